Source: an optimization exercise on an open RTL-to-GDS flow (aim: a short achievable clock period and few clock cycles). Production flows keep margins and buffers that such runs may drop. RTL that was checked went through simulation tests only; none was proved equivalent to the original. The runs stand in the order in which they began. Some may have run side by side, so a run need not build on the results above it, and the first need not be the original design. Not every run is shown, and edits may drop behaviour that the tests do not exercise. The RTL of runs 2, 4 to 9, 11, 14, 18, 20, 22 and 23 was laid out without a check of its function. The clock cells of runs 11 to 23 come from the design's own scripts or RTL, not from TritonCTS. The flow treats the clock pin as an ideal source. Dropping or thinning the clock tree relies on that and would not hold on a real chip. Power is estimated from default activity; no workload was simulated.

--- design.v ---
module FullAdder (A, B, cin, sum, cout);
	input logic A, B, cin;
	output logic sum, cout;
	assign sum = A ^ B ^ cin;
	assign cout = A&B | cin & (A^B);
endmodule 
module adder #(parameter N = 3) (
	input logic [N-1:0] a, b, 
	input logic cin,
	output logic [N-1:0] result,
	output logic cout0
	);
	wire [N-1:0]cout;
	assign cout0 = cout[N-1];
	genvar i;
	generate 
		for(i=0; i<N; i++) begin : Adders
			if (i==0) FullAdder FA0 (.A(a[i]), .B(b[i]), .cin(cin), .sum(result[i]), .cout(cout[i]));
			else FullAdder FA (.A(a[i]), .B(b[i]), .cin(cout[i-1]), .sum(result[i]), .cout(cout[i]));
		end
	endgenerate
endmodule 
module alu (
	input logic [31:0] a, b,
	input logic [1:0] ALUControl,
	output logic [31:0] Result,
	output logic [3:0] ALUFlags
	);
	logic [31:0] sum, AND, OR, b_new;
	logic cout;
	always_comb begin
		if (ALUControl[0]) b_new = ~b;  
		else b_new = b;                 
	end
	adder #(.N(32)) adding (.a, .b(b_new), .cin(ALUControl[0]), .result(sum), .cout0(cout));
	assign AND = a & b;
	assign OR = a | b;
	always_comb begin
		case(ALUControl)
			2'b10: Result = AND;
			2'b11: Result = OR;
			default: Result = sum;
		endcase
	end
	assign ALUFlags[0] = ~( (ALUControl[0]) ^ (a[31]) ^ (b[31]) ) & ( (a[31]) ^ (sum[31]) ) & ~( ALUControl[1] );
	assign ALUFlags[1] = ~ALUControl[1] & cout;
	assign ALUFlags[2] = (Result == 0);
	assign ALUFlags[3] = Result[31];
endmodule 
module reg_file(clk, wr_en, write_data, write_addr, read_addr1,
							read_addr2, read_data1, read_data2);
	input logic clk, wr_en;
	input logic [31:0] write_data;
	input logic [3:0] write_addr; 
	input logic [3:0]	read_addr1, read_addr2;
	output logic [31:0] read_data1, read_data2;
	logic [15:0][31:0] memory;
	always_ff @(posedge clk) begin
		if (wr_en) begin
			memory[write_addr] <= write_data;
		end
	end
	assign read_data1 = (wr_en && (write_addr == read_addr1)) ? write_data : memory[read_addr1];
	assign read_data2 = (wr_en && (write_addr == read_addr2)) ? write_data : memory[read_addr2];
endmodule
module arm (
    input  logic        clk, rst,
    input  logic [31:0] Instr,
    input  logic [31:0] ReadData,
    output logic [31:0] WriteData, 
    output logic [31:0] PC, ALUResult,
    output logic        MemWrite
);
    logic [31:0] PCF, PCPrime, PCPlus4F, PCPlus8D;  
	 logic [31:0] InstrF, InstrD;                    
	 logic [ 3:0] CondE;                             
    logic [ 3:0] RA1D, RA2D, RA1E, RA2E;            
    logic [31:0] RD1, RD2, RD1D, RD2D, RD1E, RD2E;  
	 logic [31:0] temp1, temp2;                      
	 logic [31:0] ExtImmD, ExtImmE;                  
	 logic [31:0] SrcAE, SrcBE;                      
    logic [ 3:0] ALUFlags;                          
    logic [31:0] ALUResultE, ALUOutM, ALUOutW;      
	 logic [ 3:0] WA3E, WA3M, WA3W;                  
	 logic [31:0] WriteDataE, WriteDataM;            
	 logic [31:0] ReadDataM, ReadDataW;              
    logic [31:0] ResultW;                           
	 logic [ 3:0] FlagsPrime, FlagsRegE;             
    logic       PCSrcD, PCSrcE, PCSrcM, PCSrcW;              
	 logic       MemtoRegD, MemtoRegE, MemtoRegM, MemtoRegW;  
	 logic       ALUSrcD, ALUSrcE;                            
	 logic       RegWriteD, RegWriteE, RegWriteM, RegWriteW;  
	 logic       CondExE;                                     
	 logic       MemWriteD, MemWriteE, MemWriteM;             
	 logic [1:0] ALUControlD, ALUControlE;                    
	 logic       BranchD, BranchE;                            
	 logic [1:0] FlagWD, FlagWE;                              
	 logic [1:0] FlagsWriteE;                                 
	 logic [1:0] RegSrcD;                                     
	 logic [1:0] ImmSrcD;                                     
	 logic       Match_1E_M, Match_2E_M;    
	 logic       Match_1E_W, Match_2E_W;    
	 logic [1:0] ForwardAE, ForwardBE;      
	 logic       Match_12D_E;               
	 logic       Idrstall, StallF, StallD;  
	 logic       FlushF, FlushD, FlushE;    
	 logic       BranchTakenE;              
	 assign PC        = PCF;         
	 assign ALUResult = ALUOutM;     
	 assign WriteData = WriteDataM;  
	 assign MemWrite  = MemWriteM;   
	 always_comb begin
		if (BranchTakenE)  PCPrime = ALUResultE;
		else if (PCSrcW) PCPrime = ResultW;
		else               PCPrime = PCPlus4F;
	 end
    assign PCPlus4F = PCF + 'd4;                      
    assign PCPlus8D = PCPlus4F;                       
    always_ff @(posedge clk) begin
        if (rst) PCF <= '0; 
        else if (~StallF) PCF <= PCPrime;
    end
	 localparam logic [31:0] BUBBLE = 32'hF00F000F;
	 assign InstrF = (rst | FlushF) ? BUBBLE : Instr;
	 always_ff @(posedge clk) begin
		if (~StallD) InstrD <= InstrF;  
		else if (FlushD) InstrD <= BUBBLE;  
	 end
    assign RA1D = RegSrcD[0] ? 4'd15        : InstrD[19:16];
    assign RA2D = RegSrcD[1] ? InstrD[15:12] : InstrD[ 3: 0];
    reg_file u_reg_file (
        .clk       (clk), 
        .wr_en     (RegWriteW),
        .write_data(ResultW),
        .write_addr(WA3W),
        .read_addr1(RA1D), 
        .read_addr2(RA2D),
        .read_data1(RD1),  
        .read_data2(RD2)   
    );
    always_comb begin
		  if (FlushD) ExtImmD = '0;
        else if      (ImmSrcD == 'b00) ExtImmD = {{24{InstrD[7]}},InstrD[7:0]};           
        else if (ImmSrcD == 'b01) ExtImmD = {20'b0, InstrD[11:0]};                  
        else                      ExtImmD = {{6{InstrD[23]}}, InstrD[23:0], 2'b00};  
    end
	 always_comb begin
			RD1D = (FlushD) ? '0 : ((RA1D == 'd15) ? PCPlus8D : RD1);
			RD2D = (FlushD) ? '0 : ((RA2D == 'd15) ? PCPlus8D : RD2);
	 end
	 always_ff @(posedge clk) begin
		if(FlushE) begin  
			RD1E <= '0;
			RD2E <= '0;
			WA3E <= '0;
			ExtImmE <= '0;
			RA1E <= '0;
			RA2E <= '0;
		end
		else begin  
			RD1E <= RD1D;
			RD2E <= RD2D;
			WA3E <= InstrD[15:12];
			ExtImmE <= ExtImmD;
			RA1E <= RA1D;
			RA2E <= RA2D;
		end
	 end
	 assign SrcAE = temp1;
	 assign SrcBE = (ALUSrcE) ? ExtImmE : temp2;
	 assign WriteDataE = temp2; 
	 always_comb begin
			case(ForwardAE)
				2'b00: temp1 = RD1E;
				2'b01: temp1 = ResultW;
				2'b10: temp1 = ALUOutM;
				default: temp1 = 'X;
			endcase
			case(ForwardBE)
				2'b00: temp2 = RD2E;
				2'b01: temp2 = ResultW;
				2'b10: temp2 = ALUOutM;
				default: temp2 = 'X;
			endcase
	 end
    alu u_alu (
        .a          (SrcAE), 
        .b          (SrcBE),
        .ALUControl (ALUControlE),
        .Result     (ALUResultE),
        .ALUFlags   (ALUFlags)
    );
	 assign FlagsWriteE = {2{CondExE}} & FlagWE;
	 assign FlagsPrime[3:2] = FlagsWriteE[1] ? ALUFlags[3:2] : FlagsRegE[3:2];
	 assign FlagsPrime[1:0] = FlagsWriteE[0] ? ALUFlags[1:0] : FlagsRegE[1:0]; 
	 always_ff @(posedge clk) begin
		if (rst) begin
			FlagsRegE <= '0;
		end
		else begin
			FlagsRegE <= FlagsPrime; 
		end
	 end
	 always_ff @(posedge clk) begin
		if (rst) begin 
			ALUOutM    <= '0;
			WriteDataM <= '0;
			WA3M       <= '0;
		end
		else begin
			ALUOutM    <= ALUResultE;
			WriteDataM <= WriteDataE;
			WA3M       <= WA3E;
		end
	 end
	 assign ReadDataM = ReadData;
	 always_ff @(posedge clk) begin
		if (rst) begin
			ReadDataW <= '0;
			ALUOutW   <= '0;
			WA3W      <= '0;
		end
		else begin
			ReadDataW <= ReadDataM;
			ALUOutW   <= ALUOutM;
			WA3W      <= WA3M;
		end
	 end
    assign ResultW = MemtoRegW ? ReadDataW : ALUOutW;     
    always_comb begin
		if (FlushD) begin  
			PCSrcD    = 0; 
         MemtoRegD = 0;  
         MemWriteD = 0; 
         ALUSrcD   = 0;
         RegWriteD = 0;
			BranchD = 0;
			FlagWD = 2'b00;
         RegSrcD   = 'b00;
         ImmSrcD   = 'b00; 
         ALUControlD = 'b00;   
		end
		else begin
        casez (InstrD[27:20])
            8'b00?_0100_? : begin    
                PCSrcD    = 0;
                MemtoRegD = 0; 
                MemWriteD = 0; 
                ALUSrcD   = InstrD[25];  
                RegWriteD = 1;
					 BranchD = 0;
					 FlagWD = InstrD[20] ? 2'b11 : 2'b00;
                RegSrcD   = 'b00;
                ImmSrcD   = 'b00; 
                ALUControlD = 'b00;
            end
            8'b00?_0010_? : begin    
                PCSrcD    = 0; 
                MemtoRegD = 0; 
                MemWriteD = 0; 
                ALUSrcD   = InstrD[25];  
                RegWriteD = 1; 
					 BranchD = 0;
					 FlagWD = InstrD[20] ? 2'b11 : 2'b00;  
                RegSrcD   = 'b00;
                ImmSrcD   = 'b00; 
                ALUControlD = 'b01;
            end
            8'b000_0000_? : begin
                PCSrcD    = 0; 
                MemtoRegD = 0; 
                MemWriteD = 0; 
                ALUSrcD   = 0; 
                RegWriteD = 1;
					 BranchD = 0;
					 FlagWD = InstrD[20] ? 2'b10 : 2'b00;
                RegSrcD   = 'b00;
                ImmSrcD   = 'b00;     
                ALUControlD = 'b10;  
            end
            8'b000_1100_? : begin
                PCSrcD    = 0; 
                MemtoRegD = 0; 
                MemWriteD = 0; 
                ALUSrcD   = 0; 
                RegWriteD = 1;
					 BranchD = 0;
					 FlagWD = InstrD[20] ? 2'b10 : 2'b00;
                RegSrcD   = 'b00;
                ImmSrcD   = 'b00;     
                ALUControlD = 'b11;
            end
            8'b010_1100_1 : begin
                PCSrcD    = 0; 
                MemtoRegD = 1; 
                MemWriteD = 0; 
                ALUSrcD   = 1;
                RegWriteD = 1;
					 BranchD = 0;
					 FlagWD = 2'b00;
                RegSrcD   = 'b10;     
                ImmSrcD   = 'b01; 
                ALUControlD = 'b00;   
            end
            8'b010_1100_0 : begin
                PCSrcD    = 0; 
                MemtoRegD = 0;  
                MemWriteD = 1; 
                ALUSrcD   = 1;
                RegWriteD = 0;
					 BranchD = 0;
					 FlagWD = 2'b00;
                RegSrcD   = 'b10;     
                ImmSrcD   = 'b01; 
                ALUControlD = 'b00;   
            end
            8'b1010_???? : begin
                    PCSrcD    = 0;  
                    MemtoRegD = 0;
                    MemWriteD = 0; 
                    ALUSrcD   = 1;
                    RegWriteD = 0;
						  BranchD = 1;
						  FlagWD = 2'b00;
                    RegSrcD   = 'b01;
                    ImmSrcD   = 'b10; 
                    ALUControlD = 'b00;   
            end
			default: begin
					PCSrcD    = 0; 
               MemtoRegD = 0;  
               MemWriteD = 0; 
               ALUSrcD   = 0;
               RegWriteD = 0;
					BranchD = 0;
					FlagWD = 2'b00;
               RegSrcD   = 'b00;
               ImmSrcD   = 'b00; 
               ALUControlD = 'b00;   
			end
        endcase
		end
    end
	 always_ff @(posedge clk) begin
		if(FlushE) begin  
			PCSrcE <= '0;
			RegWriteE <= '0;
			MemtoRegE <= '0;
			MemWriteE <= '0;
			ALUControlE <= '0;
			BranchE <= '0;
			ALUSrcE <= '0;
			FlagWE <= '0;
			CondE <= '1;  
		end
		else begin  
			PCSrcE <= PCSrcD;
			RegWriteE <= RegWriteD;
			MemtoRegE <= MemtoRegD;
			MemWriteE <= MemWriteD;
			ALUControlE <= ALUControlD;
			BranchE <= BranchD;
			ALUSrcE <= ALUSrcD;
			FlagWE <= FlagWD;
			CondE <= InstrD[31:28];
		end
	 end
	 always_comb begin
			case (CondE) 
				4'b0000: CondExE = FlagsRegE[2];                                  
				4'b0001: CondExE = ~FlagsRegE[2];                                 
				4'b0010: CondExE = FlagsRegE[1];                                  
				4'b0011: CondExE = ~FlagsRegE[1];                                 
				4'b0100: CondExE = FlagsRegE[3];                                  
				4'b0101: CondExE = ~FlagsRegE[3];                                 
				4'b0110: CondExE = FlagsRegE[0];                                  
				4'b0111: CondExE = ~FlagsRegE[0];                                 
				4'b1000: CondExE = ~FlagsRegE[2] & FlagsRegE[1];                   
				4'b1001: CondExE = FlagsRegE[2] | ~FlagsRegE[1];                   
				4'b1010: CondExE = ~(FlagsRegE[3] ^ FlagsRegE[0]);                 
				4'b1011: CondExE = FlagsRegE[3] ^ FlagsRegE[0];                    
				4'b1100: CondExE = ~FlagsRegE[2] & ~(FlagsRegE[3] ^ FlagsRegE[0]);  
				4'b1101: CondExE = FlagsRegE[2] | (FlagsRegE[3] ^ FlagsRegE[0]);    
				4'b1110: CondExE = 1;                                            
				default: CondExE = 0; 
			endcase
	 end
	 assign BranchTakenE = (CondExE) ? BranchE : '0;
	 always_ff @(posedge clk) begin
		if (rst) begin 
			PCSrcM    <= '0;
			RegWriteM <= '0;
			MemtoRegM <= '0;
			MemWriteM <= '0;
		end
		else begin
			PCSrcM    <= (PCSrcE & CondExE); 
			RegWriteM <= RegWriteE & CondExE;
			MemtoRegM <= MemtoRegE;
			MemWriteM <= MemWriteE & CondExE;
		end
	 end
	 always_ff @(posedge clk) begin
		if (rst) begin
			PCSrcW    <= '0;
			RegWriteW <= '0;
			MemtoRegW <= '0;
		end
		else begin
			PCSrcW    <= PCSrcM;
			RegWriteW <= RegWriteM;
			MemtoRegW <= MemtoRegM;
		end
	 end
	 assign Match_1E_M = (RA1E == WA3M);
	 assign Match_2E_M = (RA2E == WA3M);
	 assign Match_1E_W = (RA1E == WA3W);
	 assign Match_2E_W = (RA2E == WA3W);
	 always_comb begin
			if (Match_1E_M * RegWriteM) ForwardAE = 2'b10;
			else if (Match_1E_W * RegWriteW) ForwardAE = 2'b01;
			else ForwardAE = 2'b00;
			if (Match_2E_M * RegWriteM) ForwardBE = 2'b10;
			else if (Match_2E_W * RegWriteW) ForwardBE = 2'b01;
			else ForwardBE = 2'b00; 
	 end
	 assign FlushF = (rst) ? '0 : (BranchD | BranchTakenE);   
	 assign FlushD = (rst) ? '0 : BranchTakenE;               
	 assign FlushE = (rst) ? '0 : (Idrstall | BranchTakenE);  
	 assign Match_12D_E = (RA1D == WA3E) | (RA2D == WA3E);
	 assign Idrstall = (MemtoRegE) ? Match_12D_E : '0;
	 assign StallF = (rst) ? '0 : (Idrstall | BranchD);
	 assign StallD = (rst) ? '0 : (Idrstall);
endmodule 
--- run.sh ---
#!/bin/bash
# synth_recipe.tcl (not shown) runs the flow's synth.tcl, then flattens the netlist and writes it again
# the make line also repeats each setting of config.mk as NAME=value (left out here)
make -C /OpenROAD-flow-scripts/flow DESIGN_CONFIG=/design/flow/config.mk WORK_HOME=/design/flow/orfs CLKGATE_MAP_FILE= SYNTH_SCRIPT=/design/flow/synth_recipe.tcl finish
--- config.mk ---
export PLATFORM = sky130hd
export DESIGN_NAME = arm
export DESIGN_NICKNAME = arm
export VERILOG_FILES = /design/flow/design.v
export SDC_FILE = /design/flow/constraint.sdc
export NUM_CORES = 4
export LEC_CHECK = 0
export CAP_MARGIN = 20
export CORE_MARGIN = 2
export CORE_UTILIZATION = 40
export SLEW_MARGIN = 20
--- constraint.sdc ---
create_clock -name core_clock -period 16.0 [get_ports {clk}]
set_input_delay 3.2000 -clock core_clock [delete_from_list [all_inputs] [get_ports {clk}]]
set_output_delay 3.2000 -clock core_clock [all_outputs]
set_load 0.01 [all_outputs]
==> impl_metrics.json, run 1 <==
{
  "crit_path_frequent_cell": "fa_2",
  "rows": 122,
  "total_power_uw": 5840,
  "grt_pass1_vias": 33700,
  "worstMarginPinSlew_ps": 1100,
  "n_fill_cell": 10400,
  "min_path_type": "flip-flop to flip-flop",
  "clock_sinks": 836,
  "ios": 163,
  "clock-skew-final_ps": 26.4,
  "coreArea_mm2": 0.111,
  "syn_area_mm2": 0.0448,
  "yosysSeqAreaShare_pct": 49.5,
  "cp.arrival_ps": 15410,
  "rsz0062_at_grt": "no",
  "p_clk_share_pct": 36.8,
  "async_flop_share_pct": 0,
  "rrSetupSlack_ps": 1150,
  "antenna_found_initial": 0,
  "synth_area_leader_cell": "edfxtp_1",
  "wirelength_mm": 157,
  "area_growth_pct": 13.8,
  "synth_cell_types": 78,
  "clk_latency_ps": 680,
  "clock_path_buffers": 3,
  "gp_congestion": 0.931,
  "power_frac_seq_pct": 43.7,
  "powerDensity_mw_per_mm2": 114,
  "postRouteAntennaNets": 0,
  "ys_ff_latch": 836,
  "hold_viol": 0,
  "avgSynthCellArea_um2": 10.2,
  "startpoint_type": "flip-flop",
  "cap_violations": 0,
  "fin_setup_tns_ps": 0,
  "critPathSlowestCell": "nor3_1",
  "setup_viol": 0,
  "synth_edf_count": 544,
  "via_per_inst": 6.05,
  "gr-total-overflow": 0,
  "yosysTopAreaCellShare_pct": 36.4,
  "r2r-end": "FlagsRegE[2]$_SDFFE_PP0P_",
  "dpl.hpwl_mm": 97.9,
  "fin_nets": 4471,
  "period_share_pct": 92.8,
  "die-area_mm2": 0.115,
  "dieHeight_um": 339,
  "drive_gt1_share_pct": 11.3,
  "ys_top_cells_by_area": "edfxtp_1 36%, dfxtp_1 13%, mux4_2 6.5%, mux2i_1 6.1%, o21ai_0 5.3%",
  "startpoint": "WA3M[3]$_SDFF_PP0_",
  "port_buffers": 162,
  "reg2regPathDepth": 44,
  "drt_iter0_drc": 4519,
  "fin_cells": 5943,
  "synth_warnings": 3,
  "initial_core_util_pct": 40.4,
  "grt_max_degree": 87,
  "comb_power_share_pct": 19.5,
  "critPathKind": "flip-flop to flip-flop",
  "p_int_uw": 4090,
  "p_leak_uw": 0.0182,
  "slew_viol_final": 0,
  "grt_pass1_wl_mm": 231,
  "hold_slack_ps": 427,
  "post-route-min-period_ps": 14850,
  "track_usage_pct": 26.6,
  "cts_resized": 0,
  "cts_tree": "yes",
  "cp.required_ps": 16560,
  "routed-via-count": 36000,
  "ys.flop_type": "edfxtp_1",
  "path_max_fanout": 25,
  "synthCells": 4398,
  "firstDrtPassIters": 6,
  "clk_pin_slew_worst_paths_ps": 60,
  "htreeDepth": 3,
  "cts_setup_buffers": 0,
  "slowest_delay_ps": 620,
  "wl_per_cell_um": 26.5,
  "clock-root-buffer": "clkbuf_16",
  "die_x_um": 339,
  "peakVddDrop_mv": 0.0725,
  "dp_cells": 5766,
  "r2r_start": "WA3M[3]$_SDFF_PP0_",
  "relSlewSlack_pct": 26.5,
  "drcViolationCount": 0,
  "crit_path_end_kind": "flip-flop",
  "status": "no timing/DRC/antenna violations",
  "cts_buffers": 90,
  "max_freq_mhz": 67.3,
  "holdBufCountCts": 0,
  "swShare_pct": 29.9,
  "crit_path_end": "FlagsRegE[2]$_SDFFE_PP0P_",
  "switching_power_uw": 1750
}
==> worst min path at each step <==
stage	cells past startpoint	slack, ps	end	startpoint
6_report	1	430	CondE[0]$_SDFF_PP1_	InstrD[28]$_SDFFCE_PP1P_
5_1_grt	1	450	CondE[1]$_SDFF_PP1_	InstrD[29]$_SDFFCE_PP1P_
3_3_place_gp	1	410	CondE[0]$_SDFF_PP1_	InstrD[28]$_SDFFCE_PP1P_
3_5_place_dp	1	410	CondE[0]$_SDFF_PP1_	InstrD[28]$_SDFFCE_PP1P_
2_1_floorplan	1	410	CondE[0]$_SDFF_PP1_	InstrD[28]$_SDFFCE_PP1P_
4_1_cts	1	430	CondE[0]$_SDFF_PP1_	InstrD[28]$_SDFFCE_PP1P_
==> power by group through the flow <==
stage | Clock, uW | Sequential (uW) | Combinational (uW)
after floorplan | 0 | 2560 | 646
after CTS | 2170 | 2550 | 1110
final | 2150 | 2550 | 1140
after global routing | 2250 | 2560 | 1210
after global placement | 0 | 2590 | 1100
after detailed placement | 0 | 2590 | 1110
==> stage by stage <==
step                      worst slack [ps]  utilization (%)  cell area [um^2]
final                                 1150             46.0             51000
after global routing                   585             45.9             51000
after CTS                             1140             45.9             50900
after detailed placement              1220             43.2             48000
after global placement                1250             43.2             48000
after floorplan                      -1150                -             44900
==> Yosys cell counts (all sizes together) (16+ instances only) <==
cell and count:
a221o 26, mux2 27, fa 31, o22ai 32
inv 32, clkbuf 313, nor2 318, mux4 129
a211oi 44, dfxtp 292, xnor2 59, and2 114
and3 16, nand3 59, a211o 27, a21oi 466
xor2 36, nor3 33, a22oi 42, a31oi 33
o221ai 33, edfxtp 544, o2bb2ai 24, a221oi 53
o21ai 481, buf 80, nor2b 88, nand2b 23
mux2i 276, nand2 531
==> cell families after synthesis <==
family | count (synthesis) | share of synthesized area [%]
flops | 836 | 49.5
simple gates | 1235 | 12.4
mux | 432 | 13.3
xor+xnor | 95 | 1.86
fa+ha+maj | 37 | 1.54
compound gates | 1336 | 17.7
buf+inv | 427 | 3.72
==> worst max-delay path: cells and delay by family, from the launching register on <==
| family | cells | cell delay (ps) |
|---|---|---|
| XOR/XNOR | 1 | 170 |
| AND/OR/NAND/NOR | 6 | 2090 |
| AO/OA/AOI/OAI | 4 | 920 |
| adder cells (fa/ha/maj) | 30 | 11040 |
| buffers and inverters | 3 | 170 |
| flip-flops | 1 | 340 |
==> registers in the layout (all words and copies together), names as in the netlist, 32 cells and up <==
| register | cells |
|---|---|
| ALUOutW | 32 |
| ReadDataW | 32 |
| RD1E | 32 |
| InstrD | 32 |
| PCF | 32 |
| RD2E | 32 |
| u_reg_file.memory | 512 |
| WriteDataM | 32 |
| ALUOutM | 32 |
==> layout make-up <==
| type | instances | area, um^2 | area share, % |
|---|---|---|---|
| flip-flops and latches | 836 | 22200 | 43.5 |
| multi-input cells | 3135 | 21300 | 41.8 |
| clock buffers | 126 | 2590 | 5.09 |
| repair buffers | 274 | 2490 | 4.89 |
| well taps | 1488 | 1860 | 3.65 |
| clock inverters | 42 | 389 | 0.763 |
| inverters | 34 | 128 | 0.250 |
| diodes | 8 | 20.0 | 0.0393 |
==> metal layers <==
metal,part of all wire (%),GRT usage [%],vias to the layer above
li1,-,-,16200
met1,42,36.8,17600
met2,44,40.6,1865
met3,9.5,5.20,338
met4,4.5,11.4,0
met5,0,0,-
==> cell usage in the layout (no fill, tap or decap), types with 57 or more instances in the layout <==
master,netlist,final
edfxtp_1,544,544
nand2_1,531,522
o21ai_0,478,473
a21oi_1,466,463
nor2_1,318,312
dfxtp_1,292,290
mux2i_1,275,271
clkdlybuf4s50_1,0,161
mux4_2,129,129
and2_1,113,111
buf_4,0,111
clkbuf_16,0,95
nor2b_1,88,88
xnor2_1,59,59
nand3_1,59,57
Testbench counts, summed over its fixed seeds: cycles 39,379.
==> inputs of run 2 (changes only) <==
==> design.v (replaced) <==
module FullAdder (A, B, cin, sum, cout);
	input logic A, B, cin;
	output logic sum, cout;
	assign sum = A ^ B ^ cin;
	assign cout = A&B | cin & (A^B);
endmodule 
module adder #(parameter N = 32) (
	input  logic [N-1:0] a, b,
	input  logic         cin,
	output logic [N-1:0] result,
	output logic         cout0
	);
	localparam int L = $clog2(N);
	logic [N-1:0] p0;
	logic [N-1:0] g [0:L];
	logic [N-1:0] p [0:L];
	assign p0   = a ^ b;
	assign g[0] = (a & b) | {{(N-1){1'b0}}, p0[0] & cin};
	assign p[0] = p0;
	genvar i, k;
	generate
		for (k = 0; k < L; k++) begin : lvl
			for (i = 0; i < N; i++) begin : bit_
				if (i >= (1 << k)) begin : comb
					assign g[k+1][i] = g[k][i] | (p[k][i] & g[k][i - (1 << k)]);
					assign p[k+1][i] = p[k][i] & p[k][i - (1 << k)];
				end else begin : pass
					assign g[k+1][i] = g[k][i];
					assign p[k+1][i] = p[k][i];
				end
			end
		end
	endgenerate
	assign result = p0 ^ {g[L][N-2:0], cin};
	assign cout0  = g[L][N-1];
endmodule
module alu (
	input  logic [31:0] a, b,
	input  logic        sub,       
	input  logic        do_and,    
	input  logic        do_orr,    
	output logic [31:0] Result,
	output logic [3:0]  ALUFlags   
	);
	logic [31:0] bx, sum, pz;
	logic        cout, zsum, zlog;
	assign bx = sub ? ~b : b;
	adder #(.N(32)) adding (.a(a), .b(bx), .cin(sub), .result(sum), .cout0(cout));
	assign pz   = (a ^ bx) ^ {(a[30:0] | bx[30:0]), sub};
	assign zsum = ~|pz;
	assign zlog = do_and ? ~|(a & b) : ~|(a | b);
	always_comb begin
		if (do_and)      Result = a & b;
		else if (do_orr) Result = a | b;
		else             Result = sum;
	end
	assign ALUFlags[3] = Result[31];
	assign ALUFlags[2] = (do_and | do_orr) ? zlog : zsum;
	assign ALUFlags[1] = cout;
	assign ALUFlags[0] = ~(a[31] ^ bx[31]) & (a[31] ^ sum[31]);
endmodule
module reg_file (
	input  logic        clk, wr_en,
	input  logic [31:0] write_data,
	input  logic [3:0]  write_addr,
	input  logic [3:0]  read_addr1, read_addr2,
	output logic [31:0] read_data1, read_data2
	);
	logic [14:0][31:0] memory;
	genvar i;
	generate
		for (i = 0; i < 15; i++) begin : regs
			always_ff @(posedge clk)
				if (wr_en && write_addr == i) memory[i] <= write_data;
		end
	endgenerate
	assign read_data1 = (wr_en && write_addr == read_addr1) ? write_data : memory[read_addr1];
	assign read_data2 = (wr_en && write_addr == read_addr2) ? write_data : memory[read_addr2];
endmodule
module arm (
    input  logic        clk, rst,
    input  logic [31:0] Instr,
    input  logic [31:0] ReadData,
    output logic [31:0] WriteData,
    output logic [31:0] PC, ALUResult,
    output logic        MemWrite
);
    logic [29:0] PCF;
    logic [3:0]       btb_v;
    logic [3:0][7:0]  btb_tag;    
    logic [3:0][9:0]  btb_tgt;    
    logic [31:0] InstrD;
    logic [29:0] PCD;
    logic        validD;
    logic        validE;
    logic [3:0]  CondE;
    logic        RegWriteE, MemWriteE, MemtoRegE, SubE, AndE, OrrE;
    logic        FlagNZE, FlagCVE;
    logic [3:0]  WA3E;
    logic [31:0] SrcAE, SrcBE, StDataE;
    logic        FwdAME, FwdAWE, FwdBME, FwdBWE, FwdSME, FwdSWE;
    logic [3:0]  FlagsReg;        
    logic [31:0] ALUOutM, WriteDataM;
    logic [3:0]  WA3M;
    logic        RegWriteM, MemWriteM, MemtoRegM;
    logic [31:0] ResultW;
    logic [3:0]  WA3W;
    logic        RegWriteW;
    assign PC        = {PCF, 2'b00};
    assign ALUResult = ALUOutM;
    assign WriteData = WriteDataM;
    assign MemWrite  = MemWriteM;
    function automatic logic cond_pass(input logic [3:0] c, input logic [3:0] f);
        logic n, z, cf, v;
        {n, z, cf, v} = f;
        case (c)
            4'h0: cond_pass = z;
            4'h1: cond_pass = ~z;
            4'h2: cond_pass = cf;
            4'h3: cond_pass = ~cf;
            4'h4: cond_pass = n;
            4'h5: cond_pass = ~n;
            4'h6: cond_pass = v;
            4'h7: cond_pass = ~v;
            4'h8: cond_pass = cf & ~z;
            4'h9: cond_pass = ~cf | z;
            4'hA: cond_pass = ~(n ^ v);
            4'hB: cond_pass = n ^ v;
            4'hC: cond_pass = ~z & ~(n ^ v);
            4'hD: cond_pass = z | (n ^ v);
            4'hE: cond_pass = 1'b1;
            default: cond_pass = 1'b0;
        endcase
    endfunction
    logic [7:0] opD;
    logic isAddD, isSubD, isAndD, isOrrD, isLdrD, isStrD, isBD, immD;
    logic useAD, useBD, aluImmD;
    logic [3:0] RA1D, RA2D;
    logic [31:0] RD1, RD2, PC8D, ImmD;
    logic stall;
    assign opD    = InstrD[27:20];
    assign immD   = InstrD[25];
    assign isAddD = (opD[7:6] == 2'b00) & (opD[4:1] == 4'b0100);
    assign isSubD = (opD[7:6] == 2'b00) & (opD[4:1] == 4'b0010);
    assign isAndD = (opD[7:1] == 7'b0000000);
    assign isOrrD = (opD[7:1] == 7'b0001100);
    assign isLdrD = (opD == 8'b01011001);
    assign isStrD = (opD == 8'b01011000);
    assign isBD   = (opD[7:4] == 4'b1010);
    assign aluImmD = ((isAddD | isSubD) & immD) | isLdrD | isStrD;
    assign useAD   = isAddD | isSubD | isAndD | isOrrD | isLdrD | isStrD;
    assign useBD   = ((isAddD | isSubD) & ~immD) | isAndD | isOrrD | isStrD;
    assign RA1D = InstrD[19:16];
    assign RA2D = isStrD ? InstrD[15:12] : InstrD[3:0];
    assign ImmD = (isLdrD | isStrD) ? {20'b0, InstrD[11:0]} : {{24{InstrD[7]}}, InstrD[7:0]};
    assign PC8D = {PCD + 30'd2, 2'b00};
    reg_file u_reg_file (
        .clk       (clk),
        .wr_en     (RegWriteW),
        .write_data(ResultW),
        .write_addr(WA3W),
        .read_addr1(RA1D),
        .read_addr2(RA2D),
        .read_data1(RD1),
        .read_data2(RD2)
    );
    logic [31:0] RD1D, RD2D;
    assign RD1D = (RA1D == 4'd15) ? PC8D : RD1;
    assign RD2D = (RA2D == 4'd15) ? PC8D : RD2;
    logic fa_m, fa_w, fb_m, fb_w;
    assign fa_m = (RA1D != 4'd15) & (RA1D == WA3E);
    assign fa_w = (RA1D != 4'd15) & (RA1D == WA3M) & RegWriteM;
    assign fb_m = (RA2D != 4'd15) & (RA2D == WA3E);
    assign fb_w = (RA2D != 4'd15) & (RA2D == WA3M) & RegWriteM;
    logic condPassE;
    assign stall = validD & validE & MemtoRegE & condPassE &
                   ((useAD & fa_m) | (useBD & fb_m));
    logic [31:0] A, B, StData, ALUResultE;
    logic [3:0]  ALUFlags, FlagsPrime;
    always_comb begin
        if (FwdAME & RegWriteM)      A = ALUOutM;
        else if (FwdAWE)             A = ResultW;
        else                         A = SrcAE;
        if (FwdBME & RegWriteM)      B = ALUOutM;
        else if (FwdBWE)             B = ResultW;
        else                         B = SrcBE;
        if (FwdSME & RegWriteM)      StData = ALUOutM;
        else if (FwdSWE)             StData = ResultW;
        else                         StData = StDataE;
    end
    alu u_alu (
        .a       (A),
        .b       (B),
        .sub     (SubE),
        .do_and  (AndE),
        .do_orr  (OrrE),
        .Result  (ALUResultE),
        .ALUFlags(ALUFlags)
    );
    assign condPassE = cond_pass(CondE, FlagsReg);
    logic doE;
    assign doE = validE & condPassE;
    assign FlagsPrime[3:2] = (doE & FlagNZE) ? ALUFlags[3:2] : FlagsReg[3:2];
    assign FlagsPrime[1:0] = (doE & FlagCVE) ? ALUFlags[1:0] : FlagsReg[1:0];
    logic [29:0] TargetD, PC4D;
    logic takenD, mispD;
    assign TargetD = PCD + 30'd2 + {{6{InstrD[23]}}, InstrD[23:0]};
    assign PC4D    = PCD + 30'd1;
    assign takenD  = isBD & cond_pass(InstrD[31:28], FlagsPrime);
    assign mispD   = validD & (takenD ? (TargetD != PCF) : (PC4D != PCF));
    logic [1:0]  fidx;
    logic        btb_hit;
    assign fidx    = PCF[1:0];
    assign btb_hit = btb_v[fidx] & (btb_tag[fidx] == PCF[9:2]);
    always_ff @(posedge clk) begin
        if (rst)          PCF <= '0;
        else if (mispD)   PCF <= takenD ? TargetD : PC4D;
        else if (stall)   PCF <= PCF;
        else if (btb_hit) PCF <= {PCF[29:10], btb_tgt[fidx]};
        else              PCF <= PCF + 30'd1;
    end
    always_ff @(posedge clk) begin
        if (rst) btb_v <= '0;
        else if (mispD) begin
            btb_v[PCD[1:0]]   <= takenD;
            btb_tag[PCD[1:0]] <= PCD[9:2];
            btb_tgt[PCD[1:0]] <= TargetD[9:0];
        end
    end
    always_ff @(posedge clk) begin
        if (!stall) begin
            InstrD <= Instr;
            PCD    <= PCF;
        end
        if (rst)        validD <= 1'b0;
        else if (!stall) validD <= ~mispD;
    end
    always_ff @(posedge clk) begin
        if (rst) validE <= 1'b0;
        else     validE <= validD & ~stall;
        CondE     <= InstrD[31:28];
        RegWriteE <= isAddD | isSubD | isAndD | isOrrD | isLdrD;
        MemWriteE <= isStrD;
        MemtoRegE <= isLdrD;
        SubE      <= isSubD;
        AndE      <= isAndD;
        OrrE      <= isOrrD;
        FlagNZE   <= InstrD[20] & (isAddD | isSubD | isAndD | isOrrD);
        FlagCVE   <= InstrD[20] & (isAddD | isSubD);
        WA3E      <= InstrD[15:12];
        SrcAE     <= RD1D;
        SrcBE     <= aluImmD ? ImmD : RD2D;
        StDataE   <= RD2D;
        FwdAME    <= fa_m;
        FwdAWE    <= fa_w;
        FwdBME    <= fb_m & ~aluImmD;
        FwdBWE    <= fb_w & ~aluImmD;
        FwdSME    <= fb_m;
        FwdSWE    <= fb_w;
    end
    always_ff @(posedge clk) begin
        if (rst) FlagsReg <= '0;
        else     FlagsReg <= FlagsPrime;
    end
    always_ff @(posedge clk) begin
        if (rst) begin
            RegWriteM <= 1'b0;
            MemWriteM <= 1'b0;
        end else begin
            RegWriteM <= doE & RegWriteE;
            MemWriteM <= doE & MemWriteE;
        end
        MemtoRegM  <= MemtoRegE;
        ALUOutM    <= ALUResultE;
        WriteDataM <= StData;
        WA3M       <= WA3E;
    end
    always_ff @(posedge clk) begin
        if (rst) RegWriteW <= 1'b0;
        else     RegWriteW <= RegWriteM;
        ResultW <= MemtoRegM ? ReadData : ALUOutM;
        WA3W    <= WA3M;
    end
endmodule
--- a/config.mk
+++ b/config.mk
@@ -7,2 +7,3 @@
 export LEC_CHECK = 0
+export ABC_CLOCK_PERIOD_IN_PS = 4000
 export CAP_MARGIN = 20
==> run 2 against run 1 <==
  * Final area increased by 6.9%
  * Flip-flop and latch count is 44 higher
  * Utilization is 0.32 points lower
  * Largest cell class unchanged
  * Non-clock buffer count fell by 31
  * Sequential power rose by about 20%
  * Hold slack got worse by 80 ps
  * Die area up 7.0%
  * Count of clock-buffer cells in the layout shrank 6
  * Synthesized cell count is 1.3% lower
  * Maximum frequency up 63%
==> impl_metrics.json, run 2 <==
{
  "ios": 163,
  "cts_buffers": 93,
  "cts_setup_buffers": 0,
  "period_share_pct": 56.9,
  "max_freq_mhz": 110,
  "clock-root-buffer": "clkbuf_16",
  "grt_pass1_vias": 35000,
  "crit_path_frequent_cell": "nor2_1",
  "cap_violations": 0,
  "cts_tree": "yes",
  "routed-via-count": 36700,
  "grt_max_degree": 153,
  "path_max_fanout": 73,
  "die_x_um": 350,
  "ys.flop_type": "edfxtp_1",
  "yosysSeqAreaShare_pct": 49.5,
  "min_path_type": "flip-flop to flip-flop",
  "fin_nets": 4541,
  "crit_path_end_kind": "flip-flop",
  "drt_iter0_drc": 4641,
  "startpoint_type": "flip-flop",
  "coreArea_mm2": 0.119,
  "netlist_top_cells_count": "635 x nand2_1, 614 x edfxtp_1, 266 x dfxtp_1",
  "grt_pass1_wl_mm": 239,
  "port_buffers": 160,
  "powerDensity_mw_per_mm2": 121,
  "slew_viol_final": 0,
  "wl_per_cell_um": 27.3,
  "total_power_uw": 6570,
  "drcViolationCount": 0,
  "dieHeight_um": 350,
  "track_usage_pct": 26.5,
  "clk_pin_slew_worst_paths_ps": 60,
  "regMostFlops": "u_reg_file.memory",
  "antenna_found_initial": 6,
  "setup_viol": 0,
  "firstDrtPassIters": 6,
  "synthCells": 4343,
  "clock_sinks": 880,
  "wirelength_mm": 165,
  "rows": 127,
  "cp.required_ps": 16320,
  "ys_ff_latch": 880,
  "gr-total-overflow": 0,
  "hold_viol": 0,
  "status": "no timing/DRC/antenna violations",
  "cp.arrival_ps": 9430,
  "htreeDepth": 3,
  "synth_warnings": 6,
  "die-area_mm2": 0.123,
  "clk_latency_ps": 720,
  "critPathKind": "flip-flop to flip-flop",
  "avgSynthCellArea_um2": 11.1,
  "relSlewSlack_pct": 20.8,
  "holdBufCountCts": 0,
  "dpl.hpwl_mm": 111,
  "p_leak_uw": 0.0195,
  "via_per_inst": 6.06,
  "ys_top_cells_by_area": "edfxtp_1 38%, dfxtp_1 11%, mux4_2 8.4%, nand2_1 5.0%, mux2i_1 4.1%",
  "cts_resized": 0,
  "postRouteAntennaNets": 0,
  "slowest_delay_ps": 840,
  "gp_congestion": 0.993,
  "synth_area_leader_cell": "edfxtp_1",
  "crit_chain": "buf_4, mux2_2, mux2i_1, xnor2_1, ha_1, nand4_1, nor3_1, nor2_1, nor3_1, nor2_1, a2111oi_4, nor2_1, a21o_2, a211oi_4, nor2_1, a21oi_4, buf_4, nand2_1, o21ai_1, xor2_1, o31a_1, nand2_1, inv_2, buf_4",
  "yosysTopAreaCellShare_pct": 38.4,
  "clock-skew-final_ps": 46.0,
  "largest_register_ffs": 480,
  "synth_cell_types": 101,
  "multi_input_comb_area_mm2": 0.0229,
  "n_fill_cell": 11100,
  "fin_setup_tns_ps": 0,
  "mostFrequentLayoutCell": "nand2_1",
  "async_flop_share_pct": 0,
  "most-common-layout-cells": "634 x nand2_1, 614 x edfxtp_1, 262 x dfxtp_1, 247 x a21oi_1, 241 x o21ai_0",
  "ff_latch_area_mm2": 0.0238,
  "clock_path_buffers": 3,
  "critPathSlowestCell": "o31a_1",
  "rsz0062_at_grt": "no",
  "syn_area_mm2": 0.0480,
  "yosysMostFrequentCell": "nand2_1",
  "post-route-min-period_ps": 9110,
  "hold_slack_ps": 347,
  "area_growth_pct": 13.6,
  "synth_edf_count": 614,
  "drive_gt1_share_pct": 13.5,
  "initial_core_util_pct": 40.2,
  "worstMarginPinSlew_ps": 1180,
  "peakVddDrop_mv": 0.0875
}
## run 2: changes by cell type in the layout (fill, tap and decap cells not counted), sizes merged, moves of 77 or more
cell,previous run,this run
o21ai,481,251
a21oi,466,250
nor2,318,147
nand3,59,188
nand2,531,636
xnor2,59,158
ha,3,99
and2,114,25
mux2,27,104
## run 2: layout make-up
cell class / instances / area share [%]
flip-flops and latches: 880 / 43.6
multi-input cells: 3048 / 41.9
clock buffers: 120 / 4.78
repair buffers: 243 / 4.17
well taps: 1612 / 3.70
clock inverters: 53 / 1.10
inverters: 108 / 0.744
diodes: 1 / 0.00459
## run 2: power by group
group          internal, uW  total [uW]  switching, uW  leakage [uW]
Clock                  1290        2270            979       0.00156
Combinational           492        1240            747        0.0101
Sequential             2750        3060            311       0.00791
## run 2: metrics by stage
step | instances | cell area, um^2 | worst slack, ps | utilization, %
after CTS | 6064 | 54500 | 7100 | 45.6
after floorplan | 4344 | 48000 | 8530 | -
after detailed placement | 5891 | 51300 | 7150 | 42.9
after global placement | 5891 | 51300 | 7270 | 42.9
final | 6065 | 54500 | 6890 | 45.6
after global routing | 6064 | 54500 | 6330 | 45.6
## run 2: path summary, 6_finish.rpt
| kind | startpoint | end | slack [ps] | depth (start not counted) |
|---|---|---|---|---|
| setup / recovery | FwdBWE$_DFF_P_ | btb_tag[10]$_DFFE_PP_ | 6890 | 24 |
| hold / removal | MemtoRegE$_DFF_P_ | MemtoRegM$_DFF_P_ | 350 | 0 |
| setup reg to reg | FwdBWE$_DFF_P_ | btb_tag[10]$_DFFE_PP_ | 6890 | 24 |
| hold reg to reg | MemtoRegE$_DFF_P_ | MemtoRegM$_DFF_P_ | 350 | 0 |
## run 2: cells by family (layout without fill, tap and decap cells)
family	after synthesis	count (layout)	synth area share [%]
buf+inv	416	524	3.44
flops	880	880	49.5
mux	486	486	15.2
simple gates	1301	1301	12.5
other cells	1	3	0.00781
compound gates	895	895	11.9
fa+ha+maj	101	101	2.66
xor+xnor	263	263	4.80
## run 2: worst max-delay path: cells and delay by family (launching register included)
family | cells | cell delay, ps
AOI/OAI and AO/OA | 6 | 2270
and+or+nand+nor | 9 | 2120
buffers and inverters | 4 | 1800
muxes | 2 | 820
xor gates and xnor gates | 2 | 670
adders and majority gates | 1 | 470
DFF | 1 | 420
## run 2: per-layer routing
metal / global-route usage [%] / wire, um / vias up
li1: - / - / 16200
met1: 36.9 / 70000 / 18400
met2: 41.4 / 75200 / 1807
met3: 4.11 / 13600 / 298
met4: 10.3 / 6710 / 4
met5: 0 / 27 / -
==> inputs of run 3 (changes only) <==
--- a/design.v
+++ b/design.v
@@ -12,3 +12,3 @@
 	);
-	localparam int L = $clog2(N);
+	localparam int L = 5;  
 	logic [N-1:0] p0;
--- a/config.mk
+++ b/config.mk
@@ -7,3 +7,2 @@
 export LEC_CHECK = 0
-export ABC_CLOCK_PERIOD_IN_PS = 4000
 export CAP_MARGIN = 20
==> run 3 against run 2 <==
  * Routed wire length is the same
  * Worst setup slack is the same
  * Largest power group unchanged
  * First-iteration DRC count is the same
  * Non-clock buffer count is the same
  * Highest routed layer unchanged
  * Critical endpoint unchanged
  * Final cell count is the same
  * Total power is the same
  * Via count is the same
  * Register-to-register slack is essentially flat
  * Maximum frequency is the same
  * Area after synthesis is the same
  * Clock power is essentially flat
  * Sequential share of layout area is the same
==> impl_metrics.json, run 3 <==
{
  "period_share_pct": 56.9,
  "reg2regPathDepth": 24,
  "mostFrequentLayoutCell": "nand2_1",
  "rsz0062_at_grt": "no",
  "cap_violations": 0,
  "htreeDepth": 3,
  "setup_viol": 0,
  "regMostFlops": "u_reg_file.memory",
  "area_growth_pct": 13.6,
  "grt_pass1_wl_mm": 239,
  "hold_path_end": "MemtoRegM$_DFF_P_",
  "min_path_cells": 0,
  "dieHeight_um": 350,
  "r2r-end": "btb_tag[10]$_DFFE_PP_",
  "startpoint_type": "flip-flop",
  "max_freq_mhz": 110,
  "place_ws_ps": 7150,
  "syn_area_mm2": 0.0480,
  "critPathKind": "flip-flop to flip-flop",
  "postRouteAntennaNets": 0,
  "min_path_type": "flip-flop to flip-flop",
  "post-route-min-period_ps": 9110,
  "cts_setup_buffers": 0,
  "ios": 163,
  "track_usage_pct": 26.5,
  "grt_pass1_vias": 35000,
  "cp.required_ps": 16320,
  "clock-root-buffer": "clkbuf_16",
  "die_x_um": 350,
  "synthCells": 4343,
  "cts_buffers": 93,
  "yosysMostFrequentCell": "nand2_1",
  "rows": 127,
  "cts_resized": 0,
  "most-common-layout-cells": "634 x nand2_1, 614 x edfxtp_1, 262 x dfxtp_1, 247 x a21oi_1, 241 x o21ai_0",
  "worstMarginPinSlew_ps": 1180,
  "synth_warnings": 6,
  "initial_core_util_pct": 40.2,
  "grt_max_degree": 153,
  "setup_ws_ps": 6890,
  "ys_top_cells_by_area": "edfxtp_1 38%, dfxtp_1 11%, mux4_2 8.4%, nand2_1 5.0%, mux2i_1 4.1%",
  "coreArea_mm2": 0.119,
  "netlist_top_cells_count": "635 x nand2_1, 614 x edfxtp_1, 266 x dfxtp_1",
  "fin_setup_tns_ps": 0,
  "antenna_found_initial": 6,
  "rrSetupSlack_ps": 6890,
  "peakVddDrop_mv": 0.0875,
  "hp-start": "MemtoRegE$_DFF_P_",
  "via_per_inst": 6.06,
  "clk_pin_slew_worst_paths_ps": 60,
  "drive_gt1_share_pct": 13.5,
  "drt_iter0_drc": 4641,
  "yosysSeqAreaShare_pct": 49.5,
  "path_max_fanout": 73,
  "clock-skew-final_ps": 46.0,
  "gr-total-overflow": 0,
  "clk_latency_ps": 720,
  "ys_ff_latch": 880,
  "slew_viol_final": 0,
  "routed-via-count": 36700,
  "avgSynthCellArea_um2": 11.1,
  "cts_tree": "yes",
  "fin_nets": 4541,
  "wirelength_mm": 165,
  "status": "no timing/DRC/antenna violations",
  "ys.flop_type": "edfxtp_1",
  "synth_edf_count": 614,
  "relSlewSlack_pct": 20.8,
  "hold_viol": 0,
  "holdBufCountCts": 0,
  "largest_register_ffs": 480,
  "gp_congestion": 0.993,
  "cp.arrival_ps": 9430,
  "wl_per_cell_um": 27.3,
  "crit_path_end_kind": "flip-flop",
  "async_flop_share_pct": 0,
  "r2r_start": "FwdBWE$_DFF_P_",
  "drcViolationCount": 0,
  "die-area_mm2": 0.123,
  "clock_sinks": 880,
  "firstDrtPassIters": 6,
  "synth_cell_types": 101,
  "synth_area_leader_cell": "edfxtp_1",
  "p_leak_uw": 0.0195,
  "port_buffers": 160,
  "yosysTopAreaCellShare_pct": 38.4,
  "dpl.hpwl_mm": 111,
  "clock_path_buffers": 3,
  "powerDensity_mw_per_mm2": 121
}
==> run 3: how the worst max path moves through the flow <==
stage                           from                     to  slack [ps]  cells past startpoint
CTS                   FwdAWE$_DFF_P_   btb_tag[5]$_DFFE_PP_        7100                     22
finish                FwdBWE$_DFF_P_  btb_tag[10]$_DFFE_PP_        6890                     24
detailed placement    FwdAWE$_DFF_P_  btb_tag[10]$_DFFE_PP_        7150                     22
global route          FwdAWE$_DFF_P_  btb_tgt[17]$_DFFE_PP_        6330                     23
global placement    PCD[1]$_DFFE_PN_   btb_tag[3]$_DFFE_PP_        7270                     25
floorplan           PCD[1]$_DFFE_PN_   btb_tag[0]$_DFFE_PP_        8530                     24
==> run 3: area by class of cell <==
class | instances | area [um^2]
diodes | 1 | 2.50
clock buffers | 120 | 2610
clock inverters | 53 | 598
fillers | 11100 | 65000
inverters | 108 | 405
multi-input cells | 3048 | 22900
flip-flops and latches | 880 | 23800
well taps | 1612 | 2020
repair buffers | 243 | 2270
==> run 3: metal layers <==
layer / global-route usage (%) / share of wire (%)
met2: 41.4 / 45
met3: 4.11 / 8.2
met1: 36.9 / 42
met4: 10.3 / 4.1
met5: 0 / 0.016
==> run 3: cell families after synthesis <==
kind of cell / share of synthesized area, %
flops: 49.5
mux: 15.2
buf+inv: 3.44
simple gates: 12.5
fa+ha+maj: 2.66
xor+xnor: 4.80
compound gates: 11.9
other cells: 0.00781
==> run 3: critical path: stages (launching register included) <==
cell and delay (ps):
dfxtp_1 420, buf_4 500, mux2_2 410, mux2i_1 410, xnor2_1 170, ha_1 470
nand4_1 270, nor3_1 400, nor2_1 100, nor3_1 350, nor2_1 210, a2111oi_4 370
nor2_1 90, a21o_2 240, a211oi_4 480, nor2_1 230, a21oi_4 180, buf_4 450
nand2_1 100, o21ai_1 160, xor2_1 500, o31a_1 840, nand2_1 370, inv_2 100
buf_4 750
==> run 3: through the flow <==
stage	instances	area, um^2	hold WS [ps]	power, uW	util (%)
final	6065	54500	347	6570	45.6
after floorplan	4344	48000	331	3690	-
after CTS	6064	54500	349	6570	45.6
after global placement	5891	51300	334	4320	42.9
after global routing	6064	54500	353	6780	45.6
after detailed placement	5891	51300	340	4320	42.9
==> run 3: report_power, final <==
group / internal [uW] / total, uW / switching [uW]
registers: 2750 / 3060 / 311
logic: 492 / 1240 / 747
clock network: 1290 / 2270 / 979
Testbench counts for the RTL of run 3, summed over its fixed seeds: cycles 33,683.
==> inputs of run 4 (changes only) <==
--- a/design.v
+++ b/design.v
@@ -42,3 +42,4 @@
 	output logic [31:0] Result,
-	output logic [3:0]  ALUFlags   
+	output logic [3:0]  ALUFlags,  
+	output logic        ZFast      
 	);
@@ -57,3 +58,4 @@
 	assign ALUFlags[3] = Result[31];
-	assign ALUFlags[2] = (do_and | do_orr) ? zlog : zsum;
+	assign ZFast       = (do_and | do_orr) ? zlog : zsum;
+	assign ALUFlags[2] = ZFast;
 	assign ALUFlags[1] = cout;
@@ -175,4 +177,5 @@
     logic condPassE;
-    assign stall = validD & validE & MemtoRegE & condPassE &
-                   ((useAD & fa_m) | (useBD & fb_m));
+    logic bstall;
+    assign stall = (validD & validE & MemtoRegE & condPassE &
+                    ((useAD & fa_m) | (useBD & ~isStrD & fb_m))) | bstall;
     logic [31:0] A, B, StData, ALUResultE;
@@ -186,3 +189,3 @@
         else                         B = SrcBE;
-        if (FwdSME & RegWriteM)      StData = ALUOutM;
+        if (FwdSME & RegWriteM)      StData = MemtoRegM ? ReadData : ALUOutM;
         else if (FwdSWE)             StData = ResultW;
@@ -190,2 +193,3 @@
     end
+    logic ZFastE;
     alu u_alu (
@@ -197,3 +201,4 @@
         .Result  (ALUResultE),
-        .ALUFlags(ALUFlags)
+        .ALUFlags(ALUFlags),
+        .ZFast   (ZFastE)
     );
@@ -205,7 +210,27 @@
     logic [29:0] TargetD, PC4D;
+    logic [3:0]  condD, FlagsD;
     logic takenD, mispD;
+    logic needN, needZ, needC, needV, setNZ, setCV;
+    assign condD = InstrD[31:28];
+    always_comb begin
+        needN = 1'b0; needZ = 1'b0; needC = 1'b0; needV = 1'b0;
+        case (condD)
+            4'h0, 4'h1: needZ = 1'b1;
+            4'h2, 4'h3: needC = 1'b1;
+            4'h4, 4'h5: needN = 1'b1;
+            4'h6, 4'h7: needV = 1'b1;
+            4'h8, 4'h9: begin needC = 1'b1; needZ = 1'b1; end
+            4'hA, 4'hB: begin needN = 1'b1; needV = 1'b1; end
+            4'hC, 4'hD: begin needN = 1'b1; needV = 1'b1; needZ = 1'b1; end
+            default: ;
+        endcase
+    end
+    assign setNZ  = validE & condPassE & FlagNZE;
+    assign setCV  = validE & condPassE & FlagCVE;
+    assign bstall = validD & isBD & ((needN & setNZ) | ((needC | needV) & setCV));
+    assign FlagsD = {FlagsReg[3], setNZ ? ZFastE : FlagsReg[2], FlagsReg[1:0]};
     assign TargetD = PCD + 30'd2 + {{6{InstrD[23]}}, InstrD[23:0]};
     assign PC4D    = PCD + 30'd1;
-    assign takenD  = isBD & cond_pass(InstrD[31:28], FlagsPrime);
-    assign mispD   = validD & (takenD ? (TargetD != PCF) : (PC4D != PCF));
+    assign takenD  = isBD & cond_pass(condD, FlagsD);
+    assign mispD   = validD & ~bstall & (takenD ? (TargetD != PCF) : (PC4D != PCF));
     logic [1:0]  fidx;
@@ -221,8 +246,17 @@
     end
+    logic       upd, upd_v;
+    logic [9:0] upd_pc, upd_tgt;
+    always_ff @(posedge clk) begin
+        if (rst) upd <= 1'b0;
+        else     upd <= mispD;
+        upd_v   <= takenD;
+        upd_pc  <= PCD[9:0];
+        upd_tgt <= TargetD[9:0];
+    end
     always_ff @(posedge clk) begin
         if (rst) btb_v <= '0;
-        else if (mispD) begin
-            btb_v[PCD[1:0]]   <= takenD;
-            btb_tag[PCD[1:0]] <= PCD[9:2];
-            btb_tgt[PCD[1:0]] <= TargetD[9:0];
+        else if (upd) begin
+            btb_v[upd_pc[1:0]]   <= upd_v;
+            btb_tag[upd_pc[1:0]] <= upd_pc[9:2];
+            btb_tgt[upd_pc[1:0]] <= upd_tgt;
         end
==> flow/run.sh (new file) <==
#!/bin/bash
# The standard ORFS layout (standard.sh), with repair_timing asked to leave
# SETUP_SLACK_MARGIN ns of setup slack beyond the clock period, so that gates on
# the critical paths are sized and buffered for speed. The clock, the SDC and
# every other step are unchanged. standard.sh's output goes to standard.log;
# each ORFS step's own log is under orfs/logs/.
set -euo pipefail
export SETUP_SLACK_MARGIN="${MARGIN:-11}"
bash standard.sh > standard.log 2>&1
==> standard.sh (new file) <==
#!/bin/bash
# synth_recipe.tcl (not shown) runs the flow's synth.tcl, then flattens the netlist and writes it again
# the make line also repeats each setting of config.mk as NAME=value (left out here)
make -C /OpenROAD-flow-scripts/flow DESIGN_CONFIG=/design/flow/config.mk WORK_HOME=/design/flow/orfs CLKGATE_MAP_FILE= SYNTH_SCRIPT=/design/flow/synth_recipe.tcl "${@:-finish}"
--- a/config.mk
+++ b/config.mk
@@ -7,2 +7,3 @@
 export LEC_CHECK = 0
+export ABC_CLOCK_PERIOD_IN_PS = 4000
 export CAP_MARGIN = 20
removed: run.sh
==> run 4 against run 3 <==
  * Die area decreased by 0.74%
  * Sequential share of layout area decreased by 0.86 points
  * Total power rose by 3.2%
  * Critical path depth stayed put
  * Area after synthesis is 0.75% lower
  * Flip-flop and latch count is 25 higher
  * First-iteration DRC count decreased by 8.0%
  * Final area grew 4.7%
  * Hold slack gained 26 ps
  * Critical path type unchanged
  * Largest cell class unchanged
  * Largest power group unchanged
  * Highest routed layer unchanged
==> impl_metrics.json, run 4 <==
{
  "clock-skew-final_ps": 37.8,
  "total_power_uw": 6780,
  "rrSetupSlack_ps": 10770,
  "largest_register_ffs": 480,
  "netlist_top_cells_count": "614 x edfxtp_1, 404 x nand2_1, 291 x dfxtp_1",
  "grt_pass1_vias": 34100,
  "slowest_delay_ps": 430,
  "most-common-layout-cells": "614 x edfxtp_1, 400 x nand2_1, 250 x o21ai_0, 243 x mux4_2, 218 x dfxtp_1",
  "diodes": 0,
  "clk_latency_ps": 690,
  "min_path_type": "flip-flop to flip-flop",
  "routed-via-count": 35500,
  "syn_area_mm2": 0.0476,
  "synth_warnings": 6,
  "crit_path_end_kind": "flip-flop",
  "post-route-min-period_ps": 5230,
  "hold_slack_ps": 373,
  "cts_buffers": 94,
  "hold_viol": 0,
  "synth_edf_count": 614,
  "period_share_pct": 32.7,
  "die-area_mm2": 0.122,
  "use_met2_pct": 40.7,
  "htreeDepth": 3,
  "synth_top_family_by_area": "multiplexers",
  "synthMuxAreaShare_pct": 18.3,
  "holdBufCountCts": 0,
  "ys_top_cells_by_area": "edfxtp_1 39%, dfxtp_1 12%, mux4_2 11%, mux2i_1 4.2%, xnor2_1 3.4%",
  "via_per_inst": 6.11,
  "synth-simple-area-share_pct": 9.74,
  "ys.flop_type": "edfxtp_1",
  "dpl.hpwl_mm": 104,
  "dieHeight_um": 349,
  "async_flop_share_pct": 0,
  "max_freq_mhz": 191,
  "area_growth_pct": 19.8,
  "fin_nets": 4368,
  "rsz0062_at_grt": "yes",
  "p_leak_uw": 0.0202,
  "clock_path_buffers": 3,
  "ys_ff_latch": 905,
  "die_x_um": 349,
  "synth-xor-area-share_pct": 4.69,
  "setup_viol": 0,
  "gp_congestion": 0.982,
  "clock_sinks": 905,
  "grt_max_degree": 99,
  "initial_core_util_pct": 40.3,
  "port_buffers": 160,
  "wl_per_cell_um": 27.4,
  "clock-root-buffer": "clkbuf_16",
  "grt_pass1_wl_mm": 231,
  "met1_usage_pct": 35.5,
  "status": "no timing/DRC/antenna violations",
  "cp.arrival_ps": 5830,
  "critPathSlowestCell": "dfxtp_4",
  "clk_pin_slew_worst_paths_ps": 70,
  "gr-total-overflow": 0,
  "wirelength_mm": 159,
  "ios": 163,
  "worstMarginPinSlew_ps": 1240,
  "mostFrequentLayoutCell": "edfxtp_1",
  "synthCells": 3998,
  "cp.required_ps": 16600,
  "path_max_fanout": 7,
  "synth_compound_area_share_pct": 9.97,
  "rows": 126,
  "track_usage_pct": 25.5,
  "regMostFlops": "u_reg_file.memory",
  "cts_tree": "yes",
  "synth_fa_ha_area_share_pct": 2.82,
  "coreArea_mm2": 0.118,
  "grtUsageMet3_pct": 3.66,
  "reg2regPathDepth": 24,
  "yosysTopAreaCellShare_pct": 38.7,
  "synth_cell_types": 99,
  "min_path_cells": 0,
  "fin_setup_tns_ps": 0,
  "drt_iter0_drc": 4270,
  "postRouteAntennaNets": 0,
  "critPathKind": "flip-flop to flip-flop",
  "avgSynthCellArea_um2": 11.9,
  "yosysSeqAreaShare_pct": 50.9,
  "crit_chain": "buf_12, buf_16, mux2_2, mux2i_4, xnor2_2, inv_1, ha_4, xnor2_2, nor4_4, nand2_1, nor3_4, nor3_2, o211a_4, o21ai_4, buf_6, buf_6, nand3_4, a32oi_2, nand4_1, nor4_4, buf_4, nand4bb_4, and3_1, a211oi_1",
  "slew_viol_final": 0,
  "powerDensity_mw_per_mm2": 119,
  "relSlewSlack_pct": 16.9,
  "startpoint_type": "flip-flop",
  "peakVddDrop_mv": 0.120,
  "drcViolationCount": 0,
  "yosysMostFrequentCell": "edfxtp_1",
  "antenna_found_initial": 4,
  "synth_area_leader_cell": "edfxtp_1",
  "busiest_layer": "met2",
  "cap_violations": 0,
  "firstDrtPassIters": 6,
  "drive_gt1_share_pct": 24.0
}
run 4: cell types whose count changed after synthesis, sizes merged, moves of 36 or more:
cell	before	now
inv	101	176
clkbuf	237	196
a21oi	250	186
nand3	188	108
mux4	179	243
xor2	105	69
o211ai	53	17
nand2	636	408
run 4: final timing paths:
kind | start | end
worst min-delay path | MemtoRegE$_DFF_P_ | MemtoRegM$_DFF_P_
worst max-delay path | FwdBWE$_DFF_P_ | PCF[20]$_SDFFE_PP0P_
worst min register to register | MemtoRegE$_DFF_P_ | MemtoRegM$_DFF_P_
worst max register to register | FwdBWE$_DFF_P_ | PCF[20]$_SDFFE_PP0P_
run 4: worst max-delay path, delay by kind of cell (launching register included):
family	cells	cell delay (ps)
AOI/OAI and AO/OA	4	800
xor gates and xnor gates	2	340
adders and majority gates	1	240
buffers and inverters	6	820
DFF	1	430
muxes	2	570
and+or+nand+nor	9	1910
run 4: kinds of logic after synthesis:
family | after synthesis
AND/OR/NAND/NOR | 988
flip-flops | 905
AO/OA/AOI/OAI | 756
multiplexers | 551
buffers and inverters | 436
XOR/XNOR | 255
adder cells (fa/ha/maj) | 106
other | 1
run 4: per-layer routing:
layer  up-vias  part of all wire [%]
met4         4                   3.9
li1      15500                     -
met5         -                 0.021
met1     17800                    41
met2      1933                    46
met3       301                   8.8
run 4: report_power, final:
group | switching [uW] | leakage, uW | internal [uW]
combinational | 772 | 0.0105 | 599
sequential | 350 | 0.00813 | 2840
clock | 981 | 0.00152 | 1240
total | 2100 | 0.0202 | 4680
run 4: cell type report:
type                            count  area (um^2)
Clock inverter                     55          569
Tap cell                         1536         1920
Timing Repair Buffer              352         3410
Fill cell                       10400        61000
Sequential cell                   905        24400
Multi-Input combinational cell   2666        23500
Inverter                          177          677
Clock buffer                      120         2550
run 4: stage by stage:
stage / instances / utilization [%] / instance area, um^2 / worst slack, ps
floorplan: 3999 / - / 47700 / 11000
global placement: 5508 / 43.1 / 50900 / 8390
detailed placement: 5508 / 43.1 / 50900 / 8260
CTS: 5798 / 48.0 / 56700 / 10930
global route: 5811 / 48.3 / 57100 / 10620
finish: 5811 / 48.3 / 57100 / 10770
run 4: what timing repair did:
action | in CTS | in global routing
gates resized for setup | 318 | 77
pin swaps | 59 | 30
endpoints found under the setup margin | 196 | 68
buffers inserted | 101 | 13
gates cloned | 14 | 0
==> inputs of run 5 (changes only) <==
--- a/flow/run.sh
+++ b/flow/run.sh
@@ -7,3 +7,3 @@
 set -euo pipefail
-export SETUP_SLACK_MARGIN="${MARGIN:-11}"
+export SETUP_SLACK_MARGIN="${MARGIN:-12.5}"
 bash standard.sh > standard.log 2>&1
==> run 5 against run 4 <==
  * Still clean on timing, DRC and antenna
  * Die area unchanged
  * Clock skew fell by 3.7 ps
  * Maximum frequency is 0.24% lower
  * Count of clock-buffer cells in the layout increased by 16
  * Register-to-register slack barely moved
  * Synthesized cell count stayed put
  * Critical endpoint is now PCF[11]$_SDFFE_PP0P_
==> impl_metrics.json, run 5 <==
{
  "top_layer_used": "met5",
  "cap_violations": 0,
  "cp.arrival_ps": 5800,
  "yosysTopAreaCellShare_pct": 38.7,
  "dpl.hpwl_mm": 105,
  "dieHeight_um": 349,
  "cts_tree": "yes",
  "grt_pass1_wl_mm": 246,
  "ff_latch_area_mm2": 0.0246,
  "crit_path_end_kind": "flip-flop",
  "ys_top_cells_by_area": "edfxtp_1 39%, dfxtp_1 12%, mux4_2 11%, mux2i_1 4.2%, xnor2_1 3.4%",
  "grt_max_degree": 89,
  "holdBufCountCts": 0,
  "n_fill_cell": 9731,
  "synth_warnings": 6,
  "avgSynthCellArea_um2": 11.9,
  "cts_buffers": 95,
  "antenna_found_initial": 5,
  "ios": 163,
  "fin_nets": 4651,
  "dp_cells": 5499,
  "max_freq_mhz": 191,
  "gp_congestion": 0.961,
  "slew_viol_final": 0,
  "min_path_type": "flip-flop to flip-flop",
  "rrSetupSlack_ps": 10760,
  "synth_cell_types": 99,
  "die-area_mm2": 0.122,
  "firstDrtPassIters": 6,
  "place_area_mm2": 0.0518,
  "area_growth_pct": 33.1,
  "die_x_um": 349,
  "postRouteAntennaNets": 0,
  "fin_setup_tns_ps": 0,
  "wirelength_mm": 173,
  "critPathKind": "flip-flop to flip-flop",
  "wl_met3_mm": 14.9,
  "drcViolationCount": 0,
  "period_share_pct": 32.8,
  "yosysSeqAreaShare_pct": 50.9,
  "initial_core_util_pct": 40.3,
  "ys.flop_type": "edfxtp_1",
  "regMostFlops": "u_reg_file.memory",
  "mostFrequentLayoutCell": "edfxtp_1",
  "async_flop_share_pct": 0,
  "rsz0062_at_grt": "yes",
  "synthCells": 3998,
  "port_buffers": 160,
  "routed-via-count": 37700,
  "clk_latency_ps": 690,
  "yosysMostFrequentCell": "edfxtp_1",
  "ys_ff_latch": 905,
  "p_leak_uw": 0.0232,
  "coreArea_mm2": 0.118,
  "final_cell_area_mm2": 0.0634,
  "powerDensity_mw_per_mm2": 115,
  "hold_viol": 0,
  "most-common-layout-cells": "614 x edfxtp_1, 368 x nand2_1, 270 x buf_4, 243 x mux4_2, 183 x o21ai_0",
  "clock-skew-final_ps": 34.0,
  "synth_area_leader_cell": "edfxtp_1",
  "grt_pass1_vias": 35900,
  "clk_pin_slew_worst_paths_ps": 60,
  "multi_input_comb_area_mm2": 0.0255,
  "track_usage_pct": 27.4,
  "worstMarginPinSlew_ps": 1070,
  "netlist_top_cells_count": "614 x edfxtp_1, 404 x nand2_1, 291 x dfxtp_1",
  "path_max_fanout": 7,
  "drive_gt1_share_pct": 37.7,
  "wl_per_cell_um": 28.4,
  "clock_path_buffers": 3,
  "clock_sinks": 905,
  "setup_viol": 0,
  "gr-total-overflow": 0,
  "startpoint_type": "flip-flop",
  "cp.required_ps": 16560,
  "fin_cells": 6098,
  "wl_met2_mm": 79.8,
  "htreeDepth": 3,
  "drt_iter0_drc": 4354,
  "synth_edf_count": 614,
  "status": "no timing/DRC/antenna violations",
  "largest_register_ffs": 480,
  "peakVddDrop_mv": 0.105,
  "post-route-min-period_ps": 5240,
  "via_per_inst": 6.18,
  "rows": 126,
  "syn_area_mm2": 0.0476,
  "drt-met1-wl_mm": 70.4,
  "clock-root-buffer": "clkbuf_16",
  "hold_slack_ps": 344,
  "relSlewSlack_pct": 28.2
}
[run 5: cells by family (layout without fill, tap and decap cells)]
kind of cell,count (synthesis),count (layout),share of synthesized area [%]
DFF,905,905,50.9
and+or+nand+nor,988,994,9.74
buffers and inverters,436,992,3.58
muxes,551,551,18.3
adders and majority gates,106,106,2.82
other,1,3,0.00787
AOI/OAI and AO/OA,756,756,9.97
xor gates and xnor gates,255,255,4.69
[run 5: critical path, stage by stage (launching register included)]
cell and delay, ps:
dfxtp_4 370, buf_12 140, buf_16 140, mux2_4 310, mux2i_4 210, xnor2_2 190
ha_4 280, xnor2_4 140, nor4_4 410, nand4_1 230, nor3_4 340, nor3_2 100
o211a_4 180, o21ai_4 220, nand2_8 100, a2111oi_4 340, a41oi_2 170, o32a_1 390
buf_4 150, nand4bb_4 300, buf_6 200, nand4_1 120, o31ai_2 80
[run 5: final cells by class]
type                    instances  area share (%)
flip-flops and latches        905            38.8
repair buffers                635            11.8
clock inverters                43           0.760
diodes                          1         0.00395
repair inverters                1          0.0138
inverters                     177            1.09
clock buffers                 136            4.38
well taps                    1536            3.03
multi-input cells            2664            40.2
[run 5: metrics by stage]
stage	worst slack (ps)	util [%]	power [uW]
6_report	10760	53.7	7260
5_1_grt	10620	53.7	7480
4_1_cts	10960	51.5	7110
3_5_place_dp	8600	43.9	4500
3_3_place_gp	8760	43.9	4500
2_1_floorplan	11040	-	3880
[run 5: report_power, final]
part	switching (uW)	internal, uW
combinational	905	833
sequential	358	2860
clock	968	1340
total	2230	5030
[run 5: what timing repair did]
action / 4_1_cts / 5_1_grt
setup buffers: 254 / 116
pin swaps: 96 / 137
setup endpoints to repair: 440 / 385
gates cloned: 42 / 7
resized for setup: 1001 / 361
endpoints found under the hold margin: 0 / 0
[run 5: path summary, 6_finish.rpt]
| path | to | startpoint | cells past startpoint |
|---|---|---|---|
| hold reg to reg | MemtoRegM$_DFF_P_ | MemtoRegE$_DFF_P_ | 0 |
| setup / recovery | PCF[11]$_SDFFE_PP0P_ | FwdBWE$_DFF_P_ | 22 |
| setup reg to reg | PCF[11]$_SDFFE_PP0P_ | FwdBWE$_DFF_P_ | 22 |
| hold / removal | MemtoRegM$_DFF_P_ | MemtoRegE$_DFF_P_ | 0 |
[run 5: routing by layer]
metal,vias up,track usage (%)
li1,16100,-
met1,19100,38.2
met2,2158,43.2
met3,400,3.52
met4,2,11.6
met5,-,0
==> inputs of run 6 (changes only) <==
--- a/design.v
+++ b/design.v
@@ -102,4 +102,4 @@
     logic [31:0] SrcAE, SrcBE, StDataE;
-    logic        FwdAME, FwdAWE, FwdBME, FwdBWE, FwdSME, FwdSWE;
-    logic [3:0]  FlagsReg;        
+    logic        FwdAE, FwdBE, FwdSE;     
+    logic [3:0]  FlagsReg;                
     logic [31:0] ALUOutM, WriteDataM;
@@ -136,2 +136,5 @@
     endfunction
+    logic condPassE, doE;
+    assign condPassE = cond_pass(CondE, FlagsReg);
+    assign doE       = validE & condPassE;
     logic [7:0] opD;
@@ -140,4 +143,3 @@
     logic [3:0] RA1D, RA2D;
-    logic [31:0] RD1, RD2, PC8D, ImmD;
-    logic stall;
+    logic [31:0] RD1, RD2, PC8D, ImmD, ResultM;
     assign opD    = InstrD[27:20];
@@ -168,5 +170,3 @@
     );
-    logic [31:0] RD1D, RD2D;
-    assign RD1D = (RA1D == 4'd15) ? PC8D : RD1;
-    assign RD2D = (RA2D == 4'd15) ? PC8D : RD2;
+    assign ResultM = MemtoRegM ? ReadData : ALUOutM;
     logic fa_m, fa_w, fb_m, fb_w;
@@ -176,50 +176,32 @@
     assign fb_w = (RA2D != 4'd15) & (RA2D == WA3M) & RegWriteM;
-    logic condPassE;
-    logic bstall;
-    assign stall = (validD & validE & MemtoRegE & condPassE &
-                    ((useAD & fa_m) | (useBD & ~isStrD & fb_m))) | bstall;
-    logic [31:0] A, B, StData, ALUResultE;
-    logic [3:0]  ALUFlags, FlagsPrime;
+    logic [31:0] RD1D, RD2D;
     always_comb begin
-        if (FwdAME & RegWriteM)      A = ALUOutM;
-        else if (FwdAWE)             A = ResultW;
-        else                         A = SrcAE;
-        if (FwdBME & RegWriteM)      B = ALUOutM;
-        else if (FwdBWE)             B = ResultW;
-        else                         B = SrcBE;
-        if (FwdSME & RegWriteM)      StData = MemtoRegM ? ReadData : ALUOutM;
-        else if (FwdSWE)             StData = ResultW;
-        else                         StData = StDataE;
-    end
-    logic ZFastE;
-    alu u_alu (
-        .a       (A),
-        .b       (B),
-        .sub     (SubE),
-        .do_and  (AndE),
-        .do_orr  (OrrE),
-        .Result  (ALUResultE),
-        .ALUFlags(ALUFlags),
-        .ZFast   (ZFastE)
-    );
-    assign condPassE = cond_pass(CondE, FlagsReg);
-    logic doE;
-    assign doE = validE & condPassE;
-    assign FlagsPrime[3:2] = (doE & FlagNZE) ? ALUFlags[3:2] : FlagsReg[3:2];
-    assign FlagsPrime[1:0] = (doE & FlagCVE) ? ALUFlags[1:0] : FlagsReg[1:0];
-    logic [29:0] TargetD, PC4D;
-    logic [3:0]  condD, FlagsD;
-    logic takenD, mispD;
-    logic needN, needZ, needC, needV, setNZ, setCV;
+        if (RA1D == 4'd15) RD1D = PC8D;
+        else if (fa_w)     RD1D = ResultM;
+        else               RD1D = RD1;
+        if (RA2D == 4'd15) RD2D = PC8D;
+        else if (fb_w)     RD2D = ResultM;
+        else               RD2D = RD2;
+    end
+    logic wrE;
+    assign wrE = doE & RegWriteE;
+    logic stall, lstall, bstall;
+    assign lstall = validD & wrE & MemtoRegE &
+                    ((useAD & fa_m) | (useBD & ~isStrD & fb_m));
+    assign stall  = lstall | bstall;
+    logic [29:0] TargetD, PC4D, PCPlus1F, PCHoldF;
+    logic [3:0]  condD;
+    logic needN, needC, needV, setNZ, setCV, ZFastE, ZD;
+    logic neT, neN, btb_hit;
+    logic taken0, taken1, misp0, misp1, mispD, takenD;
+    logic [29:0] next0, next1;
+    logic [1:0]  fidx;
     assign condD = InstrD[31:28];
     always_comb begin
-        needN = 1'b0; needZ = 1'b0; needC = 1'b0; needV = 1'b0;
+        needN = 1'b0; needC = 1'b0; needV = 1'b0;
         case (condD)
-            4'h0, 4'h1: needZ = 1'b1;
-            4'h2, 4'h3: needC = 1'b1;
-            4'h4, 4'h5: needN = 1'b1;
-            4'h6, 4'h7: needV = 1'b1;
-            4'h8, 4'h9: begin needC = 1'b1; needZ = 1'b1; end
-            4'hA, 4'hB: begin needN = 1'b1; needV = 1'b1; end
-            4'hC, 4'hD: begin needN = 1'b1; needV = 1'b1; needZ = 1'b1; end
+            4'h2, 4'h3, 4'h8, 4'h9: needC = 1'b1;
+            4'h4, 4'h5:             needN = 1'b1;
+            4'h6, 4'h7:             needV = 1'b1;
+            4'hA, 4'hB, 4'hC, 4'hD: begin needN = 1'b1; needV = 1'b1; end
             default: ;
@@ -227,20 +209,29 @@
     end
-    assign setNZ  = validE & condPassE & FlagNZE;
-    assign setCV  = validE & condPassE & FlagCVE;
+    assign setNZ  = doE & FlagNZE;
+    assign setCV  = doE & FlagCVE;
     assign bstall = validD & isBD & ((needN & setNZ) | ((needC | needV) & setCV));
-    assign FlagsD = {FlagsReg[3], setNZ ? ZFastE : FlagsReg[2], FlagsReg[1:0]};
     assign TargetD = PCD + 30'd2 + {{6{InstrD[23]}}, InstrD[23:0]};
     assign PC4D    = PCD + 30'd1;
-    assign takenD  = isBD & cond_pass(condD, FlagsD);
-    assign mispD   = validD & ~bstall & (takenD ? (TargetD != PCF) : (PC4D != PCF));
-    logic [1:0]  fidx;
-    logic        btb_hit;
-    assign fidx    = PCF[1:0];
-    assign btb_hit = btb_v[fidx] & (btb_tag[fidx] == PCF[9:2]);
-    always_ff @(posedge clk) begin
-        if (rst)          PCF <= '0;
-        else if (mispD)   PCF <= takenD ? TargetD : PC4D;
-        else if (stall)   PCF <= PCF;
-        else if (btb_hit) PCF <= {PCF[29:10], btb_tgt[fidx]};
-        else              PCF <= PCF + 30'd1;
+    assign neT     = (TargetD != PCF);
+    assign neN     = (PC4D != PCF);
+    assign taken0 = isBD & cond_pass(condD, {FlagsReg[3], 1'b0, FlagsReg[1:0]});
+    assign taken1 = isBD & cond_pass(condD, {FlagsReg[3], 1'b1, FlagsReg[1:0]});
+    assign misp0  = validD & ~bstall & (taken0 ? neT : neN);
+    assign misp1  = validD & ~bstall & (taken1 ? neT : neN);
+    assign fidx     = PCF[1:0];
+    assign btb_hit  = btb_v[fidx] & (btb_tag[fidx] == PCF[9:2]);
+    assign PCPlus1F = PCF + 30'd1;
+    always_comb begin
+        if (stall)        PCHoldF = PCF;
+        else if (btb_hit) PCHoldF = {PCF[29:10], btb_tgt[fidx]};
+        else              PCHoldF = PCPlus1F;
+    end
+    assign next0 = misp0 ? (taken0 ? TargetD : PC4D) : PCHoldF;
+    assign next1 = misp1 ? (taken1 ? TargetD : PC4D) : PCHoldF;
+    assign ZD     = setNZ ? ZFastE : FlagsReg[2];
+    assign mispD  = ZD ? misp1 : misp0;
+    assign takenD = ZD ? taken1 : taken0;
+    always_ff @(posedge clk) begin
+        if (rst) PCF <= '0;
+        else     PCF <= ZD ? next1 : next0;
     end
@@ -263,2 +254,17 @@
     end
+    logic [31:0] A, B, StData, ALUResultE;
+    logic [3:0]  ALUFlags;
+    assign A      = FwdAE ? ALUOutM : SrcAE;
+    assign B      = FwdBE ? ALUOutM : SrcBE;
+    assign StData = FwdSE ? ResultM : StDataE;
+    alu u_alu (
+        .a       (A),
+        .b       (B),
+        .sub     (SubE),
+        .do_and  (AndE),
+        .do_orr  (OrrE),
+        .Result  (ALUResultE),
+        .ALUFlags(ALUFlags),
+        .ZFast   (ZFastE)
+    );
     always_ff @(posedge clk) begin
@@ -268,3 +274,3 @@
         end
-        if (rst)        validD <= 1'b0;
+        if (rst)         validD <= 1'b0;
         else if (!stall) validD <= ~mispD;
@@ -287,8 +293,5 @@
         StDataE   <= RD2D;
-        FwdAME    <= fa_m;
-        FwdAWE    <= fa_w;
-        FwdBME    <= fb_m & ~aluImmD;
-        FwdBWE    <= fb_w & ~aluImmD;
-        FwdSME    <= fb_m;
-        FwdSWE    <= fb_w;
+        FwdAE     <= fa_m & wrE;
+        FwdBE     <= fb_m & wrE & ~aluImmD;
+        FwdSE     <= fb_m & wrE;
     end
@@ -296,3 +299,6 @@
         if (rst) FlagsReg <= '0;
-        else     FlagsReg <= FlagsPrime;
+        else begin
+            if (doE & FlagNZE) FlagsReg[3:2] <= ALUFlags[3:2];
+            if (doE & FlagCVE) FlagsReg[1:0] <= ALUFlags[1:0];
+        end
     end
@@ -303,3 +309,3 @@
         end else begin
-            RegWriteM <= doE & RegWriteE;
+            RegWriteM <= wrE;
             MemWriteM <= doE & MemWriteE;
@@ -314,3 +320,3 @@
         else     RegWriteW <= RegWriteM;
-        ResultW <= MemtoRegM ? ReadData : ALUOutM;
+        ResultW <= ResultM;
         WA3W    <= WA3M;
==> run 6 against run 5 <==
  * Clock power is 2% higher
  * First-iteration DRC count rose by 29%
  * Critical path depth increased by 1
  * Utilization increased by 0.79 points
  * Worst setup slack gained 510 ps
  * Combinational power increased by 37%
  * Sequential share of layout area fell by 2.4 points
  * Non-clock buffer count increased by 103
  * Area after synthesis increased by 4.2%
  * Die area rose by 4.2%
  * Critical path type unchanged
  * Highest routed layer unchanged
==> impl_metrics.json, run 6 <==
{
  "status": "no timing/DRC/antenna violations",
  "startpoint_type": "flip-flop",
  "wl_per_cell_um": 29.7,
  "holdBufCountCts": 0,
  "ios": 163,
  "antenna_found_initial": 5,
  "drcViolationCount": 0,
  "yosysSeqAreaShare_pct": 48.8,
  "postRouteAntennaNets": 0,
  "clock_sinks": 902,
  "post-route-min-period_ps": 4730,
  "cp.required_ps": 16560,
  "place_ws_ps": 9780,
  "cts_buffers": 96,
  "p_leak_uw": 0.0252,
  "ff_latch_area_mm2": 0.0245,
  "synth_area_leader_cell": "edfxtp_1",
  "yosysMostFrequentCell": "nand2_1",
  "routed-via-count": 43400,
  "final_cell_area_mm2": 0.0673,
  "via_per_inst": 6.26,
  "fin_nets": 5393,
  "gp_congestion": 0.962,
  "multi_input_comb_area_mm2": 0.0278,
  "path_delay_family": "simple AND/OR/NAND/NOR gates",
  "dpl.hpwl_mm": 117,
  "met1_usage_pct": 41.2,
  "critPathSlowestCell": "edfxtp_1",
  "initial_core_util_pct": 40.2,
  "area_growth_pct": 35.5,
  "slowest_delay_ps": 440,
  "cp.arrival_ps": 5290,
  "clock-skew-final_ps": 52.4,
  "fin_cells": 6940,
  "synthCells": 4736,
  "clk_latency_ps": 720,
  "ys_top_cells_by_area": "edfxtp_1 37%, dfxtp_1 12%, mux4_2 7.0%, nand2_1 4.9%, mux2i_1 3.7%",
  "cp_num_buf_inv": 7,
  "drt_iter0_drc": 5623,
  "most-common-layout-cells": "628 x nand2_1, 614 x edfxtp_1, 365 x buf_4, 224 x nor2_1, 192 x inv_1",
  "yosysTopAreaCellShare_pct": 37.1,
  "period_share_pct": 29.6,
  "track_usage_pct": 31.0,
  "max_freq_mhz": 211,
  "clock-root-buffer": "clkbuf_16",
  "avgSynthCellArea_um2": 10.5,
  "relSlewSlack_pct": 24.5,
  "netlist_top_cells_count": "645 x nand2_1, 614 x edfxtp_1, 288 x dfxtp_1",
  "async_flop_share_pct": 0,
  "wirelength_mm": 206,
  "grt_pass1_wl_mm": 288,
  "die-area_mm2": 0.127,
  "path_max_fanout": 8,
  "cts_tree": "yes",
  "largest_register_ffs": 480,
  "n_fill_cell": 10300,
  "regMostFlops": "u_reg_file.memory",
  "fin_setup_tns_ps": 0,
  "htreeDepth": 3,
  "grt_pass1_vias": 41000,
  "clk_pin_slew_worst_paths_ps": 70,
  "crit_path_frequent_cell": "buf_4",
  "syn_area_mm2": 0.0496,
  "dieHeight_um": 356,
  "grt_max_degree": 63,
  "mostFrequentLayoutCell": "nand2_1",
  "crit_chain": "buf_4, nand4_1, buf_6, nor4_4, buf_6, nand3_4, xnor2_2, buf_4, ha_4, nand2_8, nor2_4, a21oi_2, buf_4, o311ai_4, nor2_4, xor2_2, a2111o_1, nor4_4, nand3_4, buf_12, buf_16, nand4_1, o221ai_2",
  "port_buffers": 160,
  "clock_path_buffers": 3,
  "critPathKind": "flip-flop to flip-flop",
  "rows": 129,
  "synth_warnings": 6,
  "use_met2_pct": 47.3,
  "setup_ws_ps": 11270,
  "ys.flop_type": "edfxtp_1",
  "hold_viol": 0,
  "ys_ff_latch": 902,
  "die_x_um": 356,
  "grtUsageMet3_pct": 6.07,
  "place_area_mm2": 0.0537,
  "min_path_type": "flip-flop to flip-flop",
  "synth_edf_count": 614,
  "rsz0062_at_grt": "yes",
  "firstDrtPassIters": 6,
  "dp_cells": 6242,
  "setup_viol": 0,
  "crit_path_end_kind": "flip-flop",
  "busiest_layer": "met2",
  "drive_gt1_share_pct": 33.0,
  "synth_cell_types": 94,
  "post-route-util_pct": 54.5,
  "gr-total-overflow": 0,
  "slew_viol_final": 0,
  "powerDensity_mw_per_mm2": 118,
  "peakVddDrop_mv": 0.0979,
  "worstMarginPinSlew_ps": 1130,
  "coreArea_mm2": 0.123,
  "cap_violations": 0
}
## run 6: cell types whose count changed in the layout (fill, tap and decap cells not counted), sizes merged, moves of 72 or more
cell | previous run | this run
a21oi | 186 | 260
buf | 553 | 649
mux2 | 108 | 36
mux4 | 243 | 154
nand2 | 411 | 645
nor2 | 171 | 257
## run 6: cell type report
class	count	area share (%)
multi-input cells	3259	41.3
diodes	1	0.00372
repair buffers	738	13.0
flip-flops and latches	902	36.4
well taps	1637	3.04
clock buffers	137	4.22
clock inverters	42	0.692
inverters	224	1.28
## run 6: cells by family after synthesis
logic type	count (synthesis)	share of synthesized area (%)
other cells	1	0.00755
fa+ha+maj	106	2.70
buf+inv	583	4.62
mux	369	11.4
flops	902	48.8
xor+xnor	283	5.36
compound gates	953	12.5
simple gates	1539	14.7
## run 6: repair_timing
action                     4_1_cts  5_1_grt
hold endpoints to repair         0        0
gates cloned                    65       18
setup endpoints to repair      421      380
pin swaps                      183      185
gates resized for setup       1241      278
setup buffers                  347       88
## run 6: power breakdown
group | switching [uW] | internal [uW] | leakage, uW
combinational | 1360 | 1030 | 0.0155
sequential | 343 | 2890 | 0.00812
clock | 1010 | 1340 | 0.00162
total | 2710 | 5260 | 0.0252
## run 6: final timing paths
| kind | startpoint | to | slack (ps) | depth (start not counted) |
|---|---|---|---|---|
| worst min-delay path | MemtoRegE$_DFF_P_ | MemtoRegM$_DFF_P_ | 350 | 0 |
| worst max-delay path | PCD[10]$_DFFE_PN_ | PCF[14]$_SDFF_PP0_ | 11270 | 23 |
| worst min register to register | MemtoRegE$_DFF_P_ | MemtoRegM$_DFF_P_ | 350 | 0 |
| worst max register to register | PCD[10]$_DFFE_PN_ | PCF[14]$_SDFF_PP0_ | 11270 | 23 |
## run 6: per-stage QoR
stage / hold WS (ps) / power [uW]
2_1_floorplan: 331 / 4260
3_3_place_gp: 337 / 4990
4_1_cts: 348 / 7750
3_5_place_dp: 339 / 5000
6_report: 347 / 7970
5_1_grt: 360 / 8210
## run 6: per-layer routing
layer,vias to the layer above,wire [um]
met1,21600,78200
met4,8,13800
met2,2768,91500
met5,-,49
li1,18500,-
met3,591,22200
==> inputs of run 7 (changes only) <==
--- a/design.v
+++ b/design.v
@@ -94,3 +94,3 @@
     logic [31:0] InstrD;
-    logic [29:0] PCD;
+    logic [29:0] PCD, PCD4, PCD8;     
     logic        validD;
@@ -159,3 +159,3 @@
     assign ImmD = (isLdrD | isStrD) ? {20'b0, InstrD[11:0]} : {{24{InstrD[7]}}, InstrD[7:0]};
-    assign PC8D = {PCD + 30'd2, 2'b00};
+    assign PC8D = {PCD8, 2'b00};
     reg_file u_reg_file (
@@ -191,3 +191,3 @@
     assign stall  = lstall | bstall;
-    logic [29:0] TargetD, PC4D, PCPlus1F, PCHoldF;
+    logic [29:0] TargetD, PC4D, PCPlus1F, PCPlus2F, PCHoldF;
     logic [3:0]  condD;
@@ -212,6 +212,11 @@
     assign bstall = validD & isBD & ((needN & setNZ) | ((needC | needV) & setCV));
-    assign TargetD = PCD + 30'd2 + {{6{InstrD[23]}}, InstrD[23:0]};
-    assign PC4D    = PCD + 30'd1;
-    assign neT     = (TargetD != PCF);
-    assign neN     = (PC4D != PCF);
+    logic [29:0] OffD, csS, csC, zt;
+    assign OffD    = {{6{InstrD[23]}}, InstrD[23:0]};
+    assign TargetD = PCD8 + OffD;
+    assign PC4D    = PCD4;
+    assign csS = PCD8 ^ OffD ^ ~PCF;
+    assign csC = {(PCD8[28:0] & OffD[28:0]) | (PCD8[28:0] & ~PCF[28:0]) | (OffD[28:0] & ~PCF[28:0]), 1'b0};
+    assign zt  = (csS ^ csC) ^ {(csS[28:0] | csC[28:0]), 1'b1};
+    assign neT = |zt;
+    assign neN = (PC4D != PCF);
     assign taken0 = isBD & cond_pass(condD, {FlagsReg[3], 1'b0, FlagsReg[1:0]});
@@ -223,2 +228,3 @@
     assign PCPlus1F = PCF + 30'd1;
+    assign PCPlus2F = PCF + 30'd2;
     always_comb begin
@@ -273,2 +279,4 @@
             PCD    <= PCF;
+            PCD4   <= PCPlus1F;
+            PCD8   <= PCPlus2F;
         end
==> flow/run.sh (replaced) <==
#!/bin/bash
# The standard ORFS layout (standard.sh), with two resizer options changed:
# repair_timing is asked to leave SETUP_SLACK_MARGIN ns of setup slack beyond
# the clock period, so that gates on the critical paths are sized and buffered
# for speed, and it may swap a cell for one of another footprint
# (MATCH_CELL_FOOTPRINT=0), so that slow port buffers can be replaced. The
# clock, the SDC and every other step are unchanged. standard.sh's output goes
# to standard.log; each ORFS step's own log is under orfs/logs/.
set -euo pipefail
export SETUP_SLACK_MARGIN="${MARGIN:-12.5}"
bash standard.sh MATCH_CELL_FOOTPRINT=0 finish > standard.log 2>&1
==> run 7 against run 6 <==
  * Clock skew shrank 8.6 ps
  * Area after synthesis grew 1.5%
  * Non-clock buffer count shrank 84
  * Final cell count shrank 4.5%
  * Clock power grew 2%
  * Combinational power shrank 2%
  * Maximum frequency grew 5.7%
  * Final area grew 0.80%
  * Via count shrank 2.6%
  * Sequential share of layout area grew 1.4 points
  * Largest cell class unchanged
  * Largest power group unchanged
==> impl_metrics.json, run 7 <==
{
  "status": "no timing/DRC/antenna violations",
  "cts_buffers": 100,
  "clock-skew-final_ps": 43.8,
  "max_freq_mhz": 224,
  "largest_register_ffs": 480,
  "fin_nets": 5116,
  "mostFrequentLayoutCell": "edfxtp_1",
  "yosysSeqAreaShare_pct": 50.4,
  "yosysMostFrequentCell": "edfxtp_1",
  "synth_area_leader_cell": "edfxtp_1",
  "grt_pass1_wl_mm": 278,
  "track_usage_pct": 29.0,
  "fin_cells": 6628,
  "worstMarginPinSlew_ps": 1140,
  "postRouteAntennaNets": 0,
  "rsz0062_at_grt": "yes",
  "syn_area_mm2": 0.0504,
  "grt_pass1_vias": 39300,
  "gr-total-overflow": 0,
  "clk_pin_slew_worst_paths_ps": 70,
  "place_area_mm2": 0.0543,
  "area_growth_pct": 34.6,
  "synthCells": 4458,
  "ys_ff_latch": 941,
  "coreArea_mm2": 0.125,
  "clock_path_buffers": 3,
  "synth_cell_types": 95,
  "dp_cells": 6000,
  "clock_sinks": 941,
  "synth_top_family_by_area": "compound AO/OA/AOI/OAI gates",
  "hold_viol": 0,
  "ys_top_cells_by_area": "edfxtp_1 39%, dfxtp_1 11%, mux4_2 6.5%, xnor2_1 3.6%, mux2i_1 3.5%",
  "cts_tree": "yes",
  "p_leak_uw": 0.0250,
  "htreeDepth": 3,
  "avgSynthCellArea_um2": 11.3,
  "fin_setup_tns_ps": 0,
  "post-route-util_pct": 54.1,
  "cp_num_buf_inv": 1,
  "critPathSlowestCell": "dfxtp_4",
  "port_buffers": 160,
  "cap_violations": 0,
  "synth_fa_ha_area_share_pct": 4.41,
  "reg2regPathDepth": 19,
  "period_share_pct": 28.0,
  "cp.arrival_ps": 1270,
  "initial_core_util_pct": 40.2,
  "routed-via-count": 42300,
  "netlist_top_cells_count": "653 x edfxtp_1, 395 x nand2_1, 288 x dfxtp_1",
  "peakVddDrop_mv": 0.0868,
  "powerDensity_mw_per_mm2": 120,
  "min_path_type": "flip-flop to flip-flop",
  "drive_gt1_share_pct": 35.1,
  "via_per_inst": 6.38,
  "yosysTopAreaCellShare_pct": 38.9,
  "firstDrtPassIters": 6,
  "antenna_found_initial": 2,
  "slowest_delay_ps": 400,
  "ys.flop_type": "edfxtp_1",
  "drcViolationCount": 0,
  "relSlewSlack_pct": 23.7,
  "hold_path_end": "upd_pc[1]$_DFF_P_",
  "synth-xor-area-share_pct": 4.80,
  "setup_viol": 0,
  "min_path_cells": 0,
  "dieHeight_um": 359,
  "synth-simple-area-share_pct": 11.0,
  "async_flop_share_pct": 0,
  "clk_latency_ps": 760,
  "gp_congestion": 0.937,
  "clock-root-buffer": "clkbuf_16",
  "most-common-layout-cells": "653 x edfxtp_1, 346 x nand2_1, 278 x buf_4, 212 x nor2_1, 207 x inv_1",
  "wl_per_cell_um": 30.5,
  "synth_edf_count": 653,
  "path_max_fanout": 2,
  "startpoint_type": "flip-flop",
  "crit_chain": "buf_6",
  "grt_max_degree": 65,
  "rrSetupSlack_ps": 11920,
  "r2r-end": "PCF[29]$_SDFF_PP0_",
  "regMostFlops": "u_reg_file.memory",
  "slew_viol_final": 0,
  "synth_warnings": 6,
  "drt_iter0_drc": 5992,
  "r2r_start": "FwdBE$_DFF_P_",
  "cp.required_ps": 12800,
  "post-route-min-period_ps": 4470,
  "synth_compound_area_share_pct": 14.4,
  "dpl.hpwl_mm": 115,
  "final_cell_area_mm2": 0.0678,
  "die-area_mm2": 0.129,
  "critPathKind": "flip-flop to output port",
  "synthMuxAreaShare_pct": 10.4,
  "wirelength_mm": 202,
  "path_delay_family": "flip-flops",
  "hp-start": "PCD[1]$_DFFE_PN_",
  "ios": 163,
  "rows": 130,
  "die_x_um": 359,
  "crit_path_end_kind": "output port"
}
run 7: cell types whose count changed after synthesis, moves of 36 or more:
cell	delta
a211oi_1	+184
a21oi_1	-70
and3_1	+36
edfxtp_1	+39
nand2_1	-250
nand3_1	-101
nand4_1	-40
o21ai_0	-45
o2bb2ai_1	+41
run 7: per-layer routing:
layer  GRT usage [%]  wire (um)
met5               0         13
met1            38.2      76500
met3            7.29      23000
met2            44.2      89500
met4            15.2      12900
run 7: layout make-up:
cell class / count / area [um^2]
Inverter: 231 / 920
Clock buffer: 142 / 2950
Timing Repair inverter: 2 / 22.5
Multi-Input combinational cell: 2961 / 28000
Antenna cell: 2 / 5.00
Sequential cell: 941 / 25700
Tap cell: 1650 / 2060
Fill cell: 10100 / 57400
Clock inverter: 45 / 380
Timing Repair Buffer: 654 / 7760
run 7: worst max-delay path by stage:
stage,startpoint,to,slack (ps),cells after the start
after global routing,ALUOutM[21]$_DFF_P_,ALUResult[21],11520,1
final,ALUOutM[15]$_DFF_P_,ALUResult[15],11530,1
after detailed placement,InstrD[22]$_DFFE_PN_,SrcBE[6]$_DFF_P_,10570,13
after floorplan,rst,btb_tag[0]$_DFFE_PP_,11190,2
after global placement,InstrD[22]$_DFFE_PN_,SrcBE[6]$_DFF_P_,10590,13
after CTS,ALUOutM[21]$_DFF_P_,ALUResult[21],11500,1
run 7: cells by family after synthesis:
group                    after synthesis
XOR/XNOR                             276
adder cells (fa/ha/maj)              159
AND/OR/NAND/NOR                     1136
flip-flops                           941
multiplexers                         339
AO/OA/AOI/OAI                       1037
other                                  1
buffers and inverters                569
run 7: per-stage QoR:
stage               total power [uW]  setup WS [ps]  hold WS (ps)
finish                          8150          11530           340
global route                    8360          11520           347
detailed placement              5090          10570           327
floorplan                       4350          11190           323
global placement                5080          10590           327
CTS                             7800          11500           337
run 7: power by group:
| group | switching [uW] | internal [uW] |
|---|---|---|
| combinational | 1330 | 1010 |
| sequential | 395 | 3020 |
| clock | 1050 | 1340 |
run 7: timing repair:
item                                     CTS  global route
cloned                                    62            21
gates resized for setup                 1022           508
endpoints found under the setup margin   450           259
hold buffers                               0             0
buffers inserted                         215           141
pin swaps                                192           312
==> inputs of run 8 (changes only) <==
--- a/design.v
+++ b/design.v
@@ -37,3 +37,3 @@
 module alu (
-	input  logic [31:0] a, b,
+	input  logic [31:0] a, b,      
 	input  logic        sub,       
@@ -47,3 +47,3 @@
 	logic        cout, zsum, zlog;
-	assign bx = sub ? ~b : b;
+	assign bx = b;
 	adder #(.N(32)) adding (.a(a), .b(bx), .cin(sub), .result(sum), .cout0(cout));
@@ -67,4 +67,4 @@
 	input  logic [3:0]  write_addr,
-	input  logic [3:0]  read_addr1, read_addr2,
-	output logic [31:0] read_data1, read_data2
+	input  logic [3:0]  read_addr1, read_addr2, read_addr3,
+	output logic [31:0] read_data1, read_data2, read_data3
 	);
@@ -80,2 +80,3 @@
 	assign read_data2 = (wr_en && write_addr == read_addr2) ? write_data : memory[read_addr2];
+	assign read_data3 = (wr_en && write_addr == read_addr3) ? write_data : memory[read_addr3];
 endmodule
@@ -90,5 +91,2 @@
     logic [29:0] PCF;
-    logic [3:0]       btb_v;
-    logic [3:0][7:0]  btb_tag;    
-    logic [3:0][9:0]  btb_tgt;    
     logic [31:0] InstrD;
@@ -102,3 +100,4 @@
     logic [31:0] SrcAE, SrcBE, StDataE;
-    logic        FwdAE, FwdBE, FwdSE;     
+    logic        FwdAE, FwdSE;            
+    logic        FwdBE, FwdBpE, FwdBnE;   
     logic [3:0]  FlagsReg;                
@@ -142,4 +141,4 @@
     logic useAD, useBD, aluImmD;
-    logic [3:0] RA1D, RA2D;
-    logic [31:0] RD1, RD2, PC8D, ImmD, ResultM;
+    logic [3:0] RA1D, RA2D, RA3D;
+    logic [31:0] RD1, RD2, RD3, PC8D, ImmD, ResultM;
     assign opD    = InstrD[27:20];
@@ -155,5 +154,6 @@
     assign useAD   = isAddD | isSubD | isAndD | isOrrD | isLdrD | isStrD;
-    assign useBD   = ((isAddD | isSubD) & ~immD) | isAndD | isOrrD | isStrD;
+    assign useBD   = ((isAddD | isSubD) & ~immD) | isAndD | isOrrD;
     assign RA1D = InstrD[19:16];
-    assign RA2D = isStrD ? InstrD[15:12] : InstrD[3:0];
+    assign RA2D = InstrD[3:0];      
+    assign RA3D = InstrD[15:12];    
     assign ImmD = (isLdrD | isStrD) ? {20'b0, InstrD[11:0]} : {{24{InstrD[7]}}, InstrD[7:0]};
@@ -167,7 +167,9 @@
         .read_addr2(RA2D),
+        .read_addr3(RA3D),
         .read_data1(RD1),
-        .read_data2(RD2)
+        .read_data2(RD2),
+        .read_data3(RD3)
     );
     assign ResultM = MemtoRegM ? ReadData : ALUOutM;
-    logic fa_m, fa_w, fb_m, fb_w;
+    logic fa_m, fa_w, fb_m, fb_w, fs_m, fs_w;
     assign fa_m = (RA1D != 4'd15) & (RA1D == WA3E);
@@ -176,3 +178,5 @@
     assign fb_w = (RA2D != 4'd15) & (RA2D == WA3M) & RegWriteM;
-    logic [31:0] RD1D, RD2D;
+    assign fs_m = (RA3D != 4'd15) & (RA3D == WA3E);
+    assign fs_w = (RA3D != 4'd15) & (RA3D == WA3M) & RegWriteM;
+    logic [31:0] RD1D, RD2D, RD3D, OpBD;
     always_comb begin
@@ -184,3 +188,7 @@
         else               RD2D = RD2;
+        if (RA3D == 4'd15) RD3D = PC8D;
+        else if (fs_w)     RD3D = ResultM;
+        else               RD3D = RD3;
     end
+    assign OpBD = aluImmD ? ImmD : RD2D;
     logic wrE;
@@ -189,3 +197,3 @@
     assign lstall = validD & wrE & MemtoRegE &
-                    ((useAD & fa_m) | (useBD & ~isStrD & fb_m));
+                    ((useAD & fa_m) | (useBD & fb_m));
     assign stall  = lstall | bstall;
@@ -194,6 +202,6 @@
     logic needN, needC, needV, setNZ, setCV, ZFastE, ZD;
-    logic neT, neN, btb_hit;
+    logic neT, neN, predF;
     logic taken0, taken1, misp0, misp1, mispD, takenD;
     logic [29:0] next0, next1;
-    logic [1:0]  fidx;
+    logic [9:0]  FTargetLo;
     assign condD = InstrD[31:28];
@@ -225,10 +233,11 @@
     assign misp1  = validD & ~bstall & (taken1 ? neT : neN);
-    assign fidx     = PCF[1:0];
-    assign btb_hit  = btb_v[fidx] & (btb_tag[fidx] == PCF[9:2]);
-    assign PCPlus1F = PCF + 30'd1;
-    assign PCPlus2F = PCF + 30'd2;
+    assign PCPlus1F  = PCF + 30'd1;
+    assign PCPlus2F  = PCF + 30'd2;
+    assign FTargetLo = PCPlus2F[9:0] + Instr[9:0];
+    assign predF     = (Instr[27:24] == 4'b1010) &
+                       ((Instr[31:28] == 4'hE) | (Instr[23] & (Instr[31:28] != 4'hF)));
     always_comb begin
-        if (stall)        PCHoldF = PCF;
-        else if (btb_hit) PCHoldF = {PCF[29:10], btb_tgt[fidx]};
-        else              PCHoldF = PCPlus1F;
+        if (stall)      PCHoldF = PCF;
+        else if (predF) PCHoldF = {PCF[29:10], FTargetLo};
+        else            PCHoldF = PCPlus1F;
     end
@@ -243,19 +252,2 @@
     end
-    logic       upd, upd_v;
-    logic [9:0] upd_pc, upd_tgt;
-    always_ff @(posedge clk) begin
-        if (rst) upd <= 1'b0;
-        else     upd <= mispD;
-        upd_v   <= takenD;
-        upd_pc  <= PCD[9:0];
-        upd_tgt <= TargetD[9:0];
-    end
-    always_ff @(posedge clk) begin
-        if (rst) btb_v <= '0;
-        else if (upd) begin
-            btb_v[upd_pc[1:0]]   <= upd_v;
-            btb_tag[upd_pc[1:0]] <= upd_pc[9:2];
-            btb_tgt[upd_pc[1:0]] <= upd_tgt;
-        end
-    end
     logic [31:0] A, B, StData, ALUResultE;
@@ -263,3 +255,4 @@
     assign A      = FwdAE ? ALUOutM : SrcAE;
-    assign B      = FwdBE ? ALUOutM : SrcBE;
+    assign B      = ({32{FwdBpE}} & ALUOutM) | ({32{FwdBnE}} & ~ALUOutM) |
+                    ({32{~FwdBE}} & SrcBE);
     assign StData = FwdSE ? ResultM : StDataE;
@@ -299,7 +292,9 @@
         SrcAE     <= RD1D;
-        SrcBE     <= aluImmD ? ImmD : RD2D;
-        StDataE   <= RD2D;
+        SrcBE     <= isSubD ? ~OpBD : OpBD;
+        StDataE   <= RD3D;
         FwdAE     <= fa_m & wrE;
         FwdBE     <= fb_m & wrE & ~aluImmD;
-        FwdSE     <= fb_m & wrE;
+        FwdBpE    <= fb_m & wrE & ~aluImmD & ~isSubD;
+        FwdBnE    <= fb_m & wrE & ~aluImmD & isSubD;
+        FwdSE     <= fs_m & wrE;
     end
==> run 8 against run 7 <==
  * Still clean on timing, DRC and antenna
  * Non-clock buffer count shrank 201
  * Global-route usage shrank 1.0 points
  * First-iteration DRC count shrank 23%
  * Critical path depth grew 12
  * Hold slack improved by 28 ps
  * Clock power is 3% lower
  * Total power fell by 12%
  * Die area decreased by 1.3%
  * Largest power group unchanged
==> impl_metrics.json, run 8 <==
{
  "postRouteAntennaNets": 0,
  "synth_cell_types": 86,
  "antenna_found_initial": 2,
  "fin_cells": 6117,
  "clock_path_buffers": 3,
  "synth_fa_ha_area_share_pct": 4.68,
  "critPathKind": "input port to flip-flop",
  "dieHeight_um": 357,
  "relSlewSlack_pct": 22.2,
  "drcViolationCount": 0,
  "clk_pin_slew_worst_paths_ps": 60,
  "cts_buffers": 93,
  "async_flop_share_pct": 0,
  "worstMarginPinSlew_ps": 1170,
  "slew_viol_final": 0,
  "wl_per_cell_um": 30.1,
  "synth_edf_count": 572,
  "fin_setup_tns_ps": 0,
  "most-common-layout-cells": "572 x edfxtp_1, 384 x mux4_2, 332 x nand2_1, 206 x mux2i_1, 198 x nor2_1",
  "final_cell_area_mm2": 0.0621,
  "min_path_type": "flip-flop to flip-flop",
  "ios": 163,
  "yosysSeqAreaShare_pct": 45.2,
  "synth_top_family_by_area": "multiplexers",
  "ys_top_cells_by_area": "edfxtp_1 35%, mux4_2 17%, dfxtp_1 11%, mux2i_1 5.4%, ha_1 3.3%",
  "setup_viol": 0,
  "holdBufCountCts": 0,
  "grt_pass1_wl_mm": 258,
  "ys_ff_latch": 836,
  "crit_path_end_kind": "flip-flop",
  "avgSynthCellArea_um2": 12.0,
  "hold_viol": 0,
  "synth-xor-area-share_pct": 5.32,
  "clock-root-buffer": "clkbuf_16",
  "clock_sinks": 836,
  "grt_max_degree": 101,
  "diodes": 0,
  "rsz0062_at_grt": "yes",
  "wirelength_mm": 184,
  "routed-via-count": 37800,
  "cap_violations": 0,
  "gr-total-overflow": 0,
  "port_buffers": 160,
  "fin_nets": 4631,
  "syn_area_mm2": 0.0497,
  "startpoint_type": "input port",
  "cts_tree": "yes",
  "hold_slack_ps": 367,
  "cp.arrival_ps": 5080,
  "place_area_mm2": 0.0540,
  "largest_register_ffs": 480,
  "synthCells": 4149,
  "netlist_top_cells_count": "572 x edfxtp_1, 384 x mux4_2, 338 x nand2_1",
  "regMostFlops": "u_reg_file.memory",
  "period_share_pct": 28.3,
  "powerDensity_mw_per_mm2": 116,
  "dp_cells": 5713,
  "p_leak_uw": 0.0221,
  "yosysTopAreaCellShare_pct": 34.5,
  "synthMuxAreaShare_pct": 23.0,
  "path_max_fanout": 2,
  "coreArea_mm2": 0.123,
  "mostFrequentLayoutCell": "edfxtp_1",
  "dpl.hpwl_mm": 110,
  "drive_gt1_share_pct": 33.2,
  "gp_congestion": 0.909,
  "rrSetupSlack_ps": 12070,
  "area_growth_pct": 24.8,
  "cp.required_ps": 16560,
  "ys.flop_type": "edfxtp_1",
  "post-route-util_pct": 50.3,
  "peakVddDrop_mv": 0.102,
  "die_x_um": 357,
  "status": "no timing/DRC/antenna violations",
  "synth_warnings": 6,
  "track_usage_pct": 28.0,
  "drt_iter0_drc": 4595,
  "yosysMostFrequentCell": "edfxtp_1",
  "firstDrtPassIters": 6,
  "htreeDepth": 3,
  "die-area_mm2": 0.127,
  "synth_compound_area_share_pct": 9.76,
  "rows": 129,
  "via_per_inst": 6.19,
  "clock-skew-final_ps": 50.8,
  "post-route-min-period_ps": 4530,
  "clk_latency_ps": 710,
  "synth-simple-area-share_pct": 7.93,
  "initial_core_util_pct": 40.3,
  "synth_area_leader_cell": "edfxtp_1",
  "max_freq_mhz": 221,
  "grt_pass1_vias": 36300
}
==> run 8: cell count changes after synthesis, sizes merged, moves of 60 or more <==
cell	before	now
a211oi	229	95
edfxtp	653	572
mux2i	179	268
a311oi	63	3
and3	120	22
o21ai	166	292
mux4	146	384
==> run 8: final cells by class <==
type                            instances  area (um^2)
Inverter                              220          893
Sequential cell                       836        22800
Fill cell                           10600        61400
Clock buffer                          128         2640
Tap cell                             1637         2050
Multi-Input combinational cell       2794        27900
Timing Repair Buffer                  453         5110
Clock inverter                         48          669
Timing Repair inverter                  1         11.3
==> run 8: logic make-up after synthesis <==
kind of cell             Yosys count
buffers and inverters            525
adder cells (fa/ha/maj)          166
AO/OA/AOI/OAI                    804
multiplexers                     659
XOR/XNOR                         302
other                              1
AND/OR/NAND/NOR                  856
flip-flops                       836
==> run 8: per-stage QoR <==
stage / power, uW / setup slack [ps]
final: 7200 / 11470
after global routing: 7420 / 11380
after CTS: 7060 / 11490
after detailed placement: 4410 / 10370
after global placement: 4400 / 10350
after floorplan: 3790 / 11100
==> run 8: timing repair <==
item                       4_1_cts  5_1_grt
pin swaps                      131      135
gates resized for setup        860      225
setup endpoints to repair      368      202
setup buffers                  160       43
gates cloned                    17        8
==> run 8: worst paths after layout <==
check	end	cells past startpoint	start
min	MemtoRegM$_DFF_P_	0	MemtoRegE$_DFF_P_
max	PCF[8]$_SDFF_PP0_	13	Instr[0]
min reg2reg	MemtoRegM$_DFF_P_	0	MemtoRegE$_DFF_P_
max reg2reg	PCF[28]$_SDFF_PP0_	15	SrcBE[2]$_DFF_P_
==> run 8: power breakdown <==
| group | leakage, uW | total (uW) | internal, uW | switching, uW |
|---|---|---|---|---|
| logic | 0.0128 | 1900 | 896 | 1010 |
| registers | 0.00761 | 2970 | 2660 | 314 |
| clock network | 0.00160 | 2320 | 1360 | 959 |
| total | 0.0221 | 7200 | 4920 | 2280 |
==> run 8: per-layer routing <==
| metal | vias to the layer above | part of all wire (%) | GRT usage [%] |
|---|---|---|---|
| li1 | 16200 | - | - |
| met1 | 19100 | 38 | 36.9 |
| met2 | 2167 | 46 | 44.3 |
| met3 | 451 | 9.9 | 5.75 |
| met4 | 2 | 5.6 | 13.3 |
| met5 | - | 0.0065 | 0 |
==> run 8: critical path, cell delays in order <==
cell	delay, ps
buf_8	100
ha_4	150
fa_2	340
a21o_1	180
a21oi_2	170
o21bai_1	100
a21oi_2	170
o21ai_1	100
xor2_1	160
nor2_1	110
a31oi_1	50
o22ai_1	170
a21oi_1	80
==> inputs of run 9 (changes only) <==
--- a/design.v
+++ b/design.v
@@ -195,6 +195,5 @@
     assign wrE = doE & RegWriteE;
-    logic stall, lstall, bstall;
-    assign lstall = validD & wrE & MemtoRegE &
-                    ((useAD & fa_m) | (useBD & fb_m));
-    assign stall  = lstall | bstall;
+    logic stall, ures;
+    assign stall = validD & wrE & MemtoRegE &
+                   ((useAD & fa_m) | (useBD & fb_m));
     logic [29:0] TargetD, PC4D, PCPlus1F, PCPlus2F, PCHoldF;
@@ -205,3 +204,6 @@
     logic [29:0] next0, next1;
-    logic [9:0]  FTargetLo;
+    logic [29:0] FTarget;
+    logic [24:0] QHi, QHiP1, QHiM1;
+    logic [5:0]  QLoSum;
+    logic        smallF;
     assign condD = InstrD[31:28];
@@ -219,3 +221,3 @@
     assign setCV  = doE & FlagCVE;
-    assign bstall = validD & isBD & ((needN & setNZ) | ((needC | needV) & setCV));
+    assign ures   = validD & isBD & ((needN & setNZ) | ((needC | needV) & setCV));
     logic [29:0] OffD, csS, csC, zt;
@@ -231,16 +233,32 @@
     assign taken1 = isBD & cond_pass(condD, {FlagsReg[3], 1'b1, FlagsReg[1:0]});
-    assign misp0  = validD & ~bstall & (taken0 ? neT : neN);
-    assign misp1  = validD & ~bstall & (taken1 ? neT : neN);
-    assign PCPlus1F  = PCF + 30'd1;
-    assign PCPlus2F  = PCF + 30'd2;
-    assign FTargetLo = PCPlus2F[9:0] + Instr[9:0];
-    assign predF     = (Instr[27:24] == 4'b1010) &
-                       ((Instr[31:28] == 4'hE) | (Instr[23] & (Instr[31:28] != 4'hF)));
+    assign misp0  = validD & ~ures & (taken0 ? neT : neN);
+    assign misp1  = validD & ~ures & (taken1 ? neT : neN);
+    logic        UresE, neTE, neNE, mispE;
+    logic [29:0] TargetE, PC4E, corrE;
+    assign mispE = validE & UresE & (condPassE ? neTE : neNE);
+    assign corrE = condPassE ? TargetE : PC4E;
+    assign PCPlus1F = PCF + 30'd1;
+    assign PCPlus2F = PCF + 30'd2;
+    assign QHi      = PCPlus2F[29:5];
+    assign QHiP1    = QHi + 25'd1;
+    assign QHiM1    = QHi - 25'd1;
+    assign QLoSum   = {1'b0, PCPlus2F[4:0]} + {1'b0, Instr[4:0]};
+    assign smallF   = Instr[23] ? (&Instr[22:5]) : ~(|Instr[22:5]);
+    always_comb begin
+        case ({Instr[23], QLoSum[5]})
+            2'b00:   FTarget = {QHi,   QLoSum[4:0]};
+            2'b01:   FTarget = {QHiP1, QLoSum[4:0]};
+            2'b10:   FTarget = {QHiM1, QLoSum[4:0]};
+            default: FTarget = {QHi,   QLoSum[4:0]};
+        endcase
+    end
+    assign predF = (Instr[27:24] == 4'b1010) & smallF &
+                   ((Instr[31:28] == 4'hE) | (Instr[23] & (Instr[31:28] != 4'hF)));
     always_comb begin
         if (stall)      PCHoldF = PCF;
-        else if (predF) PCHoldF = {PCF[29:10], FTargetLo};
+        else if (predF) PCHoldF = FTarget;
         else            PCHoldF = PCPlus1F;
     end
-    assign next0 = misp0 ? (taken0 ? TargetD : PC4D) : PCHoldF;
-    assign next1 = misp1 ? (taken1 ? TargetD : PC4D) : PCHoldF;
+    assign next0 = mispE ? corrE : misp0 ? (taken0 ? TargetD : PC4D) : PCHoldF;
+    assign next1 = mispE ? corrE : misp1 ? (taken1 ? TargetD : PC4D) : PCHoldF;
     assign ZD     = setNZ ? ZFastE : FlagsReg[2];
@@ -275,3 +293,3 @@
         end
-        if (rst)         validD <= 1'b0;
+        if (rst | mispE) validD <= 1'b0;
         else if (!stall) validD <= ~mispD;
@@ -280,3 +298,8 @@
         if (rst) validE <= 1'b0;
-        else     validE <= validD & ~stall;
+        else     validE <= validD & ~stall & ~mispE;
+        UresE     <= ures;
+        neTE      <= neT;
+        neNE      <= neN;
+        TargetE   <= TargetD;
+        PC4E      <= PC4D;
         CondE     <= InstrD[31:28];
==> run 9 against run 8 <==
  * Non-clock buffer count increased by 90
  * Routed wire length increased by 15%
  * Flip-flop and latch count increased by 63
  * Critical path type unchanged
  * Largest cell class unchanged
  * Largest power group unchanged
==> impl_metrics.json, run 9 <==
{
  "drcViolationCount": 0,
  "drt_iter0_drc": 5817,
  "relSlewSlack_pct": 20.7,
  "slew_viol_final": 0,
  "ys_ff_latch": 899,
  "critPathSlowestCell": "a311o_1",
  "most-common-layout-cells": "572 x edfxtp_1, 384 x mux4_2, 313 x nand2_1, 244 x buf_4, 234 x mux2i_1",
  "clk_latency_ps": 710,
  "cts_buffers": 100,
  "wirelength_mm": 211,
  "setup_viol": 0,
  "max_freq_mhz": 157,
  "synth_edf_count": 572,
  "rows": 134,
  "regMostFlops": "u_reg_file.memory",
  "ys_top_cells_by_area": "edfxtp_1 32%, mux4_2 16%, dfxtp_1 12%, mux2i_1 5.4%, ha_1 3.3%",
  "clock-skew-final_ps": 37.0,
  "hp-start": "MemtoRegE$_DFF_P_",
  "port_buffers": 160,
  "startpoint_type": "input port",
  "avgSynthCellArea_um2": 11.7,
  "peakVddDrop_mv": 0.0797,
  "diodes": 0,
  "synth_cell_types": 108,
  "largest_register_ffs": 480,
  "hold_slack_ps": 361,
  "clk_pin_slew_worst_paths_ps": 60,
  "holdBufCountCts": 0,
  "ios": 163,
  "grt_pass1_wl_mm": 298,
  "path_max_fanout": 5,
  "ys.flop_type": "edfxtp_1",
  "die_x_um": 371,
  "cp.arrival_ps": 6930,
  "min_path_cells": 0,
  "place_area_mm2": 0.0582,
  "cp_num_buf_inv": 3,
  "yosysTopAreaCellShare_pct": 32.0,
  "clock_sinks": 899,
  "r2r-end": "PCF[25]$_SDFF_PP0_",
  "cap_violations": 0,
  "p_leak_uw": 0.0244,
  "routed-via-count": 43100,
  "n_fill_cell": 11500,
  "slowest_delay_ps": 370,
  "area_growth_pct": 25.9,
  "reg2regPathDepth": 21,
  "initial_core_util_pct": 40.3,
  "fin_nets": 5156,
  "rsz0062_at_grt": "yes",
  "wl_per_cell_um": 31.1,
  "crit_path_frequent_cell": "a21oi_2",
  "clock_path_buffers": 3,
  "post-route-min-period_ps": 6360,
  "synth_warnings": 6,
  "rrSetupSlack_ps": 11300,
  "fin_setup_tns_ps": 0,
  "synthCells": 4601,
  "die-area_mm2": 0.137,
  "grt_max_degree": 65,
  "path_delay_family": "compound AO/OA/AOI/OAI gates",
  "hold_path_end": "MemtoRegM$_DFF_P_",
  "postRouteAntennaNets": 0,
  "status": "no timing/DRC/antenna violations",
  "cp.required_ps": 16570,
  "firstDrtPassIters": 7,
  "coreArea_mm2": 0.133,
  "post-route-util_pct": 50.7,
  "drive_gt1_share_pct": 34.9,
  "antenna_found_initial": 11,
  "final_cell_area_mm2": 0.0676,
  "synth_area_leader_cell": "edfxtp_1",
  "netlist_top_cells_count": "572 x edfxtp_1, 384 x mux4_2, 332 x o21ai_0",
  "grt_pass1_vias": 41300,
  "syn_area_mm2": 0.0537,
  "crit_path_end_kind": "flip-flop",
  "yosysSeqAreaShare_pct": 44.2,
  "async_flop_share_pct": 0,
  "min_path_type": "flip-flop to flip-flop",
  "critPathKind": "input port to flip-flop",
  "yosysMostFrequentCell": "edfxtp_1",
  "dieHeight_um": 371,
  "worstMarginPinSlew_ps": 1190,
  "powerDensity_mw_per_mm2": 114,
  "via_per_inst": 6.37,
  "cts_tree": "yes",
  "dpl.hpwl_mm": 128,
  "crit_chain": "buf_8, ha_4, a21o_1, a21oi_2, o21bai_1, a21oi_2, buf_4, ha_4, buf_12, nand4b_1, mux2i_2, o221ai_4, a32o_2, o221ai_4, a21oi_2, o311ai_4, a41oi_1, a311o_1, a32oi_1, o21ai_1",
  "track_usage_pct": 29.9,
  "period_share_pct": 39.7,
  "clock-root-buffer": "clkbuf_16",
  "r2r_start": "PCF[1]$_SDFF_PP0_",
  "mostFrequentLayoutCell": "edfxtp_1",
  "hold_viol": 0,
  "htreeDepth": 3,
  "gr-total-overflow": 0,
  "gp_congestion": 0.926
}
-- run 9: changes by cell type after synthesis, moves of 23 or more --
cell	delta
nand4_1	+31
inv_1	+23
mux2i_1	+24
dfxtp_1	+63
o22ai_1	-32
o21ai_0	+45
-- run 9: per-layer routing --
layer | GRT usage (%) | vias to the layer above | part of all wire (%)
li1 | - | 18100 | -
met1 | 40.3 | 21700 | 38
met2 | 45.8 | 2774 | 45
met3 | 7.34 | 504 | 12
met4 | 12.6 | 12 | 4.8
met5 | 0 | - | 0.084
-- run 9: through the flow --
stage               total power [uW]  instances  worst slack (ps)
detailed placement              4640       6283              7590
CTS                             7520       6706              9610
global route                    7900       6768              9490
finish                          7680       6768              9640
global placement                4640       6283              7560
floorplan                       3980       4602              8830
-- run 9: cell families after synthesis --
logic type | count (synthesis) | share of synthesized area, %
muxes | 692 | 21.9
adders and majority gates | 173 | 4.49
DFF | 899 | 44.2
xor gates and xnor gates | 291 | 4.82
AOI/OAI and AO/OA | 976 | 11.3
buffers and inverters | 578 | 4.24
and+or+nand+nor | 991 | 9.07
other | 1 | 0.00698
-- run 9: worst max-delay path by stage --
| stage | startpoint | end | slack, ps | cells past startpoint |
|---|---|---|---|---|
| floorplan | Instr[1] | PCF[25]$_SDFF_PP0_ | 8830 | 23 |
| global placement | Instr[1] | PCF[25]$_SDFF_PP0_ | 7560 | 20 |
| detailed placement | Instr[1] | PCF[25]$_SDFF_PP0_ | 7590 | 20 |
| CTS | Instr[1] | PCF[25]$_SDFF_PP0_ | 9610 | 20 |
| global route | Instr[1] | PCF[25]$_SDFF_PP0_ | 9490 | 20 |
| finish | Instr[1] | PCF[25]$_SDFF_PP0_ | 9640 | 20 |
-- run 9: what timing repair did --
| item | in CTS | in global routing |
|---|---|---|
| resized for setup | 1008 | 221 |
| pin swaps | 192 | 144 |
| cloned | 21 | 5 |
| buffers inserted | 217 | 57 |
| setup endpoints to repair | 397 | 283 |
-- run 9: power breakdown --
group          internal (uW)  switching, uW  total (uW)
logic                    957           1140        2100
clock network           1430            999        2430
registers               2820            327        3150
total                   5210           2470        7680
-- run 9: layout make-up --
| class | instances | area, um^2 | area share [%] |
|---|---|---|---|
| timing repair inverter | 1 | 8.76 | 0.0129 |
| multi-input combinational | 3126 | 31100 | 45.9 |
| timing repair buffer | 543 | 5860 | 8.66 |
| clock inverter | 43 | 531 | 0.784 |
| tap | 1768 | 2210 | 3.27 |
| sequential | 899 | 24000 | 35.5 |
| clock buffer | 142 | 2920 | 4.31 |
| inverter | 246 | 1010 | 1.50 |
-- run 9: worst register-to-register path: cells and delay by family, from the launching register on --
family,cells,cell delay [ps]
compound gates,11,2330
xor+xnor,1,320
fa+ha+maj,3,720
buf+inv,4,460
flops,1,380
mux,1,270
simple gates,1,110
==> inputs of run 10 (changes only) <==
--- a/design.v
+++ b/design.v
@@ -91,2 +91,5 @@
     logic [29:0] PCF;
+    logic [3:0]       btb_v;
+    logic [3:0][7:0]  btb_tag;    
+    logic [3:0][9:0]  btb_tgt;    
     logic [31:0] InstrD;
@@ -195,5 +198,6 @@
     assign wrE = doE & RegWriteE;
-    logic stall, ures;
-    assign stall = validD & wrE & MemtoRegE &
-                   ((useAD & fa_m) | (useBD & fb_m));
+    logic stall, lstall, bstall;
+    assign lstall = validD & wrE & MemtoRegE &
+                    ((useAD & fa_m) | (useBD & fb_m));
+    assign stall  = lstall | bstall;
     logic [29:0] TargetD, PC4D, PCPlus1F, PCPlus2F, PCHoldF;
@@ -201,9 +205,6 @@
     logic needN, needC, needV, setNZ, setCV, ZFastE, ZD;
-    logic neT, neN, predF;
+    logic neT, neN, btb_hit;
     logic taken0, taken1, misp0, misp1, mispD, takenD;
     logic [29:0] next0, next1;
-    logic [29:0] FTarget;
-    logic [24:0] QHi, QHiP1, QHiM1;
-    logic [5:0]  QLoSum;
-    logic        smallF;
+    logic [1:0]  fidx;
     assign condD = InstrD[31:28];
@@ -221,3 +222,3 @@
     assign setCV  = doE & FlagCVE;
-    assign ures   = validD & isBD & ((needN & setNZ) | ((needC | needV) & setCV));
+    assign bstall = validD & isBD & ((needN & setNZ) | ((needC | needV) & setCV));
     logic [29:0] OffD, csS, csC, zt;
@@ -233,32 +234,15 @@
     assign taken1 = isBD & cond_pass(condD, {FlagsReg[3], 1'b1, FlagsReg[1:0]});
-    assign misp0  = validD & ~ures & (taken0 ? neT : neN);
-    assign misp1  = validD & ~ures & (taken1 ? neT : neN);
-    logic        UresE, neTE, neNE, mispE;
-    logic [29:0] TargetE, PC4E, corrE;
-    assign mispE = validE & UresE & (condPassE ? neTE : neNE);
-    assign corrE = condPassE ? TargetE : PC4E;
+    assign misp0  = validD & ~bstall & (taken0 ? neT : neN);
+    assign misp1  = validD & ~bstall & (taken1 ? neT : neN);
+    assign fidx     = PCF[1:0];
+    assign btb_hit  = btb_v[fidx] & (btb_tag[fidx] == PCF[9:2]);
     assign PCPlus1F = PCF + 30'd1;
     assign PCPlus2F = PCF + 30'd2;
-    assign QHi      = PCPlus2F[29:5];
-    assign QHiP1    = QHi + 25'd1;
-    assign QHiM1    = QHi - 25'd1;
-    assign QLoSum   = {1'b0, PCPlus2F[4:0]} + {1'b0, Instr[4:0]};
-    assign smallF   = Instr[23] ? (&Instr[22:5]) : ~(|Instr[22:5]);
     always_comb begin
-        case ({Instr[23], QLoSum[5]})
-            2'b00:   FTarget = {QHi,   QLoSum[4:0]};
-            2'b01:   FTarget = {QHiP1, QLoSum[4:0]};
-            2'b10:   FTarget = {QHiM1, QLoSum[4:0]};
-            default: FTarget = {QHi,   QLoSum[4:0]};
-        endcase
-    end
-    assign predF = (Instr[27:24] == 4'b1010) & smallF &
-                   ((Instr[31:28] == 4'hE) | (Instr[23] & (Instr[31:28] != 4'hF)));
-    always_comb begin
-        if (stall)      PCHoldF = PCF;
-        else if (predF) PCHoldF = FTarget;
-        else            PCHoldF = PCPlus1F;
+        if (stall)        PCHoldF = PCF;
+        else if (btb_hit) PCHoldF = {PCF[29:10], btb_tgt[fidx]};
+        else              PCHoldF = PCPlus1F;
     end
-    assign next0 = mispE ? corrE : misp0 ? (taken0 ? TargetD : PC4D) : PCHoldF;
-    assign next1 = mispE ? corrE : misp1 ? (taken1 ? TargetD : PC4D) : PCHoldF;
+    assign next0 = misp0 ? (taken0 ? TargetD : PC4D) : PCHoldF;
+    assign next1 = misp1 ? (taken1 ? TargetD : PC4D) : PCHoldF;
     assign ZD     = setNZ ? ZFastE : FlagsReg[2];
@@ -270,2 +254,19 @@
     end
+    logic       upd, upd_v;
+    logic [9:0] upd_pc, upd_tgt;
+    always_ff @(posedge clk) begin
+        if (rst) upd <= 1'b0;
+        else     upd <= mispD;
+        upd_v   <= takenD;
+        upd_pc  <= PCD[9:0];
+        upd_tgt <= TargetD[9:0];
+    end
+    always_ff @(posedge clk) begin
+        if (rst) btb_v <= '0;
+        else if (upd) begin
+            btb_v[upd_pc[1:0]]   <= upd_v;
+            btb_tag[upd_pc[1:0]] <= upd_pc[9:2];
+            btb_tgt[upd_pc[1:0]] <= upd_tgt;
+        end
+    end
     logic [31:0] A, B, StData, ALUResultE;
@@ -293,3 +294,3 @@
         end
-        if (rst | mispE) validD <= 1'b0;
+        if (rst)         validD <= 1'b0;
         else if (!stall) validD <= ~mispD;
@@ -298,8 +299,3 @@
         if (rst) validE <= 1'b0;
-        else     validE <= validD & ~stall & ~mispE;
-        UresE     <= ures;
-        neTE      <= neT;
-        neNE      <= neN;
-        TargetE   <= TargetD;
-        PC4E      <= PC4D;
+        else     validE <= validD & ~stall;
         CondE     <= InstrD[31:28];
==> run 10 against run 9 <==
  * Final area fell by 2.1%
  * Total power increased by 4.4%
  * Via count decreased by 6.9%
  * Critical endpoint is now ALUResult[14]
  * Largest power group unchanged
  * Highest routed layer is now met4
==> impl_metrics.json, run 10 <==
{
  "hp-start": "PCD[9]$_DFFE_PN_",
  "p_clk_share_pct": 30.3,
  "wirelength_mm": 195,
  "path_delay_family": "flip-flops",
  "status": "no timing/DRC/antenna violations",
  "startpoint": "ALUOutM[14]$_DFF_P_",
  "clk_latency_ps": 730,
  "yosysSeqAreaShare_pct": 47.1,
  "port_buffers": 160,
  "ios": 163,
  "fin_setup_tns_ps": 0,
  "cap_violations": 0,
  "swShare_pct": 33.0,
  "grt_max_degree": 89,
  "startpoint_type": "flip-flop",
  "dieHeight_um": 371,
  "r2r-end": "PCF[13]$_SDFF_PP0_",
  "synthCells": 4363,
  "postRouteAntennaNets": 0,
  "multi_input_comb_area_mm2": 0.0289,
  "n_fill_cell": 11400,
  "worstMarginPinSlew_ps": 1180,
  "powerDensity_mw_per_mm2": 121,
  "yosysMostFrequentCell": "edfxtp_1",
  "critPathSlowestCell": "dfxtp_4",
  "mostFrequentLayoutCell": "edfxtp_1",
  "ys_top_cells_by_area": "edfxtp_1 36%, mux4_2 17%, dfxtp_1 11%, mux2i_1 5.4%, ha_1 3.0%",
  "firstDrtPassIters": 6,
  "area_growth_pct": 22.8,
  "clock_sinks": 943,
  "synth_edf_count": 653,
  "rows": 134,
  "ys.flop_type": "edfxtp_1",
  "netlist_top_cells_count": "653 x edfxtp_1, 402 x mux4_2, 303 x nand2_1",
  "p_int_uw": 5370,
  "cp.required_ps": 12800,
  "clock_path_buffers": 3,
  "reg2regPathDepth": 15,
  "rrSetupSlack_ps": 12200,
  "synth_area_leader_cell": "edfxtp_1",
  "grt_pass1_vias": 38800,
  "drt_iter0_drc": 5417,
  "holdBufCountCts": 0,
  "final_cell_area_mm2": 0.0662,
  "crit_chain": "buf_6",
  "hold_viol": 0,
  "slowest_delay_ps": 410,
  "regMostFlops": "u_reg_file.memory",
  "slew_viol_final": 0,
  "relSlewSlack_pct": 20.9,
  "gp_congestion": 0.926,
  "ff_latch_area_mm2": 0.0257,
  "die_x_um": 371,
  "largest_register_ffs": 480,
  "avgSynthCellArea_um2": 12.4,
  "min_path_type": "flip-flop to flip-flop",
  "antenna_found_initial": 0,
  "power_frac_seq_pct": 41.5,
  "cp.arrival_ps": 1260,
  "cp_num_buf_inv": 1,
  "period_share_pct": 27.9,
  "routed-via-count": 40200,
  "drive_gt1_share_pct": 32.8,
  "htreeDepth": 3,
  "crit_path_end_kind": "output port",
  "cts_tree": "yes",
  "comb_power_share_pct": 28.2,
  "yosysTopAreaCellShare_pct": 36.4,
  "initial_core_util_pct": 40.3,
  "clk_pin_slew_worst_paths_ps": 60,
  "synth_cell_types": 92,
  "post-route-util_pct": 49.5,
  "coreArea_mm2": 0.134,
  "dp_cells": 6038,
  "place_area_mm2": 0.0582,
  "grt_pass1_wl_mm": 275,
  "cts_buffers": 100,
  "setup_viol": 0,
  "critPathKind": "flip-flop to output port",
  "syn_area_mm2": 0.0539,
  "p_leak_uw": 0.0237,
  "track_usage_pct": 27.4,
  "fin_nets": 4829,
  "hold_path_end": "upd_pc[9]$_DFF_P_",
  "min_path_cells": 0,
  "switching_power_uw": 2650,
  "clock-root-buffer": "clkbuf_16",
  "die-area_mm2": 0.138,
  "rsz0062_at_grt": "yes",
  "post-route-min-period_ps": 4460,
  "peakVddDrop_mv": 0.0768,
  "gr-total-overflow": 0,
  "drcViolationCount": 0,
  "dpl.hpwl_mm": 116,
  "via_per_inst": 6.22,
  "synth_warnings": 6,
  "path_max_fanout": 4,
  "r2r_start": "InstrD[23]$_DFFE_PN_",
  "wl_per_cell_um": 30.2,
  "clock-skew-final_ps": 32.7,
  "most-common-layout-cells": "653 x edfxtp_1, 402 x mux4_2, 291 x nand2_1, 230 x mux2i_1, 223 x inv_1",
  "critical_path_depth": 1,
  "async_flop_share_pct": 0,
  "ys_ff_latch": 943,
  "fin_cells": 6455,
  "max_freq_mhz": 224
}
## run 10: power by group through the flow
stage	registers (uW)	logic, uW	clock network [uW]
floorplan	3280	1110	0
global placement	3440	1670	0
detailed placement	3440	1670	0
CTS	3330	2040	2460
global route	3360	2360	2550
finish	3330	2260	2430
## run 10: what timing repair did
| action | in CTS | in global routing |
|---|---|---|
| gates resized for setup | 795 | 252 |
| setup buffers | 125 | 66 |
| setup endpoints to repair | 439 | 301 |
| gates cloned | 23 | 15 |
| pin swaps | 102 | 120 |
## run 10: cells by family after synthesis
logic type      count (synthesis)  synth area share, %
xor+xnor                      300                 4.87
buf+inv                       590                 4.30
other cells                     1              0.00696
mux                           719                 22.8
compound gates                841                 9.71
simple gates                  807                 6.96
fa+ha+maj                     162                 4.21
flops                         943                 47.1
## run 10: metrics by stage
| stage | hold WS, ps | total power, uW | setup WS [ps] |
|---|---|---|---|
| after floorplan | 323 | 4380 | 11190 |
| after CTS | 342 | 7820 | 11490 |
| after global routing | 338 | 8270 | 11540 |
| after global placement | 326 | 5110 | 10600 |
| after detailed placement | 329 | 5120 | 10540 |
| final | 339 | 8020 | 11540 |
## run 10: worst max path at each step
stage                                 to  slack, ps
global route               ALUResult[14]      11540
floorplan           btb_tag[0]$_DFFE_PP_      11190
CTS                        ALUResult[14]      11490
global placement      PCF[20]$_SDFF_PP0_      10600
finish                     ALUResult[14]      11540
detailed placement    PCF[25]$_SDFF_PP0_      10540
## run 10: layer usage
layer  GRT usage (%)  routed length, um
met5               0                  0
met4            13.1               9830
met3            5.76              18800
met2            43.2              90400
met1            36.2              75900
## run 10: cell type report
type / instances / area share, %
repair inverters: 1 / 0.0113
inverters: 267 / 1.56
well taps: 1768 / 3.34
clock buffers: 120 / 4.05
multi-input cells: 2841 / 43.7
repair buffers: 447 / 7.43
diodes: 2 / 0.00756
clock inverters: 66 / 1.05
flip-flops and latches: 943 / 38.8
Testbench counts for the RTL of run 10, summed over its fixed seeds: cycles 33,433.
==> inputs of run 11 (changes only) <==
==> design.v: back to that of run 9 <==
==> flow/run.sh (replaced) <==
#!/bin/bash
# The standard ORFS layout (standard.sh), with three changes:
# - repair_timing is asked to leave SETUP_SLACK_MARGIN ns of setup slack
#   beyond the clock period, so that gates on the critical paths are sized and
#   buffered for speed;
# - it may swap a cell for one of another footprint (MATCH_CELL_FOOTPRINT=0),
#   so that slow port buffers can be replaced;
# - the clock tree is a balanced two-level tree built by flow/mycts.tcl
#   (hooked in with PRE_CTS_TCL) instead of TritonCTS's three-level tree.
# The clock, the SDC, the floorplan, power grid and every other step are
# unchanged. standard.sh's output goes to standard.log; each ORFS step's own
# log is under orfs/logs/.
set -euo pipefail
export SETUP_SLACK_MARGIN="${MARGIN:-12.5}"
export PRE_CTS_TCL="$PWD/flow/cts_hook.tcl"
bash standard.sh MATCH_CELL_FOOTPRINT=0 finish > standard.log 2>&1
==> flow/cts_hook.tcl (new file) <==
# Sourced by ORFS's cts.tcl before clock tree synthesis (PRE_CTS_TCL).
# Replaces TritonCTS's three-level H-tree with the two-level tree of
# mycts.tcl, which reaches every flip-flop through two clock buffers and so
# has a shorter clock latency. Everything after CTS in cts.tcl (placement
# legalisation, repair_timing for setup and hold) runs as usual.
source [file join [file dirname [info script]] mycts.tcl]
rename clock_tree_synthesis tritoncts_clock_tree_synthesis
proc clock_tree_synthesis { args } {
  mycts_build 20 4 sky130_fd_sc_hd__clkbuf_16
  set_propagated_clock [all_clocks]
}
==> flow/mycts.tcl (new file) <==
# Two-level clock tree built in place of TritonCTS's tree. The clock port
# drives 4 root buffers, each root drives the leaf buffers of a quarter of
# the flip-flops, and each leaf buffer drives a compact group of at most
# CTS_LEAF_MAX flip-flops. Every flip-flop is reached through exactly two
# clock buffers, and the groups are balanced in size.

proc mycts_split { pts nparts } {
  # pts: list of {payload x y}; split into nparts groups of near equal size
  # by cutting across the longer side of the bounding box, recursively
  if { $nparts <= 1 } { return [list $pts] }
  set xs {}; set ys {}
  foreach p $pts { lappend xs [lindex $p 1]; lappend ys [lindex $p 2] }
  set xs [lsort -integer $xs]; set ys [lsort -integer $ys]
  set idx [expr { ([lindex $xs end] - [lindex $xs 0]) >= ([lindex $ys end] - [lindex $ys 0]) ? 1 : 2 }]
  set sorted [lsort -integer -index $idx $pts]
  set n1 [expr { $nparts / 2 }]
  set cut [expr { ([llength $sorted] * $n1) / $nparts }]
  return [concat [mycts_split [lrange $sorted 0 [expr { $cut - 1 }]] $n1] \
                 [mycts_split [lrange $sorted $cut end] [expr { $nparts - $n1 }]]]
}

proc mycts_centroid { pts } {
  set sx 0; set sy 0
  foreach p $pts { set sx [expr { $sx + [lindex $p 1] }]; set sy [expr { $sy + [lindex $p 2] }] }
  set n [llength $pts]
  return [list [expr { $sx / $n }] [expr { $sy / $n }]]
}

proc mycts_build { leaf_max nroots bufname } {
  set block [ord::get_db_block]
  set master [[ord::get_db] findMaster $bufname]
  set clk [$block findNet clk]
  set sinks {}
  foreach it [$clk getITerms] {
    set r [$it getBBox]
    lappend sinks [list $it [expr { ([$r xMin] + [$r xMax]) / 2 }] [expr { ([$r yMin] + [$r yMax]) / 2 }]]
  }
  puts "mycts: [llength $sinks] clock sinks"
  set nleaves [expr { ([llength $sinks] + $leaf_max - 1) / $leaf_max }]
  set groups [mycts_split $sinks $nleaves]
  set leaves {}
  set i 0
  foreach g $groups {
    lassign [mycts_centroid $g] cx cy
    set inst [odb::dbInst_create $block $master "clkbuf_leaf_$i"]
    $inst setLocation [expr { $cx - [$master getWidth] / 2 }] [expr { $cy - [$master getHeight] / 2 }]
    $inst setPlacementStatus PLACED
    set net [odb::dbNet_create $block "clknet_leaf_$i"]
    $net setSigType CLOCK
    [$inst findITerm X] connect $net
    foreach p $g {
      set it [lindex $p 0]
      $it disconnect
      $it connect $net
    }
    lappend leaves [list $inst $cx $cy]
    incr i
  }
  puts "mycts: [llength $leaves] leaf buffers"
  set rgroups [mycts_split $leaves $nroots]
  set j 0
  foreach g $rgroups {
    lassign [mycts_centroid $g] cx cy
    set inst [odb::dbInst_create $block $master "clkbuf_root_$j"]
    $inst setLocation [expr { $cx - [$master getWidth] / 2 }] [expr { $cy - [$master getHeight] / 2 }]
    $inst setPlacementStatus PLACED
    set net [odb::dbNet_create $block "clknet_root_$j"]
    $net setSigType CLOCK
    [$inst findITerm X] connect $net
    foreach p $g { [[lindex $p 0] findITerm A] connect $net }
    [$inst findITerm A] connect $clk
    incr j
  }
  puts "mycts: [llength $rgroups] root buffers"
  $clk setSigType CLOCK
}
==> run 11 against run 10 <==
  * Still clean
  * Worst setup slack worse by 2100 ps
  * Final cell count is 2.9% higher
  * Critical path depth is 18 higher
  * Routed wire length is 6.7% higher
  * Via count is 6.0% higher
  * Flip-flop and latch count is 44 lower
  * Combinational power is 6% lower
  * Register-to-register slack worse by 960 ps
  * Maximum frequency is 33% lower
  * Area after synthesis is 0.33% lower
  * Critical endpoint is now PCF[25]$_SDFF_PP0_
  * Largest cell class unchanged
  * Largest power group unchanged
  * Highest routed layer is now met5
==> impl_metrics.json, run 11 <==
{
  "status": "no timing/DRC/antenna violations",
  "synth_area_leader_cell": "edfxtp_1",
  "largest_register_ffs": 480,
  "peakVddDrop_mv": 0.0785,
  "gr-total-overflow": 0,
  "fin_setup_tns_ps": 0,
  "cap_violations": 0,
  "setup_ws_ps": 9390,
  "relSlewSlack_pct": 22.1,
  "dieHeight_um": 371,
  "clk_pin_slew_worst_paths_ps": 100,
  "place_ws_ps": 7590,
  "most-common-layout-cells": "572 x edfxtp_1, 384 x mux4_2, 315 x nand2_1, 236 x mux2i_1, 225 x dfxtp_1",
  "initial_core_util_pct": 40.3,
  "fin_nets": 5112,
  "ys_top_cells_by_area": "edfxtp_1 32%, mux4_2 16%, dfxtp_1 12%, mux2i_1 5.4%, ha_1 3.3%",
  "path_max_fanout": 10,
  "hold_viol": 0,
  "gp_congestion": 0.926,
  "diodes": 0,
  "syn_area_mm2": 0.0537,
  "die-area_mm2": 0.137,
  "coreArea_mm2": 0.133,
  "avgSynthCellArea_um2": 11.7,
  "max_freq_mhz": 151,
  "hold_path_end": "MemtoRegM$_DFF_P_",
  "p_leak_uw": 0.0235,
  "slew_viol_final": 0,
  "powerDensity_mw_per_mm2": 99.9,
  "yosysSeqAreaShare_pct": 44.2,
  "via_per_inst": 6.41,
  "drcViolationCount": 0,
  "postRouteAntennaNets": 0,
  "post-route-util_pct": 49.4,
  "rrSetupSlack_ps": 11240,
  "area_growth_pct": 22.6,
  "r2r_start": "PCF[1]$_SDFF_PP0_",
  "grt_pass1_vias": 40600,
  "synth_edf_count": 572,
  "crit_chain": "buf_8, ha_4, a21o_1, a21oi_2, o21bai_2, a21oi_2, buf_4, ha_4, buf_12, buf_6, nor3_1, and3b_1, a21boi_0, a21oi_2, o311ai_4, a41oi_1, a311o_1, a32oi_1, o21ai_1",
  "yosysTopAreaCellShare_pct": 32.0,
  "synth_warnings": 6,
  "critPathKind": "input port to flip-flop",
  "synth_cell_types": 108,
  "ios": 163,
  "grt_max_degree": 105,
  "clock-skew-final_ps": 53.3,
  "grt_pass1_wl_mm": 293,
  "antenna_found_initial": 10,
  "cp.required_ps": 16360,
  "drt_iter0_drc": 5450,
  "wl_per_cell_um": 31.3,
  "port_buffers": 160,
  "place_area_mm2": 0.0582,
  "worstMarginPinSlew_ps": 1170,
  "path_delay_family": "compound AO/OA/AOI/OAI gates",
  "post-route-min-period_ps": 6610,
  "hold_slack_ps": 364,
  "startpoint_type": "input port",
  "setup_viol": 0,
  "rows": 134,
  "clk_latency_ps": 480,
  "drive_gt1_share_pct": 34.2,
  "min_path_cells": 0,
  "critPathSlowestCell": "a21boi_0",
  "crit_path_frequent_cell": "a21oi_2",
  "synthCells": 4601,
  "hp-start": "MemtoRegE$_DFF_P_",
  "period_share_pct": 41.3,
  "slowest_delay_ps": 520,
  "mostFrequentLayoutCell": "edfxtp_1",
  "routed-via-count": 42600,
  "rsz0062_at_grt": "yes",
  "regMostFlops": "u_reg_file.memory",
  "r2r-end": "PCF[25]$_SDFF_PP0_",
  "wirelength_mm": 208,
  "ys_ff_latch": 899,
  "cp.arrival_ps": 6960,
  "ys.flop_type": "edfxtp_1",
  "reg2regPathDepth": 17,
  "final_cell_area_mm2": 0.0659,
  "netlist_top_cells_count": "572 x edfxtp_1, 384 x mux4_2, 332 x o21ai_0",
  "yosysMostFrequentCell": "edfxtp_1",
  "min_path_type": "flip-flop to flip-flop",
  "async_flop_share_pct": 0,
  "firstDrtPassIters": 6,
  "track_usage_pct": 29.1,
  "die_x_um": 371,
  "dpl.hpwl_mm": 128,
  "cp_num_buf_inv": 4,
  "crit_path_end_kind": "flip-flop"
}
run 11: logic make-up (layout without fill, tap and decap cells):
group	count (synthesis)	count (layout)	synth area share, %
and+or+nand+nor	991	992	9.07
AOI/OAI and AO/OA	976	976	11.3
DFF	899	899	44.2
muxes	692	692	21.9
buffers and inverters	578	846	4.24
xor gates and xnor gates	291	291	4.82
adders and majority gates	173	173	4.49
other	1	2	0.00698
run 11: worst max path at each step:
| stage | slack, ps | startpoint | cells past startpoint | to |
|---|---|---|---|---|
| floorplan | 8830 | Instr[1] | 23 | PCF[25]$_SDFF_PP0_ |
| global placement | 7560 | Instr[1] | 20 | PCF[25]$_SDFF_PP0_ |
| detailed placement | 7590 | Instr[1] | 20 | PCF[25]$_SDFF_PP0_ |
| CTS | 9380 | Instr[1] | 20 | PCF[25]$_SDFF_PP0_ |
| global route | 9260 | Instr[1] | 22 | PCF[19]$_SDFF_PP0_ |
| finish | 9390 | Instr[1] | 19 | PCF[25]$_SDFF_PP0_ |
run 11: worst reg2reg max path, cell delays in order, from the launching register on:
cell      delay, ps
dfxtp_4         410
nand3_1         440
xnor2_1         510
ha_4            270
a21oi_2         170
buf_4           150
ha_4            190
buf_12          140
buf_6           170
nor3_1           80
and3b_1         350
a21boi_0        520
a21oi_2         160
o311ai_4        310
a41oi_1         160
a311o_1         370
a32oi_1         190
o21ai_1          80
run 11: where the power goes:
group | switching [uW] | internal (uW) | leakage [uW]
Clock | 750 | 544 | 0.000604
Combinational | 1130 | 988 | 0.0148
Sequential | 352 | 2810 | 0.00814
run 11: cell type report:
cell class                 count  area (um^2)
buffer                        49         1230
fill                       11700        67600
timing repair inverter         1         8.76
sequential                   899        24000
multi-input combinational   3126        31300
timing repair buffer         550         5970
inverter                     246         1080
tap                         1768         2210
run 11: repair_timing:
| item | 4_1_cts | 5_1_grt |
|---|---|---|
| resized for setup | 1066 | 258 |
| hold buffers | 0 | 0 |
| gates cloned | 20 | 9 |
| setup endpoints to repair | 448 | 323 |
| buffers inserted | 198 | 80 |
| pin swaps | 202 | 165 |
run 11: routing by layer:
layer  part of all wire (%)  GRT usage [%]
met5                   0.10              0
met4                    4.9           11.0
met3                     11           6.01
met2                     45           45.3
met1                     39           40.0
run 11: through the flow:
| stage | cells | total power (uW) |
|---|---|---|
| after global routing | 6639 | 6790 |
| after CTS | 6550 | 6360 |
| final | 6639 | 6580 |
| after detailed placement | 6283 | 4640 |
| after floorplan | 4602 | 3980 |
| after global placement | 6283 | 4640 |
==> inputs of run 12 (changes only) <==
--- a/design.v
+++ b/design.v
@@ -91,2 +91,5 @@
     logic [29:0] PCF;
+    logic [3:0]       btb_v;
+    logic [3:0][7:0]  btb_tag;    
+    logic [3:0][9:0]  btb_tgt;    
     logic [31:0] InstrD;
@@ -96,19 +99,20 @@
     logic [3:0]  CondE;
-    logic        RegWriteE, MemWriteE, MemtoRegE, SubE, AndE, OrrE;
+    logic        RegWriteE, MemtoRegE, SubE, AndE, OrrE;
     logic        FlagNZE, FlagCVE;
     logic [3:0]  WA3E;
-    logic [31:0] SrcAE, SrcBE, StDataE;
-    logic        FwdAE, FwdSE;            
+    logic [31:0] SrcAE, SrcBE;
+    logic        FwdAE;                   
     logic        FwdBE, FwdBpE, FwdBnE;   
     logic [3:0]  FlagsReg;                
-    logic [31:0] ALUOutM, WriteDataM;
+    logic [31:0] MemAddrE, WDataE;        
+    logic        MemWrE;
+    logic [31:0] ResM;
     logic [3:0]  WA3M;
-    logic        RegWriteM, MemWriteM, MemtoRegM;
-    logic [31:0] ResultW;
-    logic [3:0]  WA3W;
-    logic        RegWriteW;
+    logic        RegWriteM;
     assign PC        = {PCF, 2'b00};
-    assign ALUResult = ALUOutM;
-    assign WriteData = WriteDataM;
-    assign MemWrite  = MemWriteM;
+    assign ALUResult = MemAddrE;
+    assign WriteData = WDataE;
+    assign MemWrite  = MemWrE;
+    logic rstq;
+    always_ff @(posedge clk) rstq <= rst;
     function automatic logic cond_pass(input logic [3:0] c, input logic [3:0] f);
@@ -135,2 +139,3 @@
     endfunction
+    logic [31:0] ALUResultE;
     logic condPassE, doE;
@@ -140,5 +145,5 @@
     logic isAddD, isSubD, isAndD, isOrrD, isLdrD, isStrD, isBD, immD;
-    logic useAD, useBD, aluImmD;
+    logic aluImmD;
     logic [3:0] RA1D, RA2D, RA3D;
-    logic [31:0] RD1, RD2, RD3, PC8D, ImmD, ResultM;
+    logic [31:0] RD1, RD2, RD3, PC8D, ImmD;
     assign opD    = InstrD[27:20];
@@ -153,4 +158,2 @@
     assign aluImmD = ((isAddD | isSubD) & immD) | isLdrD | isStrD;
-    assign useAD   = isAddD | isSubD | isAndD | isOrrD | isLdrD | isStrD;
-    assign useBD   = ((isAddD | isSubD) & ~immD) | isAndD | isOrrD;
     assign RA1D = InstrD[19:16];
@@ -162,5 +165,5 @@
         .clk       (clk),
-        .wr_en     (RegWriteW),
-        .write_data(ResultW),
-        .write_addr(WA3W),
+        .wr_en     (RegWriteM),
+        .write_data(ResM),
+        .write_addr(WA3M),
         .read_addr1(RA1D),
@@ -172,38 +175,29 @@
     );
-    assign ResultM = MemtoRegM ? ReadData : ALUOutM;
-    logic fa_m, fa_w, fb_m, fb_w, fs_m, fs_w;
-    assign fa_m = (RA1D != 4'd15) & (RA1D == WA3E);
-    assign fa_w = (RA1D != 4'd15) & (RA1D == WA3M) & RegWriteM;
-    assign fb_m = (RA2D != 4'd15) & (RA2D == WA3E);
-    assign fb_w = (RA2D != 4'd15) & (RA2D == WA3M) & RegWriteM;
-    assign fs_m = (RA3D != 4'd15) & (RA3D == WA3E);
-    assign fs_w = (RA3D != 4'd15) & (RA3D == WA3M) & RegWriteM;
     logic [31:0] RD1D, RD2D, RD3D, OpBD;
-    always_comb begin
-        if (RA1D == 4'd15) RD1D = PC8D;
-        else if (fa_w)     RD1D = ResultM;
-        else               RD1D = RD1;
-        if (RA2D == 4'd15) RD2D = PC8D;
-        else if (fb_w)     RD2D = ResultM;
-        else               RD2D = RD2;
-        if (RA3D == 4'd15) RD3D = PC8D;
-        else if (fs_w)     RD3D = ResultM;
-        else               RD3D = RD3;
-    end
+    assign RD1D = (RA1D == 4'd15) ? PC8D : RD1;
+    assign RD2D = (RA2D == 4'd15) ? PC8D : RD2;
+    assign RD3D = (RA3D == 4'd15) ? PC8D : RD3;
     assign OpBD = aluImmD ? ImmD : RD2D;
-    logic wrE;
-    assign wrE = doE & RegWriteE;
-    logic stall, ures;
-    assign stall = validD & wrE & MemtoRegE &
-                   ((useAD & fa_m) | (useBD & fb_m));
+    logic wrE, fa_e, fb_e, fs_e;
+    assign wrE  = doE & RegWriteE;
+    assign fa_e = (RA1D != 4'd15) & (RA1D == WA3E) & wrE;
+    assign fb_e = (RA2D != 4'd15) & (RA2D == WA3E) & wrE;
+    assign fs_e = (RA3D != 4'd15) & (RA3D == WA3E) & wrE;
+    logic [31:0] AddrD, WDataD;
+    logic        condOKD, MemWrD;
+    assign AddrD   = RD1D + {20'b0, InstrD[11:0]};
+    assign WDataD  = fs_e ? (MemtoRegE ? ReadData : ALUResultE) : RD3D;
+    assign condOKD = cond_pass(InstrD[31:28], FlagsReg);
+    logic stall, ures, setNZ, setCV;
+    assign setNZ = doE & FlagNZE;
+    assign setCV = doE & FlagCVE;
+    assign stall = validD & (((isLdrD | isStrD) & fa_e) |
+                             (isStrD & (InstrD[31:28] != 4'hE) & (setNZ | setCV)));
     logic [29:0] TargetD, PC4D, PCPlus1F, PCPlus2F, PCHoldF;
     logic [3:0]  condD;
-    logic needN, needC, needV, setNZ, setCV, ZFastE, ZD;
-    logic neT, neN, predF;
+    logic needN, needC, needV, ZFastE, ZD;
+    logic neT, neN, btb_hit;
     logic taken0, taken1, misp0, misp1, mispD, takenD;
     logic [29:0] next0, next1;
-    logic [29:0] FTarget;
-    logic [24:0] QHi, QHiP1, QHiM1;
-    logic [5:0]  QLoSum;
-    logic        smallF;
+    logic [1:0]  fidx;
     assign condD = InstrD[31:28];
@@ -219,4 +213,2 @@
     end
-    assign setNZ  = doE & FlagNZE;
-    assign setCV  = doE & FlagCVE;
     assign ures   = validD & isBD & ((needN & setNZ) | ((needC | needV) & setCV));
@@ -239,23 +231,10 @@
     assign corrE = condPassE ? TargetE : PC4E;
+    assign fidx     = PCF[1:0];
+    assign btb_hit  = btb_v[fidx] & (btb_tag[fidx] == PCF[9:2]);
     assign PCPlus1F = PCF + 30'd1;
     assign PCPlus2F = PCF + 30'd2;
-    assign QHi      = PCPlus2F[29:5];
-    assign QHiP1    = QHi + 25'd1;
-    assign QHiM1    = QHi - 25'd1;
-    assign QLoSum   = {1'b0, PCPlus2F[4:0]} + {1'b0, Instr[4:0]};
-    assign smallF   = Instr[23] ? (&Instr[22:5]) : ~(|Instr[22:5]);
-    always_comb begin
-        case ({Instr[23], QLoSum[5]})
-            2'b00:   FTarget = {QHi,   QLoSum[4:0]};
-            2'b01:   FTarget = {QHiP1, QLoSum[4:0]};
-            2'b10:   FTarget = {QHiM1, QLoSum[4:0]};
-            default: FTarget = {QHi,   QLoSum[4:0]};
-        endcase
-    end
-    assign predF = (Instr[27:24] == 4'b1010) & smallF &
-                   ((Instr[31:28] == 4'hE) | (Instr[23] & (Instr[31:28] != 4'hF)));
     always_comb begin
-        if (stall)      PCHoldF = PCF;
-        else if (predF) PCHoldF = FTarget;
-        else            PCHoldF = PCPlus1F;
+        if (stall)        PCHoldF = PCF;
+        else if (btb_hit) PCHoldF = {PCF[29:10], btb_tgt[fidx]};
+        else              PCHoldF = PCPlus1F;
     end
@@ -267,11 +246,27 @@
     always_ff @(posedge clk) begin
-        if (rst) PCF <= '0;
-        else     PCF <= ZD ? next1 : next0;
+        if (rstq) PCF <= {29'b0, ~rst};
+        else      PCF <= ZD ? next1 : next0;
     end
-    logic [31:0] A, B, StData, ALUResultE;
+    logic       upd, upd_v;
+    logic [9:0] upd_pc, upd_tgt;
+    always_ff @(posedge clk) begin
+        if (rstq) upd <= 1'b0;
+        else     upd <= mispD & ~mispE;
+        upd_v   <= takenD;
+        upd_pc  <= PCD[9:0];
+        upd_tgt <= TargetD[9:0];
+    end
+    always_ff @(posedge clk) begin
+        if (rstq) btb_v <= '0;
+        else if (upd) begin
+            btb_v[upd_pc[1:0]]   <= upd_v;
+            btb_tag[upd_pc[1:0]] <= upd_pc[9:2];
+            btb_tgt[upd_pc[1:0]] <= upd_tgt;
+        end
+    end
+    logic [31:0] A, B;
     logic [3:0]  ALUFlags;
-    assign A      = FwdAE ? ALUOutM : SrcAE;
-    assign B      = ({32{FwdBpE}} & ALUOutM) | ({32{FwdBnE}} & ~ALUOutM) |
+    assign A      = FwdAE ? ResM : SrcAE;
+    assign B      = ({32{FwdBpE}} & ResM) | ({32{FwdBnE}} & ~ResM) |
                     ({32{~FwdBE}} & SrcBE);
-    assign StData = FwdSE ? ResultM : StDataE;
     alu u_alu (
@@ -293,7 +288,8 @@
         end
-        if (rst | mispE) validD <= 1'b0;
-        else if (!stall) validD <= ~mispD;
+        if (rstq)         validD <= ~rst;
+        else if (mispE)   validD <= 1'b0;
+        else if (!stall)  validD <= ~mispD;
     end
     always_ff @(posedge clk) begin
-        if (rst) validE <= 1'b0;
+        if (rstq) validE <= 1'b0;
         else     validE <= validD & ~stall & ~mispE;
@@ -306,3 +302,2 @@
         RegWriteE <= isAddD | isSubD | isAndD | isOrrD | isLdrD;
-        MemWriteE <= isStrD;
         MemtoRegE <= isLdrD;
@@ -316,11 +311,13 @@
         SrcBE     <= isSubD ? ~OpBD : OpBD;
-        StDataE   <= RD3D;
-        FwdAE     <= fa_m & wrE;
-        FwdBE     <= fb_m & wrE & ~aluImmD;
-        FwdBpE    <= fb_m & wrE & ~aluImmD & ~isSubD;
-        FwdBnE    <= fb_m & wrE & ~aluImmD & isSubD;
-        FwdSE     <= fs_m & wrE;
+        FwdAE     <= fa_e;
+        FwdBE     <= fb_e & ~aluImmD;
+        FwdBpE    <= fb_e & ~aluImmD & ~isSubD;
+        FwdBnE    <= fb_e & ~aluImmD & isSubD;
+        MemAddrE  <= AddrD;
+        WDataE    <= WDataD;
+        if (rstq) MemWrE <= 1'b0;
+        else      MemWrE <= validD & isStrD & condOKD & ~stall & ~mispE;
     end
     always_ff @(posedge clk) begin
-        if (rst) FlagsReg <= '0;
+        if (rstq) FlagsReg <= '0;
         else begin
@@ -331,19 +328,6 @@
     always_ff @(posedge clk) begin
-        if (rst) begin
-            RegWriteM <= 1'b0;
-            MemWriteM <= 1'b0;
-        end else begin
-            RegWriteM <= wrE;
-            MemWriteM <= doE & MemWriteE;
-        end
-        MemtoRegM  <= MemtoRegE;
-        ALUOutM    <= ALUResultE;
-        WriteDataM <= StData;
-        WA3M       <= WA3E;
-    end
-    always_ff @(posedge clk) begin
-        if (rst) RegWriteW <= 1'b0;
-        else     RegWriteW <= RegWriteM;
-        ResultW <= ResultM;
-        WA3W    <= WA3M;
+        if (rstq) RegWriteM <= 1'b0;
+        else      RegWriteM <= wrE;
+        ResM <= MemtoRegE ? ReadData : ALUResultE;
+        WA3M <= WA3E;
     end
==> run 12 against run 11 <==
  * Hold slack worse by 21 ps
  * Clock skew up 18 ps
  * Maximum frequency grew 52%
  * Area after synthesis up 3.5%
==> impl_metrics.json, run 12 <==
{
  "area_growth_pct": 19.7,
  "peakVddDrop_mv": 0.0838,
  "crit_path_end_kind": "output port",
  "wirelength_mm": 208,
  "switching_power_uw": 2250,
  "regMostFlops": "u_reg_file.memory",
  "antenna_found_initial": 8,
  "synth_edf_count": 654,
  "largest_register_ffs": 480,
  "drive_gt1_share_pct": 30.6,
  "async_flop_share_pct": 0,
  "coreArea_mm2": 0.138,
  "worstMarginPinSlew_ps": 1050,
  "clock-skew-final_ps": 71.1,
  "clk_pin_slew_worst_paths_ps": 110,
  "synth-simple-area-share_pct": 8.37,
  "status": "no timing/DRC/antenna violations",
  "cp.arrival_ps": 1150,
  "cp.required_ps": 12800,
  "p_clk_share_pct": 20.8,
  "setup_ws_ps": 11650,
  "path_max_fanout": 1,
  "syn_area_mm2": 0.0556,
  "p_int_uw": 4380,
  "cap_violations": 0,
  "ys.flop_type": "edfxtp_1",
  "netlist_top_cells_count": "654 x edfxtp_1, 400 x mux4_2, 375 x nand2_1",
  "gr-total-overflow": 0,
  "path_delay_family": "flip-flops",
  "port_buffers": 160,
  "dieHeight_um": 377,
  "wl_per_cell_um": 31.3,
  "ys_ff_latch": 957,
  "synth_area_leader_cell": "edfxtp_1",
  "period_share_pct": 27.2,
  "gp_congestion": 0.938,
  "die_x_um": 377,
  "fin_setup_tns_ps": 0,
  "grt_pass1_vias": 39800,
  "track_usage_pct": 28.2,
  "cp_num_buf_inv": 1,
  "swShare_pct": 33.9,
  "power_frac_seq_pct": 50.7,
  "most-common-layout-cells": "654 x edfxtp_1, 400 x mux4_2, 336 x nand2_1, 296 x inv_1, 242 x mux2i_1",
  "grt_pass1_wl_mm": 292,
  "firstDrtPassIters": 6,
  "fin_nets": 5095,
  "mostFrequentLayoutCell": "edfxtp_1",
  "synth_top_family_by_area": "multiplexers",
  "powerDensity_mw_per_mm2": 99.5,
  "synth_cell_types": 98,
  "routed-via-count": 42400,
  "yosysMostFrequentCell": "edfxtp_1",
  "synth_compound_area_share_pct": 10.1,
  "critPathKind": "flip-flop to output port",
  "max_freq_mhz": 230,
  "synth_fa_ha_area_share_pct": 4.45,
  "post-route-min-period_ps": 4350,
  "synth-xor-area-share_pct": 4.74,
  "drcViolationCount": 0,
  "crit_chain": "buf_6",
  "p_leak_uw": 0.0245,
  "place_ws_ps": 10430,
  "synthMuxAreaShare_pct": 21.5,
  "synth_warnings": 6,
  "relSlewSlack_pct": 29.8,
  "clk_latency_ps": 490,
  "yosysSeqAreaShare_pct": 46.2,
  "dpl.hpwl_mm": 133,
  "yosysTopAreaCellShare_pct": 35.3,
  "hold_viol": 0,
  "comb_power_share_pct": 28.4,
  "n_fill_cell": 12000,
  "rows": 136,
  "setup_viol": 0,
  "postRouteAntennaNets": 0,
  "drt_iter0_drc": 6016,
  "synthCells": 4609,
  "rsz0062_at_grt": "yes",
  "startpoint_type": "flip-flop",
  "grt_max_degree": 141,
  "ys_top_cells_by_area": "edfxtp_1 35%, mux4_2 16%, dfxtp_1 11%, mux2i_1 4.9%, xnor2_1 3.8%",
  "via_per_inst": 6.37,
  "slew_viol_final": 0,
  "initial_core_util_pct": 40.4,
  "min_path_type": "flip-flop to flip-flop",
  "die-area_mm2": 0.142,
  "ios": 163,
  "critPathSlowestCell": "dfxtp_4",
  "avgSynthCellArea_um2": 12.1,
  "slowest_delay_ps": 490
}
## run 12: timing repair
item                                    in CTS  in global routing
hold endpoints to repair                     0                  0
gates resized for setup                   1011                215
hold buffers                                 0                  0
buffers inserted                           172                 69
pin swaps                                  149                142
cloned                                      23                  3
endpoints found under the setup margin     348                267
## run 12: final timing paths
check	startpoint	end	slack, ps	cells past startpoint
setup / recovery	WDataE[29]$_DFF_P_	WriteData[29]	11650	1
hold / removal	PCD[1]$_DFFE_PN_	upd_pc[1]$_DFF_P_	340	0
setup reg to reg	InstrD[16]$_DFFE_PN_	MemAddrE[23]$_DFF_P_	11730	18
hold reg to reg	PCD[1]$_DFFE_PN_	upd_pc[1]$_DFF_P_	340	0
## run 12: through the flow
step / utilization (%) / total power, uW / std cells / hold slack (ps) / cell area, um^2
4_1_cts: 47.1 / 6440 / 6571 / 344 / 64900
3_3_place_gp: 43.1 / 4820 / 6324 / 323 / 59300
6_report: 48.3 / 6630 / 6646 / 343 / 66600
3_5_place_dp: 43.1 / 4820 / 6324 / 329 / 59300
5_1_grt: 48.3 / 6830 / 6643 / 350 / 66600
2_1_floorplan: - / 4130 / 4610 / 323 / 56200
## run 12: cell families after synthesis
family | after synthesis
mux | 692
other cells | 1
fa+ha+maj | 178
flops | 957
compound gates | 850
xor+xnor | 300
buf+inv | 644
simple gates | 987
## run 12: per-layer routing
metal | track usage [%] | part of all wire (%) | up-vias
met4 | 8.91 | 4.1 | 2
met3 | 6.24 | 12 | 382
li1 | - | - | 17800
met5 | 0 | 0.0053 | -
met1 | 40.8 | 40 | 21500
met2 | 41.9 | 43 | 2664
## run 12: area by class of cell
cell class / instances / area, um^2 / area share [%]
timing repair buffer: 505 / 5490 / 8.25
antenna: 3 / 7.51 / 0.0113
sequential: 957 / 26100 / 39.2
buffer: 52 / 1300 / 1.95
inverter: 321 / 1260 / 1.89
multi-input combinational: 3014 / 30200 / 45.4
tap: 1794 / 2240 / 3.37
## run 12: power groups by stage
stage / registers [uW] / clock network [uW] / logic [uW]
after floorplan: 3210 / 0 / 925
after global placement: 3410 / 0 / 1400
after detailed placement: 3420 / 0 / 1400
after CTS: 3350 / 1390 / 1700
after global routing: 3380 / 1470 / 1980
final: 3360 / 1380 / 1880
Testbench counts for the RTL of run 12, summed over its fixed seeds: cycles 32,721.
==> inputs of run 13 (changes only) <==
--- a/design.v
+++ b/design.v
@@ -99,18 +99,19 @@
     logic [3:0]  CondE;
-    logic        RegWriteE, MemtoRegE, SubE, AndE, OrrE;
+    logic        RegWriteE, MemWriteE, MemtoRegE, SubE, AndE, OrrE;
     logic        FlagNZE, FlagCVE;
     logic [3:0]  WA3E;
-    logic [31:0] SrcAE, SrcBE;
-    logic        FwdAE;                   
+    logic [31:0] SrcAE, SrcBE, StDataE;
+    logic        FwdAE, FwdSE;            
     logic        FwdBE, FwdBpE, FwdBnE;   
     logic [3:0]  FlagsReg;                
-    logic [31:0] MemAddrE, WDataE;        
-    logic        MemWrE;
-    logic [31:0] ResM;
+    logic [31:0] ALUOutM, WriteDataM;
     logic [3:0]  WA3M;
-    logic        RegWriteM;
+    logic        RegWriteM, MemWriteM, MemtoRegM;
+    logic [31:0] ResultW;
+    logic [3:0]  WA3W;
+    logic        RegWriteW;
     assign PC        = {PCF, 2'b00};
-    assign ALUResult = MemAddrE;
-    assign WriteData = WDataE;
-    assign MemWrite  = MemWrE;
+    assign ALUResult = ALUOutM;
+    assign WriteData = WriteDataM;
+    assign MemWrite  = MemWriteM;
     logic rstq;
@@ -139,3 +140,2 @@
     endfunction
-    logic [31:0] ALUResultE;
     logic condPassE, doE;
@@ -145,5 +145,5 @@
     logic isAddD, isSubD, isAndD, isOrrD, isLdrD, isStrD, isBD, immD;
-    logic aluImmD;
+    logic useAD, useBD, aluImmD;
     logic [3:0] RA1D, RA2D, RA3D;
-    logic [31:0] RD1, RD2, RD3, PC8D, ImmD;
+    logic [31:0] RD1, RD2, RD3, PC8D, ImmD, ResultM;
     assign opD    = InstrD[27:20];
@@ -158,2 +158,4 @@
     assign aluImmD = ((isAddD | isSubD) & immD) | isLdrD | isStrD;
+    assign useAD   = isAddD | isSubD | isAndD | isOrrD | isLdrD | isStrD;
+    assign useBD   = ((isAddD | isSubD) & ~immD) | isAndD | isOrrD;
     assign RA1D = InstrD[19:16];
@@ -165,5 +167,5 @@
         .clk       (clk),
-        .wr_en     (RegWriteM),
-        .write_data(ResM),
-        .write_addr(WA3M),
+        .wr_en     (RegWriteW),
+        .write_data(ResultW),
+        .write_addr(WA3W),
         .read_addr1(RA1D),
@@ -175,25 +177,31 @@
     );
+    assign ResultM = MemtoRegM ? ReadData : ALUOutM;
+    logic fa_m, fa_w, fb_m, fb_w, fs_m, fs_w;
+    assign fa_m = (RA1D != 4'd15) & (RA1D == WA3E);
+    assign fa_w = (RA1D != 4'd15) & (RA1D == WA3M) & RegWriteM;
+    assign fb_m = (RA2D != 4'd15) & (RA2D == WA3E);
+    assign fb_w = (RA2D != 4'd15) & (RA2D == WA3M) & RegWriteM;
+    assign fs_m = (RA3D != 4'd15) & (RA3D == WA3E);
+    assign fs_w = (RA3D != 4'd15) & (RA3D == WA3M) & RegWriteM;
     logic [31:0] RD1D, RD2D, RD3D, OpBD;
-    assign RD1D = (RA1D == 4'd15) ? PC8D : RD1;
-    assign RD2D = (RA2D == 4'd15) ? PC8D : RD2;
-    assign RD3D = (RA3D == 4'd15) ? PC8D : RD3;
+    always_comb begin
+        if (RA1D == 4'd15) RD1D = PC8D;
+        else if (fa_w)     RD1D = ResultM;
+        else               RD1D = RD1;
+        if (RA2D == 4'd15) RD2D = PC8D;
+        else if (fb_w)     RD2D = ResultM;
+        else               RD2D = RD2;
+        if (RA3D == 4'd15) RD3D = PC8D;
+        else if (fs_w)     RD3D = ResultM;
+        else               RD3D = RD3;
+    end
     assign OpBD = aluImmD ? ImmD : RD2D;
-    logic wrE, fa_e, fb_e, fs_e;
-    assign wrE  = doE & RegWriteE;
-    assign fa_e = (RA1D != 4'd15) & (RA1D == WA3E) & wrE;
-    assign fb_e = (RA2D != 4'd15) & (RA2D == WA3E) & wrE;
-    assign fs_e = (RA3D != 4'd15) & (RA3D == WA3E) & wrE;
-    logic [31:0] AddrD, WDataD;
-    logic        condOKD, MemWrD;
-    assign AddrD   = RD1D + {20'b0, InstrD[11:0]};
-    assign WDataD  = fs_e ? (MemtoRegE ? ReadData : ALUResultE) : RD3D;
-    assign condOKD = cond_pass(InstrD[31:28], FlagsReg);
-    logic stall, ures, setNZ, setCV;
-    assign setNZ = doE & FlagNZE;
-    assign setCV = doE & FlagCVE;
-    assign stall = validD & (((isLdrD | isStrD) & fa_e) |
-                             (isStrD & (InstrD[31:28] != 4'hE) & (setNZ | setCV)));
+    logic wrE;
+    assign wrE = doE & RegWriteE;
+    logic stall, ures;
+    assign stall = validD & wrE & MemtoRegE &
+                   ((useAD & fa_m) | (useBD & fb_m));
     logic [29:0] TargetD, PC4D, PCPlus1F, PCPlus2F, PCHoldF;
     logic [3:0]  condD;
-    logic needN, needC, needV, ZFastE, ZD;
+    logic needN, needC, needV, setNZ, setCV, ZFastE, ZD;
     logic neT, neN, btb_hit;
@@ -213,2 +221,4 @@
     end
+    assign setNZ  = doE & FlagNZE;
+    assign setCV  = doE & FlagCVE;
     assign ures   = validD & isBD & ((needN & setNZ) | ((needC | needV) & setCV));
@@ -266,7 +276,8 @@
     end
-    logic [31:0] A, B;
+    logic [31:0] A, B, StData, ALUResultE;
     logic [3:0]  ALUFlags;
-    assign A      = FwdAE ? ResM : SrcAE;
-    assign B      = ({32{FwdBpE}} & ResM) | ({32{FwdBnE}} & ~ResM) |
+    assign A      = FwdAE ? ALUOutM : SrcAE;
+    assign B      = ({32{FwdBpE}} & ALUOutM) | ({32{FwdBnE}} & ~ALUOutM) |
                     ({32{~FwdBE}} & SrcBE);
+    assign StData = FwdSE ? ResultM : StDataE;
     alu u_alu (
@@ -302,2 +313,3 @@
         RegWriteE <= isAddD | isSubD | isAndD | isOrrD | isLdrD;
+        MemWriteE <= isStrD;
         MemtoRegE <= isLdrD;
@@ -311,10 +323,8 @@
         SrcBE     <= isSubD ? ~OpBD : OpBD;
-        FwdAE     <= fa_e;
-        FwdBE     <= fb_e & ~aluImmD;
-        FwdBpE    <= fb_e & ~aluImmD & ~isSubD;
-        FwdBnE    <= fb_e & ~aluImmD & isSubD;
-        MemAddrE  <= AddrD;
-        WDataE    <= WDataD;
-        if (rstq) MemWrE <= 1'b0;
-        else      MemWrE <= validD & isStrD & condOKD & ~stall & ~mispE;
+        StDataE   <= RD3D;
+        FwdAE     <= fa_m & wrE;
+        FwdBE     <= fb_m & wrE & ~aluImmD;
+        FwdBpE    <= fb_m & wrE & ~aluImmD & ~isSubD;
+        FwdBnE    <= fb_m & wrE & ~aluImmD & isSubD;
+        FwdSE     <= fs_m & wrE;
     end
@@ -328,6 +338,19 @@
     always_ff @(posedge clk) begin
-        if (rstq) RegWriteM <= 1'b0;
-        else      RegWriteM <= wrE;
-        ResM <= MemtoRegE ? ReadData : ALUResultE;
-        WA3M <= WA3E;
+        if (rstq) begin
+            RegWriteM <= 1'b0;
+            MemWriteM <= 1'b0;
+        end else begin
+            RegWriteM <= wrE;
+            MemWriteM <= doE & MemWriteE;
+        end
+        MemtoRegM  <= MemtoRegE;
+        ALUOutM    <= ALUResultE;
+        WriteDataM <= StData;
+        WA3M       <= WA3E;
+    end
+    always_ff @(posedge clk) begin
+        if (rstq) RegWriteW <= 1'b0;
+        else     RegWriteW <= RegWriteM;
+        ResultW <= ResultM;
+        WA3W    <= WA3M;
     end
==> run 13 against run 12 <==
  * Utilization fell by 0.12 points
  * Sequential power grew 2%
  * Clock power grew 4%
  * Hold slack better by 6.5 ps
  * Largest cell class unchanged
  * Largest power group unchanged
==> impl_metrics.json, run 13 <==
{
  "diodes": 0,
  "initial_core_util_pct": 40.2,
  "hold_path_end": "upd_pc[1]$_DFF_P_",
  "postRouteAntennaNets": 0,
  "hold_viol": 0,
  "holdBufCountCts": 0,
  "firstDrtPassIters": 6,
  "synth_warnings": 6,
  "fin_cells": 6714,
  "r2r-end": "PCF[9]$_SDFF_PP0_",
  "setup_ws_ps": 11790,
  "die-area_mm2": 0.143,
  "drive_gt1_share_pct": 32.0,
  "cap_violations": 0,
  "slew_viol_final": 0,
  "yosysTopAreaCellShare_pct": 35.1,
  "ys_top_cells_by_area": "edfxtp_1 35%, mux4_2 16%, dfxtp_1 12%, mux2i_1 5.8%, ha_1 3.0%",
  "dpl.hpwl_mm": 129,
  "largest_register_ffs": 480,
  "synth_edf_count": 654,
  "drt_iter0_drc": 4864,
  "status": "no timing/DRC/antenna violations",
  "yosysMostFrequentCell": "edfxtp_1",
  "avgSynthCellArea_um2": 12.2,
  "clock-skew-final_ps": 40.1,
  "rrSetupSlack_ps": 11890,
  "r2r_start": "FwdAE$_DFF_P_",
  "path_delay_family": "flip-flops",
  "via_per_inst": 6.12,
  "setup_viol": 0,
  "antenna_found_initial": 5,
  "min_path_cells": 0,
  "min_path_type": "flip-flop to flip-flop",
  "grt_pass1_wl_mm": 288,
  "ios": 163,
  "regMostFlops": "u_reg_file.memory",
  "dp_cells": 6391,
  "most-common-layout-cells": "654 x edfxtp_1, 399 x mux4_2, 327 x nand2_1, 273 x mux2i_1, 246 x inv_1",
  "ys.flop_type": "edfxtp_1",
  "startpoint_type": "flip-flop",
  "reg2regPathDepth": 17,
  "cp.arrival_ps": 1010,
  "gr-total-overflow": 0,
  "crit_path_end_kind": "output port",
  "drcViolationCount": 0,
  "period_share_pct": 26.3,
  "powerDensity_mw_per_mm2": 105,
  "relSlewSlack_pct": 27.9,
  "dieHeight_um": 378,
  "ys_ff_latch": 997,
  "hp-start": "PCD[1]$_DFFE_PN_",
  "place_ws_ps": 10610,
  "slowest_delay_ps": 410,
  "rows": 137,
  "mostFrequentLayoutCell": "edfxtp_1",
  "worstMarginPinSlew_ps": 1080,
  "coreArea_mm2": 0.139,
  "netlist_top_cells_count": "654 x edfxtp_1, 399 x mux4_2, 343 x dfxtp_1",
  "critPathKind": "flip-flop to output port",
  "fin_setup_tns_ps": 0,
  "rsz0062_at_grt": "yes",
  "critPathSlowestCell": "dfxtp_4",
  "clk_pin_slew_worst_paths_ps": 90,
  "grt_max_degree": 73,
  "synth_area_leader_cell": "edfxtp_1",
  "max_freq_mhz": 238,
  "synth_cell_types": 93,
  "die_x_um": 378,
  "port_buffers": 160,
  "syn_area_mm2": 0.0560,
  "crit_chain": "buf_6",
  "cp_num_buf_inv": 1,
  "wl_per_cell_um": 30.3,
  "grt_pass1_vias": 39600,
  "p_leak_uw": 0.0240,
  "peakVddDrop_mv": 0.0890,
  "synthCells": 4606,
  "async_flop_share_pct": 0,
  "post-route-min-period_ps": 4210,
  "gp_congestion": 0.931,
  "cp.required_ps": 12800,
  "wirelength_mm": 203,
  "track_usage_pct": 27.6,
  "area_growth_pct": 19.7,
  "clk_latency_ps": 490,
  "routed-via-count": 41100,
  "yosysSeqAreaShare_pct": 47.3,
  "path_max_fanout": 2,
  "fin_nets": 5071
}
## run 13: cell types whose count changed in the layout (fill, tap and decap cells not counted), moves of 23 or more
cell	delta
a31oi_1	-23
a21o_1	-32
buf_6	+31
a21oi_4	+32
o21ai_1	+50
xnor2_1	-63
mux2i_1	+31
dfxtp_1	+71
xor2_1	+57
mux2_2	+35
a21oi_2	+37
inv_1	-50
## run 13: worst max-delay path by stage
stage	start	cells past startpoint	to
2_1_floorplan	ReadData[10]	6	SrcBE[10]$_DFF_P_
3_3_place_gp	ReadData[8]	7	SrcBE[8]$_DFF_P_
3_5_place_dp	ReadData[8]	7	SrcBE[8]$_DFF_P_
4_1_cts	ALUOutM[11]$_DFF_P_	1	ALUResult[11]
5_1_grt	ALUOutM[11]$_DFF_P_	1	ALUResult[11]
6_report	ALUOutM[11]$_DFF_P_	1	ALUResult[11]
## run 13: cells by family (layout without fill, tap and decap cells)
logic type / after synthesis / count (layout) / share of synthesized area, %
simple gates: 893 / 896 / 7.37
flops: 997 / 997 / 47.3
xor+xnor: 296 / 296 / 4.64
mux: 782 / 782 / 23.0
fa+ha+maj: 166 / 166 / 4.13
other cells: 1 / 2 / 0.00669
compound gates: 839 / 841 / 9.11
buf+inv: 632 / 858 / 4.40
## run 13: metal layers
metal | routed length [um] | share of wire [%] | GRT usage (%)
met5 | 34 | 0.017 | 0
met4 | 9260 | 4.6 | 10.7
met3 | 19500 | 9.6 | 6.09
met2 | 93200 | 46 | 43.6
met1 | 81400 | 40 | 37.0
## run 13: stage by stage
| stage | utilization, % | power (uW) | cell area, um^2 | hold WS (ps) |
|---|---|---|---|---|
| 3_5_place_dp | 43.3 | 5020 | 60300 | 329 |
| 5_1_grt | 48.2 | 7270 | 67100 | 356 |
| 3_3_place_gp | 43.3 | 5020 | 60300 | 325 |
| 4_1_cts | 47.1 | 6840 | 65500 | 349 |
| 6_report | 48.2 | 7040 | 67100 | 349 |
| 2_1_floorplan | - | 4330 | 56900 | 323 |
## run 13: what timing repair did
action / 4_1_cts / 5_1_grt
gates cloned: 15 / 2
setup buffers: 180 / 72
endpoints found under the setup margin: 440 / 275
resized for setup: 1003 / 237
pin swaps: 144 / 127
## run 13: layout make-up
cell class	count	area, um^2
Sequential cell	997	26800
Tap cell	1876	2350
Inverter	292	1230
Timing Repair Buffer	512	5440
Multi-Input combinational cell	2983	29900
Buffer	54	1350
Fill cell	12400	72100
## run 13: power by group
group          total [uW]  internal (uW)  switching, uW
Clock                1430            599            832
Combinational        2160            993           1170
Sequential           3440           3110            330
Testbench counts for the RTL of run 13, summed over its fixed seeds: cycles 33,295.
==> inputs of run 14 (changes only) <==
--- a/design.v
+++ b/design.v
@@ -67,3 +67,3 @@
 	input  logic [3:0]  write_addr,
-	input  logic [3:0]  read_addr1, read_addr2, read_addr3,
+	input  logic [15:0] read_sel1, read_sel2, read_sel3,
 	output logic [31:0] read_data1, read_data2, read_data3
@@ -78,5 +78,14 @@
 	endgenerate
-	assign read_data1 = (wr_en && write_addr == read_addr1) ? write_data : memory[read_addr1];
-	assign read_data2 = (wr_en && write_addr == read_addr2) ? write_data : memory[read_addr2];
-	assign read_data3 = (wr_en && write_addr == read_addr3) ? write_data : memory[read_addr3];
+	function automatic logic [31:0] read_port(input logic [15:0] sel,
+	                                          input logic [14:0][31:0] m);
+		logic [31:0] r;
+		r = '0;
+		for (int k = 0; k < 15; k++) r = r | ({32{sel[k]}} & m[k]);
+		read_port = r;
+	endfunction
+	logic wr_lo;
+	assign wr_lo = wr_en & (write_addr != 4'd15);
+	assign read_data1 = (wr_lo & read_sel1[write_addr]) ? write_data : read_port(read_sel1, memory);
+	assign read_data2 = (wr_lo & read_sel2[write_addr]) ? write_data : read_port(read_sel2, memory);
+	assign read_data3 = (wr_lo & read_sel3[write_addr]) ? write_data : read_port(read_sel3, memory);
 endmodule
@@ -91,6 +100,4 @@
     logic [29:0] PCF;
-    logic [3:0]       btb_v;
-    logic [3:0][7:0]  btb_tag;    
-    logic [3:0][9:0]  btb_tgt;    
     logic [31:0] InstrD;
+    logic [15:0] RS1D, RS2D, RS3D;    
     logic [29:0] PCD, PCD4, PCD8;     
@@ -99,21 +106,40 @@
     logic [3:0]  CondE;
-    logic        RegWriteE, MemWriteE, MemtoRegE, SubE, AndE, OrrE;
+    logic        RegWriteE, MemtoRegE, SubE, AndE, OrrE;
     logic        FlagNZE, FlagCVE;
     logic [3:0]  WA3E;
-    logic [31:0] SrcAE, SrcBE, StDataE;
-    logic        FwdAE, FwdSE;            
+    logic [31:0] SrcAE, SrcBE;
+    logic        FwdAE;                   
     logic        FwdBE, FwdBpE, FwdBnE;   
     logic [3:0]  FlagsReg;                
-    logic [31:0] ALUOutM, WriteDataM;
+    logic [31:0] MemAddrE, WDataE;        
+    logic        MemWrE;
+    logic [31:0] ResM;
     logic [3:0]  WA3M;
-    logic        RegWriteM, MemWriteM, MemtoRegM;
-    logic [31:0] ResultW;
-    logic [3:0]  WA3W;
-    logic        RegWriteW;
+    logic        RegWriteM;
     assign PC        = {PCF, 2'b00};
-    assign ALUResult = ALUOutM;
-    assign WriteData = WriteDataM;
-    assign MemWrite  = MemWriteM;
+    assign ALUResult = MemAddrE;
+    assign WriteData = WDataE;
+    assign MemWrite  = MemWrE;
     logic rstq;
     always_ff @(posedge clk) rstq <= rst;
+    function automatic logic [32:0] ks_add(input logic [31:0] a, b, input logic cin);
+        logic [31:0] p0, g, p, gn, pn;
+        p0 = a ^ b;
+        g  = (a & b) | {31'b0, p0[0] & cin};
+        p  = p0;
+        for (int k = 0; k < 5; k++) begin
+            for (int i = 0; i < 32; i++) begin
+                if (i >= (1 << k)) begin
+                    gn[i] = g[i] | (p[i] & g[i - (1 << k)]);
+                    pn[i] = p[i] & p[i - (1 << k)];
+                end else begin
+                    gn[i] = g[i];
+                    pn[i] = p[i];
+                end
+            end
+            g = gn;
+            p = pn;
+        end
+        ks_add = {g[31], p0 ^ {g[30:0], cin}};
+    endfunction
     function automatic logic cond_pass(input logic [3:0] c, input logic [3:0] f);
@@ -140,2 +166,3 @@
     endfunction
+    logic [31:0] ALUResultE;
     logic condPassE, doE;
@@ -145,5 +172,5 @@
     logic isAddD, isSubD, isAndD, isOrrD, isLdrD, isStrD, isBD, immD;
-    logic useAD, useBD, aluImmD;
+    logic aluImmD;
     logic [3:0] RA1D, RA2D, RA3D;
-    logic [31:0] RD1, RD2, RD3, PC8D, ImmD, ResultM;
+    logic [31:0] RD1, RD2, RD3, PC8D, ImmD;
     assign opD    = InstrD[27:20];
@@ -158,4 +185,2 @@
     assign aluImmD = ((isAddD | isSubD) & immD) | isLdrD | isStrD;
-    assign useAD   = isAddD | isSubD | isAndD | isOrrD | isLdrD | isStrD;
-    assign useBD   = ((isAddD | isSubD) & ~immD) | isAndD | isOrrD;
     assign RA1D = InstrD[19:16];
@@ -165,47 +190,48 @@
     assign PC8D = {PCD8, 2'b00};
-    reg_file u_reg_file (
-        .clk       (clk),
-        .wr_en     (RegWriteW),
-        .write_data(ResultW),
-        .write_addr(WA3W),
-        .read_addr1(RA1D),
-        .read_addr2(RA2D),
-        .read_addr3(RA3D),
-        .read_data1(RD1),
-        .read_data2(RD2),
-        .read_data3(RD3)
-    );
-    assign ResultM = MemtoRegM ? ReadData : ALUOutM;
-    logic fa_m, fa_w, fb_m, fb_w, fs_m, fs_w;
-    assign fa_m = (RA1D != 4'd15) & (RA1D == WA3E);
-    assign fa_w = (RA1D != 4'd15) & (RA1D == WA3M) & RegWriteM;
-    assign fb_m = (RA2D != 4'd15) & (RA2D == WA3E);
-    assign fb_w = (RA2D != 4'd15) & (RA2D == WA3M) & RegWriteM;
-    assign fs_m = (RA3D != 4'd15) & (RA3D == WA3E);
-    assign fs_w = (RA3D != 4'd15) & (RA3D == WA3M) & RegWriteM;
+    logic [14:0][31:0] regs;
+    always_ff @(posedge clk)
+        for (int k = 0; k < 15; k++)
+            if (RegWriteM && WA3M == k) regs[k] <= ResM;
+    function automatic logic [31:0] read_port(input logic [15:0] sel,
+                                              input logic [14:0][31:0] m);
+        logic [31:0] r;
+        r = '0;
+        for (int k = 0; k < 15; k++) r = r | ({32{sel[k]}} & m[k]);
+        read_port = r;
+    endfunction
+    logic wr_lo;
+    assign wr_lo = RegWriteM & (WA3M != 4'd15);
+    assign RD1 = (wr_lo & RS1D[WA3M]) ? ResM : read_port(RS1D, regs);
+    assign RD2 = (wr_lo & RS2D[WA3M]) ? ResM : read_port(RS2D, regs);
+    assign RD3 = (wr_lo & RS3D[WA3M]) ? ResM : read_port(RS3D, regs);
     logic [31:0] RD1D, RD2D, RD3D, OpBD;
-    always_comb begin
-        if (RA1D == 4'd15) RD1D = PC8D;
-        else if (fa_w)     RD1D = ResultM;
-        else               RD1D = RD1;
-        if (RA2D == 4'd15) RD2D = PC8D;
-        else if (fb_w)     RD2D = ResultM;
-        else               RD2D = RD2;
-        if (RA3D == 4'd15) RD3D = PC8D;
-        else if (fs_w)     RD3D = ResultM;
-        else               RD3D = RD3;
-    end
+    assign RD1D = RD1 | ({32{RS1D[15]}} & PC8D);
+    assign RD2D = RD2 | ({32{RS2D[15]}} & PC8D);
+    assign RD3D = RD3 | ({32{RS3D[15]}} & PC8D);
     assign OpBD = aluImmD ? ImmD : RD2D;
-    logic wrE;
-    assign wrE = doE & RegWriteE;
-    logic stall, ures;
-    assign stall = validD & wrE & MemtoRegE &
-                   ((useAD & fa_m) | (useBD & fb_m));
-    logic [29:0] TargetD, PC4D, PCPlus1F, PCPlus2F, PCHoldF;
+    logic wrE, fa_e, fb_e, fs_e;
+    assign wrE  = doE & RegWriteE;
+    assign fa_e = (RA1D != 4'd15) & (RA1D == WA3E) & wrE;
+    assign fb_e = (RA2D != 4'd15) & (RA2D == WA3E) & wrE;
+    assign fs_e = (RA3D != 4'd15) & (RA3D == WA3E) & wrE;
+    logic [31:0] AddrD, WDataD;
+    logic        condOKD, MemWrD;
+    logic [12:0] AddrLo;
+    logic [19:0] BaseHiP1;
+    assign AddrLo   = {1'b0, RD1D[11:0]} + {1'b0, InstrD[11:0]};
+    assign BaseHiP1 = RD1D[31:12] + 20'd1;
+    assign AddrD    = {AddrLo[12] ? BaseHiP1 : RD1D[31:12], AddrLo[11:0]};
+    assign WDataD  = fs_e ? (MemtoRegE ? ReadData : ALUResultE) : RD3D;
+    assign condOKD = cond_pass(InstrD[31:28], FlagsReg);
+    logic stall, ures, setNZ, setCV;
+    assign setNZ = doE & FlagNZE;
+    assign setCV = doE & FlagCVE;
+    assign stall = validD & (((isLdrD | isStrD) & fa_e) |
+                             (isStrD & (InstrD[31:28] != 4'hE) & (setNZ | setCV)));
+    logic [29:0] TargetD, PC4D, PCPlus1F, PCPlus2F;
     logic [3:0]  condD;
-    logic needN, needC, needV, setNZ, setCV, ZFastE, ZD;
-    logic neT, neN, btb_hit;
+    logic needN, needC, needV, ZFastE, ZD;
+    logic neT, neN;
     logic taken0, taken1, misp0, misp1, mispD, takenD;
-    logic [29:0] next0, next1;
-    logic [1:0]  fidx;
+    logic [29:0] PCNextF;
     assign condD = InstrD[31:28];
@@ -221,4 +247,2 @@
     end
-    assign setNZ  = doE & FlagNZE;
-    assign setCV  = doE & FlagCVE;
     assign ures   = validD & isBD & ((needN & setNZ) | ((needC | needV) & setCV));
@@ -241,13 +265,4 @@
     assign corrE = condPassE ? TargetE : PC4E;
-    assign fidx     = PCF[1:0];
-    assign btb_hit  = btb_v[fidx] & (btb_tag[fidx] == PCF[9:2]);
     assign PCPlus1F = PCF + 30'd1;
     assign PCPlus2F = PCF + 30'd2;
-    always_comb begin
-        if (stall)        PCHoldF = PCF;
-        else if (btb_hit) PCHoldF = {PCF[29:10], btb_tgt[fidx]};
-        else              PCHoldF = PCPlus1F;
-    end
-    assign next0 = mispE ? corrE : misp0 ? (taken0 ? TargetD : PC4D) : PCHoldF;
-    assign next1 = mispE ? corrE : misp1 ? (taken1 ? TargetD : PC4D) : PCHoldF;
     assign ZD     = setNZ ? ZFastE : FlagsReg[2];
@@ -255,39 +270,45 @@
     assign takenD = ZD ? taken1 : taken0;
-    always_ff @(posedge clk) begin
-        if (rstq) PCF <= {29'b0, ~rst};
-        else      PCF <= ZD ? next1 : next0;
-    end
-    logic       upd, upd_v;
-    logic [9:0] upd_pc, upd_tgt;
-    always_ff @(posedge clk) begin
-        if (rstq) upd <= 1'b0;
-        else     upd <= mispD & ~mispE;
-        upd_v   <= takenD;
-        upd_pc  <= PCD[9:0];
-        upd_tgt <= TargetD[9:0];
-    end
-    always_ff @(posedge clk) begin
-        if (rstq) btb_v <= '0;
-        else if (upd) begin
-            btb_v[upd_pc[1:0]]   <= upd_v;
-            btb_tag[upd_pc[1:0]] <= upd_pc[9:2];
-            btb_tgt[upd_pc[1:0]] <= upd_tgt;
-        end
-    end
-    logic [31:0] A, B, StData, ALUResultE;
+    logic [24:0] QHi;
+    assign QHi = PCPlus2F[29:5];
+    fetch_next u_fetch_next (
+        .Instr   (Instr),
+        .PCF     (PCF),
+        .PCPlus1F(PCPlus1F),
+        .Q2Lo    (PCPlus2F[4:0]),
+        .QHi     (QHi),
+        .QHiP1   (QHi + 25'd1),
+        .QHiM1   (QHi - 25'd1),
+        .stall   (stall),
+        .mispE   (mispE),
+        .corrE   (corrE),
+        .TargetD (TargetD),
+        .PC4D    (PC4D),
+        .misp0   (misp0),
+        .misp1   (misp1),
+        .taken0  (taken0),
+        .taken1  (taken1),
+        .ZD      (ZD),
+        .rstq    (rstq),
+        .rst     (rst),
+        .PCNext  (PCNextF)
+    );
+    always_ff @(posedge clk) PCF <= PCNextF;
+    logic [31:0] A, B;
     logic [3:0]  ALUFlags;
-    assign A      = FwdAE ? ALUOutM : SrcAE;
-    assign B      = ({32{FwdBpE}} & ALUOutM) | ({32{FwdBnE}} & ~ALUOutM) |
+    assign A      = FwdAE ? ResM : SrcAE;
+    assign B      = ({32{FwdBpE}} & ResM) | ({32{FwdBnE}} & ~ResM) |
                     ({32{~FwdBE}} & SrcBE);
-    assign StData = FwdSE ? ResultM : StDataE;
-    alu u_alu (
-        .a       (A),
-        .b       (B),
-        .sub     (SubE),
-        .do_and  (AndE),
-        .do_orr  (OrrE),
-        .Result  (ALUResultE),
-        .ALUFlags(ALUFlags),
-        .ZFast   (ZFastE)
-    );
+    logic [32:0] SumE;
+    logic        ZSumE, ZLogE;
+    assign SumE  = ks_add(A, B, SubE);
+    assign ZSumE = ~|((A ^ B) ^ {(A[30:0] | B[30:0]), SubE});
+    assign ZLogE = AndE ? ~|(A & B) : ~|(A | B);
+    always_comb begin
+        if (AndE)      ALUResultE = A & B;
+        else if (OrrE) ALUResultE = A | B;
+        else           ALUResultE = SumE[31:0];
+    end
+    assign ZFastE   = (AndE | OrrE) ? ZLogE : ZSumE;
+    assign ALUFlags = {ALUResultE[31], ZFastE, SumE[32],
+                       ~(A[31] ^ B[31]) & (A[31] ^ SumE[31])};
     always_ff @(posedge clk) begin
@@ -295,2 +316,5 @@
             InstrD <= Instr;
+            RS1D   <= 16'b1 << Instr[19:16];
+            RS2D   <= 16'b1 << Instr[3:0];
+            RS3D   <= 16'b1 << Instr[15:12];
             PCD    <= PCF;
@@ -313,3 +337,2 @@
         RegWriteE <= isAddD | isSubD | isAndD | isOrrD | isLdrD;
-        MemWriteE <= isStrD;
         MemtoRegE <= isLdrD;
@@ -323,8 +346,10 @@
         SrcBE     <= isSubD ? ~OpBD : OpBD;
-        StDataE   <= RD3D;
-        FwdAE     <= fa_m & wrE;
-        FwdBE     <= fb_m & wrE & ~aluImmD;
-        FwdBpE    <= fb_m & wrE & ~aluImmD & ~isSubD;
-        FwdBnE    <= fb_m & wrE & ~aluImmD & isSubD;
-        FwdSE     <= fs_m & wrE;
+        FwdAE     <= fa_e;
+        FwdBE     <= fb_e & ~aluImmD;
+        FwdBpE    <= fb_e & ~aluImmD & ~isSubD;
+        FwdBnE    <= fb_e & ~aluImmD & isSubD;
+        MemAddrE  <= AddrD;
+        WDataE    <= WDataD;
+        if (rstq) MemWrE <= 1'b0;
+        else      MemWrE <= validD & isStrD & condOKD & ~stall & ~mispE;
     end
@@ -338,20 +363,42 @@
     always_ff @(posedge clk) begin
-        if (rstq) begin
-            RegWriteM <= 1'b0;
-            MemWriteM <= 1'b0;
-        end else begin
-            RegWriteM <= wrE;
-            MemWriteM <= doE & MemWriteE;
-        end
-        MemtoRegM  <= MemtoRegE;
-        ALUOutM    <= ALUResultE;
-        WriteDataM <= StData;
-        WA3M       <= WA3E;
+        if (rstq) RegWriteM <= 1'b0;
+        else      RegWriteM <= wrE;
+        ResM <= MemtoRegE ? ReadData : ALUResultE;
+        WA3M <= WA3E;
     end
-    always_ff @(posedge clk) begin
-        if (rstq) RegWriteW <= 1'b0;
-        else     RegWriteW <= RegWriteM;
-        ResultW <= ResultM;
-        WA3W    <= WA3M;
+endmodule
+module fetch_next (
+    input  logic [31:0] Instr,
+    input  logic [29:0] PCF, PCPlus1F,
+    input  logic [4:0]  Q2Lo,
+    input  logic [24:0] QHi, QHiP1, QHiM1,
+    input  logic        stall, mispE,
+    input  logic [29:0] corrE, TargetD, PC4D,
+    input  logic        misp0, misp1, taken0, taken1, ZD,
+    input  logic        rstq, rst,
+    output logic [29:0] PCNext
+);
+    logic [5:0]  LoSum;
+    logic        shortF, predF;
+    logic [29:0] FTarget, hold, next0, next1;
+    assign LoSum = {1'b0, Q2Lo} + {1'b0, Instr[4:0]};
+    assign shortF = Instr[23] ? (&Instr[22:5]) : ~(|Instr[22:5]);
+    always_comb begin
+        case ({Instr[23], LoSum[5]})
+            2'b00:   FTarget = {QHi,   LoSum[4:0]};
+            2'b01:   FTarget = {QHiP1, LoSum[4:0]};
+            2'b10:   FTarget = {QHiM1, LoSum[4:0]};
+            default: FTarget = {QHi,   LoSum[4:0]};
+        endcase
     end
+    assign predF = (Instr[27:24] == 4'b1010) & shortF &
+                   ((Instr[31:28] == 4'hE) | (Instr[23] & (Instr[31:28] != 4'hF)));
+    always_comb begin
+        if (stall)      hold = PCF;
+        else if (predF) hold = FTarget;
+        else            hold = PCPlus1F;
+    end
+    assign next0 = mispE ? corrE : misp0 ? (taken0 ? TargetD : PC4D) : hold;
+    assign next1 = mispE ? corrE : misp1 ? (taken1 ? TargetD : PC4D) : hold;
+    assign PCNext = rstq ? {29'b0, ~rst} : (ZD ? next1 : next0);
 endmodule
--- a/config.mk
+++ b/config.mk
@@ -12 +12,3 @@
 export SLEW_MARGIN = 20
+export SYNTH_HIERARCHICAL = 1
+export SYNTH_MINIMUM_KEEP_SIZE = 10
==> run 14 against run 13 <==
  * Final cell count is 0.31% higher
  * Final area decreased by 8.4%
  * Critical path depth increased by 14
  * Synthesized cell count rose by 5.0%
  * Sequential power shrank 8.7%
  * Critical endpoint is now PCF[19]$_DFF_P_
  * Critical path type is now input port to flip-flop
  * Largest power group unchanged
==> impl_metrics.json, run 14 <==
{
  "dieHeight_um": 360,
  "gr-total-overflow": 0,
  "synth_compound_area_share_pct": 21.1,
  "netlist_top_cells_count": "621 x edfxtp_1, 355 x nand2_1, 326 x a22oi_1",
  "fin_nets": 5335,
  "r2r_start": "RS1D[15]$_SDFFCE_PN0N_",
  "synth_edf_count": 621,
  "grt_max_degree": 78,
  "period_share_pct": 31.0,
  "synthCells": 4837,
  "yosysTopAreaCellShare_pct": 36.8,
  "area_growth_pct": 21.4,
  "cap_violations": 0,
  "ys_ff_latch": 908,
  "grt_pass1_wl_mm": 345,
  "rows": 130,
  "port_buffers": 160,
  "die_x_um": 360,
  "ios": 163,
  "postRouteAntennaNets": 0,
  "synth-simple-area-share_pct": 11.4,
  "drt_iter0_drc": 10300,
  "track_usage_pct": 36.8,
  "synth_area_leader_cell": "edfxtp_1",
  "crit_chain": "buf_12, ha_4, a21o_1, a21oi_2, nor2b_1, o21ai_1, nand2b_1, ha_4, clkbuf_16, buf_4, nand2_4, o21ai_2, mux2i_1, a21oi_1, o21a_1",
  "relSlewSlack_pct": 24.8,
  "cp.arrival_ps": 5410,
  "fin_setup_tns_ps": 0,
  "fin_cells": 6735,
  "die-area_mm2": 0.129,
  "dpl.hpwl_mm": 146,
  "post-route-min-period_ps": 4970,
  "path_max_fanout": 7,
  "path_delay_family": "compound AO/OA/AOI/OAI gates",
  "gp_congestion": 0.974,
  "synth_warnings": 8,
  "coreArea_mm2": 0.126,
  "clk_latency_ps": 500,
  "wl_per_cell_um": 37.5,
  "rsz0062_at_grt": "yes",
  "place_area_mm2": 0.0547,
  "crit_path_frequent_cell": "ha_4",
  "syn_area_mm2": 0.0506,
  "wirelength_mm": 252,
  "grt_pass1_vias": 45000,
  "crit_path_end_kind": "flip-flop",
  "routed-via-count": 47900,
  "startpoint": "Instr[1]",
  "ys.flop_type": "edfxtp_1",
  "startpoint_type": "input port",
  "r2r-end": "MemAddrE[30]$_DFF_P_",
  "multi_input_comb_area_mm2": 0.0267,
  "synth-xor-area-share_pct": 5.39,
  "async_flop_share_pct": 0,
  "hold_slack_ps": 451,
  "hold_viol": 0,
  "critical_path_depth": 15,
  "synth_cell_types": 97,
  "regMostFlops": "regs",
  "min_path_type": "flip-flop to flip-flop",
  "slew_viol_final": 0,
  "cp_num_buf_inv": 3,
  "cp.required_ps": 16450,
  "critPathKind": "input port to flip-flop",
  "holdBufCountCts": 0,
  "firstDrtPassIters": 13,
  "status": "no timing/DRC/antenna violations",
  "final_cell_area_mm2": 0.0614,
  "most-common-layout-cells": "621 x edfxtp_1, 316 x a22oi_1, 315 x nand2_1, 243 x buf_4, 239 x inv_1",
  "ff_latch_area_mm2": 0.0247,
  "drcViolationCount": 0,
  "initial_core_util_pct": 40.3,
  "dp_cells": 6408,
  "mostFrequentLayoutCell": "edfxtp_1",
  "synth_top_family_by_area": "compound AO/OA/AOI/OAI gates",
  "drive_gt1_share_pct": 22.2,
  "rrSetupSlack_ps": 11370,
  "clk_pin_slew_worst_paths_ps": 100,
  "yosysMostFrequentCell": "edfxtp_1",
  "avgSynthCellArea_um2": 10.5,
  "ys_top_cells_by_area": "edfxtp_1 37%, dfxtp_1 11%, a22oi_1 4.8%, xnor2_1 3.9%, ha_1 3.7%",
  "antenna_found_initial": 14,
  "crit_path_end": "PCF[19]$_DFF_P_",
  "n_fill_cell": 11200,
  "largest_register_ffs": 480,
  "powerDensity_mw_per_mm2": 103,
  "synthMuxAreaShare_pct": 4.36,
  "via_per_inst": 7.11,
  "clock-skew-final_ps": 65.4,
  "setup_viol": 0,
  "peakVddDrop_mv": 0.112,
  "yosysSeqAreaShare_pct": 48.2,
  "slowest_delay_ps": 430,
  "p_leak_uw": 0.0228,
  "max_freq_mhz": 201,
  "synth_fa_ha_area_share_pct": 5.05,
  "reg2regPathDepth": 17,
  "worstMarginPinSlew_ps": 1120,
  "critPathSlowestCell": "ha_4"
}
[run 14: changes by cell type after synthesis, moves of 82 or more]
| cell | previous run | this run |
|---|---|---|
| mux2i_1 | 326 | 144 |
| a221oi_1 | 22 | 196 |
| nand4_1 | 43 | 130 |
| a22oi_1 | 7 | 326 |
| a22o_1 | 1 | 161 |
| o21ai_0 | 299 | 217 |
| mux4_2 | 399 | 11 |
[run 14: layout make-up]
cell class | count | share of cell area (%)
well taps | 1650 | 3.36
diodes | 2 | 0.00814
multi-input cells | 3336 | 43.5
repair buffers | 531 | 9.31
flip-flops and latches | 908 | 40.2
plain buffers | 50 | 2.04
inverters | 256 | 1.59
repair inverters | 2 | 0.0244
[run 14: metal layers]
layer | track usage (%) | wire length (um) | part of all wire, % | vias to the layer above
met1 | 47.5 | 90000 | 36 | 23200
met5 | 0.370 | 128 | 0.051 | -
li1 | - | - | - | 19000
met3 | 12.1 | 38900 | 15 | 1165
met4 | 21.5 | 20500 | 8.1 | 10
met2 | 53.8 | 103000 | 41 | 4568
[run 14: worst min path at each step]
stage,depth (start not counted),from,endpoint,slack (ps)
3_3_place_gp,0,WA3E[2]$_DFF_P_,WA3M[2]$_DFF_P_,420
2_1_floorplan,0,InstrD[28]$_DFFE_PN_,CondE[0]$_DFF_P_,350
4_1_cts,0,PCD4[12]$_DFFE_PN_,PC4E[12]$_DFF_P_,440
5_1_grt,0,PCD4[22]$_DFFE_PN_,PC4E[22]$_DFF_P_,460
3_5_place_dp,0,WA3E[2]$_DFF_P_,WA3M[2]$_DFF_P_,420
6_report,0,PCD4[22]$_DFFE_PN_,PC4E[22]$_DFF_P_,450
[run 14: cell families (layout without fill, tap and decap cells)]
logic type                 Yosys count  in the layout
xor gates and xnor gates           310            310
buffers and inverters              595            839
AOI/OAI and AO/OA                 1471           1471
muxes                              197            197
adders and majority gates          184            184
other                                1              4
and+or+nand+nor                   1171           1172
DFF                                908            908
[run 14: worst reg2reg max path: stages (launching register included)]
cell	delay, ps
edfxtp_1	430
clkbuf_16	170
mux4_2	490
o22ai_4	220
o22ai_4	130
clkbuf_16	220
buf_4	150
nor3_4	240
o21ai_1	160
ha_1	410
nand2_1	80
a21o_1	200
a21o_1	220
a31oi_4	250
nand4_1	210
or4b_4	600
nor3b_2	220
xor2_1	170
[run 14: per-stage QoR]
stage | utilization [%] | power, uW | worst slack (ps)
finish | 48.9 | 6300 | 11030
detailed placement | 43.6 | 4530 | 8870
CTS | 47.7 | 6100 | 11070
global placement | 43.6 | 4520 | 8940
global route | 48.9 | 6450 | 10970
floorplan | - | 3850 | 8290
[run 14: Yosys stat by module, one instance, submodules excluded]
module | times used | flip-flops and latches | cells
fetch_next | 1 | 0 | 508
arm | 1 | 908 | 4329
[run 14: what timing repair did]
action,4_1_cts,5_1_grt
gates resized for setup,968,208
setup buffers,173,67
pin swaps,106,113
cloned,31,4
endpoints found under the setup margin,459,323
[run 14: where the power goes]
group	switching (uW)	internal (uW)
Combinational	1090	733
Sequential	314	2830
Clock	783	555
==> inputs of run 15 (changes only) <==
==> design.v: back to that of run 12 <==
--- a/config.mk
+++ b/config.mk
@@ -7,3 +7,3 @@
 export LEC_CHECK = 0
-export ABC_CLOCK_PERIOD_IN_PS = 4000
+export ABC_CLOCK_PERIOD_IN_PS = 1000
 export CAP_MARGIN = 20
@@ -12,3 +12 @@
 export SLEW_MARGIN = 20
-export SYNTH_HIERARCHICAL = 1
-export SYNTH_MINIMUM_KEEP_SIZE = 10
==> run 15 against run 14 <==
  * Combinational power is 3% higher
  * Routed wire length is 18% lower
  * Maximum frequency is 14% higher
  * Critical endpoint is now WriteData[29]
  * Synthesized cell count is 4.7% lower
  * Flip-flop and latch count is 49 higher
  * Sequential power is 7.0% higher
  * Global-route usage is 8.7 points lower
  * Area after synthesis is 9.9% higher
  * Largest power group unchanged
  * Die area is 9.8% higher
  * Utilization is 0.63 points lower
  * Still clean on timing, DRC and antenna
==> impl_metrics.json, run 15 <==
{
  "status": "no timing/DRC/antenna violations",
  "avgSynthCellArea_um2": 12.1,
  "peakVddDrop_mv": 0.0838,
  "setup_viol": 0,
  "yosysTopAreaCellShare_pct": 35.3,
  "yosysSeqAreaShare_pct": 46.2,
  "initial_core_util_pct": 40.4,
  "synth_edf_count": 654,
  "dpl.hpwl_mm": 133,
  "path_delay_family": "flip-flops",
  "netlist_top_cells_count": "654 x edfxtp_1, 400 x mux4_2, 375 x nand2_1",
  "r2r_start": "InstrD[16]$_DFFE_PN_",
  "p_leak_uw": 0.0245,
  "ys.flop_type": "edfxtp_1",
  "max_freq_mhz": 230,
  "fin_nets": 5095,
  "cp.required_ps": 12800,
  "crit_path_end_kind": "output port",
  "firstDrtPassIters": 6,
  "drive_gt1_share_pct": 30.6,
  "wirelength_mm": 208,
  "cp_num_buf_inv": 1,
  "path_max_fanout": 1,
  "powerDensity_mw_per_mm2": 99.5,
  "rows": 136,
  "crit_chain": "buf_6",
  "drt_iter0_drc": 6016,
  "grt_pass1_wl_mm": 292,
  "startpoint_type": "flip-flop",
  "worstMarginPinSlew_ps": 1050,
  "grt_max_degree": 141,
  "gp_congestion": 0.938,
  "rsz0062_at_grt": "yes",
  "reg2regPathDepth": 18,
  "ios": 163,
  "synthCells": 4609,
  "critPathKind": "flip-flop to output port",
  "critPathSlowestCell": "dfxtp_4",
  "coreArea_mm2": 0.138,
  "syn_area_mm2": 0.0556,
  "mostFrequentLayoutCell": "edfxtp_1",
  "via_per_inst": 6.37,
  "track_usage_pct": 28.2,
  "antenna_found_initial": 8,
  "port_buffers": 160,
  "hold_slack_ps": 343,
  "routed-via-count": 42400,
  "die-area_mm2": 0.142,
  "rrSetupSlack_ps": 11730,
  "hp-start": "PCD[1]$_DFFE_PN_",
  "ys_ff_latch": 957,
  "fin_setup_tns_ps": 0,
  "yosysMostFrequentCell": "edfxtp_1",
  "cp.arrival_ps": 1150,
  "die_x_um": 377,
  "largest_register_ffs": 480,
  "min_path_type": "flip-flop to flip-flop",
  "period_share_pct": 27.2,
  "gr-total-overflow": 0,
  "cap_violations": 0,
  "hold_path_end": "upd_pc[1]$_DFF_P_",
  "async_flop_share_pct": 0,
  "dieHeight_um": 377,
  "clock-skew-final_ps": 71.1,
  "n_fill_cell": 12000,
  "regMostFlops": "u_reg_file.memory",
  "area_growth_pct": 19.7,
  "post-route-min-period_ps": 4350,
  "slowest_delay_ps": 490,
  "synth_cell_types": 98,
  "postRouteAntennaNets": 0,
  "clk_latency_ps": 490,
  "relSlewSlack_pct": 29.8,
  "min_path_cells": 0,
  "ys_top_cells_by_area": "edfxtp_1 35%, mux4_2 16%, dfxtp_1 11%, mux2i_1 4.9%, xnor2_1 3.8%",
  "wl_per_cell_um": 31.3,
  "drcViolationCount": 0,
  "slew_viol_final": 0,
  "synth_warnings": 6,
  "clk_pin_slew_worst_paths_ps": 110,
  "most-common-layout-cells": "654 x edfxtp_1, 400 x mux4_2, 336 x nand2_1, 296 x inv_1, 242 x mux2i_1",
  "r2r-end": "MemAddrE[23]$_DFF_P_",
  "hold_viol": 0,
  "synth_area_leader_cell": "edfxtp_1",
  "grt_pass1_vias": 39800
}
-- run 15: cell count changes in the layout (fill, tap and decap cells not counted), sizes merged, moves of 63 or more --
cell	change
nand4	-80
a22oi	-317
o22ai	+67
a22o	-159
inv	+63
a21oi	-72
mux4	+387
a221oi	-174
mux2i	+127
a222oi	-77
-- run 15: cell families (layout without fill, tap and decap cells) --
logic type,count (synthesis),count (layout),synth area share (%)
AND/OR/NAND/NOR,987,992,8.37
buffers and inverters,644,878,4.62
flip-flops,957,957,46.2
other,1,5,0.00674
AO/OA/AOI/OAI,850,850,10.1
XOR/XNOR,300,300,4.74
multiplexers,692,692,21.5
adder cells (fa/ha/maj),178,178,4.45
-- run 15: layer usage --
| metal | up-vias | track usage [%] | part of all wire (%) |
|---|---|---|---|
| met5 | - | 0 | 0.0053 |
| met4 | 2 | 8.91 | 4.1 |
| met3 | 382 | 6.24 | 12 |
| met2 | 2664 | 41.9 | 43 |
| met1 | 21500 | 40.8 | 40 |
| li1 | 17800 | - | - |
-- run 15: layout make-up --
| cell class | count | area (um^2) | share of cell area, % |
|---|---|---|---|
| Multi-Input combinational cell | 3014 | 30200 | 45.4 |
| Sequential cell | 957 | 26100 | 39.2 |
| Timing Repair Buffer | 505 | 5490 | 8.25 |
| Tap cell | 1794 | 2240 | 3.37 |
| Buffer | 52 | 1300 | 1.95 |
| Inverter | 321 | 1260 | 1.89 |
| Antenna cell | 3 | 7.51 | 0.0113 |
-- run 15: worst max-delay path by stage --
stage / startpoint / cells past startpoint / slack [ps] / end
finish: WDataE[29]$_DFF_P_ / 1 / 11650 / WriteData[29]
global route: WDataE[29]$_DFF_P_ / 1 / 11650 / WriteData[29]
CTS: WDataE[29]$_DFF_P_ / 1 / 11630 / WriteData[29]
detailed placement: InstrD[16]$_DFFE_PN_ / 17 / 10430 / MemAddrE[23]$_DFF_P_
global placement: InstrD[16]$_DFFE_PN_ / 17 / 10450 / MemAddrE[23]$_DFF_P_
floorplan: InstrD[16]$_DFFE_PN_ / 22 / 11450 / MemAddrE[28]$_DFF_P_
-- run 15: power breakdown --
part / internal (uW) / switching (uW)
sequential: 2990 / 374
combinational: 814 / 1070
clock: 578 / 803
total: 4380 / 2250
-- run 15: timing repair --
| action | in CTS | in global routing |
|---|---|---|
| buffers inserted | 172 | 69 |
| gates cloned | 23 | 3 |
| pin swaps | 149 | 142 |
| hold buffers | 0 | 0 |
| setup endpoints to repair | 348 | 267 |
| gates resized for setup | 1011 | 215 |
-- run 15: per-stage QoR --
step                      total power (uW)  setup slack, ps  std cells  util [%]  instance area (um^2)
after CTS                             6440            11630       6571      47.1                 64900
after global routing                  6830            11650       6643      48.3                 66600
after detailed placement              4820            10430       6324      43.1                 59300
after global placement                4820            10450       6324      43.1                 59300
final                                 6630            11650       6646      48.3                 66600
after floorplan                       4130            11450       4610         -                 56200
Testbench counts for the RTL of run 15, summed over its fixed seeds: cycles 32,721.
==> inputs of run 16 (changes only) <==
==> design.v: back to that of run 13 <==
--- a/flow/run.sh
+++ b/flow/run.sh
@@ -1,3 +1,3 @@
 #!/bin/bash
-# The standard ORFS layout (standard.sh), with three changes:
+# The standard ORFS layout (standard.sh), with four changes:
 # - repair_timing is asked to leave SETUP_SLACK_MARGIN ns of setup slack
@@ -7,2 +7,5 @@
 #   so that slow port buffers can be replaced;
+# - synthesis leaves adders to ABC as plain logic (ADDER_MAP_FILE empty),
+#   instead of mapping them to the library's full- and half-adder cells,
+#   whose carry chains ABC cannot restructure; registers are unchanged;
 # - the clock tree is a balanced two-level tree built by flow/mycts.tcl
@@ -15,2 +18,2 @@
 export PRE_CTS_TCL="$PWD/flow/cts_hook.tcl"
-bash standard.sh MATCH_CELL_FOOTPRINT=0 finish > standard.log 2>&1
+bash standard.sh MATCH_CELL_FOOTPRINT=0 ADDER_MAP_FILE= finish > standard.log 2>&1
--- a/config.mk
+++ b/config.mk
@@ -7,3 +7,3 @@
 export LEC_CHECK = 0
-export ABC_CLOCK_PERIOD_IN_PS = 1000
+export ABC_CLOCK_PERIOD_IN_PS = 4000
 export CAP_MARGIN = 20
==> run 16 against run 15 <==
  * Sequential power shrank 2%
  * Die area up 0.13%
  * Sequential share of layout area increased by 0.093 points
  * Final area rose by 2.6%
  * First-iteration DRC count barely moved
  * Via count rose by 0.39%
  * Synthesized cell count fell by 0.69%
  * Global-route usage shrank 0.78 points
  * Clock power is 4% higher
  * Routed wire length shrank 2.2%
  * Clock skew fell by 15 ps
  * Critical endpoint is now PC[2]
  * Largest cell class unchanged
  * Largest power group unchanged
==> impl_metrics.json, run 16 <==
{
  "rsz0062_at_grt": "yes",
  "dpl.hpwl_mm": 122,
  "synth-simple-area-share_pct": 8.96,
  "crit_chain": "buf_16, buf_6",
  "slew_viol_final": 0,
  "powerDensity_mw_per_mm2": 97.6,
  "ys_top_cells_by_area": "edfxtp_1 35%, mux4_2 16%, dfxtp_1 12%, mux2i_1 5.3%, xnor2_1 3.5%",
  "synthCells": 4577,
  "firstDrtPassIters": 6,
  "drive_gt1_share_pct": 37.2,
  "ys.flop_type": "edfxtp_1",
  "p_leak_uw": 0.0235,
  "synth_cell_types": 114,
  "wirelength_mm": 203,
  "ios": 163,
  "ys_ff_latch": 997,
  "worstMarginPinSlew_ps": 1290,
  "dp_cells": 6247,
  "avgSynthCellArea_um2": 12.2,
  "holdBufCountCts": 0,
  "synth_fa_ha_area_share_pct": 0.568,
  "peakVddDrop_mv": 0.0909,
  "relSlewSlack_pct": 13.7,
  "via_per_inst": 6.35,
  "gp_congestion": 0.912,
  "postRouteAntennaNets": 0,
  "die_x_um": 377,
  "max_freq_mhz": 233,
  "setup_viol": 0,
  "cp.arrival_ps": 1100,
  "coreArea_mm2": 0.138,
  "status": "no timing/DRC/antenna violations",
  "r2r-end": "PCF[4]$_SDFF_PP0_",
  "fin_cells": 6696,
  "fin_nets": 4969,
  "post-route-util_pct": 49.5,
  "most-common-layout-cells": "654 x edfxtp_1, 403 x mux4_2, 352 x nand2_1, 294 x buf_4, 265 x nor2_1",
  "wl_per_cell_um": 30.4,
  "hold_viol": 0,
  "crit_path_end_kind": "output port",
  "die-area_mm2": 0.142,
  "r2r_start": "FwdBnE$_DFF_P_",
  "min_path_cells": 0,
  "rows": 136,
  "synthMuxAreaShare_pct": 23.9,
  "gr-total-overflow": 0,
  "regMostFlops": "u_reg_file.memory",
  "drcViolationCount": 0,
  "rrSetupSlack_ps": 11990,
  "place_area_mm2": 0.0593,
  "clk_latency_ps": 500,
  "netlist_top_cells_count": "654 x edfxtp_1, 403 x mux4_2, 362 x nand2_1",
  "yosysTopAreaCellShare_pct": 35.3,
  "reg2regPathDepth": 18,
  "final_cell_area_mm2": 0.0683,
  "hp-start": "PCD[4]$_DFFE_PN_",
  "antenna_found_initial": 3,
  "critPathSlowestCell": "dfxtp_4",
  "mostFrequentLayoutCell": "edfxtp_1",
  "dieHeight_um": 377,
  "cap_violations": 0,
  "syn_area_mm2": 0.0557,
  "hold_path_end": "upd_pc[4]$_DFF_P_",
  "grt_pass1_wl_mm": 287,
  "path_max_fanout": 2,
  "async_flop_share_pct": 0,
  "synth_compound_area_share_pct": 10.4,
  "largest_register_ffs": 480,
  "drt_iter0_drc": 6015,
  "routed-via-count": 42500,
  "cp_num_buf_inv": 2,
  "synth_top_family_by_area": "multiplexers",
  "clk_pin_slew_worst_paths_ps": 90,
  "synth_area_leader_cell": "edfxtp_1",
  "track_usage_pct": 27.4,
  "yosysMostFrequentCell": "edfxtp_1",
  "path_delay_family": "flip-flops",
  "synth-xor-area-share_pct": 5.20,
  "startpoint_type": "flip-flop",
  "slowest_delay_ps": 380,
  "clock-skew-final_ps": 56.2,
  "yosysSeqAreaShare_pct": 47.6,
  "initial_core_util_pct": 40.4,
  "synth_warnings": 6,
  "port_buffers": 160,
  "min_path_type": "flip-flop to flip-flop",
  "cp.required_ps": 12800,
  "synth_edf_count": 654,
  "total_power_uw": 6660,
  "post-route-min-period_ps": 4300,
  "grt_pass1_vias": 40000,
  "fin_setup_tns_ps": 0,
  "area_growth_pct": 22.6,
  "period_share_pct": 26.9,
  "critPathKind": "flip-flop to output port",
  "grt_max_degree": 138
}
==> run 16: cell types whose count changed after synthesis, sizes merged, moves of 28 or more <==
cell    change
xor2       +40
mux2       +87
inv       -237
nor2       +64
clkbuf     +54
a211oi     +66
a21o       -45
ha        -145
nor2b      +43
fa         -33
maj3       +31
mux2i      +28
a21oi     +112
dfxtp      +40
==> run 16: area by class of cell <==
type                       instances  area, um^2
antenna                            1        2.50
buffer                            54        1350
timing repair buffer             632        6700
sequential                       997       26800
inverter                          84         457
tap                             1794        2240
fill                           11800       69600
multi-input combinational       3133       30700
timing repair inverter             1        11.3
==> run 16: worst max-delay path by stage <==
stage / from / endpoint / slack [ps] / depth (start not counted)
after CTS: PCF[0]$_DFF_P_ / PC[2] / 11690 / 2
after global placement: InstrD[16]$_DFFE_PN_ / SrcAE[1]$_SDFF_PP0_ / 10660 / 9
after floorplan: ReadData[12] / SrcBE[12]$_DFF_P_ / 12050 / 5
final: PCF[0]$_DFF_P_ / PC[2] / 11700 / 2
after detailed placement: InstrD[14]$_DFFE_PN_ / PCF[2]$_SDFF_PP0_ / 10560 / 15
after global routing: PCF[0]$_DFF_P_ / PC[2] / 11690 / 2
==> run 16: report_power, final <==
group | total (uW) | internal (uW) | switching, uW
clock network | 1430 | 599 | 829
logic | 1940 | 915 | 1020
registers | 3300 | 3020 | 276
total | 6660 | 4540 | 2130
==> run 16: cell families after synthesis <==
| kind of cell | Yosys count |
|---|---|
| buffers and inverters | 451 |
| AND/OR/NAND/NOR | 1063 |
| multiplexers | 810 |
| other | 1 |
| XOR/XNOR | 325 |
| adder cells (fa/ha/maj) | 31 |
| flip-flops | 997 |
| AO/OA/AOI/OAI | 899 |
==> run 16: routing by layer <==
| layer | share of wire [%] | GRT usage, % |
|---|---|---|
| met5 | 0 | 0 |
| met4 | 4.6 | 9.89 |
| met3 | 11 | 5.32 |
| met2 | 45 | 42.2 |
| met1 | 40 | 38.4 |
==> run 16: what timing repair did <==
item                       4_1_cts  5_1_grt
pin swaps                      162      213
setup buffers                  257      112
gates cloned                    19        6
setup endpoints to repair      464      314
gates resized for setup       1128      364
==> run 16: metrics by stage <==
step           setup WS (ps)  hold WS, ps
4_1_cts                11690          346
6_report               11700          345
5_1_grt                11690          350
2_1_floorplan          12050          323
3_5_place_dp           10560          327
3_3_place_gp           10660          324
Testbench counts for the RTL of run 16, summed over its fixed seeds: cycles 33,295.
==> inputs of run 17 (changes only) <==
==> design.v: back to that of run 12 <==
==> run 17 against run 16 <==
  * Still clean
  * Utilization up 0.060 points
  * Worst setup slack better by 72 ps
  * Sequential share of layout area is 1.2 points lower
  * Total power fell by 2.7%
  * Die area is essentially flat
  * Via count grew 4.5%
  * Critical path type unchanged
  * Largest power group unchanged
==> impl_metrics.json, run 17 <==
{
  "status": "no timing/DRC/antenna violations",
  "clk_pin_slew_worst_paths_ps": 80,
  "post-route-util_pct": 49.6,
  "place_area_mm2": 0.0594,
  "ys_ff_latch": 957,
  "r2r_start": "InstrD[17]$_DFFE_PN_",
  "final_cell_area_mm2": 0.0684,
  "die-area_mm2": 0.142,
  "crit_path_end_kind": "output port",
  "mostFrequentLayoutCell": "edfxtp_1",
  "rsz0062_at_grt": "yes",
  "max_freq_mhz": 237,
  "ys_top_cells_by_area": "edfxtp_1 35%, mux4_2 16%, dfxtp_1 11%, mux2i_1 5.4%, xnor2_1 4.4%",
  "coreArea_mm2": 0.138,
  "startpoint_type": "flip-flop",
  "p_leak_uw": 0.0241,
  "hold_path_end": "upd_pc[3]$_DFF_P_",
  "cp.arrival_ps": 1030,
  "relSlewSlack_pct": 19.5,
  "yosysTopAreaCellShare_pct": 35.3,
  "setup_ws_ps": 11770,
  "syn_area_mm2": 0.0557,
  "grt_pass1_vias": 41600,
  "peakVddDrop_mv": 0.110,
  "routed-via-count": 44500,
  "antenna_found_initial": 14,
  "drcViolationCount": 0,
  "rows": 136,
  "drive_gt1_share_pct": 35.7,
  "area_growth_pct": 22.8,
  "slew_viol_final": 0,
  "min_path_cells": 0,
  "postRouteAntennaNets": 0,
  "r2r-end": "MemAddrE[31]$_DFF_P_",
  "ios": 163,
  "die_x_um": 377,
  "via_per_inst": 6.57,
  "firstDrtPassIters": 6,
  "grt_max_degree": 73,
  "period_share_pct": 26.4,
  "most-common-layout-cells": "654 x edfxtp_1, 386 x mux4_2, 344 x nand2_1, 293 x buf_4, 265 x mux2i_1",
  "dieHeight_um": 377,
  "clk_latency_ps": 480,
  "drt_iter0_drc": 5762,
  "ys.flop_type": "edfxtp_1",
  "hp-start": "PCD[3]$_DFFE_PN_",
  "worstMarginPinSlew_ps": 1200,
  "synth_warnings": 6,
  "track_usage_pct": 29.6,
  "grt_pass1_wl_mm": 306,
  "initial_core_util_pct": 40.4,
  "synth_cell_types": 106,
  "gp_congestion": 0.939,
  "synthCells": 4631,
  "gr-total-overflow": 0,
  "synth_edf_count": 654,
  "cap_violations": 0,
  "post-route-min-period_ps": 4230,
  "n_fill_cell": 12000,
  "min_path_type": "flip-flop to flip-flop",
  "wirelength_mm": 221,
  "reg2regPathDepth": 14,
  "fin_setup_tns_ps": 0,
  "path_max_fanout": 2,
  "netlist_top_cells_count": "654 x edfxtp_1, 400 x nand2_1, 386 x mux4_2",
  "setup_viol": 0,
  "cp.required_ps": 12800,
  "yosysSeqAreaShare_pct": 46.2,
  "port_buffers": 160,
  "powerDensity_mw_per_mm2": 94.9,
  "clock-skew-final_ps": 45.0,
  "synth_area_leader_cell": "edfxtp_1",
  "dpl.hpwl_mm": 133,
  "rrSetupSlack_ps": 11840,
  "largest_register_ffs": 480,
  "avgSynthCellArea_um2": 12.0,
  "regMostFlops": "u_reg_file.memory",
  "hold_viol": 0,
  "async_flop_share_pct": 0,
  "place_ws_ps": 9550,
  "fin_nets": 5033,
  "wl_per_cell_um": 32.7,
  "critPathKind": "flip-flop to output port",
  "yosysMostFrequentCell": "edfxtp_1"
}
run 17: cell types whose count changed in the layout (fill, tap and decap cells not counted), moves of 26 or more:
| cell | change |
|---|---|
| a211oi_2 | -30 |
| a21oi_2 | -46 |
| a21oi_4 | -26 |
| buf_6 | -57 |
| dfxtp_1 | -61 |
| mux2i_4 | -27 |
| nor2_1 | -64 |
| o21ai_0 | +72 |
| o21ai_1 | -50 |
| o22ai_1 | -28 |
| xnor2_1 | +61 |
run 17: worst max path at each step:
stage	from	end	slack [ps]	cells after the start
after floorplan	Instr[29]	needV$_DFF_P_	12180	4
after global routing	FwdBnE$_DFF_P_	PCF[21]$_SDFF_PP0_	11720	15
after global placement	InstrD[16]$_DFFE_PN_	MemAddrE[31]$_DFF_P_	9620	14
final	PCF[1]$_SDFF_PP0_	PC[3]	11770	2
after CTS	PCF[1]$_SDFF_PP0_	PC[3]	11740	2
after detailed placement	InstrD[16]$_DFFE_PN_	MemAddrE[31]$_DFF_P_	9550	14
run 17: logic make-up after synthesis:
kind of cell | synth area share [%]
AOI/OAI and AO/OA | 10.3
xor gates and xnor gates | 6.16
adders and majority gates | 0.881
buffers and inverters | 3.46
DFF | 46.2
muxes | 23.6
other | 0.00673
and+or+nand+nor | 9.45
run 17: per-stage QoR:
step / std cells / power, uW / hold slack [ps]
floorplan: 4632 / 4050 / 323
global placement: 6324 / 4670 / 324
detailed placement: 6324 / 4680 / 327
CTS: 6623 / 6300 / 345
global route: 6759 / 6660 / 352
finish: 6761 / 6490 / 345
run 17: cell type report:
class	count	area [um^2]	share of cell area, %
multi-input cells	3248	31500	46.0
flip-flops and latches	957	26000	38.1
repair buffers	632	7020	10.3
well taps	1794	2240	3.28
plain buffers	52	1300	1.90
inverters	76	307	0.448
diodes	2	5.00	0.00732
run 17: routing by layer:
layer / vias up / GRT usage (%) / share of wire (%)
li1: 18400 / - / -
met1: 22400 / 39.6 / 37
met2: 3049 / 46.6 / 45
met3: 620 / 5.16 / 11
met4: 10 / 14.5 / 6.5
met5: - / 0 / 0.032
run 17: power by group:
part           internal (uW)  switching, uW  leakage [uW]
Clock                    578            790      0.000641
Sequential              2930            271       0.00870
Combinational            843           1080        0.0148
run 17: critical path, cell delays in order, from the launching register on:
cell     delay, ps
dfxtp_4        360
buf_12         120
buf_6          110
run 17: timing repair:
item                       in CTS  in global routing
setup buffers                 204                124
gates cloned                   43                 12
pin swaps                     145                141
hold buffers                    0                  0
gates resized for setup      1070                269
setup endpoints to repair     430                233
hold endpoints to repair        0                  0
Testbench counts for the RTL of run 17, summed over its fixed seeds: cycles 32,721.
==> inputs of run 18 (changes only) <==
--- a/design.v
+++ b/design.v
@@ -94,2 +94,3 @@
     logic [3:0][9:0]  btb_tgt;    
+    logic [3:0][3:0]  btb_cond;   
     logic [31:0] InstrD;
@@ -233,2 +234,13 @@
     assign btb_hit  = btb_v[fidx] & (btb_tag[fidx] == PCF[9:2]);
+    logic        zeValid, ZeD, btbTaken;
+    logic [31:0] ZeB;
+    assign ZeB     = isSubD ? ~ImmD : ImmD;
+    assign zeValid = validD & (isAddD | isSubD) & InstrD[20] & immD &
+                     (InstrD[31:28] == 4'hE) & ~fa_e;
+    assign ZeD     = ~|((RD1D ^ ZeB) ^ {(RD1D[30:0] | ZeB[30:0]), isSubD});
+    always_comb begin
+        btbTaken = btb_hit;
+        if (zeValid && btb_cond[fidx] == 4'h0 && !ZeD) btbTaken = 1'b0;
+        if (zeValid && btb_cond[fidx] == 4'h1 &&  ZeD) btbTaken = 1'b0;
+    end
     assign PCPlus1F = PCF + 30'd1;
@@ -237,3 +249,3 @@
         if (stall)        PCHoldF = PCF;
-        else if (btb_hit) PCHoldF = {PCF[29:10], btb_tgt[fidx]};
+        else if (btbTaken) PCHoldF = {PCF[29:10], btb_tgt[fidx]};
         else              PCHoldF = PCPlus1F;
@@ -251,2 +263,3 @@
     logic [9:0] upd_pc, upd_tgt;
+    logic [3:0] upd_cond;
     always_ff @(posedge clk) begin
@@ -257,2 +270,3 @@
         upd_tgt <= TargetD[9:0];
+        upd_cond <= InstrD[31:28];
     end
@@ -264,2 +278,3 @@
             btb_tgt[upd_pc[1:0]] <= upd_tgt;
+            btb_cond[upd_pc[1:0]] <= upd_cond;
         end
==> run 18 against run 17 <==
  * Critical endpoint is now PCF[7]$_SDFF_PP0_
  * Sequential share of layout area fell by 1.3 points
  * Synthesized cell count rose by 6.3%
  * Still clean
  * Clock power barely moved
==> impl_metrics.json, run 18 <==
{
  "status": "no timing/DRC/antenna violations",
  "yosysMostFrequentCell": "edfxtp_1",
  "die-area_mm2": 0.147,
  "most-common-layout-cells": "670 x edfxtp_1, 435 x nand2_1, 384 x buf_4, 349 x mux4_2, 283 x mux2i_1",
  "clock-skew-final_ps": 41.3,
  "rows": 139,
  "synthCells": 4924,
  "relSlewSlack_pct": 21.1,
  "hp-start": "PCD[7]$_DFFE_PN_",
  "async_flop_share_pct": 0,
  "drcViolationCount": 0,
  "slowest_delay_ps": 540,
  "rrSetupSlack_ps": 10970,
  "netlist_top_cells_count": "670 x edfxtp_1, 479 x nand2_1, 347 x mux4_2",
  "gp_congestion": 0.951,
  "clk_latency_ps": 490,
  "min_path_type": "flip-flop to flip-flop",
  "period_share_pct": 31.4,
  "post-route-min-period_ps": 5030,
  "antenna_found_initial": 12,
  "p_leak_uw": 0.0259,
  "crit_path_end_kind": "flip-flop",
  "gr-total-overflow": 0,
  "drt_iter0_drc": 6461,
  "coreArea_mm2": 0.143,
  "max_freq_mhz": 199,
  "cp.required_ps": 16360,
  "avgSynthCellArea_um2": 11.7,
  "ys_top_cells_by_area": "edfxtp_1 35%, mux4_2 14%, dfxtp_1 11%, mux2i_1 5.5%, xnor2_1 3.8%",
  "yosysSeqAreaShare_pct": 45.4,
  "p_int_uw": 4450,
  "r2r-end": "PCF[7]$_SDFF_PP0_",
  "yosysTopAreaCellShare_pct": 34.9,
  "p_clk_share_pct": 20.9,
  "slew_viol_final": 0,
  "critPathSlowestCell": "or4_4",
  "rsz0062_at_grt": "yes",
  "via_per_inst": 6.55,
  "startpoint_type": "flip-flop",
  "port_buffers": 160,
  "synth_edf_count": 670,
  "min_path_cells": 0,
  "postRouteAntennaNets": 0,
  "worstMarginPinSlew_ps": 1170,
  "ios": 163,
  "wl_per_cell_um": 32.6,
  "fin_nets": 5402,
  "synth_warnings": 6,
  "cap_violations": 0,
  "initial_core_util_pct": 40.2,
  "path_max_fanout": 7,
  "reg2regPathDepth": 19,
  "drive_gt1_share_pct": 36.7,
  "grt_pass1_vias": 45100,
  "setup_viol": 0,
  "ys.flop_type": "edfxtp_1",
  "grt_max_degree": 65,
  "crit_path_frequent_cell": "buf_6",
  "dieHeight_um": 384,
  "switching_power_uw": 2240,
  "dpl.hpwl_mm": 141,
  "ys_ff_latch": 973,
  "critPathKind": "flip-flop to flip-flop",
  "largest_register_ffs": 480,
  "regMostFlops": "u_reg_file.memory",
  "track_usage_pct": 30.7,
  "cp.arrival_ps": 5390,
  "area_growth_pct": 25.0,
  "grt_pass1_wl_mm": 330,
  "synth_area_leader_cell": "edfxtp_1",
  "die_x_um": 384,
  "routed-via-count": 47500,
  "holdBufCountCts": 0,
  "comb_power_share_pct": 31.2,
  "powerDensity_mw_per_mm2": 92.9,
  "syn_area_mm2": 0.0576,
  "power_frac_seq_pct": 47.9,
  "synth_cell_types": 119,
  "peakVddDrop_mv": 0.0835,
  "hold_slack_ps": 347,
  "r2r_start": "InstrD[16]$_DFFE_PN_",
  "fin_setup_tns_ps": 0,
  "wirelength_mm": 236,
  "hold_path_end": "upd_pc[7]$_DFF_P_",
  "mostFrequentLayoutCell": "edfxtp_1",
  "clk_pin_slew_worst_paths_ps": 100,
  "firstDrtPassIters": 7,
  "swShare_pct": 33.5,
  "crit_chain": "buf_6, buf_6, buf_8, xnor2_4, and3_4, buf_4, a21oi_4, a21oi_4, nor2_2, a41oi_4, a221o_1, or4_4, a211o_4, or3_4, buf_6, clkbuf_16, mux2i_1, a2111oi_4, nor2_1",
  "hold_viol": 0
}
-- run 18: changes by cell type after synthesis, moves of 16 or more --
cell | previous run | this run
xnor2_1 | 278 | 251
a221oi_1 | 8 | 40
nor2_1 | 236 | 256
inv_1 | 73 | 108
edfxtp_1 | 654 | 670
maj3_1 | 49 | 33
a22o_1 | 2 | 19
mux4_2 | 386 | 347
mux2i_1 | 300 | 316
clkbuf_1 | 224 | 246
nand2_1 | 400 | 479
-- run 18: critical path: cells and delay by family (launching register included) --
family	cells	cell delay, ps
AO/OA/AOI/OAI	6	1630
XOR/XNOR	1	170
buffers and inverters	6	880
flip-flops	1	440
multiplexers	1	150
AND/OR/NAND/NOR	5	1610
-- run 18: cells by family after synthesis --
family / synth area share (%)
compound gates: 11.8
flops: 45.4
mux: 22.0
xor+xnor: 5.45
buf+inv: 4.15
other cells: 0.00651
fa+ha+maj: 0.573
simple gates: 10.6
-- run 18: worst max path at each step --
stage                         start                  to  slack, ps  depth (start not counted)
3_3_place_gp   InstrD[16]$_DFFE_PN_  PCF[26]$_SDFF_PP0_       9010                         17
5_1_grt        InstrD[16]$_DFFE_PN_   PCF[6]$_SDFF_PP0_      10940                         19
4_1_cts        InstrD[17]$_DFFE_PN_  PCF[26]$_SDFF_PP0_      11160                         18
3_5_place_dp   InstrD[16]$_DFFE_PN_  PCF[26]$_SDFF_PP0_       8980                         17
2_1_floorplan  InstrD[16]$_DFFE_PN_  PCF[26]$_SDFF_PP0_      11830                         21
6_report       InstrD[16]$_DFFE_PN_   PCF[7]$_SDFF_PP0_      10970                         19
-- run 18: repair_timing --
action / CTS / global route
cloned: 43 / 5
buffers inserted: 334 / 95
setup endpoints to repair: 412 / 238
pin swaps: 174 / 154
gates resized for setup: 1167 / 250
-- run 18: power groups by stage --
stage               clock network, uW  logic, uW  registers, uW
floorplan                           0        979           3160
global placement                    0       1450           3300
detailed placement                  0       1460           3300
CTS                              1400       1900           3190
global route                     1490       2160           3220
finish                           1400       2080           3210
-- run 18: layout make-up --
type / count / area, um^2
fillers: 12400 / 71300
multi-input cells: 3446 / 33100
flip-flops and latches: 973 / 26500
repair buffers: 747 / 8230
well taps: 1903 / 2380
plain buffers: 53 / 1330
inverters: 115 / 469
diodes: 7 / 17.5
-- run 18: per-layer routing --
layer	routed length (um)	up-vias	GRT usage, %	part of all wire (%)
li1	-	19600	-	-
met1	87900	23700	40.6	37
met2	102000	3341	46.2	43
met3	30300	717	8.36	13
met4	16200	10	15.9	6.9
met5	85	-	0	0.036
-- run 18: through the flow --
stage               total power, uW  instances  cell area (um^2)  setup slack [ps]  utilization [%]
floorplan                      4140       4925             58500             11830                -
global placement               4750       6706             61500              9010             42.9
detailed placement             4760       6706             61500              8980             42.9
CTS                            6490       7136             70000             11160             48.8
global route                   6860       7240             72000             10940             50.2
finish                         6690       7244             72000             10970             50.2
==> inputs of run 19 (changes only) <==
--- a/design.v
+++ b/design.v
@@ -94,3 +94,2 @@
     logic [3:0][9:0]  btb_tgt;    
-    logic [3:0][3:0]  btb_cond;   
     logic [31:0] InstrD;
@@ -234,13 +233,2 @@
     assign btb_hit  = btb_v[fidx] & (btb_tag[fidx] == PCF[9:2]);
-    logic        zeValid, ZeD, btbTaken;
-    logic [31:0] ZeB;
-    assign ZeB     = isSubD ? ~ImmD : ImmD;
-    assign zeValid = validD & (isAddD | isSubD) & InstrD[20] & immD &
-                     (InstrD[31:28] == 4'hE) & ~fa_e;
-    assign ZeD     = ~|((RD1D ^ ZeB) ^ {(RD1D[30:0] | ZeB[30:0]), isSubD});
-    always_comb begin
-        btbTaken = btb_hit;
-        if (zeValid && btb_cond[fidx] == 4'h0 && !ZeD) btbTaken = 1'b0;
-        if (zeValid && btb_cond[fidx] == 4'h1 &&  ZeD) btbTaken = 1'b0;
-    end
     assign PCPlus1F = PCF + 30'd1;
@@ -249,3 +237,3 @@
         if (stall)        PCHoldF = PCF;
-        else if (btbTaken) PCHoldF = {PCF[29:10], btb_tgt[fidx]};
+        else if (btb_hit) PCHoldF = {PCF[29:10], btb_tgt[fidx]};
         else              PCHoldF = PCPlus1F;
@@ -263,3 +251,2 @@
     logic [9:0] upd_pc, upd_tgt;
-    logic [3:0] upd_cond;
     always_ff @(posedge clk) begin
@@ -270,3 +257,2 @@
         upd_tgt <= TargetD[9:0];
-        upd_cond <= InstrD[31:28];
     end
@@ -278,3 +264,2 @@
             btb_tgt[upd_pc[1:0]] <= upd_tgt;
-            btb_cond[upd_pc[1:0]] <= upd_cond;
         end
--- a/config.mk
+++ b/config.mk
@@ -10,3 +10,3 @@
 export CORE_MARGIN = 2
-export CORE_UTILIZATION = 40
+export CORE_UTILIZATION = 55
 export SLEW_MARGIN = 20
==> run 19 against run 18 <==
  * Synthesized cell count decreased by 6.0%
  * Global-route usage increased by 9.2 points
  * Final cell count decreased by 13%
  * Flip-flop and latch count decreased by 16
  * Worst setup slack improved by 790 ps
  * Hold slack got worse by 2.9 ps
  * Die area decreased by 29%
  * Sequential power increased by 1%
  * Critical endpoint is now PC[2]
==> impl_metrics.json, run 19 <==
{
  "synth_fa_ha_area_share_pct": 0.881,
  "n_fill_cell": 7421,
  "synthMuxAreaShare_pct": 23.6,
  "crit_chain": "buf_12, buf_6",
  "synthCells": 4631,
  "holdBufCountCts": 0,
  "synth_warnings": 6,
  "critPathKind": "flip-flop to output port",
  "grt_pass1_wl_mm": 298,
  "post-route-util_pct": 67.0,
  "status": "no timing/DRC/antenna violations",
  "gp_congestion": 1.00,
  "yosysSeqAreaShare_pct": 46.2,
  "hold_path_end": "upd_pc[5]$_DFF_P_",
  "grt_max_degree": 133,
  "coreArea_mm2": 0.100,
  "cp_num_buf_inv": 2,
  "peakVddDrop_mv": 0.113,
  "path_max_fanout": 2,
  "port_buffers": 160,
  "fin_setup_tns_ps": 0,
  "slew_viol_final": 0,
  "mostFrequentLayoutCell": "edfxtp_1",
  "postRouteAntennaNets": 0,
  "initial_core_util_pct": 55.5,
  "max_freq_mhz": 236,
  "routed-via-count": 43900,
  "cp.required_ps": 12800,
  "r2r-end": "PCF[15]$_SDFF_PP0_",
  "setup_viol": 0,
  "fin_nets": 5008,
  "most-common-layout-cells": "654 x edfxtp_1, 386 x mux4_2, 363 x nand2_1, 313 x buf_4, 266 x mux2i_1",
  "r2r_start": "FwdAE$_DFF_P_",
  "fin_cells": 6298,
  "netlist_top_cells_count": "654 x edfxtp_1, 400 x nand2_1, 386 x mux4_2",
  "slowest_delay_ps": 360,
  "relSlewSlack_pct": 26.4,
  "clk_latency_ps": 480,
  "hp-start": "PCD[5]$_DFFE_PN_",
  "drive_gt1_share_pct": 35.3,
  "syn_area_mm2": 0.0557,
  "min_path_type": "flip-flop to flip-flop",
  "clock-skew-final_ps": 35.6,
  "reg2regPathDepth": 14,
  "antenna_found_initial": 2,
  "ys.flop_type": "edfxtp_1",
  "async_flop_share_pct": 0,
  "synth_compound_area_share_pct": 10.3,
  "synth-simple-area-share_pct": 9.45,
  "ios": 163,
  "dpl.hpwl_mm": 132,
  "synth_top_family_by_area": "multiplexers",
  "hold_slack_ps": 344,
  "regMostFlops": "u_reg_file.memory",
  "grt_pass1_vias": 41400,
  "min_path_cells": 0,
  "setup_ws_ps": 11750,
  "rrSetupSlack_ps": 11850,
  "drcViolationCount": 0,
  "cap_violations": 0,
  "startpoint_type": "flip-flop",
  "ys_ff_latch": 957,
  "synth_cell_types": 106,
  "track_usage_pct": 39.9,
  "die-area_mm2": 0.104,
  "post-route-min-period_ps": 4250,
  "area_growth_pct": 20.6,
  "p_leak_uw": 0.0238,
  "drt_iter0_drc": 5844,
  "powerDensity_mw_per_mm2": 95.7,
  "worstMarginPinSlew_ps": 1100,
  "dp_cells": 5883,
  "synth_edf_count": 654,
  "crit_path_end_kind": "output port",
  "via_per_inst": 6.97,
  "largest_register_ffs": 480,
  "clk_pin_slew_worst_paths_ps": 80,
  "hold_viol": 0,
  "cp.arrival_ps": 1050,
  "die_x_um": 322,
  "wl_per_cell_um": 33.9,
  "avgSynthCellArea_um2": 12.0,
  "firstDrtPassIters": 7,
  "place_ws_ps": 10440,
  "gr-total-overflow": 0,
  "yosysTopAreaCellShare_pct": 35.3,
  "yosysMostFrequentCell": "edfxtp_1",
  "critical_path_depth": 2,
  "dieHeight_um": 322,
  "period_share_pct": 26.5,
  "ys_top_cells_by_area": "edfxtp_1 35%, mux4_2 16%, dfxtp_1 11%, mux2i_1 5.4%, xnor2_1 4.4%",
  "synth_area_leader_cell": "edfxtp_1",
  "rsz0062_at_grt": "yes",
  "rows": 116,
  "critPathSlowestCell": "dfxtp_4",
  "synth-xor-area-share_pct": 6.16,
  "wirelength_mm": 213,
  "path_delay_family": "flip-flops"
}
==> run 19: changes by cell type after synthesis, moves of 13 or more <==
cell / change
mux2i_1: -16
mux4_2: +39
xnor2_1: +27
inv_1: -35
clkbuf_1: -22
a22o_1: -17
a221oi_1: -32
nor2_1: -20
edfxtp_1: -16
a31oi_1: -13
xor2_1: +13
maj3_1: +16
nand2_1: -79
==> run 19: final cells by class <==
cell class / count / area (um^2) / area share (%)
antenna: 1 / 2.50 / 0.00373
buffer: 52 / 1300 / 1.94
inverter: 76 / 305 / 0.455
multi-input combinational: 3244 / 31300 / 46.6
sequential: 957 / 26100 / 38.8
tap: 1357 / 1700 / 2.53
timing repair buffer: 611 / 6460 / 9.62
==> run 19: how the worst max path moves through the flow <==
stage	from	to	slack, ps
floorplan	Instr[29]	needV$_DFF_P_	12180
global placement	InstrD[16]$_DFFE_PN_	PCD8[1]$_DFFE_PN_	10670
detailed placement	FwdAE$_DFF_P_	PCF[15]$_SDFF_PP0_	10440
CTS	PCF[0]$_DFF_P_	PC[2]	11740
global route	PCF[0]$_DFF_P_	PC[2]	11730
finish	PCF[0]$_DFF_P_	PC[2]	11750
==> run 19: stage by stage <==
stage / total power (uW) / area (um^2)
floorplan: 4050 / 56300
global placement: 4640 / 58800
detailed placement: 4640 / 58800
CTS: 6250 / 65000
global route: 6610 / 67200
finish: 6430 / 67200
==> run 19: power breakdown <==
group	switching, uW	total, uW	internal, uW
registers	321	3250	2930
clock network	794	1370	577
logic	996	1810	811
total	2110	6430	4320
==> run 19: what timing repair did <==
item / CTS / global route
buffers inserted: 229 / 97
gates resized for setup: 1021 / 250
cloned: 29 / 7
pin swaps: 121 / 126
endpoints found under the setup margin: 408 / 232
==> run 19: layer usage <==
| metal | routed length, um | global-route usage, % | share of wire (%) |
|---|---|---|---|
| met4 | 16500 | 22.8 | 7.8 |
| met3 | 23100 | 7.28 | 11 |
| met2 | 95300 | 62.3 | 45 |
| met5 | 0 | 0 | 0 |
| met1 | 78500 | 52.8 | 37 |
==> run 19: logic make-up (layout without fill, tap and decap cells) <==
family,Yosys count,after routing
XOR/XNOR,378,378
AND/OR/NAND/NOR,1102,1108
AO/OA/AOI/OAI,895,895
flip-flops,957,957
other,1,3
multiplexers,812,812
buffers and inverters,437,739
adder cells (fa/ha/maj),49,49
Testbench counts for the RTL of run 19, summed over its fixed seeds: cycles 32,721.
==> inputs of run 20 (changes only) <==
--- a/design.v
+++ b/design.v
@@ -94,2 +94,3 @@
     logic [3:0][9:0]  btb_tgt;    
+    logic [3:0][3:0]  btb_cond;   
     logic [31:0] InstrD;
@@ -175,2 +176,10 @@
     );
+    logic [15:0] IsOne;
+    logic        ResMIsOne, wr_lo;
+    assign ResMIsOne = (ResM == 32'd1);
+    assign wr_lo     = RegWriteM & (WA3M != 4'd15);
+    always_ff @(posedge clk)
+        for (int k = 0; k < 15; k++)
+            if (RegWriteM && WA3M == k) IsOne[k] <= ResMIsOne;
+    assign IsOne[15] = 1'b0;
     logic [31:0] RD1D, RD2D, RD3D, OpBD;
@@ -233,2 +242,12 @@
     assign btb_hit  = btb_v[fidx] & (btb_tag[fidx] == PCF[9:2]);
+    logic        zeValid, ZeD, btbTaken;
+    assign zeValid = validD & InstrD[20] & immD & (InstrD[31:28] == 4'hE) &
+                     ((isSubD & (InstrD[7:0] == 8'h01)) | (isAddD & (InstrD[7:0] == 8'hFF))) &
+                     (RA1D != 4'd15) & ~fa_e;
+    assign ZeD     = (wr_lo & (WA3M == RA1D)) ? ResMIsOne : IsOne[RA1D[3:0]];
+    always_comb begin
+        btbTaken = btb_hit;
+        if (zeValid && btb_cond[fidx] == 4'h0 && !ZeD) btbTaken = 1'b0;
+        if (zeValid && btb_cond[fidx] == 4'h1 &&  ZeD) btbTaken = 1'b0;
+    end
     assign PCPlus1F = PCF + 30'd1;
@@ -237,3 +256,3 @@
         if (stall)        PCHoldF = PCF;
-        else if (btb_hit) PCHoldF = {PCF[29:10], btb_tgt[fidx]};
+        else if (btbTaken) PCHoldF = {PCF[29:10], btb_tgt[fidx]};
         else              PCHoldF = PCPlus1F;
@@ -251,2 +270,3 @@
     logic [9:0] upd_pc, upd_tgt;
+    logic [3:0] upd_cond;
     always_ff @(posedge clk) begin
@@ -257,2 +277,3 @@
         upd_tgt <= TargetD[9:0];
+        upd_cond <= InstrD[31:28];
     end
@@ -264,2 +285,3 @@
             btb_tgt[upd_pc[1:0]] <= upd_tgt;
+            btb_cond[upd_pc[1:0]] <= upd_cond;
         end
--- a/config.mk
+++ b/config.mk
@@ -10,3 +10,3 @@
 export CORE_MARGIN = 2
-export CORE_UTILIZATION = 55
+export CORE_UTILIZATION = 40
 export SLEW_MARGIN = 20
==> run 20 against run 19 <==
  * Via count is 0.59% higher
  * Routed wire length up 4.4%
  * Flip-flop and latch count grew 31
  * Still clean on timing, DRC and antenna
  * Register-to-register slack lost 210 ps
  * First-iteration DRC count grew 9.1%
  * Total power is 2.8% higher
  * Largest power group unchanged
  * Combinational power rose by 4%
  * Utilization shrank 17 points
  * Clock skew is 19 ps higher
  * Highest routed layer is now met5
  * Sequential share of layout area up 0.16 points
==> impl_metrics.json, run 20 <==
{
  "period_share_pct": 27.2,
  "critPathSlowestCell": "a31oi_2",
  "coreArea_mm2": 0.139,
  "ys_top_cells_by_area": "edfxtp_1 37%, mux4_2 15%, dfxtp_1 11%, mux2i_1 4.7%, xnor2_1 4.4%",
  "yosysMostFrequentCell": "edfxtp_1",
  "rsz0062_at_grt": "yes",
  "largest_register_ffs": 480,
  "grt_pass1_vias": 41700,
  "crit_chain": "buf_4, buf_4, buf_12, buf_4, mux4_2, nor2_1, a211oi_1, o21ai_0, a31oi_2, o2111ai_2, a211oi_4, o21ai_4, nor3_4, buf_6, and3_4, nand3_2, xnor2_2",
  "yosysTopAreaCellShare_pct": 36.6,
  "hold_viol": 0,
  "routed-via-count": 44200,
  "crit_path_end_kind": "flip-flop",
  "crit_path_frequent_cell": "buf_4",
  "track_usage_pct": 30.0,
  "power_frac_seq_pct": 50.2,
  "rows": 137,
  "ios": 163,
  "rrSetupSlack_ps": 11640,
  "gp_congestion": 0.966,
  "wl_per_cell_um": 32.4,
  "post-route-util_pct": 49.7,
  "r2r-end": "MemAddrE[27]$_DFF_P_",
  "die_x_um": 379,
  "wirelength_mm": 223,
  "dieHeight_um": 379,
  "min_path_type": "flip-flop to flip-flop",
  "swShare_pct": 32.8,
  "synth_warnings": 7,
  "clock-skew-final_ps": 54.5,
  "r2r_start": "InstrD[16]$_DFFE_PN_",
  "relSlewSlack_pct": 23.2,
  "cp_num_buf_inv": 5,
  "place_area_mm2": 0.0603,
  "grt_pass1_wl_mm": 310,
  "port_buffers": 160,
  "p_int_uw": 4440,
  "most-common-layout-cells": "685 x edfxtp_1, 389 x mux4_2, 382 x nand2_1, 339 x buf_4, 250 x xnor2_1",
  "synth_edf_count": 685,
  "max_freq_mhz": 229,
  "cp.required_ps": 16330,
  "powerDensity_mw_per_mm2": 95.3,
  "die-area_mm2": 0.143,
  "drive_gt1_share_pct": 36.9,
  "min_path_cells": 0,
  "path_delay_family": "compound AO/OA/AOI/OAI gates",
  "startpoint_type": "flip-flop",
  "clk_pin_slew_worst_paths_ps": 90,
  "ys.flop_type": "edfxtp_1",
  "path_max_fanout": 12,
  "reg2regPathDepth": 17,
  "firstDrtPassIters": 6,
  "hp-start": "PCD[8]$_DFFE_PN_",
  "async_flop_share_pct": 0,
  "antenna_found_initial": 13,
  "fin_setup_tns_ps": 0,
  "p_leak_uw": 0.0242,
  "holdBufCountCts": 0,
  "regMostFlops": "u_reg_file.memory",
  "final_cell_area_mm2": 0.0693,
  "clk_latency_ps": 490,
  "yosysSeqAreaShare_pct": 47.4,
  "cap_violations": 0,
  "drt_iter0_drc": 6376,
  "post-route-min-period_ps": 4360,
  "area_growth_pct": 23.4,
  "p_clk_share_pct": 21.4,
  "critPathKind": "flip-flop to flip-flop",
  "grt_max_degree": 66,
  "synthCells": 4611,
  "syn_area_mm2": 0.0562,
  "drcViolationCount": 0,
  "cp.arrival_ps": 4690,
  "netlist_top_cells_count": "685 x edfxtp_1, 425 x nand2_1, 385 x mux4_2",
  "worstMarginPinSlew_ps": 1140,
  "ys_ff_latch": 988,
  "comb_power_share_pct": 28.5,
  "peakVddDrop_mv": 0.0829,
  "gr-total-overflow": 0,
  "fin_nets": 5057,
  "setup_viol": 0,
  "hold_path_end": "upd_pc[8]$_DFF_P_",
  "slew_viol_final": 0,
  "initial_core_util_pct": 40.3,
  "avgSynthCellArea_um2": 12.2,
  "synth_area_leader_cell": "edfxtp_1",
  "postRouteAntennaNets": 0,
  "dpl.hpwl_mm": 136,
  "mostFrequentLayoutCell": "edfxtp_1",
  "slowest_delay_ps": 490,
  "status": "no timing/DRC/antenna violations",
  "switching_power_uw": 2170,
  "synth_cell_types": 111,
  "via_per_inst": 6.43
}
[run 20: cell count changes after synthesis, moves of 21 or more]
cell,before,now
a31oi_1,27,52
edfxtp_1,654,685
mux2i_1,300,263
nand2_1,400,425
nor2_1,236,278
nor2b_1,51,30
[run 20: worst register-to-register path: cells and delay by family, from the launching register on]
| kind | cells | cell delay, ps |
|---|---|---|
| compound gates | 6 | 1920 |
| xor+xnor | 1 | 170 |
| buf+inv | 5 | 760 |
| flops | 1 | 460 |
| mux | 1 | 330 |
| simple gates | 4 | 590 |
[run 20: cells by family after synthesis]
family	Yosys count	share of synthesized area (%)
AND/OR/NAND/NOR	1134	9.55
flip-flops	988	47.4
AO/OA/AOI/OAI	813	9.22
multiplexers	798	23.5
buffers and inverters	442	3.31
XOR/XNOR	376	5.90
adder cells (fa/ha/maj)	59	1.06
other	1	0.00668
[run 20: stage by stage]
stage	power, uW	instances	hold slack [ps]	setup WS, ps
detailed placement	4750	6378	327	10360
CTS	6450	6780	347	11730
global route	6800	6867	351	11590
global placement	4750	6377	324	10300
finish	6610	6870	342	11640
floorplan	4140	4612	323	12170
[run 20: layout make-up]
| type | instances | area (um^2) |
|---|---|---|
| fill | 12000 | 70000 |
| tap | 1876 | 2350 |
| inverter | 85 | 363 |
| antenna | 5 | 12.5 |
| sequential | 988 | 27000 |
| timing repair inverter | 1 | 11.3 |
| timing repair buffer | 673 | 7190 |
| buffer | 54 | 1350 |
| multi-input combinational | 3188 | 31000 |
[run 20: repair_timing]
| action | CTS | global route |
|---|---|---|
| buffers inserted | 312 | 80 |
| gates cloned | 36 | 5 |
| pin swaps | 121 | 102 |
| endpoints found under the setup margin | 403 | 242 |
| gates resized for setup | 1000 | 234 |
[run 20: worst max path at each step]
stage / slack, ps / endpoint / startpoint / depth (start not counted)
floorplan: 12170 / needV$_DFF_P_ / Instr[30] / 4
global placement: 10300 / PCF[14]$_SDFF_PP0_ / FwdBE$_DFF_P_ / 13
detailed placement: 10360 / PCF[14]$_SDFF_PP0_ / FwdAE$_DFF_P_ / 14
CTS: 11730 / PC[2] / PCF[0]$_DFF_P_ / 2
global route: 11590 / MemAddrE[27]$_DFF_P_ / InstrD[16]$_DFFE_PN_ / 17
finish: 11640 / MemAddrE[27]$_DFF_P_ / InstrD[16]$_DFFE_PN_ / 17
[run 20: power groups by stage]
stage / Sequential [uW] / Clock, uW / Combinational [uW]
final: 3320 / 1410 / 1880
after global routing: 3330 / 1510 / 1960
after CTS: 3300 / 1420 / 1730
after detailed placement: 3410 / 0 / 1340
after global placement: 3410 / 0 / 1340
after floorplan: 3210 / 0 / 928
[run 20: metal layers]
layer  part of all wire [%]  track usage, %
met5                  0.035               0
met4                    6.5            14.6
met3                     12            7.61
met2                     43            45.0
met1                     38            40.5
==> inputs of run 21 (changes only) <==
--- a/design.v
+++ b/design.v
@@ -94,3 +94,2 @@
     logic [3:0][9:0]  btb_tgt;    
-    logic [3:0][3:0]  btb_cond;   
     logic [31:0] InstrD;
@@ -176,10 +175,2 @@
     );
-    logic [15:0] IsOne;
-    logic        ResMIsOne, wr_lo;
-    assign ResMIsOne = (ResM == 32'd1);
-    assign wr_lo     = RegWriteM & (WA3M != 4'd15);
-    always_ff @(posedge clk)
-        for (int k = 0; k < 15; k++)
-            if (RegWriteM && WA3M == k) IsOne[k] <= ResMIsOne;
-    assign IsOne[15] = 1'b0;
     logic [31:0] RD1D, RD2D, RD3D, OpBD;
@@ -242,12 +233,2 @@
     assign btb_hit  = btb_v[fidx] & (btb_tag[fidx] == PCF[9:2]);
-    logic        zeValid, ZeD, btbTaken;
-    assign zeValid = validD & InstrD[20] & immD & (InstrD[31:28] == 4'hE) &
-                     ((isSubD & (InstrD[7:0] == 8'h01)) | (isAddD & (InstrD[7:0] == 8'hFF))) &
-                     (RA1D != 4'd15) & ~fa_e;
-    assign ZeD     = (wr_lo & (WA3M == RA1D)) ? ResMIsOne : IsOne[RA1D[3:0]];
-    always_comb begin
-        btbTaken = btb_hit;
-        if (zeValid && btb_cond[fidx] == 4'h0 && !ZeD) btbTaken = 1'b0;
-        if (zeValid && btb_cond[fidx] == 4'h1 &&  ZeD) btbTaken = 1'b0;
-    end
     assign PCPlus1F = PCF + 30'd1;
@@ -256,3 +237,3 @@
         if (stall)        PCHoldF = PCF;
-        else if (btbTaken) PCHoldF = {PCF[29:10], btb_tgt[fidx]};
+        else if (btb_hit) PCHoldF = {PCF[29:10], btb_tgt[fidx]};
         else              PCHoldF = PCPlus1F;
@@ -270,3 +251,2 @@
     logic [9:0] upd_pc, upd_tgt;
-    logic [3:0] upd_cond;
     always_ff @(posedge clk) begin
@@ -277,3 +257,2 @@
         upd_tgt <= TargetD[9:0];
-        upd_cond <= InstrD[31:28];
     end
@@ -285,3 +264,2 @@
             btb_tgt[upd_pc[1:0]] <= upd_tgt;
-            btb_cond[upd_pc[1:0]] <= upd_cond;
         end
--- a/flow/run.sh
+++ b/flow/run.sh
@@ -16,3 +16,3 @@
 set -euo pipefail
-export SETUP_SLACK_MARGIN="${MARGIN:-12.5}"
+export SETUP_SLACK_MARGIN="${MARGIN:-11.9}"
 export PRE_CTS_TCL="$PWD/flow/cts_hook.tcl"
==> run 21 against run 20 <==
  * Hold slack better by 3.9 ps
  * Worst setup slack improved by 100 ps
  * Maximum frequency rose by 2.4%
  * Critical path depth fell by 15
  * Register-to-register slack better by 260 ps
  * Global-route usage shrank 2.5 points
  * Sequential power fell by 2%
  * Final cell count fell by 5.1%
  * Clock skew is 11 ps lower
  * Die area fell by 0.85%
  * Area after synthesis decreased by 0.86%
  * Flip-flop and latch count decreased by 31
==> impl_metrics.json, run 21 <==
{
  "status": "no timing/DRC/antenna violations",
  "hold_viol": 0,
  "clk_latency_ps": 480,
  "synth_cell_types": 106,
  "coreArea_mm2": 0.138,
  "min_path_cells": 0,
  "powerDensity_mw_per_mm2": 96.8,
  "dieHeight_um": 377,
  "grt_pass1_wl_mm": 287,
  "most-common-layout-cells": "654 x edfxtp_1, 393 x nand2_1, 386 x mux4_2, 280 x mux2i_1, 268 x xnor2_1",
  "r2r-end": "MemAddrE[31]$_DFF_P_",
  "min_path_type": "flip-flop to flip-flop",
  "drive_gt1_share_pct": 26.5,
  "synthCells": 4631,
  "firstDrtPassIters": 5,
  "die-area_mm2": 0.142,
  "path_max_fanout": 2,
  "clk_pin_slew_worst_paths_ps": 80,
  "hp-start": "PCD[6]$_DFFE_PN_",
  "cap_violations": 0,
  "place_ws_ps": 10530,
  "max_freq_mhz": 235,
  "peakVddDrop_mv": 0.0873,
  "largest_register_ffs": 480,
  "port_buffers": 160,
  "mostFrequentLayoutCell": "edfxtp_1",
  "wl_per_cell_um": 31.0,
  "clock-skew-final_ps": 43.0,
  "regMostFlops": "u_reg_file.memory",
  "die_x_um": 377,
  "synth_warnings": 6,
  "yosysMostFrequentCell": "edfxtp_1",
  "ys.flop_type": "edfxtp_1",
  "r2r_start": "InstrD[17]$_DFFE_PN_",
  "routed-via-count": 42000,
  "p_leak_uw": 0.0216,
  "reg2regPathDepth": 15,
  "crit_path_end_kind": "output port",
  "cp.required_ps": 12800,
  "post-route-util_pct": 45.9,
  "dp_cells": 6319,
  "holdBufCountCts": 0,
  "rsz0062_at_grt": "yes",
  "fin_cells": 6519,
  "initial_core_util_pct": 40.4,
  "antenna_found_initial": 7,
  "rows": 136,
  "grt_pass1_vias": 40300,
  "grt_max_degree": 111,
  "total_power_uw": 6120,
  "diodes": 0,
  "drt_iter0_drc": 5516,
  "avgSynthCellArea_um2": 12.0,
  "postRouteAntennaNets": 0,
  "async_flop_share_pct": 0,
  "slew_viol_final": 0,
  "setup_ws_ps": 11740,
  "ys_ff_latch": 957,
  "synth_edf_count": 654,
  "fin_nets": 4793,
  "dpl.hpwl_mm": 127,
  "setup_viol": 0,
  "netlist_top_cells_count": "654 x edfxtp_1, 400 x nand2_1, 386 x mux4_2",
  "hold_path_end": "upd_pc[6]$_DFF_P_",
  "critPathKind": "flip-flop to output port",
  "yosysSeqAreaShare_pct": 46.2,
  "track_usage_pct": 27.5,
  "gp_congestion": 0.970,
  "yosysTopAreaCellShare_pct": 35.3,
  "wirelength_mm": 202,
  "post-route-min-period_ps": 4260,
  "area_growth_pct": 13.5,
  "syn_area_mm2": 0.0557,
  "fin_setup_tns_ps": 0,
  "synth_area_leader_cell": "edfxtp_1",
  "gr-total-overflow": 0,
  "relSlewSlack_pct": 27.6,
  "startpoint_type": "flip-flop",
  "rrSetupSlack_ps": 11900,
  "via_per_inst": 6.44,
  "worstMarginPinSlew_ps": 1090,
  "ys_top_cells_by_area": "edfxtp_1 35%, mux4_2 16%, dfxtp_1 11%, mux2i_1 5.4%, xnor2_1 4.4%",
  "period_share_pct": 26.6,
  "drcViolationCount": 0,
  "ios": 163,
  "cp.arrival_ps": 1060
}
[run 21: cell count changes after synthesis, sizes merged, moves of 15 or more]
cell | before | now
nand2b | 42 | 58
o21ai | 261 | 293
a211oi | 42 | 57
nor2 | 278 | 236
o211ai | 17 | 33
a31oi | 52 | 28
mux2i | 265 | 301
nand2 | 426 | 400
nor2b | 30 | 51
edfxtp | 685 | 654
[run 21: cells by family after synthesis]
group                      synth area share, %
and+or+nand+nor                           9.45
DFF                                       46.2
AOI/OAI and AO/OA                         10.3
muxes                                     23.6
buffers and inverters                     3.46
xor gates and xnor gates                  6.16
adders and majority gates                0.881
other                                  0.00673
[run 21: stage by stage]
step           hold WS [ps]  cell area [um^2]
5_1_grt                 356             63200
3_3_place_gp            324             58800
4_1_cts                 347             62100
2_1_floorplan           323             55700
3_5_place_dp            327             58800
6_report                346             63200
[run 21: worst max path at each step]
stage,from,endpoint,slack [ps],cells after the start
3_5_place_dp,InstrD[17]$_DFFE_PN_,MemAddrE[28]$_DFF_P_,10530,14
4_1_cts,PCF[1]$_SDFF_PP0_,PC[3],11730,2
2_1_floorplan,Instr[29],needV$_DFF_P_,12010,4
3_3_place_gp,InstrD[17]$_DFFE_PN_,MemAddrE[31]$_DFF_P_,10640,12
6_report,PCF[26]$_SDFF_PP0_,PC[28],11740,2
5_1_grt,PCF[26]$_SDFF_PP0_,PC[28],11730,2
[run 21: timing repair]
item | 4_1_cts | 5_1_grt
pin swaps | 28 | 22
setup buffers | 88 | 39
setup endpoints to repair | 289 | 231
cloned | 20 | 1
endpoints found under the hold margin | 0 | 0
resized for setup | 704 | 165
[run 21: power by group]
part           leakage [uW]  switching (uW)  internal [uW]  total, uW
Clock              0.000641             792            577       1370
Combinational        0.0123             855            654       1510
Sequential          0.00870             310           2930       3240
[run 21: area by class of cell]
cell class / count / area, um^2
flip-flops and latches: 957 / 26000
inverters: 76 / 287
repair buffers: 397 / 4080
multi-input cells: 3243 / 29300
plain buffers: 52 / 1300
fillers: 12400 / 74600
well taps: 1794 / 2240
[run 21: critical path, cell delays in order, from the launching register on]
cell and delay [ps]:
dfxtp_4 360, buf_12 120, buf_6 110
[run 21: routing by layer]
| layer | wire length [um] | part of all wire, % | global-route usage (%) | up-vias |
|---|---|---|---|---|
| met1 | 78500 | 39 | 36.5 | 21300 |
| met4 | 11100 | 5.5 | 12.1 | 4 |
| met2 | 93100 | 46 | 44.3 | 2370 |
| li1 | - | - | - | 17900 |
| met3 | 19200 | 9.5 | 4.32 | 470 |
| met5 | 22 | 0.011 | 0 | - |
Testbench counts for the RTL of run 21, summed over its fixed seeds: cycles 32,721.
==> inputs of run 22 (changes only) <==
--- a/design.v
+++ b/design.v
@@ -94,2 +94,3 @@
     logic [3:0][9:0]  btb_tgt;    
+    logic [3:0][3:0]  btb_cond;   
     logic [31:0] InstrD;
@@ -175,2 +176,10 @@
     );
+    logic [15:0] IsOne;
+    logic        ResMIsOne, wr_lo;
+    assign ResMIsOne = (ResM == 32'd1);
+    assign wr_lo     = RegWriteM & (WA3M != 4'd15);
+    always_ff @(posedge clk)
+        for (int k = 0; k < 15; k++)
+            if (RegWriteM && WA3M == k) IsOne[k] <= ResMIsOne;
+    assign IsOne[15] = 1'b0;
     logic [31:0] RD1D, RD2D, RD3D, OpBD;
@@ -233,2 +242,12 @@
     assign btb_hit  = btb_v[fidx] & (btb_tag[fidx] == PCF[9:2]);
+    logic        zeValid, ZeD, btbTaken;
+    assign zeValid = validD & InstrD[20] & immD & (InstrD[31:28] == 4'hE) &
+                     ((isSubD & (InstrD[7:0] == 8'h01)) | (isAddD & (InstrD[7:0] == 8'hFF))) &
+                     (RA1D != 4'd15) & ~fa_e;
+    assign ZeD     = (wr_lo & (WA3M == RA1D)) ? ResMIsOne : IsOne[RA1D[3:0]];
+    always_comb begin
+        btbTaken = btb_hit;
+        if (zeValid && btb_cond[fidx] == 4'h0 && !ZeD) btbTaken = 1'b0;
+        if (zeValid && btb_cond[fidx] == 4'h1 &&  ZeD) btbTaken = 1'b0;
+    end
     assign PCPlus1F = PCF + 30'd1;
@@ -237,3 +256,3 @@
         if (stall)        PCHoldF = PCF;
-        else if (btb_hit) PCHoldF = {PCF[29:10], btb_tgt[fidx]};
+        else if (btbTaken) PCHoldF = {PCF[29:10], btb_tgt[fidx]};
         else              PCHoldF = PCPlus1F;
@@ -251,2 +270,3 @@
     logic [9:0] upd_pc, upd_tgt;
+    logic [3:0] upd_cond;
     always_ff @(posedge clk) begin
@@ -257,2 +277,3 @@
         upd_tgt <= TargetD[9:0];
+        upd_cond <= InstrD[31:28];
     end
@@ -264,2 +285,3 @@
             btb_tgt[upd_pc[1:0]] <= upd_tgt;
+            btb_cond[upd_pc[1:0]] <= upd_cond;
         end
==> run 22 against run 21 <==
  * Via count rose by 3.8%
  * Final cell count increased by 4.4%
  * Routed wire length rose by 5.4%
  * Die area is 0.86% higher
  * Hold slack lost 1.9 ps
  * Total power is 5.7% higher
  * Utilization grew 2.6 points
  * Critical endpoint is now PC[2]
  * Largest power group unchanged
==> impl_metrics.json, run 22 <==
{
  "ys_top_cells_by_area": "edfxtp_1 37%, mux4_2 15%, dfxtp_1 11%, mux2i_1 4.7%, xnor2_1 4.4%",
  "status": "no timing/DRC/antenna violations",
  "p_leak_uw": 0.0233,
  "synth-xor-area-share_pct": 5.90,
  "via_per_inst": 6.40,
  "synth_edf_count": 685,
  "mostFrequentLayoutCell": "edfxtp_1",
  "place_ws_ps": 10010,
  "cp.arrival_ps": 1080,
  "critPathKind": "flip-flop to output port",
  "dieHeight_um": 379,
  "synth_fa_ha_area_share_pct": 1.06,
  "startpoint_type": "flip-flop",
  "clk_pin_slew_worst_paths_ps": 90,
  "wirelength_mm": 213,
  "synth_area_leader_cell": "edfxtp_1",
  "die-area_mm2": 0.143,
  "setup_viol": 0,
  "drt_iter0_drc": 5983,
  "coreArea_mm2": 0.139,
  "netlist_top_cells_count": "685 x edfxtp_1, 425 x nand2_1, 385 x mux4_2",
  "hp-start": "PCD[3]$_DFFE_PN_",
  "die_x_um": 379,
  "synth_warnings": 7,
  "cp.required_ps": 12800,
  "clk_latency_ps": 530,
  "ys.flop_type": "edfxtp_1",
  "routed-via-count": 43600,
  "startpoint": "PCF[0]$_DFF_P_",
  "ys_ff_latch": 988,
  "grt_pass1_vias": 40700,
  "drive_gt1_share_pct": 33.3,
  "async_flop_share_pct": 0,
  "drcViolationCount": 0,
  "gp_congestion": 0.959,
  "crit_chain": "buf_16, buf_6",
  "dpl.hpwl_mm": 132,
  "post-route-min-period_ps": 4280,
  "wl_per_cell_um": 31.3,
  "postRouteAntennaNets": 0,
  "synth_cell_types": 111,
  "synth_compound_area_share_pct": 9.22,
  "grt_pass1_wl_mm": 296,
  "r2r_start": "PCF[6]$_SDFF_PP0_",
  "critical_path_depth": 2,
  "path_delay_family": "flip-flops",
  "r2r-end": "PCF[9]$_SDFF_PP0_",
  "critPathSlowestCell": "dfxtp_4",
  "relSlewSlack_pct": 28.4,
  "min_path_cells": 0,
  "setup_ws_ps": 11720,
  "period_share_pct": 26.8,
  "clock-skew-final_ps": 91.8,
  "ios": 163,
  "initial_core_util_pct": 40.3,
  "yosysMostFrequentCell": "edfxtp_1",
  "synthCells": 4611,
  "avgSynthCellArea_um2": 12.2,
  "path_max_fanout": 2,
  "fin_nets": 4994,
  "hold_slack_ps": 344,
  "port_buffers": 160,
  "yosysSeqAreaShare_pct": 47.4,
  "grt_max_degree": 65,
  "rows": 137,
  "cap_violations": 0,
  "fin_setup_tns_ps": 0,
  "slew_viol_final": 0,
  "crit_path_end_kind": "output port",
  "slowest_delay_ps": 370,
  "rsz0062_at_grt": "yes",
  "synthMuxAreaShare_pct": 23.5,
  "hold_path_end": "upd_pc[3]$_DFF_P_",
  "total_power_uw": 6470,
  "regMostFlops": "u_reg_file.memory",
  "reg2regPathDepth": 15,
  "peakVddDrop_mv": 0.0873,
  "synth-simple-area-share_pct": 9.55,
  "area_growth_pct": 20.3,
  "synth_top_family_by_area": "multiplexers",
  "antenna_found_initial": 6,
  "most-common-layout-cells": "685 x edfxtp_1, 410 x nand2_1, 389 x mux4_2, 331 x buf_4, 250 x xnor2_1",
  "max_freq_mhz": 234,
  "powerDensity_mw_per_mm2": 95.7,
  "cp_num_buf_inv": 2,
  "track_usage_pct": 28.2,
  "gr-total-overflow": 0,
  "worstMarginPinSlew_ps": 1070,
  "largest_register_ffs": 480,
  "firstDrtPassIters": 7,
  "hold_viol": 0,
  "yosysTopAreaCellShare_pct": 36.6,
  "syn_area_mm2": 0.0562,
  "rrSetupSlack_ps": 11780,
  "min_path_type": "flip-flop to flip-flop"
}
[run 22: cell count changes after synthesis, moves of 21 or more]
cell	delta
nand2_1	+25
mux2i_1	-37
nor2_1	+42
edfxtp_1	+31
a31oi_1	+25
nor2b_1	-21
[run 22: final cells by class]
| cell class | instances | area, um^2 |
|---|---|---|
| tap | 1876 | 2350 |
| buffer | 54 | 1350 |
| fill | 12200 | 71800 |
| sequential | 988 | 26900 |
| multi-input combinational | 3187 | 30200 |
| inverter | 85 | 359 |
| antenna | 2 | 5.00 |
| timing repair buffer | 610 | 6320 |
| timing repair inverter | 2 | 18.8 |
[run 22: logic make-up after synthesis]
family,Yosys count
muxes,798
other,1
buffers and inverters,442
adders and majority gates,59
xor gates and xnor gates,376
AOI/OAI and AO/OA,813
and+or+nand+nor,1134
DFF,988
[run 22: worst max-delay path by stage]
| stage | end | slack [ps] |
|---|---|---|
| finish | PC[2] | 11720 |
| global route | MemAddrE[31]$_DFF_P_ | 11650 |
| CTS | WriteData[31] | 11710 |
| detailed placement | MemAddrE[31]$_DFF_P_ | 10010 |
| global placement | MemAddrE[30]$_DFF_P_ | 10090 |
| floorplan | needV$_DFF_P_ | 11990 |
[run 22: layer usage]
layer | vias up | routed length, um | track usage, %
met2 | 2666 | 97900 | 45.4
li1 | 18200 | - | -
met4 | 4 | 10500 | 10.5
met3 | 501 | 22400 | 5.41
met5 | - | 22 | 0
met1 | 22200 | 81800 | 37.9
[run 22: through the flow]
| stage | cell area, um^2 | utilization [%] | cells |
|---|---|---|---|
| 4_1_cts | 64900 | 46.6 | 6692 |
| 2_1_floorplan | 56200 | - | 4612 |
| 6_report | 67600 | 48.5 | 6804 |
| 3_3_place_gp | 59600 | 42.8 | 6404 |
| 3_5_place_dp | 59600 | 42.8 | 6405 |
| 5_1_grt | 67600 | 48.5 | 6803 |
[run 22: repair_timing]
action	4_1_cts	5_1_grt
gates cloned	26	11
gates resized for setup	889	326
hold buffers	0	0
buffers inserted	207	99
hold endpoints to repair	0	0
setup endpoints to repair	370	178
pin swaps	53	106
[run 22: power breakdown]
part,switching [uW],internal (uW)
combinational,1010,767
sequential,246,3020
clock,828,598
total,2090,4380
[run 22: worst register-to-register path: stages, from the launching register on]
cell and delay (ps):
dfxtp_4 410, buf_4 130, buf_12 150, inv_1 110, maj3_2 350, maj3_1 350, a22oi_1 160, a21o_1 200
o2111ai_1 130, or4_4 550, or4_4 470, o2111ai_4 240, buf_12 220, and2_4 250, o211ai_1 130, a221oi_2 270
==> inputs of run 23 (changes only) <==
--- a/design.v
+++ b/design.v
@@ -91,2 +91,3 @@
     logic [29:0] PCF;
+    logic [29:0] PCN;                 
     logic [3:0]       btb_v;
@@ -96,3 +97,3 @@
     logic [31:0] InstrD;
-    logic [29:0] PCD, PCD4, PCD8;     
+    logic [29:0] PCD, PCD4, PCD8, PCD12;   
     logic        validD;
@@ -237,5 +238,6 @@
     logic        UresE, neTE, neNE, mispE;
-    logic [29:0] TargetE, PC4E, corrE;
-    assign mispE = validE & UresE & (condPassE ? neTE : neNE);
-    assign corrE = condPassE ? TargetE : PC4E;
+    logic [29:0] TargetE, PC4E, corrE, TargetE1, PC8E, corrE1;
+    assign mispE  = validE & UresE & (condPassE ? neTE : neNE);
+    assign corrE  = condPassE ? TargetE : PC4E;
+    assign corrE1 = condPassE ? TargetE1 : PC8E;
     assign fidx     = PCF[1:0];
@@ -252,11 +254,17 @@
     end
-    assign PCPlus1F = PCF + 30'd1;
-    assign PCPlus2F = PCF + 30'd2;
+    logic [29:0] BtbT, BtbT1, PCHoldN, nextN0, nextN1, TargetD1;
+    assign PCPlus1F = PCN;
+    assign PCPlus2F = PCN + 30'd1;
+    assign BtbT     = {PCF[29:10], btb_tgt[fidx]};
+    assign BtbT1    = BtbT + 30'd1;
+    assign TargetD1 = PCD12 + OffD;
     always_comb begin
-        if (stall)        PCHoldF = PCF;
-        else if (btbTaken) PCHoldF = {PCF[29:10], btb_tgt[fidx]};
-        else              PCHoldF = PCPlus1F;
-    end
-    assign next0 = mispE ? corrE : misp0 ? (taken0 ? TargetD : PC4D) : PCHoldF;
-    assign next1 = mispE ? corrE : misp1 ? (taken1 ? TargetD : PC4D) : PCHoldF;
+        if (stall)         begin PCHoldF = PCF;  PCHoldN = PCN;      end
+        else if (btbTaken) begin PCHoldF = BtbT; PCHoldN = BtbT1;    end
+        else               begin PCHoldF = PCN;  PCHoldN = PCPlus2F; end
+    end
+    assign next0  = mispE ? corrE  : misp0 ? (taken0 ? TargetD  : PC4D) : PCHoldF;
+    assign next1  = mispE ? corrE  : misp1 ? (taken1 ? TargetD  : PC4D) : PCHoldF;
+    assign nextN0 = mispE ? corrE1 : misp0 ? (taken0 ? TargetD1 : PCD8) : PCHoldN;
+    assign nextN1 = mispE ? corrE1 : misp1 ? (taken1 ? TargetD1 : PCD8) : PCHoldN;
     assign ZD     = setNZ ? ZFastE : FlagsReg[2];
@@ -267,2 +275,4 @@
         else      PCF <= ZD ? next1 : next0;
+        if (rstq) PCN <= {28'b0, ~rst, rst};
+        else      PCN <= ZD ? nextN1 : nextN0;
     end
@@ -309,2 +319,3 @@
             PCD8   <= PCPlus2F;
+            PCD12  <= PCN + 30'd2;
         end
@@ -322,2 +333,4 @@
         PC4E      <= PC4D;
+        TargetE1  <= TargetD1;
+        PC8E      <= PCD8;
         CondE     <= InstrD[31:28];
==> run 23 against run 22 <==
  * Still clean
  * Synthesized cell count grew 15%
  * Total power up 14%
  * Critical path depth up 12
  * Combinational power grew 17%
  * Global-route usage increased by 0.097 points
  * Clock skew down 47 ps
  * Routed wire length up 13%
  * Hold slack better by 5.9 ps
  * Final area increased by 10%
  * Clock power up about 10%
  * Final cell count rose by 12%
  * Critical endpoint is now PCF[6]$_SDFF_PP0_
  * Largest cell class unchanged
  * Largest power group unchanged
==> impl_metrics.json, run 23 <==
{
  "antenna_found_initial": 12,
  "mostFrequentLayoutCell": "edfxtp_1",
  "reg2regPathDepth": 14,
  "drcViolationCount": 0,
  "total_power_uw": 7360,
  "relSlewSlack_pct": 29.7,
  "max_freq_mhz": 215,
  "ys_top_cells_by_area": "edfxtp_1 34%, mux4_2 14%, dfxtp_1 13%, mux2i_1 4.8%, xnor2_1 4.0%",
  "powerDensity_mw_per_mm2": 98.8,
  "dpl.hpwl_mm": 146,
  "rsz0062_at_grt": "yes",
  "rrSetupSlack_ps": 11350,
  "gr-total-overflow": 0,
  "ys_ff_latch": 1108,
  "wirelength_mm": 241,
  "startpoint_type": "flip-flop",
  "multi_input_comb_area_mm2": 0.0338,
  "fin_setup_tns_ps": 0,
  "track_usage_pct": 28.3,
  "synth-simple-area-share_pct": 9.87,
  "hold_viol": 0,
  "yosysMostFrequentCell": "edfxtp_1",
  "dieHeight_um": 401,
  "slew_viol_final": 0,
  "grt_pass1_vias": 46700,
  "synth_fa_ha_area_share_pct": 0.957,
  "ff_latch_area_mm2": 0.0296,
  "synth-xor-area-share_pct": 6.67,
  "syn_area_mm2": 0.0629,
  "peakVddDrop_mv": 0.0919,
  "hp-start": "PCD[3]$_DFFE_PN_",
  "clock-skew-final_ps": 44.6,
  "cp.arrival_ps": 4980,
  "routed-via-count": 49100,
  "synth_area_leader_cell": "edfxtp_1",
  "yosysTopAreaCellShare_pct": 34.1,
  "path_max_fanout": 8,
  "wl_per_cell_um": 31.7,
  "place_area_mm2": 0.0665,
  "crit_path_end_kind": "flip-flop",
  "setup_viol": 0,
  "worstMarginPinSlew_ps": 1050,
  "initial_core_util_pct": 40.3,
  "synthMuxAreaShare_pct": 21.7,
  "synthCells": 5297,
  "die_x_um": 401,
  "fin_nets": 5604,
  "diodes": 0,
  "hold_slack_ps": 350,
  "async_flop_share_pct": 0,
  "yosysSeqAreaShare_pct": 46.6,
  "grt_max_degree": 96,
  "coreArea_mm2": 0.156,
  "rows": 145,
  "cap_violations": 0,
  "regMostFlops": "u_reg_file.memory",
  "most-common-layout-cells": "715 x edfxtp_1, 485 x nand2_1, 395 x mux4_2, 309 x buf_4, 282 x dfxtp_1",
  "critPathKind": "flip-flop to flip-flop",
  "r2r_start": "FwdBnE$_DFF_P_",
  "port_buffers": 160,
  "area_growth_pct": 18.5,
  "synth_warnings": 7,
  "gp_congestion": 0.958,
  "netlist_top_cells_count": "715 x edfxtp_1, 498 x nand2_1, 395 x mux4_2",
  "firstDrtPassIters": 5,
  "die-area_mm2": 0.160,
  "r2r-end": "PCF[6]$_SDFF_PP0_",
  "avgSynthCellArea_um2": 11.9,
  "clk_pin_slew_worst_paths_ps": 90,
  "largest_register_ffs": 480,
  "synth_edf_count": 715,
  "status": "no timing/DRC/antenna violations",
  "via_per_inst": 6.46,
  "p_leak_uw": 0.0259,
  "clk_latency_ps": 510,
  "synth_top_family_by_area": "multiplexers",
  "min_path_type": "flip-flop to flip-flop",
  "post-route-util_pct": 47.7,
  "period_share_pct": 29.1,
  "synth_compound_area_share_pct": 10.7,
  "ys.flop_type": "edfxtp_1",
  "grt_pass1_wl_mm": 336,
  "ios": 163,
  "drt_iter0_drc": 6079,
  "drive_gt1_share_pct": 30.0,
  "cp.required_ps": 16330,
  "post-route-min-period_ps": 4650,
  "postRouteAntennaNets": 0,
  "final_cell_area_mm2": 0.0746,
  "hold_path_end": "upd_pc[3]$_DFF_P_",
  "min_path_cells": 0,
  "n_fill_cell": 13600,
  "synth_cell_types": 109
}
==> run 23: cell count changes after synthesis, moves of 20 or more <==
cell and change:
xor2_1 +33, o21ai_0 +43, mux2i_1 +37, nor2_1 +35, o22ai_1 +20, o211ai_1 +27
nand2_1 +73, nand4_1 +21, a21oi_1 -21, o221ai_1 +40, edfxtp_1 +30, clkbuf_1 +78
dfxtp_1 +90
==> run 23: through the flow <==
step | cells | setup WS (ps)
6_report | 7594 | 11350
5_1_grt | 7594 | 11360
4_1_cts | 7495 | 11550
3_5_place_dp | 7208 | 9090
3_3_place_gp | 7207 | 9220
2_1_floorplan | 5298 | 11850
==> run 23: where the power goes <==
part / internal (uW) / switching [uW] / leakage [uW]
combinational: 892 / 1190 / 0.0152
clock: 663 / 913 / 0.000739
sequential: 3390 / 306 / 0.0100
==> run 23: area by class of cell <==
class / count / area share, %
timing repair buffer: 619 / 9.13
tap: 2058 / 3.45
multi-input combinational: 3674 / 45.3
sequential: 1108 / 39.7
inverter: 75 / 0.401
buffer: 60 / 2.01
==> run 23: layer usage <==
layer  share of wire [%]  vias up  track usage [%]
li1                    -    20700                -
met1                  37    24600             36.7
met2                  46     3090             46.4
met3                  10      703             4.49
met4                 6.4        4             13.5
met5               0.010        -                0
==> run 23: worst max path at each step <==
stage	start	end	slack, ps	cells past startpoint
CTS	FwdAE$_DFF_P_	PCF[6]$_SDFF_PP0_	11550	15
global placement	InstrD[17]$_DFFE_PN_	MemAddrE[31]$_DFF_P_	9220	16
global route	FwdBnE$_DFF_P_	PCF[6]$_SDFF_PP0_	11360	15
finish	FwdBnE$_DFF_P_	PCF[6]$_SDFF_PP0_	11350	14
detailed placement	InstrD[17]$_DFFE_PN_	MemAddrE[31]$_DFF_P_	9090	16
floorplan	InstrD[16]$_DFFE_PN_	PCN[8]$_SDFF_PP0_	11850	16
==> run 23: critical path, cell delays in order (launching register included) <==
cell and delay, ps:
dfxtp_4 410, clkbuf_16 200, buf_12 150, mux2_2 300, o21ai_1 450, o21ai_0 210, a221oi_1 340, nand4_1 110
or4_1 410, a311o_2 480, and2_4 240, mux2_4 400, buf_4 180, a221oi_1 430, a221oi_2 150
==> run 23: timing repair <==
item                                    4_1_cts  5_1_grt
hold buffers                                  0        0
pin swaps                                    99       63
cloned                                       46       10
endpoints found under the setup margin      391      287
resized for setup                           914      271
setup buffers                               181       89
==> run 23: kinds of logic (layout without fill, tap and decap cells) <==
group | after synthesis | after routing
other cells | 1 | 2
buf+inv | 518 | 754
compound gates | 1020 | 1021
simple gates | 1312 | 1313
fa+ha+maj | 60 | 60
flops | 1108 | 1108
xor+xnor | 438 | 438
mux | 840 | 840

## static timing again, ports no longer ideal
No port has a modelled driver above. Below, the same layouts with a new extraction and two added sets of constraints.
Step 1 assumes that a clkbuf_16 drives the clock port and a buf_2 every other input.
Step 2 also shifts input and output timing later by t, the mid clock arrival at the registers, as if the neighbouring blocks saw the same clock.
Slacks: ideal ports / drivers / drivers and shift; pairs: ideal ports / drivers.
| run | shift t [ns] | slack for setup (ns) | worst slew at a driven data input, ns | pins driven straight from the clock port |
|---|---|---|---|---|
| run 1 | 0.742 | 1.148 / 1.148 / 1.148 | 0.06 | 1 |
| run 2 | 0.771 | 6.892 / 6.892 / 6.892 | 0.09 | 1 |
| run 3 | 0.771 | 6.892 / 6.892 / 6.892 | 0.09 | 1 |
| run 4 | 0.751 | 10.771 / 10.771 / 10.771 | 0.06 | 1 |
| run 5 | 0.747 | 10.758 / 10.758 / 10.758 | 0.13 | 1 |
| run 6 | 0.777 | 11.270 / 11.270 / 11.235 | 0.12 | 1 |
| run 7 | 0.823 | 11.526 / 11.442 / 11.177 | 0.09 | 1 |
| run 8 | 0.772 | 11.472 / 11.500 / 10.746 | 0.09 | 1 |
| run 9 | 0.764 | 9.642 / 9.676 / 8.912 | 0.08 | 1 |
| run 10 | 0.792 | 11.542 / 11.462 / 11.272 | 0.09 | 1 |
| run 11 | 0.615 | 9.393 / 9.518 / 8.903 | 0.07 | 4 |
| run 12 | 0.622 | 11.651 / 11.488 / 11.732 | 0.16 | 4 |
| run 13 | 0.620 | 11.792 / 11.637 / 11.379 | 0.21 | 4 |
| run 14 | 0.643 | 11.034 / 11.116 / 10.472 | 0.13 | 4 |
| run 15 | 0.622 | 11.651 / 11.488 / 11.732 | 0.16 | 4 |
| run 16 | 0.627 | 11.700 / 11.538 / 11.514 | 0.16 | 4 |
| run 17 | 0.621 | 11.772 / 11.605 / 11.660 | 0.08 | 4 |
| run 18 | 0.641 | 10.969 / 10.969 / 10.969 | 0.09 | 4 |
| run 19 | 0.634 | 11.755 / 11.581 / 11.814 | 0.10 | 4 |
| run 20 | 0.628 | 11.642 / 11.572 / 11.642 | 0.13 | 4 |
| run 21 | 0.633 | 11.742 / 11.571 / 11.375 | 0.05 | 4 |
| run 22 | 0.661 | 11.718 / 11.543 / 11.343 | 0.10 | 4 |
| run 23 | 0.659 | 11.352 / 11.351 / 11.351 | 0.07 | 4 |
After both steps every run listed still meets setup and hold. The setup slack of run 9, which loses most, moves by +0.034 ns with the drivers and by -0.730 ns with both steps.
